This design comes from an exercise in tuning for small area, a short achievable clock period and few clock cycles per item on the open sky130 flow, not from production work.
In this exercise RTL edits were held to simulation tests only and were not proved equivalent to the original.
Order is by start time. A run may have started before the one above it ended, and the first run may already hold edits.
Not every run is shown, and edits may drop behaviour that the tests do not exercise.
No activity file was given, so power comes from the tool's default toggle rates.

$ cat design/flow/design.v
module mux 
#(parameter width =32)
(input [width-1:0] in_0,
input [width-1:0] in_1,
input sel,
output [width-1:0] out 
);
assign out = (sel==1'b1) ? in_1 : in_0 ;
endmodule
module mux_4_1 
#(parameter width =32,sel_width=2)
(input [width-1:0] in_0,in_1,in_2,in_3 ,  
input [sel_width-1:0] sel,
output reg [width-1:0] out 
);
always @ (*)begin
    case(sel) 
        2'b00: out=in_0; 
        2'b01: out=in_1;
        2'b10: out=in_2;
        2'b11: out=in_3;
        default: out=in_3;
    endcase 
end
endmodule 
module adder
#(parameter width =32)
(input [width-1:0] in_0,
input [width-1:0] in_1,
output [width-1:0] out 
);
assign out = in_0+in_1 ;
endmodule
module PC_Adder 
#(parameter ins_width =32)
(
input [ins_width-1:0]PC_in,
output[ins_width-1:0]PC_out 
);
assign PC_out=PC_in+32'd4;
endmodule 
module shift_left
#(parameter width=32)
(input [width-1:0] in,
output reg [width-1:0] out
);
always @(*)begin
out=(in<<2);  
end
endmodule
module sign_extention
#(parameter in_width=16,out_width=32)
(input [in_width-1:0] in,
output reg  [out_width-1:0] out 
);
always @ (*)begin
   out ={{in_width{in[in_width-1]}},in};
end
endmodule 
module ALU 
#(parameter width=32)
(input [width-1:0] op1 ,
input [width-1:0] op2,
input [2:0] ALU_control ,
output reg [width-1:0] result 
);
localparam [2:0] And=3'b000;
localparam [2:0] Or=3'b001;
localparam [2:0] add=3'b010;
localparam [2:0] sub=3'b100;
localparam [2:0] mul=3'b101;
localparam [2:0] slt=3'b110;
always @ (*)begin
    case(ALU_control)
    And:result=op1&op2;
    Or:result=op1|op2;
    add:result=op1+op2;
    sub:result=op1-op2;
    mul:result=op1*op2;
    slt:result= (op1<op2) ? {{(width-1){1'b0}}, 1'b1}:{(width){1'b0}};  
    default:result={width{1'b0}};
    endcase
end
endmodule 
module alu_decoder
#(parameter code_width=6,width_alu_op=2,width_alu_control=3 )
(input [code_width-1:0] func,
 input [width_alu_op-1:0] alu_op,
 output reg [width_alu_control-1:0] alu_control 
);
localparam [code_width-1:0] add=6'b10_0000;
localparam [code_width-1:0] sub=6'b10_0010;
localparam [code_width-1:0] slt=6'b10_1010;
localparam [code_width-1:0] mul=6'b01_1100;
localparam [code_width-1:0] And=6'b10_0100 ;
localparam [code_width-1:0] OR=6'b10_0101 ;
always @ (*)begin
    case(alu_op)
     2'b00:   alu_control=3'b010;
     2'b01:   alu_control=3'b100;
     2'b10:   case(func)
               add: alu_control=3'b010;
               sub: alu_control=3'b100;
               slt: alu_control=3'b110;
               mul: alu_control=3'b101;
               And: alu_control=3'b000;
               OR:  alu_control=3'b001;
               default:alu_control=3'b111;  
              endcase
    default :alu_control=3'b111;
    endcase
end
endmodule 
module main_decoder
#(parameter code_width=6,width_alu_op=2)
(input [code_width-1:0] op_code ,
output reg [width_alu_op-1:0] alu_control,
output reg mem2reg,
output reg mem_wr,
output reg branch,
output reg alu_src,
output reg reg_dst,
output reg reg_wr,
output reg jmp 
);
localparam [code_width-1:0] load=6'b10_0011;
localparam [code_width-1:0] store=6'b10_1011;
localparam [code_width-1:0] r_type=6'b00_0000;
localparam [code_width-1:0] add_imed=6'b00_1000;
localparam [code_width-1:0] branch_eq=6'b00_0100;
localparam [code_width-1:0] jmp_ins=6'b00_0010;
always @ (*)begin
    case(op_code)
    load:begin
        jmp=1'b0; 
        alu_control=2'b00;
        mem_wr=1'b0;
        reg_wr=1'b1;
        reg_dst=1'b0;
        alu_src=1'b1;
        mem2reg=1'b1;
        branch=1'b0;  
    end
    store:begin
        jmp=1'b0; 
        alu_control=2'b00;
        mem_wr=1'b1;
        reg_wr=1'b0;
        reg_dst=1'b0;
        alu_src=1'b1;
        mem2reg=1'b1;
        branch=1'b0; 
    end
    r_type:begin
        jmp=1'b0; 
        alu_control=2'b10;
        mem_wr=1'b0;
        reg_wr=1'b1;
        reg_dst=1'b1;
        alu_src=1'b0;
        mem2reg=1'b0;
        branch=1'b0; 
    end
    add_imed:begin
        jmp=1'b0; 
        alu_control=2'b00;
        mem_wr=1'b0;
        reg_wr=1'b1;
        reg_dst=1'b0;
        alu_src=1'b1;
        mem2reg=1'b0;
        branch=1'b0; 
    end
    branch_eq:begin
        jmp=1'b0; 
        alu_control=2'b01;
        mem_wr=1'b0;
        reg_wr=1'b0;
        reg_dst=1'b0;
        alu_src=1'b0;
        mem2reg=1'b0;
        branch=1'b1; 
    end
    jmp_ins:begin
        jmp=1'b1; 
        alu_control=2'b00;
        mem_wr=1'b0;
        reg_wr=1'b0;
        reg_dst=1'b0;
        alu_src=1'b0;
        mem2reg=1'b0;
        branch=1'b0; 
    end
    default :begin
        jmp=1'b0; 
        alu_control=2'b00;
        mem_wr=1'b0;
        reg_wr=1'b0;
        reg_dst=1'b0;
        alu_src=1'b0;
        mem2reg=1'b0;
        branch=1'b0; 
    end
    endcase 
end
endmodule 
module control_unit 
#(parameter width_code=6,width_alu_control=3)
(input [width_code-1:0] op_code,
input [width_code-1:0] func,
output [width_alu_control-1:0] alu_control,
output mem2reg,
output mem_wr,
output branch,
output alu_src,
output reg_dst,
output reg_wr,
output jmp 
);
localparam [1:0] width_alu_op=2;
wire [width_alu_op-1:0] alu_op;
main_decoder main_dec
(.op_code(op_code) ,
.alu_control(alu_op),
.mem2reg(mem2reg),
.mem_wr(mem_wr),
.branch(branch),
.alu_src(alu_src),
.reg_dst(reg_dst),
.reg_wr(reg_wr),
.jmp(jmp) 
);
alu_decoder alu_dec
(.func(func),
.alu_op(alu_op),
.alu_control(alu_control)
);
endmodule 
module hazard_unit 
#(parameter op_width=5,mux_sel=2)
(
    input branch_d,  
    input jmp_d,
 input [op_width-1:0] RsE,  
 input [op_width-1:0] RtE, 
 input [op_width-1:0] RsD,  
 input [op_width-1:0] RtD, 
 input [op_width-1:0] write_reg_m , 
 input [op_width-1:0] write_reg_w , 
  input [op_width-1:0] write_reg_e , 
 input reg_write_mem,  
 input reg_write_wr, 
 input reg_write_e,  
 input mem2reg_e,  
 input mem2reg_m, 
output reg [mux_sel-1:0] Forward_A_E,  
output reg [mux_sel-1:0] Forward_B_E,  
output  Forward_A_D,  
output  Forward_B_D,  
output stall_F ,  
output stall_D, 
output flush_E 
);
wire lw_stall;
wire branch;
assign lw_stall=((RsD==RtE) || (RtD==RtE)) && mem2reg_e ;
assign branch=((branch_d & reg_write_e & ((write_reg_e == RsD) | (write_reg_e == RtD))) | (branch_d & mem2reg_m & ((write_reg_m == RsD) | (write_reg_m == RtD))));;
assign stall_F=lw_stall||branch;
assign stall_D=lw_stall||branch;
assign flush_E=lw_stall||branch||jmp_d;
assign Forward_A_D = ((RsD!=0)&&(RsD==write_reg_m)&&reg_write_mem);
assign Forward_B_D = ((RtD!=0)&&(RtD==write_reg_m)&&reg_write_mem);
localparam [mux_sel-1:0] reg_file=2'b00; 
localparam [mux_sel-1:0] forward_wr=2'b01; 
localparam [mux_sel-1:0] forward_mem=2'b10; 
always @ (*)begin
    if((RsE!=0)&&((RsE==write_reg_m)&&reg_write_mem ))
    Forward_A_E=forward_mem;
    else if  ((RsE!=0)&&((RsE==write_reg_w)&&reg_write_wr ))
     Forward_A_E=forward_wr;
     else 
     Forward_A_E=reg_file;
end
always @ (*)begin
    if((RtE!=0)&&(RtE==write_reg_m)&&reg_write_mem )
    Forward_B_E=forward_mem;
    else if  ((RtE!=0)&&(RtE==write_reg_w)&&reg_write_wr )
     Forward_B_E=forward_wr;
     else 
     Forward_B_E=reg_file;
end
endmodule  
module Reg_file 
#(parameter width =32,depth=32,op_width=5)
(input clk,
input reset ,
input WE ,  
input [op_width-1:0] R_op1, 
input [op_width-1:0] R_op2,  
input [op_width-1:0] W_op,  
input  [width-1:0] W_data,  
output [width-1:0] RD1,  
output [width-1:0] RD2  
);
integer  i;
reg [width-1:0] reg_mem [0:depth-1];  
assign RD1=(R_op1=={op_width{1'b0}}) ? {width{1'b0}} : reg_mem[R_op1];
assign RD2=(R_op2=={op_width{1'b0}}) ? {width{1'b0}} : reg_mem[R_op2];
always @ (negedge clk ,negedge reset ) begin
    if(!reset) begin
        for (i=0;i<depth;i=i+1)begin
            reg_mem[i]<={width{1'b0}};
            end
        end
        else if(WE==1'b1) begin
         reg_mem[W_op]<=W_data;
            end 
    end
endmodule 
module Fetch_Pipe_Reg  
#(parameter width =32)
(input clk ,
input reset ,
input en,
input [width-1:0] pc_in,
output reg  [width-1:0] pc_out
);
always @ (posedge clk,negedge reset )begin
if(!reset)
pc_out<={width{1'b0}};
else if (!en)
pc_out<=pc_in;
end
endmodule 
module fetch_stage 
#(parameter inst_width=32)
( input [inst_width-1:0] pc ,
input [inst_width-1:0] imem_data ,  
output [inst_width-1:0] instruction ,
output [inst_width-1:0] pc_plus4
);
PC_Adder #(.ins_width(32)) pc_adder 
(
.PC_in(pc),
.PC_out(pc_plus4) 
);
assign instruction=imem_data;
endmodule 
module Decode_Pipe_Reg
#(parameter ins_width=32)
(input clk,
input en,
input reset ,
input clr,
input [ins_width-1:0] in_instruction ,
input [ins_width-1:0] pcplus4_in,
output  reg [ins_width-1:0] ins_out,
output  reg [ins_width-1:0] pcplus4_out 
);
always @ (posedge clk, negedge reset ) begin
    if (!reset)begin
    ins_out<={ins_width{1'b0}};
    pcplus4_out<={ins_width{1'b0}};
    end
else if ((clr==1'b1)&&!en)begin
 ins_out<={ins_width{1'b0}};
 pcplus4_out<={ins_width{1'b0}};
end
else if (!en)begin
ins_out<=in_instruction;
pcplus4_out<=pcplus4_in;
end
end
endmodule 
module decode_stage 
#(parameter instr_width=32 , data_width=32,pc_source_width=2 ,op_width=5)
(
    input clk ,
    input reset,
    input Forward_A_D,
    input Forward_B_D,
    input jmp,branch,
    input [data_width-1:0] alu_out_m,
    input [instr_width-1:0] instruction ,
    input [instr_width-1:0] pcplus4,
    input [data_width-1:0] result_w , 
    input [op_width-1:0] write_reg_w,
    input reg_write_w,  
    output [data_width-1:0] rd1,  
    output [data_width-1:0] rd2, 
    output [instr_width-1:0] pc_branch_d ,
    output [pc_source_width-1:0] pc_src_d,
    output [instr_width-1:0] sign_extended_d, 
    output [op_width-1:0] rsd,
    output [op_width-1:0] rtd,
    output [op_width-1:0] rde
);
wire [instr_width-1:0] sign_extended;  
wire [instr_width-1:0] sign_extended_shifted;  
wire [data_width-1:0] rd1_out;
wire [data_width-1:0] rd2_out;
wire branch_and_equal;
wire equal;
assign sign_extended_d=sign_extended;
assign rsd=instruction[25:21];
assign rtd=instruction[20:16];
assign rde=instruction[15:11];
assign pc_src_d={jmp,branch_and_equal};
assign equal = (rd1_out==rd2_out) ? 1'b1:1'b0 ;
assign branch_and_equal=equal&&branch;
 Reg_file #(.width (32),.depth(32),.op_width(5)) reg_file
(.clk(clk),
 .reset(reset) ,
 .WE(reg_write_w) ,  
.R_op1(instruction[25:21]), 
 .R_op2(instruction[20:16]),  
 .W_op(write_reg_w),  
 .W_data(result_w),  
.RD1(rd1),  
.RD2(rd2)  
);
mux  #(.width(32)) rd1_forward
(.in_0(rd1),
.in_1(alu_out_m),
 .sel(Forward_A_D),
 .out(rd1_out) 
);
mux  #(.width(32)) rd2_forward
(.in_0(rd2),
 .in_1(alu_out_m),
 .sel(Forward_B_D),
 .out(rd2_out) 
);
sign_extention #(.in_width(16),.out_width(32)) sign_exten
( .in(instruction[15:0]),
  .out(sign_extended) 
);
adder #(.width(32)) pc_bracnh_adder
( .in_0(sign_extended_shifted),
.in_1(pcplus4),
 .out(pc_branch_d) 
);
shift_left #(.width(32)) shft_lft
( .in(sign_extended),
  .out(sign_extended_shifted)
);
endmodule
module execute_pipe_reg
#(parameter data_width=32,alu_ctrl_width=3,op_width=5)
(input clk,
input reset ,
input clr,
input reg_write_d,
input mem2reg_d,
input mem_wr_d,
input [alu_ctrl_width-1:0] alu_control_d,
input alu_src_d,
input reg_dst_d,
input [data_width-1:0] rd1_d,
input [data_width-1:0] rd2_d,
input [op_width-1:0] rsd_d,
input [op_width-1:0] rtd_d,
input [op_width-1:0] rde_d,
input [data_width-1:0] sign_extend_d,
output reg reg_write,
output reg mem2reg,
output reg mem_wr,
output reg  [alu_ctrl_width-1:0] alu_control,
output reg  alu_src,
output reg  reg_dst,
output reg [data_width-1:0] rd1_e,
output reg [data_width-1:0] rd2_e,
output reg[op_width-1:0] rse,
output reg [op_width-1:0] rte,
output reg [op_width-1:0] rdE,
output reg [data_width-1:0] sign_extend
);
always @ (posedge clk,negedge reset)begin
    if(!reset)begin
 reg_write<=1'b0;
mem2reg<=1'b0;
mem_wr<=1'b0;
alu_control<={alu_ctrl_width{1'b0}};
alu_src<=1'b0;
reg_dst<=1'b0;
rd1_e<={data_width{1'b0}};
rd2_e<={data_width{1'b0}};
rse<={op_width{1'b0}};
rte<= {op_width{1'b0}};
rdE<={op_width{1'b0}};
sign_extend<={data_width{1'b0}};
    end
    else if(clr==1'b1) begin
reg_write<=1'b0;
mem2reg<=1'b0;
mem_wr<=1'b0;
alu_control<={alu_ctrl_width{1'b0}};
alu_src<=1'b0;
reg_dst<=1'b0;
rd1_e<={data_width{1'b0}};
rd2_e<={data_width{1'b0}};
rse<={op_width{1'b0}};
rte<= {op_width{1'b0}};
rdE<={op_width{1'b0}};
sign_extend<={data_width{1'b0}};
    end
    else begin
reg_write<=reg_write_d;   
mem2reg<=mem2reg_d;
mem_wr<=mem_wr_d;
alu_control<=alu_control_d;
alu_src<=alu_src_d;
reg_dst<=reg_dst_d;
rd1_e<=rd1_d;
rd2_e<=rd2_d;
rse<=rsd_d;
rte<=  rtd_d;
rdE<=rde_d;
sign_extend<=sign_extend_d;
    end
end
endmodule 
module execute_stage
#(parameter data_width=32,op_width=5,forward_sel_width=2,alu_ctrl_width=3)
( input [data_width-1:0] rd1,  
  input [data_width-1:0] rd2,  
  input [data_width-1:0] result_w ,  
  input [data_width-1:0] alu_out_m ,  
  input [op_width-1:0] rte,
  input [op_width-1:0] rde,
  input [data_width-1:0] sign_extend_e,
  input alu_src_e,regdst_e,
  input [forward_sel_width-1:0] forward_ae,
input [forward_sel_width-1:0] forward_be,
input [alu_ctrl_width-1:0] alu_ctrl_e,
  output [data_width-1:0] alu_result,
  output [data_width-1:0] write_data_e,
  output [op_width-1:0] write_reg
);
wire [data_width-1:0] src_a ; 
wire [data_width-1:0] src_b ; 
 mux_4_1  #(.width(32),.sel_width(2)) mux_forward_ae
(.in_0(rd1),
.in_1(result_w),
.in_2(alu_out_m),
.in_3({data_width{1'b0}}) ,  
.sel(forward_ae),
.out(src_a) 
);
 mux_4_1  #(.width(data_width),.sel_width(2)) mux_forward_be
(.in_0(rd2),
.in_1(result_w),
.in_2(alu_out_m),
.in_3({data_width{1'b0}}) ,  
.sel(forward_be),
.out(write_data_e)
);
mux #( .width (data_width)) mux_alu_src
(.in_0(write_data_e),
.in_1(sign_extend_e),
.sel(alu_src_e),
.out(src_b) 
);
ALU #(.width(32)) alu
(.op1(src_a) ,
.op2(src_b),
.ALU_control(alu_ctrl_e) ,
.result(alu_result) 
);
mux #( .width (op_width)) mux_reg_dest
(.in_0(rte),
.in_1(rde),
.sel(regdst_e),
.out(write_reg) 
);
endmodule
module memory_pipe_reg 
#(parameter data_width=32 ,op_width=5)
(input clk,
input reset ,
input [data_width-1:0] alu_result ,
input [data_width-1:0] write_data_e , 
input [op_width-1:0] write_reg_e,  
input reg_write_e,
input mem2reg_e,
input mem_write_e,
output reg reg_write_m,
output reg mem2reg_m,
output reg mem_write_m,
output reg [data_width-1:0] alu_result_m,
output reg [data_width-1:0] write_data_m,
output reg [op_width-1:0] write_reg_m
);
always @ (posedge clk ,negedge reset )begin
    if (!reset)begin
reg_write_m<=1'b0;
 mem2reg_m<=1'b0;
 mem_write_m<=1'b0;
alu_result_m<={data_width{1'b0}};
write_data_m<={data_width{1'b0}};
 write_reg_m<={op_width{1'b0}};
    end
    else begin
reg_write_m<=reg_write_e;
 mem2reg_m<=mem2reg_e;
 mem_write_m<=mem_write_e;
alu_result_m<=alu_result;
write_data_m<=write_data_e;
 write_reg_m<=write_reg_e;
    end
end
endmodule 
module memory_stage 
#(parameter data_width=32,op_width=5)
(input clk,
input reset,
    input [data_width-1:0] in_alu_out_m,
input  [data_width-1:0] write_data_mem,
input mem_write_m,
output [data_width-1:0] data_out, 
output [data_width-1:0] dmem_addr,
output [data_width-1:0] dmem_wdata,
output dmem_we,
input [data_width-1:0] dmem_rdata
);
assign dmem_addr=in_alu_out_m;
assign dmem_wdata=write_data_mem;
assign dmem_we=mem_write_m;
assign data_out=dmem_rdata;
endmodule
module wr_back_pipe_reg 
#(parameter data_width=32,op_width=5)
(input clk ,
input reset ,
input reg_wr_m,
input mem2reg_m,
input [data_width-1:0] data,  
input [op_width-1:0] write_reg_m,
input [data_width-1:0] alu_result_m ,
output reg reg_wr_w,
output reg mem2reg_w,
output reg [data_width-1:0] data_w,
output reg [op_width-1:0] write_reg_w,
output reg  [data_width-1:0] alu_result_w
);
always @ (posedge clk,negedge reset  )begin
    if (!reset )begin
 reg_wr_w<=1'b0;
mem2reg_w<=1'b0;
 data_w<={data_width{1'b0}};
write_reg_w<={op_width{1'b0}};
alu_result_w<={data_width{1'b0}};
    end
else begin
reg_wr_w<=reg_wr_m;
mem2reg_w<=mem2reg_m;
data_w<=data;
write_reg_w<=write_reg_m;
alu_result_w<=alu_result_m;
end
end
endmodule 
module data_path
#(parameter data_width=32 ,instr_width=32,width_alu_control=3,pc_source_width=2,op_width=5,code_width=6,forward_sel_width=2)
(
input clk ,
input reset ,
input stall_f,stall_d,flush_e,forward_ad,forward_bd,
input [forward_sel_width-1:0] forward_ae,forward_be,
input [width_alu_control-1:0] alu_control,
input  mem2reg,mem_wr, branch, alu_src, reg_dst, reg_wr, jmp ,
output [instr_width-1:0] imem_addr,
input [instr_width-1:0] imem_data,
output [data_width-1:0] dmem_addr,
output [data_width-1:0] dmem_wdata,
output dmem_we,
input [data_width-1:0] dmem_rdata,
output [op_width-1:0] h_rsd,h_rtd,h_rse,h_rte,
output [op_width-1:0] h_write_reg_m,h_write_reg_e,h_write_reg_w,
output reg_wr_e,reg_write_m,reg_wr_w,mem2reg_e,mem2reg_m,
output [code_width-1:0] op_code,func
);
wire [instr_width-1:0] pc;
wire [instr_width-1:0] pc_f;
wire [instr_width-1:0] pc_plus4;
wire [instr_width-1:0] instruction;
wire [instr_width-1:0] instr_d;  
wire [instr_width-1:0] pc_plus4_d;
wire [instr_width-1:0] pc_branch_d;
wire [pc_source_width-1:0] pc_src_d;
wire [data_width-1:0] rd1_d;
wire [data_width-1:0] rd2_d;
wire [data_width-1:0] sign_extended_d;
wire [op_width-1:0] rsd,rtd,rde;
wire clr_d ;   
wire [data_width-1:0] rd1_e;
wire [data_width-1:0] rd2_e;
wire [data_width-1:0] sign_extended_e;
wire [op_width-1:0] rse,rte,rde_e;
wire [width_alu_control-1:0] alu_control_e;
wire [data_width-1:0] alu_result_e;
wire [data_width-1:0] write_data_e;
wire [op_width-1:0]  write_reg_e;
wire mem_wr_e,alu_src_e, reg_dst_e; 
wire mem_write_m;
wire [data_width-1:0] alu_result_m;
wire [data_width-1:0] write_data_m;
wire [op_width-1:0] write_reg_m;
wire [data_width-1:0] mem_data_m; 
wire mem2reg_w;
wire [data_width-1:0] mem_data_w;
wire [op_width-1:0] write_reg_w;
wire  [data_width-1:0] alu_result_w;
wire [data_width-1:0] result_w;
assign imem_addr=pc_f;
assign op_code=instr_d[31:26];
assign func=instr_d[5:0];
 assign h_rsd=rsd;
 assign h_rtd=rtd;
 assign h_rse=rse;
 assign h_rte=rte;
assign  h_write_reg_m=write_reg_m;
assign h_write_reg_e=write_reg_e;
assign h_write_reg_w=write_reg_w;
 mux_4_1 #( .width(32),.sel_width(2)) mux_pc_src_d
(
.in_0(pc_plus4),
.in_1(pc_branch_d),
.in_2({pc_plus4_d[31:28],instr_d[25:0],2'b00}),
.in_3({32{1'b0}}) ,  
.sel(pc_src_d),
.out(pc)
);
 Fetch_Pipe_Reg #(.width(32))  fetch_pipe_register
(.clk(clk) ,
 .reset(reset) ,
 .en(stall_f),
 .pc_in(pc),
 .pc_out(pc_f)
);
fetch_stage  #(.inst_width(32)) fetch_stage_
( 
 .pc(pc_f) ,
 .imem_data(imem_data) ,
 .instruction(instruction) ,
 .pc_plus4(pc_plus4)
);
assign clr_d=pc_src_d[0] || pc_src_d[1];
 Decode_Pipe_Reg #(.ins_width(32)) decode_pipe_register
(.clk(clk),
 .en(stall_d),
 .reset(reset) ,
 .clr(clr_d),
 .in_instruction(instruction) ,
 .pcplus4_in(pc_plus4),
 .ins_out(instr_d),
 .pcplus4_out(pc_plus4_d) 
);
 decode_stage #(.instr_width(32) , .data_width(32),.pc_source_width(2) ,.op_width(5)) Decode_stage
( .clk(clk) ,
  .reset(reset),
  .Forward_A_D(forward_ad),
  .Forward_B_D(forward_bd),
  .jmp(jmp),
  .branch(branch),
  .alu_out_m(alu_result_m),
  .instruction(instr_d) ,
  .pcplus4(pc_plus4_d),
  .result_w(result_w) , 
  .write_reg_w(write_reg_w),
  .reg_write_w(reg_wr_w),  
  .rd1(rd1_d),  
  .rd2(rd2_d), 
  .pc_branch_d(pc_branch_d) ,
  .pc_src_d(pc_src_d),
  .sign_extended_d(sign_extended_d), 
  .rsd(rsd),
  .rtd(rtd),
  .rde(rde)
);
 execute_pipe_reg #(.data_width(32),.alu_ctrl_width(3),.op_width(5)) execute_register
(.clk(clk),
.reset(reset) ,
.clr(flush_e),
.reg_write_d(reg_wr),
.mem2reg_d(mem2reg),
.mem_wr_d(mem_wr),
.alu_control_d(alu_control),
.alu_src_d(alu_src),
.reg_dst_d(reg_dst),
.rd1_d(rd1_d),
.rd2_d(rd2_d),
.rsd_d(rsd),
.rtd_d(rtd),
.rde_d(rde),
.sign_extend_d(sign_extended_d),
.reg_write(reg_wr_e),
.mem2reg(mem2reg_e),
.mem_wr(mem_wr_e),
.alu_control(alu_control_e),
.alu_src(alu_src_e),
.reg_dst(reg_dst_e),
.rd1_e(rd1_e),
.rd2_e(rd2_e),
.rse(rse),
.rte(rte),
.rdE(rde_e),
.sign_extend(sign_extended_e)
);
execute_stage #( .data_width(32),.op_width(5),.forward_sel_width(2),.alu_ctrl_width(3)) Execute_Stage
( .rd1(rd1_e),  
  .rd2(rd2_e),  
  .result_w(result_w) ,  
  .alu_out_m(alu_result_m) ,  
  .rte(rte),
  .rde(rde_e),
  .sign_extend_e(sign_extended_e),
  .alu_src_e(alu_src_e),
  .regdst_e(reg_dst_e),
  .forward_ae(forward_ae),
  .forward_be(forward_be),
  .alu_ctrl_e(alu_control_e),
  .alu_result(alu_result_e),
  .write_data_e(write_data_e),
  .write_reg(write_reg_e)
);
memory_pipe_reg #(.data_width(32) ,.op_width(5)) memory_register
(.clk(clk),
 .reset(reset) ,
 .alu_result(alu_result_e) ,
 .write_data_e(write_data_e) , 
 .write_reg_e(write_reg_e),  
 .reg_write_e(reg_wr_e),
 .mem2reg_e(mem2reg_e),
 .mem_write_e(mem_wr_e),
 .reg_write_m(reg_write_m),
 .mem2reg_m(mem2reg_m),
 .mem_write_m(mem_write_m),
 .alu_result_m(alu_result_m),
 .write_data_m(write_data_m),
 .write_reg_m(write_reg_m)
);
 memory_stage #(.data_width(32),.op_width(5)) mem_stage
(.clk(clk),
 .reset(reset),
 .in_alu_out_m(alu_result_m),
 .write_data_mem(write_data_m),
 .mem_write_m(mem_write_m),
 .data_out(mem_data_m), 
 .dmem_addr(dmem_addr),
 .dmem_wdata(dmem_wdata),
 .dmem_we(dmem_we),
 .dmem_rdata(dmem_rdata)
);
wr_back_pipe_reg #(.data_width(32),.op_width(5)) write_back_register
(.clk(clk) ,
 .reset(reset) ,
 .reg_wr_m(reg_write_m),
 .mem2reg_m(mem2reg_m),
 .data(mem_data_m),  
 .write_reg_m(write_reg_m),
 .alu_result_m(alu_result_m) ,
 .reg_wr_w(reg_wr_w),
 .mem2reg_w(mem2reg_w),
 .data_w(mem_data_w),
 .write_reg_w(write_reg_w),
.alu_result_w(alu_result_w)
);
mux #( .width (32)) mux_mem2reg_w
(.in_0(alu_result_w),
 .in_1(mem_data_w),
 .sel(mem2reg_w),
 .out(result_w) 
);
endmodule 
module P_MIPS 
#(parameter data_width=32 ,instr_width=32,width_alu_control=3,pc_source_width=2,op_width=5,code_width=6,forward_sel_width=2)
(
input clk,
input reset ,
output [instr_width-1:0] imem_addr,
input [instr_width-1:0] imem_data,
output [data_width-1:0] dmem_addr,
output [data_width-1:0] dmem_wdata,
output dmem_we,
input [data_width-1:0] dmem_rdata
);
wire [code_width-1:0] op_code,func ;
wire [width_alu_control-1:0] alu_control;
wire  mem2reg,mem_wr, branch, alu_src,reg_dst,reg_wr, jmp  ;
wire  [forward_sel_width-1:0] Forward_A_E;  
wire  [forward_sel_width-1:0] Forward_B_E;  
wire  Forward_A_D;  
wire  Forward_B_D;  
wire [op_width-1:0] h_rsd,h_rtd,h_rse,h_rte;
wire [op_width-1:0] h_write_reg_m,h_write_reg_e,h_write_reg_w;
wire reg_wr_e,reg_write_m,reg_wr_w,mem2reg_e,mem2reg_m;
wire stall_F ;  
wire stall_D; 
wire flush_E; 
control_unit #(.width_code(6),.width_alu_control(3)) ctrl_unit
(.op_code(op_code),
 .func(func),
 .alu_control(alu_control),
 .mem2reg(mem2reg),
 .mem_wr(mem_wr),
 .branch(branch),
 .alu_src(alu_src),
 .reg_dst(reg_dst),
 .reg_wr(reg_wr),
 .jmp(jmp) 
);
 hazard_unit #(.op_width(5),.mux_sel(2)) hazard_unt
(
 .branch_d(branch),  
 .jmp_d(jmp),
 .RsE(h_rse),  
 .RtE(h_rte), 
 .RsD(h_rsd),  
 .RtD(h_rtd), 
 .write_reg_m(h_write_reg_m) , 
 .write_reg_w(h_write_reg_w) , 
 .write_reg_e(h_write_reg_e) , 
 .reg_write_mem(reg_write_m),  
 .reg_write_wr(reg_wr_w), 
 .reg_write_e(reg_wr_e),  
 .mem2reg_e(mem2reg_e),  
 .mem2reg_m(mem2reg_m), 
.Forward_A_E(Forward_A_E),  
.Forward_B_E(Forward_B_E),  
.Forward_A_D(Forward_A_D),  
.Forward_B_D(Forward_B_D),  
.stall_F(stall_F) ,  
.stall_D(stall_D), 
.flush_E(flush_E) 
);
 data_path #(.data_width(32) ,.instr_width(32),.width_alu_control(3),.pc_source_width(2),.op_width(5),.code_width(6),.forward_sel_width(2)) data_path_
(
.clk(clk) ,
.reset(reset) ,
 .stall_f(stall_F),
 .stall_d(stall_D),
 .flush_e(flush_E),
 .forward_ad(Forward_A_D),
 .forward_bd(Forward_B_D),
 .forward_ae(Forward_A_E),
 .forward_be(Forward_B_E),
.alu_control(alu_control),
.mem2reg(mem2reg),
.mem_wr(mem_wr),
.branch(branch), 
.alu_src(alu_src), 
.reg_dst(reg_dst), 
.reg_wr(reg_wr), 
.jmp(jmp) ,
.imem_addr(imem_addr),
.imem_data(imem_data),
.dmem_addr(dmem_addr),
.dmem_wdata(dmem_wdata),
.dmem_we(dmem_we),
.dmem_rdata(dmem_rdata),
.h_rsd(h_rsd),
.h_rtd(h_rtd),
.h_rse(h_rse),
.h_rte(h_rte),
.h_write_reg_m(h_write_reg_m),
.h_write_reg_e(h_write_reg_e),
.h_write_reg_w(h_write_reg_w),
.reg_wr_e(reg_wr_e),
.reg_write_m(reg_write_m),
.reg_wr_w(reg_wr_w),
.mem2reg_e(mem2reg_e),
.mem2reg_m(mem2reg_m),
.op_code(op_code),
.func(func)
);
endmodule 
$ cat design/flow/run.sh
#!/bin/bash
# synth_recipe.tcl (not shown) runs the flow's synth.tcl, then flattens the netlist and writes it again
# the make line also repeats each setting of config.mk as NAME=value (left out here)
make -C /OpenROAD-flow-scripts/flow DESIGN_CONFIG=/design/flow/config.mk WORK_HOME=/design/flow/orfs CLKGATE_MAP_FILE= SYNTH_SCRIPT=/design/flow/synth_recipe.tcl finish
$ cat design/flow/config.mk
export PLATFORM = sky130hd
export DESIGN_NAME = P_MIPS
export DESIGN_NICKNAME = P_MIPS
export VERILOG_FILES = /design/flow/design.v
export SDC_FILE = /design/flow/constraint.sdc
export NUM_CORES = 4
export LEC_CHECK = 0
export CAP_MARGIN = 20
export CORE_MARGIN = 2
export CORE_UTILIZATION = 30
export SETUP_SLACK_MARGIN = 3
export SLEW_MARGIN = 20
$ cat design/flow/constraint.sdc
create_clock -name core_clock -period 12.0 [get_ports {clk}]
set_input_delay 2.4000 -clock core_clock [delete_from_list [all_inputs] [get_ports {clk}]]
set_output_delay 2.4000 -clock core_clock [all_outputs]
set_load 0.01 [all_outputs]
==> run summary, run 1 <==
- Status: no timing/DRC/antenna violations
- Worst path cell trace: nand3b_1 -> a2111oi_4 -> a2111oi_2 -> nand4_1 -> a2bb2oi_4 -> a221oi_1 -> o21ai_2 -> and4_1 -> nand4_1 -> nor4_4 -> buf_6 -> buf_16 -> buf_6 -> mux2i_1 -> nand2_1 -> o311ai_2
- CTS max path bufs: 3
- Crit path capture type: flop
- Number of global-route vias before repair: 83300
- Max-Cap Viols: 0
- Sequential area share after synthesis: 0.383
- Main synth FF type: dfrtn_1
- Final wirelength: 461000 um
- Critical Path AT: 11.13 ns
- Power Density: 134 nW/um2
- Pins Over Slew Limit: 0
- CP endpoint: data_path_.fetch_pipe_register.pc_out[21]
- Setup TNS: 0 ns
- Initial antenna violation count: 69
- Reg2reg setup slack: 1.59 ns
- Clock network power share: 0.353
- Final Wtd Congestion: 1.02
- CP delay by family, top: simple AND/OR/NAND/NOR gates
- Reg2Reg Depth: 16
- Top routing layer in use: met5
- CP bufs+invs: 3
- Initial Utilization: 0.302
- DR WL met3: 75800 um
- Fillers: 29200
- Setup CP Type: flop to flop
- Vias per cell: 6.29
- DRC violations left: 0
- Cell accounting for the most synthesized area: dfrtn_1
- CTS Buf Count: 151
- Most frequent cell after synthesis: nor2_1
- Total chip power: 13.9 mW
- Combinational share of power: 0.263
- Pint: 8.95 mW
- Metal-1 WL: 166000 um
- Overflow after GRT: 0
- Layout cell share with drive strength beyond 1: 0.135
- Net Sw Power: 5.00 mW
- Core area: 288000 um2
- Final Hold Viols: 0
- Dpl hpwl: 292000 um
- Skew-Pair Late Insertion Delay: 0.86 ns
- Row count: 197
- Top post-synthesis cells by count: nor2_1, dfrtn_1, nand2_1
- Slowest-stage cell, CP: nand4_1
- Die area: 294000 um2
- Clk sinks: 1329
- Leak: 46.0 nW
- Sw Share: 0.359
- Sequential share of power: 0.383
- Die Width: 542 um
- DRT Pass-1 Iters: 12
- Hold-fix buffers at CTS: 0
- Post-Syn Area: 86900 um2
- Layout area overhead: 19.4%
- Largest cells by area after synthesis: dfrtn_1, dfrtp_1, fa_1, nor2_1, a21oi_1
- Synth top area share: 0.286
- WL/cell: 32.8 um
- Worst path max stage delay: 0.59 ns
- Critical path depth: 16
- Boundary pin count: 163
- Crit. Startpoint: data_path_.Decode_stage.reg_file.reg_mem[24][13]
- Yosys warning count: 14
- ANT nets after route: 0
- Die H: 542 um
- Syn avg cell area: 8.62 um2
- Nets: 10800
- Reg-to-Reg End: data_path_.fetch_pipe_register.pc_out[21]
- Register Area: 33300 um2
- Count of buffers from port buffering: 162
- Type of origin of the critical path: flop
- WP data required: 12.72 ns
- H-tree levels: 4
- Final clock skew: 0.119 ns
- Final count of negative-setup-slack endpoints: 0
- Peak VDD IR: 140 uV
- Final Util: 0.360
- Routed vias: 88700
- Gate Count Post-Synth: 10100
- First-pass GRT wire length: 642000 um
- Largest net degree at the start of global routing: 149
- Share of flip-flops with an asynchronous set or reset: 1.00
- Post-Syn Nets: 10800
- Hold Crit Class: flop to flop
- Slew HR: 0.117
- Drt initial violations: 14900
- Unique masters post-synth: 106
- Yosys reg bits: 1329
- EDFF count, synth: 0
- Total track usage: 0.305
- Met2 routed WL: 177000 um
- Area of the multi-input gates: 50800 um2
- Root Buffer Master: clkbuf_16
- Worst r2r src: data_path_.Decode_stage.reg_file.reg_mem[24][13]
- CTS tree: yes
- RSZ-0062 raised after global routing: yes
- Worst-Margin Slew: 1.32 ns
- Worst Path Max Fanout: 7
- Clk slew on worst S/H paths: 0.06 ns
- Min-delay src: data_path_.memory_register.mem2reg_m
[final cells by class]
type,count,area share
Multi-Input combinational cell,7354,0.489
Sequential cell,1329,0.321
Timing Repair Buffer,722,0.0716
Tap cell,3781,0.0456
Clock buffer,221,0.0442
Inverter,559,0.0213
Clock inverter,51,0.00531
Antenna cell,66,0.00159
Timing Repair inverter,4,0.000289
[logic make-up after synthesis]
group | share of synthesized area
adders and majority gates | 0.131
DFF | 0.383
buffers and inverters | 0.0649
xor gates and xnor gates | 0.0231
and+or+nand+nor | 0.216
AOI/OAI and AO/OA | 0.172
muxes | 0.0111
[worst register-to-register path: stages (launching register included)]
cell	delay (ns)
dfrtn_1	0.44
nand3b_1	0.14
a2111oi_4	0.42
a2111oi_2	0.08
nand4_1	0.20
a2bb2oi_4	0.34
a221oi_1	0.19
o21ai_2	0.34
and4_1	0.30
nand4_1	0.59
nor4_4	0.45
buf_6	0.22
buf_16	0.17
buf_6	0.11
mux2i_1	0.17
nand2_1	0.09
o311ai_2	0.13
[sequential cells by signal (all words and copies together), names as in the netlist, 3 cells and up]
name	count
data_path_.Decode_stage.reg_file.reg_mem	992
data_path_.decode_pipe_register.ins_out	32
data_path_.decode_pipe_register.pcplus4_out	32
data_path_.execute_register.alu_control	3
data_path_.execute_register.rd1_e	32
data_path_.execute_register.rd2_e	32
data_path_.execute_register.rse	5
data_path_.execute_register.rte	5
data_path_.execute_register.sign_extend	16
data_path_.fetch_pipe_register.pc_out	32
data_path_.memory_register.alu_result_m	32
data_path_.memory_register.write_data_m	32
data_path_.memory_register.write_reg_m	5
data_path_.write_back_register.alu_result_w	32
data_path_.write_back_register.data_w	32
data_path_.write_back_register.write_reg_w	5
[layer usage]
metal,up-vias,global-route usage
li1,35200,-
met1,43000,0.380
met2,8118,0.402
met3,2291,0.142
met4,38,0.231
met5,-,0.00707
[worst min-delay path by stage]
stage                                               end  slack [ns]  cells after the start
2_1_floorplan    data_path_.memory_register.mem_write_m        0.33                      0
3_3_place_gp     data_path_.memory_register.mem_write_m        0.35                      0
3_5_place_dp   data_path_.write_back_register.mem2reg_w        0.36                      0
4_1_cts          data_path_.memory_register.mem_write_m        0.36                      0
5_1_grt          data_path_.memory_register.mem_write_m        0.37                      0
6_report       data_path_.write_back_register.mem2reg_w        0.37                      0
[timing repair]
action / CTS / global route
setup endpoints to repair: 467 / 264
buffers inserted: 147 / 45
pin swaps: 93 / 156
resized for setup: 321 / 263
gates cloned: 18 / 9
[per-stage QoR]
| step | hold slack (ns) | setup WS [ns] | cells | instance area, um2 |
|---|---|---|---|---|
| after floorplan | 0.331 | 2.81 | 10100 | 87000 |
| after global placement | 0.351 | 0.891 | 13500 | 93500 |
| after detailed placement | 0.355 | 0.890 | 13500 | 93600 |
| after CTS | 0.362 | 1.95 | 14000 | 102000 |
| after global routing | 0.368 | 1.74 | 14000 | 104000 |
| final | 0.370 | 1.59 | 14100 | 104000 |
[power by group through the flow]
stage / Combinational (mW) / Sequential [mW] / Clock [mW]
finish: 3.67 / 5.34 / 4.93
detailed placement: 3.16 / 5.38 / 0
CTS: 3.36 / 5.31 / 4.91
global route: 3.82 / 5.36 / 5.09
global placement: 3.13 / 5.38 / 0
floorplan: 1.78 / 5.19 / 0
[layout by cell type (no fill, tap or decap), drive strengths merged, types with 84 or more instances in the layout]
| master | instances |
|---|---|
| a2111oi | 129 |
| xnor2 | 157 |
| ha | 249 |
| fa | 411 |
| o21ai | 614 |
| a221oi | 88 |
| inv | 534 |
| mux2i | 84 |
| a22oi | 178 |
| nor2 | 1196 |
| dfrtp | 337 |
| clkbuf | 228 |
| nand3 | 737 |
| and2 | 91 |
| nand2 | 989 |
| a22o | 87 |
| a21oi | 855 |
| buf | 553 |
| and3 | 420 |
| clkdlybuf4s50 | 161 |
| dfrtn | 992 |
| nand4 | 240 |
Testbench counts, summed over its fixed seeds: cycles 140,913, instrs 112,529.
==> inputs of run 2 (changes only) <==
==> design/flow/design.v (replaced) <==
module mul_s1(input [31:0] a, input [31:0] b, output [121:0] r);
wire pp_0_0 = a[0] & b[0];
wire pp_0_1 = a[0] & b[1];
wire pp_1_0 = a[1] & b[0];
wire pp_0_2 = a[0] & b[2];
wire pp_1_1 = a[1] & b[1];
wire pp_2_0 = a[2] & b[0];
wire pp_0_3 = a[0] & b[3];
wire pp_1_2 = a[1] & b[2];
wire pp_2_1 = a[2] & b[1];
wire pp_3_0 = a[3] & b[0];
wire pp_0_4 = a[0] & b[4];
wire pp_1_3 = a[1] & b[3];
wire pp_2_2 = a[2] & b[2];
wire pp_3_1 = a[3] & b[1];
wire pp_4_0 = a[4] & b[0];
wire pp_0_5 = a[0] & b[5];
wire pp_1_4 = a[1] & b[4];
wire pp_2_3 = a[2] & b[3];
wire pp_3_2 = a[3] & b[2];
wire pp_4_1 = a[4] & b[1];
wire pp_5_0 = a[5] & b[0];
wire pp_0_6 = a[0] & b[6];
wire pp_1_5 = a[1] & b[5];
wire pp_2_4 = a[2] & b[4];
wire pp_3_3 = a[3] & b[3];
wire pp_4_2 = a[4] & b[2];
wire pp_5_1 = a[5] & b[1];
wire pp_6_0 = a[6] & b[0];
wire pp_0_7 = a[0] & b[7];
wire pp_1_6 = a[1] & b[6];
wire pp_2_5 = a[2] & b[5];
wire pp_3_4 = a[3] & b[4];
wire pp_4_3 = a[4] & b[3];
wire pp_5_2 = a[5] & b[2];
wire pp_6_1 = a[6] & b[1];
wire pp_7_0 = a[7] & b[0];
wire pp_0_8 = a[0] & b[8];
wire pp_1_7 = a[1] & b[7];
wire pp_2_6 = a[2] & b[6];
wire pp_3_5 = a[3] & b[5];
wire pp_4_4 = a[4] & b[4];
wire pp_5_3 = a[5] & b[3];
wire pp_6_2 = a[6] & b[2];
wire pp_7_1 = a[7] & b[1];
wire pp_8_0 = a[8] & b[0];
wire pp_0_9 = a[0] & b[9];
wire pp_1_8 = a[1] & b[8];
wire pp_2_7 = a[2] & b[7];
wire pp_3_6 = a[3] & b[6];
wire pp_4_5 = a[4] & b[5];
wire pp_5_4 = a[5] & b[4];
wire pp_6_3 = a[6] & b[3];
wire pp_7_2 = a[7] & b[2];
wire pp_8_1 = a[8] & b[1];
wire pp_9_0 = a[9] & b[0];
wire pp_0_10 = a[0] & b[10];
wire pp_1_9 = a[1] & b[9];
wire pp_2_8 = a[2] & b[8];
wire pp_3_7 = a[3] & b[7];
wire pp_4_6 = a[4] & b[6];
wire pp_5_5 = a[5] & b[5];
wire pp_6_4 = a[6] & b[4];
wire pp_7_3 = a[7] & b[3];
wire pp_8_2 = a[8] & b[2];
wire pp_9_1 = a[9] & b[1];
wire pp_10_0 = a[10] & b[0];
wire pp_0_11 = a[0] & b[11];
wire pp_1_10 = a[1] & b[10];
wire pp_2_9 = a[2] & b[9];
wire pp_3_8 = a[3] & b[8];
wire pp_4_7 = a[4] & b[7];
wire pp_5_6 = a[5] & b[6];
wire pp_6_5 = a[6] & b[5];
wire pp_7_4 = a[7] & b[4];
wire pp_8_3 = a[8] & b[3];
wire pp_9_2 = a[9] & b[2];
wire pp_10_1 = a[10] & b[1];
wire pp_11_0 = a[11] & b[0];
wire pp_0_12 = a[0] & b[12];
wire pp_1_11 = a[1] & b[11];
wire pp_2_10 = a[2] & b[10];
wire pp_3_9 = a[3] & b[9];
wire pp_4_8 = a[4] & b[8];
wire pp_5_7 = a[5] & b[7];
wire pp_6_6 = a[6] & b[6];
wire pp_7_5 = a[7] & b[5];
wire pp_8_4 = a[8] & b[4];
wire pp_9_3 = a[9] & b[3];
wire pp_10_2 = a[10] & b[2];
wire pp_11_1 = a[11] & b[1];
wire pp_12_0 = a[12] & b[0];
wire pp_0_13 = a[0] & b[13];
wire pp_1_12 = a[1] & b[12];
wire pp_2_11 = a[2] & b[11];
wire pp_3_10 = a[3] & b[10];
wire pp_4_9 = a[4] & b[9];
wire pp_5_8 = a[5] & b[8];
wire pp_6_7 = a[6] & b[7];
wire pp_7_6 = a[7] & b[6];
wire pp_8_5 = a[8] & b[5];
wire pp_9_4 = a[9] & b[4];
wire pp_10_3 = a[10] & b[3];
wire pp_11_2 = a[11] & b[2];
wire pp_12_1 = a[12] & b[1];
wire pp_13_0 = a[13] & b[0];
wire pp_0_14 = a[0] & b[14];
wire pp_1_13 = a[1] & b[13];
wire pp_2_12 = a[2] & b[12];
wire pp_3_11 = a[3] & b[11];
wire pp_4_10 = a[4] & b[10];
wire pp_5_9 = a[5] & b[9];
wire pp_6_8 = a[6] & b[8];
wire pp_7_7 = a[7] & b[7];
wire pp_8_6 = a[8] & b[6];
wire pp_9_5 = a[9] & b[5];
wire pp_10_4 = a[10] & b[4];
wire pp_11_3 = a[11] & b[3];
wire pp_12_2 = a[12] & b[2];
wire pp_13_1 = a[13] & b[1];
wire pp_14_0 = a[14] & b[0];
wire pp_0_15 = a[0] & b[15];
wire pp_1_14 = a[1] & b[14];
wire pp_2_13 = a[2] & b[13];
wire pp_3_12 = a[3] & b[12];
wire pp_4_11 = a[4] & b[11];
wire pp_5_10 = a[5] & b[10];
wire pp_6_9 = a[6] & b[9];
wire pp_7_8 = a[7] & b[8];
wire pp_8_7 = a[8] & b[7];
wire pp_9_6 = a[9] & b[6];
wire pp_10_5 = a[10] & b[5];
wire pp_11_4 = a[11] & b[4];
wire pp_12_3 = a[12] & b[3];
wire pp_13_2 = a[13] & b[2];
wire pp_14_1 = a[14] & b[1];
wire pp_15_0 = a[15] & b[0];
wire pp_0_16 = a[0] & b[16];
wire pp_1_15 = a[1] & b[15];
wire pp_2_14 = a[2] & b[14];
wire pp_3_13 = a[3] & b[13];
wire pp_4_12 = a[4] & b[12];
wire pp_5_11 = a[5] & b[11];
wire pp_6_10 = a[6] & b[10];
wire pp_7_9 = a[7] & b[9];
wire pp_8_8 = a[8] & b[8];
wire pp_9_7 = a[9] & b[7];
wire pp_10_6 = a[10] & b[6];
wire pp_11_5 = a[11] & b[5];
wire pp_12_4 = a[12] & b[4];
wire pp_13_3 = a[13] & b[3];
wire pp_14_2 = a[14] & b[2];
wire pp_15_1 = a[15] & b[1];
wire pp_16_0 = a[16] & b[0];
wire pp_0_17 = a[0] & b[17];
wire pp_1_16 = a[1] & b[16];
wire pp_2_15 = a[2] & b[15];
wire pp_3_14 = a[3] & b[14];
wire pp_4_13 = a[4] & b[13];
wire pp_5_12 = a[5] & b[12];
wire pp_6_11 = a[6] & b[11];
wire pp_7_10 = a[7] & b[10];
wire pp_8_9 = a[8] & b[9];
wire pp_9_8 = a[9] & b[8];
wire pp_10_7 = a[10] & b[7];
wire pp_11_6 = a[11] & b[6];
wire pp_12_5 = a[12] & b[5];
wire pp_13_4 = a[13] & b[4];
wire pp_14_3 = a[14] & b[3];
wire pp_15_2 = a[15] & b[2];
wire pp_16_1 = a[16] & b[1];
wire pp_17_0 = a[17] & b[0];
wire pp_0_18 = a[0] & b[18];
wire pp_1_17 = a[1] & b[17];
wire pp_2_16 = a[2] & b[16];
wire pp_3_15 = a[3] & b[15];
wire pp_4_14 = a[4] & b[14];
wire pp_5_13 = a[5] & b[13];
wire pp_6_12 = a[6] & b[12];
wire pp_7_11 = a[7] & b[11];
wire pp_8_10 = a[8] & b[10];
wire pp_9_9 = a[9] & b[9];
wire pp_10_8 = a[10] & b[8];
wire pp_11_7 = a[11] & b[7];
wire pp_12_6 = a[12] & b[6];
wire pp_13_5 = a[13] & b[5];
wire pp_14_4 = a[14] & b[4];
wire pp_15_3 = a[15] & b[3];
wire pp_16_2 = a[16] & b[2];
wire pp_17_1 = a[17] & b[1];
wire pp_18_0 = a[18] & b[0];
wire pp_0_19 = a[0] & b[19];
wire pp_1_18 = a[1] & b[18];
wire pp_2_17 = a[2] & b[17];
wire pp_3_16 = a[3] & b[16];
wire pp_4_15 = a[4] & b[15];
wire pp_5_14 = a[5] & b[14];
wire pp_6_13 = a[6] & b[13];
wire pp_7_12 = a[7] & b[12];
wire pp_8_11 = a[8] & b[11];
wire pp_9_10 = a[9] & b[10];
wire pp_10_9 = a[10] & b[9];
wire pp_11_8 = a[11] & b[8];
wire pp_12_7 = a[12] & b[7];
wire pp_13_6 = a[13] & b[6];
wire pp_14_5 = a[14] & b[5];
wire pp_15_4 = a[15] & b[4];
wire pp_16_3 = a[16] & b[3];
wire pp_17_2 = a[17] & b[2];
wire pp_18_1 = a[18] & b[1];
wire pp_19_0 = a[19] & b[0];
wire pp_0_20 = a[0] & b[20];
wire pp_1_19 = a[1] & b[19];
wire pp_2_18 = a[2] & b[18];
wire pp_3_17 = a[3] & b[17];
wire pp_4_16 = a[4] & b[16];
wire pp_5_15 = a[5] & b[15];
wire pp_6_14 = a[6] & b[14];
wire pp_7_13 = a[7] & b[13];
wire pp_8_12 = a[8] & b[12];
wire pp_9_11 = a[9] & b[11];
wire pp_10_10 = a[10] & b[10];
wire pp_11_9 = a[11] & b[9];
wire pp_12_8 = a[12] & b[8];
wire pp_13_7 = a[13] & b[7];
wire pp_14_6 = a[14] & b[6];
wire pp_15_5 = a[15] & b[5];
wire pp_16_4 = a[16] & b[4];
wire pp_17_3 = a[17] & b[3];
wire pp_18_2 = a[18] & b[2];
wire pp_19_1 = a[19] & b[1];
wire pp_20_0 = a[20] & b[0];
wire pp_0_21 = a[0] & b[21];
wire pp_1_20 = a[1] & b[20];
wire pp_2_19 = a[2] & b[19];
wire pp_3_18 = a[3] & b[18];
wire pp_4_17 = a[4] & b[17];
wire pp_5_16 = a[5] & b[16];
wire pp_6_15 = a[6] & b[15];
wire pp_7_14 = a[7] & b[14];
wire pp_8_13 = a[8] & b[13];
wire pp_9_12 = a[9] & b[12];
wire pp_10_11 = a[10] & b[11];
wire pp_11_10 = a[11] & b[10];
wire pp_12_9 = a[12] & b[9];
wire pp_13_8 = a[13] & b[8];
wire pp_14_7 = a[14] & b[7];
wire pp_15_6 = a[15] & b[6];
wire pp_16_5 = a[16] & b[5];
wire pp_17_4 = a[17] & b[4];
wire pp_18_3 = a[18] & b[3];
wire pp_19_2 = a[19] & b[2];
wire pp_20_1 = a[20] & b[1];
wire pp_21_0 = a[21] & b[0];
wire pp_0_22 = a[0] & b[22];
wire pp_1_21 = a[1] & b[21];
wire pp_2_20 = a[2] & b[20];
wire pp_3_19 = a[3] & b[19];
wire pp_4_18 = a[4] & b[18];
wire pp_5_17 = a[5] & b[17];
wire pp_6_16 = a[6] & b[16];
wire pp_7_15 = a[7] & b[15];
wire pp_8_14 = a[8] & b[14];
wire pp_9_13 = a[9] & b[13];
wire pp_10_12 = a[10] & b[12];
wire pp_11_11 = a[11] & b[11];
wire pp_12_10 = a[12] & b[10];
wire pp_13_9 = a[13] & b[9];
wire pp_14_8 = a[14] & b[8];
wire pp_15_7 = a[15] & b[7];
wire pp_16_6 = a[16] & b[6];
wire pp_17_5 = a[17] & b[5];
wire pp_18_4 = a[18] & b[4];
wire pp_19_3 = a[19] & b[3];
wire pp_20_2 = a[20] & b[2];
wire pp_21_1 = a[21] & b[1];
wire pp_22_0 = a[22] & b[0];
wire pp_0_23 = a[0] & b[23];
wire pp_1_22 = a[1] & b[22];
wire pp_2_21 = a[2] & b[21];
wire pp_3_20 = a[3] & b[20];
wire pp_4_19 = a[4] & b[19];
wire pp_5_18 = a[5] & b[18];
wire pp_6_17 = a[6] & b[17];
wire pp_7_16 = a[7] & b[16];
wire pp_8_15 = a[8] & b[15];
wire pp_9_14 = a[9] & b[14];
wire pp_10_13 = a[10] & b[13];
wire pp_11_12 = a[11] & b[12];
wire pp_12_11 = a[12] & b[11];
wire pp_13_10 = a[13] & b[10];
wire pp_14_9 = a[14] & b[9];
wire pp_15_8 = a[15] & b[8];
wire pp_16_7 = a[16] & b[7];
wire pp_17_6 = a[17] & b[6];
wire pp_18_5 = a[18] & b[5];
wire pp_19_4 = a[19] & b[4];
wire pp_20_3 = a[20] & b[3];
wire pp_21_2 = a[21] & b[2];
wire pp_22_1 = a[22] & b[1];
wire pp_23_0 = a[23] & b[0];
wire pp_0_24 = a[0] & b[24];
wire pp_1_23 = a[1] & b[23];
wire pp_2_22 = a[2] & b[22];
wire pp_3_21 = a[3] & b[21];
wire pp_4_20 = a[4] & b[20];
wire pp_5_19 = a[5] & b[19];
wire pp_6_18 = a[6] & b[18];
wire pp_7_17 = a[7] & b[17];
wire pp_8_16 = a[8] & b[16];
wire pp_9_15 = a[9] & b[15];
wire pp_10_14 = a[10] & b[14];
wire pp_11_13 = a[11] & b[13];
wire pp_12_12 = a[12] & b[12];
wire pp_13_11 = a[13] & b[11];
wire pp_14_10 = a[14] & b[10];
wire pp_15_9 = a[15] & b[9];
wire pp_16_8 = a[16] & b[8];
wire pp_17_7 = a[17] & b[7];
wire pp_18_6 = a[18] & b[6];
wire pp_19_5 = a[19] & b[5];
wire pp_20_4 = a[20] & b[4];
wire pp_21_3 = a[21] & b[3];
wire pp_22_2 = a[22] & b[2];
wire pp_23_1 = a[23] & b[1];
wire pp_24_0 = a[24] & b[0];
wire pp_0_25 = a[0] & b[25];
wire pp_1_24 = a[1] & b[24];
wire pp_2_23 = a[2] & b[23];
wire pp_3_22 = a[3] & b[22];
wire pp_4_21 = a[4] & b[21];
wire pp_5_20 = a[5] & b[20];
wire pp_6_19 = a[6] & b[19];
wire pp_7_18 = a[7] & b[18];
wire pp_8_17 = a[8] & b[17];
wire pp_9_16 = a[9] & b[16];
wire pp_10_15 = a[10] & b[15];
wire pp_11_14 = a[11] & b[14];
wire pp_12_13 = a[12] & b[13];
wire pp_13_12 = a[13] & b[12];
wire pp_14_11 = a[14] & b[11];
wire pp_15_10 = a[15] & b[10];
wire pp_16_9 = a[16] & b[9];
wire pp_17_8 = a[17] & b[8];
wire pp_18_7 = a[18] & b[7];
wire pp_19_6 = a[19] & b[6];
wire pp_20_5 = a[20] & b[5];
wire pp_21_4 = a[21] & b[4];
wire pp_22_3 = a[22] & b[3];
wire pp_23_2 = a[23] & b[2];
wire pp_24_1 = a[24] & b[1];
wire pp_25_0 = a[25] & b[0];
wire pp_0_26 = a[0] & b[26];
wire pp_1_25 = a[1] & b[25];
wire pp_2_24 = a[2] & b[24];
wire pp_3_23 = a[3] & b[23];
wire pp_4_22 = a[4] & b[22];
wire pp_5_21 = a[5] & b[21];
wire pp_6_20 = a[6] & b[20];
wire pp_7_19 = a[7] & b[19];
wire pp_8_18 = a[8] & b[18];
wire pp_9_17 = a[9] & b[17];
wire pp_10_16 = a[10] & b[16];
wire pp_11_15 = a[11] & b[15];
wire pp_12_14 = a[12] & b[14];
wire pp_13_13 = a[13] & b[13];
wire pp_14_12 = a[14] & b[12];
wire pp_15_11 = a[15] & b[11];
wire pp_16_10 = a[16] & b[10];
wire pp_17_9 = a[17] & b[9];
wire pp_18_8 = a[18] & b[8];
wire pp_19_7 = a[19] & b[7];
wire pp_20_6 = a[20] & b[6];
wire pp_21_5 = a[21] & b[5];
wire pp_22_4 = a[22] & b[4];
wire pp_23_3 = a[23] & b[3];
wire pp_24_2 = a[24] & b[2];
wire pp_25_1 = a[25] & b[1];
wire pp_26_0 = a[26] & b[0];
wire pp_0_27 = a[0] & b[27];
wire pp_1_26 = a[1] & b[26];
wire pp_2_25 = a[2] & b[25];
wire pp_3_24 = a[3] & b[24];
wire pp_4_23 = a[4] & b[23];
wire pp_5_22 = a[5] & b[22];
wire pp_6_21 = a[6] & b[21];
wire pp_7_20 = a[7] & b[20];
wire pp_8_19 = a[8] & b[19];
wire pp_9_18 = a[9] & b[18];
wire pp_10_17 = a[10] & b[17];
wire pp_11_16 = a[11] & b[16];
wire pp_12_15 = a[12] & b[15];
wire pp_13_14 = a[13] & b[14];
wire pp_14_13 = a[14] & b[13];
wire pp_15_12 = a[15] & b[12];
wire pp_16_11 = a[16] & b[11];
wire pp_17_10 = a[17] & b[10];
wire pp_18_9 = a[18] & b[9];
wire pp_19_8 = a[19] & b[8];
wire pp_20_7 = a[20] & b[7];
wire pp_21_6 = a[21] & b[6];
wire pp_22_5 = a[22] & b[5];
wire pp_23_4 = a[23] & b[4];
wire pp_24_3 = a[24] & b[3];
wire pp_25_2 = a[25] & b[2];
wire pp_26_1 = a[26] & b[1];
wire pp_27_0 = a[27] & b[0];
wire pp_0_28 = a[0] & b[28];
wire pp_1_27 = a[1] & b[27];
wire pp_2_26 = a[2] & b[26];
wire pp_3_25 = a[3] & b[25];
wire pp_4_24 = a[4] & b[24];
wire pp_5_23 = a[5] & b[23];
wire pp_6_22 = a[6] & b[22];
wire pp_7_21 = a[7] & b[21];
wire pp_8_20 = a[8] & b[20];
wire pp_9_19 = a[9] & b[19];
wire pp_10_18 = a[10] & b[18];
wire pp_11_17 = a[11] & b[17];
wire pp_12_16 = a[12] & b[16];
wire pp_13_15 = a[13] & b[15];
wire pp_14_14 = a[14] & b[14];
wire pp_15_13 = a[15] & b[13];
wire pp_16_12 = a[16] & b[12];
wire pp_17_11 = a[17] & b[11];
wire pp_18_10 = a[18] & b[10];
wire pp_19_9 = a[19] & b[9];
wire pp_20_8 = a[20] & b[8];
wire pp_21_7 = a[21] & b[7];
wire pp_22_6 = a[22] & b[6];
wire pp_23_5 = a[23] & b[5];
wire pp_24_4 = a[24] & b[4];
wire pp_25_3 = a[25] & b[3];
wire pp_26_2 = a[26] & b[2];
wire pp_27_1 = a[27] & b[1];
wire pp_28_0 = a[28] & b[0];
wire pp_0_29 = a[0] & b[29];
wire pp_1_28 = a[1] & b[28];
wire pp_2_27 = a[2] & b[27];
wire pp_3_26 = a[3] & b[26];
wire pp_4_25 = a[4] & b[25];
wire pp_5_24 = a[5] & b[24];
wire pp_6_23 = a[6] & b[23];
wire pp_7_22 = a[7] & b[22];
wire pp_8_21 = a[8] & b[21];
wire pp_9_20 = a[9] & b[20];
wire pp_10_19 = a[10] & b[19];
wire pp_11_18 = a[11] & b[18];
wire pp_12_17 = a[12] & b[17];
wire pp_13_16 = a[13] & b[16];
wire pp_14_15 = a[14] & b[15];
wire pp_15_14 = a[15] & b[14];
wire pp_16_13 = a[16] & b[13];
wire pp_17_12 = a[17] & b[12];
wire pp_18_11 = a[18] & b[11];
wire pp_19_10 = a[19] & b[10];
wire pp_20_9 = a[20] & b[9];
wire pp_21_8 = a[21] & b[8];
wire pp_22_7 = a[22] & b[7];
wire pp_23_6 = a[23] & b[6];
wire pp_24_5 = a[24] & b[5];
wire pp_25_4 = a[25] & b[4];
wire pp_26_3 = a[26] & b[3];
wire pp_27_2 = a[27] & b[2];
wire pp_28_1 = a[28] & b[1];
wire pp_29_0 = a[29] & b[0];
wire pp_0_30 = a[0] & b[30];
wire pp_1_29 = a[1] & b[29];
wire pp_2_28 = a[2] & b[28];
wire pp_3_27 = a[3] & b[27];
wire pp_4_26 = a[4] & b[26];
wire pp_5_25 = a[5] & b[25];
wire pp_6_24 = a[6] & b[24];
wire pp_7_23 = a[7] & b[23];
wire pp_8_22 = a[8] & b[22];
wire pp_9_21 = a[9] & b[21];
wire pp_10_20 = a[10] & b[20];
wire pp_11_19 = a[11] & b[19];
wire pp_12_18 = a[12] & b[18];
wire pp_13_17 = a[13] & b[17];
wire pp_14_16 = a[14] & b[16];
wire pp_15_15 = a[15] & b[15];
wire pp_16_14 = a[16] & b[14];
wire pp_17_13 = a[17] & b[13];
wire pp_18_12 = a[18] & b[12];
wire pp_19_11 = a[19] & b[11];
wire pp_20_10 = a[20] & b[10];
wire pp_21_9 = a[21] & b[9];
wire pp_22_8 = a[22] & b[8];
wire pp_23_7 = a[23] & b[7];
wire pp_24_6 = a[24] & b[6];
wire pp_25_5 = a[25] & b[5];
wire pp_26_4 = a[26] & b[4];
wire pp_27_3 = a[27] & b[3];
wire pp_28_2 = a[28] & b[2];
wire pp_29_1 = a[29] & b[1];
wire pp_30_0 = a[30] & b[0];
wire pp_0_31 = a[0] & b[31];
wire pp_1_30 = a[1] & b[30];
wire pp_2_29 = a[2] & b[29];
wire pp_3_28 = a[3] & b[28];
wire pp_4_27 = a[4] & b[27];
wire pp_5_26 = a[5] & b[26];
wire pp_6_25 = a[6] & b[25];
wire pp_7_24 = a[7] & b[24];
wire pp_8_23 = a[8] & b[23];
wire pp_9_22 = a[9] & b[22];
wire pp_10_21 = a[10] & b[21];
wire pp_11_20 = a[11] & b[20];
wire pp_12_19 = a[12] & b[19];
wire pp_13_18 = a[13] & b[18];
wire pp_14_17 = a[14] & b[17];
wire pp_15_16 = a[15] & b[16];
wire pp_16_15 = a[16] & b[15];
wire pp_17_14 = a[17] & b[14];
wire pp_18_13 = a[18] & b[13];
wire pp_19_12 = a[19] & b[12];
wire pp_20_11 = a[20] & b[11];
wire pp_21_10 = a[21] & b[10];
wire pp_22_9 = a[22] & b[9];
wire pp_23_8 = a[23] & b[8];
wire pp_24_7 = a[24] & b[7];
wire pp_25_6 = a[25] & b[6];
wire pp_26_5 = a[26] & b[5];
wire pp_27_4 = a[27] & b[4];
wire pp_28_3 = a[28] & b[3];
wire pp_29_2 = a[29] & b[2];
wire pp_30_1 = a[30] & b[1];
wire pp_31_0 = a[31] & b[0];
wire s1 = pp_0_28 ^ pp_1_27;
wire c2 = pp_0_28 & pp_1_27;
wire s3 = pp_0_29 ^ pp_1_28 ^ pp_2_27;
wire c4 = (pp_0_29 & pp_1_28) | (pp_0_29 & pp_2_27) | (pp_1_28 & pp_2_27);
wire s5 = pp_3_26 ^ pp_4_25;
wire c6 = pp_3_26 & pp_4_25;
wire s7 = pp_0_30 ^ pp_1_29 ^ pp_2_28;
wire c8 = (pp_0_30 & pp_1_29) | (pp_0_30 & pp_2_28) | (pp_1_29 & pp_2_28);
wire s9 = pp_3_27 ^ pp_4_26 ^ pp_5_25;
wire c10 = (pp_3_27 & pp_4_26) | (pp_3_27 & pp_5_25) | (pp_4_26 & pp_5_25);
wire s11 = pp_6_24 ^ pp_7_23;
wire c12 = pp_6_24 & pp_7_23;
wire s13 = pp_0_31 ^ pp_1_30 ^ pp_2_29;
wire s15 = pp_3_28 ^ pp_4_27 ^ pp_5_26;
wire s17 = pp_6_25 ^ pp_7_24 ^ pp_8_23;
wire s19 = pp_9_22 ^ pp_10_21;
wire s21 = pp_0_19 ^ pp_1_18;
wire c22 = pp_0_19 & pp_1_18;
wire s23 = pp_0_20 ^ pp_1_19 ^ pp_2_18;
wire c24 = (pp_0_20 & pp_1_19) | (pp_0_20 & pp_2_18) | (pp_1_19 & pp_2_18);
wire s25 = pp_3_17 ^ pp_4_16;
wire c26 = pp_3_17 & pp_4_16;
wire s27 = pp_0_21 ^ pp_1_20 ^ pp_2_19;
wire c28 = (pp_0_21 & pp_1_20) | (pp_0_21 & pp_2_19) | (pp_1_20 & pp_2_19);
wire s29 = pp_3_18 ^ pp_4_17 ^ pp_5_16;
wire c30 = (pp_3_18 & pp_4_17) | (pp_3_18 & pp_5_16) | (pp_4_17 & pp_5_16);
wire s31 = pp_6_15 ^ pp_7_14;
wire c32 = pp_6_15 & pp_7_14;
wire s33 = pp_0_22 ^ pp_1_21 ^ pp_2_20;
wire c34 = (pp_0_22 & pp_1_21) | (pp_0_22 & pp_2_20) | (pp_1_21 & pp_2_20);
wire s35 = pp_3_19 ^ pp_4_18 ^ pp_5_17;
wire c36 = (pp_3_19 & pp_4_18) | (pp_3_19 & pp_5_17) | (pp_4_18 & pp_5_17);
wire s37 = pp_6_16 ^ pp_7_15 ^ pp_8_14;
wire c38 = (pp_6_16 & pp_7_15) | (pp_6_16 & pp_8_14) | (pp_7_15 & pp_8_14);
wire s39 = pp_9_13 ^ pp_10_12;
wire c40 = pp_9_13 & pp_10_12;
wire s41 = pp_0_23 ^ pp_1_22 ^ pp_2_21;
wire c42 = (pp_0_23 & pp_1_22) | (pp_0_23 & pp_2_21) | (pp_1_22 & pp_2_21);
wire s43 = pp_3_20 ^ pp_4_19 ^ pp_5_18;
wire c44 = (pp_3_20 & pp_4_19) | (pp_3_20 & pp_5_18) | (pp_4_19 & pp_5_18);
wire s45 = pp_6_17 ^ pp_7_16 ^ pp_8_15;
wire c46 = (pp_6_17 & pp_7_16) | (pp_6_17 & pp_8_15) | (pp_7_16 & pp_8_15);
wire s47 = pp_9_14 ^ pp_10_13 ^ pp_11_12;
wire c48 = (pp_9_14 & pp_10_13) | (pp_9_14 & pp_11_12) | (pp_10_13 & pp_11_12);
wire s49 = pp_12_11 ^ pp_13_10;
wire c50 = pp_12_11 & pp_13_10;
wire s51 = pp_0_24 ^ pp_1_23 ^ pp_2_22;
wire c52 = (pp_0_24 & pp_1_23) | (pp_0_24 & pp_2_22) | (pp_1_23 & pp_2_22);
wire s53 = pp_3_21 ^ pp_4_20 ^ pp_5_19;
wire c54 = (pp_3_21 & pp_4_20) | (pp_3_21 & pp_5_19) | (pp_4_20 & pp_5_19);
wire s55 = pp_6_18 ^ pp_7_17 ^ pp_8_16;
wire c56 = (pp_6_18 & pp_7_17) | (pp_6_18 & pp_8_16) | (pp_7_17 & pp_8_16);
wire s57 = pp_9_15 ^ pp_10_14 ^ pp_11_13;
wire c58 = (pp_9_15 & pp_10_14) | (pp_9_15 & pp_11_13) | (pp_10_14 & pp_11_13);
wire s59 = pp_12_12 ^ pp_13_11 ^ pp_14_10;
wire c60 = (pp_12_12 & pp_13_11) | (pp_12_12 & pp_14_10) | (pp_13_11 & pp_14_10);
wire s61 = pp_15_9 ^ pp_16_8;
wire c62 = pp_15_9 & pp_16_8;
wire s63 = pp_0_25 ^ pp_1_24 ^ pp_2_23;
wire c64 = (pp_0_25 & pp_1_24) | (pp_0_25 & pp_2_23) | (pp_1_24 & pp_2_23);
wire s65 = pp_3_22 ^ pp_4_21 ^ pp_5_20;
wire c66 = (pp_3_22 & pp_4_21) | (pp_3_22 & pp_5_20) | (pp_4_21 & pp_5_20);
wire s67 = pp_6_19 ^ pp_7_18 ^ pp_8_17;
wire c68 = (pp_6_19 & pp_7_18) | (pp_6_19 & pp_8_17) | (pp_7_18 & pp_8_17);
wire s69 = pp_9_16 ^ pp_10_15 ^ pp_11_14;
wire c70 = (pp_9_16 & pp_10_15) | (pp_9_16 & pp_11_14) | (pp_10_15 & pp_11_14);
wire s71 = pp_12_13 ^ pp_13_12 ^ pp_14_11;
wire c72 = (pp_12_13 & pp_13_12) | (pp_12_13 & pp_14_11) | (pp_13_12 & pp_14_11);
wire s73 = pp_15_10 ^ pp_16_9 ^ pp_17_8;
wire c74 = (pp_15_10 & pp_16_9) | (pp_15_10 & pp_17_8) | (pp_16_9 & pp_17_8);
wire s75 = pp_18_7 ^ pp_19_6;
wire c76 = pp_18_7 & pp_19_6;
wire s77 = pp_0_26 ^ pp_1_25 ^ pp_2_24;
wire c78 = (pp_0_26 & pp_1_25) | (pp_0_26 & pp_2_24) | (pp_1_25 & pp_2_24);
wire s79 = pp_3_23 ^ pp_4_22 ^ pp_5_21;
wire c80 = (pp_3_23 & pp_4_22) | (pp_3_23 & pp_5_21) | (pp_4_22 & pp_5_21);
wire s81 = pp_6_20 ^ pp_7_19 ^ pp_8_18;
wire c82 = (pp_6_20 & pp_7_19) | (pp_6_20 & pp_8_18) | (pp_7_19 & pp_8_18);
wire s83 = pp_9_17 ^ pp_10_16 ^ pp_11_15;
wire c84 = (pp_9_17 & pp_10_16) | (pp_9_17 & pp_11_15) | (pp_10_16 & pp_11_15);
wire s85 = pp_12_14 ^ pp_13_13 ^ pp_14_12;
wire c86 = (pp_12_14 & pp_13_13) | (pp_12_14 & pp_14_12) | (pp_13_13 & pp_14_12);
wire s87 = pp_15_11 ^ pp_16_10 ^ pp_17_9;
wire c88 = (pp_15_11 & pp_16_10) | (pp_15_11 & pp_17_9) | (pp_16_10 & pp_17_9);
wire s89 = pp_18_8 ^ pp_19_7 ^ pp_20_6;
wire c90 = (pp_18_8 & pp_19_7) | (pp_18_8 & pp_20_6) | (pp_19_7 & pp_20_6);
wire s91 = pp_21_5 ^ pp_22_4;
wire c92 = pp_21_5 & pp_22_4;
wire s93 = pp_0_27 ^ pp_1_26 ^ pp_2_25;
wire c94 = (pp_0_27 & pp_1_26) | (pp_0_27 & pp_2_25) | (pp_1_26 & pp_2_25);
wire s95 = pp_3_24 ^ pp_4_23 ^ pp_5_22;
wire c96 = (pp_3_24 & pp_4_23) | (pp_3_24 & pp_5_22) | (pp_4_23 & pp_5_22);
wire s97 = pp_6_21 ^ pp_7_20 ^ pp_8_19;
wire c98 = (pp_6_21 & pp_7_20) | (pp_6_21 & pp_8_19) | (pp_7_20 & pp_8_19);
wire s99 = pp_9_18 ^ pp_10_17 ^ pp_11_16;
wire c100 = (pp_9_18 & pp_10_17) | (pp_9_18 & pp_11_16) | (pp_10_17 & pp_11_16);
wire s101 = pp_12_15 ^ pp_13_14 ^ pp_14_13;
wire c102 = (pp_12_15 & pp_13_14) | (pp_12_15 & pp_14_13) | (pp_13_14 & pp_14_13);
wire s103 = pp_15_12 ^ pp_16_11 ^ pp_17_10;
wire c104 = (pp_15_12 & pp_16_11) | (pp_15_12 & pp_17_10) | (pp_16_11 & pp_17_10);
wire s105 = pp_18_9 ^ pp_19_8 ^ pp_20_7;
wire c106 = (pp_18_9 & pp_19_8) | (pp_18_9 & pp_20_7) | (pp_19_8 & pp_20_7);
wire s107 = pp_21_6 ^ pp_22_5 ^ pp_23_4;
wire c108 = (pp_21_6 & pp_22_5) | (pp_21_6 & pp_23_4) | (pp_22_5 & pp_23_4);
wire s109 = pp_24_3 ^ pp_25_2;
wire c110 = pp_24_3 & pp_25_2;
wire s111 = pp_2_26 ^ pp_3_25 ^ pp_4_24;
wire c112 = (pp_2_26 & pp_3_25) | (pp_2_26 & pp_4_24) | (pp_3_25 & pp_4_24);
wire s113 = pp_5_23 ^ pp_6_22 ^ pp_7_21;
wire c114 = (pp_5_23 & pp_6_22) | (pp_5_23 & pp_7_21) | (pp_6_22 & pp_7_21);
wire s115 = pp_8_20 ^ pp_9_19 ^ pp_10_18;
wire c116 = (pp_8_20 & pp_9_19) | (pp_8_20 & pp_10_18) | (pp_9_19 & pp_10_18);
wire s117 = pp_11_17 ^ pp_12_16 ^ pp_13_15;
wire c118 = (pp_11_17 & pp_12_16) | (pp_11_17 & pp_13_15) | (pp_12_16 & pp_13_15);
wire s119 = pp_14_14 ^ pp_15_13 ^ pp_16_12;
wire c120 = (pp_14_14 & pp_15_13) | (pp_14_14 & pp_16_12) | (pp_15_13 & pp_16_12);
wire s121 = pp_17_11 ^ pp_18_10 ^ pp_19_9;
wire c122 = (pp_17_11 & pp_18_10) | (pp_17_11 & pp_19_9) | (pp_18_10 & pp_19_9);
wire s123 = pp_20_8 ^ pp_21_7 ^ pp_22_6;
wire c124 = (pp_20_8 & pp_21_7) | (pp_20_8 & pp_22_6) | (pp_21_7 & pp_22_6);
wire s125 = pp_23_5 ^ pp_24_4 ^ pp_25_3;
wire c126 = (pp_23_5 & pp_24_4) | (pp_23_5 & pp_25_3) | (pp_24_4 & pp_25_3);
wire s127 = pp_26_2 ^ pp_27_1 ^ pp_28_0;
wire c128 = (pp_26_2 & pp_27_1) | (pp_26_2 & pp_28_0) | (pp_27_1 & pp_28_0);
wire s129 = pp_5_24 ^ pp_6_23 ^ pp_7_22;
wire c130 = (pp_5_24 & pp_6_23) | (pp_5_24 & pp_7_22) | (pp_6_23 & pp_7_22);
wire s131 = pp_8_21 ^ pp_9_20 ^ pp_10_19;
wire c132 = (pp_8_21 & pp_9_20) | (pp_8_21 & pp_10_19) | (pp_9_20 & pp_10_19);
wire s133 = pp_11_18 ^ pp_12_17 ^ pp_13_16;
wire c134 = (pp_11_18 & pp_12_17) | (pp_11_18 & pp_13_16) | (pp_12_17 & pp_13_16);
wire s135 = pp_14_15 ^ pp_15_14 ^ pp_16_13;
wire c136 = (pp_14_15 & pp_15_14) | (pp_14_15 & pp_16_13) | (pp_15_14 & pp_16_13);
wire s137 = pp_17_12 ^ pp_18_11 ^ pp_19_10;
wire c138 = (pp_17_12 & pp_18_11) | (pp_17_12 & pp_19_10) | (pp_18_11 & pp_19_10);
wire s139 = pp_20_9 ^ pp_21_8 ^ pp_22_7;
wire c140 = (pp_20_9 & pp_21_8) | (pp_20_9 & pp_22_7) | (pp_21_8 & pp_22_7);
wire s141 = pp_23_6 ^ pp_24_5 ^ pp_25_4;
wire c142 = (pp_23_6 & pp_24_5) | (pp_23_6 & pp_25_4) | (pp_24_5 & pp_25_4);
wire s143 = pp_26_3 ^ pp_27_2 ^ pp_28_1;
wire c144 = (pp_26_3 & pp_27_2) | (pp_26_3 & pp_28_1) | (pp_27_2 & pp_28_1);
wire s145 = pp_29_0 ^ s3 ^ s5;
wire c146 = (pp_29_0 & s3) | (pp_29_0 & s5) | (s3 & s5);
wire s147 = pp_8_22 ^ pp_9_21 ^ pp_10_20;
wire c148 = (pp_8_22 & pp_9_21) | (pp_8_22 & pp_10_20) | (pp_9_21 & pp_10_20);
wire s149 = pp_11_19 ^ pp_12_18 ^ pp_13_17;
wire c150 = (pp_11_19 & pp_12_18) | (pp_11_19 & pp_13_17) | (pp_12_18 & pp_13_17);
wire s151 = pp_14_16 ^ pp_15_15 ^ pp_16_14;
wire c152 = (pp_14_16 & pp_15_15) | (pp_14_16 & pp_16_14) | (pp_15_15 & pp_16_14);
wire s153 = pp_17_13 ^ pp_18_12 ^ pp_19_11;
wire c154 = (pp_17_13 & pp_18_12) | (pp_17_13 & pp_19_11) | (pp_18_12 & pp_19_11);
wire s155 = pp_20_10 ^ pp_21_9 ^ pp_22_8;
wire c156 = (pp_20_10 & pp_21_9) | (pp_20_10 & pp_22_8) | (pp_21_9 & pp_22_8);
wire s157 = pp_23_7 ^ pp_24_6 ^ pp_25_5;
wire c158 = (pp_23_7 & pp_24_6) | (pp_23_7 & pp_25_5) | (pp_24_6 & pp_25_5);
wire s159 = pp_26_4 ^ pp_27_3 ^ pp_28_2;
wire c160 = (pp_26_4 & pp_27_3) | (pp_26_4 & pp_28_2) | (pp_27_3 & pp_28_2);
wire s161 = pp_29_1 ^ pp_30_0 ^ s7;
wire c162 = (pp_29_1 & pp_30_0) | (pp_29_1 & s7) | (pp_30_0 & s7);
wire s163 = s9 ^ s11 ^ c4;
wire c164 = (s9 & s11) | (s9 & c4) | (s11 & c4);
wire s165 = pp_11_20 ^ pp_12_19 ^ pp_13_18;
wire s167 = pp_14_17 ^ pp_15_16 ^ pp_16_15;
wire s169 = pp_17_14 ^ pp_18_13 ^ pp_19_12;
wire s171 = pp_20_11 ^ pp_21_10 ^ pp_22_9;
wire s173 = pp_23_8 ^ pp_24_7 ^ pp_25_6;
wire s175 = pp_26_5 ^ pp_27_4 ^ pp_28_3;
wire s177 = pp_29_2 ^ pp_30_1 ^ pp_31_0;
wire s179 = s13 ^ s15 ^ s17;
wire s181 = s19 ^ c8 ^ c10;
wire s183 = pp_0_13 ^ pp_1_12;
wire c184 = pp_0_13 & pp_1_12;
wire s185 = pp_0_14 ^ pp_1_13 ^ pp_2_12;
wire c186 = (pp_0_14 & pp_1_13) | (pp_0_14 & pp_2_12) | (pp_1_13 & pp_2_12);
wire s187 = pp_3_11 ^ pp_4_10;
wire c188 = pp_3_11 & pp_4_10;
wire s189 = pp_0_15 ^ pp_1_14 ^ pp_2_13;
wire c190 = (pp_0_15 & pp_1_14) | (pp_0_15 & pp_2_13) | (pp_1_14 & pp_2_13);
wire s191 = pp_3_12 ^ pp_4_11 ^ pp_5_10;
wire c192 = (pp_3_12 & pp_4_11) | (pp_3_12 & pp_5_10) | (pp_4_11 & pp_5_10);
wire s193 = pp_6_9 ^ pp_7_8;
wire c194 = pp_6_9 & pp_7_8;
wire s195 = pp_0_16 ^ pp_1_15 ^ pp_2_14;
wire c196 = (pp_0_16 & pp_1_15) | (pp_0_16 & pp_2_14) | (pp_1_15 & pp_2_14);
wire s197 = pp_3_13 ^ pp_4_12 ^ pp_5_11;
wire c198 = (pp_3_13 & pp_4_12) | (pp_3_13 & pp_5_11) | (pp_4_12 & pp_5_11);
wire s199 = pp_6_10 ^ pp_7_9 ^ pp_8_8;
wire c200 = (pp_6_10 & pp_7_9) | (pp_6_10 & pp_8_8) | (pp_7_9 & pp_8_8);
wire s201 = pp_9_7 ^ pp_10_6;
wire c202 = pp_9_7 & pp_10_6;
wire s203 = pp_0_17 ^ pp_1_16 ^ pp_2_15;
wire c204 = (pp_0_17 & pp_1_16) | (pp_0_17 & pp_2_15) | (pp_1_16 & pp_2_15);
wire s205 = pp_3_14 ^ pp_4_13 ^ pp_5_12;
wire c206 = (pp_3_14 & pp_4_13) | (pp_3_14 & pp_5_12) | (pp_4_13 & pp_5_12);
wire s207 = pp_6_11 ^ pp_7_10 ^ pp_8_9;
wire c208 = (pp_6_11 & pp_7_10) | (pp_6_11 & pp_8_9) | (pp_7_10 & pp_8_9);
wire s209 = pp_9_8 ^ pp_10_7 ^ pp_11_6;
wire c210 = (pp_9_8 & pp_10_7) | (pp_9_8 & pp_11_6) | (pp_10_7 & pp_11_6);
wire s211 = pp_12_5 ^ pp_13_4;
wire c212 = pp_12_5 & pp_13_4;
wire s213 = pp_0_18 ^ pp_1_17 ^ pp_2_16;
wire c214 = (pp_0_18 & pp_1_17) | (pp_0_18 & pp_2_16) | (pp_1_17 & pp_2_16);
wire s215 = pp_3_15 ^ pp_4_14 ^ pp_5_13;
wire c216 = (pp_3_15 & pp_4_14) | (pp_3_15 & pp_5_13) | (pp_4_14 & pp_5_13);
wire s217 = pp_6_12 ^ pp_7_11 ^ pp_8_10;
wire c218 = (pp_6_12 & pp_7_11) | (pp_6_12 & pp_8_10) | (pp_7_11 & pp_8_10);
wire s219 = pp_9_9 ^ pp_10_8 ^ pp_11_7;
wire c220 = (pp_9_9 & pp_10_8) | (pp_9_9 & pp_11_7) | (pp_10_8 & pp_11_7);
wire s221 = pp_12_6 ^ pp_13_5 ^ pp_14_4;
wire c222 = (pp_12_6 & pp_13_5) | (pp_12_6 & pp_14_4) | (pp_13_5 & pp_14_4);
wire s223 = pp_15_3 ^ pp_16_2;
wire c224 = pp_15_3 & pp_16_2;
wire s225 = pp_2_17 ^ pp_3_16 ^ pp_4_15;
wire c226 = (pp_2_17 & pp_3_16) | (pp_2_17 & pp_4_15) | (pp_3_16 & pp_4_15);
wire s227 = pp_5_14 ^ pp_6_13 ^ pp_7_12;
wire c228 = (pp_5_14 & pp_6_13) | (pp_5_14 & pp_7_12) | (pp_6_13 & pp_7_12);
wire s229 = pp_8_11 ^ pp_9_10 ^ pp_10_9;
wire c230 = (pp_8_11 & pp_9_10) | (pp_8_11 & pp_10_9) | (pp_9_10 & pp_10_9);
wire s231 = pp_11_8 ^ pp_12_7 ^ pp_13_6;
wire c232 = (pp_11_8 & pp_12_7) | (pp_11_8 & pp_13_6) | (pp_12_7 & pp_13_6);
wire s233 = pp_14_5 ^ pp_15_4 ^ pp_16_3;
wire c234 = (pp_14_5 & pp_15_4) | (pp_14_5 & pp_16_3) | (pp_15_4 & pp_16_3);
wire s235 = pp_17_2 ^ pp_18_1 ^ pp_19_0;
wire c236 = (pp_17_2 & pp_18_1) | (pp_17_2 & pp_19_0) | (pp_18_1 & pp_19_0);
wire s237 = pp_5_15 ^ pp_6_14 ^ pp_7_13;
wire c238 = (pp_5_15 & pp_6_14) | (pp_5_15 & pp_7_13) | (pp_6_14 & pp_7_13);
wire s239 = pp_8_12 ^ pp_9_11 ^ pp_10_10;
wire c240 = (pp_8_12 & pp_9_11) | (pp_8_12 & pp_10_10) | (pp_9_11 & pp_10_10);
wire s241 = pp_11_9 ^ pp_12_8 ^ pp_13_7;
wire c242 = (pp_11_9 & pp_12_8) | (pp_11_9 & pp_13_7) | (pp_12_8 & pp_13_7);
wire s243 = pp_14_6 ^ pp_15_5 ^ pp_16_4;
wire c244 = (pp_14_6 & pp_15_5) | (pp_14_6 & pp_16_4) | (pp_15_5 & pp_16_4);
wire s245 = pp_17_3 ^ pp_18_2 ^ pp_19_1;
wire c246 = (pp_17_3 & pp_18_2) | (pp_17_3 & pp_19_1) | (pp_18_2 & pp_19_1);
wire s247 = pp_20_0 ^ s23 ^ s25;
wire c248 = (pp_20_0 & s23) | (pp_20_0 & s25) | (s23 & s25);
wire s249 = pp_8_13 ^ pp_9_12 ^ pp_10_11;
wire c250 = (pp_8_13 & pp_9_12) | (pp_8_13 & pp_10_11) | (pp_9_12 & pp_10_11);
wire s251 = pp_11_10 ^ pp_12_9 ^ pp_13_8;
wire c252 = (pp_11_10 & pp_12_9) | (pp_11_10 & pp_13_8) | (pp_12_9 & pp_13_8);
wire s253 = pp_14_7 ^ pp_15_6 ^ pp_16_5;
wire c254 = (pp_14_7 & pp_15_6) | (pp_14_7 & pp_16_5) | (pp_15_6 & pp_16_5);
wire s255 = pp_17_4 ^ pp_18_3 ^ pp_19_2;
wire c256 = (pp_17_4 & pp_18_3) | (pp_17_4 & pp_19_2) | (pp_18_3 & pp_19_2);
wire s257 = pp_20_1 ^ pp_21_0 ^ s27;
wire c258 = (pp_20_1 & pp_21_0) | (pp_20_1 & s27) | (pp_21_0 & s27);
wire s259 = s29 ^ s31 ^ c24;
wire c260 = (s29 & s31) | (s29 & c24) | (s31 & c24);
wire s261 = pp_11_11 ^ pp_12_10 ^ pp_13_9;
wire c262 = (pp_11_11 & pp_12_10) | (pp_11_11 & pp_13_9) | (pp_12_10 & pp_13_9);
wire s263 = pp_14_8 ^ pp_15_7 ^ pp_16_6;
wire c264 = (pp_14_8 & pp_15_7) | (pp_14_8 & pp_16_6) | (pp_15_7 & pp_16_6);
wire s265 = pp_17_5 ^ pp_18_4 ^ pp_19_3;
wire c266 = (pp_17_5 & pp_18_4) | (pp_17_5 & pp_19_3) | (pp_18_4 & pp_19_3);
wire s267 = pp_20_2 ^ pp_21_1 ^ pp_22_0;
wire c268 = (pp_20_2 & pp_21_1) | (pp_20_2 & pp_22_0) | (pp_21_1 & pp_22_0);
wire s269 = s33 ^ s35 ^ s37;
wire c270 = (s33 & s35) | (s33 & s37) | (s35 & s37);
wire s271 = s39 ^ c28 ^ c30;
wire c272 = (s39 & c28) | (s39 & c30) | (c28 & c30);
wire s273 = pp_14_9 ^ pp_15_8 ^ pp_16_7;
wire c274 = (pp_14_9 & pp_15_8) | (pp_14_9 & pp_16_7) | (pp_15_8 & pp_16_7);
wire s275 = pp_17_6 ^ pp_18_5 ^ pp_19_4;
wire c276 = (pp_17_6 & pp_18_5) | (pp_17_6 & pp_19_4) | (pp_18_5 & pp_19_4);
wire s277 = pp_20_3 ^ pp_21_2 ^ pp_22_1;
wire c278 = (pp_20_3 & pp_21_2) | (pp_20_3 & pp_22_1) | (pp_21_2 & pp_22_1);
wire s279 = pp_23_0 ^ s41 ^ s43;
wire c280 = (pp_23_0 & s41) | (pp_23_0 & s43) | (s41 & s43);
wire s281 = s45 ^ s47 ^ s49;
wire c282 = (s45 & s47) | (s45 & s49) | (s47 & s49);
wire s283 = c34 ^ c36 ^ c38;
wire c284 = (c34 & c36) | (c34 & c38) | (c36 & c38);
wire s285 = pp_17_7 ^ pp_18_6 ^ pp_19_5;
wire c286 = (pp_17_7 & pp_18_6) | (pp_17_7 & pp_19_5) | (pp_18_6 & pp_19_5);
wire s287 = pp_20_4 ^ pp_21_3 ^ pp_22_2;
wire c288 = (pp_20_4 & pp_21_3) | (pp_20_4 & pp_22_2) | (pp_21_3 & pp_22_2);
wire s289 = pp_23_1 ^ pp_24_0 ^ s51;
wire c290 = (pp_23_1 & pp_24_0) | (pp_23_1 & s51) | (pp_24_0 & s51);
wire s291 = s53 ^ s55 ^ s57;
wire c292 = (s53 & s55) | (s53 & s57) | (s55 & s57);
wire s293 = s59 ^ s61 ^ c42;
wire c294 = (s59 & s61) | (s59 & c42) | (s61 & c42);
wire s295 = c44 ^ c46 ^ c48;
wire c296 = (c44 & c46) | (c44 & c48) | (c46 & c48);
wire s297 = pp_20_5 ^ pp_21_4 ^ pp_22_3;
wire c298 = (pp_20_5 & pp_21_4) | (pp_20_5 & pp_22_3) | (pp_21_4 & pp_22_3);
wire s299 = pp_23_2 ^ pp_24_1 ^ pp_25_0;
wire c300 = (pp_23_2 & pp_24_1) | (pp_23_2 & pp_25_0) | (pp_24_1 & pp_25_0);
wire s301 = s63 ^ s65 ^ s67;
wire c302 = (s63 & s65) | (s63 & s67) | (s65 & s67);
wire s303 = s69 ^ s71 ^ s73;
wire c304 = (s69 & s71) | (s69 & s73) | (s71 & s73);
wire s305 = s75 ^ c52 ^ c54;
wire c306 = (s75 & c52) | (s75 & c54) | (c52 & c54);
wire s307 = c56 ^ c58 ^ c60;
wire c308 = (c56 & c58) | (c56 & c60) | (c58 & c60);
wire s309 = pp_23_3 ^ pp_24_2 ^ pp_25_1;
wire c310 = (pp_23_3 & pp_24_2) | (pp_23_3 & pp_25_1) | (pp_24_2 & pp_25_1);
wire s311 = pp_26_0 ^ s77 ^ s79;
wire c312 = (pp_26_0 & s77) | (pp_26_0 & s79) | (s77 & s79);
wire s313 = s81 ^ s83 ^ s85;
wire c314 = (s81 & s83) | (s81 & s85) | (s83 & s85);
wire s315 = s87 ^ s89 ^ s91;
wire c316 = (s87 & s89) | (s87 & s91) | (s89 & s91);
wire s317 = c64 ^ c66 ^ c68;
wire c318 = (c64 & c66) | (c64 & c68) | (c66 & c68);
wire s319 = c70 ^ c72 ^ c74;
wire c320 = (c70 & c72) | (c70 & c74) | (c72 & c74);
wire s321 = pp_26_1 ^ pp_27_0 ^ s93;
wire c322 = (pp_26_1 & pp_27_0) | (pp_26_1 & s93) | (pp_27_0 & s93);
wire s323 = s95 ^ s97 ^ s99;
wire c324 = (s95 & s97) | (s95 & s99) | (s97 & s99);
wire s325 = s101 ^ s103 ^ s105;
wire c326 = (s101 & s103) | (s101 & s105) | (s103 & s105);
wire s327 = s107 ^ s109 ^ c78;
wire c328 = (s107 & s109) | (s107 & c78) | (s109 & c78);
wire s329 = c80 ^ c82 ^ c84;
wire c330 = (c80 & c82) | (c80 & c84) | (c82 & c84);
wire s331 = c86 ^ c88 ^ c90;
wire c332 = (c86 & c88) | (c86 & c90) | (c88 & c90);
wire s333 = s1 ^ s111 ^ s113;
wire c334 = (s1 & s111) | (s1 & s113) | (s111 & s113);
wire s335 = s115 ^ s117 ^ s119;
wire c336 = (s115 & s117) | (s115 & s119) | (s117 & s119);
wire s337 = s121 ^ s123 ^ s125;
wire c338 = (s121 & s123) | (s121 & s125) | (s123 & s125);
wire s339 = s127 ^ c94 ^ c96;
wire c340 = (s127 & c94) | (s127 & c96) | (c94 & c96);
wire s341 = c98 ^ c100 ^ c102;
wire c342 = (c98 & c100) | (c98 & c102) | (c100 & c102);
wire s343 = c104 ^ c106 ^ c108;
wire c344 = (c104 & c106) | (c104 & c108) | (c106 & c108);
wire s345 = c2 ^ s129 ^ s131;
wire c346 = (c2 & s129) | (c2 & s131) | (s129 & s131);
wire s347 = s133 ^ s135 ^ s137;
wire c348 = (s133 & s135) | (s133 & s137) | (s135 & s137);
wire s349 = s139 ^ s141 ^ s143;
wire c350 = (s139 & s141) | (s139 & s143) | (s141 & s143);
wire s351 = s145 ^ c112 ^ c114;
wire c352 = (s145 & c112) | (s145 & c114) | (c112 & c114);
wire s353 = c116 ^ c118 ^ c120;
wire c354 = (c116 & c118) | (c116 & c120) | (c118 & c120);
wire s355 = c122 ^ c124 ^ c126;
wire c356 = (c122 & c124) | (c122 & c126) | (c124 & c126);
wire s357 = c6 ^ s147 ^ s149;
wire c358 = (c6 & s147) | (c6 & s149) | (s147 & s149);
wire s359 = s151 ^ s153 ^ s155;
wire c360 = (s151 & s153) | (s151 & s155) | (s153 & s155);
wire s361 = s157 ^ s159 ^ s161;
wire c362 = (s157 & s159) | (s157 & s161) | (s159 & s161);
wire s363 = s163 ^ c130 ^ c132;
wire c364 = (s163 & c130) | (s163 & c132) | (c130 & c132);
wire s365 = c134 ^ c136 ^ c138;
wire c366 = (c134 & c136) | (c134 & c138) | (c136 & c138);
wire s367 = c140 ^ c142 ^ c144;
wire c368 = (c140 & c142) | (c140 & c144) | (c142 & c144);
wire s369 = c12 ^ s165 ^ s167;
wire s371 = s169 ^ s171 ^ s173;
wire s373 = s175 ^ s177 ^ s179;
wire s375 = s181 ^ c148 ^ c150;
wire s377 = c152 ^ c154 ^ c156;
wire s379 = c158 ^ c160 ^ c162;
wire s381 = pp_0_9 ^ pp_1_8;
wire c382 = pp_0_9 & pp_1_8;
wire s383 = pp_0_10 ^ pp_1_9 ^ pp_2_8;
wire c384 = (pp_0_10 & pp_1_9) | (pp_0_10 & pp_2_8) | (pp_1_9 & pp_2_8);
wire s385 = pp_3_7 ^ pp_4_6;
wire c386 = pp_3_7 & pp_4_6;
wire s387 = pp_0_11 ^ pp_1_10 ^ pp_2_9;
wire c388 = (pp_0_11 & pp_1_10) | (pp_0_11 & pp_2_9) | (pp_1_10 & pp_2_9);
wire s389 = pp_3_8 ^ pp_4_7 ^ pp_5_6;
wire c390 = (pp_3_8 & pp_4_7) | (pp_3_8 & pp_5_6) | (pp_4_7 & pp_5_6);
wire s391 = pp_6_5 ^ pp_7_4;
wire c392 = pp_6_5 & pp_7_4;
wire s393 = pp_0_12 ^ pp_1_11 ^ pp_2_10;
wire c394 = (pp_0_12 & pp_1_11) | (pp_0_12 & pp_2_10) | (pp_1_11 & pp_2_10);
wire s395 = pp_3_9 ^ pp_4_8 ^ pp_5_7;
wire c396 = (pp_3_9 & pp_4_8) | (pp_3_9 & pp_5_7) | (pp_4_8 & pp_5_7);
wire s397 = pp_6_6 ^ pp_7_5 ^ pp_8_4;
wire c398 = (pp_6_6 & pp_7_5) | (pp_6_6 & pp_8_4) | (pp_7_5 & pp_8_4);
wire s399 = pp_9_3 ^ pp_10_2;
wire c400 = pp_9_3 & pp_10_2;
wire s401 = pp_2_11 ^ pp_3_10 ^ pp_4_9;
wire c402 = (pp_2_11 & pp_3_10) | (pp_2_11 & pp_4_9) | (pp_3_10 & pp_4_9);
wire s403 = pp_5_8 ^ pp_6_7 ^ pp_7_6;
wire c404 = (pp_5_8 & pp_6_7) | (pp_5_8 & pp_7_6) | (pp_6_7 & pp_7_6);
wire s405 = pp_8_5 ^ pp_9_4 ^ pp_10_3;
wire c406 = (pp_8_5 & pp_9_4) | (pp_8_5 & pp_10_3) | (pp_9_4 & pp_10_3);
wire s407 = pp_11_2 ^ pp_12_1 ^ pp_13_0;
wire c408 = (pp_11_2 & pp_12_1) | (pp_11_2 & pp_13_0) | (pp_12_1 & pp_13_0);
wire s409 = pp_5_9 ^ pp_6_8 ^ pp_7_7;
wire c410 = (pp_5_9 & pp_6_8) | (pp_5_9 & pp_7_7) | (pp_6_8 & pp_7_7);
wire s411 = pp_8_6 ^ pp_9_5 ^ pp_10_4;
wire c412 = (pp_8_6 & pp_9_5) | (pp_8_6 & pp_10_4) | (pp_9_5 & pp_10_4);
wire s413 = pp_11_3 ^ pp_12_2 ^ pp_13_1;
wire c414 = (pp_11_3 & pp_12_2) | (pp_11_3 & pp_13_1) | (pp_12_2 & pp_13_1);
wire s415 = pp_14_0 ^ s185 ^ s187;
wire c416 = (pp_14_0 & s185) | (pp_14_0 & s187) | (s185 & s187);
wire s417 = pp_8_7 ^ pp_9_6 ^ pp_10_5;
wire c418 = (pp_8_7 & pp_9_6) | (pp_8_7 & pp_10_5) | (pp_9_6 & pp_10_5);
wire s419 = pp_11_4 ^ pp_12_3 ^ pp_13_2;
wire c420 = (pp_11_4 & pp_12_3) | (pp_11_4 & pp_13_2) | (pp_12_3 & pp_13_2);
wire s421 = pp_14_1 ^ pp_15_0 ^ s189;
wire c422 = (pp_14_1 & pp_15_0) | (pp_14_1 & s189) | (pp_15_0 & s189);
wire s423 = s191 ^ s193 ^ c186;
wire c424 = (s191 & s193) | (s191 & c186) | (s193 & c186);
wire s425 = pp_11_5 ^ pp_12_4 ^ pp_13_3;
wire c426 = (pp_11_5 & pp_12_4) | (pp_11_5 & pp_13_3) | (pp_12_4 & pp_13_3);
wire s427 = pp_14_2 ^ pp_15_1 ^ pp_16_0;
wire c428 = (pp_14_2 & pp_15_1) | (pp_14_2 & pp_16_0) | (pp_15_1 & pp_16_0);
wire s429 = s195 ^ s197 ^ s199;
wire c430 = (s195 & s197) | (s195 & s199) | (s197 & s199);
wire s431 = s201 ^ c190 ^ c192;
wire c432 = (s201 & c190) | (s201 & c192) | (c190 & c192);
wire s433 = pp_14_3 ^ pp_15_2 ^ pp_16_1;
wire c434 = (pp_14_3 & pp_15_2) | (pp_14_3 & pp_16_1) | (pp_15_2 & pp_16_1);
wire s435 = pp_17_0 ^ s203 ^ s205;
wire c436 = (pp_17_0 & s203) | (pp_17_0 & s205) | (s203 & s205);
wire s437 = s207 ^ s209 ^ s211;
wire c438 = (s207 & s209) | (s207 & s211) | (s209 & s211);
wire s439 = c196 ^ c198 ^ c200;
wire c440 = (c196 & c198) | (c196 & c200) | (c198 & c200);
wire s441 = pp_17_1 ^ pp_18_0 ^ s213;
wire c442 = (pp_17_1 & pp_18_0) | (pp_17_1 & s213) | (pp_18_0 & s213);
wire s443 = s215 ^ s217 ^ s219;
wire c444 = (s215 & s217) | (s215 & s219) | (s217 & s219);
wire s445 = s221 ^ s223 ^ c204;
wire c446 = (s221 & s223) | (s221 & c204) | (s223 & c204);
wire s447 = c206 ^ c208 ^ c210;
wire c448 = (c206 & c208) | (c206 & c210) | (c208 & c210);
wire s449 = s21 ^ s225 ^ s227;
wire c450 = (s21 & s225) | (s21 & s227) | (s225 & s227);
wire s451 = s229 ^ s231 ^ s233;
wire c452 = (s229 & s231) | (s229 & s233) | (s231 & s233);
wire s453 = s235 ^ c214 ^ c216;
wire c454 = (s235 & c214) | (s235 & c216) | (c214 & c216);
wire s455 = c218 ^ c220 ^ c222;
wire c456 = (c218 & c220) | (c218 & c222) | (c220 & c222);
wire s457 = c22 ^ s237 ^ s239;
wire c458 = (c22 & s237) | (c22 & s239) | (s237 & s239);
wire s459 = s241 ^ s243 ^ s245;
wire c460 = (s241 & s243) | (s241 & s245) | (s243 & s245);
wire s461 = s247 ^ c226 ^ c228;
wire c462 = (s247 & c226) | (s247 & c228) | (c226 & c228);
wire s463 = c230 ^ c232 ^ c234;
wire c464 = (c230 & c232) | (c230 & c234) | (c232 & c234);
wire s465 = c26 ^ s249 ^ s251;
wire c466 = (c26 & s249) | (c26 & s251) | (s249 & s251);
wire s467 = s253 ^ s255 ^ s257;
wire c468 = (s253 & s255) | (s253 & s257) | (s255 & s257);
wire s469 = s259 ^ c238 ^ c240;
wire c470 = (s259 & c238) | (s259 & c240) | (c238 & c240);
wire s471 = c242 ^ c244 ^ c246;
wire c472 = (c242 & c244) | (c242 & c246) | (c244 & c246);
wire s473 = c32 ^ s261 ^ s263;
wire c474 = (c32 & s261) | (c32 & s263) | (s261 & s263);
wire s475 = s265 ^ s267 ^ s269;
wire c476 = (s265 & s267) | (s265 & s269) | (s267 & s269);
wire s477 = s271 ^ c250 ^ c252;
wire c478 = (s271 & c250) | (s271 & c252) | (c250 & c252);
wire s479 = c254 ^ c256 ^ c258;
wire c480 = (c254 & c256) | (c254 & c258) | (c256 & c258);
wire s481 = c40 ^ s273 ^ s275;
wire c482 = (c40 & s273) | (c40 & s275) | (s273 & s275);
wire s483 = s277 ^ s279 ^ s281;
wire c484 = (s277 & s279) | (s277 & s281) | (s279 & s281);
wire s485 = s283 ^ c262 ^ c264;
wire c486 = (s283 & c262) | (s283 & c264) | (c262 & c264);
wire s487 = c266 ^ c268 ^ c270;
wire c488 = (c266 & c268) | (c266 & c270) | (c268 & c270);
wire s489 = c50 ^ s285 ^ s287;
wire c490 = (c50 & s285) | (c50 & s287) | (s285 & s287);
wire s491 = s289 ^ s291 ^ s293;
wire c492 = (s289 & s291) | (s289 & s293) | (s291 & s293);
wire s493 = s295 ^ c274 ^ c276;
wire c494 = (s295 & c274) | (s295 & c276) | (c274 & c276);
wire s495 = c278 ^ c280 ^ c282;
wire c496 = (c278 & c280) | (c278 & c282) | (c280 & c282);
wire s497 = c62 ^ s297 ^ s299;
wire c498 = (c62 & s297) | (c62 & s299) | (s297 & s299);
wire s499 = s301 ^ s303 ^ s305;
wire c500 = (s301 & s303) | (s301 & s305) | (s303 & s305);
wire s501 = s307 ^ c286 ^ c288;
wire c502 = (s307 & c286) | (s307 & c288) | (c286 & c288);
wire s503 = c290 ^ c292 ^ c294;
wire c504 = (c290 & c292) | (c290 & c294) | (c292 & c294);
wire s505 = c76 ^ s309 ^ s311;
wire c506 = (c76 & s309) | (c76 & s311) | (s309 & s311);
wire s507 = s313 ^ s315 ^ s317;
wire c508 = (s313 & s315) | (s313 & s317) | (s315 & s317);
wire s509 = s319 ^ c298 ^ c300;
wire c510 = (s319 & c298) | (s319 & c300) | (c298 & c300);
wire s511 = c302 ^ c304 ^ c306;
wire c512 = (c302 & c304) | (c302 & c306) | (c304 & c306);
wire s513 = c92 ^ s321 ^ s323;
wire c514 = (c92 & s321) | (c92 & s323) | (s321 & s323);
wire s515 = s325 ^ s327 ^ s329;
wire c516 = (s325 & s327) | (s325 & s329) | (s327 & s329);
wire s517 = s331 ^ c310 ^ c312;
wire c518 = (s331 & c310) | (s331 & c312) | (c310 & c312);
wire s519 = c314 ^ c316 ^ c318;
wire c520 = (c314 & c316) | (c314 & c318) | (c316 & c318);
wire s521 = c110 ^ s333 ^ s335;
wire c522 = (c110 & s333) | (c110 & s335) | (s333 & s335);
wire s523 = s337 ^ s339 ^ s341;
wire c524 = (s337 & s339) | (s337 & s341) | (s339 & s341);
wire s525 = s343 ^ c322 ^ c324;
wire c526 = (s343 & c322) | (s343 & c324) | (c322 & c324);
wire s527 = c326 ^ c328 ^ c330;
wire c528 = (c326 & c328) | (c326 & c330) | (c328 & c330);
wire s529 = c128 ^ s345 ^ s347;
wire c530 = (c128 & s345) | (c128 & s347) | (s345 & s347);
wire s531 = s349 ^ s351 ^ s353;
wire c532 = (s349 & s351) | (s349 & s353) | (s351 & s353);
wire s533 = s355 ^ c334 ^ c336;
wire c534 = (s355 & c334) | (s355 & c336) | (c334 & c336);
wire s535 = c338 ^ c340 ^ c342;
wire c536 = (c338 & c340) | (c338 & c342) | (c340 & c342);
wire s537 = c146 ^ s357 ^ s359;
wire c538 = (c146 & s357) | (c146 & s359) | (s357 & s359);
wire s539 = s361 ^ s363 ^ s365;
wire c540 = (s361 & s363) | (s361 & s365) | (s363 & s365);
wire s541 = s367 ^ c346 ^ c348;
wire c542 = (s367 & c346) | (s367 & c348) | (c346 & c348);
wire s543 = c350 ^ c352 ^ c354;
wire c544 = (c350 & c352) | (c350 & c354) | (c352 & c354);
wire s545 = c164 ^ s369 ^ s371;
wire s547 = s373 ^ s375 ^ s377;
wire s549 = s379 ^ c358 ^ c360;
wire s551 = c362 ^ c364 ^ c366;
wire s553 = pp_0_6 ^ pp_1_5;
wire c554 = pp_0_6 & pp_1_5;
wire s555 = pp_0_7 ^ pp_1_6 ^ pp_2_5;
wire c556 = (pp_0_7 & pp_1_6) | (pp_0_7 & pp_2_5) | (pp_1_6 & pp_2_5);
wire s557 = pp_3_4 ^ pp_4_3;
wire c558 = pp_3_4 & pp_4_3;
wire s559 = pp_0_8 ^ pp_1_7 ^ pp_2_6;
wire c560 = (pp_0_8 & pp_1_7) | (pp_0_8 & pp_2_6) | (pp_1_7 & pp_2_6);
wire s561 = pp_3_5 ^ pp_4_4 ^ pp_5_3;
wire c562 = (pp_3_5 & pp_4_4) | (pp_3_5 & pp_5_3) | (pp_4_4 & pp_5_3);
wire s563 = pp_6_2 ^ pp_7_1;
wire c564 = pp_6_2 & pp_7_1;
wire s565 = pp_2_7 ^ pp_3_6 ^ pp_4_5;
wire c566 = (pp_2_7 & pp_3_6) | (pp_2_7 & pp_4_5) | (pp_3_6 & pp_4_5);
wire s567 = pp_5_4 ^ pp_6_3 ^ pp_7_2;
wire c568 = (pp_5_4 & pp_6_3) | (pp_5_4 & pp_7_2) | (pp_6_3 & pp_7_2);
wire s569 = pp_8_1 ^ pp_9_0 ^ s381;
wire c570 = (pp_8_1 & pp_9_0) | (pp_8_1 & s381) | (pp_9_0 & s381);
wire s571 = pp_5_5 ^ pp_6_4 ^ pp_7_3;
wire c572 = (pp_5_5 & pp_6_4) | (pp_5_5 & pp_7_3) | (pp_6_4 & pp_7_3);
wire s573 = pp_8_2 ^ pp_9_1 ^ pp_10_0;
wire c574 = (pp_8_2 & pp_9_1) | (pp_8_2 & pp_10_0) | (pp_9_1 & pp_10_0);
wire s575 = s383 ^ s385 ^ c382;
wire c576 = (s383 & s385) | (s383 & c382) | (s385 & c382);
wire s577 = pp_8_3 ^ pp_9_2 ^ pp_10_1;
wire c578 = (pp_8_3 & pp_9_2) | (pp_8_3 & pp_10_1) | (pp_9_2 & pp_10_1);
wire s579 = pp_11_0 ^ s387 ^ s389;
wire c580 = (pp_11_0 & s387) | (pp_11_0 & s389) | (s387 & s389);
wire s581 = s391 ^ c384 ^ c386;
wire c582 = (s391 & c384) | (s391 & c386) | (c384 & c386);
wire s583 = pp_11_1 ^ pp_12_0 ^ s393;
wire c584 = (pp_11_1 & pp_12_0) | (pp_11_1 & s393) | (pp_12_0 & s393);
wire s585 = s395 ^ s397 ^ s399;
wire c586 = (s395 & s397) | (s395 & s399) | (s397 & s399);
wire s587 = c388 ^ c390 ^ c392;
wire c588 = (c388 & c390) | (c388 & c392) | (c390 & c392);
wire s589 = s183 ^ s401 ^ s403;
wire c590 = (s183 & s401) | (s183 & s403) | (s401 & s403);
wire s591 = s405 ^ s407 ^ c394;
wire c592 = (s405 & s407) | (s405 & c394) | (s407 & c394);
wire s593 = c396 ^ c398 ^ c400;
wire c594 = (c396 & c398) | (c396 & c400) | (c398 & c400);
wire s595 = c184 ^ s409 ^ s411;
wire c596 = (c184 & s409) | (c184 & s411) | (s409 & s411);
wire s597 = s413 ^ s415 ^ c402;
wire c598 = (s413 & s415) | (s413 & c402) | (s415 & c402);
wire s599 = c404 ^ c406 ^ c408;
wire c600 = (c404 & c406) | (c404 & c408) | (c406 & c408);
wire s601 = c188 ^ s417 ^ s419;
wire c602 = (c188 & s417) | (c188 & s419) | (s417 & s419);
wire s603 = s421 ^ s423 ^ c410;
wire c604 = (s421 & s423) | (s421 & c410) | (s423 & c410);
wire s605 = c412 ^ c414 ^ c416;
wire c606 = (c412 & c414) | (c412 & c416) | (c414 & c416);
wire s607 = c194 ^ s425 ^ s427;
wire c608 = (c194 & s425) | (c194 & s427) | (s425 & s427);
wire s609 = s429 ^ s431 ^ c418;
wire c610 = (s429 & s431) | (s429 & c418) | (s431 & c418);
wire s611 = c420 ^ c422 ^ c424;
wire c612 = (c420 & c422) | (c420 & c424) | (c422 & c424);
wire s613 = c202 ^ s433 ^ s435;
wire c614 = (c202 & s433) | (c202 & s435) | (s433 & s435);
wire s615 = s437 ^ s439 ^ c426;
wire c616 = (s437 & s439) | (s437 & c426) | (s439 & c426);
wire s617 = c428 ^ c430 ^ c432;
wire c618 = (c428 & c430) | (c428 & c432) | (c430 & c432);
wire s619 = c212 ^ s441 ^ s443;
wire c620 = (c212 & s441) | (c212 & s443) | (s441 & s443);
wire s621 = s445 ^ s447 ^ c434;
wire c622 = (s445 & s447) | (s445 & c434) | (s447 & c434);
wire s623 = c436 ^ c438 ^ c440;
wire c624 = (c436 & c438) | (c436 & c440) | (c438 & c440);
wire s625 = c224 ^ s449 ^ s451;
wire c626 = (c224 & s449) | (c224 & s451) | (s449 & s451);
wire s627 = s453 ^ s455 ^ c442;
wire c628 = (s453 & s455) | (s453 & c442) | (s455 & c442);
wire s629 = c444 ^ c446 ^ c448;
wire c630 = (c444 & c446) | (c444 & c448) | (c446 & c448);
wire s631 = c236 ^ s457 ^ s459;
wire c632 = (c236 & s457) | (c236 & s459) | (s457 & s459);
wire s633 = s461 ^ s463 ^ c450;
wire c634 = (s461 & s463) | (s461 & c450) | (s463 & c450);
wire s635 = c452 ^ c454 ^ c456;
wire c636 = (c452 & c454) | (c452 & c456) | (c454 & c456);
wire s637 = c248 ^ s465 ^ s467;
wire c638 = (c248 & s465) | (c248 & s467) | (s465 & s467);
wire s639 = s469 ^ s471 ^ c458;
wire c640 = (s469 & s471) | (s469 & c458) | (s471 & c458);
wire s641 = c460 ^ c462 ^ c464;
wire c642 = (c460 & c462) | (c460 & c464) | (c462 & c464);
wire s643 = c260 ^ s473 ^ s475;
wire c644 = (c260 & s473) | (c260 & s475) | (s473 & s475);
wire s645 = s477 ^ s479 ^ c466;
wire c646 = (s477 & s479) | (s477 & c466) | (s479 & c466);
wire s647 = c468 ^ c470 ^ c472;
wire c648 = (c468 & c470) | (c468 & c472) | (c470 & c472);
wire s649 = c272 ^ s481 ^ s483;
wire c650 = (c272 & s481) | (c272 & s483) | (s481 & s483);
wire s651 = s485 ^ s487 ^ c474;
wire c652 = (s485 & s487) | (s485 & c474) | (s487 & c474);
wire s653 = c476 ^ c478 ^ c480;
wire c654 = (c476 & c478) | (c476 & c480) | (c478 & c480);
wire s655 = c284 ^ s489 ^ s491;
wire c656 = (c284 & s489) | (c284 & s491) | (s489 & s491);
wire s657 = s493 ^ s495 ^ c482;
wire c658 = (s493 & s495) | (s493 & c482) | (s495 & c482);
wire s659 = c484 ^ c486 ^ c488;
wire c660 = (c484 & c486) | (c484 & c488) | (c486 & c488);
wire s661 = c296 ^ s497 ^ s499;
wire c662 = (c296 & s497) | (c296 & s499) | (s497 & s499);
wire s663 = s501 ^ s503 ^ c490;
wire c664 = (s501 & s503) | (s501 & c490) | (s503 & c490);
wire s665 = c492 ^ c494 ^ c496;
wire c666 = (c492 & c494) | (c492 & c496) | (c494 & c496);
wire s667 = c308 ^ s505 ^ s507;
wire c668 = (c308 & s505) | (c308 & s507) | (s505 & s507);
wire s669 = s509 ^ s511 ^ c498;
wire c670 = (s509 & s511) | (s509 & c498) | (s511 & c498);
wire s671 = c500 ^ c502 ^ c504;
wire c672 = (c500 & c502) | (c500 & c504) | (c502 & c504);
wire s673 = c320 ^ s513 ^ s515;
wire c674 = (c320 & s513) | (c320 & s515) | (s513 & s515);
wire s675 = s517 ^ s519 ^ c506;
wire c676 = (s517 & s519) | (s517 & c506) | (s519 & c506);
wire s677 = c508 ^ c510 ^ c512;
wire c678 = (c508 & c510) | (c508 & c512) | (c510 & c512);
wire s679 = c332 ^ s521 ^ s523;
wire c680 = (c332 & s521) | (c332 & s523) | (s521 & s523);
wire s681 = s525 ^ s527 ^ c514;
wire c682 = (s525 & s527) | (s525 & c514) | (s527 & c514);
wire s683 = c516 ^ c518 ^ c520;
wire c684 = (c516 & c518) | (c516 & c520) | (c518 & c520);
wire s685 = c344 ^ s529 ^ s531;
wire c686 = (c344 & s529) | (c344 & s531) | (s529 & s531);
wire s687 = s533 ^ s535 ^ c522;
wire c688 = (s533 & s535) | (s533 & c522) | (s535 & c522);
wire s689 = c524 ^ c526 ^ c528;
wire c690 = (c524 & c526) | (c524 & c528) | (c526 & c528);
wire s691 = c356 ^ s537 ^ s539;
wire c692 = (c356 & s537) | (c356 & s539) | (s537 & s539);
wire s693 = s541 ^ s543 ^ c530;
wire c694 = (s541 & s543) | (s541 & c530) | (s543 & c530);
wire s695 = c532 ^ c534 ^ c536;
wire c696 = (c532 & c534) | (c532 & c536) | (c534 & c536);
wire s697 = c368 ^ s545 ^ s547;
wire s699 = s549 ^ s551 ^ c538;
wire s701 = c540 ^ c542 ^ c544;
wire s703 = pp_0_4 ^ pp_1_3;
wire c704 = pp_0_4 & pp_1_3;
wire s705 = pp_0_5 ^ pp_1_4 ^ pp_2_3;
wire c706 = (pp_0_5 & pp_1_4) | (pp_0_5 & pp_2_3) | (pp_1_4 & pp_2_3);
wire s707 = pp_3_2 ^ pp_4_1;
wire c708 = pp_3_2 & pp_4_1;
wire s709 = pp_2_4 ^ pp_3_3 ^ pp_4_2;
wire c710 = (pp_2_4 & pp_3_3) | (pp_2_4 & pp_4_2) | (pp_3_3 & pp_4_2);
wire s711 = pp_5_1 ^ pp_6_0 ^ s553;
wire c712 = (pp_5_1 & pp_6_0) | (pp_5_1 & s553) | (pp_6_0 & s553);
wire s713 = pp_5_2 ^ pp_6_1 ^ pp_7_0;
wire c714 = (pp_5_2 & pp_6_1) | (pp_5_2 & pp_7_0) | (pp_6_1 & pp_7_0);
wire s715 = s555 ^ s557 ^ c554;
wire c716 = (s555 & s557) | (s555 & c554) | (s557 & c554);
wire s717 = pp_8_0 ^ s559 ^ s561;
wire c718 = (pp_8_0 & s559) | (pp_8_0 & s561) | (s559 & s561);
wire s719 = s563 ^ c556 ^ c558;
wire c720 = (s563 & c556) | (s563 & c558) | (c556 & c558);
wire s721 = s565 ^ s567 ^ s569;
wire c722 = (s565 & s567) | (s565 & s569) | (s567 & s569);
wire s723 = c560 ^ c562 ^ c564;
wire c724 = (c560 & c562) | (c560 & c564) | (c562 & c564);
wire s725 = s571 ^ s573 ^ s575;
wire c726 = (s571 & s573) | (s571 & s575) | (s573 & s575);
wire s727 = c566 ^ c568 ^ c570;
wire c728 = (c566 & c568) | (c566 & c570) | (c568 & c570);
wire s729 = s577 ^ s579 ^ s581;
wire c730 = (s577 & s579) | (s577 & s581) | (s579 & s581);
wire s731 = c572 ^ c574 ^ c576;
wire c732 = (c572 & c574) | (c572 & c576) | (c574 & c576);
wire s733 = s583 ^ s585 ^ s587;
wire c734 = (s583 & s585) | (s583 & s587) | (s585 & s587);
wire s735 = c578 ^ c580 ^ c582;
wire c736 = (c578 & c580) | (c578 & c582) | (c580 & c582);
wire s737 = s589 ^ s591 ^ s593;
wire c738 = (s589 & s591) | (s589 & s593) | (s591 & s593);
wire s739 = c584 ^ c586 ^ c588;
wire c740 = (c584 & c586) | (c584 & c588) | (c586 & c588);
wire s741 = s595 ^ s597 ^ s599;
wire c742 = (s595 & s597) | (s595 & s599) | (s597 & s599);
wire s743 = c590 ^ c592 ^ c594;
wire c744 = (c590 & c592) | (c590 & c594) | (c592 & c594);
wire s745 = s601 ^ s603 ^ s605;
wire c746 = (s601 & s603) | (s601 & s605) | (s603 & s605);
wire s747 = c596 ^ c598 ^ c600;
wire c748 = (c596 & c598) | (c596 & c600) | (c598 & c600);
wire s749 = s607 ^ s609 ^ s611;
wire c750 = (s607 & s609) | (s607 & s611) | (s609 & s611);
wire s751 = c602 ^ c604 ^ c606;
wire c752 = (c602 & c604) | (c602 & c606) | (c604 & c606);
wire s753 = s613 ^ s615 ^ s617;
wire c754 = (s613 & s615) | (s613 & s617) | (s615 & s617);
wire s755 = c608 ^ c610 ^ c612;
wire c756 = (c608 & c610) | (c608 & c612) | (c610 & c612);
wire s757 = s619 ^ s621 ^ s623;
wire c758 = (s619 & s621) | (s619 & s623) | (s621 & s623);
wire s759 = c614 ^ c616 ^ c618;
wire c760 = (c614 & c616) | (c614 & c618) | (c616 & c618);
wire s761 = s625 ^ s627 ^ s629;
wire c762 = (s625 & s627) | (s625 & s629) | (s627 & s629);
wire s763 = c620 ^ c622 ^ c624;
wire c764 = (c620 & c622) | (c620 & c624) | (c622 & c624);
wire s765 = s631 ^ s633 ^ s635;
wire c766 = (s631 & s633) | (s631 & s635) | (s633 & s635);
wire s767 = c626 ^ c628 ^ c630;
wire c768 = (c626 & c628) | (c626 & c630) | (c628 & c630);
wire s769 = s637 ^ s639 ^ s641;
wire c770 = (s637 & s639) | (s637 & s641) | (s639 & s641);
wire s771 = c632 ^ c634 ^ c636;
wire c772 = (c632 & c634) | (c632 & c636) | (c634 & c636);
wire s773 = s643 ^ s645 ^ s647;
wire c774 = (s643 & s645) | (s643 & s647) | (s645 & s647);
wire s775 = c638 ^ c640 ^ c642;
wire c776 = (c638 & c640) | (c638 & c642) | (c640 & c642);
wire s777 = s649 ^ s651 ^ s653;
wire c778 = (s649 & s651) | (s649 & s653) | (s651 & s653);
wire s779 = c644 ^ c646 ^ c648;
wire c780 = (c644 & c646) | (c644 & c648) | (c646 & c648);
wire s781 = s655 ^ s657 ^ s659;
wire c782 = (s655 & s657) | (s655 & s659) | (s657 & s659);
wire s783 = c650 ^ c652 ^ c654;
wire c784 = (c650 & c652) | (c650 & c654) | (c652 & c654);
wire s785 = s661 ^ s663 ^ s665;
wire c786 = (s661 & s663) | (s661 & s665) | (s663 & s665);
wire s787 = c656 ^ c658 ^ c660;
wire c788 = (c656 & c658) | (c656 & c660) | (c658 & c660);
wire s789 = s667 ^ s669 ^ s671;
wire c790 = (s667 & s669) | (s667 & s671) | (s669 & s671);
wire s791 = c662 ^ c664 ^ c666;
wire c792 = (c662 & c664) | (c662 & c666) | (c664 & c666);
wire s793 = s673 ^ s675 ^ s677;
wire c794 = (s673 & s675) | (s673 & s677) | (s675 & s677);
wire s795 = c668 ^ c670 ^ c672;
wire c796 = (c668 & c670) | (c668 & c672) | (c670 & c672);
wire s797 = s679 ^ s681 ^ s683;
wire c798 = (s679 & s681) | (s679 & s683) | (s681 & s683);
wire s799 = c674 ^ c676 ^ c678;
wire c800 = (c674 & c676) | (c674 & c678) | (c676 & c678);
wire s801 = s685 ^ s687 ^ s689;
wire c802 = (s685 & s687) | (s685 & s689) | (s687 & s689);
wire s803 = c680 ^ c682 ^ c684;
wire c804 = (c680 & c682) | (c680 & c684) | (c682 & c684);
wire s805 = s691 ^ s693 ^ s695;
wire c806 = (s691 & s693) | (s691 & s695) | (s693 & s695);
wire s807 = c686 ^ c688 ^ c690;
wire c808 = (c686 & c688) | (c686 & c690) | (c688 & c690);
wire s809 = s697 ^ s699 ^ s701;
wire s811 = c692 ^ c694 ^ c696;
assign r = {c808, c806, s811, s809, c804, c802, s807, s805, c800, c798, s803, s801, c796, c794, s799, s797, c792, c790, s795, s793, c788, c786, s791, s789, c784, c782, s787, s785, c780, c778, s783, s781, c776, c774, s779, s777, c772, c770, s775, s773, c768, c766, s771, s769, c764, c762, s767, s765, c760, c758, s763, s761, c756, c754, s759, s757, c752, c750, s755, s753, c748, c746, s751, s749, c744, c742, s747, s745, c740, c738, s743, s741, c736, c734, s739, s737, c732, c730, s735, s733, c728, c726, s731, s729, c724, c722, s727, s725, c720, c718, s723, s721, c716, c714, s719, s717, c712, c710, s715, s713, c708, c706, s711, s709, c704, s707, s705, pp_5_0, s703, pp_4_0, pp_3_1, pp_2_2, pp_3_0, pp_2_1, pp_1_2, pp_0_3, pp_2_0, pp_1_1, pp_0_2, pp_1_0, pp_0_1, pp_0_0};
endmodule
module mul_s2(input [121:0] r, output [31:0] p);
wire s813 = r[6] ^ r[7];
wire c814 = r[6] & r[7];
wire s815 = r[10] ^ r[11] ^ r[12];
wire c816 = (r[10] & r[11]) | (r[10] & r[12]) | (r[11] & r[12]);
wire s817 = r[14] ^ r[15] ^ r[16];
wire c818 = (r[14] & r[15]) | (r[14] & r[16]) | (r[15] & r[16]);
wire s819 = r[18] ^ r[19] ^ r[20];
wire c820 = (r[18] & r[19]) | (r[18] & r[20]) | (r[19] & r[20]);
wire s821 = r[22] ^ r[23] ^ r[24];
wire c822 = (r[22] & r[23]) | (r[22] & r[24]) | (r[23] & r[24]);
wire s823 = r[26] ^ r[27] ^ r[28];
wire c824 = (r[26] & r[27]) | (r[26] & r[28]) | (r[27] & r[28]);
wire s825 = r[30] ^ r[31] ^ r[32];
wire c826 = (r[30] & r[31]) | (r[30] & r[32]) | (r[31] & r[32]);
wire s827 = r[34] ^ r[35] ^ r[36];
wire c828 = (r[34] & r[35]) | (r[34] & r[36]) | (r[35] & r[36]);
wire s829 = r[38] ^ r[39] ^ r[40];
wire c830 = (r[38] & r[39]) | (r[38] & r[40]) | (r[39] & r[40]);
wire s831 = r[42] ^ r[43] ^ r[44];
wire c832 = (r[42] & r[43]) | (r[42] & r[44]) | (r[43] & r[44]);
wire s833 = r[46] ^ r[47] ^ r[48];
wire c834 = (r[46] & r[47]) | (r[46] & r[48]) | (r[47] & r[48]);
wire s835 = r[50] ^ r[51] ^ r[52];
wire c836 = (r[50] & r[51]) | (r[50] & r[52]) | (r[51] & r[52]);
wire s837 = r[54] ^ r[55] ^ r[56];
wire c838 = (r[54] & r[55]) | (r[54] & r[56]) | (r[55] & r[56]);
wire s839 = r[58] ^ r[59] ^ r[60];
wire c840 = (r[58] & r[59]) | (r[58] & r[60]) | (r[59] & r[60]);
wire s841 = r[62] ^ r[63] ^ r[64];
wire c842 = (r[62] & r[63]) | (r[62] & r[64]) | (r[63] & r[64]);
wire s843 = r[66] ^ r[67] ^ r[68];
wire c844 = (r[66] & r[67]) | (r[66] & r[68]) | (r[67] & r[68]);
wire s845 = r[70] ^ r[71] ^ r[72];
wire c846 = (r[70] & r[71]) | (r[70] & r[72]) | (r[71] & r[72]);
wire s847 = r[74] ^ r[75] ^ r[76];
wire c848 = (r[74] & r[75]) | (r[74] & r[76]) | (r[75] & r[76]);
wire s849 = r[78] ^ r[79] ^ r[80];
wire c850 = (r[78] & r[79]) | (r[78] & r[80]) | (r[79] & r[80]);
wire s851 = r[82] ^ r[83] ^ r[84];
wire c852 = (r[82] & r[83]) | (r[82] & r[84]) | (r[83] & r[84]);
wire s853 = r[86] ^ r[87] ^ r[88];
wire c854 = (r[86] & r[87]) | (r[86] & r[88]) | (r[87] & r[88]);
wire s855 = r[90] ^ r[91] ^ r[92];
wire c856 = (r[90] & r[91]) | (r[90] & r[92]) | (r[91] & r[92]);
wire s857 = r[94] ^ r[95] ^ r[96];
wire c858 = (r[94] & r[95]) | (r[94] & r[96]) | (r[95] & r[96]);
wire s859 = r[98] ^ r[99] ^ r[100];
wire c860 = (r[98] & r[99]) | (r[98] & r[100]) | (r[99] & r[100]);
wire s861 = r[102] ^ r[103] ^ r[104];
wire c862 = (r[102] & r[103]) | (r[102] & r[104]) | (r[103] & r[104]);
wire s863 = r[106] ^ r[107] ^ r[108];
wire c864 = (r[106] & r[107]) | (r[106] & r[108]) | (r[107] & r[108]);
wire s865 = r[110] ^ r[111] ^ r[112];
wire c866 = (r[110] & r[111]) | (r[110] & r[112]) | (r[111] & r[112]);
wire s867 = r[114] ^ r[115] ^ r[116];
wire c868 = (r[114] & r[115]) | (r[114] & r[116]) | (r[115] & r[116]);
wire s869 = r[118] ^ r[119] ^ r[120];
wire s871 = r[3] ^ r[4];
wire c872 = r[3] & r[4];
wire s873 = r[8] ^ r[9] ^ s813;
wire c874 = (r[8] & r[9]) | (r[8] & s813) | (r[9] & s813);
wire s875 = r[13] ^ s815 ^ c814;
wire c876 = (r[13] & s815) | (r[13] & c814) | (s815 & c814);
wire s877 = r[17] ^ s817 ^ c816;
wire c878 = (r[17] & s817) | (r[17] & c816) | (s817 & c816);
wire s879 = r[21] ^ s819 ^ c818;
wire c880 = (r[21] & s819) | (r[21] & c818) | (s819 & c818);
wire s881 = r[25] ^ s821 ^ c820;
wire c882 = (r[25] & s821) | (r[25] & c820) | (s821 & c820);
wire s883 = r[29] ^ s823 ^ c822;
wire c884 = (r[29] & s823) | (r[29] & c822) | (s823 & c822);
wire s885 = r[33] ^ s825 ^ c824;
wire c886 = (r[33] & s825) | (r[33] & c824) | (s825 & c824);
wire s887 = r[37] ^ s827 ^ c826;
wire c888 = (r[37] & s827) | (r[37] & c826) | (s827 & c826);
wire s889 = r[41] ^ s829 ^ c828;
wire c890 = (r[41] & s829) | (r[41] & c828) | (s829 & c828);
wire s891 = r[45] ^ s831 ^ c830;
wire c892 = (r[45] & s831) | (r[45] & c830) | (s831 & c830);
wire s893 = r[49] ^ s833 ^ c832;
wire c894 = (r[49] & s833) | (r[49] & c832) | (s833 & c832);
wire s895 = r[53] ^ s835 ^ c834;
wire c896 = (r[53] & s835) | (r[53] & c834) | (s835 & c834);
wire s897 = r[57] ^ s837 ^ c836;
wire c898 = (r[57] & s837) | (r[57] & c836) | (s837 & c836);
wire s899 = r[61] ^ s839 ^ c838;
wire c900 = (r[61] & s839) | (r[61] & c838) | (s839 & c838);
wire s901 = r[65] ^ s841 ^ c840;
wire c902 = (r[65] & s841) | (r[65] & c840) | (s841 & c840);
wire s903 = r[69] ^ s843 ^ c842;
wire c904 = (r[69] & s843) | (r[69] & c842) | (s843 & c842);
wire s905 = r[73] ^ s845 ^ c844;
wire c906 = (r[73] & s845) | (r[73] & c844) | (s845 & c844);
wire s907 = r[77] ^ s847 ^ c846;
wire c908 = (r[77] & s847) | (r[77] & c846) | (s847 & c846);
wire s909 = r[81] ^ s849 ^ c848;
wire c910 = (r[81] & s849) | (r[81] & c848) | (s849 & c848);
wire s911 = r[85] ^ s851 ^ c850;
wire c912 = (r[85] & s851) | (r[85] & c850) | (s851 & c850);
wire s913 = r[89] ^ s853 ^ c852;
wire c914 = (r[89] & s853) | (r[89] & c852) | (s853 & c852);
wire s915 = r[93] ^ s855 ^ c854;
wire c916 = (r[93] & s855) | (r[93] & c854) | (s855 & c854);
wire s917 = r[97] ^ s857 ^ c856;
wire c918 = (r[97] & s857) | (r[97] & c856) | (s857 & c856);
wire s919 = r[101] ^ s859 ^ c858;
wire c920 = (r[101] & s859) | (r[101] & c858) | (s859 & c858);
wire s921 = r[105] ^ s861 ^ c860;
wire c922 = (r[105] & s861) | (r[105] & c860) | (s861 & c860);
wire s923 = r[109] ^ s863 ^ c862;
wire c924 = (r[109] & s863) | (r[109] & c862) | (s863 & c862);
wire s925 = r[113] ^ s865 ^ c864;
wire c926 = (r[113] & s865) | (r[113] & c864) | (s865 & c864);
wire s927 = r[117] ^ s867 ^ c866;
wire c928 = (r[117] & s867) | (r[117] & c866) | (s867 & c866);
wire s929 = r[121] ^ s869 ^ c868;
wire [31:0] x = {s929, s927, s925, s923, s921, s919, s917, s915, s913, s911, s909, s907, s905, s903, s901, s899, s897, s895, s893, s891, s889, s887, s885, s883, s881, s879, s877, s875, s873, r[5], r[1], r[0]};
wire [31:0] y = {c928, c926, c924, c922, c920, c918, c916, c914, c912, c910, c908, c906, c904, c902, c900, c898, c896, c894, c892, c890, c888, c886, c884, c882, c880, c878, c876, c874, c872, s871, r[2], 1'b0};
assign p = x + y;
endmodule
module P_MIPS (
    input         clk,
    input         reset,
    output [31:0] imem_addr,
    input  [31:0] imem_data,
    output [31:0] dmem_addr,
    output [31:0] dmem_wdata,
    output        dmem_we,
    input  [31:0] dmem_rdata
);
reg  [31:0] pc;
reg         d_valid;
reg  [31:0] d_ir;
reg  [31:0] d_pc4;
reg         e_we, e_late, e_load, e_mul, e_store, e_beq, e_pred;
reg  [4:0]  e_dest;
reg  [31:0] e_rsv, e_rtv, e_imm, e_alt;
reg         e_fam, e_faw, e_fbm, e_fbw, e_bimm;
reg         e_add, e_sub, e_and, e_or, e_slt;
reg         m_we, m_load, m_mul, m_store;
reg  [4:0]  m_dest;
reg  [31:0] m_alu, m_sdata;
reg         w_we;
reg  [4:0]  w_dest;
reg  [31:0] w_val;
reg         rst_q;
reg  [31:0] rf [1:31];
wire [31:0] rf_wd = w_val & {32{rst_q}};
genvar gi;
generate
    for (gi = 1; gi < 32; gi = gi + 1) begin : g_rf
        always @(posedge clk)
            if (!rst_q || (w_we && w_dest == gi))
                rf[gi] <= rf_wd;
    end
endgenerate
always @(posedge clk or negedge reset)
    if (!reset) rst_q <= 1'b0;
    else        rst_q <= 1'b1;
wire [5:0]  op   = d_ir[31:26];
wire [4:0]  rs   = d_ir[25:21];
wire [4:0]  rt   = d_ir[20:16];
wire [4:0]  rd   = d_ir[15:11];
wire [5:0]  fn   = d_ir[5:0];
wire [15:0] imm  = d_ir[15:0];
wire is_r    = op == 6'h00;
wire is_j    = op == 6'h02;
wire is_beq  = op == 6'h04;
wire is_addi = op == 6'h08;
wire is_lw   = op == 6'h23;
wire is_sw   = op == 6'h2B;
wire is_mul  = is_r && fn == 6'h1C;
wire [4:0] dest  = is_r ? rd : rt;
wire d_wr    = (is_r || is_addi || is_lw) && dest != 5'd0;
wire use_rs  = is_r || is_addi || is_lw || is_sw || is_beq;
wire use_rt  = is_r || is_sw || is_beq;
wire rs_eq_rt = rs == rt;
wire stall = d_valid && e_late &&
             ((use_rs && rs == e_dest) || (use_rt && rt == e_dest));
wire [31:0] rs_rf = (rs == 5'd0) ? 32'd0 : rf[rs];
wire [31:0] rt_rf = (rt == 5'd0) ? 32'd0 : rf[rt];
wire [31:0] rs_v  = (w_we && w_dest == rs) ? w_val : rs_rf;
wire [31:0] rt_v  = (w_we && w_dest == rt) ? w_val : rt_rf;
wire [31:0] sext  = {{16{imm[15]}}, imm};
wire [31:0] br_tgt = d_pc4 + {sext[29:0], 2'b00};
wire [31:0] j_tgt  = {d_pc4[31:28], d_ir[25:0], 2'b00};
wire br_taken_pred = imm[15] || rs_eq_rt;
wire d_redirect = d_valid && !stall && (is_j || (is_beq && br_taken_pred));
wire [31:0] d_tgt = is_j ? j_tgt : br_tgt;
wire fam = e_we && !e_late && e_dest == rs;
wire faw = !fam && m_we && m_dest == rs;
wire fbm = e_we && !e_late && e_dest == rt;
wire fbw = !fbm && m_we && m_dest == rt;
wire [31:0] opa = ({32{e_fam}} & m_alu) | ({32{e_faw}} & w_val) |
                  ({32{!e_fam && !e_faw}} & e_rsv);
wire [31:0] rtf = ({32{e_fbm}} & m_alu) | ({32{e_fbw}} & w_val) |
                  ({32{!e_fbm && !e_fbw}} & e_rtv);
wire [31:0] opb = e_bimm ? e_imm : rtf;
wire [31:0] opbx = opb ^ {32{e_sub | e_slt}};
wire [32:0] sum  = {1'b0, opa} + {1'b0, opbx} + {32'd0, e_sub | e_slt};
wire [31:0] alu  = ({32{e_add | e_sub}} & sum[31:0]) |
                   ({32{e_and}} & (opa & opb)) |
                   ({32{e_or}}  & (opa | opb)) |
                   {31'd0, e_slt & !sum[32]};
wire eq = opa == rtf;
wire e_mispredict = e_beq && (eq != e_pred);
wire [121:0] mul_r;
mul_s1 u_mul1 (.a(opa), .b(rtf), .r(mul_r));
reg  [121:0] m_mr;
wire [31:0]  m_prod;
mul_s2 u_mul2 (.r(m_mr), .p(m_prod));
wire [31:0] m_val = m_load ? dmem_rdata : m_mul ? m_prod : m_alu;
assign dmem_addr  = m_alu;
assign dmem_wdata = m_sdata;
assign dmem_we    = m_store;
assign imem_addr  = pc;
wire [31:0] pc4 = pc + 32'd4;
always @(posedge clk or negedge reset) begin
    if (!reset) begin
        pc      <= 32'd0;
        d_valid <= 1'b0;
        e_we <= 1'b0; e_late <= 1'b0; e_load <= 1'b0; e_mul <= 1'b0;
        e_store <= 1'b0; e_beq <= 1'b0;
        m_we <= 1'b0; m_load <= 1'b0; m_mul <= 1'b0; m_store <= 1'b0;
        w_we <= 1'b0;
    end else begin
        if (e_mispredict)    pc <= e_alt;
        else if (stall)      pc <= pc;
        else if (d_redirect) pc <= d_tgt;
        else                 pc <= pc4;
        if (e_mispredict)  d_valid <= 1'b0;
        else if (!stall)   d_valid <= !d_redirect;
        if (e_mispredict || stall || !d_valid) begin
            e_we <= 1'b0; e_late <= 1'b0; e_load <= 1'b0; e_mul <= 1'b0;
            e_store <= 1'b0; e_beq <= 1'b0;
        end else begin
            e_we    <= d_wr;
            e_late  <= is_lw || is_mul;
            e_load  <= is_lw;
            e_mul   <= is_mul;
            e_store <= is_sw;
            e_beq   <= is_beq && !rs_eq_rt;
        end
        m_we    <= e_we;
        m_load  <= e_load;
        m_mul   <= e_mul;
        m_store <= e_store;
        w_we    <= m_we;
    end
end
always @(posedge clk) begin
    if (!stall) begin
        d_ir  <= imem_data;
        d_pc4 <= pc4;
    end
    e_dest <= dest;
    e_rsv  <= rs_v;
    e_rtv  <= rt_v;
    e_imm  <= sext;
    e_pred <= br_taken_pred;
    e_alt  <= br_taken_pred ? d_pc4 : br_tgt;
    e_fam  <= fam;
    e_faw  <= faw;
    e_fbm  <= fbm;
    e_fbw  <= fbw;
    e_bimm <= is_addi || is_lw || is_sw;
    e_add  <= is_addi || is_lw || is_sw || (is_r && fn == 6'h20);
    e_sub  <= is_r && fn == 6'h22;
    e_and  <= is_r && fn == 6'h24;
    e_or   <= is_r && fn == 6'h25;
    e_slt  <= is_r && fn == 6'h2A;
    m_dest  <= e_dest;
    m_alu   <= alu;
    m_sdata <= rtf;
    m_mr    <= mul_r;
    w_dest  <= m_dest;
    w_val   <= m_val;
end
endmodule
==> design/flow/config.mk (replaced) <==
export PLATFORM = sky130hd
export DESIGN_NAME = P_MIPS
export DESIGN_NICKNAME = P_MIPS
export VERILOG_FILES = /design/flow/design.v
export SDC_FILE = /design/flow/constraint.sdc
export NUM_CORES = 4
export LEC_CHECK = 0
export ABC_CLOCK_PERIOD_IN_PS = 3500
export CAP_MARGIN = 20
export CORE_MARGIN = 2
export CORE_UTILIZATION = 45
export SETUP_SLACK_MARGIN = 5
export SLEW_MARGIN = 20
==> run 2 against run 1 <==
Compared with the run above: sequential power up about 20%; clock skew down 0.041 ns; routed wire length down 25%; register-to-register slack better by 4.3 ns; synthesized cell count down 35%; clock-buffer cell count down 26; design area down 16%; clock power up 6.3%; via count down 29%.
==> run summary, run 2 <==
- Nets: 7296 (-33%)
- Row count: 150 (-24%)
- Post-Syn Area: 75900 um2 (-13%)
- Leak: 32.4 nW (-30%)
- Slowest-stage cell, CP: buf_4
- CTS max path bufs: 3 (unchanged)
- Initial Utilization: 0.453 (+0.152)
- Skew-Pair Late Insertion Delay: 0.86 ns (about the same)
- WP data required: 12.75 ns (+0.03 ns)
- Sequential share of power: 0.364 (-0.019)
- Final Util: 0.519 (+0.159)
- Drt initial violations: 13100 (-12%)
- CP delay by family, top: simple AND/OR/NAND/NOR gates
- Hold Crit Class: flop to flop
- Multiplexer share of the synthesized area: 0.00694 (-0.00419)
- Unique masters post-synth: 80 (-25%)
- EDFF count, synth: 1056 (+1056)
- Most frequent cells in the layout: edfxtp_1, a22oi_1, inv_1, nor2_1, nand2_1
- Clock network power share: 0.299 (-0.054)
- Sw Share: 0.367 (+0.00835)
- Simple-gate share of the synthesized area: 0.0941 (-0.122)
- Number of global-route vias before repair: 60700 (-27%)
- Yosys warning count: 34 (+20)
- Share of flip-flops with an asynchronous set or reset: 0.0309 (-0.969)
- Reg2Reg Depth: 16 (unchanged)
- Worst hold slack: 0.350 ns (-0.0207 ns)
- Setup TNS: 0 ns (unchanged)
- Min Clock Period, post-route: 6.15 ns
- Clk slew on worst S/H paths: 0.06 ns (about the same)
- Die Width: 415 um (-24%)
- RSZ-0062 raised after global routing: no
- Total chip power: 17.5 mW (+26%)
- Sequential area share after synthesis: 0.527 (+0.144)
- Post-Syn Nets: 7169 (-34%)
- Gate Count Post-Synth: 6558 (-35%)
- Yosys reg bits: 1457 (+9.6%)
- Die H: 415 um (-24%)
- Vias per cell: 6.99 (+11%)
- Net Sw Power: 6.44 mW (+29%)
- Total track usage: 0.391 (+0.0859)
- Top reg by flops: rf
- Layout cell share with drive strength beyond 1: 0.0945 (-0.0401)
- Cell accounting for the most synthesized area: edfxtp_1
- Final clock skew: 0.0785 ns (-0.0407 ns)
- DRT Pass-1 Iters: 10 (-2)
- Post-cts sizing count: 0 (-100%)
- Crit path capture type: flop
- CP dominant cell by count: buf_4
- Fin crit share: 0.512
- WHS Path Cells: 0 (unchanged)
- Largest net degree at the start of global routing: 67 (-55%)
- Core area: 167000 um2 (-42%)
- Overflow after GRT: 0 (unchanged)
- Critical path depth: 16 (unchanged)
- Worst path cell trace: buf_4 -> nor2_4 -> buf_4 -> a21oi_2 -> buf_4 -> inv_1 -> ha_1 -> nor4_1 -> nand4_1 -> or4_1 -> o31a_1 -> o21ai_4 -> buf_4 -> nand2_1 -> or4_1 -> a32oi_1
- Pins Over Slew Limit: 0 (unchanged)
- Largest family of logic cells by synthesized area: compound AO/OA/AOI/OAI gates
- Most common cell after layout, fill and taps aside: edfxtp_1
- Dpl hpwl: 208000 um (-29%)
- Hold-fix buffers at CTS: 0 (unchanged)
- Combinational share of power: 0.337 (+0.074)
- Synthesized-area fraction occupied by xor and xnor cells: 0.0279 (+0.00479)
- Die area: 172000 um2 (-42%)
- Max FFs per register: 992 (unchanged)
- Boundary pin count: 163 (unchanged)
- DRC violations left: 0 (unchanged)
- Most frequent cell after synthesis: edfxtp_1
- Final count of negative-setup-slack endpoints: 0 (unchanged)
- Pint: 11.1 mW (+24%)
- CTS tree: yes
- Slew HR: 0.101 (-0.0161)
- Count of buffers from port buffering: 162 (unchanged)
- Synth top area share: 0.418 (+0.132)
- Post-synthesis compound-gate area fraction: 0.167 (-0.00445)
- Worst path max stage delay: 0.61 ns (+0.02 ns)
- F_max: 0.163 GHz
- Layout area overhead: 14.5%
- Routed vias: 63100 (-29%)
- Root Buffer Master: clkbuf_16
- ANT nets after route: 0 (unchanged)
- CP bufs+invs: 5 (+2)
- Main synth FF type: edfxtp_1
- Post-CTS setup buffers: 0 (-100%)
- Clk sinks: 1457 (+9.6%)
- Biggest regs: rf x992, m_mr x122
- First-pass GRT wire length: 471000 um (-27%)
- Critical Path AT: 6.90 ns (-4.23 ns)
- Max-Cap Viols: 0 (unchanged)
- Final wirelength: 344000 um (-25%)
- Worst-Margin Slew: 1.34 ns (+0.0223 ns)
- Setup CP Type: flop to flop
- Final Wtd Congestion: 1.01 (-1.1%)
- Worst Path Max Fanout: 66 (+59)
- CTS Buf Count: 157 (+4.0%)
- Type of origin of the critical path: flop
- Top post-synthesis cells by count: edfxtp_1, a22oi_1, nor2_1
- Power Density: 202 nW/um2 (+50%)
- Final Hold Viols: 0 (unchanged)
- Initial antenna violation count: 6 (-91%)
- Peak VDD IR: 185 uV (+32%)
- H-tree levels: 4 (unchanged)
- Syn avg cell area: 11.6 um2 (+34%)
- Post-Synth Adder-Cell Area: 0.130 (-0.000207)
- Status: no timing/DRC/antenna violations
- WL/cell: 38.2 um (+16%)
- Largest cells by area after synthesis: edfxtp_1, fa_1, dfxtp_1, a22oi_1, nor2_1
-- run 2: per-stage QoR --
stage                     std cells  worst slack (ns)  cell area (um2)
after floorplan                6558              7.07            75900
after global placement         8723              6.13            81100
after detailed placement       8723              6.08            81100
after CTS                      9015              6.06            86700
after global routing           9022              5.66            86900
final                          9028              5.85            86900
-- run 2: worst paths after layout --
kind	slack, ns	from	endpoint
max	5.85	e_faw	pc[29]
min	0.35	e_mul	m_mul
max reg2reg	5.85	e_faw	pc[29]
min reg2reg	0.35	e_mul	m_mul
max in group asynchronous	9.75	reset	rst_q
min in group asynchronous	1.71	reset	pc[12]
-- run 2: power by group through the flow --
stage	Combinational, mW	Sequential [mW]	Clock [mW]
floorplan	3.50	6.35	0
global placement	5.67	6.47	0
detailed placement	5.73	6.48	0
CTS	5.77	6.38	5.25
global route	6.41	6.43	5.45
finish	5.91	6.39	5.24
-- run 2: worst reg2reg max path, cell delays in order (launching register included) --
cell and delay, ns:
dfxtp_1 0.31, buf_4 0.24, nor2_4 0.46, buf_4 0.43
a21oi_2 0.10, buf_4 0.23, inv_1 0.53, ha_1 0.36
nor4_1 0.47, nand4_1 0.35, or4_1 0.58, o31a_1 0.33
o21ai_4 0.16, buf_4 0.61, nand2_1 0.20, or4_1 0.57
a32oi_1 0.15
-- run 2: per-layer routing --
metal  vias up  GRT usage  share of wire
met5         -          0       0.000046
met4         2      0.263          0.083
met3      1484      0.130           0.15
met2      6090      0.553           0.41
met1     31000      0.509           0.36
li1      24500          -              -
-- run 2: layout make-up --
| type | instances | area (um2) |
|---|---|---|
| clock inverters | 97 | 1340 |
| flip-flops and latches | 1457 | 40000 |
| inverters | 546 | 2050 |
| well taps | 2204 | 2760 |
| fillers | 14600 | 80500 |
| clock buffers | 195 | 4240 |
| repair buffers | 361 | 3150 |
| multi-input cells | 4162 | 33300 |
| diodes | 6 | 15.0 |
-- run 2: kinds of logic (layout without fill, tap and decap cells) --
| kind of cell | Yosys count | after routing |
|---|---|---|
| AOI/OAI and AO/OA | 1763 | 1763 |
| and+or+nand+nor | 1560 | 1560 |
| DFF | 1457 | 1457 |
| buffers and inverters | 939 | 1199 |
| adders and majority gates | 545 | 545 |
| xor gates and xnor gates | 242 | 242 |
| muxes | 51 | 51 |
| other | 1 | 7 |
Testbench counts for the RTL of run 2, summed over its fixed seeds: cycles 136,306, instrs 112,529.
==> inputs of run 3 (changes only) <==
==> design/flow/design.v (replaced) <==
module mul_s1(input [31:0] a, input [31:0] b, output [118:0] r);
wire bm0 = 1'b0, b00 = b[0], b10 = b[1];
wire one0 = b00 ^ bm0;
wire two0 = (b10 & ~b00 & ~bm0) | (~b10 & b00 & bm0);
wire neg0 = b10 & ~(b00 & bm0);
wire p0_0 = ((one0 & a[0]) | (two0 & 1'b0)) ^ neg0;
wire p0_1 = ((one0 & a[1]) | (two0 & a[0])) ^ neg0;
wire p0_2 = ((one0 & a[2]) | (two0 & a[1])) ^ neg0;
wire p0_3 = ((one0 & a[3]) | (two0 & a[2])) ^ neg0;
wire p0_4 = ((one0 & a[4]) | (two0 & a[3])) ^ neg0;
wire p0_5 = ((one0 & a[5]) | (two0 & a[4])) ^ neg0;
wire p0_6 = ((one0 & a[6]) | (two0 & a[5])) ^ neg0;
wire p0_7 = ((one0 & a[7]) | (two0 & a[6])) ^ neg0;
wire p0_8 = ((one0 & a[8]) | (two0 & a[7])) ^ neg0;
wire p0_9 = ((one0 & a[9]) | (two0 & a[8])) ^ neg0;
wire p0_10 = ((one0 & a[10]) | (two0 & a[9])) ^ neg0;
wire p0_11 = ((one0 & a[11]) | (two0 & a[10])) ^ neg0;
wire p0_12 = ((one0 & a[12]) | (two0 & a[11])) ^ neg0;
wire p0_13 = ((one0 & a[13]) | (two0 & a[12])) ^ neg0;
wire p0_14 = ((one0 & a[14]) | (two0 & a[13])) ^ neg0;
wire p0_15 = ((one0 & a[15]) | (two0 & a[14])) ^ neg0;
wire p0_16 = ((one0 & a[16]) | (two0 & a[15])) ^ neg0;
wire p0_17 = ((one0 & a[17]) | (two0 & a[16])) ^ neg0;
wire p0_18 = ((one0 & a[18]) | (two0 & a[17])) ^ neg0;
wire p0_19 = ((one0 & a[19]) | (two0 & a[18])) ^ neg0;
wire p0_20 = ((one0 & a[20]) | (two0 & a[19])) ^ neg0;
wire p0_21 = ((one0 & a[21]) | (two0 & a[20])) ^ neg0;
wire p0_22 = ((one0 & a[22]) | (two0 & a[21])) ^ neg0;
wire p0_23 = ((one0 & a[23]) | (two0 & a[22])) ^ neg0;
wire p0_24 = ((one0 & a[24]) | (two0 & a[23])) ^ neg0;
wire p0_25 = ((one0 & a[25]) | (two0 & a[24])) ^ neg0;
wire p0_26 = ((one0 & a[26]) | (two0 & a[25])) ^ neg0;
wire p0_27 = ((one0 & a[27]) | (two0 & a[26])) ^ neg0;
wire p0_28 = ((one0 & a[28]) | (two0 & a[27])) ^ neg0;
wire p0_29 = ((one0 & a[29]) | (two0 & a[28])) ^ neg0;
wire p0_30 = ((one0 & a[30]) | (two0 & a[29])) ^ neg0;
wire p0_31 = ((one0 & a[31]) | (two0 & a[30])) ^ neg0;
wire bm1 = b[1], b01 = b[2], b11 = b[3];
wire one1 = b01 ^ bm1;
wire two1 = (b11 & ~b01 & ~bm1) | (~b11 & b01 & bm1);
wire neg1 = b11 & ~(b01 & bm1);
wire p1_0 = ((one1 & a[0]) | (two1 & 1'b0)) ^ neg1;
wire p1_1 = ((one1 & a[1]) | (two1 & a[0])) ^ neg1;
wire p1_2 = ((one1 & a[2]) | (two1 & a[1])) ^ neg1;
wire p1_3 = ((one1 & a[3]) | (two1 & a[2])) ^ neg1;
wire p1_4 = ((one1 & a[4]) | (two1 & a[3])) ^ neg1;
wire p1_5 = ((one1 & a[5]) | (two1 & a[4])) ^ neg1;
wire p1_6 = ((one1 & a[6]) | (two1 & a[5])) ^ neg1;
wire p1_7 = ((one1 & a[7]) | (two1 & a[6])) ^ neg1;
wire p1_8 = ((one1 & a[8]) | (two1 & a[7])) ^ neg1;
wire p1_9 = ((one1 & a[9]) | (two1 & a[8])) ^ neg1;
wire p1_10 = ((one1 & a[10]) | (two1 & a[9])) ^ neg1;
wire p1_11 = ((one1 & a[11]) | (two1 & a[10])) ^ neg1;
wire p1_12 = ((one1 & a[12]) | (two1 & a[11])) ^ neg1;
wire p1_13 = ((one1 & a[13]) | (two1 & a[12])) ^ neg1;
wire p1_14 = ((one1 & a[14]) | (two1 & a[13])) ^ neg1;
wire p1_15 = ((one1 & a[15]) | (two1 & a[14])) ^ neg1;
wire p1_16 = ((one1 & a[16]) | (two1 & a[15])) ^ neg1;
wire p1_17 = ((one1 & a[17]) | (two1 & a[16])) ^ neg1;
wire p1_18 = ((one1 & a[18]) | (two1 & a[17])) ^ neg1;
wire p1_19 = ((one1 & a[19]) | (two1 & a[18])) ^ neg1;
wire p1_20 = ((one1 & a[20]) | (two1 & a[19])) ^ neg1;
wire p1_21 = ((one1 & a[21]) | (two1 & a[20])) ^ neg1;
wire p1_22 = ((one1 & a[22]) | (two1 & a[21])) ^ neg1;
wire p1_23 = ((one1 & a[23]) | (two1 & a[22])) ^ neg1;
wire p1_24 = ((one1 & a[24]) | (two1 & a[23])) ^ neg1;
wire p1_25 = ((one1 & a[25]) | (two1 & a[24])) ^ neg1;
wire p1_26 = ((one1 & a[26]) | (two1 & a[25])) ^ neg1;
wire p1_27 = ((one1 & a[27]) | (two1 & a[26])) ^ neg1;
wire p1_28 = ((one1 & a[28]) | (two1 & a[27])) ^ neg1;
wire p1_29 = ((one1 & a[29]) | (two1 & a[28])) ^ neg1;
wire bm2 = b[3], b02 = b[4], b12 = b[5];
wire one2 = b02 ^ bm2;
wire two2 = (b12 & ~b02 & ~bm2) | (~b12 & b02 & bm2);
wire neg2 = b12 & ~(b02 & bm2);
wire p2_0 = ((one2 & a[0]) | (two2 & 1'b0)) ^ neg2;
wire p2_1 = ((one2 & a[1]) | (two2 & a[0])) ^ neg2;
wire p2_2 = ((one2 & a[2]) | (two2 & a[1])) ^ neg2;
wire p2_3 = ((one2 & a[3]) | (two2 & a[2])) ^ neg2;
wire p2_4 = ((one2 & a[4]) | (two2 & a[3])) ^ neg2;
wire p2_5 = ((one2 & a[5]) | (two2 & a[4])) ^ neg2;
wire p2_6 = ((one2 & a[6]) | (two2 & a[5])) ^ neg2;
wire p2_7 = ((one2 & a[7]) | (two2 & a[6])) ^ neg2;
wire p2_8 = ((one2 & a[8]) | (two2 & a[7])) ^ neg2;
wire p2_9 = ((one2 & a[9]) | (two2 & a[8])) ^ neg2;
wire p2_10 = ((one2 & a[10]) | (two2 & a[9])) ^ neg2;
wire p2_11 = ((one2 & a[11]) | (two2 & a[10])) ^ neg2;
wire p2_12 = ((one2 & a[12]) | (two2 & a[11])) ^ neg2;
wire p2_13 = ((one2 & a[13]) | (two2 & a[12])) ^ neg2;
wire p2_14 = ((one2 & a[14]) | (two2 & a[13])) ^ neg2;
wire p2_15 = ((one2 & a[15]) | (two2 & a[14])) ^ neg2;
wire p2_16 = ((one2 & a[16]) | (two2 & a[15])) ^ neg2;
wire p2_17 = ((one2 & a[17]) | (two2 & a[16])) ^ neg2;
wire p2_18 = ((one2 & a[18]) | (two2 & a[17])) ^ neg2;
wire p2_19 = ((one2 & a[19]) | (two2 & a[18])) ^ neg2;
wire p2_20 = ((one2 & a[20]) | (two2 & a[19])) ^ neg2;
wire p2_21 = ((one2 & a[21]) | (two2 & a[20])) ^ neg2;
wire p2_22 = ((one2 & a[22]) | (two2 & a[21])) ^ neg2;
wire p2_23 = ((one2 & a[23]) | (two2 & a[22])) ^ neg2;
wire p2_24 = ((one2 & a[24]) | (two2 & a[23])) ^ neg2;
wire p2_25 = ((one2 & a[25]) | (two2 & a[24])) ^ neg2;
wire p2_26 = ((one2 & a[26]) | (two2 & a[25])) ^ neg2;
wire p2_27 = ((one2 & a[27]) | (two2 & a[26])) ^ neg2;
wire bm3 = b[5], b03 = b[6], b13 = b[7];
wire one3 = b03 ^ bm3;
wire two3 = (b13 & ~b03 & ~bm3) | (~b13 & b03 & bm3);
wire neg3 = b13 & ~(b03 & bm3);
wire p3_0 = ((one3 & a[0]) | (two3 & 1'b0)) ^ neg3;
wire p3_1 = ((one3 & a[1]) | (two3 & a[0])) ^ neg3;
wire p3_2 = ((one3 & a[2]) | (two3 & a[1])) ^ neg3;
wire p3_3 = ((one3 & a[3]) | (two3 & a[2])) ^ neg3;
wire p3_4 = ((one3 & a[4]) | (two3 & a[3])) ^ neg3;
wire p3_5 = ((one3 & a[5]) | (two3 & a[4])) ^ neg3;
wire p3_6 = ((one3 & a[6]) | (two3 & a[5])) ^ neg3;
wire p3_7 = ((one3 & a[7]) | (two3 & a[6])) ^ neg3;
wire p3_8 = ((one3 & a[8]) | (two3 & a[7])) ^ neg3;
wire p3_9 = ((one3 & a[9]) | (two3 & a[8])) ^ neg3;
wire p3_10 = ((one3 & a[10]) | (two3 & a[9])) ^ neg3;
wire p3_11 = ((one3 & a[11]) | (two3 & a[10])) ^ neg3;
wire p3_12 = ((one3 & a[12]) | (two3 & a[11])) ^ neg3;
wire p3_13 = ((one3 & a[13]) | (two3 & a[12])) ^ neg3;
wire p3_14 = ((one3 & a[14]) | (two3 & a[13])) ^ neg3;
wire p3_15 = ((one3 & a[15]) | (two3 & a[14])) ^ neg3;
wire p3_16 = ((one3 & a[16]) | (two3 & a[15])) ^ neg3;
wire p3_17 = ((one3 & a[17]) | (two3 & a[16])) ^ neg3;
wire p3_18 = ((one3 & a[18]) | (two3 & a[17])) ^ neg3;
wire p3_19 = ((one3 & a[19]) | (two3 & a[18])) ^ neg3;
wire p3_20 = ((one3 & a[20]) | (two3 & a[19])) ^ neg3;
wire p3_21 = ((one3 & a[21]) | (two3 & a[20])) ^ neg3;
wire p3_22 = ((one3 & a[22]) | (two3 & a[21])) ^ neg3;
wire p3_23 = ((one3 & a[23]) | (two3 & a[22])) ^ neg3;
wire p3_24 = ((one3 & a[24]) | (two3 & a[23])) ^ neg3;
wire p3_25 = ((one3 & a[25]) | (two3 & a[24])) ^ neg3;
wire bm4 = b[7], b04 = b[8], b14 = b[9];
wire one4 = b04 ^ bm4;
wire two4 = (b14 & ~b04 & ~bm4) | (~b14 & b04 & bm4);
wire neg4 = b14 & ~(b04 & bm4);
wire p4_0 = ((one4 & a[0]) | (two4 & 1'b0)) ^ neg4;
wire p4_1 = ((one4 & a[1]) | (two4 & a[0])) ^ neg4;
wire p4_2 = ((one4 & a[2]) | (two4 & a[1])) ^ neg4;
wire p4_3 = ((one4 & a[3]) | (two4 & a[2])) ^ neg4;
wire p4_4 = ((one4 & a[4]) | (two4 & a[3])) ^ neg4;
wire p4_5 = ((one4 & a[5]) | (two4 & a[4])) ^ neg4;
wire p4_6 = ((one4 & a[6]) | (two4 & a[5])) ^ neg4;
wire p4_7 = ((one4 & a[7]) | (two4 & a[6])) ^ neg4;
wire p4_8 = ((one4 & a[8]) | (two4 & a[7])) ^ neg4;
wire p4_9 = ((one4 & a[9]) | (two4 & a[8])) ^ neg4;
wire p4_10 = ((one4 & a[10]) | (two4 & a[9])) ^ neg4;
wire p4_11 = ((one4 & a[11]) | (two4 & a[10])) ^ neg4;
wire p4_12 = ((one4 & a[12]) | (two4 & a[11])) ^ neg4;
wire p4_13 = ((one4 & a[13]) | (two4 & a[12])) ^ neg4;
wire p4_14 = ((one4 & a[14]) | (two4 & a[13])) ^ neg4;
wire p4_15 = ((one4 & a[15]) | (two4 & a[14])) ^ neg4;
wire p4_16 = ((one4 & a[16]) | (two4 & a[15])) ^ neg4;
wire p4_17 = ((one4 & a[17]) | (two4 & a[16])) ^ neg4;
wire p4_18 = ((one4 & a[18]) | (two4 & a[17])) ^ neg4;
wire p4_19 = ((one4 & a[19]) | (two4 & a[18])) ^ neg4;
wire p4_20 = ((one4 & a[20]) | (two4 & a[19])) ^ neg4;
wire p4_21 = ((one4 & a[21]) | (two4 & a[20])) ^ neg4;
wire p4_22 = ((one4 & a[22]) | (two4 & a[21])) ^ neg4;
wire p4_23 = ((one4 & a[23]) | (two4 & a[22])) ^ neg4;
wire bm5 = b[9], b05 = b[10], b15 = b[11];
wire one5 = b05 ^ bm5;
wire two5 = (b15 & ~b05 & ~bm5) | (~b15 & b05 & bm5);
wire neg5 = b15 & ~(b05 & bm5);
wire p5_0 = ((one5 & a[0]) | (two5 & 1'b0)) ^ neg5;
wire p5_1 = ((one5 & a[1]) | (two5 & a[0])) ^ neg5;
wire p5_2 = ((one5 & a[2]) | (two5 & a[1])) ^ neg5;
wire p5_3 = ((one5 & a[3]) | (two5 & a[2])) ^ neg5;
wire p5_4 = ((one5 & a[4]) | (two5 & a[3])) ^ neg5;
wire p5_5 = ((one5 & a[5]) | (two5 & a[4])) ^ neg5;
wire p5_6 = ((one5 & a[6]) | (two5 & a[5])) ^ neg5;
wire p5_7 = ((one5 & a[7]) | (two5 & a[6])) ^ neg5;
wire p5_8 = ((one5 & a[8]) | (two5 & a[7])) ^ neg5;
wire p5_9 = ((one5 & a[9]) | (two5 & a[8])) ^ neg5;
wire p5_10 = ((one5 & a[10]) | (two5 & a[9])) ^ neg5;
wire p5_11 = ((one5 & a[11]) | (two5 & a[10])) ^ neg5;
wire p5_12 = ((one5 & a[12]) | (two5 & a[11])) ^ neg5;
wire p5_13 = ((one5 & a[13]) | (two5 & a[12])) ^ neg5;
wire p5_14 = ((one5 & a[14]) | (two5 & a[13])) ^ neg5;
wire p5_15 = ((one5 & a[15]) | (two5 & a[14])) ^ neg5;
wire p5_16 = ((one5 & a[16]) | (two5 & a[15])) ^ neg5;
wire p5_17 = ((one5 & a[17]) | (two5 & a[16])) ^ neg5;
wire p5_18 = ((one5 & a[18]) | (two5 & a[17])) ^ neg5;
wire p5_19 = ((one5 & a[19]) | (two5 & a[18])) ^ neg5;
wire p5_20 = ((one5 & a[20]) | (two5 & a[19])) ^ neg5;
wire p5_21 = ((one5 & a[21]) | (two5 & a[20])) ^ neg5;
wire bm6 = b[11], b06 = b[12], b16 = b[13];
wire one6 = b06 ^ bm6;
wire two6 = (b16 & ~b06 & ~bm6) | (~b16 & b06 & bm6);
wire neg6 = b16 & ~(b06 & bm6);
wire p6_0 = ((one6 & a[0]) | (two6 & 1'b0)) ^ neg6;
wire p6_1 = ((one6 & a[1]) | (two6 & a[0])) ^ neg6;
wire p6_2 = ((one6 & a[2]) | (two6 & a[1])) ^ neg6;
wire p6_3 = ((one6 & a[3]) | (two6 & a[2])) ^ neg6;
wire p6_4 = ((one6 & a[4]) | (two6 & a[3])) ^ neg6;
wire p6_5 = ((one6 & a[5]) | (two6 & a[4])) ^ neg6;
wire p6_6 = ((one6 & a[6]) | (two6 & a[5])) ^ neg6;
wire p6_7 = ((one6 & a[7]) | (two6 & a[6])) ^ neg6;
wire p6_8 = ((one6 & a[8]) | (two6 & a[7])) ^ neg6;
wire p6_9 = ((one6 & a[9]) | (two6 & a[8])) ^ neg6;
wire p6_10 = ((one6 & a[10]) | (two6 & a[9])) ^ neg6;
wire p6_11 = ((one6 & a[11]) | (two6 & a[10])) ^ neg6;
wire p6_12 = ((one6 & a[12]) | (two6 & a[11])) ^ neg6;
wire p6_13 = ((one6 & a[13]) | (two6 & a[12])) ^ neg6;
wire p6_14 = ((one6 & a[14]) | (two6 & a[13])) ^ neg6;
wire p6_15 = ((one6 & a[15]) | (two6 & a[14])) ^ neg6;
wire p6_16 = ((one6 & a[16]) | (two6 & a[15])) ^ neg6;
wire p6_17 = ((one6 & a[17]) | (two6 & a[16])) ^ neg6;
wire p6_18 = ((one6 & a[18]) | (two6 & a[17])) ^ neg6;
wire p6_19 = ((one6 & a[19]) | (two6 & a[18])) ^ neg6;
wire bm7 = b[13], b07 = b[14], b17 = b[15];
wire one7 = b07 ^ bm7;
wire two7 = (b17 & ~b07 & ~bm7) | (~b17 & b07 & bm7);
wire neg7 = b17 & ~(b07 & bm7);
wire p7_0 = ((one7 & a[0]) | (two7 & 1'b0)) ^ neg7;
wire p7_1 = ((one7 & a[1]) | (two7 & a[0])) ^ neg7;
wire p7_2 = ((one7 & a[2]) | (two7 & a[1])) ^ neg7;
wire p7_3 = ((one7 & a[3]) | (two7 & a[2])) ^ neg7;
wire p7_4 = ((one7 & a[4]) | (two7 & a[3])) ^ neg7;
wire p7_5 = ((one7 & a[5]) | (two7 & a[4])) ^ neg7;
wire p7_6 = ((one7 & a[6]) | (two7 & a[5])) ^ neg7;
wire p7_7 = ((one7 & a[7]) | (two7 & a[6])) ^ neg7;
wire p7_8 = ((one7 & a[8]) | (two7 & a[7])) ^ neg7;
wire p7_9 = ((one7 & a[9]) | (two7 & a[8])) ^ neg7;
wire p7_10 = ((one7 & a[10]) | (two7 & a[9])) ^ neg7;
wire p7_11 = ((one7 & a[11]) | (two7 & a[10])) ^ neg7;
wire p7_12 = ((one7 & a[12]) | (two7 & a[11])) ^ neg7;
wire p7_13 = ((one7 & a[13]) | (two7 & a[12])) ^ neg7;
wire p7_14 = ((one7 & a[14]) | (two7 & a[13])) ^ neg7;
wire p7_15 = ((one7 & a[15]) | (two7 & a[14])) ^ neg7;
wire p7_16 = ((one7 & a[16]) | (two7 & a[15])) ^ neg7;
wire p7_17 = ((one7 & a[17]) | (two7 & a[16])) ^ neg7;
wire bm8 = b[15], b08 = b[16], b18 = b[17];
wire one8 = b08 ^ bm8;
wire two8 = (b18 & ~b08 & ~bm8) | (~b18 & b08 & bm8);
wire neg8 = b18 & ~(b08 & bm8);
wire p8_0 = ((one8 & a[0]) | (two8 & 1'b0)) ^ neg8;
wire p8_1 = ((one8 & a[1]) | (two8 & a[0])) ^ neg8;
wire p8_2 = ((one8 & a[2]) | (two8 & a[1])) ^ neg8;
wire p8_3 = ((one8 & a[3]) | (two8 & a[2])) ^ neg8;
wire p8_4 = ((one8 & a[4]) | (two8 & a[3])) ^ neg8;
wire p8_5 = ((one8 & a[5]) | (two8 & a[4])) ^ neg8;
wire p8_6 = ((one8 & a[6]) | (two8 & a[5])) ^ neg8;
wire p8_7 = ((one8 & a[7]) | (two8 & a[6])) ^ neg8;
wire p8_8 = ((one8 & a[8]) | (two8 & a[7])) ^ neg8;
wire p8_9 = ((one8 & a[9]) | (two8 & a[8])) ^ neg8;
wire p8_10 = ((one8 & a[10]) | (two8 & a[9])) ^ neg8;
wire p8_11 = ((one8 & a[11]) | (two8 & a[10])) ^ neg8;
wire p8_12 = ((one8 & a[12]) | (two8 & a[11])) ^ neg8;
wire p8_13 = ((one8 & a[13]) | (two8 & a[12])) ^ neg8;
wire p8_14 = ((one8 & a[14]) | (two8 & a[13])) ^ neg8;
wire p8_15 = ((one8 & a[15]) | (two8 & a[14])) ^ neg8;
wire bm9 = b[17], b09 = b[18], b19 = b[19];
wire one9 = b09 ^ bm9;
wire two9 = (b19 & ~b09 & ~bm9) | (~b19 & b09 & bm9);
wire neg9 = b19 & ~(b09 & bm9);
wire p9_0 = ((one9 & a[0]) | (two9 & 1'b0)) ^ neg9;
wire p9_1 = ((one9 & a[1]) | (two9 & a[0])) ^ neg9;
wire p9_2 = ((one9 & a[2]) | (two9 & a[1])) ^ neg9;
wire p9_3 = ((one9 & a[3]) | (two9 & a[2])) ^ neg9;
wire p9_4 = ((one9 & a[4]) | (two9 & a[3])) ^ neg9;
wire p9_5 = ((one9 & a[5]) | (two9 & a[4])) ^ neg9;
wire p9_6 = ((one9 & a[6]) | (two9 & a[5])) ^ neg9;
wire p9_7 = ((one9 & a[7]) | (two9 & a[6])) ^ neg9;
wire p9_8 = ((one9 & a[8]) | (two9 & a[7])) ^ neg9;
wire p9_9 = ((one9 & a[9]) | (two9 & a[8])) ^ neg9;
wire p9_10 = ((one9 & a[10]) | (two9 & a[9])) ^ neg9;
wire p9_11 = ((one9 & a[11]) | (two9 & a[10])) ^ neg9;
wire p9_12 = ((one9 & a[12]) | (two9 & a[11])) ^ neg9;
wire p9_13 = ((one9 & a[13]) | (two9 & a[12])) ^ neg9;
wire bm10 = b[19], b010 = b[20], b110 = b[21];
wire one10 = b010 ^ bm10;
wire two10 = (b110 & ~b010 & ~bm10) | (~b110 & b010 & bm10);
wire neg10 = b110 & ~(b010 & bm10);
wire p10_0 = ((one10 & a[0]) | (two10 & 1'b0)) ^ neg10;
wire p10_1 = ((one10 & a[1]) | (two10 & a[0])) ^ neg10;
wire p10_2 = ((one10 & a[2]) | (two10 & a[1])) ^ neg10;
wire p10_3 = ((one10 & a[3]) | (two10 & a[2])) ^ neg10;
wire p10_4 = ((one10 & a[4]) | (two10 & a[3])) ^ neg10;
wire p10_5 = ((one10 & a[5]) | (two10 & a[4])) ^ neg10;
wire p10_6 = ((one10 & a[6]) | (two10 & a[5])) ^ neg10;
wire p10_7 = ((one10 & a[7]) | (two10 & a[6])) ^ neg10;
wire p10_8 = ((one10 & a[8]) | (two10 & a[7])) ^ neg10;
wire p10_9 = ((one10 & a[9]) | (two10 & a[8])) ^ neg10;
wire p10_10 = ((one10 & a[10]) | (two10 & a[9])) ^ neg10;
wire p10_11 = ((one10 & a[11]) | (two10 & a[10])) ^ neg10;
wire bm11 = b[21], b011 = b[22], b111 = b[23];
wire one11 = b011 ^ bm11;
wire two11 = (b111 & ~b011 & ~bm11) | (~b111 & b011 & bm11);
wire neg11 = b111 & ~(b011 & bm11);
wire p11_0 = ((one11 & a[0]) | (two11 & 1'b0)) ^ neg11;
wire p11_1 = ((one11 & a[1]) | (two11 & a[0])) ^ neg11;
wire p11_2 = ((one11 & a[2]) | (two11 & a[1])) ^ neg11;
wire p11_3 = ((one11 & a[3]) | (two11 & a[2])) ^ neg11;
wire p11_4 = ((one11 & a[4]) | (two11 & a[3])) ^ neg11;
wire p11_5 = ((one11 & a[5]) | (two11 & a[4])) ^ neg11;
wire p11_6 = ((one11 & a[6]) | (two11 & a[5])) ^ neg11;
wire p11_7 = ((one11 & a[7]) | (two11 & a[6])) ^ neg11;
wire p11_8 = ((one11 & a[8]) | (two11 & a[7])) ^ neg11;
wire p11_9 = ((one11 & a[9]) | (two11 & a[8])) ^ neg11;
wire bm12 = b[23], b012 = b[24], b112 = b[25];
wire one12 = b012 ^ bm12;
wire two12 = (b112 & ~b012 & ~bm12) | (~b112 & b012 & bm12);
wire neg12 = b112 & ~(b012 & bm12);
wire p12_0 = ((one12 & a[0]) | (two12 & 1'b0)) ^ neg12;
wire p12_1 = ((one12 & a[1]) | (two12 & a[0])) ^ neg12;
wire p12_2 = ((one12 & a[2]) | (two12 & a[1])) ^ neg12;
wire p12_3 = ((one12 & a[3]) | (two12 & a[2])) ^ neg12;
wire p12_4 = ((one12 & a[4]) | (two12 & a[3])) ^ neg12;
wire p12_5 = ((one12 & a[5]) | (two12 & a[4])) ^ neg12;
wire p12_6 = ((one12 & a[6]) | (two12 & a[5])) ^ neg12;
wire p12_7 = ((one12 & a[7]) | (two12 & a[6])) ^ neg12;
wire bm13 = b[25], b013 = b[26], b113 = b[27];
wire one13 = b013 ^ bm13;
wire two13 = (b113 & ~b013 & ~bm13) | (~b113 & b013 & bm13);
wire neg13 = b113 & ~(b013 & bm13);
wire p13_0 = ((one13 & a[0]) | (two13 & 1'b0)) ^ neg13;
wire p13_1 = ((one13 & a[1]) | (two13 & a[0])) ^ neg13;
wire p13_2 = ((one13 & a[2]) | (two13 & a[1])) ^ neg13;
wire p13_3 = ((one13 & a[3]) | (two13 & a[2])) ^ neg13;
wire p13_4 = ((one13 & a[4]) | (two13 & a[3])) ^ neg13;
wire p13_5 = ((one13 & a[5]) | (two13 & a[4])) ^ neg13;
wire bm14 = b[27], b014 = b[28], b114 = b[29];
wire one14 = b014 ^ bm14;
wire two14 = (b114 & ~b014 & ~bm14) | (~b114 & b014 & bm14);
wire neg14 = b114 & ~(b014 & bm14);
wire p14_0 = ((one14 & a[0]) | (two14 & 1'b0)) ^ neg14;
wire p14_1 = ((one14 & a[1]) | (two14 & a[0])) ^ neg14;
wire p14_2 = ((one14 & a[2]) | (two14 & a[1])) ^ neg14;
wire p14_3 = ((one14 & a[3]) | (two14 & a[2])) ^ neg14;
wire bm15 = b[29], b015 = b[30], b115 = b[31];
wire one15 = b015 ^ bm15;
wire two15 = (b115 & ~b015 & ~bm15) | (~b115 & b015 & bm15);
wire neg15 = b115 & ~(b015 & bm15);
wire p15_0 = ((one15 & a[0]) | (two15 & 1'b0)) ^ neg15;
wire p15_1 = ((one15 & a[1]) | (two15 & a[0])) ^ neg15;
wire s1 = p0_24 ^ p1_22;
wire c2 = p0_24 & p1_22;
wire s3 = p0_25 ^ p1_23;
wire c4 = p0_25 & p1_23;
wire s5 = p0_26 ^ p1_24 ^ p2_22;
wire c6 = (p0_26 & p1_24) | (p0_26 & p2_22) | (p1_24 & p2_22);
wire s7 = p3_20 ^ p4_18;
wire c8 = p3_20 & p4_18;
wire s9 = p0_27 ^ p1_25 ^ p2_23;
wire c10 = (p0_27 & p1_25) | (p0_27 & p2_23) | (p1_25 & p2_23);
wire s11 = p3_21 ^ p4_19;
wire c12 = p3_21 & p4_19;
wire s13 = p0_28 ^ p1_26 ^ p2_24;
wire c14 = (p0_28 & p1_26) | (p0_28 & p2_24) | (p1_26 & p2_24);
wire s15 = p3_22 ^ p4_20 ^ p5_18;
wire c16 = (p3_22 & p4_20) | (p3_22 & p5_18) | (p4_20 & p5_18);
wire s17 = p6_16 ^ p7_14;
wire c18 = p6_16 & p7_14;
wire s19 = p0_29 ^ p1_27 ^ p2_25;
wire c20 = (p0_29 & p1_27) | (p0_29 & p2_25) | (p1_27 & p2_25);
wire s21 = p3_23 ^ p4_21 ^ p5_19;
wire c22 = (p3_23 & p4_21) | (p3_23 & p5_19) | (p4_21 & p5_19);
wire s23 = p6_17 ^ p7_15;
wire c24 = p6_17 & p7_15;
wire s25 = p0_30 ^ p1_28 ^ p2_26;
wire c26 = (p0_30 & p1_28) | (p0_30 & p2_26) | (p1_28 & p2_26);
wire s27 = p3_24 ^ p4_22 ^ p5_20;
wire c28 = (p3_24 & p4_22) | (p3_24 & p5_20) | (p4_22 & p5_20);
wire s29 = p6_18 ^ p7_16 ^ p8_14;
wire c30 = (p6_18 & p7_16) | (p6_18 & p8_14) | (p7_16 & p8_14);
wire s31 = p9_12 ^ p10_10;
wire c32 = p9_12 & p10_10;
wire s33 = p0_31 ^ p1_29 ^ p2_27;
wire s35 = p3_25 ^ p4_23 ^ p5_21;
wire s37 = p6_19 ^ p7_17 ^ p8_15;
wire s39 = p9_13 ^ p10_11;
wire s41 = p0_16 ^ p1_14;
wire c42 = p0_16 & p1_14;
wire s43 = p0_17 ^ p1_15;
wire c44 = p0_17 & p1_15;
wire s45 = p0_18 ^ p1_16 ^ p2_14;
wire c46 = (p0_18 & p1_16) | (p0_18 & p2_14) | (p1_16 & p2_14);
wire s47 = p3_12 ^ p4_10;
wire c48 = p3_12 & p4_10;
wire s49 = p0_19 ^ p1_17 ^ p2_15;
wire c50 = (p0_19 & p1_17) | (p0_19 & p2_15) | (p1_17 & p2_15);
wire s51 = p3_13 ^ p4_11;
wire c52 = p3_13 & p4_11;
wire s53 = p0_20 ^ p1_18 ^ p2_16;
wire c54 = (p0_20 & p1_18) | (p0_20 & p2_16) | (p1_18 & p2_16);
wire s55 = p3_14 ^ p4_12 ^ p5_10;
wire c56 = (p3_14 & p4_12) | (p3_14 & p5_10) | (p4_12 & p5_10);
wire s57 = p6_8 ^ p7_6;
wire c58 = p6_8 & p7_6;
wire s59 = p0_21 ^ p1_19 ^ p2_17;
wire c60 = (p0_21 & p1_19) | (p0_21 & p2_17) | (p1_19 & p2_17);
wire s61 = p3_15 ^ p4_13 ^ p5_11;
wire c62 = (p3_15 & p4_13) | (p3_15 & p5_11) | (p4_13 & p5_11);
wire s63 = p6_9 ^ p7_7;
wire c64 = p6_9 & p7_7;
wire s65 = p0_22 ^ p1_20 ^ p2_18;
wire c66 = (p0_22 & p1_20) | (p0_22 & p2_18) | (p1_20 & p2_18);
wire s67 = p3_16 ^ p4_14 ^ p5_12;
wire c68 = (p3_16 & p4_14) | (p3_16 & p5_12) | (p4_14 & p5_12);
wire s69 = p6_10 ^ p7_8 ^ p8_6;
wire c70 = (p6_10 & p7_8) | (p6_10 & p8_6) | (p7_8 & p8_6);
wire s71 = p9_4 ^ p10_2;
wire c72 = p9_4 & p10_2;
wire s73 = p0_23 ^ p1_21 ^ p2_19;
wire c74 = (p0_23 & p1_21) | (p0_23 & p2_19) | (p1_21 & p2_19);
wire s75 = p3_17 ^ p4_15 ^ p5_13;
wire c76 = (p3_17 & p4_15) | (p3_17 & p5_13) | (p4_15 & p5_13);
wire s77 = p6_11 ^ p7_9 ^ p8_7;
wire c78 = (p6_11 & p7_9) | (p6_11 & p8_7) | (p7_9 & p8_7);
wire s79 = p9_5 ^ p10_3;
wire c80 = p9_5 & p10_3;
wire s81 = p2_20 ^ p3_18 ^ p4_16;
wire c82 = (p2_20 & p3_18) | (p2_20 & p4_16) | (p3_18 & p4_16);
wire s83 = p5_14 ^ p6_12 ^ p7_10;
wire c84 = (p5_14 & p6_12) | (p5_14 & p7_10) | (p6_12 & p7_10);
wire s85 = p8_8 ^ p9_6 ^ p10_4;
wire c86 = (p8_8 & p9_6) | (p8_8 & p10_4) | (p9_6 & p10_4);
wire s87 = p11_2 ^ p12_0 ^ neg12;
wire c88 = (p11_2 & p12_0) | (p11_2 & neg12) | (p12_0 & neg12);
wire s89 = p2_21 ^ p3_19 ^ p4_17;
wire c90 = (p2_21 & p3_19) | (p2_21 & p4_17) | (p3_19 & p4_17);
wire s91 = p5_15 ^ p6_13 ^ p7_11;
wire c92 = (p5_15 & p6_13) | (p5_15 & p7_11) | (p6_13 & p7_11);
wire s93 = p8_9 ^ p9_7 ^ p10_5;
wire c94 = (p8_9 & p9_7) | (p8_9 & p10_5) | (p9_7 & p10_5);
wire s95 = p11_3 ^ p12_1 ^ s3;
wire c96 = (p11_3 & p12_1) | (p11_3 & s3) | (p12_1 & s3);
wire s97 = p5_16 ^ p6_14 ^ p7_12;
wire c98 = (p5_16 & p6_14) | (p5_16 & p7_12) | (p6_14 & p7_12);
wire s99 = p8_10 ^ p9_8 ^ p10_6;
wire c100 = (p8_10 & p9_8) | (p8_10 & p10_6) | (p9_8 & p10_6);
wire s101 = p11_4 ^ p12_2 ^ p13_0;
wire c102 = (p11_4 & p12_2) | (p11_4 & p13_0) | (p12_2 & p13_0);
wire s103 = neg13 ^ s5 ^ s7;
wire c104 = (neg13 & s5) | (neg13 & s7) | (s5 & s7);
wire s105 = p5_17 ^ p6_15 ^ p7_13;
wire c106 = (p5_17 & p6_15) | (p5_17 & p7_13) | (p6_15 & p7_13);
wire s107 = p8_11 ^ p9_9 ^ p10_7;
wire c108 = (p8_11 & p9_9) | (p8_11 & p10_7) | (p9_9 & p10_7);
wire s109 = p11_5 ^ p12_3 ^ p13_1;
wire c110 = (p11_5 & p12_3) | (p11_5 & p13_1) | (p12_3 & p13_1);
wire s111 = s9 ^ s11 ^ c6;
wire c112 = (s9 & s11) | (s9 & c6) | (s11 & c6);
wire s113 = p8_12 ^ p9_10 ^ p10_8;
wire c114 = (p8_12 & p9_10) | (p8_12 & p10_8) | (p9_10 & p10_8);
wire s115 = p11_6 ^ p12_4 ^ p13_2;
wire c116 = (p11_6 & p12_4) | (p11_6 & p13_2) | (p12_4 & p13_2);
wire s117 = p14_0 ^ neg14 ^ s13;
wire c118 = (p14_0 & neg14) | (p14_0 & s13) | (neg14 & s13);
wire s119 = s15 ^ s17 ^ c10;
wire c120 = (s15 & s17) | (s15 & c10) | (s17 & c10);
wire s121 = p8_13 ^ p9_11 ^ p10_9;
wire c122 = (p8_13 & p9_11) | (p8_13 & p10_9) | (p9_11 & p10_9);
wire s123 = p11_7 ^ p12_5 ^ p13_3;
wire c124 = (p11_7 & p12_5) | (p11_7 & p13_3) | (p12_5 & p13_3);
wire s125 = p14_1 ^ s19 ^ s21;
wire c126 = (p14_1 & s19) | (p14_1 & s21) | (s19 & s21);
wire s127 = s23 ^ c14 ^ c16;
wire c128 = (s23 & c14) | (s23 & c16) | (c14 & c16);
wire s129 = p11_8 ^ p12_6 ^ p13_4;
wire c130 = (p11_8 & p12_6) | (p11_8 & p13_4) | (p12_6 & p13_4);
wire s131 = p14_2 ^ p15_0 ^ neg15;
wire c132 = (p14_2 & p15_0) | (p14_2 & neg15) | (p15_0 & neg15);
wire s133 = s25 ^ s27 ^ s29;
wire c134 = (s25 & s27) | (s25 & s29) | (s27 & s29);
wire s135 = s31 ^ c20 ^ c22;
wire c136 = (s31 & c20) | (s31 & c22) | (c20 & c22);
wire s137 = p11_9 ^ p12_7 ^ p13_5;
wire s139 = p14_3 ^ p15_1 ^ s33;
wire s141 = s35 ^ s37 ^ s39;
wire s143 = c26 ^ c28 ^ c30;
wire s145 = p0_10 ^ p1_8;
wire c146 = p0_10 & p1_8;
wire s147 = p0_11 ^ p1_9;
wire c148 = p0_11 & p1_9;
wire s149 = p0_12 ^ p1_10 ^ p2_8;
wire c150 = (p0_12 & p1_10) | (p0_12 & p2_8) | (p1_10 & p2_8);
wire s151 = p3_6 ^ p4_4;
wire c152 = p3_6 & p4_4;
wire s153 = p0_13 ^ p1_11 ^ p2_9;
wire c154 = (p0_13 & p1_11) | (p0_13 & p2_9) | (p1_11 & p2_9);
wire s155 = p3_7 ^ p4_5;
wire c156 = p3_7 & p4_5;
wire s157 = p0_14 ^ p1_12 ^ p2_10;
wire c158 = (p0_14 & p1_12) | (p0_14 & p2_10) | (p1_12 & p2_10);
wire s159 = p3_8 ^ p4_6 ^ p5_4;
wire c160 = (p3_8 & p4_6) | (p3_8 & p5_4) | (p4_6 & p5_4);
wire s161 = p6_2 ^ p7_0;
wire c162 = p6_2 & p7_0;
wire s163 = p0_15 ^ p1_13 ^ p2_11;
wire c164 = (p0_15 & p1_13) | (p0_15 & p2_11) | (p1_13 & p2_11);
wire s165 = p3_9 ^ p4_7 ^ p5_5;
wire c166 = (p3_9 & p4_7) | (p3_9 & p5_5) | (p4_7 & p5_5);
wire s167 = p6_3 ^ p7_1;
wire c168 = p6_3 & p7_1;
wire s169 = p2_12 ^ p3_10 ^ p4_8;
wire c170 = (p2_12 & p3_10) | (p2_12 & p4_8) | (p3_10 & p4_8);
wire s171 = p5_6 ^ p6_4 ^ p7_2;
wire c172 = (p5_6 & p6_4) | (p5_6 & p7_2) | (p6_4 & p7_2);
wire s173 = p8_0 ^ neg8 ^ s41;
wire c174 = (p8_0 & neg8) | (p8_0 & s41) | (neg8 & s41);
wire s175 = p2_13 ^ p3_11 ^ p4_9;
wire c176 = (p2_13 & p3_11) | (p2_13 & p4_9) | (p3_11 & p4_9);
wire s177 = p5_7 ^ p6_5 ^ p7_3;
wire c178 = (p5_7 & p6_5) | (p5_7 & p7_3) | (p6_5 & p7_3);
wire s179 = p8_1 ^ s43 ^ c42;
wire c180 = (p8_1 & s43) | (p8_1 & c42) | (s43 & c42);
wire s181 = p5_8 ^ p6_6 ^ p7_4;
wire c182 = (p5_8 & p6_6) | (p5_8 & p7_4) | (p6_6 & p7_4);
wire s183 = p8_2 ^ p9_0 ^ neg9;
wire c184 = (p8_2 & p9_0) | (p8_2 & neg9) | (p9_0 & neg9);
wire s185 = s45 ^ s47 ^ c44;
wire c186 = (s45 & s47) | (s45 & c44) | (s47 & c44);
wire s187 = p5_9 ^ p6_7 ^ p7_5;
wire c188 = (p5_9 & p6_7) | (p5_9 & p7_5) | (p6_7 & p7_5);
wire s189 = p8_3 ^ p9_1 ^ s49;
wire c190 = (p8_3 & p9_1) | (p8_3 & s49) | (p9_1 & s49);
wire s191 = s51 ^ c46 ^ c48;
wire c192 = (s51 & c46) | (s51 & c48) | (c46 & c48);
wire s193 = p8_4 ^ p9_2 ^ p10_0;
wire c194 = (p8_4 & p9_2) | (p8_4 & p10_0) | (p9_2 & p10_0);
wire s195 = neg10 ^ s53 ^ s55;
wire c196 = (neg10 & s53) | (neg10 & s55) | (s53 & s55);
wire s197 = s57 ^ c50 ^ c52;
wire c198 = (s57 & c50) | (s57 & c52) | (c50 & c52);
wire s199 = p8_5 ^ p9_3 ^ p10_1;
wire c200 = (p8_5 & p9_3) | (p8_5 & p10_1) | (p9_3 & p10_1);
wire s201 = s59 ^ s61 ^ s63;
wire c202 = (s59 & s61) | (s59 & s63) | (s61 & s63);
wire s203 = c54 ^ c56 ^ c58;
wire c204 = (c54 & c56) | (c54 & c58) | (c56 & c58);
wire s205 = p11_0 ^ neg11 ^ s65;
wire c206 = (p11_0 & neg11) | (p11_0 & s65) | (neg11 & s65);
wire s207 = s67 ^ s69 ^ s71;
wire c208 = (s67 & s69) | (s67 & s71) | (s69 & s71);
wire s209 = c60 ^ c62 ^ c64;
wire c210 = (c60 & c62) | (c60 & c64) | (c62 & c64);
wire s211 = p11_1 ^ s73 ^ s75;
wire c212 = (p11_1 & s73) | (p11_1 & s75) | (s73 & s75);
wire s213 = s77 ^ s79 ^ c66;
wire c214 = (s77 & s79) | (s77 & c66) | (s79 & c66);
wire s215 = c68 ^ c70 ^ c72;
wire c216 = (c68 & c70) | (c68 & c72) | (c70 & c72);
wire s217 = s1 ^ s81 ^ s83;
wire c218 = (s1 & s81) | (s1 & s83) | (s81 & s83);
wire s219 = s85 ^ s87 ^ c74;
wire c220 = (s85 & s87) | (s85 & c74) | (s87 & c74);
wire s221 = c76 ^ c78 ^ c80;
wire c222 = (c76 & c78) | (c76 & c80) | (c78 & c80);
wire s223 = c2 ^ s89 ^ s91;
wire c224 = (c2 & s89) | (c2 & s91) | (s89 & s91);
wire s225 = s93 ^ s95 ^ c82;
wire c226 = (s93 & s95) | (s93 & c82) | (s95 & c82);
wire s227 = c84 ^ c86 ^ c88;
wire c228 = (c84 & c86) | (c84 & c88) | (c86 & c88);
wire s229 = c4 ^ s97 ^ s99;
wire c230 = (c4 & s97) | (c4 & s99) | (s97 & s99);
wire s231 = s101 ^ s103 ^ c90;
wire c232 = (s101 & s103) | (s101 & c90) | (s103 & c90);
wire s233 = c92 ^ c94 ^ c96;
wire c234 = (c92 & c94) | (c92 & c96) | (c94 & c96);
wire s235 = c8 ^ s105 ^ s107;
wire c236 = (c8 & s105) | (c8 & s107) | (s105 & s107);
wire s237 = s109 ^ s111 ^ c98;
wire c238 = (s109 & s111) | (s109 & c98) | (s111 & c98);
wire s239 = c100 ^ c102 ^ c104;
wire c240 = (c100 & c102) | (c100 & c104) | (c102 & c104);
wire s241 = c12 ^ s113 ^ s115;
wire c242 = (c12 & s113) | (c12 & s115) | (s113 & s115);
wire s243 = s117 ^ s119 ^ c106;
wire c244 = (s117 & s119) | (s117 & c106) | (s119 & c106);
wire s245 = c108 ^ c110 ^ c112;
wire c246 = (c108 & c110) | (c108 & c112) | (c110 & c112);
wire s247 = c18 ^ s121 ^ s123;
wire c248 = (c18 & s121) | (c18 & s123) | (s121 & s123);
wire s249 = s125 ^ s127 ^ c114;
wire c250 = (s125 & s127) | (s125 & c114) | (s127 & c114);
wire s251 = c116 ^ c118 ^ c120;
wire c252 = (c116 & c118) | (c116 & c120) | (c118 & c120);
wire s253 = c24 ^ s129 ^ s131;
wire c254 = (c24 & s129) | (c24 & s131) | (s129 & s131);
wire s255 = s133 ^ s135 ^ c122;
wire c256 = (s133 & s135) | (s133 & c122) | (s135 & c122);
wire s257 = c124 ^ c126 ^ c128;
wire c258 = (c124 & c126) | (c124 & c128) | (c126 & c128);
wire s259 = c32 ^ s137 ^ s139;
wire s261 = s141 ^ s143 ^ c130;
wire s263 = c132 ^ c134 ^ c136;
wire s265 = p0_6 ^ p1_4;
wire c266 = p0_6 & p1_4;
wire s267 = p0_7 ^ p1_5;
wire c268 = p0_7 & p1_5;
wire s269 = p0_8 ^ p1_6 ^ p2_4;
wire c270 = (p0_8 & p1_6) | (p0_8 & p2_4) | (p1_6 & p2_4);
wire s271 = p3_2 ^ p4_0;
wire c272 = p3_2 & p4_0;
wire s273 = p0_9 ^ p1_7 ^ p2_5;
wire c274 = (p0_9 & p1_7) | (p0_9 & p2_5) | (p1_7 & p2_5);
wire s275 = p3_3 ^ p4_1;
wire c276 = p3_3 & p4_1;
wire s277 = p2_6 ^ p3_4 ^ p4_2;
wire c278 = (p2_6 & p3_4) | (p2_6 & p4_2) | (p3_4 & p4_2);
wire s279 = p5_0 ^ neg5 ^ s145;
wire c280 = (p5_0 & neg5) | (p5_0 & s145) | (neg5 & s145);
wire s281 = p2_7 ^ p3_5 ^ p4_3;
wire c282 = (p2_7 & p3_5) | (p2_7 & p4_3) | (p3_5 & p4_3);
wire s283 = p5_1 ^ s147 ^ c146;
wire c284 = (p5_1 & s147) | (p5_1 & c146) | (s147 & c146);
wire s285 = p5_2 ^ p6_0 ^ neg6;
wire c286 = (p5_2 & p6_0) | (p5_2 & neg6) | (p6_0 & neg6);
wire s287 = s149 ^ s151 ^ c148;
wire c288 = (s149 & s151) | (s149 & c148) | (s151 & c148);
wire s289 = p5_3 ^ p6_1 ^ s153;
wire c290 = (p5_3 & p6_1) | (p5_3 & s153) | (p6_1 & s153);
wire s291 = s155 ^ c150 ^ c152;
wire c292 = (s155 & c150) | (s155 & c152) | (c150 & c152);
wire s293 = neg7 ^ s157 ^ s159;
wire c294 = (neg7 & s157) | (neg7 & s159) | (s157 & s159);
wire s295 = s161 ^ c154 ^ c156;
wire c296 = (s161 & c154) | (s161 & c156) | (c154 & c156);
wire s297 = s163 ^ s165 ^ s167;
wire c298 = (s163 & s165) | (s163 & s167) | (s165 & s167);
wire s299 = c158 ^ c160 ^ c162;
wire c300 = (c158 & c160) | (c158 & c162) | (c160 & c162);
wire s301 = s169 ^ s171 ^ s173;
wire c302 = (s169 & s171) | (s169 & s173) | (s171 & s173);
wire s303 = c164 ^ c166 ^ c168;
wire c304 = (c164 & c166) | (c164 & c168) | (c166 & c168);
wire s305 = s175 ^ s177 ^ s179;
wire c306 = (s175 & s177) | (s175 & s179) | (s177 & s179);
wire s307 = c170 ^ c172 ^ c174;
wire c308 = (c170 & c172) | (c170 & c174) | (c172 & c174);
wire s309 = s181 ^ s183 ^ s185;
wire c310 = (s181 & s183) | (s181 & s185) | (s183 & s185);
wire s311 = c176 ^ c178 ^ c180;
wire c312 = (c176 & c178) | (c176 & c180) | (c178 & c180);
wire s313 = s187 ^ s189 ^ s191;
wire c314 = (s187 & s189) | (s187 & s191) | (s189 & s191);
wire s315 = c182 ^ c184 ^ c186;
wire c316 = (c182 & c184) | (c182 & c186) | (c184 & c186);
wire s317 = s193 ^ s195 ^ s197;
wire c318 = (s193 & s195) | (s193 & s197) | (s195 & s197);
wire s319 = c188 ^ c190 ^ c192;
wire c320 = (c188 & c190) | (c188 & c192) | (c190 & c192);
wire s321 = s199 ^ s201 ^ s203;
wire c322 = (s199 & s201) | (s199 & s203) | (s201 & s203);
wire s323 = c194 ^ c196 ^ c198;
wire c324 = (c194 & c196) | (c194 & c198) | (c196 & c198);
wire s325 = s205 ^ s207 ^ s209;
wire c326 = (s205 & s207) | (s205 & s209) | (s207 & s209);
wire s327 = c200 ^ c202 ^ c204;
wire c328 = (c200 & c202) | (c200 & c204) | (c202 & c204);
wire s329 = s211 ^ s213 ^ s215;
wire c330 = (s211 & s213) | (s211 & s215) | (s213 & s215);
wire s331 = c206 ^ c208 ^ c210;
wire c332 = (c206 & c208) | (c206 & c210) | (c208 & c210);
wire s333 = s217 ^ s219 ^ s221;
wire c334 = (s217 & s219) | (s217 & s221) | (s219 & s221);
wire s335 = c212 ^ c214 ^ c216;
wire c336 = (c212 & c214) | (c212 & c216) | (c214 & c216);
wire s337 = s223 ^ s225 ^ s227;
wire c338 = (s223 & s225) | (s223 & s227) | (s225 & s227);
wire s339 = c218 ^ c220 ^ c222;
wire c340 = (c218 & c220) | (c218 & c222) | (c220 & c222);
wire s341 = s229 ^ s231 ^ s233;
wire c342 = (s229 & s231) | (s229 & s233) | (s231 & s233);
wire s343 = c224 ^ c226 ^ c228;
wire c344 = (c224 & c226) | (c224 & c228) | (c226 & c228);
wire s345 = s235 ^ s237 ^ s239;
wire c346 = (s235 & s237) | (s235 & s239) | (s237 & s239);
wire s347 = c230 ^ c232 ^ c234;
wire c348 = (c230 & c232) | (c230 & c234) | (c232 & c234);
wire s349 = s241 ^ s243 ^ s245;
wire c350 = (s241 & s243) | (s241 & s245) | (s243 & s245);
wire s351 = c236 ^ c238 ^ c240;
wire c352 = (c236 & c238) | (c236 & c240) | (c238 & c240);
wire s353 = s247 ^ s249 ^ s251;
wire c354 = (s247 & s249) | (s247 & s251) | (s249 & s251);
wire s355 = c242 ^ c244 ^ c246;
wire c356 = (c242 & c244) | (c242 & c246) | (c244 & c246);
wire s357 = s253 ^ s255 ^ s257;
wire c358 = (s253 & s255) | (s253 & s257) | (s255 & s257);
wire s359 = c248 ^ c250 ^ c252;
wire c360 = (c248 & c250) | (c248 & c252) | (c250 & c252);
wire s361 = s259 ^ s261 ^ s263;
wire s363 = c254 ^ c256 ^ c258;
assign r = {c360, c358, s363, s361, c356, c354, s359, s357, c352, c350, s355, s353, c348, c346, s351, s349, c344, c342, s347, s345, c340, c338, s343, s341, c336, c334, s339, s337, c332, c330, s335, s333, c328, c326, s331, s329, c324, c322, s327, s325, c320, c318, s323, s321, c316, c314, s319, s317, c312, c310, s315, s313, c308, c306, s311, s309, c304, c302, s307, s305, c300, c298, s303, s301, c296, c294, s299, s297, c292, c290, s295, s293, c288, c286, s291, s289, c284, c282, s287, s285, c280, c278, s283, s281, c276, c274, s279, s277, c272, c270, s275, s273, c268, s271, s269, neg4, c266, s267, p3_1, p2_3, s265, neg3, p3_0, p2_2, p2_1, p1_3, p0_5, neg2, p2_0, p1_2, p0_4, p1_1, p0_3, neg1, p1_0, p0_2, p0_1, neg0, p0_0};
endmodule
module mul_s2(input [118:0] r, output [31:0] p);
wire s365 = r[8] ^ r[9];
wire c366 = r[8] & r[9];
wire s367 = r[12] ^ r[13];
wire c368 = r[12] & r[13];
wire s369 = r[15] ^ r[16] ^ r[17];
wire c370 = (r[15] & r[16]) | (r[15] & r[17]) | (r[16] & r[17]);
wire s371 = r[19] ^ r[20] ^ r[21];
wire c372 = (r[19] & r[20]) | (r[19] & r[21]) | (r[20] & r[21]);
wire s373 = r[23] ^ r[24] ^ r[25];
wire c374 = (r[23] & r[24]) | (r[23] & r[25]) | (r[24] & r[25]);
wire s375 = r[27] ^ r[28] ^ r[29];
wire c376 = (r[27] & r[28]) | (r[27] & r[29]) | (r[28] & r[29]);
wire s377 = r[31] ^ r[32] ^ r[33];
wire c378 = (r[31] & r[32]) | (r[31] & r[33]) | (r[32] & r[33]);
wire s379 = r[35] ^ r[36] ^ r[37];
wire c380 = (r[35] & r[36]) | (r[35] & r[37]) | (r[36] & r[37]);
wire s381 = r[39] ^ r[40] ^ r[41];
wire c382 = (r[39] & r[40]) | (r[39] & r[41]) | (r[40] & r[41]);
wire s383 = r[43] ^ r[44] ^ r[45];
wire c384 = (r[43] & r[44]) | (r[43] & r[45]) | (r[44] & r[45]);
wire s385 = r[47] ^ r[48] ^ r[49];
wire c386 = (r[47] & r[48]) | (r[47] & r[49]) | (r[48] & r[49]);
wire s387 = r[51] ^ r[52] ^ r[53];
wire c388 = (r[51] & r[52]) | (r[51] & r[53]) | (r[52] & r[53]);
wire s389 = r[55] ^ r[56] ^ r[57];
wire c390 = (r[55] & r[56]) | (r[55] & r[57]) | (r[56] & r[57]);
wire s391 = r[59] ^ r[60] ^ r[61];
wire c392 = (r[59] & r[60]) | (r[59] & r[61]) | (r[60] & r[61]);
wire s393 = r[63] ^ r[64] ^ r[65];
wire c394 = (r[63] & r[64]) | (r[63] & r[65]) | (r[64] & r[65]);
wire s395 = r[67] ^ r[68] ^ r[69];
wire c396 = (r[67] & r[68]) | (r[67] & r[69]) | (r[68] & r[69]);
wire s397 = r[71] ^ r[72] ^ r[73];
wire c398 = (r[71] & r[72]) | (r[71] & r[73]) | (r[72] & r[73]);
wire s399 = r[75] ^ r[76] ^ r[77];
wire c400 = (r[75] & r[76]) | (r[75] & r[77]) | (r[76] & r[77]);
wire s401 = r[79] ^ r[80] ^ r[81];
wire c402 = (r[79] & r[80]) | (r[79] & r[81]) | (r[80] & r[81]);
wire s403 = r[83] ^ r[84] ^ r[85];
wire c404 = (r[83] & r[84]) | (r[83] & r[85]) | (r[84] & r[85]);
wire s405 = r[87] ^ r[88] ^ r[89];
wire c406 = (r[87] & r[88]) | (r[87] & r[89]) | (r[88] & r[89]);
wire s407 = r[91] ^ r[92] ^ r[93];
wire c408 = (r[91] & r[92]) | (r[91] & r[93]) | (r[92] & r[93]);
wire s409 = r[95] ^ r[96] ^ r[97];
wire c410 = (r[95] & r[96]) | (r[95] & r[97]) | (r[96] & r[97]);
wire s411 = r[99] ^ r[100] ^ r[101];
wire c412 = (r[99] & r[100]) | (r[99] & r[101]) | (r[100] & r[101]);
wire s413 = r[103] ^ r[104] ^ r[105];
wire c414 = (r[103] & r[104]) | (r[103] & r[105]) | (r[104] & r[105]);
wire s415 = r[107] ^ r[108] ^ r[109];
wire c416 = (r[107] & r[108]) | (r[107] & r[109]) | (r[108] & r[109]);
wire s417 = r[111] ^ r[112] ^ r[113];
wire c418 = (r[111] & r[112]) | (r[111] & r[113]) | (r[112] & r[113]);
wire s419 = r[115] ^ r[116] ^ r[117];
wire s421 = r[3] ^ r[4];
wire c422 = r[3] & r[4];
wire s423 = r[6] ^ r[7];
wire c424 = r[6] & r[7];
wire s425 = r[10] ^ r[11] ^ s365;
wire c426 = (r[10] & r[11]) | (r[10] & s365) | (r[11] & s365);
wire s427 = r[14] ^ s367 ^ c366;
wire c428 = (r[14] & s367) | (r[14] & c366) | (s367 & c366);
wire s429 = r[18] ^ s369 ^ c368;
wire c430 = (r[18] & s369) | (r[18] & c368) | (s369 & c368);
wire s431 = r[22] ^ s371 ^ c370;
wire c432 = (r[22] & s371) | (r[22] & c370) | (s371 & c370);
wire s433 = r[26] ^ s373 ^ c372;
wire c434 = (r[26] & s373) | (r[26] & c372) | (s373 & c372);
wire s435 = r[30] ^ s375 ^ c374;
wire c436 = (r[30] & s375) | (r[30] & c374) | (s375 & c374);
wire s437 = r[34] ^ s377 ^ c376;
wire c438 = (r[34] & s377) | (r[34] & c376) | (s377 & c376);
wire s439 = r[38] ^ s379 ^ c378;
wire c440 = (r[38] & s379) | (r[38] & c378) | (s379 & c378);
wire s441 = r[42] ^ s381 ^ c380;
wire c442 = (r[42] & s381) | (r[42] & c380) | (s381 & c380);
wire s443 = r[46] ^ s383 ^ c382;
wire c444 = (r[46] & s383) | (r[46] & c382) | (s383 & c382);
wire s445 = r[50] ^ s385 ^ c384;
wire c446 = (r[50] & s385) | (r[50] & c384) | (s385 & c384);
wire s447 = r[54] ^ s387 ^ c386;
wire c448 = (r[54] & s387) | (r[54] & c386) | (s387 & c386);
wire s449 = r[58] ^ s389 ^ c388;
wire c450 = (r[58] & s389) | (r[58] & c388) | (s389 & c388);
wire s451 = r[62] ^ s391 ^ c390;
wire c452 = (r[62] & s391) | (r[62] & c390) | (s391 & c390);
wire s453 = r[66] ^ s393 ^ c392;
wire c454 = (r[66] & s393) | (r[66] & c392) | (s393 & c392);
wire s455 = r[70] ^ s395 ^ c394;
wire c456 = (r[70] & s395) | (r[70] & c394) | (s395 & c394);
wire s457 = r[74] ^ s397 ^ c396;
wire c458 = (r[74] & s397) | (r[74] & c396) | (s397 & c396);
wire s459 = r[78] ^ s399 ^ c398;
wire c460 = (r[78] & s399) | (r[78] & c398) | (s399 & c398);
wire s461 = r[82] ^ s401 ^ c400;
wire c462 = (r[82] & s401) | (r[82] & c400) | (s401 & c400);
wire s463 = r[86] ^ s403 ^ c402;
wire c464 = (r[86] & s403) | (r[86] & c402) | (s403 & c402);
wire s465 = r[90] ^ s405 ^ c404;
wire c466 = (r[90] & s405) | (r[90] & c404) | (s405 & c404);
wire s467 = r[94] ^ s407 ^ c406;
wire c468 = (r[94] & s407) | (r[94] & c406) | (s407 & c406);
wire s469 = r[98] ^ s409 ^ c408;
wire c470 = (r[98] & s409) | (r[98] & c408) | (s409 & c408);
wire s471 = r[102] ^ s411 ^ c410;
wire c472 = (r[102] & s411) | (r[102] & c410) | (s411 & c410);
wire s473 = r[106] ^ s413 ^ c412;
wire c474 = (r[106] & s413) | (r[106] & c412) | (s413 & c412);
wire s475 = r[110] ^ s415 ^ c414;
wire c476 = (r[110] & s415) | (r[110] & c414) | (s415 & c414);
wire s477 = r[114] ^ s417 ^ c416;
wire c478 = (r[114] & s417) | (r[114] & c416) | (s417 & c416);
wire s479 = r[118] ^ s419 ^ c418;
wire [31:0] x = {s479, s477, s475, s473, s471, s469, s467, s465, s463, s461, s459, s457, s455, s453, s451, s449, s447, s445, s443, s441, s439, s437, s435, s433, s431, s429, s427, s425, s423, r[5], r[2], r[0]};
wire [31:0] y = {c478, c476, c474, c472, c470, c468, c466, c464, c462, c460, c458, c456, c454, c452, c450, c448, c446, c444, c442, c440, c438, c436, c434, c432, c430, c428, c426, c424, c422, s421, 1'b0, r[1]};
assign p = x + y;
endmodule
module P_MIPS (
    input         clk,
    input         reset,
    output [31:0] imem_addr,
    input  [31:0] imem_data,
    output [31:0] dmem_addr,
    output [31:0] dmem_wdata,
    output        dmem_we,
    input  [31:0] dmem_rdata
);
localparam NMR = 119;    
reg  [31:0] pc;
reg         d_valid;
reg  [31:0] d_ir;
reg  [31:0] d_pc4;
reg         d_pred;      
reg         e_we, e_late, e_load, e_mul, e_store, e_beq, e_pred;
reg  [4:0]  e_dest;
reg  [31:0] e_rsv, e_rtv, e_alt;
reg  [15:0] e_imm;
reg         e_bimm, e_add, e_sub, e_and, e_or, e_slt;
reg         m_we, m_load, m_mul, m_store;
reg  [4:0]  m_dest;
reg  [31:0] m_alu, m_sdata;
reg  [NMR-1:0] m_mr;
reg         w_we;
reg  [4:0]  w_dest;
reg  [31:0] w_val;
reg         rst_q;
reg  [31:0] rf [1:31];
wire [31:0] rf_wd = w_val & {32{rst_q}};
genvar gi;
generate
    for (gi = 1; gi < 32; gi = gi + 1) begin : g_rf
        always @(posedge clk)
            if (!rst_q || (w_we && w_dest == gi))
                rf[gi] <= rf_wd;
    end
endgenerate
always @(posedge clk or negedge reset)
    if (!reset) rst_q <= 1'b0;
    else        rst_q <= 1'b1;
wire [31:0] pc4 = pc + 32'd4;
wire [5:0]  f_op  = imem_data[31:26];
wire [15:0] f_imm = imem_data[15:0];
wire f_is_j   = f_op == 6'h02;
wire f_is_beq = f_op == 6'h04;
wire f_small  = (&f_imm[15:7]) || !(|f_imm[15:7]);
wire [8:0] f_blo = {1'b0, pc4[9:2]} + {1'b0, f_imm[7:0]};
wire f_near   = f_small && (f_blo[8] == f_imm[15]);
wire f_btaken = f_is_beq && f_near && (f_imm[15] || imem_data[25:21] == imem_data[20:16]);
wire f_taken  = f_is_j || f_btaken;
wire [31:0] f_tgt  = f_is_j ? {pc4[31:28], imem_data[25:0], 2'b00} :
                              {pc4[31:10], f_blo[7:0], 2'b00};
wire [5:0]  op   = d_ir[31:26];
wire [4:0]  rs   = d_ir[25:21];
wire [4:0]  rt   = d_ir[20:16];
wire [4:0]  rd   = d_ir[15:11];
wire [5:0]  fn   = d_ir[5:0];
wire [15:0] imm  = d_ir[15:0];
wire is_r    = op == 6'h00;
wire is_beq  = op == 6'h04;
wire is_addi = op == 6'h08;
wire is_lw   = op == 6'h23;
wire is_sw   = op == 6'h2B;
wire is_mul  = is_r && fn == 6'h1C;
wire [31:0] br_tgt = d_pc4 + {{14{imm[15]}}, imm, 2'b00};
wire [4:0] dest  = is_r ? rd : rt;
wire d_wr    = (is_r || is_addi || is_lw) && dest != 5'd0;
wire use_rs  = is_r || is_addi || is_lw || is_sw || is_beq;
wire use_rt  = is_r || is_sw || is_beq;
wire stall = d_valid && e_late &&
             ((use_rs && rs == e_dest) || (use_rt && rt == e_dest));
wire [31:0] opb  = e_bimm ? {{16{e_imm[15]}}, e_imm} : e_rtv;
wire [31:0] opbx = opb ^ {32{e_sub | e_slt}};
wire [32:0] sum  = {1'b0, e_rsv} + {1'b0, opbx} + {32'd0, e_sub | e_slt};
wire [31:0] alu  = ({32{e_add | e_sub}} & sum[31:0]) |
                   ({32{e_and}} & (e_rsv & opb)) |
                   ({32{e_or}}  & (e_rsv | opb)) |
                   {31'd0, e_slt & !sum[32]};
wire e_mispredict = e_beq && ((e_rsv == e_rtv) != e_pred);
wire [NMR-1:0] mul_r;
mul_s1 u_mul1 (.a(e_rsv), .b(e_rtv), .r(mul_r));
wire [31:0] m_prod;
mul_s2 u_mul2 (.r(m_mr), .p(m_prod));
wire [31:0] m_val = m_load ? dmem_rdata : m_mul ? m_prod : m_alu;
assign dmem_addr  = m_alu;
assign dmem_wdata = m_sdata;
assign dmem_we    = m_store;
assign imem_addr  = pc;
wire [31:0] rs_rf = (rs == 5'd0) ? 32'd0 : rf[rs];
wire [31:0] rt_rf = (rt == 5'd0) ? 32'd0 : rf[rt];
wire sa_e = e_we && !e_late && e_dest == rs;
wire sa_m = m_we && m_dest == rs;
wire sa_w = w_we && w_dest == rs;
wire sb_e = e_we && !e_late && e_dest == rt;
wire sb_m = m_we && m_dest == rt;
wire sb_w = w_we && w_dest == rt;
wire [31:0] rs_o = sa_m ? m_val : sa_w ? w_val : rs_rf;
wire [31:0] rt_o = sb_m ? m_val : sb_w ? w_val : rt_rf;
wire [31:0] rs_v = sa_e ? alu : rs_o;
wire [31:0] rt_v = sb_e ? alu : rt_o;
always @(posedge clk or negedge reset) begin
    if (!reset) begin
        pc      <= 32'd0;
        d_valid <= 1'b0;
        e_we <= 1'b0; e_late <= 1'b0; e_load <= 1'b0; e_mul <= 1'b0;
        e_store <= 1'b0; e_beq <= 1'b0;
        m_we <= 1'b0; m_load <= 1'b0; m_mul <= 1'b0; m_store <= 1'b0;
        w_we <= 1'b0;
    end else begin
        if (e_mispredict)  pc <= e_alt;
        else if (stall)    pc <= pc;
        else if (f_taken)  pc <= f_tgt;
        else               pc <= pc4;
        if (e_mispredict)  d_valid <= 1'b0;
        else if (!stall)   d_valid <= 1'b1;
        if (e_mispredict || stall || !d_valid) begin
            e_we <= 1'b0; e_late <= 1'b0; e_load <= 1'b0; e_mul <= 1'b0;
            e_store <= 1'b0; e_beq <= 1'b0;
        end else begin
            e_we    <= d_wr;
            e_late  <= is_lw || is_mul;
            e_load  <= is_lw;
            e_mul   <= is_mul;
            e_store <= is_sw;
            e_beq   <= is_beq;
        end
        m_we    <= e_we;
        m_load  <= e_load;
        m_mul   <= e_mul;
        m_store <= e_store;
        w_we    <= m_we;
    end
end
always @(posedge clk) begin
    if (!stall) begin
        d_ir   <= imem_data;
        d_pc4  <= pc4;
        d_pred <= f_taken;
    end
    e_dest <= dest;
    e_rsv  <= rs_v;
    e_rtv  <= rt_v;
    e_imm  <= imm;
    e_pred <= d_pred;
    e_alt  <= d_pred ? d_pc4 : br_tgt;
    e_bimm <= is_addi || is_lw || is_sw;
    e_add  <= is_addi || is_lw || is_sw || (is_r && fn == 6'h20);
    e_sub  <= is_r && fn == 6'h22;
    e_and  <= is_r && fn == 6'h24;
    e_or   <= is_r && fn == 6'h25;
    e_slt  <= is_r && fn == 6'h2A;
    m_dest  <= e_dest;
    m_alu   <= alu;
    m_sdata <= e_rtv;
    m_mr    <= mul_r;
    w_dest  <= m_dest;
    w_val   <= m_val;
end
endmodule
==> design/flow/flow/run.sh (new file) <==
#!/bin/bash
set -euo pipefail
MARGIN=$(cat flow/margin.txt)
bash standard.sh SETUP_SLACK_MARGIN=$MARGIN finish > flow_make.log 2>&1
==> design/flow/flow/margin.txt (new file) <==
8.3
==> design/flow/standard.sh (new file) <==
#!/bin/bash
# synth_recipe.tcl (not shown) runs the flow's synth.tcl, then flattens the netlist and writes it again
# the make line also repeats each setting of config.mk as NAME=value (left out here)
make -C /OpenROAD-flow-scripts/flow DESIGN_CONFIG=/design/flow/config.mk WORK_HOME=/design/flow/orfs CLKGATE_MAP_FILE= SYNTH_SCRIPT=/design/flow/synth_recipe.tcl "${@:-finish}"
--- a/design/flow/config.mk
+++ b/design/flow/config.mk
@@ -9,5 +9,4 @@
 export CAP_MARGIN = 20
 export CORE_MARGIN = 2
 export CORE_UTILIZATION = 45
-export SETUP_SLACK_MARGIN = 5
 export SLEW_MARGIN = 20
removed: design/flow/run.sh
==> run 3 against run 2 <==
Compared with the run above: still clean; global-route usage increased by 0.85 points; critical path depth decreased by 3; clock power decreased by 4%; sequential power increased by 0.9%; critical endpoint is now pc[5]; largest cell class unchanged; highest routed layer unchanged.
==> run summary, run 3 <==
- Setup TNS: 0 ns (unchanged)
- Worst Hold End: e_alt[1]
- Gate Count Post-Synth: 6475 (-1.3%)
- Layout area overhead: 20.0%
- Net Sw Power: 9.79 mW (+52%)
- CTS Buf Count: 158 (+0.64%)
- Most frequent cell after synthesis: a22oi_1
- F_max: 0.238 GHz (+46%)
- Die area: 168000 um2 (-2.2%)
- Die Width: 410 um (-1.1%)
- Initial antenna violation count: 24 (+18)
- ANT nets after route: 0 (unchanged)
- Final wirelength: 347000 um (+0.85%)
- Boundary pin count: 163 (unchanged)
- RSZ-0062 raised after global routing: yes
- Synth top area share: 0.428 (+0.0101)
- Count of buffers from port buffering: 162 (unchanged)
- Number of global-route vias before repair: 61800 (+1.7%)
- Initial Utilization: 0.452 (-0.00173)
- Core area: 164000 um2 (-1.9%)
- DR WL met3: 58700 um (+14%)
- Skew-Pair Late Insertion Delay: 0.86 ns (about the same)
- Reg2reg setup slack: 7.80 ns (+1.95 ns)
- Setup CP Type: input port to flop
- Clk slew on worst S/H paths: 0.06 ns (about the same)
- Max-Cap Viols: 0 (unchanged)
- CTS max path bufs: 3 (unchanged)
- Yosys warning count: 34 (unchanged)
- Syn avg cell area: 11.5 um2 (-1.0%)
- Yosys reg bits: 1450 (-0.48%)
- DRT Pass-1 Iters: 11 (+1)
- Top routing layer in use: met5
- Routed vias: 65400 (+3.5%)
- Leak: 33.6 nW (+3.7%)
- Type of origin of the critical path: input port
- First-pass GRT wire length: 473000 um (+0.27%)
- Main synth FF type: edfxtp_1
- Reg2Reg Depth: 14 (-2)
- Dpl hpwl: 202000 um (-2.6%)
- Worst r2r src: m_mr[63]
- Final count of negative-setup-slack endpoints: 0 (unchanged)
- H-tree levels: 4 (unchanged)
- Nets: 7162 (-1.8%)
- Met2 routed WL: 137000 um (-3.3%)
- Metal-1 WL: 121000 um (-1.6%)
- Power Density: 268 nW/um2 (+33%)
- Sequential share of power: 0.271 (-0.093)
- Row count: 149 (-0.67%)
- Peak VDD IR: 501 uV (+170%)
- Pint: 14.0 mW (+26%)
- Crit path capture type: flop
- Die H: 410 um (-1.1%)
- Cell accounting for the most synthesized area: edfxtp_1
- DRC violations left: 0 (unchanged)
- Min Clock Period, post-route: 4.21 ns (-1.94 ns)
- Post-DP Area: 79300 um2 (-2.3%)
- Vias per cell: 7.19 (+2.8%)
- Root Buffer Master: clkbuf_16
- Clk sinks: 1450 (-0.48%)
- Max FFs per register: 992 (unchanged)
- Critical Path AT: 4.93 ns (-1.97 ns)
- Largest net degree at the start of global routing: 72 (+7.5%)
- Final Wtd Congestion: 0.994 (-1.5%)
- Fin crit share: 0.351 (-0.162)
- Reg-to-Reg End: e_rtv[26]
- Top post-synthesis cells by count: a22oi_1, edfxtp_1, nand2_1
- Final Hold Viols: 0 (unchanged)
- Biggest regs: rf x992, m_mr x119
- Fin area: 89000 um2 (+2.4%)
- Most common cell after layout, fill and taps aside: a22oi_1
- WL/cell: 38.2 um (+0.13%)
- Post-Syn Area: 74200 um2 (-2.3%)
- Worst-Margin Slew: 1.29 ns (-0.0533 ns)
- Slew HR: 0.136 (+0.0345)
- WP data required: 12.72 ns (-0.03 ns)
- Hold Crit Class: flop to flop
- Clock network power share: 0.211 (-0.088)
- Top reg by flops: rf
- CTS tree: yes
- Final clock skew: 0.0532 ns (-0.0253 ns)
- Drt initial violations: 13600 (+4.3%)
- Combinational share of power: 0.518 (+0.181)
- Worst Path Max Fanout: 5 (-92%)
- Total track usage: 0.399 (+0.00850)
- Layout cell share with drive strength beyond 1: 0.192 (+0.0973)
- Sequential area share after synthesis: 0.537 (+0.0104)
- EDFF count, synth: 1057 (+0.095%)
- Post-Syn Nets: 6877 (-4.1%)
- Most frequent cells in the layout: a22oi_1, edfxtp_1, nand2_1, buf_4, inv_1
- Hold-fix buffers at CTS: 0 (unchanged)
- Min-delay src: d_pc4[1]
- Status: no timing/DRC/antenna violations
- Largest cells by area after synthesis: edfxtp_1, a22oi_1, dfxtp_1, fa_1, xnor2_1
- Share of flip-flops with an asynchronous set or reset: 0.0310 (+0.000149)
- Sw Share: 0.411 (+0.0438)
- Unique masters post-synth: 89 (+11%)
- WHS Path Cells: 0 (unchanged)
- Pins Over Slew Limit: 0 (unchanged)
- Overflow after GRT: 0 (unchanged)
## run 3: changes by cell type after synthesis, sizes merged, moves of 52 or more
cell,change
a221oi,-121
a22o,-166
a22oi,+505
fa,-218
inv,-217
mux2i,+52
nor2,-256
o21ai,+119
o31ai,-63
xnor2,+105
xor2,+123
## run 3: cells by family (layout without fill, tap and decap cells)
logic type / count (synthesis) / count (layout) / synth area share
adder cells (fa/ha/maj): 336 / 336 / 0.0760
XOR/XNOR: 470 / 470 / 0.0555
flip-flops: 1450 / 1450 / 0.537
AO/OA/AOI/OAI: 2071 / 2071 / 0.194
multiplexers: 120 / 120 / 0.0169
AND/OR/NAND/NOR: 1249 / 1250 / 0.0809
other: 1 / 15 / 0.0000506
buffers and inverters: 778 / 1192 / 0.0398
## run 3: area by class of cell
type / instances / area (um2)
Clock inverter: 94 / 1030
Fill cell: 13800 / 75200
Timing Repair Buffer: 594 / 5480
Clock buffer: 196 / 4230
Antenna cell: 14 / 35.0
Inverter: 308 / 1160
Multi-Input combinational cell: 4248 / 34300
Sequential cell: 1450 / 40000
Tap cell: 2189 / 2740
## run 3: timing repair
item / in CTS / in global routing
cloned: 5 / 1
gates resized for setup: 888 / 266
setup buffers: 167 / 72
pin swaps: 135 / 133
endpoints found under the setup margin: 288 / 209
## run 3: how the worst max path moves through the flow
stage                 startpoint   endpoint  slack [ns]
floorplan           imem_data[0]      pc[6]        7.14
global placement    imem_data[0]      pc[5]        6.23
detailed placement  imem_data[0]      pc[5]        6.22
CTS                 imem_data[0]      pc[5]        7.65
global route            m_mr[53]  e_rtv[30]        7.66
finish              imem_data[0]      pc[5]        7.79
## run 3: metrics by stage
| stage | setup slack (ns) | util | total power [mW] | instances | hold WS, ns |
|---|---|---|---|---|---|
| after floorplan | 7.14 | - | 12.1 | 6475 | 0.323 |
| after global placement | 6.23 | 0.482 | 15.2 | 8539 | 0.327 |
| after detailed placement | 6.22 | 0.483 | 15.4 | 8544 | 0.332 |
| after CTS | 7.65 | 0.532 | 22.3 | 9006 | 0.344 |
| after global routing | 7.66 | 0.542 | 24.8 | 9080 | 0.352 |
| final | 7.79 | 0.542 | 23.8 | 9093 | 0.342 |
## run 3: power groups by stage
stage / Sequential, mW / Clock, mW / Combinational (mW)
2_1_floorplan: 6.35 / 0 / 5.79
3_3_place_gp: 6.54 / 0 / 8.71
3_5_place_dp: 6.55 / 0 / 8.81
4_1_cts: 6.43 / 5.02 / 10.9
5_1_grt: 6.48 / 5.22 / 13.1
6_report: 6.45 / 5.04 / 12.3
## run 3: critical path: stages
cell,delay [ns]
buf_8,0.10
ha_4,0.15
fa_2,0.36
a21o_1,0.17
a21oi_2,0.17
o21bai_2,0.11
a2111oi_4,0.32
nor3_2,0.09
mux2i_2,0.26
nand2b_4,0.21
o211ai_1,0.12
o22a_1,0.20
mux2_4,0.26
## run 3: metal layers
metal | global-route usage | vias up
li1 | - | 25200
met1 | 0.513 | 31800
met2 | 0.540 | 6620
met3 | 0.173 | 1791
met4 | 0.266 | 26
met5 | 0.00316 | -
Testbench counts for the RTL of run 3, summed over its fixed seeds: cycles 124,666, instrs 112,529.
==> inputs of run 4 (changes only) <==
--- a/design/flow/design.v
+++ b/design/flow/design.v
@@ -1,8 +1,8 @@
 module mul_s1(input [31:0] a, input [31:0] b, output [118:0] r);
 wire bm0 = 1'b0, b00 = b[0], b10 = b[1];
 wire one0 = b00 ^ bm0;
-wire two0 = (b10 & ~b00 & ~bm0) | (~b10 & b00 & bm0);
-wire neg0 = b10 & ~(b00 & bm0);
+wire two0 = ~one0 & (b10 ^ b00);
+wire neg0 = b10;
 wire p0_0 = ((one0 & a[0]) | (two0 & 1'b0)) ^ neg0;
 wire p0_1 = ((one0 & a[1]) | (two0 & a[0])) ^ neg0;
 wire p0_2 = ((one0 & a[2]) | (two0 & a[1])) ^ neg0;
@@ -37,8 +37,8 @@
 wire p0_31 = ((one0 & a[31]) | (two0 & a[30])) ^ neg0;
 wire bm1 = b[1], b01 = b[2], b11 = b[3];
 wire one1 = b01 ^ bm1;
-wire two1 = (b11 & ~b01 & ~bm1) | (~b11 & b01 & bm1);
-wire neg1 = b11 & ~(b01 & bm1);
+wire two1 = ~one1 & (b11 ^ b01);
+wire neg1 = b11;
 wire p1_0 = ((one1 & a[0]) | (two1 & 1'b0)) ^ neg1;
 wire p1_1 = ((one1 & a[1]) | (two1 & a[0])) ^ neg1;
 wire p1_2 = ((one1 & a[2]) | (two1 & a[1])) ^ neg1;
@@ -71,8 +71,8 @@
 wire p1_29 = ((one1 & a[29]) | (two1 & a[28])) ^ neg1;
 wire bm2 = b[3], b02 = b[4], b12 = b[5];
 wire one2 = b02 ^ bm2;
-wire two2 = (b12 & ~b02 & ~bm2) | (~b12 & b02 & bm2);
-wire neg2 = b12 & ~(b02 & bm2);
+wire two2 = ~one2 & (b12 ^ b02);
+wire neg2 = b12;
 wire p2_0 = ((one2 & a[0]) | (two2 & 1'b0)) ^ neg2;
 wire p2_1 = ((one2 & a[1]) | (two2 & a[0])) ^ neg2;
 wire p2_2 = ((one2 & a[2]) | (two2 & a[1])) ^ neg2;
@@ -103,8 +103,8 @@
 wire p2_27 = ((one2 & a[27]) | (two2 & a[26])) ^ neg2;
 wire bm3 = b[5], b03 = b[6], b13 = b[7];
 wire one3 = b03 ^ bm3;
-wire two3 = (b13 & ~b03 & ~bm3) | (~b13 & b03 & bm3);
-wire neg3 = b13 & ~(b03 & bm3);
+wire two3 = ~one3 & (b13 ^ b03);
+wire neg3 = b13;
 wire p3_0 = ((one3 & a[0]) | (two3 & 1'b0)) ^ neg3;
 wire p3_1 = ((one3 & a[1]) | (two3 & a[0])) ^ neg3;
 wire p3_2 = ((one3 & a[2]) | (two3 & a[1])) ^ neg3;
@@ -133,8 +133,8 @@
 wire p3_25 = ((one3 & a[25]) | (two3 & a[24])) ^ neg3;
 wire bm4 = b[7], b04 = b[8], b14 = b[9];
 wire one4 = b04 ^ bm4;
-wire two4 = (b14 & ~b04 & ~bm4) | (~b14 & b04 & bm4);
-wire neg4 = b14 & ~(b04 & bm4);
+wire two4 = ~one4 & (b14 ^ b04);
+wire neg4 = b14;
 wire p4_0 = ((one4 & a[0]) | (two4 & 1'b0)) ^ neg4;
 wire p4_1 = ((one4 & a[1]) | (two4 & a[0])) ^ neg4;
 wire p4_2 = ((one4 & a[2]) | (two4 & a[1])) ^ neg4;
@@ -161,8 +161,8 @@
 wire p4_23 = ((one4 & a[23]) | (two4 & a[22])) ^ neg4;
 wire bm5 = b[9], b05 = b[10], b15 = b[11];
 wire one5 = b05 ^ bm5;
-wire two5 = (b15 & ~b05 & ~bm5) | (~b15 & b05 & bm5);
-wire neg5 = b15 & ~(b05 & bm5);
+wire two5 = ~one5 & (b15 ^ b05);
+wire neg5 = b15;
 wire p5_0 = ((one5 & a[0]) | (two5 & 1'b0)) ^ neg5;
 wire p5_1 = ((one5 & a[1]) | (two5 & a[0])) ^ neg5;
 wire p5_2 = ((one5 & a[2]) | (two5 & a[1])) ^ neg5;
@@ -187,8 +187,8 @@
 wire p5_21 = ((one5 & a[21]) | (two5 & a[20])) ^ neg5;
 wire bm6 = b[11], b06 = b[12], b16 = b[13];
 wire one6 = b06 ^ bm6;
-wire two6 = (b16 & ~b06 & ~bm6) | (~b16 & b06 & bm6);
-wire neg6 = b16 & ~(b06 & bm6);
+wire two6 = ~one6 & (b16 ^ b06);
+wire neg6 = b16;
 wire p6_0 = ((one6 & a[0]) | (two6 & 1'b0)) ^ neg6;
 wire p6_1 = ((one6 & a[1]) | (two6 & a[0])) ^ neg6;
 wire p6_2 = ((one6 & a[2]) | (two6 & a[1])) ^ neg6;
@@ -211,8 +211,8 @@
 wire p6_19 = ((one6 & a[19]) | (two6 & a[18])) ^ neg6;
 wire bm7 = b[13], b07 = b[14], b17 = b[15];
 wire one7 = b07 ^ bm7;
-wire two7 = (b17 & ~b07 & ~bm7) | (~b17 & b07 & bm7);
-wire neg7 = b17 & ~(b07 & bm7);
+wire two7 = ~one7 & (b17 ^ b07);
+wire neg7 = b17;
 wire p7_0 = ((one7 & a[0]) | (two7 & 1'b0)) ^ neg7;
 wire p7_1 = ((one7 & a[1]) | (two7 & a[0])) ^ neg7;
 wire p7_2 = ((one7 & a[2]) | (two7 & a[1])) ^ neg7;
@@ -233,8 +233,8 @@
 wire p7_17 = ((one7 & a[17]) | (two7 & a[16])) ^ neg7;
 wire bm8 = b[15], b08 = b[16], b18 = b[17];
 wire one8 = b08 ^ bm8;
-wire two8 = (b18 & ~b08 & ~bm8) | (~b18 & b08 & bm8);
-wire neg8 = b18 & ~(b08 & bm8);
+wire two8 = ~one8 & (b18 ^ b08);
+wire neg8 = b18;
 wire p8_0 = ((one8 & a[0]) | (two8 & 1'b0)) ^ neg8;
 wire p8_1 = ((one8 & a[1]) | (two8 & a[0])) ^ neg8;
 wire p8_2 = ((one8 & a[2]) | (two8 & a[1])) ^ neg8;
@@ -253,8 +253,8 @@
 wire p8_15 = ((one8 & a[15]) | (two8 & a[14])) ^ neg8;
 wire bm9 = b[17], b09 = b[18], b19 = b[19];
 wire one9 = b09 ^ bm9;
-wire two9 = (b19 & ~b09 & ~bm9) | (~b19 & b09 & bm9);
-wire neg9 = b19 & ~(b09 & bm9);
+wire two9 = ~one9 & (b19 ^ b09);
+wire neg9 = b19;
 wire p9_0 = ((one9 & a[0]) | (two9 & 1'b0)) ^ neg9;
 wire p9_1 = ((one9 & a[1]) | (two9 & a[0])) ^ neg9;
 wire p9_2 = ((one9 & a[2]) | (two9 & a[1])) ^ neg9;
@@ -271,8 +271,8 @@
 wire p9_13 = ((one9 & a[13]) | (two9 & a[12])) ^ neg9;
 wire bm10 = b[19], b010 = b[20], b110 = b[21];
 wire one10 = b010 ^ bm10;
-wire two10 = (b110 & ~b010 & ~bm10) | (~b110 & b010 & bm10);
-wire neg10 = b110 & ~(b010 & bm10);
+wire two10 = ~one10 & (b110 ^ b010);
+wire neg10 = b110;
 wire p10_0 = ((one10 & a[0]) | (two10 & 1'b0)) ^ neg10;
 wire p10_1 = ((one10 & a[1]) | (two10 & a[0])) ^ neg10;
 wire p10_2 = ((one10 & a[2]) | (two10 & a[1])) ^ neg10;
@@ -287,8 +287,8 @@
 wire p10_11 = ((one10 & a[11]) | (two10 & a[10])) ^ neg10;
 wire bm11 = b[21], b011 = b[22], b111 = b[23];
 wire one11 = b011 ^ bm11;
-wire two11 = (b111 & ~b011 & ~bm11) | (~b111 & b011 & bm11);
-wire neg11 = b111 & ~(b011 & bm11);
+wire two11 = ~one11 & (b111 ^ b011);
+wire neg11 = b111;
 wire p11_0 = ((one11 & a[0]) | (two11 & 1'b0)) ^ neg11;
 wire p11_1 = ((one11 & a[1]) | (two11 & a[0])) ^ neg11;
 wire p11_2 = ((one11 & a[2]) | (two11 & a[1])) ^ neg11;
@@ -301,8 +301,8 @@
 wire p11_9 = ((one11 & a[9]) | (two11 & a[8])) ^ neg11;
 wire bm12 = b[23], b012 = b[24], b112 = b[25];
 wire one12 = b012 ^ bm12;
-wire two12 = (b112 & ~b012 & ~bm12) | (~b112 & b012 & bm12);
-wire neg12 = b112 & ~(b012 & bm12);
+wire two12 = ~one12 & (b112 ^ b012);
+wire neg12 = b112;
 wire p12_0 = ((one12 & a[0]) | (two12 & 1'b0)) ^ neg12;
 wire p12_1 = ((one12 & a[1]) | (two12 & a[0])) ^ neg12;
 wire p12_2 = ((one12 & a[2]) | (two12 & a[1])) ^ neg12;
@@ -313,8 +313,8 @@
 wire p12_7 = ((one12 & a[7]) | (two12 & a[6])) ^ neg12;
 wire bm13 = b[25], b013 = b[26], b113 = b[27];
 wire one13 = b013 ^ bm13;
-wire two13 = (b113 & ~b013 & ~bm13) | (~b113 & b013 & bm13);
-wire neg13 = b113 & ~(b013 & bm13);
+wire two13 = ~one13 & (b113 ^ b013);
+wire neg13 = b113;
 wire p13_0 = ((one13 & a[0]) | (two13 & 1'b0)) ^ neg13;
 wire p13_1 = ((one13 & a[1]) | (two13 & a[0])) ^ neg13;
 wire p13_2 = ((one13 & a[2]) | (two13 & a[1])) ^ neg13;
@@ -323,16 +323,16 @@
 wire p13_5 = ((one13 & a[5]) | (two13 & a[4])) ^ neg13;
 wire bm14 = b[27], b014 = b[28], b114 = b[29];
 wire one14 = b014 ^ bm14;
-wire two14 = (b114 & ~b014 & ~bm14) | (~b114 & b014 & bm14);
-wire neg14 = b114 & ~(b014 & bm14);
+wire two14 = ~one14 & (b114 ^ b014);
+wire neg14 = b114;
 wire p14_0 = ((one14 & a[0]) | (two14 & 1'b0)) ^ neg14;
 wire p14_1 = ((one14 & a[1]) | (two14 & a[0])) ^ neg14;
 wire p14_2 = ((one14 & a[2]) | (two14 & a[1])) ^ neg14;
 wire p14_3 = ((one14 & a[3]) | (two14 & a[2])) ^ neg14;
 wire bm15 = b[29], b015 = b[30], b115 = b[31];
 wire one15 = b015 ^ bm15;
-wire two15 = (b115 & ~b015 & ~bm15) | (~b115 & b015 & bm15);
-wire neg15 = b115 & ~(b015 & bm15);
+wire two15 = ~one15 & (b115 ^ b015);
+wire neg15 = b115;
 wire p15_0 = ((one15 & a[0]) | (two15 & 1'b0)) ^ neg15;
 wire p15_1 = ((one15 & a[1]) | (two15 & a[0])) ^ neg15;
 wire s1 = p0_24 ^ p1_22;
@@ -825,9 +825,8 @@
 reg         d_pred;      
 reg         e_we, e_late, e_load, e_mul, e_store, e_beq, e_pred;
 reg  [4:0]  e_dest;
-reg  [31:0] e_rsv, e_rtv, e_alt;
-reg  [15:0] e_imm;
-reg         e_bimm, e_add, e_sub, e_and, e_or, e_slt;
+reg  [31:0] e_rsv, e_rtv, e_opb, e_alt;    
+reg         e_add, e_sub, e_and, e_or, e_slt;
 reg         m_we, m_load, m_mul, m_store;
 reg  [4:0]  m_dest;
 reg  [31:0] m_alu, m_sdata;
@@ -854,13 +853,12 @@
 wire [15:0] f_imm = imem_data[15:0];
 wire f_is_j   = f_op == 6'h02;
 wire f_is_beq = f_op == 6'h04;
-wire f_small  = (&f_imm[15:7]) || !(|f_imm[15:7]);
-wire [8:0] f_blo = {1'b0, pc4[9:2]} + {1'b0, f_imm[7:0]};
-wire f_near   = f_small && (f_blo[8] == f_imm[15]);
-wire f_btaken = f_is_beq && f_near && (f_imm[15] || imem_data[25:21] == imem_data[20:16]);
-wire f_taken  = f_is_j || f_btaken;
-wire [31:0] f_tgt  = f_is_j ? {pc4[31:28], imem_data[25:0], 2'b00} :
-                              {pc4[31:10], f_blo[7:0], 2'b00};
+wire f_small  = (&f_imm[15:5]) || !(|f_imm[15:5]);
+wire f_bt     = f_is_beq && f_small && (f_imm[15] || imem_data[25:21] == imem_data[20:16]);
+wire f_taken  = f_is_j || f_bt;
+wire [5:0]  f_low  = pc4[7:2] + f_imm[5:0];
+wire [31:0] f_btgt = {pc4[31:8], f_low, 2'b00};
+wire [31:0] f_jtgt = {pc4[31:28], imem_data[25:0], 2'b00};
 wire [5:0]  op   = d_ir[31:26];
 wire [4:0]  rs   = d_ir[25:21];
 wire [4:0]  rt   = d_ir[20:16];
@@ -880,19 +878,22 @@
 wire use_rt  = is_r || is_sw || is_beq;
 wire stall = d_valid && e_late &&
              ((use_rs && rs == e_dest) || (use_rt && rt == e_dest));
-wire [31:0] opb  = e_bimm ? {{16{e_imm[15]}}, e_imm} : e_rtv;
-wire [31:0] opbx = opb ^ {32{e_sub | e_slt}};
-wire [32:0] sum  = {1'b0, e_rsv} + {1'b0, opbx} + {32'd0, e_sub | e_slt};
+wire [32:0] sum  = {1'b0, e_rsv} + {1'b0, e_opb} + {32'd0, e_sub | e_slt};
 wire [31:0] alu  = ({32{e_add | e_sub}} & sum[31:0]) |
-                   ({32{e_and}} & (e_rsv & opb)) |
-                   ({32{e_or}}  & (e_rsv | opb)) |
+                   ({32{e_and}} & (e_rsv & e_opb)) |
+                   ({32{e_or}}  & (e_rsv | e_opb)) |
                    {31'd0, e_slt & !sum[32]};
 wire e_mispredict = e_beq && ((e_rsv == e_rtv) != e_pred);
+wire d_fix = d_valid && is_beq && d_pred && br_tgt[31:8] != d_pc4[31:8] && !stall;
+wire [31:0] pc_other = e_mispredict ? e_alt : d_fix ? br_tgt : stall ? pc : pc4;
+wire f_ok   = !stall && !e_mispredict && !d_fix;
+wire f_go_b = f_ok && f_bt;
+wire f_go_j = f_ok && f_is_j;
 wire [NMR-1:0] mul_r;
 mul_s1 u_mul1 (.a(e_rsv), .b(e_rtv), .r(mul_r));
 wire [31:0] m_prod;
 mul_s2 u_mul2 (.r(m_mr), .p(m_prod));
-wire [31:0] m_val = m_load ? dmem_rdata : m_mul ? m_prod : m_alu;
+wire [31:0] m_val = m_mul ? m_prod : m_load ? dmem_rdata : m_alu;
 assign dmem_addr  = m_alu;
 assign dmem_wdata = m_sdata;
 assign dmem_we    = m_store;
@@ -909,6 +910,9 @@
 wire [31:0] rt_o = sb_m ? m_val : sb_w ? w_val : rt_rf;
 wire [31:0] rs_v = sa_e ? alu : rs_o;
 wire [31:0] rt_v = sb_e ? alu : rt_o;
+wire d_bimm = is_addi || is_lw || is_sw;
+wire d_inv  = is_r && (fn == 6'h22 || fn == 6'h2A);
+wire [31:0] opb_v = d_bimm ? {{16{imm[15]}}, imm} : (rt_v ^ {32{d_inv}});
 always @(posedge clk or negedge reset) begin
     if (!reset) begin
         pc      <= 32'd0;
@@ -918,12 +922,10 @@
         m_we <= 1'b0; m_load <= 1'b0; m_mul <= 1'b0; m_store <= 1'b0;
         w_we <= 1'b0;
     end else begin
-        if (e_mispredict)  pc <= e_alt;
-        else if (stall)    pc <= pc;
-        else if (f_taken)  pc <= f_tgt;
-        else               pc <= pc4;
+        pc <= ({32{f_go_b}} & f_btgt) | ({32{f_go_j}} & f_jtgt) |
+              ({32{!f_go_b && !f_go_j}} & pc_other);
         if (e_mispredict)  d_valid <= 1'b0;
-        else if (!stall)   d_valid <= 1'b1;
+        else if (!stall)   d_valid <= !d_fix;
         if (e_mispredict || stall || !d_valid) begin
             e_we <= 1'b0; e_late <= 1'b0; e_load <= 1'b0; e_mul <= 1'b0;
             e_store <= 1'b0; e_beq <= 1'b0;
@@ -951,10 +953,9 @@
     e_dest <= dest;
     e_rsv  <= rs_v;
     e_rtv  <= rt_v;
-    e_imm  <= imm;
     e_pred <= d_pred;
     e_alt  <= d_pred ? d_pc4 : br_tgt;
-    e_bimm <= is_addi || is_lw || is_sw;
+    e_opb  <= opb_v;
     e_add  <= is_addi || is_lw || is_sw || (is_r && fn == 6'h20);
     e_sub  <= is_r && fn == 6'h22;
     e_and  <= is_r && fn == 6'h24;
==> run 4 against run 3 <==
Compared with the run above: still clean on timing, DRC and antenna; non-clock buffer count rose by 96; die area rose by 5.2%; via count rose by 10%; highest routed layer unchanged.
==> run summary, run 4 <==
- Post-synthesis compound-gate area fraction: 0.224 (+0.0304)
- RSZ-0062 raised after global routing: yes
- Initial antenna violation count: 14 (-42%)
- Core area: 172000 um2 (+4.7%)
- Largest cells by area after synthesis: edfxtp_1, dfxtp_1, a22oi_1, fa_1, a221oi_1
- Total track usage: 0.416 (+0.0163)
- DRC violations left: 0 (unchanged)
- Die H: 421 um (+2.6%)
- Sequential area share after synthesis: 0.513 (-0.0240)
- Peak VDD IR: 418 uV (-17%)
- Biggest regs: rf x992, m_mr x119
- Root Buffer Master: clkbuf_16
- Leak: 35.3 nW (+5.1%)
- WL/cell: 38.7 um (+1.2%)
- Dpl hpwl: 207000 um (+2.2%)
- Gate Count Post-Synth: 7184 (+11%)
- Worst-Margin Slew: 1.25 ns (-0.0397 ns)
- ANT nets after route: 0 (unchanged)
- EDFF count, synth: 1057 (unchanged)
- Final clock skew: 0.0334 ns (-0.0197 ns)
- Layout cell share with drive strength beyond 1: 0.202 (+0.0101)
- Drt initial violations: 15400 (+13%)
- Largest family of logic cells by synthesized area: compound AO/OA/AOI/OAI gates
- Routed vias: 72100 (+10%)
- Syn avg cell area: 10.9 um2 (-5.1%)
- Area of the multi-input gates: 38300 um2 (+12%)
- Final Hold Viols: 0 (unchanged)
- Combinational share of power: 0.514 (-0.004)
- Boundary pin count: 163 (unchanged)
- Power Density: 248 nW/um2 (-7.2%)
- Hold-fix buffers at CTS: 0 (unchanged)
- Die area: 177000 um2 (+5.2%)
- Share of flip-flops with an asynchronous set or reset: 0.0308 (-0.000234)
- Top reg by flops: rf
- Sw Share: 0.415 (+0.00426)
- First-pass GRT wire length: 517000 um (+9.3%)
- Largest net degree at the start of global routing: 67 (-6.9%)
- CTS Buf Count: 162 (+2.5%)
- Type of origin of the critical path: flop
- Nets: 7825 (+9.3%)
- Worst hold slack: 0.337 ns (-0.00507 ns)
- Overflow after GRT: 0 (unchanged)
- Final count of negative-setup-slack endpoints: 0 (unchanged)
- Slew HR: 0.162 (+0.0265)
- Top post-synthesis cells by count: edfxtp_1, a22oi_1, clkbuf_1
- Register Area: 40300 um2 (+0.54%)
- Pins Over Slew Limit: 0 (unchanged)
- Unique masters post-synth: 93 (+4.5%)
- Count of buffers from port buffering: 162 (unchanged)
- Simple-gate share of the synthesized area: 0.0937 (+0.0128)
- Number of global-route vias before repair: 66900 (+8.2%)
- Main synth FF type: edfxtp_1
- Fin area: 94900 um2 (+6.6%)
- Hold Crit Class: flop to flop
- Worst Path Max Fanout: 4 (-1)
- WP data required: 12.66 ns (-0.06 ns)
- Clock network power share: 0.212 (about the same)
- Most frequent cell after synthesis: edfxtp_1
- Cell accounting for the most synthesized area: edfxtp_1
- CTS max path bufs: 3 (unchanged)
- Clk sinks: 1461 (+0.76%)
- Most frequent cells in the layout: edfxtp_1, a22oi_1, nand2_1, nor2_1, buf_4
- Pint: 13.8 mW (-1.8%)
- DRT Pass-1 Iters: 12 (+1)
- Setup CP Type: flop to flop
- Post-DP Area: 82800 um2 (+4.4%)
- Max FFs per register: 992 (unchanged)
- Sequential share of power: 0.274 (+0.003)
- DP Worst Slack: 6.30 ns (+0.0759 ns)
- Status: no timing/DRC/antenna violations
- Synthesized-area fraction occupied by xor and xnor cells: 0.0359 (-0.0196)
- Vias per cell: 7.31 (+1.7%)
- Skew-Pair Late Insertion Delay: 0.84 ns (-0.02 ns)
- Final Wtd Congestion: 0.986 (-0.73%)
- Net Sw Power: 9.78 mW (-0.11%)
- Fin crit share: 0.366 (+0.0156)
- Multiplexer share of the synthesized area: 0.0142 (-0.00264)
- Fillers: 14400 (+4.4%)
- H-tree levels: 4 (unchanged)
- Min Clock Period, post-route: 4.39 ns (+0.188 ns)
- Die Width: 421 um (+2.6%)
- Worst setup margin: 7.61 ns (-0.188 ns)
- Critical Path AT: 5.05 ns (+0.12 ns)
- Yosys warning count: 34 (unchanged)
- Row count: 152 (+2.0%)
- Final Util: 0.552 (+0.00989)
- Yosys reg bits: 1461 (+0.76%)
- Post-Syn Area: 78100 um2 (+5.3%)
- CTS tree: yes
- Layout area overhead: 21.5%
- Initial Utilization: 0.454 (+0.00254)
- Crit path capture type: flop
- F_max: 0.228 GHz (-4.3%)
- Synth top area share: 0.406 (-0.0214)
- Post-Syn Nets: 7602 (+11%)
- Final wirelength: 381000 um (+9.7%)
- Setup TNS: 0 ns (unchanged)
- Post-Synth Adder-Cell Area: 0.0749 (-0.00114)
- Max-Cap Viols: 0 (unchanged)
- Clk slew on worst S/H paths: 0.06 ns (about the same)
- Most common cell after layout, fill and taps aside: edfxtp_1
-- run 4: cell types whose count changed after synthesis, sizes merged, moves of 125 or more --
cell    previous run  this run
a221oi            16       288
xnor2            265       140
a22oi           1078       607
clkbuf           384       539
a22o              29       192
nor2             263       524
-- run 4: power groups by stage --
stage | Clock (mW) | Sequential [mW] | Combinational [mW]
CTS | 4.97 | 6.43 | 10.7
finish | 5.00 | 6.45 | 12.1
floorplan | 0 | 6.38 | 5.43
detailed placement | 0 | 6.53 | 8.20
global placement | 0 | 6.52 | 8.07
global route | 5.17 | 6.48 | 12.6
-- run 4: cell families after synthesis --
group	Yosys count
multiplexers	108
other	1
flip-flops	1461
buffers and inverters	894
AND/OR/NAND/NOR	1598
AO/OA/AOI/OAI	2458
XOR/XNOR	312
adder cells (fa/ha/maj)	352
-- run 4: path summary, 6_finish.rpt --
path | from | endpoint | slack [ns] | depth (start not counted)
hold reg to reg | e_mul | m_mul | 0.34 | 0
min in group asynchronous | reset | pc[28] | 1.72 | 2
setup / recovery | m_mr[33] | e_opb[23] | 7.61 | 17
max in group asynchronous | reset | rst_q | 9.72 | 2
hold / removal | e_mul | m_mul | 0.34 | 0
setup reg to reg | m_mr[33] | e_opb[23] | 7.61 | 17
-- run 4: repair_timing --
item / CTS / global route
resized for setup: 1194 / 209
buffers inserted: 217 / 70
pin swaps: 160 / 81
gates cloned: 24 / 8
setup endpoints to repair: 306 / 215
-- run 4: critical path, cell delays in order (launching register included) --
cell and delay [ns]:
dfxtp_1 0.36, inv_1 0.07, fa_1 0.46, fa_1 0.54, inv_2 0.07, ha_4 0.26
a21oi_4 0.19, o21ai_2 0.11, a2111oi_4 0.47, o311ai_4 0.23, a31o_4 0.28, a21oi_4 0.19
xor2_4 0.34, a21oi_4 0.13, o21ai_2 0.21, o21ai_2 0.09, nand2_1 0.11, o211ai_1 0.09
-- run 4: area by class of cell --
cell class	instances	area share
clock inverters	92	0.00900
repair buffers	690	0.0759
inverters	260	0.0107
diodes	12	0.000317
multi-input cells	4832	0.403
well taps	2310	0.0305
clock buffers	201	0.0458
flip-flops and latches	1461	0.424
-- run 4: metal layers --
metal | global-route usage | vias up | part of all wire
met4 | 0.269 | 29 | 0.088
met1 | 0.523 | 34800 | 0.34
met5 | 0.0164 | - | 0.0021
met2 | 0.580 | 7265 | 0.40
met3 | 0.177 | 1943 | 0.17
li1 | - | 28100 | -
-- run 4: per-stage QoR --
| step | instances | power (mW) |
|---|---|---|
| after floorplan | 7184 | 11.8 |
| after global placement | 9231 | 14.6 |
| after detailed placement | 9232 | 14.7 |
| after CTS | 9766 | 22.1 |
| after global routing | 9846 | 24.3 |
| final | 9858 | 23.6 |
Testbench counts for the RTL of run 4, summed over its fixed seeds: cycles 124,887, instrs 112,529.
==> inputs of run 5 (changes only) <==
--- a/design/flow/design.v
+++ b/design/flow/design.v
@@ -807,6 +807,20 @@
 wire [31:0] y = {c478, c476, c474, c472, c470, c468, c466, c464, c462, c460, c458, c456, c454, c452, c450, c448, c446, c444, c442, c440, c438, c436, c434, c432, c430, c428, c426, c424, c422, s421, 1'b0, r[1]};
 assign p = x + y;
 endmodule
+module rf_read (
+    input  [991:0] regs,     
+    input  [4:0]   sel,
+    output [31:0]  q
+);
+integer i;
+reg [31:0] acc;
+always @(*) begin
+    acc = 32'd0;
+    for (i = 1; i < 32; i = i + 1)
+        acc = acc | ({32{sel == i}} & regs[(i-1)*32 +: 32]);
+end
+assign q = acc;
+endmodule
 module P_MIPS (
     input         clk,
     input         reset,
@@ -823,10 +837,12 @@
 reg  [31:0] d_ir;
 reg  [31:0] d_pc4;
 reg         d_pred;      
+reg         d_cross;     
 reg         e_we, e_late, e_load, e_mul, e_store, e_beq, e_pred;
 reg  [4:0]  e_dest;
-reg  [31:0] e_rsv, e_rtv, e_opb, e_alt;    
-reg         e_add, e_sub, e_and, e_or, e_slt;
+reg  [31:0] e_rsv, e_rtv, e_alt;
+reg  [15:0] e_imm;
+reg         e_bimm, e_add, e_sub, e_and, e_or, e_slt;
 reg         m_we, m_load, m_mul, m_store;
 reg  [4:0]  m_dest;
 reg  [31:0] m_alu, m_sdata;
@@ -856,8 +872,9 @@
 wire f_small  = (&f_imm[15:5]) || !(|f_imm[15:5]);
 wire f_bt     = f_is_beq && f_small && (f_imm[15] || imem_data[25:21] == imem_data[20:16]);
 wire f_taken  = f_is_j || f_bt;
-wire [5:0]  f_low  = pc4[7:2] + f_imm[5:0];
-wire [31:0] f_btgt = {pc4[31:8], f_low, 2'b00};
+wire [6:0]  f_low  = {1'b0, pc4[7:2]} + {1'b0, f_imm[5:0]};
+wire [31:0] f_btgt = {pc4[31:8], f_low[5:0], 2'b00};
+wire f_cross = f_low[6] != f_imm[15];
 wire [31:0] f_jtgt = {pc4[31:28], imem_data[25:0], 2'b00};
 wire [5:0]  op   = d_ir[31:26];
 wire [4:0]  rs   = d_ir[25:21];
@@ -878,13 +895,15 @@
 wire use_rt  = is_r || is_sw || is_beq;
 wire stall = d_valid && e_late &&
              ((use_rs && rs == e_dest) || (use_rt && rt == e_dest));
-wire [32:0] sum  = {1'b0, e_rsv} + {1'b0, e_opb} + {32'd0, e_sub | e_slt};
+wire [31:0] opb  = e_bimm ? {{16{e_imm[15]}}, e_imm} : e_rtv;
+wire [31:0] opbx = opb ^ {32{e_sub | e_slt}};
+wire [32:0] sum  = {1'b0, e_rsv} + {1'b0, opbx} + {32'd0, e_sub | e_slt};
 wire [31:0] alu  = ({32{e_add | e_sub}} & sum[31:0]) |
-                   ({32{e_and}} & (e_rsv & e_opb)) |
-                   ({32{e_or}}  & (e_rsv | e_opb)) |
+                   ({32{e_and}} & (e_rsv & opb)) |
+                   ({32{e_or}}  & (e_rsv | opb)) |
                    {31'd0, e_slt & !sum[32]};
 wire e_mispredict = e_beq && ((e_rsv == e_rtv) != e_pred);
-wire d_fix = d_valid && is_beq && d_pred && br_tgt[31:8] != d_pc4[31:8] && !stall;
+wire d_fix = d_valid && is_beq && d_pred && d_cross && !stall;
 wire [31:0] pc_other = e_mispredict ? e_alt : d_fix ? br_tgt : stall ? pc : pc4;
 wire f_ok   = !stall && !e_mispredict && !d_fix;
 wire f_go_b = f_ok && f_bt;
@@ -893,26 +912,32 @@
 mul_s1 u_mul1 (.a(e_rsv), .b(e_rtv), .r(mul_r));
 wire [31:0] m_prod;
 mul_s2 u_mul2 (.r(m_mr), .p(m_prod));
-wire [31:0] m_val = m_mul ? m_prod : m_load ? dmem_rdata : m_alu;
+wire [31:0] m_vnm = m_load ? dmem_rdata : m_alu;    
 assign dmem_addr  = m_alu;
 assign dmem_wdata = m_sdata;
 assign dmem_we    = m_store;
 assign imem_addr  = pc;
-wire [31:0] rs_rf = (rs == 5'd0) ? 32'd0 : rf[rs];
-wire [31:0] rt_rf = (rt == 5'd0) ? 32'd0 : rf[rt];
+wire [991:0] rf_flat;
+generate
+    for (gi = 1; gi < 32; gi = gi + 1) begin : g_rff
+        assign rf_flat[(gi-1)*32 +: 32] = rf[gi];
+    end
+endgenerate
+wire [31:0] rs_rf, rt_rf;
+rf_read u_rs (.regs(rf_flat), .sel(rs), .q(rs_rf));
+rf_read u_rt (.regs(rf_flat), .sel(rt), .q(rt_rf));
 wire sa_e = e_we && !e_late && e_dest == rs;
 wire sa_m = m_we && m_dest == rs;
 wire sa_w = w_we && w_dest == rs;
 wire sb_e = e_we && !e_late && e_dest == rt;
 wire sb_m = m_we && m_dest == rt;
 wire sb_w = w_we && w_dest == rt;
-wire [31:0] rs_o = sa_m ? m_val : sa_w ? w_val : rs_rf;
-wire [31:0] rt_o = sb_m ? m_val : sb_w ? w_val : rt_rf;
-wire [31:0] rs_v = sa_e ? alu : rs_o;
-wire [31:0] rt_v = sb_e ? alu : rt_o;
-wire d_bimm = is_addi || is_lw || is_sw;
-wire d_inv  = is_r && (fn == 6'h22 || fn == 6'h2A);
-wire [31:0] opb_v = d_bimm ? {{16{imm[15]}}, imm} : (rt_v ^ {32{d_inv}});
+wire sa_p = !sa_e && sa_m && m_mul;
+wire sb_p = !sb_e && sb_m && m_mul;
+wire [31:0] rs_o = sa_m ? m_vnm : sa_w ? w_val : rs_rf;
+wire [31:0] rt_o = sb_m ? m_vnm : sb_w ? w_val : rt_rf;
+wire [31:0] rs_v = sa_p ? m_prod : sa_e ? alu : rs_o;
+wire [31:0] rt_v = sb_p ? m_prod : sb_e ? alu : rt_o;
 always @(posedge clk or negedge reset) begin
     if (!reset) begin
         pc      <= 32'd0;
@@ -949,13 +974,15 @@
         d_ir   <= imem_data;
         d_pc4  <= pc4;
         d_pred <= f_taken;
+        d_cross <= f_cross;
     end
     e_dest <= dest;
     e_rsv  <= rs_v;
     e_rtv  <= rt_v;
     e_pred <= d_pred;
     e_alt  <= d_pred ? d_pc4 : br_tgt;
-    e_opb  <= opb_v;
+    e_imm  <= imm;
+    e_bimm <= is_addi || is_lw || is_sw;
     e_add  <= is_addi || is_lw || is_sw || (is_r && fn == 6'h20);
     e_sub  <= is_r && fn == 6'h22;
     e_and  <= is_r && fn == 6'h24;
@@ -966,6 +993,6 @@
     m_sdata <= e_rtv;
     m_mr    <= mul_r;
     w_dest  <= m_dest;
-    w_val   <= m_val;
+    w_val   <= m_mul ? m_prod : m_vnm;
 end
 endmodule
--- a/design/flow/config.mk
+++ b/design/flow/config.mk
@@ -9,4 +9,6 @@
 export CAP_MARGIN = 20
 export CORE_MARGIN = 2
 export CORE_UTILIZATION = 45
+export CTS_CLUSTER_DIAMETER = 70
+export CTS_CLUSTER_SIZE = 30
 export SLEW_MARGIN = 20
==> run 5 against run 4 <==
Compared with the run above: cell count rose by 3.1%; still clean on timing, DRC and antenna; hold slack improved by 0.015 ns; combinational power shrank 3%; largest cell class unchanged; power shrank 6.2%; largest power group unchanged.
==> run summary, run 5 <==
- Routed vias: 71700 (-0.53%)
- CTS max path bufs: 3 (unchanged)
- Drt initial violations: 14200 (-7.5%)
- Worst Path Max Fanout: 5 (+1)
- Clk slew on worst S/H paths: 0.08 ns (+0.02 ns)
- WHS Path Cells: 0 (unchanged)
- Total track usage: 0.396 (-0.0194)
- Root Buffer Master: clkbuf_16
- Power Density: 242 nW/um2 (-2.4%)
- Row count: 153 (+0.66%)
- Layout cell share with drive strength beyond 1: 0.154 (-0.0480)
- Most frequent cell after synthesis: edfxtp_1
- Die area: 178000 um2 (+0.88%)
- Final clock skew: 0.0576 ns (+0.0241 ns)
- Dpl cells: 9738 (+5.5%)
- Post-Syn Nets: 8091 (+6.4%)
- WP data required: 12.65 ns (about the same)
- Hold Crit Class: flop to flop
- Combinational share of power: 0.532 (+0.018)
- Leak: 34.1 nW (-3.2%)
- H-tree levels: 3 (-1)
- Boundary pin count: 163 (unchanged)
- Vias per cell: 7.05 (-3.6%)
- Reg-to-Reg End: e_rtv[29]
- CTS tree: yes
- DP Worst Slack: 6.61 ns (+0.309 ns)
- Sequential area share after synthesis: 0.505 (-0.00793)
- Final Hold Viols: 0 (unchanged)
- Skew-Pair Late Insertion Delay: 0.81 ns (-0.03 ns)
- Yosys warning count: 3 (-91%)
- Layout area overhead: 15.7%
- Total chip power: 22.1 mW (-6.2%)
- Setup TNS: 0 ns (unchanged)
- Setup CP Type: flop to flop
- Crit. Startpoint: m_mr[16]
- Syn avg cell area: 10.2 um2 (-5.9%)
- Largest cells by area after synthesis: edfxtp_1, a22oi_1, dfxtp_1, fa_1, nand2_1
- Critical Path AT: 4.59 ns (-0.46 ns)
- Reg2reg setup slack: 8.05 ns (+0.45 ns)
- Synth top area share: 0.403 (-0.00318)
- Min-delay src: e_load
- DRT Pass-1 Iters: 10 (-2)
- CTS Buf Count: 101 (-38%)
- Worst hold slack: 0.351 ns (+0.0147 ns)
- Worst Hold End: m_load
- Final wirelength: 367000 um (-3.8%)
- RSZ-0062 raised after global routing: yes
- Fin crit share: 0.329 (-0.0374)
- Number of global-route vias before repair: 66200 (-1.0%)
- Initial antenna violation count: 12 (-2)
- First-pass GRT wire length: 504000 um (-2.4%)
- Final count of negative-setup-slack endpoints: 0 (unchanged)
- Crit path capture type: flop
- Unique masters post-synth: 84 (-9.7%)
- Dpl hpwl: 207000 um (about the same)
- Worst r2r src: m_mr[16]
- Initial Utilization: 0.453 (-0.000983)
- Worst-Margin Slew: 1.18 ns (-0.0750 ns)
- EDFF count, synth: 1058 (+0.095%)
- Pins Over Slew Limit: 0 (unchanged)
- Sequential share of power: 0.291 (+0.017)
- Status: no timing/DRC/antenna violations
- Top post-synthesis cells by count: edfxtp_1, a22oi_1, nand2_1
- Die H: 422 um (+0.44%)
- Die Width: 422 um (+0.44%)
- Top reg by flops: rf
- Final Wtd Congestion: 0.958 (-2.9%)
- Min Clock Period, post-route: 3.95 ns (-0.448 ns)
- Clock network power share: 0.178 (-0.034)
- Final Util: 0.524 (-0.0274)
- Max FFs per register: 992 (unchanged)
- DRC violations left: 0 (unchanged)
- Nets: 8131 (+3.9%)
- Reg2Reg Depth: 19 (+2)
- Share of flip-flops with an asynchronous set or reset: 0.0311 (+0.000298)
- Post-Syn Area: 78800 um2 (+0.88%)
- F_max: 0.253 GHz (+11%)
- Max-Cap Viols: 0 (unchanged)
- Post-DP Area: 83200 um2 (+0.54%)
- Most frequent cells in the layout: edfxtp_1, a22oi_1, nand2_1, nor2_1, o21ai_0
- Count of buffers from port buffering: 162 (unchanged)
- Pint: 12.5 mW (-8.9%)
- Core area: 174000 um2 (+1.1%)
- Overflow after GRT: 0 (unchanged)
- Net Sw Power: 9.54 mW (-2.4%)
- Gate Count Post-Synth: 7706 (+7.3%)
- Clk sinks: 1447 (-0.96%)
- Type of origin of the critical path: flop
- Main synth FF type: edfxtp_1
- ANT nets after route: 0 (unchanged)
- Yosys reg bits: 1447 (-0.96%)
- Largest net degree at the start of global routing: 85 (+27%)
- Peak VDD IR: 458 uV (+9.6%)
- Sw Share: 0.432 (+0.0169)
- Fin area: 91100 um2 (-3.9%)
- Biggest regs: rf x992, m_mr x119
- Slew HR: 0.210 (+0.0476)
- WL/cell: 36.1 um (-6.7%)
- Most common cell after layout, fill and taps aside: edfxtp_1
- Cell accounting for the most synthesized area: edfxtp_1
- Worst setup margin: 8.05 ns (+0.448 ns)
- Post-Layout Cell Count: 10200 (+3.1%)
run 5: kinds of logic after synthesis:
family	share of synthesized area
AOI/OAI and AO/OA	0.215
adders and majority gates	0.0765
muxes	0.0115
DFF	0.505
xor gates and xnor gates	0.0316
other	0.0000476
and+or+nand+nor	0.120
buffers and inverters	0.0406
run 5: worst max path at each step:
| stage | to | slack (ns) | depth (start not counted) |
|---|---|---|---|
| after detailed placement | pc[24] | 6.61 | 11 |
| after global routing | e_rtv[25] | 7.97 | 15 |
| after floorplan | pc[24] | 7.77 | 11 |
| final | e_rtv[29] | 8.05 | 19 |
| after global placement | pc[24] | 6.62 | 11 |
| after CTS | e_rtv[25] | 8.14 | 17 |
run 5: repair_timing:
item,in CTS,in global routing
pin swaps,90,90
gates cloned,6,2
buffers inserted,151,71
setup endpoints to repair,292,164
gates resized for setup,909,204
hold buffers,0,0
run 5: area by class of cell:
| class | instances | area [um2] |
|---|---|---|
| inverter | 190 | 737 |
| multi-input combinational | 5420 | 38300 |
| antenna | 8 | 20.0 |
| clock inverter | 83 | 1070 |
| timing repair buffer | 586 | 5500 |
| fill | 15300 | 82700 |
| sequential | 1447 | 40000 |
| clock buffer | 109 | 2610 |
| tap | 2325 | 2910 |
run 5: power groups by stage:
stage | clock network [mW] | logic (mW) | registers, mW
finish | 3.92 | 11.7 | 6.43
global route | 4.09 | 12.4 | 6.47
CTS | 3.91 | 10.2 | 6.41
detailed placement | 0 | 8.20 | 6.58
global placement | 0 | 8.10 | 6.57
floorplan | 0 | 5.14 | 6.35
run 5: worst max-delay path, cell delays in order (launching register included):
cell and delay (ns):
dfxtp_2 0.33, fa_1 0.55, inv_2 0.05, fa_1 0.49, inv_2 0.05, ha_4 0.22
o21ai_4 0.09, o311a_1 0.25, o31ai_4 0.12, a21oi_4 0.19, o211ai_1 0.10, buf_4 0.17
buf_4 0.13, buf_4 0.13, a211oi_2 0.25, xor2_1 0.17, buf_4 0.16, a21oi_4 0.07
a21oi_2 0.24, a21oi_1 0.07
run 5: layer usage:
layer  vias to the layer above  global-route usage  wire length (um)
met5                         -                   0                49
met4                         6               0.272             32600
met3                      1574               0.135             57800
met2                      6567               0.555            147000
met1                     34600               0.515            129000
li1                      29000                   -                 -
Testbench counts for the RTL of run 5, summed over its fixed seeds: cycles 124,887, instrs 112,529.
==> inputs of run 6 (changes only) <==
==> design/flow/design.v (replaced) <==
module mul_s1(input [31:0] a, input [31:0] b, output [124:0] r);
wire bm0 = 1'b0, b00 = b[0], b10 = b[1];
wire one0 = b00 ^ bm0;
wire two0 = (b10 & ~b00 & ~bm0) | (~b10 & b00 & bm0);
wire neg0 = b10 & ~(b00 & bm0);
wire p0_0 = ((one0 & a[0]) | (two0 & 1'b0)) ^ neg0;
wire p0_1 = ((one0 & a[1]) | (two0 & a[0])) ^ neg0;
wire p0_2 = ((one0 & a[2]) | (two0 & a[1])) ^ neg0;
wire p0_3 = ((one0 & a[3]) | (two0 & a[2])) ^ neg0;
wire p0_4 = ((one0 & a[4]) | (two0 & a[3])) ^ neg0;
wire p0_5 = ((one0 & a[5]) | (two0 & a[4])) ^ neg0;
wire p0_6 = ((one0 & a[6]) | (two0 & a[5])) ^ neg0;
wire p0_7 = ((one0 & a[7]) | (two0 & a[6])) ^ neg0;
wire p0_8 = ((one0 & a[8]) | (two0 & a[7])) ^ neg0;
wire p0_9 = ((one0 & a[9]) | (two0 & a[8])) ^ neg0;
wire p0_10 = ((one0 & a[10]) | (two0 & a[9])) ^ neg0;
wire p0_11 = ((one0 & a[11]) | (two0 & a[10])) ^ neg0;
wire p0_12 = ((one0 & a[12]) | (two0 & a[11])) ^ neg0;
wire p0_13 = ((one0 & a[13]) | (two0 & a[12])) ^ neg0;
wire p0_14 = ((one0 & a[14]) | (two0 & a[13])) ^ neg0;
wire p0_15 = ((one0 & a[15]) | (two0 & a[14])) ^ neg0;
wire p0_16 = ((one0 & a[16]) | (two0 & a[15])) ^ neg0;
wire p0_17 = ((one0 & a[17]) | (two0 & a[16])) ^ neg0;
wire p0_18 = ((one0 & a[18]) | (two0 & a[17])) ^ neg0;
wire p0_19 = ((one0 & a[19]) | (two0 & a[18])) ^ neg0;
wire p0_20 = ((one0 & a[20]) | (two0 & a[19])) ^ neg0;
wire p0_21 = ((one0 & a[21]) | (two0 & a[20])) ^ neg0;
wire p0_22 = ((one0 & a[22]) | (two0 & a[21])) ^ neg0;
wire p0_23 = ((one0 & a[23]) | (two0 & a[22])) ^ neg0;
wire p0_24 = ((one0 & a[24]) | (two0 & a[23])) ^ neg0;
wire p0_25 = ((one0 & a[25]) | (two0 & a[24])) ^ neg0;
wire p0_26 = ((one0 & a[26]) | (two0 & a[25])) ^ neg0;
wire p0_27 = ((one0 & a[27]) | (two0 & a[26])) ^ neg0;
wire p0_28 = ((one0 & a[28]) | (two0 & a[27])) ^ neg0;
wire p0_29 = ((one0 & a[29]) | (two0 & a[28])) ^ neg0;
wire p0_30 = ((one0 & a[30]) | (two0 & a[29])) ^ neg0;
wire p0_31 = ((one0 & a[31]) | (two0 & a[30])) ^ neg0;
wire bm1 = b[1], b01 = b[2], b11 = b[3];
wire one1 = b01 ^ bm1;
wire two1 = (b11 & ~b01 & ~bm1) | (~b11 & b01 & bm1);
wire neg1 = b11 & ~(b01 & bm1);
wire p1_0 = ((one1 & a[0]) | (two1 & 1'b0)) ^ neg1;
wire p1_1 = ((one1 & a[1]) | (two1 & a[0])) ^ neg1;
wire p1_2 = ((one1 & a[2]) | (two1 & a[1])) ^ neg1;
wire p1_3 = ((one1 & a[3]) | (two1 & a[2])) ^ neg1;
wire p1_4 = ((one1 & a[4]) | (two1 & a[3])) ^ neg1;
wire p1_5 = ((one1 & a[5]) | (two1 & a[4])) ^ neg1;
wire p1_6 = ((one1 & a[6]) | (two1 & a[5])) ^ neg1;
wire p1_7 = ((one1 & a[7]) | (two1 & a[6])) ^ neg1;
wire p1_8 = ((one1 & a[8]) | (two1 & a[7])) ^ neg1;
wire p1_9 = ((one1 & a[9]) | (two1 & a[8])) ^ neg1;
wire p1_10 = ((one1 & a[10]) | (two1 & a[9])) ^ neg1;
wire p1_11 = ((one1 & a[11]) | (two1 & a[10])) ^ neg1;
wire p1_12 = ((one1 & a[12]) | (two1 & a[11])) ^ neg1;
wire p1_13 = ((one1 & a[13]) | (two1 & a[12])) ^ neg1;
wire p1_14 = ((one1 & a[14]) | (two1 & a[13])) ^ neg1;
wire p1_15 = ((one1 & a[15]) | (two1 & a[14])) ^ neg1;
wire p1_16 = ((one1 & a[16]) | (two1 & a[15])) ^ neg1;
wire p1_17 = ((one1 & a[17]) | (two1 & a[16])) ^ neg1;
wire p1_18 = ((one1 & a[18]) | (two1 & a[17])) ^ neg1;
wire p1_19 = ((one1 & a[19]) | (two1 & a[18])) ^ neg1;
wire p1_20 = ((one1 & a[20]) | (two1 & a[19])) ^ neg1;
wire p1_21 = ((one1 & a[21]) | (two1 & a[20])) ^ neg1;
wire p1_22 = ((one1 & a[22]) | (two1 & a[21])) ^ neg1;
wire p1_23 = ((one1 & a[23]) | (two1 & a[22])) ^ neg1;
wire p1_24 = ((one1 & a[24]) | (two1 & a[23])) ^ neg1;
wire p1_25 = ((one1 & a[25]) | (two1 & a[24])) ^ neg1;
wire p1_26 = ((one1 & a[26]) | (two1 & a[25])) ^ neg1;
wire p1_27 = ((one1 & a[27]) | (two1 & a[26])) ^ neg1;
wire p1_28 = ((one1 & a[28]) | (two1 & a[27])) ^ neg1;
wire p1_29 = ((one1 & a[29]) | (two1 & a[28])) ^ neg1;
wire bm2 = b[3], b02 = b[4], b12 = b[5];
wire one2 = b02 ^ bm2;
wire two2 = (b12 & ~b02 & ~bm2) | (~b12 & b02 & bm2);
wire neg2 = b12 & ~(b02 & bm2);
wire p2_0 = ((one2 & a[0]) | (two2 & 1'b0)) ^ neg2;
wire p2_1 = ((one2 & a[1]) | (two2 & a[0])) ^ neg2;
wire p2_2 = ((one2 & a[2]) | (two2 & a[1])) ^ neg2;
wire p2_3 = ((one2 & a[3]) | (two2 & a[2])) ^ neg2;
wire p2_4 = ((one2 & a[4]) | (two2 & a[3])) ^ neg2;
wire p2_5 = ((one2 & a[5]) | (two2 & a[4])) ^ neg2;
wire p2_6 = ((one2 & a[6]) | (two2 & a[5])) ^ neg2;
wire p2_7 = ((one2 & a[7]) | (two2 & a[6])) ^ neg2;
wire p2_8 = ((one2 & a[8]) | (two2 & a[7])) ^ neg2;
wire p2_9 = ((one2 & a[9]) | (two2 & a[8])) ^ neg2;
wire p2_10 = ((one2 & a[10]) | (two2 & a[9])) ^ neg2;
wire p2_11 = ((one2 & a[11]) | (two2 & a[10])) ^ neg2;
wire p2_12 = ((one2 & a[12]) | (two2 & a[11])) ^ neg2;
wire p2_13 = ((one2 & a[13]) | (two2 & a[12])) ^ neg2;
wire p2_14 = ((one2 & a[14]) | (two2 & a[13])) ^ neg2;
wire p2_15 = ((one2 & a[15]) | (two2 & a[14])) ^ neg2;
wire p2_16 = ((one2 & a[16]) | (two2 & a[15])) ^ neg2;
wire p2_17 = ((one2 & a[17]) | (two2 & a[16])) ^ neg2;
wire p2_18 = ((one2 & a[18]) | (two2 & a[17])) ^ neg2;
wire p2_19 = ((one2 & a[19]) | (two2 & a[18])) ^ neg2;
wire p2_20 = ((one2 & a[20]) | (two2 & a[19])) ^ neg2;
wire p2_21 = ((one2 & a[21]) | (two2 & a[20])) ^ neg2;
wire p2_22 = ((one2 & a[22]) | (two2 & a[21])) ^ neg2;
wire p2_23 = ((one2 & a[23]) | (two2 & a[22])) ^ neg2;
wire p2_24 = ((one2 & a[24]) | (two2 & a[23])) ^ neg2;
wire p2_25 = ((one2 & a[25]) | (two2 & a[24])) ^ neg2;
wire p2_26 = ((one2 & a[26]) | (two2 & a[25])) ^ neg2;
wire p2_27 = ((one2 & a[27]) | (two2 & a[26])) ^ neg2;
wire bm3 = b[5], b03 = b[6], b13 = b[7];
wire one3 = b03 ^ bm3;
wire two3 = (b13 & ~b03 & ~bm3) | (~b13 & b03 & bm3);
wire neg3 = b13 & ~(b03 & bm3);
wire p3_0 = ((one3 & a[0]) | (two3 & 1'b0)) ^ neg3;
wire p3_1 = ((one3 & a[1]) | (two3 & a[0])) ^ neg3;
wire p3_2 = ((one3 & a[2]) | (two3 & a[1])) ^ neg3;
wire p3_3 = ((one3 & a[3]) | (two3 & a[2])) ^ neg3;
wire p3_4 = ((one3 & a[4]) | (two3 & a[3])) ^ neg3;
wire p3_5 = ((one3 & a[5]) | (two3 & a[4])) ^ neg3;
wire p3_6 = ((one3 & a[6]) | (two3 & a[5])) ^ neg3;
wire p3_7 = ((one3 & a[7]) | (two3 & a[6])) ^ neg3;
wire p3_8 = ((one3 & a[8]) | (two3 & a[7])) ^ neg3;
wire p3_9 = ((one3 & a[9]) | (two3 & a[8])) ^ neg3;
wire p3_10 = ((one3 & a[10]) | (two3 & a[9])) ^ neg3;
wire p3_11 = ((one3 & a[11]) | (two3 & a[10])) ^ neg3;
wire p3_12 = ((one3 & a[12]) | (two3 & a[11])) ^ neg3;
wire p3_13 = ((one3 & a[13]) | (two3 & a[12])) ^ neg3;
wire p3_14 = ((one3 & a[14]) | (two3 & a[13])) ^ neg3;
wire p3_15 = ((one3 & a[15]) | (two3 & a[14])) ^ neg3;
wire p3_16 = ((one3 & a[16]) | (two3 & a[15])) ^ neg3;
wire p3_17 = ((one3 & a[17]) | (two3 & a[16])) ^ neg3;
wire p3_18 = ((one3 & a[18]) | (two3 & a[17])) ^ neg3;
wire p3_19 = ((one3 & a[19]) | (two3 & a[18])) ^ neg3;
wire p3_20 = ((one3 & a[20]) | (two3 & a[19])) ^ neg3;
wire p3_21 = ((one3 & a[21]) | (two3 & a[20])) ^ neg3;
wire p3_22 = ((one3 & a[22]) | (two3 & a[21])) ^ neg3;
wire p3_23 = ((one3 & a[23]) | (two3 & a[22])) ^ neg3;
wire p3_24 = ((one3 & a[24]) | (two3 & a[23])) ^ neg3;
wire p3_25 = ((one3 & a[25]) | (two3 & a[24])) ^ neg3;
wire bm4 = b[7], b04 = b[8], b14 = b[9];
wire one4 = b04 ^ bm4;
wire two4 = (b14 & ~b04 & ~bm4) | (~b14 & b04 & bm4);
wire neg4 = b14 & ~(b04 & bm4);
wire p4_0 = ((one4 & a[0]) | (two4 & 1'b0)) ^ neg4;
wire p4_1 = ((one4 & a[1]) | (two4 & a[0])) ^ neg4;
wire p4_2 = ((one4 & a[2]) | (two4 & a[1])) ^ neg4;
wire p4_3 = ((one4 & a[3]) | (two4 & a[2])) ^ neg4;
wire p4_4 = ((one4 & a[4]) | (two4 & a[3])) ^ neg4;
wire p4_5 = ((one4 & a[5]) | (two4 & a[4])) ^ neg4;
wire p4_6 = ((one4 & a[6]) | (two4 & a[5])) ^ neg4;
wire p4_7 = ((one4 & a[7]) | (two4 & a[6])) ^ neg4;
wire p4_8 = ((one4 & a[8]) | (two4 & a[7])) ^ neg4;
wire p4_9 = ((one4 & a[9]) | (two4 & a[8])) ^ neg4;
wire p4_10 = ((one4 & a[10]) | (two4 & a[9])) ^ neg4;
wire p4_11 = ((one4 & a[11]) | (two4 & a[10])) ^ neg4;
wire p4_12 = ((one4 & a[12]) | (two4 & a[11])) ^ neg4;
wire p4_13 = ((one4 & a[13]) | (two4 & a[12])) ^ neg4;
wire p4_14 = ((one4 & a[14]) | (two4 & a[13])) ^ neg4;
wire p4_15 = ((one4 & a[15]) | (two4 & a[14])) ^ neg4;
wire p4_16 = ((one4 & a[16]) | (two4 & a[15])) ^ neg4;
wire p4_17 = ((one4 & a[17]) | (two4 & a[16])) ^ neg4;
wire p4_18 = ((one4 & a[18]) | (two4 & a[17])) ^ neg4;
wire p4_19 = ((one4 & a[19]) | (two4 & a[18])) ^ neg4;
wire p4_20 = ((one4 & a[20]) | (two4 & a[19])) ^ neg4;
wire p4_21 = ((one4 & a[21]) | (two4 & a[20])) ^ neg4;
wire p4_22 = ((one4 & a[22]) | (two4 & a[21])) ^ neg4;
wire p4_23 = ((one4 & a[23]) | (two4 & a[22])) ^ neg4;
wire bm5 = b[9], b05 = b[10], b15 = b[11];
wire one5 = b05 ^ bm5;
wire two5 = (b15 & ~b05 & ~bm5) | (~b15 & b05 & bm5);
wire neg5 = b15 & ~(b05 & bm5);
wire p5_0 = ((one5 & a[0]) | (two5 & 1'b0)) ^ neg5;
wire p5_1 = ((one5 & a[1]) | (two5 & a[0])) ^ neg5;
wire p5_2 = ((one5 & a[2]) | (two5 & a[1])) ^ neg5;
wire p5_3 = ((one5 & a[3]) | (two5 & a[2])) ^ neg5;
wire p5_4 = ((one5 & a[4]) | (two5 & a[3])) ^ neg5;
wire p5_5 = ((one5 & a[5]) | (two5 & a[4])) ^ neg5;
wire p5_6 = ((one5 & a[6]) | (two5 & a[5])) ^ neg5;
wire p5_7 = ((one5 & a[7]) | (two5 & a[6])) ^ neg5;
wire p5_8 = ((one5 & a[8]) | (two5 & a[7])) ^ neg5;
wire p5_9 = ((one5 & a[9]) | (two5 & a[8])) ^ neg5;
wire p5_10 = ((one5 & a[10]) | (two5 & a[9])) ^ neg5;
wire p5_11 = ((one5 & a[11]) | (two5 & a[10])) ^ neg5;
wire p5_12 = ((one5 & a[12]) | (two5 & a[11])) ^ neg5;
wire p5_13 = ((one5 & a[13]) | (two5 & a[12])) ^ neg5;
wire p5_14 = ((one5 & a[14]) | (two5 & a[13])) ^ neg5;
wire p5_15 = ((one5 & a[15]) | (two5 & a[14])) ^ neg5;
wire p5_16 = ((one5 & a[16]) | (two5 & a[15])) ^ neg5;
wire p5_17 = ((one5 & a[17]) | (two5 & a[16])) ^ neg5;
wire p5_18 = ((one5 & a[18]) | (two5 & a[17])) ^ neg5;
wire p5_19 = ((one5 & a[19]) | (two5 & a[18])) ^ neg5;
wire p5_20 = ((one5 & a[20]) | (two5 & a[19])) ^ neg5;
wire p5_21 = ((one5 & a[21]) | (two5 & a[20])) ^ neg5;
wire bm6 = b[11], b06 = b[12], b16 = b[13];
wire one6 = b06 ^ bm6;
wire two6 = (b16 & ~b06 & ~bm6) | (~b16 & b06 & bm6);
wire neg6 = b16 & ~(b06 & bm6);
wire p6_0 = ((one6 & a[0]) | (two6 & 1'b0)) ^ neg6;
wire p6_1 = ((one6 & a[1]) | (two6 & a[0])) ^ neg6;
wire p6_2 = ((one6 & a[2]) | (two6 & a[1])) ^ neg6;
wire p6_3 = ((one6 & a[3]) | (two6 & a[2])) ^ neg6;
wire p6_4 = ((one6 & a[4]) | (two6 & a[3])) ^ neg6;
wire p6_5 = ((one6 & a[5]) | (two6 & a[4])) ^ neg6;
wire p6_6 = ((one6 & a[6]) | (two6 & a[5])) ^ neg6;
wire p6_7 = ((one6 & a[7]) | (two6 & a[6])) ^ neg6;
wire p6_8 = ((one6 & a[8]) | (two6 & a[7])) ^ neg6;
wire p6_9 = ((one6 & a[9]) | (two6 & a[8])) ^ neg6;
wire p6_10 = ((one6 & a[10]) | (two6 & a[9])) ^ neg6;
wire p6_11 = ((one6 & a[11]) | (two6 & a[10])) ^ neg6;
wire p6_12 = ((one6 & a[12]) | (two6 & a[11])) ^ neg6;
wire p6_13 = ((one6 & a[13]) | (two6 & a[12])) ^ neg6;
wire p6_14 = ((one6 & a[14]) | (two6 & a[13])) ^ neg6;
wire p6_15 = ((one6 & a[15]) | (two6 & a[14])) ^ neg6;
wire p6_16 = ((one6 & a[16]) | (two6 & a[15])) ^ neg6;
wire p6_17 = ((one6 & a[17]) | (two6 & a[16])) ^ neg6;
wire p6_18 = ((one6 & a[18]) | (two6 & a[17])) ^ neg6;
wire p6_19 = ((one6 & a[19]) | (two6 & a[18])) ^ neg6;
wire bm7 = b[13], b07 = b[14], b17 = b[15];
wire one7 = b07 ^ bm7;
wire two7 = (b17 & ~b07 & ~bm7) | (~b17 & b07 & bm7);
wire neg7 = b17 & ~(b07 & bm7);
wire p7_0 = ((one7 & a[0]) | (two7 & 1'b0)) ^ neg7;
wire p7_1 = ((one7 & a[1]) | (two7 & a[0])) ^ neg7;
wire p7_2 = ((one7 & a[2]) | (two7 & a[1])) ^ neg7;
wire p7_3 = ((one7 & a[3]) | (two7 & a[2])) ^ neg7;
wire p7_4 = ((one7 & a[4]) | (two7 & a[3])) ^ neg7;
wire p7_5 = ((one7 & a[5]) | (two7 & a[4])) ^ neg7;
wire p7_6 = ((one7 & a[6]) | (two7 & a[5])) ^ neg7;
wire p7_7 = ((one7 & a[7]) | (two7 & a[6])) ^ neg7;
wire p7_8 = ((one7 & a[8]) | (two7 & a[7])) ^ neg7;
wire p7_9 = ((one7 & a[9]) | (two7 & a[8])) ^ neg7;
wire p7_10 = ((one7 & a[10]) | (two7 & a[9])) ^ neg7;
wire p7_11 = ((one7 & a[11]) | (two7 & a[10])) ^ neg7;
wire p7_12 = ((one7 & a[12]) | (two7 & a[11])) ^ neg7;
wire p7_13 = ((one7 & a[13]) | (two7 & a[12])) ^ neg7;
wire p7_14 = ((one7 & a[14]) | (two7 & a[13])) ^ neg7;
wire p7_15 = ((one7 & a[15]) | (two7 & a[14])) ^ neg7;
wire p7_16 = ((one7 & a[16]) | (two7 & a[15])) ^ neg7;
wire p7_17 = ((one7 & a[17]) | (two7 & a[16])) ^ neg7;
wire bm8 = b[15], b08 = b[16], b18 = b[17];
wire one8 = b08 ^ bm8;
wire two8 = (b18 & ~b08 & ~bm8) | (~b18 & b08 & bm8);
wire neg8 = b18 & ~(b08 & bm8);
wire p8_0 = ((one8 & a[0]) | (two8 & 1'b0)) ^ neg8;
wire p8_1 = ((one8 & a[1]) | (two8 & a[0])) ^ neg8;
wire p8_2 = ((one8 & a[2]) | (two8 & a[1])) ^ neg8;
wire p8_3 = ((one8 & a[3]) | (two8 & a[2])) ^ neg8;
wire p8_4 = ((one8 & a[4]) | (two8 & a[3])) ^ neg8;
wire p8_5 = ((one8 & a[5]) | (two8 & a[4])) ^ neg8;
wire p8_6 = ((one8 & a[6]) | (two8 & a[5])) ^ neg8;
wire p8_7 = ((one8 & a[7]) | (two8 & a[6])) ^ neg8;
wire p8_8 = ((one8 & a[8]) | (two8 & a[7])) ^ neg8;
wire p8_9 = ((one8 & a[9]) | (two8 & a[8])) ^ neg8;
wire p8_10 = ((one8 & a[10]) | (two8 & a[9])) ^ neg8;
wire p8_11 = ((one8 & a[11]) | (two8 & a[10])) ^ neg8;
wire p8_12 = ((one8 & a[12]) | (two8 & a[11])) ^ neg8;
wire p8_13 = ((one8 & a[13]) | (two8 & a[12])) ^ neg8;
wire p8_14 = ((one8 & a[14]) | (two8 & a[13])) ^ neg8;
wire p8_15 = ((one8 & a[15]) | (two8 & a[14])) ^ neg8;
wire bm9 = b[17], b09 = b[18], b19 = b[19];
wire one9 = b09 ^ bm9;
wire two9 = (b19 & ~b09 & ~bm9) | (~b19 & b09 & bm9);
wire neg9 = b19 & ~(b09 & bm9);
wire p9_0 = ((one9 & a[0]) | (two9 & 1'b0)) ^ neg9;
wire p9_1 = ((one9 & a[1]) | (two9 & a[0])) ^ neg9;
wire p9_2 = ((one9 & a[2]) | (two9 & a[1])) ^ neg9;
wire p9_3 = ((one9 & a[3]) | (two9 & a[2])) ^ neg9;
wire p9_4 = ((one9 & a[4]) | (two9 & a[3])) ^ neg9;
wire p9_5 = ((one9 & a[5]) | (two9 & a[4])) ^ neg9;
wire p9_6 = ((one9 & a[6]) | (two9 & a[5])) ^ neg9;
wire p9_7 = ((one9 & a[7]) | (two9 & a[6])) ^ neg9;
wire p9_8 = ((one9 & a[8]) | (two9 & a[7])) ^ neg9;
wire p9_9 = ((one9 & a[9]) | (two9 & a[8])) ^ neg9;
wire p9_10 = ((one9 & a[10]) | (two9 & a[9])) ^ neg9;
wire p9_11 = ((one9 & a[11]) | (two9 & a[10])) ^ neg9;
wire p9_12 = ((one9 & a[12]) | (two9 & a[11])) ^ neg9;
wire p9_13 = ((one9 & a[13]) | (two9 & a[12])) ^ neg9;
wire bm10 = b[19], b010 = b[20], b110 = b[21];
wire one10 = b010 ^ bm10;
wire two10 = (b110 & ~b010 & ~bm10) | (~b110 & b010 & bm10);
wire neg10 = b110 & ~(b010 & bm10);
wire p10_0 = ((one10 & a[0]) | (two10 & 1'b0)) ^ neg10;
wire p10_1 = ((one10 & a[1]) | (two10 & a[0])) ^ neg10;
wire p10_2 = ((one10 & a[2]) | (two10 & a[1])) ^ neg10;
wire p10_3 = ((one10 & a[3]) | (two10 & a[2])) ^ neg10;
wire p10_4 = ((one10 & a[4]) | (two10 & a[3])) ^ neg10;
wire p10_5 = ((one10 & a[5]) | (two10 & a[4])) ^ neg10;
wire p10_6 = ((one10 & a[6]) | (two10 & a[5])) ^ neg10;
wire p10_7 = ((one10 & a[7]) | (two10 & a[6])) ^ neg10;
wire p10_8 = ((one10 & a[8]) | (two10 & a[7])) ^ neg10;
wire p10_9 = ((one10 & a[9]) | (two10 & a[8])) ^ neg10;
wire p10_10 = ((one10 & a[10]) | (two10 & a[9])) ^ neg10;
wire p10_11 = ((one10 & a[11]) | (two10 & a[10])) ^ neg10;
wire bm11 = b[21], b011 = b[22], b111 = b[23];
wire one11 = b011 ^ bm11;
wire two11 = (b111 & ~b011 & ~bm11) | (~b111 & b011 & bm11);
wire neg11 = b111 & ~(b011 & bm11);
wire p11_0 = ((one11 & a[0]) | (two11 & 1'b0)) ^ neg11;
wire p11_1 = ((one11 & a[1]) | (two11 & a[0])) ^ neg11;
wire p11_2 = ((one11 & a[2]) | (two11 & a[1])) ^ neg11;
wire p11_3 = ((one11 & a[3]) | (two11 & a[2])) ^ neg11;
wire p11_4 = ((one11 & a[4]) | (two11 & a[3])) ^ neg11;
wire p11_5 = ((one11 & a[5]) | (two11 & a[4])) ^ neg11;
wire p11_6 = ((one11 & a[6]) | (two11 & a[5])) ^ neg11;
wire p11_7 = ((one11 & a[7]) | (two11 & a[6])) ^ neg11;
wire p11_8 = ((one11 & a[8]) | (two11 & a[7])) ^ neg11;
wire p11_9 = ((one11 & a[9]) | (two11 & a[8])) ^ neg11;
wire bm12 = b[23], b012 = b[24], b112 = b[25];
wire one12 = b012 ^ bm12;
wire two12 = (b112 & ~b012 & ~bm12) | (~b112 & b012 & bm12);
wire neg12 = b112 & ~(b012 & bm12);
wire p12_0 = ((one12 & a[0]) | (two12 & 1'b0)) ^ neg12;
wire p12_1 = ((one12 & a[1]) | (two12 & a[0])) ^ neg12;
wire p12_2 = ((one12 & a[2]) | (two12 & a[1])) ^ neg12;
wire p12_3 = ((one12 & a[3]) | (two12 & a[2])) ^ neg12;
wire p12_4 = ((one12 & a[4]) | (two12 & a[3])) ^ neg12;
wire p12_5 = ((one12 & a[5]) | (two12 & a[4])) ^ neg12;
wire p12_6 = ((one12 & a[6]) | (two12 & a[5])) ^ neg12;
wire p12_7 = ((one12 & a[7]) | (two12 & a[6])) ^ neg12;
wire bm13 = b[25], b013 = b[26], b113 = b[27];
wire one13 = b013 ^ bm13;
wire two13 = (b113 & ~b013 & ~bm13) | (~b113 & b013 & bm13);
wire neg13 = b113 & ~(b013 & bm13);
wire p13_0 = ((one13 & a[0]) | (two13 & 1'b0)) ^ neg13;
wire p13_1 = ((one13 & a[1]) | (two13 & a[0])) ^ neg13;
wire p13_2 = ((one13 & a[2]) | (two13 & a[1])) ^ neg13;
wire p13_3 = ((one13 & a[3]) | (two13 & a[2])) ^ neg13;
wire p13_4 = ((one13 & a[4]) | (two13 & a[3])) ^ neg13;
wire p13_5 = ((one13 & a[5]) | (two13 & a[4])) ^ neg13;
wire bm14 = b[27], b014 = b[28], b114 = b[29];
wire one14 = b014 ^ bm14;
wire two14 = (b114 & ~b014 & ~bm14) | (~b114 & b014 & bm14);
wire neg14 = b114 & ~(b014 & bm14);
wire p14_0 = ((one14 & a[0]) | (two14 & 1'b0)) ^ neg14;
wire p14_1 = ((one14 & a[1]) | (two14 & a[0])) ^ neg14;
wire p14_2 = ((one14 & a[2]) | (two14 & a[1])) ^ neg14;
wire p14_3 = ((one14 & a[3]) | (two14 & a[2])) ^ neg14;
wire bm15 = b[29], b015 = b[30], b115 = b[31];
wire one15 = b015 ^ bm15;
wire two15 = (b115 & ~b015 & ~bm15) | (~b115 & b015 & bm15);
wire neg15 = b115 & ~(b015 & bm15);
wire p15_0 = ((one15 & a[0]) | (two15 & 1'b0)) ^ neg15;
wire p15_1 = ((one15 & a[1]) | (two15 & a[0])) ^ neg15;
wire s1 = p0_24 ^ p1_22;
wire c2 = p0_24 & p1_22;
wire s3 = p0_25 ^ p1_23;
wire c4 = p0_25 & p1_23;
wire s5 = p0_26 ^ p1_24 ^ p2_22;
wire c6 = (p0_26 & p1_24) | (p0_26 & p2_22) | (p1_24 & p2_22);
wire s7 = p3_20 ^ p4_18;
wire c8 = p3_20 & p4_18;
wire s9 = p0_27 ^ p1_25 ^ p2_23;
wire c10 = (p0_27 & p1_25) | (p0_27 & p2_23) | (p1_25 & p2_23);
wire s11 = p3_21 ^ p4_19;
wire c12 = p3_21 & p4_19;
wire s13 = p0_28 ^ p1_26 ^ p2_24;
wire c14 = (p0_28 & p1_26) | (p0_28 & p2_24) | (p1_26 & p2_24);
wire s15 = p3_22 ^ p4_20 ^ p5_18;
wire c16 = (p3_22 & p4_20) | (p3_22 & p5_18) | (p4_20 & p5_18);
wire s17 = p6_16 ^ p7_14;
wire c18 = p6_16 & p7_14;
wire s19 = p0_29 ^ p1_27 ^ p2_25;
wire c20 = (p0_29 & p1_27) | (p0_29 & p2_25) | (p1_27 & p2_25);
wire s21 = p3_23 ^ p4_21 ^ p5_19;
wire c22 = (p3_23 & p4_21) | (p3_23 & p5_19) | (p4_21 & p5_19);
wire s23 = p6_17 ^ p7_15;
wire c24 = p6_17 & p7_15;
wire s25 = p0_30 ^ p1_28 ^ p2_26;
wire c26 = (p0_30 & p1_28) | (p0_30 & p2_26) | (p1_28 & p2_26);
wire s27 = p3_24 ^ p4_22 ^ p5_20;
wire c28 = (p3_24 & p4_22) | (p3_24 & p5_20) | (p4_22 & p5_20);
wire s29 = p6_18 ^ p7_16 ^ p8_14;
wire c30 = (p6_18 & p7_16) | (p6_18 & p8_14) | (p7_16 & p8_14);
wire s31 = p9_12 ^ p10_10;
wire c32 = p9_12 & p10_10;
wire s33 = p0_16 ^ p1_14;
wire c34 = p0_16 & p1_14;
wire s35 = p0_17 ^ p1_15;
wire c36 = p0_17 & p1_15;
wire s37 = p0_18 ^ p1_16 ^ p2_14;
wire c38 = (p0_18 & p1_16) | (p0_18 & p2_14) | (p1_16 & p2_14);
wire s39 = p3_12 ^ p4_10;
wire c40 = p3_12 & p4_10;
wire s41 = p0_19 ^ p1_17 ^ p2_15;
wire c42 = (p0_19 & p1_17) | (p0_19 & p2_15) | (p1_17 & p2_15);
wire s43 = p3_13 ^ p4_11;
wire c44 = p3_13 & p4_11;
wire s45 = p0_20 ^ p1_18 ^ p2_16;
wire c46 = (p0_20 & p1_18) | (p0_20 & p2_16) | (p1_18 & p2_16);
wire s47 = p3_14 ^ p4_12 ^ p5_10;
wire c48 = (p3_14 & p4_12) | (p3_14 & p5_10) | (p4_12 & p5_10);
wire s49 = p6_8 ^ p7_6;
wire c50 = p6_8 & p7_6;
wire s51 = p0_21 ^ p1_19 ^ p2_17;
wire c52 = (p0_21 & p1_19) | (p0_21 & p2_17) | (p1_19 & p2_17);
wire s53 = p3_15 ^ p4_13 ^ p5_11;
wire c54 = (p3_15 & p4_13) | (p3_15 & p5_11) | (p4_13 & p5_11);
wire s55 = p6_9 ^ p7_7;
wire c56 = p6_9 & p7_7;
wire s57 = p0_22 ^ p1_20 ^ p2_18;
wire c58 = (p0_22 & p1_20) | (p0_22 & p2_18) | (p1_20 & p2_18);
wire s59 = p3_16 ^ p4_14 ^ p5_12;
wire c60 = (p3_16 & p4_14) | (p3_16 & p5_12) | (p4_14 & p5_12);
wire s61 = p6_10 ^ p7_8 ^ p8_6;
wire c62 = (p6_10 & p7_8) | (p6_10 & p8_6) | (p7_8 & p8_6);
wire s63 = p9_4 ^ p10_2;
wire c64 = p9_4 & p10_2;
wire s65 = p0_23 ^ p1_21 ^ p2_19;
wire c66 = (p0_23 & p1_21) | (p0_23 & p2_19) | (p1_21 & p2_19);
wire s67 = p3_17 ^ p4_15 ^ p5_13;
wire c68 = (p3_17 & p4_15) | (p3_17 & p5_13) | (p4_15 & p5_13);
wire s69 = p6_11 ^ p7_9 ^ p8_7;
wire c70 = (p6_11 & p7_9) | (p6_11 & p8_7) | (p7_9 & p8_7);
wire s71 = p9_5 ^ p10_3;
wire c72 = p9_5 & p10_3;
wire s73 = p2_20 ^ p3_18 ^ p4_16;
wire c74 = (p2_20 & p3_18) | (p2_20 & p4_16) | (p3_18 & p4_16);
wire s75 = p5_14 ^ p6_12 ^ p7_10;
wire c76 = (p5_14 & p6_12) | (p5_14 & p7_10) | (p6_12 & p7_10);
wire s77 = p8_8 ^ p9_6 ^ p10_4;
wire c78 = (p8_8 & p9_6) | (p8_8 & p10_4) | (p9_6 & p10_4);
wire s79 = p11_2 ^ p12_0 ^ neg12;
wire c80 = (p11_2 & p12_0) | (p11_2 & neg12) | (p12_0 & neg12);
wire s81 = p2_21 ^ p3_19 ^ p4_17;
wire c82 = (p2_21 & p3_19) | (p2_21 & p4_17) | (p3_19 & p4_17);
wire s83 = p5_15 ^ p6_13 ^ p7_11;
wire c84 = (p5_15 & p6_13) | (p5_15 & p7_11) | (p6_13 & p7_11);
wire s85 = p8_9 ^ p9_7 ^ p10_5;
wire c86 = (p8_9 & p9_7) | (p8_9 & p10_5) | (p9_7 & p10_5);
wire s87 = p11_3 ^ p12_1 ^ s3;
wire c88 = (p11_3 & p12_1) | (p11_3 & s3) | (p12_1 & s3);
wire s89 = p5_16 ^ p6_14 ^ p7_12;
wire c90 = (p5_16 & p6_14) | (p5_16 & p7_12) | (p6_14 & p7_12);
wire s91 = p8_10 ^ p9_8 ^ p10_6;
wire c92 = (p8_10 & p9_8) | (p8_10 & p10_6) | (p9_8 & p10_6);
wire s93 = p11_4 ^ p12_2 ^ p13_0;
wire c94 = (p11_4 & p12_2) | (p11_4 & p13_0) | (p12_2 & p13_0);
wire s95 = neg13 ^ s5 ^ s7;
wire c96 = (neg13 & s5) | (neg13 & s7) | (s5 & s7);
wire s97 = p5_17 ^ p6_15 ^ p7_13;
wire c98 = (p5_17 & p6_15) | (p5_17 & p7_13) | (p6_15 & p7_13);
wire s99 = p8_11 ^ p9_9 ^ p10_7;
wire c100 = (p8_11 & p9_9) | (p8_11 & p10_7) | (p9_9 & p10_7);
wire s101 = p11_5 ^ p12_3 ^ p13_1;
wire c102 = (p11_5 & p12_3) | (p11_5 & p13_1) | (p12_3 & p13_1);
wire s103 = s9 ^ s11 ^ c6;
wire c104 = (s9 & s11) | (s9 & c6) | (s11 & c6);
wire s105 = p8_12 ^ p9_10 ^ p10_8;
wire c106 = (p8_12 & p9_10) | (p8_12 & p10_8) | (p9_10 & p10_8);
wire s107 = p11_6 ^ p12_4 ^ p13_2;
wire c108 = (p11_6 & p12_4) | (p11_6 & p13_2) | (p12_4 & p13_2);
wire s109 = p14_0 ^ neg14 ^ s13;
wire c110 = (p14_0 & neg14) | (p14_0 & s13) | (neg14 & s13);
wire s111 = s15 ^ s17 ^ c10;
wire c112 = (s15 & s17) | (s15 & c10) | (s17 & c10);
wire s113 = p8_13 ^ p9_11 ^ p10_9;
wire c114 = (p8_13 & p9_11) | (p8_13 & p10_9) | (p9_11 & p10_9);
wire s115 = p11_7 ^ p12_5 ^ p13_3;
wire c116 = (p11_7 & p12_5) | (p11_7 & p13_3) | (p12_5 & p13_3);
wire s117 = p14_1 ^ s19 ^ s21;
wire c118 = (p14_1 & s19) | (p14_1 & s21) | (s19 & s21);
wire s119 = s23 ^ c14 ^ c16;
wire c120 = (s23 & c14) | (s23 & c16) | (c14 & c16);
wire s121 = p11_8 ^ p12_6 ^ p13_4;
wire c122 = (p11_8 & p12_6) | (p11_8 & p13_4) | (p12_6 & p13_4);
wire s123 = p14_2 ^ p15_0 ^ neg15;
wire c124 = (p14_2 & p15_0) | (p14_2 & neg15) | (p15_0 & neg15);
wire s125 = s25 ^ s27 ^ s29;
wire c126 = (s25 & s27) | (s25 & s29) | (s27 & s29);
wire s127 = s31 ^ c20 ^ c22;
wire c128 = (s31 & c20) | (s31 & c22) | (c20 & c22);
wire s129 = p0_10 ^ p1_8;
wire c130 = p0_10 & p1_8;
wire s131 = p0_11 ^ p1_9;
wire c132 = p0_11 & p1_9;
wire s133 = p0_12 ^ p1_10 ^ p2_8;
wire c134 = (p0_12 & p1_10) | (p0_12 & p2_8) | (p1_10 & p2_8);
wire s135 = p3_6 ^ p4_4;
wire c136 = p3_6 & p4_4;
wire s137 = p0_13 ^ p1_11 ^ p2_9;
wire c138 = (p0_13 & p1_11) | (p0_13 & p2_9) | (p1_11 & p2_9);
wire s139 = p3_7 ^ p4_5;
wire c140 = p3_7 & p4_5;
wire s141 = p0_14 ^ p1_12 ^ p2_10;
wire c142 = (p0_14 & p1_12) | (p0_14 & p2_10) | (p1_12 & p2_10);
wire s143 = p3_8 ^ p4_6 ^ p5_4;
wire c144 = (p3_8 & p4_6) | (p3_8 & p5_4) | (p4_6 & p5_4);
wire s145 = p6_2 ^ p7_0;
wire c146 = p6_2 & p7_0;
wire s147 = p0_15 ^ p1_13 ^ p2_11;
wire c148 = (p0_15 & p1_13) | (p0_15 & p2_11) | (p1_13 & p2_11);
wire s149 = p3_9 ^ p4_7 ^ p5_5;
wire c150 = (p3_9 & p4_7) | (p3_9 & p5_5) | (p4_7 & p5_5);
wire s151 = p6_3 ^ p7_1;
wire c152 = p6_3 & p7_1;
wire s153 = p2_12 ^ p3_10 ^ p4_8;
wire c154 = (p2_12 & p3_10) | (p2_12 & p4_8) | (p3_10 & p4_8);
wire s155 = p5_6 ^ p6_4 ^ p7_2;
wire c156 = (p5_6 & p6_4) | (p5_6 & p7_2) | (p6_4 & p7_2);
wire s157 = p8_0 ^ neg8 ^ s33;
wire c158 = (p8_0 & neg8) | (p8_0 & s33) | (neg8 & s33);
wire s159 = p2_13 ^ p3_11 ^ p4_9;
wire c160 = (p2_13 & p3_11) | (p2_13 & p4_9) | (p3_11 & p4_9);
wire s161 = p5_7 ^ p6_5 ^ p7_3;
wire c162 = (p5_7 & p6_5) | (p5_7 & p7_3) | (p6_5 & p7_3);
wire s163 = p8_1 ^ s35 ^ c34;
wire c164 = (p8_1 & s35) | (p8_1 & c34) | (s35 & c34);
wire s165 = p5_8 ^ p6_6 ^ p7_4;
wire c166 = (p5_8 & p6_6) | (p5_8 & p7_4) | (p6_6 & p7_4);
wire s167 = p8_2 ^ p9_0 ^ neg9;
wire c168 = (p8_2 & p9_0) | (p8_2 & neg9) | (p9_0 & neg9);
wire s169 = s37 ^ s39 ^ c36;
wire c170 = (s37 & s39) | (s37 & c36) | (s39 & c36);
wire s171 = p5_9 ^ p6_7 ^ p7_5;
wire c172 = (p5_9 & p6_7) | (p5_9 & p7_5) | (p6_7 & p7_5);
wire s173 = p8_3 ^ p9_1 ^ s41;
wire c174 = (p8_3 & p9_1) | (p8_3 & s41) | (p9_1 & s41);
wire s175 = s43 ^ c38 ^ c40;
wire c176 = (s43 & c38) | (s43 & c40) | (c38 & c40);
wire s177 = p8_4 ^ p9_2 ^ p10_0;
wire c178 = (p8_4 & p9_2) | (p8_4 & p10_0) | (p9_2 & p10_0);
wire s179 = neg10 ^ s45 ^ s47;
wire c180 = (neg10 & s45) | (neg10 & s47) | (s45 & s47);
wire s181 = s49 ^ c42 ^ c44;
wire c182 = (s49 & c42) | (s49 & c44) | (c42 & c44);
wire s183 = p8_5 ^ p9_3 ^ p10_1;
wire c184 = (p8_5 & p9_3) | (p8_5 & p10_1) | (p9_3 & p10_1);
wire s185 = s51 ^ s53 ^ s55;
wire c186 = (s51 & s53) | (s51 & s55) | (s53 & s55);
wire s187 = c46 ^ c48 ^ c50;
wire c188 = (c46 & c48) | (c46 & c50) | (c48 & c50);
wire s189 = p11_0 ^ neg11 ^ s57;
wire c190 = (p11_0 & neg11) | (p11_0 & s57) | (neg11 & s57);
wire s191 = s59 ^ s61 ^ s63;
wire c192 = (s59 & s61) | (s59 & s63) | (s61 & s63);
wire s193 = c52 ^ c54 ^ c56;
wire c194 = (c52 & c54) | (c52 & c56) | (c54 & c56);
wire s195 = p11_1 ^ s65 ^ s67;
wire c196 = (p11_1 & s65) | (p11_1 & s67) | (s65 & s67);
wire s197 = s69 ^ s71 ^ c58;
wire c198 = (s69 & s71) | (s69 & c58) | (s71 & c58);
wire s199 = c60 ^ c62 ^ c64;
wire c200 = (c60 & c62) | (c60 & c64) | (c62 & c64);
wire s201 = s1 ^ s73 ^ s75;
wire c202 = (s1 & s73) | (s1 & s75) | (s73 & s75);
wire s203 = s77 ^ s79 ^ c66;
wire c204 = (s77 & s79) | (s77 & c66) | (s79 & c66);
wire s205 = c68 ^ c70 ^ c72;
wire c206 = (c68 & c70) | (c68 & c72) | (c70 & c72);
wire s207 = c2 ^ s81 ^ s83;
wire c208 = (c2 & s81) | (c2 & s83) | (s81 & s83);
wire s209 = s85 ^ s87 ^ c74;
wire c210 = (s85 & s87) | (s85 & c74) | (s87 & c74);
wire s211 = c76 ^ c78 ^ c80;
wire c212 = (c76 & c78) | (c76 & c80) | (c78 & c80);
wire s213 = c4 ^ s89 ^ s91;
wire c214 = (c4 & s89) | (c4 & s91) | (s89 & s91);
wire s215 = s93 ^ s95 ^ c82;
wire c216 = (s93 & s95) | (s93 & c82) | (s95 & c82);
wire s217 = c84 ^ c86 ^ c88;
wire c218 = (c84 & c86) | (c84 & c88) | (c86 & c88);
wire s219 = c8 ^ s97 ^ s99;
wire c220 = (c8 & s97) | (c8 & s99) | (s97 & s99);
wire s221 = s101 ^ s103 ^ c90;
wire c222 = (s101 & s103) | (s101 & c90) | (s103 & c90);
wire s223 = c92 ^ c94 ^ c96;
wire c224 = (c92 & c94) | (c92 & c96) | (c94 & c96);
wire s225 = c12 ^ s105 ^ s107;
wire c226 = (c12 & s105) | (c12 & s107) | (s105 & s107);
wire s227 = s109 ^ s111 ^ c98;
wire c228 = (s109 & s111) | (s109 & c98) | (s111 & c98);
wire s229 = c100 ^ c102 ^ c104;
wire c230 = (c100 & c102) | (c100 & c104) | (c102 & c104);
wire s231 = c18 ^ s113 ^ s115;
wire c232 = (c18 & s113) | (c18 & s115) | (s113 & s115);
wire s233 = s117 ^ s119 ^ c106;
wire c234 = (s117 & s119) | (s117 & c106) | (s119 & c106);
wire s235 = c108 ^ c110 ^ c112;
wire c236 = (c108 & c110) | (c108 & c112) | (c110 & c112);
wire s237 = c24 ^ s121 ^ s123;
wire c238 = (c24 & s121) | (c24 & s123) | (s121 & s123);
wire s239 = s125 ^ s127 ^ c114;
wire c240 = (s125 & s127) | (s125 & c114) | (s127 & c114);
wire s241 = c116 ^ c118 ^ c120;
wire c242 = (c116 & c118) | (c116 & c120) | (c118 & c120);
wire s243 = c26 ^ c28 ^ c30;
wire s245 = c32 ^ c122 ^ c124;
wire s247 = c126 ^ c128;
wire s249 = p0_6 ^ p1_4;
wire c250 = p0_6 & p1_4;
wire s251 = p0_7 ^ p1_5;
wire c252 = p0_7 & p1_5;
wire s253 = p0_8 ^ p1_6 ^ p2_4;
wire c254 = (p0_8 & p1_6) | (p0_8 & p2_4) | (p1_6 & p2_4);
wire s255 = p3_2 ^ p4_0;
wire c256 = p3_2 & p4_0;
wire s257 = p0_9 ^ p1_7 ^ p2_5;
wire c258 = (p0_9 & p1_7) | (p0_9 & p2_5) | (p1_7 & p2_5);
wire s259 = p3_3 ^ p4_1;
wire c260 = p3_3 & p4_1;
wire s261 = p2_6 ^ p3_4 ^ p4_2;
wire c262 = (p2_6 & p3_4) | (p2_6 & p4_2) | (p3_4 & p4_2);
wire s263 = p5_0 ^ neg5 ^ s129;
wire c264 = (p5_0 & neg5) | (p5_0 & s129) | (neg5 & s129);
wire s265 = p2_7 ^ p3_5 ^ p4_3;
wire c266 = (p2_7 & p3_5) | (p2_7 & p4_3) | (p3_5 & p4_3);
wire s267 = p5_1 ^ s131 ^ c130;
wire c268 = (p5_1 & s131) | (p5_1 & c130) | (s131 & c130);
wire s269 = p5_2 ^ p6_0 ^ neg6;
wire c270 = (p5_2 & p6_0) | (p5_2 & neg6) | (p6_0 & neg6);
wire s271 = s133 ^ s135 ^ c132;
wire c272 = (s133 & s135) | (s133 & c132) | (s135 & c132);
wire s273 = p5_3 ^ p6_1 ^ s137;
wire c274 = (p5_3 & p6_1) | (p5_3 & s137) | (p6_1 & s137);
wire s275 = s139 ^ c134 ^ c136;
wire c276 = (s139 & c134) | (s139 & c136) | (c134 & c136);
wire s277 = neg7 ^ s141 ^ s143;
wire c278 = (neg7 & s141) | (neg7 & s143) | (s141 & s143);
wire s279 = s145 ^ c138 ^ c140;
wire c280 = (s145 & c138) | (s145 & c140) | (c138 & c140);
wire s281 = s147 ^ s149 ^ s151;
wire c282 = (s147 & s149) | (s147 & s151) | (s149 & s151);
wire s283 = c142 ^ c144 ^ c146;
wire c284 = (c142 & c144) | (c142 & c146) | (c144 & c146);
wire s285 = s153 ^ s155 ^ s157;
wire c286 = (s153 & s155) | (s153 & s157) | (s155 & s157);
wire s287 = c148 ^ c150 ^ c152;
wire c288 = (c148 & c150) | (c148 & c152) | (c150 & c152);
wire s289 = s159 ^ s161 ^ s163;
wire c290 = (s159 & s161) | (s159 & s163) | (s161 & s163);
wire s291 = c154 ^ c156 ^ c158;
wire c292 = (c154 & c156) | (c154 & c158) | (c156 & c158);
wire s293 = s165 ^ s167 ^ s169;
wire c294 = (s165 & s167) | (s165 & s169) | (s167 & s169);
wire s295 = c160 ^ c162 ^ c164;
wire c296 = (c160 & c162) | (c160 & c164) | (c162 & c164);
wire s297 = s171 ^ s173 ^ s175;
wire c298 = (s171 & s173) | (s171 & s175) | (s173 & s175);
wire s299 = c166 ^ c168 ^ c170;
wire c300 = (c166 & c168) | (c166 & c170) | (c168 & c170);
wire s301 = s177 ^ s179 ^ s181;
wire c302 = (s177 & s179) | (s177 & s181) | (s179 & s181);
wire s303 = c172 ^ c174 ^ c176;
wire c304 = (c172 & c174) | (c172 & c176) | (c174 & c176);
wire s305 = s183 ^ s185 ^ s187;
wire c306 = (s183 & s185) | (s183 & s187) | (s185 & s187);
wire s307 = c178 ^ c180 ^ c182;
wire c308 = (c178 & c180) | (c178 & c182) | (c180 & c182);
wire s309 = s189 ^ s191 ^ s193;
wire c310 = (s189 & s191) | (s189 & s193) | (s191 & s193);
wire s311 = c184 ^ c186 ^ c188;
wire c312 = (c184 & c186) | (c184 & c188) | (c186 & c188);
wire s313 = s195 ^ s197 ^ s199;
wire c314 = (s195 & s197) | (s195 & s199) | (s197 & s199);
wire s315 = c190 ^ c192 ^ c194;
wire c316 = (c190 & c192) | (c190 & c194) | (c192 & c194);
wire s317 = s201 ^ s203 ^ s205;
wire c318 = (s201 & s203) | (s201 & s205) | (s203 & s205);
wire s319 = c196 ^ c198 ^ c200;
wire c320 = (c196 & c198) | (c196 & c200) | (c198 & c200);
wire s321 = s207 ^ s209 ^ s211;
wire c322 = (s207 & s209) | (s207 & s211) | (s209 & s211);
wire s323 = c202 ^ c204 ^ c206;
wire c324 = (c202 & c204) | (c202 & c206) | (c204 & c206);
wire s325 = s213 ^ s215 ^ s217;
wire c326 = (s213 & s215) | (s213 & s217) | (s215 & s217);
wire s327 = c208 ^ c210 ^ c212;
wire c328 = (c208 & c210) | (c208 & c212) | (c210 & c212);
wire s329 = s219 ^ s221 ^ s223;
wire c330 = (s219 & s221) | (s219 & s223) | (s221 & s223);
wire s331 = c214 ^ c216 ^ c218;
wire c332 = (c214 & c216) | (c214 & c218) | (c216 & c218);
wire s333 = s225 ^ s227 ^ s229;
wire c334 = (s225 & s227) | (s225 & s229) | (s227 & s229);
wire s335 = c220 ^ c222 ^ c224;
wire c336 = (c220 & c222) | (c220 & c224) | (c222 & c224);
wire s337 = s231 ^ s233 ^ s235;
wire c338 = (s231 & s233) | (s231 & s235) | (s233 & s235);
wire s339 = c226 ^ c228 ^ c230;
wire c340 = (c226 & c228) | (c226 & c230) | (c228 & c230);
wire s341 = s237 ^ s239 ^ s241;
wire c342 = (s237 & s239) | (s237 & s241) | (s239 & s241);
wire s343 = c232 ^ c234 ^ c236;
wire c344 = (c232 & c234) | (c232 & c236) | (c234 & c236);
wire s345 = s243 ^ s245 ^ s247;
wire s347 = c238 ^ c240 ^ c242;
wire x349 = p0_31 ^ p1_29 ^ p2_27;
wire x350 = p3_25 ^ p4_23 ^ p5_21;
wire x351 = p6_19 ^ p7_17 ^ p8_15;
wire x352 = p9_13 ^ p10_11 ^ p11_9;
wire x353 = p12_7 ^ p13_5 ^ p14_3;
wire x354 = p15_1;
assign r = {x354, x353, x352, x351, x350, x349, c344, c342, s347, s345, c340, c338, s343, s341, c336, c334, s339, s337, c332, c330, s335, s333, c328, c326, s331, s329, c324, c322, s327, s325, c320, c318, s323, s321, c316, c314, s319, s317, c312, c310, s315, s313, c308, c306, s311, s309, c304, c302, s307, s305, c300, c298, s303, s301, c296, c294, s299, s297, c292, c290, s295, s293, c288, c286, s291, s289, c284, c282, s287, s285, c280, c278, s283, s281, c276, c274, s279, s277, c272, c270, s275, s273, c268, c266, s271, s269, c264, c262, s267, s265, c260, c258, s263, s261, c256, c254, s259, s257, c252, s255, s253, neg4, c250, s251, p3_1, p2_3, s249, neg3, p3_0, p2_2, p2_1, p1_3, p0_5, neg2, p2_0, p1_2, p0_4, p1_1, p0_3, neg1, p1_0, p0_2, p0_1, neg0, p0_0};
endmodule
module mul_s2(input [124:0] r, output [31:0] p);
wire s355 = r[8] ^ r[9];
wire c356 = r[8] & r[9];
wire s357 = r[12] ^ r[13];
wire c358 = r[12] & r[13];
wire s359 = r[15] ^ r[16] ^ r[17];
wire c360 = (r[15] & r[16]) | (r[15] & r[17]) | (r[16] & r[17]);
wire s361 = r[19] ^ r[20] ^ r[21];
wire c362 = (r[19] & r[20]) | (r[19] & r[21]) | (r[20] & r[21]);
wire s363 = r[23] ^ r[24] ^ r[25];
wire c364 = (r[23] & r[24]) | (r[23] & r[25]) | (r[24] & r[25]);
wire s365 = r[27] ^ r[28] ^ r[29];
wire c366 = (r[27] & r[28]) | (r[27] & r[29]) | (r[28] & r[29]);
wire s367 = r[31] ^ r[32] ^ r[33];
wire c368 = (r[31] & r[32]) | (r[31] & r[33]) | (r[32] & r[33]);
wire s369 = r[35] ^ r[36] ^ r[37];
wire c370 = (r[35] & r[36]) | (r[35] & r[37]) | (r[36] & r[37]);
wire s371 = r[39] ^ r[40] ^ r[41];
wire c372 = (r[39] & r[40]) | (r[39] & r[41]) | (r[40] & r[41]);
wire s373 = r[43] ^ r[44] ^ r[45];
wire c374 = (r[43] & r[44]) | (r[43] & r[45]) | (r[44] & r[45]);
wire s375 = r[47] ^ r[48] ^ r[49];
wire c376 = (r[47] & r[48]) | (r[47] & r[49]) | (r[48] & r[49]);
wire s377 = r[51] ^ r[52] ^ r[53];
wire c378 = (r[51] & r[52]) | (r[51] & r[53]) | (r[52] & r[53]);
wire s379 = r[55] ^ r[56] ^ r[57];
wire c380 = (r[55] & r[56]) | (r[55] & r[57]) | (r[56] & r[57]);
wire s381 = r[59] ^ r[60] ^ r[61];
wire c382 = (r[59] & r[60]) | (r[59] & r[61]) | (r[60] & r[61]);
wire s383 = r[63] ^ r[64] ^ r[65];
wire c384 = (r[63] & r[64]) | (r[63] & r[65]) | (r[64] & r[65]);
wire s385 = r[67] ^ r[68] ^ r[69];
wire c386 = (r[67] & r[68]) | (r[67] & r[69]) | (r[68] & r[69]);
wire s387 = r[71] ^ r[72] ^ r[73];
wire c388 = (r[71] & r[72]) | (r[71] & r[73]) | (r[72] & r[73]);
wire s389 = r[75] ^ r[76] ^ r[77];
wire c390 = (r[75] & r[76]) | (r[75] & r[77]) | (r[76] & r[77]);
wire s391 = r[79] ^ r[80] ^ r[81];
wire c392 = (r[79] & r[80]) | (r[79] & r[81]) | (r[80] & r[81]);
wire s393 = r[83] ^ r[84] ^ r[85];
wire c394 = (r[83] & r[84]) | (r[83] & r[85]) | (r[84] & r[85]);
wire s395 = r[87] ^ r[88] ^ r[89];
wire c396 = (r[87] & r[88]) | (r[87] & r[89]) | (r[88] & r[89]);
wire s397 = r[91] ^ r[92] ^ r[93];
wire c398 = (r[91] & r[92]) | (r[91] & r[93]) | (r[92] & r[93]);
wire s399 = r[95] ^ r[96] ^ r[97];
wire c400 = (r[95] & r[96]) | (r[95] & r[97]) | (r[96] & r[97]);
wire s401 = r[99] ^ r[100] ^ r[101];
wire c402 = (r[99] & r[100]) | (r[99] & r[101]) | (r[100] & r[101]);
wire s403 = r[103] ^ r[104] ^ r[105];
wire c404 = (r[103] & r[104]) | (r[103] & r[105]) | (r[104] & r[105]);
wire s405 = r[107] ^ r[108] ^ r[109];
wire c406 = (r[107] & r[108]) | (r[107] & r[109]) | (r[108] & r[109]);
wire s407 = r[111] ^ r[112] ^ r[113];
wire c408 = (r[111] & r[112]) | (r[111] & r[113]) | (r[112] & r[113]);
wire s409 = r[115] ^ r[116] ^ r[117];
wire s411 = r[118] ^ r[119] ^ r[120];
wire s413 = r[121] ^ r[122] ^ r[123];
wire s415 = r[3] ^ r[4];
wire c416 = r[3] & r[4];
wire s417 = r[6] ^ r[7];
wire c418 = r[6] & r[7];
wire s419 = r[10] ^ r[11] ^ s355;
wire c420 = (r[10] & r[11]) | (r[10] & s355) | (r[11] & s355);
wire s421 = r[14] ^ s357 ^ c356;
wire c422 = (r[14] & s357) | (r[14] & c356) | (s357 & c356);
wire s423 = r[18] ^ s359 ^ c358;
wire c424 = (r[18] & s359) | (r[18] & c358) | (s359 & c358);
wire s425 = r[22] ^ s361 ^ c360;
wire c426 = (r[22] & s361) | (r[22] & c360) | (s361 & c360);
wire s427 = r[26] ^ s363 ^ c362;
wire c428 = (r[26] & s363) | (r[26] & c362) | (s363 & c362);
wire s429 = r[30] ^ s365 ^ c364;
wire c430 = (r[30] & s365) | (r[30] & c364) | (s365 & c364);
wire s431 = r[34] ^ s367 ^ c366;
wire c432 = (r[34] & s367) | (r[34] & c366) | (s367 & c366);
wire s433 = r[38] ^ s369 ^ c368;
wire c434 = (r[38] & s369) | (r[38] & c368) | (s369 & c368);
wire s435 = r[42] ^ s371 ^ c370;
wire c436 = (r[42] & s371) | (r[42] & c370) | (s371 & c370);
wire s437 = r[46] ^ s373 ^ c372;
wire c438 = (r[46] & s373) | (r[46] & c372) | (s373 & c372);
wire s439 = r[50] ^ s375 ^ c374;
wire c440 = (r[50] & s375) | (r[50] & c374) | (s375 & c374);
wire s441 = r[54] ^ s377 ^ c376;
wire c442 = (r[54] & s377) | (r[54] & c376) | (s377 & c376);
wire s443 = r[58] ^ s379 ^ c378;
wire c444 = (r[58] & s379) | (r[58] & c378) | (s379 & c378);
wire s445 = r[62] ^ s381 ^ c380;
wire c446 = (r[62] & s381) | (r[62] & c380) | (s381 & c380);
wire s447 = r[66] ^ s383 ^ c382;
wire c448 = (r[66] & s383) | (r[66] & c382) | (s383 & c382);
wire s449 = r[70] ^ s385 ^ c384;
wire c450 = (r[70] & s385) | (r[70] & c384) | (s385 & c384);
wire s451 = r[74] ^ s387 ^ c386;
wire c452 = (r[74] & s387) | (r[74] & c386) | (s387 & c386);
wire s453 = r[78] ^ s389 ^ c388;
wire c454 = (r[78] & s389) | (r[78] & c388) | (s389 & c388);
wire s455 = r[82] ^ s391 ^ c390;
wire c456 = (r[82] & s391) | (r[82] & c390) | (s391 & c390);
wire s457 = r[86] ^ s393 ^ c392;
wire c458 = (r[86] & s393) | (r[86] & c392) | (s393 & c392);
wire s459 = r[90] ^ s395 ^ c394;
wire c460 = (r[90] & s395) | (r[90] & c394) | (s395 & c394);
wire s461 = r[94] ^ s397 ^ c396;
wire c462 = (r[94] & s397) | (r[94] & c396) | (s397 & c396);
wire s463 = r[98] ^ s399 ^ c398;
wire c464 = (r[98] & s399) | (r[98] & c398) | (s399 & c398);
wire s465 = r[102] ^ s401 ^ c400;
wire c466 = (r[102] & s401) | (r[102] & c400) | (s401 & c400);
wire s467 = r[106] ^ s403 ^ c402;
wire c468 = (r[106] & s403) | (r[106] & c402) | (s403 & c402);
wire s469 = r[110] ^ s405 ^ c404;
wire c470 = (r[110] & s405) | (r[110] & c404) | (s405 & c404);
wire s471 = r[114] ^ s407 ^ c406;
wire c472 = (r[114] & s407) | (r[114] & c406) | (s407 & c406);
wire s473 = r[124] ^ s409 ^ s411;
wire s475 = s413 ^ c408;
wire s477 = s473 ^ s475;
wire [31:0] x = {c472, s471, s469, s467, s465, s463, s461, s459, s457, s455, s453, s451, s449, s447, s445, s443, s441, s439, s437, s435, s433, s431, s429, s427, s425, s423, s421, s419, s417, r[5], r[2], r[0]};
wire [31:0] y = {s477, c470, c468, c466, c464, c462, c460, c458, c456, c454, c452, c450, c448, c446, c444, c442, c440, c438, c436, c434, c432, c430, c428, c426, c424, c422, c420, c418, c416, s415, 1'b0, r[1]};
assign p = x + y;
endmodule
module rf_read (
    input  [991:0] regs,     
    input  [4:0]   sel,
    output [31:0]  q
);
integer i;
reg [31:0] acc;
always @(*) begin
    acc = 32'd0;
    for (i = 1; i < 32; i = i + 1)
        acc = acc | ({32{sel == i}} & regs[(i-1)*32 +: 32]);
end
assign q = acc;
endmodule
module P_MIPS (
    input         clk,
    input         reset,
    output [31:0] imem_addr,
    input  [31:0] imem_data,
    output [31:0] dmem_addr,
    output [31:0] dmem_wdata,
    output        dmem_we,
    input  [31:0] dmem_rdata
);
localparam NMR = 125;    
reg  [31:0] pc;
reg         d_valid;
reg  [31:0] d_ir;
reg         d_pred;      
reg         d_cross;     
reg         e_we, e_late, e_load, e_mul, e_store, e_beq, e_pred;
reg  [4:0]  e_dest;
reg  [31:0] e_rsv, e_rtv, e_alt;
reg  [15:0] e_imm;
reg         e_bimm, e_add, e_sub, e_and, e_or, e_slt;
reg         m_we, m_load, m_mul, m_store;
reg  [4:0]  m_dest;
reg  [31:0] m_alu, m_sdata;
reg  [NMR-1:0] m_mr;
reg         w_we;
reg  [4:0]  w_dest;
reg  [31:0] w_val;
reg         rst_q;
reg  [31:0] rf [1:31];
wire [31:0] rf_wd = w_val & {32{rst_q}};
genvar gi;
generate
    for (gi = 1; gi < 32; gi = gi + 1) begin : g_rf
        always @(posedge clk)
            if (!rst_q || (w_we && w_dest == gi))
                rf[gi] <= rf_wd;
    end
endgenerate
always @(posedge clk or negedge reset)
    if (!reset) rst_q <= 1'b0;
    else        rst_q <= 1'b1;
wire [31:0] pc4 = pc + 32'd4;
wire [5:0]  f_op  = imem_data[31:26];
wire [15:0] f_imm = imem_data[15:0];
wire f_is_j   = f_op == 6'h02;
wire f_is_beq = f_op == 6'h04;
wire f_small  = (&f_imm[15:5]) || !(|f_imm[15:5]);
wire f_bt     = f_is_beq && f_small && (f_imm[15] || imem_data[25:21] == imem_data[20:16]);
wire f_taken  = f_is_j || f_bt;
wire [6:0]  f_low  = {1'b0, pc4[7:2]} + {1'b0, f_imm[5:0]};
wire [31:0] f_btgt = {pc4[31:8], f_low[5:0], 2'b00};
wire f_cross = f_low[6] != f_imm[15];
wire [31:0] f_jtgt = {pc4[31:28], imem_data[25:0], 2'b00};
wire [5:0]  op   = d_ir[31:26];
wire [4:0]  rs   = d_ir[25:21];
wire [4:0]  rt   = d_ir[20:16];
wire [4:0]  rd   = d_ir[15:11];
wire [5:0]  fn   = d_ir[5:0];
wire [15:0] imm  = d_ir[15:0];
wire is_r    = op == 6'h00;
wire is_beq  = op == 6'h04;
wire is_addi = op == 6'h08;
wire is_lw   = op == 6'h23;
wire is_sw   = op == 6'h2B;
wire is_mul  = is_r && fn == 6'h1C;
wire [5:0]  pcl_back = pc[7:2] - imm[5:0];
wire [31:0] d_pc4_t = {pc[31:8], pcl_back, 2'b00};    
wire [31:0] br_tgt  = pc + {{14{imm[15]}}, imm, 2'b00};   
wire [31:0] fix_tgt = {pc[31:8] + {{23{imm[15]}}, 1'b1}, pc[7:0]};
wire [4:0] dest  = is_r ? rd : rt;
wire d_wr    = (is_r || is_addi || is_lw) && dest != 5'd0;
wire use_rs  = is_r || is_addi || is_lw || is_sw || is_beq;
wire use_rt  = is_r || is_sw || is_beq;
wire stall = d_valid && e_late &&
             ((use_rs && rs == e_dest) || (use_rt && rt == e_dest));
wire [31:0] opb  = e_bimm ? {{16{e_imm[15]}}, e_imm} : e_rtv;
wire [31:0] opbx = opb ^ {32{e_sub | e_slt}};
wire [32:0] sum  = {1'b0, e_rsv} + {1'b0, opbx} + {32'd0, e_sub | e_slt};
wire [31:0] alu  = ({32{e_add | e_sub}} & sum[31:0]) |
                   ({32{e_and}} & (e_rsv & opb)) |
                   ({32{e_or}}  & (e_rsv | opb)) |
                   {31'd0, e_slt & !sum[32]};
wire e_mispredict = e_beq && ((e_rsv == e_rtv) != e_pred);
wire d_fix = d_valid && is_beq && d_pred && d_cross && !stall;
wire [31:0] pc_other = e_mispredict ? e_alt : d_fix ? fix_tgt : stall ? pc : pc4;
wire f_ok   = !stall && !e_mispredict && !d_fix;
wire f_go_b = f_ok && f_bt;
wire f_go_j = f_ok && f_is_j;
wire [NMR-1:0] mul_r;
mul_s1 u_mul1 (.a(e_rsv), .b(e_rtv), .r(mul_r));
wire [31:0] m_prod;
mul_s2 u_mul2 (.r(m_mr), .p(m_prod));
wire [31:0] m_vnm = m_load ? dmem_rdata : m_alu;    
assign dmem_addr  = m_alu;
assign dmem_wdata = m_sdata;
assign dmem_we    = m_store;
assign imem_addr  = pc;
wire [991:0] rf_flat;
generate
    for (gi = 1; gi < 32; gi = gi + 1) begin : g_rff
        assign rf_flat[(gi-1)*32 +: 32] = rf[gi];
    end
endgenerate
wire [31:0] rs_rf, rt_rf;
rf_read u_rs (.regs(rf_flat), .sel(rs), .q(rs_rf));
rf_read u_rt (.regs(rf_flat), .sel(rt), .q(rt_rf));
wire sa_e = e_we && !e_late && e_dest == rs;
wire sa_m = m_we && m_dest == rs;
wire sa_w = w_we && w_dest == rs;
wire sb_e = e_we && !e_late && e_dest == rt;
wire sb_m = m_we && m_dest == rt;
wire sb_w = w_we && w_dest == rt;
wire sa_p = !sa_e && sa_m && m_mul;
wire sb_p = !sb_e && sb_m && m_mul;
wire [31:0] rs_o = sa_m ? m_vnm : sa_w ? w_val : rs_rf;
wire [31:0] rt_o = sb_m ? m_vnm : sb_w ? w_val : rt_rf;
wire [31:0] rs_v = sa_p ? m_prod : sa_e ? alu : rs_o;
wire [31:0] rt_v = sb_p ? m_prod : sb_e ? alu : rt_o;
always @(posedge clk or negedge reset) begin
    if (!reset) begin
        pc      <= 32'd0;
        d_valid <= 1'b0;
        e_we <= 1'b0; e_late <= 1'b0; e_load <= 1'b0; e_mul <= 1'b0;
        e_store <= 1'b0; e_beq <= 1'b0;
        m_we <= 1'b0; m_load <= 1'b0; m_mul <= 1'b0; m_store <= 1'b0;
        w_we <= 1'b0;
    end else begin
        pc <= ({32{f_go_b}} & f_btgt) | ({32{f_go_j}} & f_jtgt) |
              ({32{!f_go_b && !f_go_j}} & pc_other);
        if (e_mispredict)  d_valid <= 1'b0;
        else if (!stall)   d_valid <= !d_fix;
        if (e_mispredict || stall || !d_valid) begin
            e_we <= 1'b0; e_late <= 1'b0; e_load <= 1'b0; e_mul <= 1'b0;
            e_store <= 1'b0; e_beq <= 1'b0;
        end else begin
            e_we    <= d_wr;
            e_late  <= is_lw || is_mul;
            e_load  <= is_lw;
            e_mul   <= is_mul;
            e_store <= is_sw;
            e_beq   <= is_beq;
        end
        m_we    <= e_we;
        m_load  <= e_load;
        m_mul   <= e_mul;
        m_store <= e_store;
        w_we    <= m_we;
    end
end
always @(posedge clk) begin
    if (!stall) begin
        d_ir   <= imem_data;
        d_pred <= f_taken;
        d_cross <= f_cross;
    end
    e_dest <= dest;
    e_rsv  <= rs_v;
    e_rtv  <= rt_v;
    e_pred <= d_pred;
    e_alt  <= d_pred ? d_pc4_t : br_tgt;
    e_imm  <= imm;
    e_bimm <= is_addi || is_lw || is_sw;
    e_add  <= is_addi || is_lw || is_sw || (is_r && fn == 6'h20);
    e_sub  <= is_r && fn == 6'h22;
    e_and  <= is_r && fn == 6'h24;
    e_or   <= is_r && fn == 6'h25;
    e_slt  <= is_r && fn == 6'h2A;
    m_dest  <= e_dest;
    m_alu   <= alu;
    m_sdata <= e_rtv;
    m_mr    <= mul_r;
    w_dest  <= m_dest;
    w_val   <= m_mul ? m_prod : m_vnm;
end
endmodule
==> run 6 against run 5 <==
Compared with the run above: first-iteration DRC count decreased by 5.9%; clock power is 2% higher; area after synthesis decreased by 5.9%; highest routed layer unchanged; register-to-register slack worse by 0.05 ns; sequential share of layout area rose by 1.3 points; non-clock buffer count shrank 8; still clean on timing, DRC and antenna; critical endpoint is now e_rtv[27].
==> run summary, run 6 <==
- Status: no timing/DRC/antenna violations
- Initial Utilization: 0.454 (+0.00108)
- Setup CP Type: flop to flop
- Sequential area share after synthesis: 0.527 (+0.0215)
- Hold Crit Class: flop to flop
- Dpl hpwl: 196000 um (-5.1%)
- Boundary pin count: 163 (unchanged)
- Critical Path AT: 4.67 ns (+0.08 ns)
- Post-Layout Cell Count: 9017 (-11%)
- Core area: 163000 um2 (-6.1%)
- Cell accounting for the most synthesized area: edfxtp_1
- First-pass GRT wire length: 472000 um (-6.3%)
- Syn avg cell area: 11.3 um2 (+11%)
- Gate Count Post-Synth: 6533 (-15%)
- Power Density: 253 nW/um2 (+4.2%)
- Largest net degree at the start of global routing: 71 (-16%)
- Max FFs per register: 992 (unchanged)
- Die Width: 410 um (-3.0%)
- Main synth FF type: edfxtp_1
- Dpl cells: 8574 (-12%)
- Unique masters post-synth: 89 (+6.0%)
- Min Clock Period, post-route: 4.00 ns (+0.0494 ns)
- Slew HR: 0.128 (-0.0817)
- Post-Syn Nets: 6948 (-14%)
- Share of flip-flops with an asynchronous set or reset: 0.0316 (+0.000480)
- Layout area overhead: 17.1%
- Final count of negative-setup-slack endpoints: 0 (unchanged)
- Skew-Pair Late Insertion Delay: 0.81 ns (about the same)
- Top reg by flops: rf
- Vias per cell: 7.21 (+2.3%)
- Die area: 168000 um2 (-5.9%)
- Overflow after GRT: 0 (unchanged)
- ANT nets after route: 0 (unchanged)
- Setup TNS: 0 ns (unchanged)
- Register Area: 39200 um2 (-1.9%)
- Clk sinks: 1425 (-1.5%)
- Worst Path Max Fanout: 20 (+15)
- CTS tree: yes
- Area of the multi-input gates: 35100 um2 (-8.5%)
- Worst path max stage delay: 0.74 ns (+0.19 ns)
- Total track usage: 0.399 (+0.00255)
- DRT Pass-1 Iters: 9 (-1)
- Count of buffers from port buffering: 162 (unchanged)
- Peak VDD IR: 577 uV (+26%)
- Slowest-stage cell, CP: nor2_4
- DRC violations left: 0 (unchanged)
- Final Util: 0.532 (+0.00749)
- Max-Cap Viols: 0 (unchanged)
- Reg2Reg Depth: 11 (-8)
- H-tree levels: 3 (unchanged)
- WP data required: 12.68 ns (+0.03 ns)
- Clk slew on worst S/H paths: 0.08 ns (about the same)
- WHS Path Cells: 0 (unchanged)
- Initial antenna violation count: 25 (+13)
- Fin area: 86800 um2 (-4.8%)
- Hold-fix buffers at CTS: 0 (unchanged)
- Final clock skew: 0.0685 ns (+0.0109 ns)
- Fillers: 13900 (-9.1%)
- Worst-Margin Slew: 1.29 ns (+0.117 ns)
- WL/cell: 38.4 um (+6.6%)
- Fin crit share: 0.333 (+0.00412)
- Nets: 7155 (-12%)
- Type of origin of the critical path: flop
- Layout cell share with drive strength beyond 1: 0.179 (+0.0257)
- Number of global-route vias before repair: 60900 (-8.0%)
- CTS Buf Count: 104 (+3.0%)
- Yosys reg bits: 1425 (-1.5%)
- Row count: 148 (-3.3%)
- F_max: 0.250 GHz (-1.2%)
- Worst hold slack: 0.319 ns (-0.0326 ns)
- Synth top area share: 0.416 (+0.0124)
- Most frequent cell after synthesis: a22oi_1
- Pins Over Slew Limit: 0 (unchanged)
- Drt initial violations: 13400 (-5.9%)
- Most frequent cells in the layout: a22oi_1, edfxtp_1, nand2_1, buf_4, dfxtp_1
- Leak: 32.6 nW (-4.5%)
- Biggest regs: rf x992, m_mr x125
- Final Hold Viols: 0 (unchanged)
- RSZ-0062 raised after global routing: yes
- Routed vias: 65000 (-9.3%)
- Top post-synthesis cells by count: a22oi_1, edfxtp_1, nand2_1
- Die H: 410 um (-3.0%)
- Post-Syn Area: 74100 um2 (-5.9%)
- EDFF count, synth: 1026 (-3.0%)
- Final Wtd Congestion: 0.969 (+1.2%)
- Final wirelength: 347000 um (-5.4%)
- Post-DP Area: 78900 um2 (-5.2%)
- Largest cells by area after synthesis: edfxtp_1, a22oi_1, dfxtp_1, fa_1, xnor2_1
- CTS max path bufs: 3 (unchanged)
- Most common cell after layout, fill and taps aside: a22oi_1
- Crit path capture type: flop
- Yosys warning count: 3 (unchanged)
- Worst path cell trace: nand3b_1 -> nor2_4 -> buf_4 -> a222oi_1 -> nand3_1 -> nor2_1 -> nand3_1 -> o21ai_0 -> nor2_1 -> a211oi_1 -> o21ai_1
- Root Buffer Master: clkbuf_16
==> run 6: kinds of logic after synthesis <==
kind of cell               share of synthesized area
other                                      0.0000506
buffers and inverters                         0.0359
adders and majority gates                     0.0785
DFF                                            0.527
xor gates and xnor gates                      0.0587
AOI/OAI and AO/OA                              0.195
and+or+nand+nor                               0.0926
muxes                                         0.0123
==> run 6: routing by layer <==
layer  share of wire  GRT usage
met1            0.35      0.519
met2            0.40      0.555
met3            0.17      0.154
met4           0.083      0.248
met5          0.0012    0.00718
==> run 6: cell type report <==
type | instances | area share
well taps | 2175 | 0.0314
flip-flops and latches | 1425 | 0.452
diodes | 10 | 0.000288
repair buffers | 578 | 0.0596
clock buffers | 111 | 0.0308
clock inverters | 87 | 0.0134
multi-input cells | 4437 | 0.404
inverters | 194 | 0.00848
==> run 6: through the flow <==
step / power (mW) / setup WS [ns]
CTS: 20.6 / 8.02
floorplan: 11.6 / 7.90
global route: 22.8 / 7.93
global placement: 14.8 / 6.44
detailed placement: 14.9 / 6.43
finish: 21.9 / 8.00
==> run 6: worst max-delay path: cells and delay by family, from the launching register on <==
| kind | cells | cell delay [ns] |
|---|---|---|
| buf+inv | 1 | 0.60 |
| simple gates | 6 | 1.74 |
| flops | 1 | 0.57 |
| compound gates | 4 | 0.91 |
==> run 6: where the power goes <==
group          internal [mW]  leakage [nW]  switching, mW
logic                   4.80          16.6           6.78
registers               5.89          14.1          0.459
clock network           1.85          1.86           2.14
==> run 6: path summary, 6_finish.rpt <==
path	from	endpoint	slack (ns)
worst max-delay path	d_ir[20]	e_rtv[27]	8.00
worst min-delay path	e_mul	m_mul	0.32
worst max register to register	d_ir[20]	e_rtv[27]	8.00
worst min register to register	e_mul	m_mul	0.32
max in group asynchronous	reset	rst_q	9.68
min in group asynchronous	reset	pc[10]	1.78
==> run 6: repair_timing <==
action,CTS,global route
gates cloned,10,4
pin swaps,102,109
gates resized for setup,799,276
endpoints found under the setup margin,278,153
setup buffers,142,78
Testbench counts for the RTL of run 6, summed over its fixed seeds: cycles 124,887, instrs 112,529.
==> inputs of run 7 (changes only) <==
==> design/flow/flow/margin.txt (replaced) <==
8.1
==> run 7 against run 6 <==
Compared with the run above: critical path type unchanged; highest routed layer unchanged; fmax shrank 1.7%; routed wire length down 1.3%; synthesized cell count did not move; still clean; flip-flop and latch count did not move; largest power group unchanged.
==> run summary, run 7 <==
- Status: no timing/DRC/antenna violations
- CP delay by family, top: compound AO/OA/AOI/OAI gates
- Slowest-stage cell, CP: edfxtp_1
- Post-Syn Nets: 6948 (unchanged)
- Register Area: 39100 um2 (-0.19%)
- DRC violations left: 0 (unchanged)
- Die area: 168000 um2 (unchanged)
- Post-DP Area: 78900 um2 (about the same)
- Row count: 148 (unchanged)
- Min Clock Period, post-route: 4.06 ns (+0.0671 ns)
- DRT Pass-1 Iters: 11 (+2)
- Core area: 163000 um2 (unchanged)
- Nets: 7058 (-1.4%)
- H-tree levels: 3 (unchanged)
- Largest net degree at the start of global routing: 71 (unchanged)
- Reg2reg setup slack: 7.94 ns (-0.07 ns)
- Syn avg cell area: 11.3 um2 (unchanged)
- Type of origin of the critical path: flop
- Gate Count Post-Synth: 6533 (unchanged)
- Reg-to-Reg End: e_rtv[19]
- EDFF count, synth: 1026 (unchanged)
- Sequential area share after synthesis: 0.527 (unchanged)
- Largest cells by area after synthesis: edfxtp_1, a22oi_1, dfxtp_1, fa_1, xnor2_1
- Crit path capture type: flop
- Boundary pin count: 163 (unchanged)
- Fin crit share: 0.339 (+0.00559)
- CTS Buf Count: 104 (unchanged)
- Final wirelength: 342000 um (-1.3%)
- Max-Cap Viols: 0 (unchanged)
- Share of flip-flops with an asynchronous set or reset: 0.0316 (unchanged)
- Min-delay src: e_store
- Yosys warning count: 3 (unchanged)
- Setup TNS: 0 ns (unchanged)
- Power Density: 248 nW/um2 (-1.9%)
- Fillers: 14100 (+1.3%)
- First-pass GRT wire length: 467000 um (-1.2%)
- Layout cell share with drive strength beyond 1: 0.135 (-0.0443)
- Pins Over Slew Limit: 0 (unchanged)
- Drt initial violations: 14300 (+7.3%)
- Post-Synth Adder-Cell Area: 0.0785 (unchanged)
- CP dominant cell by count: buf_4
- Peak VDD IR: 554 uV (-3.9%)
- Unique masters post-synth: 89 (unchanged)
- Leak: 31.9 nW (-2.3%)
- Area of the multi-input gates: 34300 um2 (-2.2%)
- RSZ-0062 raised after global routing: yes
- Post-synthesis compound-gate area fraction: 0.195 (unchanged)
- Most frequent cell after synthesis: a22oi_1
- Skew-Pair Late Insertion Delay: 0.80 ns (about the same)
- Setup CP Type: flop to flop
- Cell accounting for the most synthesized area: edfxtp_1
- Dpl hpwl: 194000 um (-1.1%)
- Worst r2r src: d_ir[18]
- Routed vias: 64300 (-1.1%)
- Post-Syn Area: 74100 um2 (unchanged)
- Total chip power: 21.1 mW (-3.9%)
- Biggest regs: rf x992, m_mr x125
- Top post-synthesis cells by count: a22oi_1, edfxtp_1, nand2_1
- Final count of negative-setup-slack endpoints: 0 (unchanged)
- Final clock skew: 0.0495 ns (-0.0190 ns)
- Clk slew on worst S/H paths: 0.10 ns (+0.02 ns)
- Critical Path AT: 4.75 ns (+0.08 ns)
- Yosys reg bits: 1425 (unchanged)
- Worst Hold End: m_store
- CP bufs+invs: 2 (+1)
- Multiplexer share of the synthesized area: 0.0123 (unchanged)
- Worst path cell trace: or3b_2 -> nor2_4 -> buf_4 -> buf_4 -> a22oi_1 -> nand2_1 -> nor3_1 -> a31oi_1 -> a22o_1 -> a211oi_1 -> a21oi_1
- Synth top area share: 0.416 (unchanged)
- Max FFs per register: 992 (unchanged)
- WL/cell: 38.4 um (-0.19%)
- Top reg by flops: rf
- Synthesized-area fraction occupied by xor and xnor cells: 0.0587 (unchanged)
- Clk sinks: 1425 (unchanged)
- Fin area: 85000 um2 (-2.0%)
- Die H: 410 um (unchanged)
- Hold Crit Class: flop to flop
- Die Width: 410 um (unchanged)
- Simple-gate share of the synthesized area: 0.0926 (unchanged)
- Largest family of logic cells by synthesized area: compound AO/OA/AOI/OAI gates
- Overflow after GRT: 0 (unchanged)
- WP data required: 12.69 ns (about the same)
- Total track usage: 0.394 (-0.00482)
- Worst Path Max Fanout: 17 (-15%)
- Worst-Margin Slew: 1.31 ns (+0.0199 ns)
- Most common cell after layout, fill and taps aside: a22oi_1
- Worst path max stage delay: 0.68 ns (-0.06 ns)
- F_max: 0.246 GHz (-1.7%)
- ANT nets after route: 0 (unchanged)
- CTS tree: yes
- Initial antenna violation count: 30 (+20%)
- WHS Path Cells: 0 (unchanged)
- Root Buffer Master: clkbuf_16
- Most frequent cells in the layout: a22oi_1, edfxtp_1, nand2_1, dfxtp_1, buf_4
- Hold-fix buffers at CTS: 0 (unchanged)
- CTS max path bufs: 3 (unchanged)
- Layout area overhead: 14.8%
- Vias per cell: 7.21 (about the same)
- Main synth FF type: edfxtp_1
- Final Wtd Congestion: 0.962 (-0.78%)
- Initial Utilization: 0.454 (unchanged)
- Number of global-route vias before repair: 60300 (-1.0%)
- Slew HR: 0.116 (-0.0122)
- Reg2Reg Depth: 11 (unchanged)
- Final Hold Viols: 0 (unchanged)
- Count of buffers from port buffering: 162 (unchanged)
## run 7: cell counts after synthesis
Identical to the previous run, type by type.
## run 7: cells by family after synthesis
logic type,count (synthesis)
muxes,87
other,1
xor gates and xnor gates,497
DFF,1425
and+or+nand+nor,1467
adders and majority gates,349
buffers and inverters,675
AOI/OAI and AO/OA,2032
## run 7: worst max path at each step
stage | start | to | slack, ns | depth (start not counted)
finish | d_ir[18] | e_rtv[19] | 7.94 | 11
global route | e_rtv[0] | pc[24] | 7.91 | 13
CTS | e_rtv[13] | m_mr[111] | 7.90 | 11
detailed placement | imem_data[10] | pc[22] | 6.42 | 9
global placement | imem_data[10] | pc[22] | 6.50 | 9
floorplan | imem_data[10] | pc[24] | 7.90 | 8
## run 7: cell type report
class	instances	share of cell area
tap	2175	0.0320
clock buffer	106	0.0309
timing repair buffer	484	0.0489
multi-input combinational	4434	0.403
clock inverter	92	0.0160
sequential	1425	0.460
inverter	194	0.00859
antenna	6	0.000177
## run 7: power by group
group / total, mW / switching (mW) / internal (mW)
clock network: 4.08 / 2.20 / 1.88
logic: 10.7 / 6.47 / 4.21
registers: 6.32 / 0.429 / 5.89
total: 21.1 / 9.10 / 12.0
## run 7: routing by layer
metal  part of all wire  routed length, um  up-vias  track usage
met3               0.17              59200     1566        0.165
met2               0.40             136000     6470        0.541
met4              0.081              27700       40        0.247
li1                   -                  -    25100            -
met1               0.35             119000    31200        0.510
met5             0.0010                350        -      0.00431
## run 7: worst reg2reg max path: stages, from the launching register on
cell and delay [ns]:
edfxtp_1 0.68, or3b_2 0.64, nor2_4 0.13, buf_4 0.53, buf_4 0.56, a22oi_1 0.18, nand2_1 0.15, nor3_1 0.07
a31oi_1 0.57, a22o_1 0.24, a211oi_1 0.06, a21oi_1 0.18
## run 7: what timing repair did
item | in CTS | in global routing
setup buffers | 80 | 60
pin swaps | 52 | 77
cloned | 0 | 3
resized for setup | 321 | 152
setup endpoints to repair | 221 | 106
## run 7: metrics by stage
| step | util | std cells | hold slack [ns] | setup slack (ns) |
|---|---|---|---|---|
| after global placement | 0.483 | 8569 | 0.332 | 6.50 |
| after global routing | 0.521 | 8910 | 0.368 | 7.91 |
| after detailed placement | 0.483 | 8569 | 0.335 | 6.42 |
| after CTS | 0.515 | 8847 | 0.356 | 7.90 |
| final | 0.521 | 8916 | 0.353 | 7.94 |
| after floorplan | - | 6533 | 0.331 | 7.90 |
==> inputs of run 8 (changes only) <==
--- a/design/flow/design.v
+++ b/design/flow/design.v
@@ -1,4 +1,4 @@
-module mul_s1(input [31:0] a, input [31:0] b, output [124:0] r);
+module mul_s1(input [31:0] a, input [31:0] b, output [107:0] r);
 wire bm0 = 1'b0, b00 = b[0], b10 = b[1];
 wire one0 = b00 ^ bm0;
 wire two0 = (b10 & ~b00 & ~bm0) | (~b10 & b00 & bm0);
@@ -678,131 +678,131 @@
 wire c344 = (c232 & c234) | (c232 & c236) | (c234 & c236);
 wire s345 = s243 ^ s245 ^ s247;
 wire s347 = c238 ^ c240 ^ c242;
-wire x349 = p0_31 ^ p1_29 ^ p2_27;
-wire x350 = p3_25 ^ p4_23 ^ p5_21;
-wire x351 = p6_19 ^ p7_17 ^ p8_15;
-wire x352 = p9_13 ^ p10_11 ^ p11_9;
-wire x353 = p12_7 ^ p13_5 ^ p14_3;
-wire x354 = p15_1;
-assign r = {x354, x353, x352, x351, x350, x349, c344, c342, s347, s345, c340, c338, s343, s341, c336, c334, s339, s337, c332, c330, s335, s333, c328, c326, s331, s329, c324, c322, s327, s325, c320, c318, s323, s321, c316, c314, s319, s317, c312, c310, s315, s313, c308, c306, s311, s309, c304, c302, s307, s305, c300, c298, s303, s301, c296, c294, s299, s297, c292, c290, s295, s293, c288, c286, s291, s289, c284, c282, s287, s285, c280, c278, s283, s281, c276, c274, s279, s277, c272, c270, s275, s273, c268, c266, s271, s269, c264, c262, s267, s265, c260, c258, s263, s261, c256, c254, s259, s257, c252, s255, s253, neg4, c250, s251, p3_1, p2_3, s249, neg3, p3_0, p2_2, p2_1, p1_3, p0_5, neg2, p2_0, p1_2, p0_4, p1_1, p0_3, neg1, p1_0, p0_2, p0_1, neg0, p0_0};
+wire s349 = p0_4 ^ p1_2;
+wire c350 = p0_4 & p1_2;
+wire s351 = p0_5 ^ p1_3;
+wire c352 = p0_5 & p1_3;
+wire s353 = p2_2 ^ p3_0 ^ neg3;
+wire c354 = (p2_2 & p3_0) | (p2_2 & neg3) | (p3_0 & neg3);
+wire s355 = p2_3 ^ p3_1 ^ s251;
+wire c356 = (p2_3 & p3_1) | (p2_3 & s251) | (p3_1 & s251);
+wire s357 = neg4 ^ s253 ^ s255;
+wire c358 = (neg4 & s253) | (neg4 & s255) | (s253 & s255);
+wire s359 = s257 ^ s259 ^ c254;
+wire c360 = (s257 & s259) | (s257 & c254) | (s259 & c254);
+wire s361 = s261 ^ s263 ^ c258;
+wire c362 = (s261 & s263) | (s261 & c258) | (s263 & c258);
+wire s363 = s265 ^ s267 ^ c262;
+wire c364 = (s265 & s267) | (s265 & c262) | (s267 & c262);
+wire s365 = s269 ^ s271 ^ c266;
+wire c366 = (s269 & s271) | (s269 & c266) | (s271 & c266);
+wire s367 = s273 ^ s275 ^ c270;
+wire c368 = (s273 & s275) | (s273 & c270) | (s275 & c270);
+wire s369 = s277 ^ s279 ^ c274;
+wire c370 = (s277 & s279) | (s277 & c274) | (s279 & c274);
+wire s371 = s281 ^ s283 ^ c278;
+wire c372 = (s281 & s283) | (s281 & c278) | (s283 & c278);
+wire s373 = s285 ^ s287 ^ c282;
+wire c374 = (s285 & s287) | (s285 & c282) | (s287 & c282);
+wire s375 = s289 ^ s291 ^ c286;
+wire c376 = (s289 & s291) | (s289 & c286) | (s291 & c286);
+wire s377 = s293 ^ s295 ^ c290;
+wire c378 = (s293 & s295) | (s293 & c290) | (s295 & c290);
+wire s379 = s297 ^ s299 ^ c294;
+wire c380 = (s297 & s299) | (s297 & c294) | (s299 & c294);
+wire s381 = s301 ^ s303 ^ c298;
+wire c382 = (s301 & s303) | (s301 & c298) | (s303 & c298);
+wire s383 = s305 ^ s307 ^ c302;
+wire c384 = (s305 & s307) | (s305 & c302) | (s307 & c302);
+wire s385 = s309 ^ s311 ^ c306;
+wire c386 = (s309 & s311) | (s309 & c306) | (s311 & c306);
+wire x387 = p0_31 ^ p1_29 ^ p2_27;
+wire x388 = p3_25 ^ p4_23 ^ p5_21;
+wire x389 = p6_19 ^ p7_17 ^ p8_15;
+wire x390 = p9_13 ^ p10_11 ^ p11_9;
+wire x391 = p12_7 ^ p13_5 ^ p14_3;
+wire x392 = p15_1;
+assign r = {x392, x391, x390, x389, x388, x387, c344, c342, s347, s345, c340, c338, s343, s341, c336, c334, s339, s337, c332, c330, s335, s333, c328, c326, s331, s329, c324, c322, s327, s325, c320, c318, s323, s321, c316, c314, s319, s317, c386, c312, c310, s315, s313, c384, s385, c308, c382, s383, c304, c380, s381, c300, c378, s379, c296, c376, s377, c292, c374, s375, c288, c372, s373, c284, c370, s371, c280, c368, s369, c276, c366, s367, c272, c364, s365, c268, c362, s363, c264, c360, s361, c260, c358, s359, c256, c356, s357, c252, c354, s355, c250, c352, s353, s249, c350, s351, p2_1, s349, neg2, p2_0, p1_1, p0_3, neg1, p1_0, p0_2, p0_1, neg0, p0_0};
 endmodule
-module mul_s2(input [124:0] r, output [31:0] p);
-wire s355 = r[8] ^ r[9];
-wire c356 = r[8] & r[9];
-wire s357 = r[12] ^ r[13];
-wire c358 = r[12] & r[13];
-wire s359 = r[15] ^ r[16] ^ r[17];
-wire c360 = (r[15] & r[16]) | (r[15] & r[17]) | (r[16] & r[17]);
-wire s361 = r[19] ^ r[20] ^ r[21];
-wire c362 = (r[19] & r[20]) | (r[19] & r[21]) | (r[20] & r[21]);
-wire s363 = r[23] ^ r[24] ^ r[25];
-wire c364 = (r[23] & r[24]) | (r[23] & r[25]) | (r[24] & r[25]);
-wire s365 = r[27] ^ r[28] ^ r[29];
-wire c366 = (r[27] & r[28]) | (r[27] & r[29]) | (r[28] & r[29]);
-wire s367 = r[31] ^ r[32] ^ r[33];
-wire c368 = (r[31] & r[32]) | (r[31] & r[33]) | (r[32] & r[33]);
-wire s369 = r[35] ^ r[36] ^ r[37];
-wire c370 = (r[35] & r[36]) | (r[35] & r[37]) | (r[36] & r[37]);
-wire s371 = r[39] ^ r[40] ^ r[41];
-wire c372 = (r[39] & r[40]) | (r[39] & r[41]) | (r[40] & r[41]);
-wire s373 = r[43] ^ r[44] ^ r[45];
-wire c374 = (r[43] & r[44]) | (r[43] & r[45]) | (r[44] & r[45]);
-wire s375 = r[47] ^ r[48] ^ r[49];
-wire c376 = (r[47] & r[48]) | (r[47] & r[49]) | (r[48] & r[49]);
-wire s377 = r[51] ^ r[52] ^ r[53];
-wire c378 = (r[51] & r[52]) | (r[51] & r[53]) | (r[52] & r[53]);
-wire s379 = r[55] ^ r[56] ^ r[57];
-wire c380 = (r[55] & r[56]) | (r[55] & r[57]) | (r[56] & r[57]);
-wire s381 = r[59] ^ r[60] ^ r[61];
-wire c382 = (r[59] & r[60]) | (r[59] & r[61]) | (r[60] & r[61]);
-wire s383 = r[63] ^ r[64] ^ r[65];
-wire c384 = (r[63] & r[64]) | (r[63] & r[65]) | (r[64] & r[65]);
-wire s385 = r[67] ^ r[68] ^ r[69];
-wire c386 = (r[67] & r[68]) | (r[67] & r[69]) | (r[68] & r[69]);
-wire s387 = r[71] ^ r[72] ^ r[73];
-wire c388 = (r[71] & r[72]) | (r[71] & r[73]) | (r[72] & r[73]);
-wire s389 = r[75] ^ r[76] ^ r[77];
-wire c390 = (r[75] & r[76]) | (r[75] & r[77]) | (r[76] & r[77]);
-wire s391 = r[79] ^ r[80] ^ r[81];
-wire c392 = (r[79] & r[80]) | (r[79] & r[81]) | (r[80] & r[81]);
-wire s393 = r[83] ^ r[84] ^ r[85];
-wire c394 = (r[83] & r[84]) | (r[83] & r[85]) | (r[84] & r[85]);
-wire s395 = r[87] ^ r[88] ^ r[89];
-wire c396 = (r[87] & r[88]) | (r[87] & r[89]) | (r[88] & r[89]);
-wire s397 = r[91] ^ r[92] ^ r[93];
-wire c398 = (r[91] & r[92]) | (r[91] & r[93]) | (r[92] & r[93]);
-wire s399 = r[95] ^ r[96] ^ r[97];
-wire c400 = (r[95] & r[96]) | (r[95] & r[97]) | (r[96] & r[97]);
-wire s401 = r[99] ^ r[100] ^ r[101];
-wire c402 = (r[99] & r[100]) | (r[99] & r[101]) | (r[100] & r[101]);
-wire s403 = r[103] ^ r[104] ^ r[105];
-wire c404 = (r[103] & r[104]) | (r[103] & r[105]) | (r[104] & r[105]);
-wire s405 = r[107] ^ r[108] ^ r[109];
-wire c406 = (r[107] & r[108]) | (r[107] & r[109]) | (r[108] & r[109]);
-wire s407 = r[111] ^ r[112] ^ r[113];
-wire c408 = (r[111] & r[112]) | (r[111] & r[113]) | (r[112] & r[113]);
-wire s409 = r[115] ^ r[116] ^ r[117];
-wire s411 = r[118] ^ r[119] ^ r[120];
-wire s413 = r[121] ^ r[122] ^ r[123];
+module mul_s2(input [107:0] r, output [31:0] p);
+wire s393 = r[65] ^ r[66] ^ r[67];
+wire c394 = (r[65] & r[66]) | (r[65] & r[67]) | (r[66] & r[67]);
+wire s395 = r[70] ^ r[71] ^ r[72];
+wire c396 = (r[70] & r[71]) | (r[70] & r[72]) | (r[71] & r[72]);
+wire s397 = r[74] ^ r[75] ^ r[76];
+wire c398 = (r[74] & r[75]) | (r[74] & r[76]) | (r[75] & r[76]);
+wire s399 = r[78] ^ r[79] ^ r[80];
+wire c400 = (r[78] & r[79]) | (r[78] & r[80]) | (r[79] & r[80]);
+wire s401 = r[82] ^ r[83] ^ r[84];
+wire c402 = (r[82] & r[83]) | (r[82] & r[84]) | (r[83] & r[84]);
+wire s403 = r[86] ^ r[87] ^ r[88];
+wire c404 = (r[86] & r[87]) | (r[86] & r[88]) | (r[87] & r[88]);
+wire s405 = r[90] ^ r[91] ^ r[92];
+wire c406 = (r[90] & r[91]) | (r[90] & r[92]) | (r[91] & r[92]);
+wire s407 = r[94] ^ r[95] ^ r[96];
+wire c408 = (r[94] & r[95]) | (r[94] & r[96]) | (r[95] & r[96]);
+wire s409 = r[98] ^ r[99] ^ r[100];
+wire s411 = r[101] ^ r[102] ^ r[103];
+wire s413 = r[104] ^ r[105] ^ r[106];
 wire s415 = r[3] ^ r[4];
 wire c416 = r[3] & r[4];
 wire s417 = r[6] ^ r[7];
 wire c418 = r[6] & r[7];
-wire s419 = r[10] ^ r[11] ^ s355;
-wire c420 = (r[10] & r[11]) | (r[10] & s355) | (r[11] & s355);
-wire s421 = r[14] ^ s357 ^ c356;
-wire c422 = (r[14] & s357) | (r[14] & c356) | (s357 & c356);
-wire s423 = r[18] ^ s359 ^ c358;
-wire c424 = (r[18] & s359) | (r[18] & c358) | (s359 & c358);
-wire s425 = r[22] ^ s361 ^ c360;
-wire c426 = (r[22] & s361) | (r[22] & c360) | (s361 & c360);
-wire s427 = r[26] ^ s363 ^ c362;
-wire c428 = (r[26] & s363) | (r[26] & c362) | (s363 & c362);
-wire s429 = r[30] ^ s365 ^ c364;
-wire c430 = (r[30] & s365) | (r[30] & c364) | (s365 & c364);
-wire s431 = r[34] ^ s367 ^ c366;
-wire c432 = (r[34] & s367) | (r[34] & c366) | (s367 & c366);
-wire s433 = r[38] ^ s369 ^ c368;
-wire c434 = (r[38] & s369) | (r[38] & c368) | (s369 & c368);
-wire s435 = r[42] ^ s371 ^ c370;
-wire c436 = (r[42] & s371) | (r[42] & c370) | (s371 & c370);
-wire s437 = r[46] ^ s373 ^ c372;
-wire c438 = (r[46] & s373) | (r[46] & c372) | (s373 & c372);
-wire s439 = r[50] ^ s375 ^ c374;
-wire c440 = (r[50] & s375) | (r[50] & c374) | (s375 & c374);
-wire s441 = r[54] ^ s377 ^ c376;
-wire c442 = (r[54] & s377) | (r[54] & c376) | (s377 & c376);
-wire s443 = r[58] ^ s379 ^ c378;
-wire c444 = (r[58] & s379) | (r[58] & c378) | (s379 & c378);
-wire s445 = r[62] ^ s381 ^ c380;
-wire c446 = (r[62] & s381) | (r[62] & c380) | (s381 & c380);
-wire s447 = r[66] ^ s383 ^ c382;
-wire c448 = (r[66] & s383) | (r[66] & c382) | (s383 & c382);
-wire s449 = r[70] ^ s385 ^ c384;
-wire c450 = (r[70] & s385) | (r[70] & c384) | (s385 & c384);
-wire s451 = r[74] ^ s387 ^ c386;
-wire c452 = (r[74] & s387) | (r[74] & c386) | (s387 & c386);
-wire s453 = r[78] ^ s389 ^ c388;
-wire c454 = (r[78] & s389) | (r[78] & c388) | (s389 & c388);
-wire s455 = r[82] ^ s391 ^ c390;
-wire c456 = (r[82] & s391) | (r[82] & c390) | (s391 & c390);
-wire s457 = r[86] ^ s393 ^ c392;
-wire c458 = (r[86] & s393) | (r[86] & c392) | (s393 & c392);
-wire s459 = r[90] ^ s395 ^ c394;
-wire c460 = (r[90] & s395) | (r[90] & c394) | (s395 & c394);
-wire s461 = r[94] ^ s397 ^ c396;
-wire c462 = (r[94] & s397) | (r[94] & c396) | (s397 & c396);
-wire s463 = r[98] ^ s399 ^ c398;
-wire c464 = (r[98] & s399) | (r[98] & c398) | (s399 & c398);
-wire s465 = r[102] ^ s401 ^ c400;
-wire c466 = (r[102] & s401) | (r[102] & c400) | (s401 & c400);
-wire s467 = r[106] ^ s403 ^ c402;
-wire c468 = (r[106] & s403) | (r[106] & c402) | (s403 & c402);
-wire s469 = r[110] ^ s405 ^ c404;
-wire c470 = (r[110] & s405) | (r[110] & c404) | (s405 & c404);
-wire s471 = r[114] ^ s407 ^ c406;
-wire c472 = (r[114] & s407) | (r[114] & c406) | (s407 & c406);
-wire s473 = r[124] ^ s409 ^ s411;
+wire s419 = r[8] ^ r[9] ^ r[10];
+wire c420 = (r[8] & r[9]) | (r[8] & r[10]) | (r[9] & r[10]);
+wire s421 = r[11] ^ r[12] ^ r[13];
+wire c422 = (r[11] & r[12]) | (r[11] & r[13]) | (r[12] & r[13]);
+wire s423 = r[14] ^ r[15] ^ r[16];
+wire c424 = (r[14] & r[15]) | (r[14] & r[16]) | (r[15] & r[16]);
+wire s425 = r[17] ^ r[18] ^ r[19];
+wire c426 = (r[17] & r[18]) | (r[17] & r[19]) | (r[18] & r[19]);
+wire s427 = r[20] ^ r[21] ^ r[22];
+wire c428 = (r[20] & r[21]) | (r[20] & r[22]) | (r[21] & r[22]);
+wire s429 = r[23] ^ r[24] ^ r[25];
+wire c430 = (r[23] & r[24]) | (r[23] & r[25]) | (r[24] & r[25]);
+wire s431 = r[26] ^ r[27] ^ r[28];
+wire c432 = (r[26] & r[27]) | (r[26] & r[28]) | (r[27] & r[28]);
+wire s433 = r[29] ^ r[30] ^ r[31];
+wire c434 = (r[29] & r[30]) | (r[29] & r[31]) | (r[30] & r[31]);
+wire s435 = r[32] ^ r[33] ^ r[34];
+wire c436 = (r[32] & r[33]) | (r[32] & r[34]) | (r[33] & r[34]);
+wire s437 = r[35] ^ r[36] ^ r[37];
+wire c438 = (r[35] & r[36]) | (r[35] & r[37]) | (r[36] & r[37]);
+wire s439 = r[38] ^ r[39] ^ r[40];
+wire c440 = (r[38] & r[39]) | (r[38] & r[40]) | (r[39] & r[40]);
+wire s441 = r[41] ^ r[42] ^ r[43];
+wire c442 = (r[41] & r[42]) | (r[41] & r[43]) | (r[42] & r[43]);
+wire s443 = r[44] ^ r[45] ^ r[46];
+wire c444 = (r[44] & r[45]) | (r[44] & r[46]) | (r[45] & r[46]);
+wire s445 = r[47] ^ r[48] ^ r[49];
+wire c446 = (r[47] & r[48]) | (r[47] & r[49]) | (r[48] & r[49]);
+wire s447 = r[50] ^ r[51] ^ r[52];
+wire c448 = (r[50] & r[51]) | (r[50] & r[52]) | (r[51] & r[52]);
+wire s449 = r[53] ^ r[54] ^ r[55];
+wire c450 = (r[53] & r[54]) | (r[53] & r[55]) | (r[54] & r[55]);
+wire s451 = r[56] ^ r[57] ^ r[58];
+wire c452 = (r[56] & r[57]) | (r[56] & r[58]) | (r[57] & r[58]);
+wire s453 = r[59] ^ r[60] ^ r[61];
+wire c454 = (r[59] & r[60]) | (r[59] & r[61]) | (r[60] & r[61]);
+wire s455 = r[62] ^ r[63] ^ r[64];
+wire c456 = (r[62] & r[63]) | (r[62] & r[64]) | (r[63] & r[64]);
+wire s457 = r[68] ^ r[69] ^ s393;
+wire c458 = (r[68] & r[69]) | (r[68] & s393) | (r[69] & s393);
+wire s459 = r[73] ^ s395 ^ c394;
+wire c460 = (r[73] & s395) | (r[73] & c394) | (s395 & c394);
+wire s461 = r[77] ^ s397 ^ c396;
+wire c462 = (r[77] & s397) | (r[77] & c396) | (s397 & c396);
+wire s463 = r[81] ^ s399 ^ c398;
+wire c464 = (r[81] & s399) | (r[81] & c398) | (s399 & c398);
+wire s465 = r[85] ^ s401 ^ c400;
+wire c466 = (r[85] & s401) | (r[85] & c400) | (s401 & c400);
+wire s467 = r[89] ^ s403 ^ c402;
+wire c468 = (r[89] & s403) | (r[89] & c402) | (s403 & c402);
+wire s469 = r[93] ^ s405 ^ c404;
+wire c470 = (r[93] & s405) | (r[93] & c404) | (s405 & c404);
+wire s471 = r[97] ^ s407 ^ c406;
+wire c472 = (r[97] & s407) | (r[97] & c406) | (s407 & c406);
+wire s473 = r[107] ^ s409 ^ s411;
 wire s475 = s413 ^ c408;
 wire s477 = s473 ^ s475;
 wire [31:0] x = {c472, s471, s469, s467, s465, s463, s461, s459, s457, s455, s453, s451, s449, s447, s445, s443, s441, s439, s437, s435, s433, s431, s429, s427, s425, s423, s421, s419, s417, r[5], r[2], r[0]};
@@ -833,7 +833,7 @@
     output        dmem_we,
     input  [31:0] dmem_rdata
 );
-localparam NMR = 125;    
+localparam NMR = 108;    
 reg  [31:0] pc;
 reg         d_valid;
 reg  [31:0] d_ir;
==> run 8 against run 7 <==
Compared with the run above: fmax fell by 0.69%; still clean; largest power group unchanged; non-clock buffer count down 15; first-iteration DRC count fell by 4.9%; die area decreased by 0.66%; power down 9.6%; routed wire length grew 0.20%; register-to-register slack lost 0.03 ns.
==> run summary, run 8 <==
- Synth top area share: 0.418 (+0.00278)
- F_max: 0.244 GHz (-0.69%)
- Type of origin of the critical path: flop
- Routed vias: 64000 (-0.40%)
- Slowest-stage cell, CP: a31oi_1
- Dpl hpwl: 191000 um (-1.7%)
- Top reg by flops: rf
- Reg2Reg Depth: 11 (unchanged)
- Worst path cell trace: or3b_2 -> nor2_4 -> buf_6 -> a22oi_1 -> nand4_1 -> nor3_1 -> a31oi_1 -> nor2_1 -> a21oi_1 -> o22ai_1 -> nor2_1
- Die H: 408 um (-0.33%)
- Setup CP Type: flop to flop
- Root Buffer Master: clkbuf_16
- Gate Count Post-Synth: 6517 (-0.24%)
- Crit path capture type: flop
- Skew-Pair Late Insertion Delay: 0.81 ns (about the same)
- Initial antenna violation count: 30 (unchanged)
- First-pass GRT wire length: 467000 um (+0.13%)
- Vias per cell: 7.20 (-0.19%)
- CP bufs+invs: 1 (-1)
- CTS tree: yes
- Area of the multi-input gates: 33800 um2 (-1.5%)
- Largest net degree at the start of global routing: 70 (-1.4%)
- Main synth FF type: edfxtp_1
- Clk sinks: 1408 (-1.2%)
- Max-Cap Viols: 0 (unchanged)
- Syn avg cell area: 11.3 um2 (-0.42%)
- DRT Pass-1 Iters: 12 (+1)
- Sequential share of power: 0.326 (+0.026)
- Worst Path Max Fanout: 23 (+6)
- Yosys warning count: 3 (unchanged)
- Hold Crit Class: flop to flop
- Final Hold Viols: 0 (unchanged)
- Largest cells by area after synthesis: edfxtp_1, a22oi_1, dfxtp_1, fa_1, xnor2_1
- Pins Over Slew Limit: 0 (unchanged)
- Yosys reg bits: 1408 (-1.2%)
- Initial Utilization: 0.453 (-0.00148)
- Power Density: 226 nW/um2 (-8.6%)
- DP Worst Slack: 6.27 ns (-0.150 ns)
- Cell accounting for the most synthesized area: edfxtp_1
- Critical Path AT: 4.80 ns (+0.05 ns)
- CTS max path bufs: 3 (unchanged)
- Worst setup margin: 7.91 ns (-0.0281 ns)
- Most frequent cells in the layout: a22oi_1, edfxtp_1, nand2_1, dfxtp_1, buf_4
- Final count of negative-setup-slack endpoints: 0 (unchanged)
- Most common cell after layout, fill and taps aside: a22oi_1
- Hold-fix buffers at CTS: 0 (unchanged)
- Number of global-route vias before repair: 61000 (+1.1%)
- Setup TNS: 0 ns (unchanged)
- WP data required: 12.71 ns (+0.02 ns)
- Total chip power: 19.0 mW (-9.6%)
- WL/cell: 38.5 um (+0.42%)
- Register Area: 38800 um2 (-0.89%)
- Nets: 7033 (-0.35%)
- Leak: 31.6 nW (-0.92%)
- Max FFs per register: 992 (unchanged)
- WHS Path Cells: 0 (unchanged)
- Post-Syn Area: 73600 um2 (-0.67%)
- Biggest regs: rf x992, m_mr x108
- Peak VDD IR: 378 uV (-32%)
- Drt initial violations: 13600 (-4.9%)
- Boundary pin count: 163 (unchanged)
- Final Wtd Congestion: 0.970 (+0.85%)
- Fin crit share: 0.341 (+0.00234)
- Top post-synthesis cells by count: a22oi_1, edfxtp_1, nand2_1
- Post-Layout Cell Count: 8897 (-0.21%)
- Core area: 163000 um2 (-0.34%)
- Row count: 148 (unchanged)
- CP dominant cell by count: nor2_1
- Pint: 10.9 mW (-8.8%)
- EDFF count, synth: 1026 (unchanged)
- Layout cell share with drive strength beyond 1: 0.128 (-0.00738)
- Clock network power share: 0.211 (+0.018)
- CP delay by family, top: simple AND/OR/NAND/NOR gates
- H-tree levels: 3 (unchanged)
- Layout area overhead: 14.3%
- Worst hold slack: 0.350 ns (-0.00324 ns)
- Critical path depth: 11 (unchanged)
- Net Sw Power: 8.13 mW (-11%)
- Sequential area share after synthesis: 0.525 (-0.00110)
- Overflow after GRT: 0 (unchanged)
- Worst-Margin Slew: 1.19 ns (-0.124 ns)
- Combinational share of power: 0.463 (-0.044)
- CTS Buf Count: 106 (+1.9%)
- Worst path max stage delay: 0.73 ns (+0.05 ns)
- Final clock skew: 0.0572 ns (+0.00767 ns)
- Die area: 167000 um2 (-0.66%)
- Clk slew on worst S/H paths: 0.09 ns (about the same)
- Slew HR: 0.207 (+0.0907)
- Sw Share: 0.427 (-0.00515)
- Most frequent cell after synthesis: a22oi_1
- Dpl cells: 8572 (+0.035%)
- DRC violations left: 0 (unchanged)
- Count of buffers from port buffering: 162 (unchanged)
- ANT nets after route: 0 (unchanged)
- Final wirelength: 343000 um (+0.20%)
- Unique masters post-synth: 90 (+1.1%)
- Post-Syn Nets: 6931 (-0.24%)
- RSZ-0062 raised after global routing: yes
- Min Clock Period, post-route: 4.09 ns (+0.0281 ns)
- Die Width: 408 um (-0.33%)
- Fillers: 14300 (+1.1%)
- Share of flip-flops with an asynchronous set or reset: 0.0320 (+0.000381)
- Total track usage: 0.396 (+0.00196)
- Status: no timing/DRC/antenna violations
[run 8: power by group through the flow]
stage	logic (mW)	registers, mW	clock network, mW
floorplan	4.86	6.17	0
global placement	7.71	6.35	0
detailed placement	7.78	6.35	0
CTS	8.26	6.19	4.01
global route	9.53	6.24	4.19
finish	8.82	6.21	4.02
[run 8: through the flow]
step           area, um2   util
2_1_floorplan      73700      -
4_1_cts            83300  0.513
3_5_place_dp       78500  0.483
3_3_place_gp       78500  0.483
6_report           84100  0.517
5_1_grt            84100  0.517
[run 8: cells by family (layout without fill, tap and decap cells)]
group	Yosys count	count (layout)	share of synthesized area
buffers and inverters	687	878	0.0363
adder cells (fa/ha/maj)	348	348	0.0787
XOR/XNOR	492	492	0.0585
other	1	14	0.0000509
flip-flops	1408	1408	0.525
AND/OR/NAND/NOR	1473	1474	0.0930
multiplexers	87	87	0.0125
AO/OA/AOI/OAI	2021	2021	0.196
[run 8: worst paths after layout]
kind                                from         to  slack, ns
worst min-delay path               e_mul      m_mul       0.35
worst max-delay path            d_ir[24]  e_rsv[16]       7.91
worst min register to register     e_mul      m_mul       0.35
max in group asynchronous          reset      rst_q       9.67
min in group asynchronous          reset    m_store       1.75
worst max register to register  d_ir[24]  e_rsv[16]       7.91
[run 8: repair_timing]
action,in CTS,in global routing
setup endpoints to repair,239,120
cloned,0,6
buffers inserted,72,35
pin swaps,33,21
resized for setup,324,114
[run 8: routing by layer]
metal | track usage | up-vias | routed length, um
li1 | - | 25000 | -
met1 | 0.504 | 31000 | 119000
met2 | 0.553 | 6403 | 137000
met3 | 0.153 | 1623 | 56600
met4 | 0.271 | 32 | 29800
met5 | 0.00316 | - | 281
[run 8: layout make-up]
type | count | share of cell area
clock inverter | 83 | 0.0132
multi-input combinational | 4423 | 0.401
tap | 2175 | 0.0323
antenna | 13 | 0.000387
timing repair buffer | 469 | 0.0490
clock buffer | 115 | 0.0329
sequential | 1408 | 0.461
inverter | 211 | 0.00946
Testbench counts for the RTL of run 8, summed over its fixed seeds: cycles 124,887, instrs 112,529.
==> inputs of run 9 (changes only) <==
==> design/flow/flow/margin.txt (replaced) <==
8.3
==> run 9 against run 8 <==
Compared with the run above: critical path depth increased by 1; non-clock buffer count up 70; still clean; synthesized cell count unchanged; largest power group unchanged.
==> run summary, run 9 <==
- Die H: 408 um (unchanged)
- Skew-Pair Late Insertion Delay: 0.79 ns (-0.02 ns)
- Unique masters post-synth: 90 (unchanged)
- Top post-synthesis cells by count: a22oi_1, edfxtp_1, nand2_1
- WL/cell: 38.1 um (-1.0%)
- Max FFs per register: 992 (unchanged)
- Worst Hold End: m_load
- Worst Path Max Fanout: 7 (-70%)
- Worst-Margin Slew: 1.25 ns (+0.0563 ns)
- Net Sw Power: 8.22 mW (+1.1%)
- WP data required: 12.66 ns (-0.05 ns)
- Hold-fix buffers at CTS: 0 (unchanged)
- Min Clock Period, post-route: 3.90 ns (-0.187 ns)
- Core area: 163000 um2 (unchanged)
- Leak: 32.0 nW (+1.5%)
- Sequential area share after synthesis: 0.525 (unchanged)
- Clock network power share: 0.203 (-0.008)
- First-pass GRT wire length: 464000 um (-0.59%)
- Yosys warning count: 3 (unchanged)
- Min-delay src: e_load
- Fin crit share: 0.325 (-0.0155)
- Post-Syn Area: 73600 um2 (unchanged)
- CTS max path bufs: 3 (unchanged)
- Overflow after GRT: 0 (unchanged)
- DRC violations left: 0 (unchanged)
- Count of buffers from port buffering: 162 (unchanged)
- Drt initial violations: 13400 (-2.0%)
- Number of global-route vias before repair: 60900 (-0.041%)
- Initial Utilization: 0.453 (unchanged)
- Boundary pin count: 163 (unchanged)
- Most frequent cells in the layout: a22oi_1, edfxtp_1, nand2_1, buf_4, dfxtp_1
- Reg-to-Reg End: e_rtv[17]
- Type of origin of the critical path: input port
- Worst hold slack: 0.352 ns (+0.00161 ns)
- H-tree levels: 3 (unchanged)
- Root Buffer Master: clkbuf_16
- Yosys reg bits: 1408 (unchanged)
- Reg2Reg Depth: 11 (unchanged)
- Post-Syn Nets: 6931 (unchanged)
- Crit path capture type: flop
- Hold Crit Class: flop to flop
- Share of flip-flops with an asynchronous set or reset: 0.0320 (unchanged)
- Layout cell share with drive strength beyond 1: 0.166 (+0.0383)
- Pint: 11.0 mW (+0.67%)
- Syn avg cell area: 11.3 um2 (unchanged)
- Power Density: 225 nW/um2 (-0.63%)
- Vias per cell: 7.19 (-0.16%)
- Peak VDD IR: 409 uV (+8.3%)
- Most common cell after layout, fill and taps aside: a22oi_1
- Final Wtd Congestion: 0.967 (-0.26%)
- Final count of negative-setup-slack endpoints: 0 (unchanged)
- Nets: 7099 (+0.94%)
- Cell accounting for the most synthesized area: edfxtp_1
- Clk slew on worst S/H paths: 0.08 ns (about the same)
- EDFF count, synth: 1026 (unchanged)
- ANT nets after route: 0 (unchanged)
- Most frequent cell after synthesis: a22oi_1
- DRT Pass-1 Iters: 13 (+1)
- Largest cells by area after synthesis: edfxtp_1, a22oi_1, dfxtp_1, fa_1, xnor2_1
- Setup TNS: 0 ns (unchanged)
- Layout area overhead: 16.0%
- WHS Path Cells: 0 (unchanged)
- Combinational share of power: 0.473 (+0.010)
- Main synth FF type: edfxtp_1
- Pins Over Slew Limit: 0 (unchanged)
- Final Util: 0.525 (+0.00773)
- Status: no timing/DRC/antenna violations
- Biggest regs: rf x992, m_mr x108
- Fillers: 14200 (-0.14%)
- Dpl hpwl: 190000 um (-0.37%)
- Sw Share: 0.428 (+0.00106)
- Largest net degree at the start of global routing: 59 (-16%)
- Worst r2r src: d_ir[19]
- Sequential share of power: 0.323 (-0.003)
- Final clock skew: 0.0620 ns (+0.00478 ns)
- Row count: 148 (unchanged)
- Setup CP Type: input port to flop
- Top reg by flops: rf
- Routed vias: 64400 (+0.52%)
- Slew HR: 0.160 (-0.0463)
- Initial antenna violation count: 20 (-33%)
- Gate Count Post-Synth: 6517 (unchanged)
- Synth top area share: 0.418 (unchanged)
- Final wirelength: 342000 um (-0.36%)
- CTS Buf Count: 101 (-4.7%)
- Clk sinks: 1408 (unchanged)
- CTS tree: yes
- F_max: 0.256 GHz (+4.8%)
- Max-Cap Viols: 0 (unchanged)
- Final Hold Viols: 0 (unchanged)
- Total track usage: 0.393 (-0.00232)
- Reg2reg setup slack: 8.17 ns (+0.26 ns)
- Die area: 167000 um2 (unchanged)
- Critical Path AT: 4.57 ns (-0.23 ns)
- Die Width: 408 um (unchanged)
- RSZ-0062 raised after global routing: yes
==> run 9: cell counts after synthesis <==
Identical to the previous run, type by type.
==> run 9: area by class of cell <==
class | instances | area (um2) | area share
antenna | 8 | 20.0 | 0.000234
clock buffer | 104 | 2560 | 0.0300
clock inverter | 88 | 1200 | 0.0140
inverter | 211 | 803 | 0.00941
multi-input combinational | 4424 | 34400 | 0.403
sequential | 1408 | 38900 | 0.455
tap | 2175 | 2720 | 0.0319
timing repair buffer | 539 | 4860 | 0.0569
==> run 9: what timing repair did <==
action                     4_1_cts  5_1_grt
pin swaps                       72       61
cloned                           8        4
setup endpoints to repair      285      164
setup buffers                  116       68
resized for setup              796      189
==> run 9: metrics by stage <==
step	instances	power (mW)	setup WS [ns]	area [um2]
final	8957	19.2	8.10	85400
after global routing	8949	20.1	8.08	85400
after floorplan	6517	11.0	7.92	73700
after detailed placement	8561	14.1	6.29	78400
after global placement	8561	14.0	6.29	78400
after CTS	8877	18.5	8.21	83900
==> run 9: power groups by stage <==
stage | Sequential [mW] | Combinational, mW | Clock (mW)
CTS | 6.19 | 8.45 | 3.90
global route | 6.25 | 9.74 | 4.07
floorplan | 6.17 | 4.86 | 0
detailed placement | 6.35 | 7.75 | 0
finish | 6.21 | 9.09 | 3.91
global placement | 6.34 | 7.67 | 0
==> run 9: worst max path at each step <==
stage                     cells past startpoint             to           from
after floorplan                              10         pc[13]  imem_data[13]
after global placement                       10         pc[17]  imem_data[10]
after detailed placement                     10         pc[17]  imem_data[10]
after CTS                                     1  imem_addr[14]         pc[14]
after global routing                         12         pc[13]  imem_data[22]
final                                        12         pc[13]  imem_data[18]
==> run 9: cell families after synthesis <==
kind of cell | count (synthesis) | synth area share
AO/OA/AOI/OAI | 2021 | 0.196
AND/OR/NAND/NOR | 1473 | 0.0930
flip-flops | 1408 | 0.525
buffers and inverters | 687 | 0.0363
XOR/XNOR | 492 | 0.0585
adder cells (fa/ha/maj) | 348 | 0.0787
multiplexers | 87 | 0.0125
other | 1 | 0.0000509
==> run 9: critical path, cell delays in order <==
cell	delay (ns)
buf_4	0.14
xnor2_2	0.13
nand4_1	0.31
o21ai_2	0.32
nand3b_1	0.18
a21boi_4	0.18
buf_6	0.16
a31oi_4	0.04
nor2_1	0.11
a211o_1	0.14
a21boi_1	0.08
a2111o_1	0.38
==> run 9: per-layer routing <==
metal	global-route usage	routed length, um	part of all wire
met5	0.00144	164	0.00048
met4	0.267	30400	0.089
met1	0.499	117000	0.34
met2	0.550	137000	0.40
met3	0.156	56800	0.17
==> inputs of run 10 (changes only) <==
--- a/design/flow/design.v
+++ b/design/flow/design.v
@@ -1,4 +1,4 @@
-module mul_s1(input [31:0] a, input [31:0] b, output [107:0] r);
+module mul_s1(input [31:0] a, input [31:0] b, output [105:0] r);
 wire bm0 = 1'b0, b00 = b[0], b10 = b[1];
 wire one0 = b00 ^ bm0;
 wire two0 = (b10 & ~b00 & ~bm0) | (~b10 & b00 & bm0);
@@ -716,34 +716,34 @@
 wire c384 = (s305 & s307) | (s305 & c302) | (s307 & c302);
 wire s385 = s309 ^ s311 ^ c306;
 wire c386 = (s309 & s311) | (s309 & c306) | (s311 & c306);
-wire x387 = p0_31 ^ p1_29 ^ p2_27;
-wire x388 = p3_25 ^ p4_23 ^ p5_21;
-wire x389 = p6_19 ^ p7_17 ^ p8_15;
-wire x390 = p9_13 ^ p10_11 ^ p11_9;
-wire x391 = p12_7 ^ p13_5 ^ p14_3;
-wire x392 = p15_1;
-assign r = {x392, x391, x390, x389, x388, x387, c344, c342, s347, s345, c340, c338, s343, s341, c336, c334, s339, s337, c332, c330, s335, s333, c328, c326, s331, s329, c324, c322, s327, s325, c320, c318, s323, s321, c316, c314, s319, s317, c386, c312, c310, s315, s313, c384, s385, c308, c382, s383, c304, c380, s381, c300, c378, s379, c296, c376, s377, c292, c374, s375, c288, c372, s373, c284, c370, s371, c280, c368, s369, c276, c366, s367, c272, c364, s365, c268, c362, s363, c264, c360, s361, c260, c358, s359, c256, c356, s357, c252, c354, s355, c250, c352, s353, s249, c350, s351, p2_1, s349, neg2, p2_0, p1_1, p0_3, neg1, p1_0, p0_2, p0_1, neg0, p0_0};
+wire s387 = s313 ^ s315 ^ c310;
+wire c388 = (s313 & s315) | (s313 & c310) | (s315 & c310);
+wire s389 = s317 ^ s319 ^ c314;
+wire c390 = (s317 & s319) | (s317 & c314) | (s319 & c314);
+wire x391 = p0_31 ^ p1_29 ^ p2_27;
+wire x392 = p3_25 ^ p4_23 ^ p5_21;
+wire x393 = p6_19 ^ p7_17 ^ p8_15;
+wire x394 = p9_13 ^ p10_11 ^ p11_9;
+wire x395 = p12_7 ^ p13_5 ^ p14_3;
+wire x396 = p15_1;
+assign r = {x396, x395, x394, x393, x392, x391, c344, c342, s347, s345, c340, c338, s343, s341, c336, c334, s339, s337, c332, c330, s335, s333, c328, c326, s331, s329, c324, c322, s327, s325, c390, c320, c318, s323, s321, c388, s389, c316, c386, s387, c312, c384, s385, c308, c382, s383, c304, c380, s381, c300, c378, s379, c296, c376, s377, c292, c374, s375, c288, c372, s373, c284, c370, s371, c280, c368, s369, c276, c366, s367, c272, c364, s365, c268, c362, s363, c264, c360, s361, c260, c358, s359, c256, c356, s357, c252, c354, s355, c250, c352, s353, s249, c350, s351, p2_1, s349, neg2, p2_0, p1_1, p0_3, neg1, p1_0, p0_2, p0_1, neg0, p0_0};
 endmodule
-module mul_s2(input [107:0] r, output [31:0] p);
-wire s393 = r[65] ^ r[66] ^ r[67];
-wire c394 = (r[65] & r[66]) | (r[65] & r[67]) | (r[66] & r[67]);
-wire s395 = r[70] ^ r[71] ^ r[72];
-wire c396 = (r[70] & r[71]) | (r[70] & r[72]) | (r[71] & r[72]);
-wire s397 = r[74] ^ r[75] ^ r[76];
-wire c398 = (r[74] & r[75]) | (r[74] & r[76]) | (r[75] & r[76]);
-wire s399 = r[78] ^ r[79] ^ r[80];
-wire c400 = (r[78] & r[79]) | (r[78] & r[80]) | (r[79] & r[80]);
-wire s401 = r[82] ^ r[83] ^ r[84];
-wire c402 = (r[82] & r[83]) | (r[82] & r[84]) | (r[83] & r[84]);
-wire s403 = r[86] ^ r[87] ^ r[88];
-wire c404 = (r[86] & r[87]) | (r[86] & r[88]) | (r[87] & r[88]);
-wire s405 = r[90] ^ r[91] ^ r[92];
-wire c406 = (r[90] & r[91]) | (r[90] & r[92]) | (r[91] & r[92]);
-wire s407 = r[94] ^ r[95] ^ r[96];
-wire c408 = (r[94] & r[95]) | (r[94] & r[96]) | (r[95] & r[96]);
-wire s409 = r[98] ^ r[99] ^ r[100];
-wire s411 = r[101] ^ r[102] ^ r[103];
-wire s413 = r[104] ^ r[105] ^ r[106];
+module mul_s2(input [105:0] r, output [31:0] p);
+wire s397 = r[71] ^ r[72] ^ r[73];
+wire c398 = (r[71] & r[72]) | (r[71] & r[73]) | (r[72] & r[73]);
+wire s399 = r[76] ^ r[77] ^ r[78];
+wire c400 = (r[76] & r[77]) | (r[76] & r[78]) | (r[77] & r[78]);
+wire s401 = r[80] ^ r[81] ^ r[82];
+wire c402 = (r[80] & r[81]) | (r[80] & r[82]) | (r[81] & r[82]);
+wire s403 = r[84] ^ r[85] ^ r[86];
+wire c404 = (r[84] & r[85]) | (r[84] & r[86]) | (r[85] & r[86]);
+wire s405 = r[88] ^ r[89] ^ r[90];
+wire c406 = (r[88] & r[89]) | (r[88] & r[90]) | (r[89] & r[90]);
+wire s407 = r[92] ^ r[93] ^ r[94];
+wire c408 = (r[92] & r[93]) | (r[92] & r[94]) | (r[93] & r[94]);
+wire s409 = r[96] ^ r[97] ^ r[98];
+wire s411 = r[99] ^ r[100] ^ r[101];
+wire s413 = r[102] ^ r[103] ^ r[104];
 wire s415 = r[3] ^ r[4];
 wire c416 = r[3] & r[4];
 wire s417 = r[6] ^ r[7];
@@ -786,23 +786,23 @@
 wire c454 = (r[59] & r[60]) | (r[59] & r[61]) | (r[60] & r[61]);
 wire s455 = r[62] ^ r[63] ^ r[64];
 wire c456 = (r[62] & r[63]) | (r[62] & r[64]) | (r[63] & r[64]);
-wire s457 = r[68] ^ r[69] ^ s393;
-wire c458 = (r[68] & r[69]) | (r[68] & s393) | (r[69] & s393);
-wire s459 = r[73] ^ s395 ^ c394;
-wire c460 = (r[73] & s395) | (r[73] & c394) | (s395 & c394);
-wire s461 = r[77] ^ s397 ^ c396;
-wire c462 = (r[77] & s397) | (r[77] & c396) | (s397 & c396);
-wire s463 = r[81] ^ s399 ^ c398;
-wire c464 = (r[81] & s399) | (r[81] & c398) | (s399 & c398);
-wire s465 = r[85] ^ s401 ^ c400;
-wire c466 = (r[85] & s401) | (r[85] & c400) | (s401 & c400);
-wire s467 = r[89] ^ s403 ^ c402;
-wire c468 = (r[89] & s403) | (r[89] & c402) | (s403 & c402);
-wire s469 = r[93] ^ s405 ^ c404;
-wire c470 = (r[93] & s405) | (r[93] & c404) | (s405 & c404);
-wire s471 = r[97] ^ s407 ^ c406;
-wire c472 = (r[97] & s407) | (r[97] & c406) | (s407 & c406);
-wire s473 = r[107] ^ s409 ^ s411;
+wire s457 = r[65] ^ r[66] ^ r[67];
+wire c458 = (r[65] & r[66]) | (r[65] & r[67]) | (r[66] & r[67]);
+wire s459 = r[68] ^ r[69] ^ r[70];
+wire c460 = (r[68] & r[69]) | (r[68] & r[70]) | (r[69] & r[70]);
+wire s461 = r[74] ^ r[75] ^ s397;
+wire c462 = (r[74] & r[75]) | (r[74] & s397) | (r[75] & s397);
+wire s463 = r[79] ^ s399 ^ c398;
+wire c464 = (r[79] & s399) | (r[79] & c398) | (s399 & c398);
+wire s465 = r[83] ^ s401 ^ c400;
+wire c466 = (r[83] & s401) | (r[83] & c400) | (s401 & c400);
+wire s467 = r[87] ^ s403 ^ c402;
+wire c468 = (r[87] & s403) | (r[87] & c402) | (s403 & c402);
+wire s469 = r[91] ^ s405 ^ c404;
+wire c470 = (r[91] & s405) | (r[91] & c404) | (s405 & c404);
+wire s471 = r[95] ^ s407 ^ c406;
+wire c472 = (r[95] & s407) | (r[95] & c406) | (s407 & c406);
+wire s473 = r[105] ^ s409 ^ s411;
 wire s475 = s413 ^ c408;
 wire s477 = s473 ^ s475;
 wire [31:0] x = {c472, s471, s469, s467, s465, s463, s461, s459, s457, s455, s453, s451, s449, s447, s445, s443, s441, s439, s437, s435, s433, s431, s429, s427, s425, s423, s421, s419, s417, r[5], r[2], r[0]};
@@ -833,7 +833,7 @@
     output        dmem_we,
     input  [31:0] dmem_rdata
 );
-localparam NMR = 108;    
+localparam NMR = 106;    
 reg  [31:0] pc;
 reg         d_valid;
 reg  [31:0] d_ir;
==> run 10 against run 9 <==
Compared with the run above: critical path type is now flop to flop; sequential power hardly changed; clock power is 2% higher; core utilization hardly changed; critical path depth stayed put; die area hardly changed; worst setup slack worse by 0.042 ns; critical endpoint is now e_rtv[17]; still clean on timing, DRC and antenna; highest routed layer unchanged; design area hardly changed.
==> run summary, run 10 <==
- Status: no timing/DRC/antenna violations
- Initial antenna violation count: 19 (-5.0%)
- Top reg by flops: rf
- Die Width: 408 um (about the same)
- Largest cells by area after synthesis: edfxtp_1, a22oi_1, dfxtp_1, fa_1, xnor2_1
- Synth top area share: 0.419 (about the same)
- Worst-Margin Slew: 1.16 ns (-0.0863 ns)
- Reg2reg setup slack: 8.05 ns (-0.12 ns)
- Post-Syn Nets: 6941 (+0.14%)
- Worst Hold End: m_mul
- Syn avg cell area: 11.3 um2 (-0.16%)
- Final clock skew: 0.0406 ns (-0.0213 ns)
- Most frequent cells in the layout: a22oi_1, edfxtp_1, nand2_1, buf_4, dfxtp_1
- Synthesized-area fraction occupied by xor and xnor cells: 0.0590 (+0.000481)
- Clk sinks: 1406 (-0.14%)
- Final wirelength: 341000 um (-0.27%)
- Worst Path Max Fanout: 17 (+10)
- Min-delay src: e_mul
- EDFF count, synth: 1026 (unchanged)
- Reg-to-Reg End: e_rtv[17]
- Worst setup margin: 8.05 ns (-0.0421 ns)
- WHS Path Cells: 0 (unchanged)
- Largest net degree at the start of global routing: 66 (+12%)
- Layout cell share with drive strength beyond 1: 0.166 (+0.000247)
- First-pass GRT wire length: 466000 um (+0.42%)
- Sequential area share after synthesis: 0.525 (about the same)
- DRC violations left: 0 (unchanged)
- Final Hold Viols: 0 (unchanged)
- Root Buffer Master: clkbuf_16
- Boundary pin count: 163 (unchanged)
- F_max: 0.253 GHz (-1.1%)
- Cell accounting for the most synthesized area: edfxtp_1
- Skew-Pair Late Insertion Delay: 0.78 ns (about the same)
- Final Wtd Congestion: 0.978 (+1.1%)
- Pins Over Slew Limit: 0 (unchanged)
- Final count of negative-setup-slack endpoints: 0 (unchanged)
- Post-Synth Adder-Cell Area: 0.0787 (about the same)
- Die H: 408 um (about the same)
- Yosys warning count: 3 (unchanged)
- Dpl cells: 8575 (+0.16%)
- Hold Crit Class: flop to flop
- Worst hold slack: 0.356 ns (+0.00457 ns)
- Reg2Reg Depth: 12 (+1)
- Total chip power: 19.0 mW (-0.85%)
- Clk slew on worst S/H paths: 0.11 ns (+0.03 ns)
- Post-Syn Area: 73600 um2 (about the same)
- CTS tree: yes
- Fin crit share: 0.329 (+0.00350)
- Count of buffers from port buffering: 162 (unchanged)
- Gate Count Post-Synth: 6527 (+0.15%)
- Nets: 7125 (+0.37%)
- CTS Buf Count: 101 (unchanged)
- DRT Pass-1 Iters: 12 (-1)
- Largest family of logic cells by synthesized area: compound AO/OA/AOI/OAI gates
- Critical Path AT: 4.54 ns (-0.03 ns)
- Area of the multi-input gates: 34200 um2 (-0.49%)
- Max FFs per register: 992 (unchanged)
- Overflow after GRT: 0 (unchanged)
- WP data required: 12.59 ns (-0.07 ns)
- Most frequent cell after synthesis: a22oi_1
- Post-Layout Cell Count: 8985 (+0.31%)
- ANT nets after route: 0 (unchanged)
- Multiplexer share of the synthesized area: 0.0114 (-0.00109)
- Top post-synthesis cells by count: a22oi_1, edfxtp_1, nand2_1
- Biggest regs: rf x992, m_mr x106
- Max-Cap Viols: 0 (unchanged)
- Most common cell after layout, fill and taps aside: a22oi_1
- Main synth FF type: edfxtp_1
- Row count: 148 (unchanged)
- Simple-gate share of the synthesized area: 0.0929 (-0.000111)
- Peak VDD IR: 281 uV (-31%)
- Slew HR: 0.227 (+0.0663)
- Register Area: 38800 um2 (about the same)
- RSZ-0062 raised after global routing: yes
- DP Worst Slack: 6.58 ns (+0.288 ns)
- Fillers: 14200 (-0.40%)
- Number of global-route vias before repair: 61200 (+0.36%)
- Crit path capture type: flop
- H-tree levels: 3 (unchanged)
- WL/cell: 37.9 um (-0.58%)
- Worst r2r src: d_ir[16]
- Type of origin of the critical path: flop
- Initial Utilization: 0.453 (about the same)
- Dpl hpwl: 192000 um (+1.1%)
- Leak: 32.4 nW (+1.2%)
- Core area: 163000 um2 (unchanged)
- Min Clock Period, post-route: 3.95 ns (+0.0421 ns)
- Drt initial violations: 13600 (+1.7%)
- Total track usage: 0.393 (-0.000744)
- Setup TNS: 0 ns (unchanged)
- Layout area overhead: 16.0% (about the same)
- Unique masters post-synth: 86 (-4.4%)
- Die area: 167000 um2 (about the same)
- Post-synthesis compound-gate area fraction: 0.197 (+0.00134)
- Routed vias: 64800 (+0.66%)
- Yosys reg bits: 1406 (-0.14%)
- Vias per cell: 7.21 (+0.34%)
- Setup CP Type: flop to flop
- Share of flip-flops with an asynchronous set or reset: 0.0320 (+0.0000455)
- CTS max path bufs: 3 (unchanged)
- Power Density: 223 nW/um2 (-0.85%)
## run 10: where the power goes
group | internal (mW) | leakage, nW | total (mW) | switching [mW]
Combinational | 3.40 | 16.6 | 8.84 | 5.45
Sequential | 5.82 | 13.9 | 6.22 | 0.397
Clock | 1.85 | 1.86 | 3.99 | 2.14
Total | 11.1 | 32.4 | 19.0 | 7.99
## run 10: layout make-up
class	instances	area share
inverters	224	0.00995
repair buffers	561	0.0577
well taps	2175	0.0319
multi-input cells	4417	0.401
clock inverters	83	0.0139
flip-flops and latches	1406	0.455
diodes	10	0.000293
clock buffers	109	0.0309
## run 10: through the flow
step	area, um2	utilization
floorplan	73700	-
global placement	78500	0.483
detailed placement	78500	0.483
CTS	84100	0.518
global route	85400	0.525
finish	85400	0.525
## run 10: layer usage
metal	vias up	global-route usage	share of wire
met4	24	0.252	0.084
met2	6464	0.542	0.40
met1	31500	0.520	0.35
met5	-	0	0.00055
li1	25200	-	-
met3	1582	0.140	0.16
## run 10: worst max path at each step
stage,startpoint,to,slack (ns),cells past startpoint
detailed placement,imem_data[26],pc[20],6.58,9
CTS,pc[12],imem_addr[12],8.20,1
floorplan,imem_data[26],pc[20],7.75,8
global placement,imem_data[26],pc[20],6.57,9
global route,e_bimm,e_rtv[25],8.10,16
finish,d_ir[16],e_rtv[17],8.05,12
## run 10: cell families (layout without fill, tap and decap cells)
logic type | Yosys count | count (layout)
flops | 1406 | 1406
compound gates | 2033 | 2033
other cells | 1 | 11
xor+xnor | 496 | 496
mux | 80 | 80
fa+ha+maj | 348 | 348
simple gates | 1458 | 1459
buf+inv | 705 | 977
## run 10: critical path, stage by stage (launching register included)
cell and delay, ns:
edfxtp_1 0.54, or2_4 0.34, nor2_4 0.04, buf_4 0.31, buf_4 0.39, a22oi_1 0.35
nand2_1 0.09, nor4_1 0.25, nand4_1 0.21, o221ai_1 0.51, o311ai_0 0.27, o21ai_0 0.19
o21ai_0 0.24
## run 10: what timing repair did
item,CTS,global route
endpoints found under the setup margin,280,170
cloned,4,6
pin swaps,57,75
hold buffers,0,0
gates resized for setup,727,195
setup buffers,130,68
Testbench counts for the RTL of run 10, summed over its fixed seeds: cycles 124,887, instrs 112,529.

## afterwards: timing with drivers on the ports
How much do the figures lean on ideal ports? The routed layouts below were timed once more, with nothing changed but the port constraints.
Step 1 sets driving cells, clkbuf_16 on the clock port and buf_2 on the other inputs (assumed; they add their load-dependent delay and slew).
Step 2 also shifts input and output timing later by t, the mid clock arrival at the registers, as if the neighbouring blocks saw the same clock.
a / b / c = ideal / step 1 / step 2; a / b = the first two.
| run | t (ns) | setup WS [ns] | hold slack, ns | worst data-port slew with drivers (ns) | cell pins on the clock port's net |
|---|---|---|---|---|---|
| run 2 | 0.901 | 5.853 / 5.853 / 5.853 | 0.350 / 0.350 / 0.350 | 0.06 | 1 |
| run 3 | 0.924 | 7.794 / 7.803 / 6.919 | 0.342 / 0.342 / 0.342 | 0.17 | 1 |
| run 4 | 0.922 | 7.606 / 7.606 / 6.990 | 0.337 / 0.337 / 0.337 | 0.06 | 1 |
| run 5 | 0.861 | 8.054 / 8.054 / 7.412 | 0.351 / 0.351 / 0.351 | 0.08 | 1 |
| run 6 | 0.849 | 8.005 / 8.005 / 7.510 | 0.319 / 0.319 / 0.319 | 0.20 | 1 |
| run 7 | 0.857 | 7.938 / 7.938 / 7.352 | 0.353 / 0.353 / 0.353 | 0.16 | 1 |
| run 8 | 0.863 | 7.910 / 7.910 / 7.214 | 0.350 / 0.350 / 0.350 | 0.15 | 1 |
| run 9 | 0.870 | 8.096 / 8.131 / 7.292 | 0.352 / 0.352 / 0.352 | 0.17 | 1 |
| run 10 | 0.851 | 8.054 / 8.054 / 7.554 | 0.356 / 0.356 / 0.356 | 0.14 | 1 |
After both steps setup and hold are still met in every run listed. For run 3, which loses most, drivers alone change the setup slack by +0.009 ns; drivers and shift together by -0.875 ns.
